This design comes from an exercise in tuning for small area, a short achievable clock period and few clock cycles on the open sky130 flow, not from production work. At most, simulation tests tie the RTL to the original design; equivalence was not proved. Runs are listed by start time; runs that overlapped did not see each other's results, and the first one shown may already differ from the original design. Not every run is shown, and edits may drop behaviour that the tests do not exercise. For runs 1 to 5, 8 to 10, 14, 16, 18 to 21, 24, 27, 33, 34 and 37 to 39, only the layout was checked, not whether the RTL still works.

<file path="flow/run.sh">
#!/bin/bash
# synth_recipe.tcl (not shown) runs the flow's synth.tcl, then flattens the netlist and writes it again
# the make line also repeats each setting of config.mk as NAME=value (left out here)
make -C /OpenROAD-flow-scripts/flow DESIGN_CONFIG=/design/flow/config.mk WORK_HOME=/design/flow/orfs CLKGATE_MAP_FILE= SYNTH_SCRIPT=/design/flow/synth_recipe.tcl finish
</file>
<file path="flow/config.mk">
export PLATFORM = sky130hd
export DESIGN_NAME = geofence
export DESIGN_NICKNAME = geofence
export VERILOG_FILES = /design/flow/design.v
export SDC_FILE = /design/flow/constraint.sdc
export NUM_CORES = 4
export LEC_CHECK = 0
export CAP_MARGIN = 20
export CORE_MARGIN = 2
export CORE_UTILIZATION = 40
export SLEW_MARGIN = 20
</file>
<file path="flow/constraint.sdc">
create_clock -name core_clock -period 10.0 [get_ports {clk}]
set_input_delay 2.0000 -clock core_clock [delete_from_list [all_inputs] [get_ports {clk}]]
set_output_delay 2.0000 -clock core_clock [all_outputs]
set_load 0.01 [all_outputs]
</file>
<file path="flow/design.v">
module geofence ( clk,reset,X,Y,valid,is_inside);
input clk;
input reset;
input [9:0] X;
input [9:0] Y;
output reg valid;
output reg is_inside;
reg [2:0] cnt, base, now;
reg [9:0] x [5:0];
reg [9:0] y [5:0];
reg [9:0] xx,yy;
reg [3:0] state;
reg signed [20:0] cross_p;
reg signed [10:0] mul1, mul2, sub1, sub2;
wire signed [20:0] multiply; 
assign multiply = mul1 * mul2;
wire signed [10:0] substract; 
assign substract = sub1 - sub2;
always @(posedge clk or posedge reset) begin
    if(reset) begin
        valid <= 0;
        is_inside <= 0;
        cnt <= 0;
        state <= 0;
		mul1 <= 0;
		mul2 <= 0;
    end
    else begin
        case(state)
            4'd0: begin
				cnt <= 0;
                valid <= 0;
                xx <= X;
                yy <= Y;
                state <= 1;
            end
            4'd1: begin                
                x[cnt] <= X;
                y[cnt] <= Y;                
                if(cnt == 3'd5) begin
                    state <= 2;
                    base <= 5;
                    now <= 0;
                    cnt <= 0;
                end
                else begin
                    cnt <= cnt + 1;
                end
            end
            4'd2: begin
                sub1 <= x[now];
                sub2 <= x[0];
                state <= 3;
            end
            4'd3: begin
                sub1 <= y[now+1];
                sub2 <= y[0];
                mul1 <= substract;
                state <= 4;
            end
            4'd4: begin
                sub1 <= x[now+1];
                sub2 <= x[0];
                mul2 <= substract;
                state <= 5;
            end
            4'd5: begin
                cross_p <= multiply;
                sub1 <= y[now];
                sub2 <= y[0];
                mul1 <= substract;
                state <= 6;
            end
            4'd6: begin
                mul2 <= substract;
                state <= 7;
            end
            4'd7: begin
                if(cross_p > multiply) begin  
                    x[now+1] <= x[now];
                    y[now+1] <= y[now];
                    x[now] <= x[now+1];                             
                    y[now] <= y[now+1];                    
                end                  
                if(now + 1 == base) begin                                                
                    if(base == 1) begin
                        state <= 8;
                        is_inside <= 1;
                    end
                    else begin
                        base <= base - 1;
                        now <= 0;
                        state <= 4'd2;
                    end
                end
                else begin
                    now <= now + 1;
                    state <= 4'd2;
                end
            end
            4'd8: begin
                sub1 <= x[cnt];
                sub2 <= xx;
                state <= 9;
            end
            4'd9: begin
                if(cnt == 5)
                    sub1 <= y[0];
                else
                    sub1 <= y[cnt+1];
                sub2 <= y[cnt];
                mul1 <= substract;
                state <= 10;
            end
            4'd10: begin
                if(cnt == 5)
                    sub1 <= x[0];
                else
                    sub1 <= x[cnt+1];
                sub2 <= x[cnt];
                mul2 <= substract;
                state <= 11;
            end
            4'd11: begin
                cross_p <= multiply;
                sub1 <= y[cnt];
                sub2 <= yy;
                mul1 <= substract;
                state <= 12;
            end
            4'd12: begin
                mul2 <= substract;
                state <= 13;
            end
            4'd13: begin
                if(cross_p > multiply) begin
                    is_inside <= 0;
                    state <= 14;
                end
                else begin
                    if(cnt == 5) begin
                        state <= 14;
                    end
                    else begin
                        state <= 4'd8;
                        cnt <= cnt + 1;
                    end
                end                
            end
            4'd14: begin
                valid <= 1;
                state <= 15;
            end
			4'd15: begin
				valid <= 0;
				state <= 4'd0;
			end
        endcase
    end
end
endmodule
</file>
==> results of run 1 <==
-- metrics by stage --
stage          utilization, %  instances  hold slack (ps)  cell area (sq um)
2_1_floorplan               -       2038              515              18800
3_3_place_gp             42.1       2558              484              19600
3_5_place_dp             42.1       2558              484              19600
4_1_cts                  44.3       2610              500              20600
5_1_grt                  44.3       2610              538              20600
6_report                 44.3       2611              494              20600
-- worst min-delay path by stage --
stage | start | endpoint | slack, ps | cells past startpoint
after floorplan | cnt[0] | cnt[0] | 510 | 1
after global placement | is_inside | is_inside | 480 | 1
after detailed placement | is_inside | is_inside | 480 | 1
after CTS | is_inside | is_inside | 500 | 1
after global routing | is_inside | is_inside | 540 | 1
final | is_inside | is_inside | 490 | 1
-- layout by cell type, fill, tap and decap left out, types with 13 or more instances in the layout --
master             n
buf_4             46
dfrtp_1           31
o21ai_0          203
fa_1             114
nor2_1            97
o22ai_1           13
and2_1            63
a21oi_1          147
a222oi_1          84
clkdlybuf4s50_1   23
ha_1              87
a22oi_1           51
mux2_2            13
a221oi_1          35
inv_1            182
mux2i_1           31
a21o_1            24
nand2_1          216
xnor2_1           25
o21ai_1           19
nand2b_1          19
o211ai_1          29
clkbuf_16         28
nor2b_1           21
nor3_1            20
edfxtp_1         187
a211oi_1          20
-- registers in the layout, indices dropped and copies added, names as in the netlist, 4 cells and up --
register,cells
y,60
x,60
state,4
yy,10
mul2,11
sub2,10
cross_p,21
xx,10
sub1,10
mul1,11
-- per-layer routing --
layer | GRT usage, % | vias up | wire length [um]
li1 | - | 7338 | -
met1 | 36.0 | 7973 | 25900
met2 | 38.8 | 1167 | 27100
met3 | 6.38 | 181 | 7840
met4 | 9.98 | 0 | 2280
met5 | 0 | - | 0
-- cell families (layout without fill, tap and decap cells) --
kind of cell    count (synthesis)  after routing  share of synthesized area, %
compound gates                702            702                          24.6
xor+xnor                       35             35                          1.63
fa+ha+maj                     204            204                          18.1
buf+inv                       338            303                          6.95
flops                         218            218                          34.0
mux                            44             44                          2.43
other cells                     0              1                             0
simple gates                  497            497                          12.2
-- critical path: cells and delay by family, from the launching register on --
family	cells	cell delay, ps
AOI/OAI and AO/OA	6	1090
xor gates and xnor gates	1	180
adders and majority gates	7	3340
buffers and inverters	4	700
DFF	1	530
and+or+nand+nor	7	1660
-- cell type report --
type | count | area (sq um) | share of cell area, %
diodes | 1 | 2.50 | 0.0122
clock buffers | 36 | 751 | 3.65
clock inverters | 16 | 268 | 1.30
inverters | 182 | 683 | 3.32
multi-input cells | 1482 | 11100 | 54.2
flip-flops and latches | 218 | 6390 | 31.1
well taps | 607 | 759 | 3.69
repair buffers | 69 | 576 | 2.80
==> flow_metrics.env, run 1 <==
export IMPL_ys_seq_elements=218
export IMPL_grt_total_usage_pct=25.9
export IMPL_maxSlewHeadroom_pct=19.8
export IMPL_reg2reg_from="mul2[3]"
export IMPL_hold_violations=0
export IMPL_clk_pin_slew_ps=60
export IMPL_area_growth_pct=9.57
export IMPL_grt_max_degree=63
export IMPL_fin_skew_ps=63.5
export IMPL_yosysTopAreaCellShare_pct=29.9
export IMPL_syn_area_per_cell_sq_um=9.21
export IMPL_vias=16659
export IMPL_tritoncts="yes"
export IMPL_ys_seq_area_share_pct=34.0
export IMPL_portBuffers=23
export IMPL_crit_path_max_fanout=13
export IMPL_maxCapViolations=0
export IMPL_ff2ff_path_depth=25
export IMPL_first_iter_violations=3063
export IMPL_htreeDepth=1
export IMPL_crit_path_max_incr_delay_ps=740
export IMPL_worstSetupEndpointType="flop"
export IMPL_fin_tns_setup_ps=0
export IMPL_synthMostInstantiatedCell="nand2_1"
export IMPL_nets=2207
export IMPL_root_buffer="clkbuf_16"
export IMPL_cts_setup_buffers=0
export IMPL_yosys_warnings=3
export IMPL_layout_drive_gt1_share_pct=6.39
export IMPL_gp_congestion=0.949
export IMPL_numCtsBuffers=28
export IMPL_reg2reg_slack_ps=2160
export IMPL_viasPerCell=6.38
export IMPL_crit_path_start="mul2[3]"
export IMPL_synthArstFlopShare_pct=14.2
export IMPL_avgRoutedWirePerCell_um=24.2
export IMPL_antenna_left=0
export IMPL_critPathLaunchType="flop"
export IMPL_coreArea_sq_um=46500
export IMPL_clock_fmax_mhz=128
export IMPL_min_period_over_period_pct=78.4
export IMPL_worstMarginPinSlew_ps=1200
export IMPL_crit_slowest_cell="fa_1"
export IMPL_grt_pass1_wl_um=96900
export IMPL_cpMostUsedCell="fa_1"
export IMPL_critPathKind="reg -> reg"
export IMPL_clock_latency_ps=610
export IMPL_dp_slack_ps=2160
export IMPL_die_area_sq_um=48700
export IMPL_endpoint="x[2][4]"
export IMPL_drt_wl_total_um=63100
export IMPL_first_pass_iters=13
export IMPL_antenna_found_initial=0
export IMPL_synth_ff_type="edfxtp_1"
export IMPL_worst_slack_ps=2160
export IMPL_io_pin_count=24
export IMPL_initial_utilization_pct=40.4
export IMPL_report_final_slew_viol_count=0
export IMPL_synth_area_leaders="edfxtp_1 30%, fa_1 12%, ha_1 6.0%, o21ai_0 5.4%, a222oi_1 4.5%"
export IMPL_synth_commonest_cells="216 x nand2_1, 204 x o21ai_0, 187 x edfxtp_1, 182 x inv_1, 150 x a21oi_1"
export IMPL_hold_class="reg -> reg"
export IMPL_rows=79
export IMPL_setup_violations=0
export IMPL_synth_cells=2038
export IMPL_synth_edff_count=187
export IMPL_synth_top_area_cell="edfxtp_1"
export IMPL_die_h_um=221
export IMPL_r2r_end="x[2][4]"
export IMPL_cts_resized=0
export IMPL_worst_endpoint_required_ps=10240
export IMPL_yosysUniqueCellTypes=59
export IMPL_cts_buffer_depth=3
export IMPL_drc=0
export IMPL_arrival_ps=8080
export IMPL_synthesis_area_sq_um=18800
export IMPL_grt_pass1_vias=16369
export IMPL_fin_crit_ps=7840
export IMPL_status="complete, no violations"
export IMPL_hpwlAfterDp_um=41100
export IMPL_postCtsHoldBufs=0
export IMPL_rsz0062_at_grt="no"
export IMPL_die_w_um=221
export IMPL_syn_num_nets=2264
export IMPL_overflow=0
export IMPL_fillers=4418
export IMPL_cts_sinks=218
Power of run 1 is not shown: default switching activity piles up to over one toggle a cycle in this logic, so the estimate is an artifact.
==> run 2: changes to the inputs <==
==> flow/design.v (replaced) <==
module geofence (clk, reset, X, Y, valid, is_inside);
input clk;
input reset;
input [9:0] X;
input [9:0] Y;
output reg valid;
output reg is_inside;
reg [3:0] ph;
reg [9:0] rx, ry;                  
reg signed [10:0] vx, vy;          
reg vz;                            
reg signed [10:0] ax, ay, bx, by;  
reg ins;                           
wire signed [21:0] pa1 = ax * vy;
wire signed [21:0] pa2 = ay * vx;
wire signed [21:0] pb1 = bx * vy;
wire signed [21:0] pb2 = by * vx;
wire a_neg  = pa1 < pa2;
wire a_zero = pa1 == pa2;
wire b_pos  = pb1 > pb2;
wire b_zero = pb1 == pb2;
wire opp_a = (ax[10] ^ vx[10]) | (ay[10] ^ vy[10]);
wire opp_b = (bx[10] ^ vx[10]) | (by[10] ^ vy[10]);
wire hit = vz | (a_zero & opp_a) | (b_zero & opp_b) | (a_neg & b_pos);
wire new_a = a_neg & ~b_pos;
wire new_b = ~a_neg & b_pos;
wire first = (ph == 4'd2);
wire ins_nx = first ? vz : (ins | hit);
always @(posedge clk or posedge reset) begin
    if (reset) begin
        ph <= 4'd0;
        valid <= 1'b0;
    end else begin
        valid <= (ph == 4'd7);
        ph <= (ph == 4'd8) ? 4'd0 : ph + 4'd1;
    end
end
always @(posedge clk) begin
    if (ph == 4'd0) begin
        rx <= X;
        ry <= Y;
    end
    vx <= $signed({1'b0, X}) - $signed({1'b0, rx});
    vy <= $signed({1'b0, Y}) - $signed({1'b0, ry});
    vz <= (X == rx) & (Y == ry);
    if (first | new_a) begin
        ax <= vx;
        ay <= vy;
    end
    if (first | new_b) begin
        bx <= vx;
        by <= vy;
    end
    ins <= ins_nx;
    if (ph == 4'd7)
        is_inside <= ins_nx;
end
endmodule
==> run 2 against run 1 <==
- highest routed layer unchanged
- largest cell class unchanged
- still clean on timing, DRC and antenna
- sequential share of layout area fell by 21 points
- worst hold slack improved by 1.1 ps
- register-to-register slack got worse by 1200 ps
==> flow_metrics.env, run 2 <==
export IMPL_status="complete, no violations"
export IMPL_drt_wl_total_um=53300
export IMPL_hold_class="reg -> reg"
export IMPL_ys_seq_area_share_pct=10.7
export IMPL_antenna_left=0
export IMPL_die_w_um=248
export IMPL_portBuffers=23
export IMPL_maxCapViolations=0
export IMPL_rsz0062_at_grt="no"
export IMPL_clock_fmax_mhz=110
export IMPL_clk_pin_slew_ps=70
export IMPL_grt_pass1_wl_um=90300
export IMPL_yosysUniqueCellTypes=67
export IMPL_syn_area_per_cell_sq_um=9.24
export IMPL_timing_hold_worst_path_depth=1
export IMPL_yosysTopAreaCellShare_pct=39.5
export IMPL_setup_violations=0
export IMPL_cts_resized=0
export IMPL_synthArstFlopShare_pct=5.32
export IMPL_reg2reg_slack_ps=930
export IMPL_synth_area_leaders="fa_1 40%, ha_1 13%, inv_1 10%, edfxtp_1 8.2%, and2_1 5.6%"
export IMPL_hold_violations=0
export IMPL_report_final_slew_viol_count=0
export IMPL_worst_endpoint_required_ps=9960
export IMPL_io_pin_count=24
export IMPL_fin_skew_ps=11.4
export IMPL_worstMarginPinSlew_ps=1130
export IMPL_die_area_sq_um=61500
export IMPL_first_pass_iters=5
export IMPL_layout_commonest_cell="inv_1"
export IMPL_gp_congestion=0.876
export IMPL_tritoncts="yes"
export IMPL_synth_edff_count=65
export IMPL_reg2reg_from="vx[10]"
export IMPL_cts_setup_buffers=0
export IMPL_cts_buffer_depth=2
export IMPL_grt_total_usage_pct=18.5
export IMPL_final_cells=3315
export IMPL_initial_utilization_pct=40.4
export IMPL_hpwlAfterDp_um=44700
export IMPL_worstSetupEndpointType="flop"
export IMPL_root_buffer="clkbuf_16"
export IMPL_mostFrequentLayoutCells="657 x inv_1, 470 x fa_1, 272 x nand2_1, 255 x ha_1, 214 x and2_1"
export IMPL_avgRoutedWirePerCell_um=16.1
export IMPL_arrival_ps=9030
export IMPL_overflow=0
export IMPL_fin_tns_setup_ps=0
export IMPL_htreeDepth=3
export IMPL_synthesis_area_sq_um=23800
export IMPL_maxSlewHeadroom_pct=24.7
export IMPL_coreArea_sq_um=58900
export IMPL_nets=3284
export IMPL_area_growth_pct=5.65
export IMPL_viasPerCell=4.86
export IMPL_cts_sinks=94
export IMPL_min_to="ph[0]"
export IMPL_die_h_um=248
export IMPL_clock_latency_ps=350
export IMPL_yosys_warnings=1
export IMPL_critPathKind="reg -> reg"
export IMPL_synth_cells=2576
export IMPL_fin_crit_ps=9070
export IMPL_critPathLaunchType="flop"
export IMPL_antenna_found_initial=0
export IMPL_crit_path_max_fanout=22
export IMPL_layout_drive_gt1_share_pct=2.12
export IMPL_r2r_end="ax[5]"
export IMPL_grt_max_degree=25
export IMPL_antennaDiodeCount=0
export IMPL_postCtsHoldBufs=0
export IMPL_syn_num_nets=3323
export IMPL_first_iter_violations=764
export IMPL_fillers=5701
export IMPL_ff2ff_path_depth=23
export IMPL_synth_ff_type="edfxtp_1"
export IMPL_synth_commonest_cells="657 x inv_1, 470 x fa_1, 272 x nand2_1, 255 x ha_1, 214 x and2_1"
export IMPL_dp_cells=3299
export IMPL_hold_start="ph[0]"
export IMPL_numCtsBuffers=9
export IMPL_rows=89
export IMPL_synthMostInstantiatedCell="inv_1"
export IMPL_grt_pass1_vias=17764
export IMPL_ys_seq_elements=94
export IMPL_drc=0
export IMPL_synth_top_area_cell="fa_1"
export IMPL_vias=16097
export IMPL_min_period_over_period_pct=90.7
==> run 2: cell count changes after synthesis, sizes merged, moves of 122 or more <==
cell and change:
edfxtp -122, fa +356, inv +475, and2 +151, ha +165, o21ai -175
==> run 2: cells by family after synthesis <==
kind of cell / Yosys count / synth area share (%)
mux: 4 / 0.189
buf+inv: 751 / 11.8
fa+ha+maj: 725 / 52.9
flops: 94 / 10.7
compound gates: 233 / 6.66
xor+xnor: 106 / 3.90
simple gates: 663 / 13.7
==> run 2: area by class of cell <==
| class | count | area, sq um | area share, % |
|---|---|---|---|
| multi-input combinational | 1731 | 18400 | 73.3 |
| sequential | 94 | 2560 | 10.2 |
| inverter | 659 | 2470 | 9.84 |
| tap | 773 | 967 | 3.85 |
| timing repair buffer | 42 | 373 | 1.48 |
| clock buffer | 9 | 225 | 0.896 |
| clock inverter | 7 | 120 | 0.478 |
==> run 2: through the flow <==
step | hold slack [ps] | cell area [sq um] | setup slack [ps] | utilization (%)
after detailed placement | 482 | 24800 | 903 | 42.1
final | 495 | 25100 | 932 | 42.7
after global routing | 543 | 25100 | 392 | 42.7
after global placement | 468 | 24800 | 1260 | 42.1
after CTS | 493 | 25100 | 883 | 42.7
after floorplan | 420 | 23800 | 1550 | -
==> run 2: layer usage <==
layer	GRT usage [%]	wire, um
met2	33.5	26600
met4	4.23	1240
met3	1.08	1460
met1	24.3	24000
met5	0	0
==> run 2: worst max-delay path by stage <==
stage          endpoint   start  slack [ps]  cells after the start
2_1_floorplan     ax[0]  vx[10]        1550                     25
3_5_place_dp      ax[9]  vx[10]         900                     23
3_3_place_gp      ax[5]  vx[10]        1260                     23
6_report          ax[5]  vx[10]         930                     23
5_1_grt           ax[5]  vx[10]         390                     23
4_1_cts           ax[9]  vx[10]         880                     23
==> run 2: worst max-delay path, cell delays in order, from the launching register on <==
cell and delay (ps):
dfxtp_1 860, clkinv_1 740, nor2_1 310, fa_1 460, fa_1 520, fa_1 430
fa_1 500, inv_1 50, fa_1 470, inv_1 40, ha_1 340, a21o_1 210
a21oi_1 220, nor2b_1 210, a31oi_1 140, a311o_1 400, a21oi_1 190, xnor2_1 140
ha_1 370, nand4_1 150, nor4_1 510, a31oi_1 180, o21a_1 330, o21ai_2 870
Power of run 2 is left out for the same reason.
==> run 3: changes to the inputs <==
==> flow/design.v (replaced) <==
module geofence (clk, reset, X, Y, valid, is_inside);
input clk;
input reset;
input [9:0] X;
input [9:0] Y;
output reg valid;
output reg is_inside;
reg [3:0] ph;
reg [9:0] rx, ry;                  
reg vxs, vys;                      
reg [9:0] vxm, vym;                
reg vz;                            
reg axs, ays, bxs, bys;            
reg [9:0] axm, aym, bxm, bym;
reg ins;                           
wire [10:0] dx = {1'b0, X} - {1'b0, rx};
wire [10:0] dy = {1'b0, Y} - {1'b0, ry};
wire [9:0] dxm = dx[10] ? rx - X : dx[9:0];
wire [9:0] dym = dy[10] ? ry - Y : dy[9:0];
wire da_neg, da_zero, db_neg, db_zero;
geofence_xsign ua (.p(axm), .q(vym), .r(aym), .t(vxm), .neg(da_neg), .zero(da_zero));
geofence_xsign ub (.p(bxm), .q(vym), .r(bym), .t(vxm), .neg(db_neg), .zero(db_zero));
wire vxz = ~|vxm;
wire vyz = ~|vym;
wire a1 = axs ^ vys, a2 = ays ^ vxs;
wire b1 = bxs ^ vys, b2 = bys ^ vxs;
wire az = (~|axm | vyz) & (~|aym | vxz);
wire bz = (~|bxm | vyz) & (~|bym | vxz);
wire a_zero = (a1 == a2) ? da_zero : az;
wire b_zero = (b1 == b2) ? db_zero : bz;
wire a_neg = (a1 == a2) ? ~da_zero & (da_neg ^ a1) : ~az & a1;
wire b_pos = (b1 == b2) ? ~db_zero & ~(db_neg ^ b1) : ~bz & ~b1;
wire opp_a = (axs ^ vxs) | (ays ^ vys);
wire opp_b = (bxs ^ vxs) | (bys ^ vys);
wire hit = vz | (a_zero & opp_a) | (b_zero & opp_b) | (a_neg & b_pos);
wire new_a = a_neg & ~b_pos;
wire new_b = ~a_neg & b_pos;
wire first = (ph == 4'd2);
wire ins_nx = first ? vz : (ins | hit);
always @(posedge clk or posedge reset) begin
    if (reset) begin
        ph <= 4'd0;
        valid <= 1'b0;
    end else begin
        valid <= (ph == 4'd7);
        ph <= (ph == 4'd8) ? 4'd0 : ph + 4'd1;
    end
end
always @(posedge clk) begin
    if (ph == 4'd0) begin
        rx <= X;
        ry <= Y;
    end
    vxs <= dx[10];
    vys <= dy[10];
    vxm <= dxm;
    vym <= dym;
    vz <= (X == rx) & (Y == ry);
    if (first | new_a) begin
        axs <= vxs; ays <= vys; axm <= vxm; aym <= vym;
    end
    if (first | new_b) begin
        bxs <= vxs; bys <= vys; bxm <= vxm; bym <= vym;
    end
    ins <= ins_nx;
    if (ph == 4'd7)
        is_inside <= ins_nx;
end
endmodule
module geofence_xsign (p, q, r, t, neg, zero);
input [9:0] p, q, r, t;
output neg, zero;
wire n1 = (p[0] & q[0]);
wire n2 = ~(r[0] & t[0]);
wire n3 = (p[0] & q[1]);
wire n4 = ~(r[0] & t[1]);
wire n5 = (p[1] & q[0]);
wire n6 = ~(r[1] & t[0]);
wire n7 = (p[0] & q[2]);
wire n8 = ~(r[0] & t[2]);
wire n9 = (p[1] & q[1]);
wire n10 = ~(r[1] & t[1]);
wire n11 = (p[2] & q[0]);
wire n12 = ~(r[2] & t[0]);
wire n13 = (p[0] & q[3]);
wire n14 = ~(r[0] & t[3]);
wire n15 = (p[1] & q[2]);
wire n16 = ~(r[1] & t[2]);
wire n17 = (p[2] & q[1]);
wire n18 = ~(r[2] & t[1]);
wire n19 = (p[3] & q[0]);
wire n20 = ~(r[3] & t[0]);
wire n21 = (p[0] & q[4]);
wire n22 = ~(r[0] & t[4]);
wire n23 = (p[1] & q[3]);
wire n24 = ~(r[1] & t[3]);
wire n25 = (p[2] & q[2]);
wire n26 = ~(r[2] & t[2]);
wire n27 = (p[3] & q[1]);
wire n28 = ~(r[3] & t[1]);
wire n29 = (p[4] & q[0]);
wire n30 = ~(r[4] & t[0]);
wire n31 = (p[0] & q[5]);
wire n32 = ~(r[0] & t[5]);
wire n33 = (p[1] & q[4]);
wire n34 = ~(r[1] & t[4]);
wire n35 = (p[2] & q[3]);
wire n36 = ~(r[2] & t[3]);
wire n37 = (p[3] & q[2]);
wire n38 = ~(r[3] & t[2]);
wire n39 = (p[4] & q[1]);
wire n40 = ~(r[4] & t[1]);
wire n41 = (p[5] & q[0]);
wire n42 = ~(r[5] & t[0]);
wire n43 = (p[0] & q[6]);
wire n44 = ~(r[0] & t[6]);
wire n45 = (p[1] & q[5]);
wire n46 = ~(r[1] & t[5]);
wire n47 = (p[2] & q[4]);
wire n48 = ~(r[2] & t[4]);
wire n49 = (p[3] & q[3]);
wire n50 = ~(r[3] & t[3]);
wire n51 = (p[4] & q[2]);
wire n52 = ~(r[4] & t[2]);
wire n53 = (p[5] & q[1]);
wire n54 = ~(r[5] & t[1]);
wire n55 = (p[6] & q[0]);
wire n56 = ~(r[6] & t[0]);
wire n57 = (p[0] & q[7]);
wire n58 = ~(r[0] & t[7]);
wire n59 = (p[1] & q[6]);
wire n60 = ~(r[1] & t[6]);
wire n61 = (p[2] & q[5]);
wire n62 = ~(r[2] & t[5]);
wire n63 = (p[3] & q[4]);
wire n64 = ~(r[3] & t[4]);
wire n65 = (p[4] & q[3]);
wire n66 = ~(r[4] & t[3]);
wire n67 = (p[5] & q[2]);
wire n68 = ~(r[5] & t[2]);
wire n69 = (p[6] & q[1]);
wire n70 = ~(r[6] & t[1]);
wire n71 = (p[7] & q[0]);
wire n72 = ~(r[7] & t[0]);
wire n73 = (p[0] & q[8]);
wire n74 = ~(r[0] & t[8]);
wire n75 = (p[1] & q[7]);
wire n76 = ~(r[1] & t[7]);
wire n77 = (p[2] & q[6]);
wire n78 = ~(r[2] & t[6]);
wire n79 = (p[3] & q[5]);
wire n80 = ~(r[3] & t[5]);
wire n81 = (p[4] & q[4]);
wire n82 = ~(r[4] & t[4]);
wire n83 = (p[5] & q[3]);
wire n84 = ~(r[5] & t[3]);
wire n85 = (p[6] & q[2]);
wire n86 = ~(r[6] & t[2]);
wire n87 = (p[7] & q[1]);
wire n88 = ~(r[7] & t[1]);
wire n89 = (p[8] & q[0]);
wire n90 = ~(r[8] & t[0]);
wire n91 = (p[0] & q[9]);
wire n92 = ~(r[0] & t[9]);
wire n93 = (p[1] & q[8]);
wire n94 = ~(r[1] & t[8]);
wire n95 = (p[2] & q[7]);
wire n96 = ~(r[2] & t[7]);
wire n97 = (p[3] & q[6]);
wire n98 = ~(r[3] & t[6]);
wire n99 = (p[4] & q[5]);
wire n100 = ~(r[4] & t[5]);
wire n101 = (p[5] & q[4]);
wire n102 = ~(r[5] & t[4]);
wire n103 = (p[6] & q[3]);
wire n104 = ~(r[6] & t[3]);
wire n105 = (p[7] & q[2]);
wire n106 = ~(r[7] & t[2]);
wire n107 = (p[8] & q[1]);
wire n108 = ~(r[8] & t[1]);
wire n109 = (p[9] & q[0]);
wire n110 = ~(r[9] & t[0]);
wire n111 = (p[1] & q[9]);
wire n112 = ~(r[1] & t[9]);
wire n113 = (p[2] & q[8]);
wire n114 = ~(r[2] & t[8]);
wire n115 = (p[3] & q[7]);
wire n116 = ~(r[3] & t[7]);
wire n117 = (p[4] & q[6]);
wire n118 = ~(r[4] & t[6]);
wire n119 = (p[5] & q[5]);
wire n120 = ~(r[5] & t[5]);
wire n121 = (p[6] & q[4]);
wire n122 = ~(r[6] & t[4]);
wire n123 = (p[7] & q[3]);
wire n124 = ~(r[7] & t[3]);
wire n125 = (p[8] & q[2]);
wire n126 = ~(r[8] & t[2]);
wire n127 = (p[9] & q[1]);
wire n128 = ~(r[9] & t[1]);
wire n129 = (p[2] & q[9]);
wire n130 = ~(r[2] & t[9]);
wire n131 = (p[3] & q[8]);
wire n132 = ~(r[3] & t[8]);
wire n133 = (p[4] & q[7]);
wire n134 = ~(r[4] & t[7]);
wire n135 = (p[5] & q[6]);
wire n136 = ~(r[5] & t[6]);
wire n137 = (p[6] & q[5]);
wire n138 = ~(r[6] & t[5]);
wire n139 = (p[7] & q[4]);
wire n140 = ~(r[7] & t[4]);
wire n141 = (p[8] & q[3]);
wire n142 = ~(r[8] & t[3]);
wire n143 = (p[9] & q[2]);
wire n144 = ~(r[9] & t[2]);
wire n145 = (p[3] & q[9]);
wire n146 = ~(r[3] & t[9]);
wire n147 = (p[4] & q[8]);
wire n148 = ~(r[4] & t[8]);
wire n149 = (p[5] & q[7]);
wire n150 = ~(r[5] & t[7]);
wire n151 = (p[6] & q[6]);
wire n152 = ~(r[6] & t[6]);
wire n153 = (p[7] & q[5]);
wire n154 = ~(r[7] & t[5]);
wire n155 = (p[8] & q[4]);
wire n156 = ~(r[8] & t[4]);
wire n157 = (p[9] & q[3]);
wire n158 = ~(r[9] & t[3]);
wire n159 = (p[4] & q[9]);
wire n160 = ~(r[4] & t[9]);
wire n161 = (p[5] & q[8]);
wire n162 = ~(r[5] & t[8]);
wire n163 = (p[6] & q[7]);
wire n164 = ~(r[6] & t[7]);
wire n165 = (p[7] & q[6]);
wire n166 = ~(r[7] & t[6]);
wire n167 = (p[8] & q[5]);
wire n168 = ~(r[8] & t[5]);
wire n169 = (p[9] & q[4]);
wire n170 = ~(r[9] & t[4]);
wire n171 = (p[5] & q[9]);
wire n172 = ~(r[5] & t[9]);
wire n173 = (p[6] & q[8]);
wire n174 = ~(r[6] & t[8]);
wire n175 = (p[7] & q[7]);
wire n176 = ~(r[7] & t[7]);
wire n177 = (p[8] & q[6]);
wire n178 = ~(r[8] & t[6]);
wire n179 = (p[9] & q[5]);
wire n180 = ~(r[9] & t[5]);
wire n181 = (p[6] & q[9]);
wire n182 = ~(r[6] & t[9]);
wire n183 = (p[7] & q[8]);
wire n184 = ~(r[7] & t[8]);
wire n185 = (p[8] & q[7]);
wire n186 = ~(r[8] & t[7]);
wire n187 = (p[9] & q[6]);
wire n188 = ~(r[9] & t[6]);
wire n189 = (p[7] & q[9]);
wire n190 = ~(r[7] & t[9]);
wire n191 = (p[8] & q[8]);
wire n192 = ~(r[8] & t[8]);
wire n193 = (p[9] & q[7]);
wire n194 = ~(r[9] & t[7]);
wire n195 = (p[8] & q[9]);
wire n196 = ~(r[8] & t[9]);
wire n197 = (p[9] & q[8]);
wire n198 = ~(r[9] & t[8]);
wire n199 = (p[9] & q[9]);
wire n200 = ~(r[9] & t[9]);
wire n201 = n91 ^ n92 ^ n93;
wire n202 = (n91 & n92) | (n91 & n93) | (n92 & n93);
wire n203 = n111 ^ n112;
wire n204 = n111 & n112;
wire n205 = n43 ^ n44 ^ n45;
wire n206 = (n43 & n44) | (n43 & n45) | (n44 & n45);
wire n207 = n57 ^ n58 ^ n59;
wire n208 = (n57 & n58) | (n57 & n59) | (n58 & n59);
wire n209 = n60 ^ n61 ^ n62;
wire n210 = (n60 & n61) | (n60 & n62) | (n61 & n62);
wire n211 = n63 ^ n64;
wire n212 = n63 & n64;
wire n213 = n73 ^ n74 ^ n75;
wire n214 = (n73 & n74) | (n73 & n75) | (n74 & n75);
wire n215 = n76 ^ n77 ^ n78;
wire n216 = (n76 & n77) | (n76 & n78) | (n77 & n78);
wire n217 = n79 ^ n80 ^ n81;
wire n218 = (n79 & n80) | (n79 & n81) | (n80 & n81);
wire n219 = n82 ^ n83 ^ n84;
wire n220 = (n82 & n83) | (n82 & n84) | (n83 & n84);
wire n221 = n85 ^ n86;
wire n222 = n85 & n86;
wire n223 = n94 ^ n95 ^ n96;
wire n224 = (n94 & n95) | (n94 & n96) | (n95 & n96);
wire n225 = n97 ^ n98 ^ n99;
wire n226 = (n97 & n98) | (n97 & n99) | (n98 & n99);
wire n227 = n100 ^ n101 ^ n102;
wire n228 = (n100 & n101) | (n100 & n102) | (n101 & n102);
wire n229 = n103 ^ n104 ^ n105;
wire n230 = (n103 & n104) | (n103 & n105) | (n104 & n105);
wire n231 = n106 ^ n107 ^ n108;
wire n232 = (n106 & n107) | (n106 & n108) | (n107 & n108);
wire n233 = n109 ^ n110;
wire n234 = n109 & n110;
wire n235 = n113 ^ n114 ^ n115;
wire n236 = (n113 & n114) | (n113 & n115) | (n114 & n115);
wire n237 = n116 ^ n117 ^ n118;
wire n238 = (n116 & n117) | (n116 & n118) | (n117 & n118);
wire n239 = n119 ^ n120 ^ n121;
wire n240 = (n119 & n120) | (n119 & n121) | (n120 & n121);
wire n241 = n122 ^ n123 ^ n124;
wire n242 = (n122 & n123) | (n122 & n124) | (n123 & n124);
wire n243 = n125 ^ n126 ^ n127;
wire n244 = (n125 & n126) | (n125 & n127) | (n126 & n127);
wire n245 = n128 ^ 1'b1 ^ n202;
wire n246 = (n128 & 1'b1) | (n128 & n202) | (1'b1 & n202);
wire n247 = n129 ^ n130 ^ n131;
wire n248 = (n129 & n130) | (n129 & n131) | (n130 & n131);
wire n249 = n132 ^ n133 ^ n134;
wire n250 = (n132 & n133) | (n132 & n134) | (n133 & n134);
wire n251 = n135 ^ n136 ^ n137;
wire n252 = (n135 & n136) | (n135 & n137) | (n136 & n137);
wire n253 = n138 ^ n139 ^ n140;
wire n254 = (n138 & n139) | (n138 & n140) | (n139 & n140);
wire n255 = n141 ^ n142 ^ n143;
wire n256 = (n141 & n142) | (n141 & n143) | (n142 & n143);
wire n257 = n145 ^ n146 ^ n147;
wire n258 = (n145 & n146) | (n145 & n147) | (n146 & n147);
wire n259 = n148 ^ n149 ^ n150;
wire n260 = (n148 & n149) | (n148 & n150) | (n149 & n150);
wire n261 = n151 ^ n152 ^ n153;
wire n262 = (n151 & n152) | (n151 & n153) | (n152 & n153);
wire n263 = n159 ^ n160 ^ n161;
wire n264 = (n159 & n160) | (n159 & n161) | (n160 & n161);
wire n265 = n21 ^ n22 ^ n23;
wire n266 = (n21 & n22) | (n21 & n23) | (n22 & n23);
wire n267 = n31 ^ n32 ^ n33;
wire n268 = (n31 & n32) | (n31 & n33) | (n32 & n33);
wire n269 = n34 ^ n35 ^ n36;
wire n270 = (n34 & n35) | (n34 & n36) | (n35 & n36);
wire n271 = n37 ^ n38;
wire n272 = n37 & n38;
wire n273 = n46 ^ n47 ^ n48;
wire n274 = (n46 & n47) | (n46 & n48) | (n47 & n48);
wire n275 = n49 ^ n50 ^ n51;
wire n276 = (n49 & n50) | (n49 & n51) | (n50 & n51);
wire n277 = n52 ^ n53 ^ n54;
wire n278 = (n52 & n53) | (n52 & n54) | (n53 & n54);
wire n279 = n55 ^ n56;
wire n280 = n55 & n56;
wire n281 = n65 ^ n66 ^ n67;
wire n282 = (n65 & n66) | (n65 & n67) | (n66 & n67);
wire n283 = n68 ^ n69 ^ n70;
wire n284 = (n68 & n69) | (n68 & n70) | (n69 & n70);
wire n285 = n71 ^ n72 ^ 1'b1;
wire n286 = (n71 & n72) | (n71 & 1'b1) | (n72 & 1'b1);
wire n287 = n206 ^ n207 ^ n209;
wire n288 = (n206 & n207) | (n206 & n209) | (n207 & n209);
wire n289 = n87 ^ n88 ^ n89;
wire n290 = (n87 & n88) | (n87 & n89) | (n88 & n89);
wire n291 = n90 ^ 1'b1 ^ n208;
wire n292 = (n90 & 1'b1) | (n90 & n208) | (1'b1 & n208);
wire n293 = n210 ^ n212 ^ n213;
wire n294 = (n210 & n212) | (n210 & n213) | (n212 & n213);
wire n295 = n215 ^ n217 ^ n219;
wire n296 = (n215 & n217) | (n215 & n219) | (n217 & n219);
wire n297 = 1'b1 ^ n201 ^ n214;
wire n298 = (1'b1 & n201) | (1'b1 & n214) | (n201 & n214);
wire n299 = n216 ^ n218 ^ n220;
wire n300 = (n216 & n218) | (n216 & n220) | (n218 & n220);
wire n301 = n222 ^ n223 ^ n225;
wire n302 = (n222 & n223) | (n222 & n225) | (n223 & n225);
wire n303 = n227 ^ n229 ^ n231;
wire n304 = (n227 & n229) | (n227 & n231) | (n229 & n231);
wire n305 = n203 ^ n224 ^ n226;
wire n306 = (n203 & n224) | (n203 & n226) | (n224 & n226);
wire n307 = n228 ^ n230 ^ n232;
wire n308 = (n228 & n230) | (n228 & n232) | (n230 & n232);
wire n309 = n234 ^ n235 ^ n237;
wire n310 = (n234 & n235) | (n234 & n237) | (n235 & n237);
wire n311 = n239 ^ n241 ^ n243;
wire n312 = (n239 & n241) | (n239 & n243) | (n241 & n243);
wire n313 = n144 ^ n204 ^ n236;
wire n314 = (n144 & n204) | (n144 & n236) | (n204 & n236);
wire n315 = n238 ^ n240 ^ n242;
wire n316 = (n238 & n240) | (n238 & n242) | (n240 & n242);
wire n317 = n244 ^ n246 ^ n247;
wire n318 = (n244 & n246) | (n244 & n247) | (n246 & n247);
wire n319 = n249 ^ n251 ^ n253;
wire n320 = (n249 & n251) | (n249 & n253) | (n251 & n253);
wire n321 = n154 ^ n155 ^ n156;
wire n322 = (n154 & n155) | (n154 & n156) | (n155 & n156);
wire n323 = n157 ^ n158 ^ n248;
wire n324 = (n157 & n158) | (n157 & n248) | (n158 & n248);
wire n325 = n250 ^ n252 ^ n254;
wire n326 = (n250 & n252) | (n250 & n254) | (n252 & n254);
wire n327 = n256 ^ n257 ^ n259;
wire n328 = (n256 & n257) | (n256 & n259) | (n257 & n259);
wire n329 = n162 ^ n163 ^ n164;
wire n330 = (n162 & n163) | (n162 & n164) | (n163 & n164);
wire n331 = n165 ^ n166 ^ n167;
wire n332 = (n165 & n166) | (n165 & n167) | (n166 & n167);
wire n333 = n168 ^ n169 ^ n170;
wire n334 = (n168 & n169) | (n168 & n170) | (n169 & n170);
wire n335 = n258 ^ n260 ^ n262;
wire n336 = (n258 & n260) | (n258 & n262) | (n260 & n262);
wire n337 = n171 ^ n172 ^ n173;
wire n338 = (n171 & n172) | (n171 & n173) | (n172 & n173);
wire n339 = n174 ^ n175 ^ n176;
wire n340 = (n174 & n175) | (n174 & n176) | (n175 & n176);
wire n341 = n177 ^ n178 ^ n179;
wire n342 = (n177 & n178) | (n177 & n179) | (n178 & n179);
wire n343 = n181 ^ n182 ^ n183;
wire n344 = (n181 & n182) | (n181 & n183) | (n182 & n183);
wire n345 = n7 ^ n8;
wire n346 = n7 & n8;
wire n347 = n13 ^ n14 ^ n15;
wire n348 = (n13 & n14) | (n13 & n15) | (n14 & n15);
wire n349 = n16 ^ n17 ^ n18;
wire n350 = (n16 & n17) | (n16 & n18) | (n17 & n18);
wire n351 = n24 ^ n25 ^ n26;
wire n352 = (n24 & n25) | (n24 & n26) | (n25 & n26);
wire n353 = n27 ^ n28 ^ n29;
wire n354 = (n27 & n28) | (n27 & n29) | (n28 & n29);
wire n355 = n30 ^ 1'b1;
wire n356 = n30 & 1'b1;
wire n357 = n39 ^ n40 ^ n41;
wire n358 = (n39 & n40) | (n39 & n41) | (n40 & n41);
wire n359 = n42 ^ 1'b1 ^ n266;
wire n360 = (n42 & 1'b1) | (n42 & n266) | (1'b1 & n266);
wire n361 = n267 ^ n269 ^ n271;
wire n362 = (n267 & n269) | (n267 & n271) | (n269 & n271);
wire n363 = 1'b1 ^ n205 ^ n268;
wire n364 = (1'b1 & n205) | (1'b1 & n268) | (n205 & n268);
wire n365 = n270 ^ n272 ^ n273;
wire n366 = (n270 & n272) | (n270 & n273) | (n272 & n273);
wire n367 = n275 ^ n277 ^ n279;
wire n368 = (n275 & n277) | (n275 & n279) | (n277 & n279);
wire n369 = n211 ^ n274 ^ n276;
wire n370 = (n211 & n274) | (n211 & n276) | (n274 & n276);
wire n371 = n278 ^ n280 ^ n281;
wire n372 = (n278 & n280) | (n278 & n281) | (n280 & n281);
wire n373 = n283 ^ n285 ^ n287;
wire n374 = (n283 & n285) | (n283 & n287) | (n285 & n287);
wire n375 = n221 ^ n282 ^ n284;
wire n376 = (n221 & n282) | (n221 & n284) | (n282 & n284);
wire n377 = n286 ^ n288 ^ n289;
wire n378 = (n286 & n288) | (n286 & n289) | (n288 & n289);
wire n379 = n291 ^ n293 ^ n295;
wire n380 = (n291 & n293) | (n291 & n295) | (n293 & n295);
wire n381 = n233 ^ n290 ^ n292;
wire n382 = (n233 & n290) | (n233 & n292) | (n290 & n292);
wire n383 = n294 ^ n296 ^ n297;
wire n384 = (n294 & n296) | (n294 & n297) | (n296 & n297);
wire n385 = n299 ^ n301 ^ n303;
wire n386 = (n299 & n301) | (n299 & n303) | (n301 & n303);
wire n387 = n245 ^ n298 ^ n300;
wire n388 = (n245 & n298) | (n245 & n300) | (n298 & n300);
wire n389 = n302 ^ n304 ^ n305;
wire n390 = (n302 & n304) | (n302 & n305) | (n304 & n305);
wire n391 = n307 ^ n309 ^ n311;
wire n392 = (n307 & n309) | (n307 & n311) | (n309 & n311);
wire n393 = n255 ^ n306 ^ n308;
wire n394 = (n255 & n306) | (n255 & n308) | (n306 & n308);
wire n395 = n310 ^ n312 ^ n313;
wire n396 = (n310 & n312) | (n310 & n313) | (n312 & n313);
wire n397 = n315 ^ n317 ^ n319;
wire n398 = (n315 & n317) | (n315 & n319) | (n317 & n319);
wire n399 = n261 ^ n314 ^ n316;
wire n400 = (n261 & n314) | (n261 & n316) | (n314 & n316);
wire n401 = n318 ^ n320 ^ n321;
wire n402 = (n318 & n320) | (n318 & n321) | (n320 & n321);
wire n403 = n323 ^ n325 ^ n327;
wire n404 = (n323 & n325) | (n323 & n327) | (n325 & n327);
wire n405 = n263 ^ n322 ^ n324;
wire n406 = (n263 & n322) | (n263 & n324) | (n322 & n324);
wire n407 = n326 ^ n328 ^ n329;
wire n408 = (n326 & n328) | (n326 & n329) | (n328 & n329);
wire n409 = n331 ^ n333 ^ n335;
wire n410 = (n331 & n333) | (n331 & n335) | (n333 & n335);
wire n411 = n180 ^ n264 ^ n330;
wire n412 = (n180 & n264) | (n180 & n330) | (n264 & n330);
wire n413 = n332 ^ n334 ^ n336;
wire n414 = (n332 & n334) | (n332 & n336) | (n334 & n336);
wire n415 = n337 ^ n339 ^ n341;
wire n416 = (n337 & n339) | (n337 & n341) | (n339 & n341);
wire n417 = n184 ^ n185 ^ n186;
wire n418 = (n184 & n185) | (n184 & n186) | (n185 & n186);
wire n419 = n187 ^ n188 ^ n338;
wire n420 = (n187 & n188) | (n187 & n338) | (n188 & n338);
wire n421 = n340 ^ n342 ^ n343;
wire n422 = (n340 & n342) | (n340 & n343) | (n342 & n343);
wire n423 = n189 ^ n190 ^ n191;
wire n424 = (n189 & n190) | (n189 & n191) | (n190 & n191);
wire n425 = n192 ^ n193 ^ n194;
wire n426 = (n192 & n193) | (n192 & n194) | (n193 & n194);
wire n427 = n3 ^ n4;
wire n428 = n3 & n4;
wire n429 = n9 ^ n10 ^ n11;
wire n430 = (n9 & n10) | (n9 & n11) | (n10 & n11);
wire n431 = n12 ^ 1'b1;
wire n432 = n12 & 1'b1;
wire n433 = n19 ^ n20 ^ 1'b1;
wire n434 = (n19 & n20) | (n19 & 1'b1) | (n20 & 1'b1);
wire n435 = n346 ^ n347 ^ n349;
wire n436 = (n346 & n347) | (n346 & n349) | (n347 & n349);
wire n437 = n265 ^ n348 ^ n350;
wire n438 = (n265 & n348) | (n265 & n350) | (n348 & n350);
wire n439 = n351 ^ n353 ^ n355;
wire n440 = (n351 & n353) | (n351 & n355) | (n353 & n355);
wire n441 = n352 ^ n354 ^ n356;
wire n442 = (n352 & n354) | (n352 & n356) | (n354 & n356);
wire n443 = n357 ^ n359 ^ n361;
wire n444 = (n357 & n359) | (n357 & n361) | (n359 & n361);
wire n445 = n358 ^ n360 ^ n362;
wire n446 = (n358 & n360) | (n358 & n362) | (n360 & n362);
wire n447 = n363 ^ n365 ^ n367;
wire n448 = (n363 & n365) | (n363 & n367) | (n365 & n367);
wire n449 = n364 ^ n366 ^ n368;
wire n450 = (n364 & n366) | (n364 & n368) | (n366 & n368);
wire n451 = n369 ^ n371 ^ n373;
wire n452 = (n369 & n371) | (n369 & n373) | (n371 & n373);
wire n453 = n370 ^ n372 ^ n374;
wire n454 = (n370 & n372) | (n370 & n374) | (n372 & n374);
wire n455 = n375 ^ n377 ^ n379;
wire n456 = (n375 & n377) | (n375 & n379) | (n377 & n379);
wire n457 = n376 ^ n378 ^ n380;
wire n458 = (n376 & n378) | (n376 & n380) | (n378 & n380);
wire n459 = n381 ^ n383 ^ n385;
wire n460 = (n381 & n383) | (n381 & n385) | (n383 & n385);
wire n461 = n382 ^ n384 ^ n386;
wire n462 = (n382 & n384) | (n382 & n386) | (n384 & n386);
wire n463 = n387 ^ n389 ^ n391;
wire n464 = (n387 & n389) | (n387 & n391) | (n389 & n391);
wire n465 = n388 ^ n390 ^ n392;
wire n466 = (n388 & n390) | (n388 & n392) | (n390 & n392);
wire n467 = n393 ^ n395 ^ n397;
wire n468 = (n393 & n395) | (n393 & n397) | (n395 & n397);
wire n469 = n394 ^ n396 ^ n398;
wire n470 = (n394 & n396) | (n394 & n398) | (n396 & n398);
wire n471 = n399 ^ n401 ^ n403;
wire n472 = (n399 & n401) | (n399 & n403) | (n401 & n403);
wire n473 = n400 ^ n402 ^ n404;
wire n474 = (n400 & n402) | (n400 & n404) | (n402 & n404);
wire n475 = n405 ^ n407 ^ n409;
wire n476 = (n405 & n407) | (n405 & n409) | (n407 & n409);
wire n477 = n406 ^ n408 ^ n410;
wire n478 = (n406 & n408) | (n406 & n410) | (n408 & n410);
wire n479 = n411 ^ n413 ^ n415;
wire n480 = (n411 & n413) | (n411 & n415) | (n413 & n415);
wire n481 = n412 ^ n414 ^ n416;
wire n482 = (n412 & n414) | (n412 & n416) | (n414 & n416);
wire n483 = n417 ^ n419 ^ n421;
wire n484 = (n417 & n419) | (n417 & n421) | (n419 & n421);
wire n485 = n344 ^ n418 ^ n420;
wire n486 = (n344 & n418) | (n344 & n420) | (n418 & n420);
wire n487 = n422 ^ n423 ^ n425;
wire n488 = (n422 & n423) | (n422 & n425) | (n423 & n425);
wire n489 = n195 ^ n196 ^ n197;
wire n490 = (n195 & n196) | (n195 & n197) | (n196 & n197);
wire n491 = n198 ^ n424 ^ n426;
wire n492 = (n198 & n424) | (n198 & n426) | (n424 & n426);
wire n493 = n5 ^ n6;
wire n494 = n5 & n6;
wire n495 = n345 ^ n428 ^ n429;
wire n496 = (n345 & n428) | (n345 & n429) | (n428 & n429);
wire n497 = n430 ^ n432 ^ n433;
wire n498 = (n430 & n432) | (n430 & n433) | (n432 & n433);
wire n499 = n434 ^ n436 ^ n437;
wire n500 = (n434 & n436) | (n434 & n437) | (n436 & n437);
wire n501 = n438 ^ n440 ^ n441;
wire n502 = (n438 & n440) | (n438 & n441) | (n440 & n441);
wire n503 = n442 ^ n444 ^ n445;
wire n504 = (n442 & n444) | (n442 & n445) | (n444 & n445);
wire n505 = n446 ^ n448 ^ n449;
wire n506 = (n446 & n448) | (n446 & n449) | (n448 & n449);
wire n507 = n450 ^ n452 ^ n453;
wire n508 = (n450 & n452) | (n450 & n453) | (n452 & n453);
wire n509 = n454 ^ n456 ^ n457;
wire n510 = (n454 & n456) | (n454 & n457) | (n456 & n457);
wire n511 = n458 ^ n460 ^ n461;
wire n512 = (n458 & n460) | (n458 & n461) | (n460 & n461);
wire n513 = n462 ^ n464 ^ n465;
wire n514 = (n462 & n464) | (n462 & n465) | (n464 & n465);
wire n515 = n466 ^ n468 ^ n469;
wire n516 = (n466 & n468) | (n466 & n469) | (n468 & n469);
wire n517 = n470 ^ n472 ^ n473;
wire n518 = (n470 & n472) | (n470 & n473) | (n472 & n473);
wire n519 = n474 ^ n476 ^ n477;
wire n520 = (n474 & n476) | (n474 & n477) | (n476 & n477);
wire n521 = n478 ^ n480 ^ n481;
wire n522 = (n478 & n480) | (n478 & n481) | (n480 & n481);
wire n523 = n482 ^ n484 ^ n485;
wire n524 = (n482 & n484) | (n482 & n485) | (n484 & n485);
wire n525 = n486 ^ n488 ^ n489;
wire n526 = (n486 & n488) | (n486 & n489) | (n488 & n489);
wire n527 = n199 ^ n200 ^ n490;
wire n528 = (n199 & n200) | (n199 & n490) | (n200 & n490);
wire n529 = n1 ^ n2;
wire n530 = n1 & n2;
wire n531 = 1'b1 ^ n427 ^ n493;
wire n532 = (1'b1 & n427) | (1'b1 & n493) | (n427 & n493);
wire n533 = n431 ^ n494 ^ n495;
wire n534 = (n431 & n494) | (n431 & n495) | (n494 & n495);
wire n535 = n435 ^ n496 ^ n497;
wire n536 = (n435 & n496) | (n435 & n497) | (n496 & n497);
wire n537 = n439 ^ n498 ^ n499;
wire n538 = (n439 & n498) | (n439 & n499) | (n498 & n499);
wire n539 = n443 ^ n500 ^ n501;
wire n540 = (n443 & n500) | (n443 & n501) | (n500 & n501);
wire n541 = n447 ^ n502 ^ n503;
wire n542 = (n447 & n502) | (n447 & n503) | (n502 & n503);
wire n543 = n451 ^ n504 ^ n505;
wire n544 = (n451 & n504) | (n451 & n505) | (n504 & n505);
wire n545 = n455 ^ n506 ^ n507;
wire n546 = (n455 & n506) | (n455 & n507) | (n506 & n507);
wire n547 = n459 ^ n508 ^ n509;
wire n548 = (n459 & n508) | (n459 & n509) | (n508 & n509);
wire n549 = n463 ^ n510 ^ n511;
wire n550 = (n463 & n510) | (n463 & n511) | (n510 & n511);
wire n551 = n467 ^ n512 ^ n513;
wire n552 = (n467 & n512) | (n467 & n513) | (n512 & n513);
wire n553 = n471 ^ n514 ^ n515;
wire n554 = (n471 & n514) | (n471 & n515) | (n514 & n515);
wire n555 = n475 ^ n516 ^ n517;
wire n556 = (n475 & n516) | (n475 & n517) | (n516 & n517);
wire n557 = n479 ^ n518 ^ n519;
wire n558 = (n479 & n518) | (n479 & n519) | (n518 & n519);
wire n559 = n483 ^ n520 ^ n521;
wire n560 = (n483 & n520) | (n483 & n521) | (n520 & n521);
wire n561 = n487 ^ n522 ^ n523;
wire n562 = (n487 & n522) | (n487 & n523) | (n522 & n523);
wire n563 = n491 ^ n524 ^ n525;
wire n564 = (n491 & n524) | (n491 & n525) | (n524 & n525);
wire n565 = n492 ^ n526 ^ n527;
wire n566 = (n492 & n526) | (n492 & n527) | (n526 & n527);
wire [20:0] ra = {1'b1, n528, n564, n562, n560, n558, n556, n554, n552, n550, n548, n546, n544, n542, n540, n538, n536, n534, n532, n530, 1'b1};
wire [20:0] rb = {1'b0, n566, n565, n563, n561, n559, n557, n555, n553, n551, n549, n547, n545, n543, n541, n539, n537, n535, n533, n531, n529};
wire [20:0] sum = ra + rb;
assign neg = sum[20];
wire [20:0] zx = (ra ^ rb) ^ {(ra[19:0] | rb[19:0]), 1'b0};
assign zero = ~|zx;
endmodule
==> run 3 against run 2 <==
- still clean on timing, DRC and antenna
- register-to-register slack improved by 2000 ps
- global-route usage is 1.6 points higher
- fmax is 28% higher
- design area down 28%
- flip-flop and latch count stayed put
- critical endpoint is now bym[7]
==> flow_metrics.env, run 3 <==
export IMPL_status="complete, no violations"
export IMPL_ys_seq_area_share_pct=15.0
export IMPL_synth_mux_area_share_pct=1.00
export IMPL_crit_path_max_fanout=23
export IMPL_hold_class="reg -> reg"
export IMPL_fin_crit_ps=7080
export IMPL_synth_commonest_cells="411 x inv_1, 330 x fa_1, 235 x nand2_1, 188 x and2_1, 153 x ha_1"
export IMPL_coreArea_sq_um=41900
export IMPL_final_cells=2302
export IMPL_yosysUniqueCellTypes=55
export IMPL_die_w_um=210
export IMPL_synth_edff_count=65
export IMPL_grt_pass1_vias=13222
export IMPL_synth_area_leaders="fa_1 39%, edfxtp_1 11%, ha_1 11%, inv_1 9.1%, and2_1 6.9%"
export IMPL_portBuffers=23
export IMPL_fin_util_pct=42.9
export IMPL_maxCapViolations=0
export IMPL_root_buffer="clkbuf_16"
export IMPL_synth_xor_area_share_pct=3.29
export IMPL_synthMostInstantiatedCell="inv_1"
export IMPL_maxSlewHeadroom_pct=28.3
export IMPL_critPathLaunchType="flop"
export IMPL_synth_top_family_by_area="adder cells"
export IMPL_numCtsBuffers=9
export IMPL_overflow=0
export IMPL_die_area_sq_um=44200
export IMPL_initial_utilization_pct=40.6
export IMPL_synth_compound_area_share_pct=3.82
export IMPL_synthArstFlopShare_pct=5.32
export IMPL_antenna_found_initial=0
export IMPL_synthSimpleGateAreaFrac_pct=15.7
export IMPL_yosysTopAreaCellShare_pct=38.8
export IMPL_hpwlAfterDp_um=31700
export IMPL_clock_latency_ps=350
export IMPL_critPathKind="reg -> reg"
export IMPL_dp_slack_ps=2930
export IMPL_first_iter_violations=797
export IMPL_nets=2263
export IMPL_worst_endpoint_required_ps=9960
export IMPL_grt_pass1_wl_um=69100
export IMPL_min_period_over_period_pct=70.8
export IMPL_syn_num_nets=2301
export IMPL_grt_max_degree=24
export IMPL_cts_resized=0
export IMPL_worstSetupEndpointType="flop"
export IMPL_synth_ff_type="edfxtp_1"
export IMPL_rsz0062_at_grt="no"
export IMPL_first_pass_iters=5
export IMPL_layout_commonest_cell="inv_1"
export IMPL_cts_setup_buffers=0
export IMPL_cts_buffer_depth=2
export IMPL_io_pin_count=24
export IMPL_fin_tns_setup_ps=0
export IMPL_yosys_warnings=1
export IMPL_synthAdderAreaFrac_pct=50.1
export IMPL_drc=0
export IMPL_hold_violations=0
export IMPL_gp_congestion=0.850
export IMPL_layout_drive_gt1_share_pct=1.93
export IMPL_antennaDiodeCount=0
export IMPL_drt_wl_total_um=41700
export IMPL_report_final_slew_viol_count=0
export IMPL_ys_seq_elements=94
export IMPL_arrival_ps=7040
export IMPL_rows=75
export IMPL_viasPerCell=5.11
export IMPL_mostFrequentLayoutCells="411 x inv_1, 330 x fa_1, 235 x nand2_1, 188 x and2_1, 153 x ha_1"
export IMPL_grt_total_usage_pct=20.2
export IMPL_worstMarginPinSlew_ps=1070
export IMPL_htreeDepth=3
export IMPL_vias=11768
export IMPL_clock_fmax_mhz=141
export IMPL_avgRoutedWirePerCell_um=18.1
export IMPL_antenna_left=0
export IMPL_synth_cells=1796
export IMPL_synth_top_area_cell="fa_1"
export IMPL_fillers=4028
export IMPL_setup_violations=0
export IMPL_worst_slack_ps=2920
export IMPL_syn_area_per_cell_sq_um=9.48
export IMPL_synthesis_area_sq_um=17000
export IMPL_tritoncts="yes"
export IMPL_die_h_um=210
export IMPL_area_growth_pct=5.78
export IMPL_cts_sinks=94
export IMPL_clk_pin_slew_ps=70
export IMPL_dp_cells=2286
export IMPL_fin_skew_ps=11.2
export IMPL_postCtsHoldBufs=0
==> run 3: changes by cell type after synthesis, sizes merged, moves of 13 or more <==
cell / before / now
inv: 657 / 412
fa: 470 / 330
ha: 255 / 153
xnor2: 72 / 17
nor2: 75 / 34
a21oi: 66 / 29
nand2: 272 / 235
a21o: 36 / 6
and2: 214 / 188
o21ai: 49 / 25
nand2b: 22 / 4
mux2i: 3 / 17
xor2: 34 / 47
==> run 3: layout make-up <==
type | count | area (sq um) | share of cell area, %
multi-input combinational | 1204 | 12600 | 70.0
sequential | 94 | 2560 | 14.2
inverter | 412 | 1550 | 8.59
tap | 539 | 674 | 3.75
timing repair buffer | 37 | 335 | 1.86
clock buffer | 13 | 272 | 1.51
clock inverter | 3 | 25.0 | 0.139
==> run 3: worst paths after layout <==
check	from	end	cells after the start	slack, ps
max in group asynchronous	reset	ph[1]	2	7970
min	ph[0]	ph[0]	1	490
max	vym[4]	bym[7]	16	2920
max reg2reg	vym[4]	bym[7]	16	2920
min in group asynchronous	reset	valid	2	1860
min reg2reg	ph[0]	ph[0]	1	490
==> run 3: cell families after synthesis <==
kind of cell / Yosys count
AOI/OAI and AO/OA: 100
adders and majority gates: 483
and+or+nand+nor: 540
DFF: 94
muxes: 17
xor gates and xnor gates: 64
buffers and inverters: 498
==> run 3: layer usage <==
metal  vias up  wire (um)  GRT usage, %
li1       5267          -             -
met1      6050      17100          25.9
met2       387      20800          34.7
met3        64       2870          3.81
met4         0        935          5.70
met5         -          0             0
==> run 3: per-stage QoR <==
step | hold WS (ps) | instance area, sq um
final | 495 | 18000
after global routing | 499 | 18000
after CTS | 492 | 18000
after detailed placement | 480 | 17700
after global placement | 470 | 17700
after floorplan | 424 | 17000
==> run 3: worst max-delay path: stages, from the launching register on <==
cell and delay, ps:
dfxtp_1 1020, nand2_1 190, fa_1 610, fa_1 450, fa_1 480, fa_1 520, fa_1 540, inv_1 50
fa_1 490, ha_1 330, xor2_1 190, nand2_1 70, nor4_1 330, nand2_1 190, nand4b_1 140, o311a_1 270
a22o_1 790
Power of run 3 is left out for the same reason.
==> run 4: changes to the inputs <==
==> flow/design.v (replaced) <==
module geofence (clk, reset, X, Y, valid, is_inside);
input clk;
input reset;
input [9:0] X;
input [9:0] Y;
output reg valid;
output reg is_inside;
reg [3:0] ph;
reg [9:0] rx, ry;                  
reg vxs, vys;                      
reg [9:0] vxm, vym;                
reg vz;                            
reg axs, ays, bxs, bys;            
reg [9:0] axm, aym, bxm, bym;
reg ins;                           
wire [10:0] dx = {1'b0, X} - {1'b0, rx};
wire [10:0] dy = {1'b0, Y} - {1'b0, ry};
wire [9:0] dxm = dx[10] ? rx - X : dx[9:0];
wire [9:0] dym = dy[10] ? ry - Y : dy[9:0];
wire da_neg, da_zero, db_neg, db_zero;
geofence_xsign ua (.p(axm), .q(vym), .r(aym), .t(vxm), .neg(da_neg), .zero(da_zero));
geofence_xsign ub (.p(bxm), .q(vym), .r(bym), .t(vxm), .neg(db_neg), .zero(db_zero));
wire vxz = ~|vxm;
wire vyz = ~|vym;
wire a1 = axs ^ vys, a2 = ays ^ vxs;
wire b1 = bxs ^ vys, b2 = bys ^ vxs;
wire az = (~|axm | vyz) & (~|aym | vxz);
wire bz = (~|bxm | vyz) & (~|bym | vxz);
wire a_zero = (a1 == a2) ? da_zero : az;
wire b_zero = (b1 == b2) ? db_zero : bz;
wire a_neg = (a1 == a2) ? ~da_zero & (da_neg ^ a1) : ~az & a1;
wire b_pos = (b1 == b2) ? ~db_zero & ~(db_neg ^ b1) : ~bz & ~b1;
wire opp_a = (axs ^ vxs) | (ays ^ vys);
wire opp_b = (bxs ^ vxs) | (bys ^ vys);
wire hit = vz | (a_zero & opp_a) | (b_zero & opp_b) | (a_neg & b_pos);
wire new_a = a_neg & ~b_pos;
wire new_b = ~a_neg & b_pos;
wire first = (ph == 4'd2);
wire ins_nx = first ? vz : (ins | hit);
always @(posedge clk or posedge reset) begin
    if (reset) begin
        ph <= 4'd0;
        valid <= 1'b0;
    end else begin
        valid <= (ph == 4'd7);
        ph <= (ph == 4'd8) ? 4'd0 : ph + 4'd1;
    end
end
always @(posedge clk) begin
    if (ph == 4'd0) begin
        rx <= X;
        ry <= Y;
    end
    vxs <= dx[10];
    vys <= dy[10];
    vxm <= dxm;
    vym <= dym;
    vz <= (X == rx) & (Y == ry);
    if (first | new_a) begin
        axs <= vxs; ays <= vys; axm <= vxm; aym <= vym;
    end
    if (first | new_b) begin
        bxs <= vxs; bys <= vys; bxm <= vxm; bym <= vym;
    end
    ins <= ins_nx;
    if (ph == 4'd7)
        is_inside <= ins_nx;
end
endmodule
module geofence_xsign (p, q, r, t, neg, zero);
input [9:0] p, q, r, t;
output neg, zero;
wire n1 = (p[0] & q[0]);
wire n2 = ~(r[0] & t[0]);
wire n3 = (p[0] & q[1]);
wire n4 = ~(r[0] & t[1]);
wire n5 = (p[1] & q[0]);
wire n6 = ~(r[1] & t[0]);
wire n7 = (p[0] & q[2]);
wire n8 = ~(r[0] & t[2]);
wire n9 = (p[1] & q[1]);
wire n10 = ~(r[1] & t[1]);
wire n11 = (p[2] & q[0]);
wire n12 = ~(r[2] & t[0]);
wire n13 = (p[0] & q[3]);
wire n14 = ~(r[0] & t[3]);
wire n15 = (p[1] & q[2]);
wire n16 = ~(r[1] & t[2]);
wire n17 = (p[2] & q[1]);
wire n18 = ~(r[2] & t[1]);
wire n19 = (p[3] & q[0]);
wire n20 = ~(r[3] & t[0]);
wire n21 = (p[0] & q[4]);
wire n22 = ~(r[0] & t[4]);
wire n23 = (p[1] & q[3]);
wire n24 = ~(r[1] & t[3]);
wire n25 = (p[2] & q[2]);
wire n26 = ~(r[2] & t[2]);
wire n27 = (p[3] & q[1]);
wire n28 = ~(r[3] & t[1]);
wire n29 = (p[4] & q[0]);
wire n30 = ~(r[4] & t[0]);
wire n31 = (p[0] & q[5]);
wire n32 = ~(r[0] & t[5]);
wire n33 = (p[1] & q[4]);
wire n34 = ~(r[1] & t[4]);
wire n35 = (p[2] & q[3]);
wire n36 = ~(r[2] & t[3]);
wire n37 = (p[3] & q[2]);
wire n38 = ~(r[3] & t[2]);
wire n39 = (p[4] & q[1]);
wire n40 = ~(r[4] & t[1]);
wire n41 = (p[5] & q[0]);
wire n42 = ~(r[5] & t[0]);
wire n43 = (p[0] & q[6]);
wire n44 = ~(r[0] & t[6]);
wire n45 = (p[1] & q[5]);
wire n46 = ~(r[1] & t[5]);
wire n47 = (p[2] & q[4]);
wire n48 = ~(r[2] & t[4]);
wire n49 = (p[3] & q[3]);
wire n50 = ~(r[3] & t[3]);
wire n51 = (p[4] & q[2]);
wire n52 = ~(r[4] & t[2]);
wire n53 = (p[5] & q[1]);
wire n54 = ~(r[5] & t[1]);
wire n55 = (p[6] & q[0]);
wire n56 = ~(r[6] & t[0]);
wire n57 = (p[0] & q[7]);
wire n58 = ~(r[0] & t[7]);
wire n59 = (p[1] & q[6]);
wire n60 = ~(r[1] & t[6]);
wire n61 = (p[2] & q[5]);
wire n62 = ~(r[2] & t[5]);
wire n63 = (p[3] & q[4]);
wire n64 = ~(r[3] & t[4]);
wire n65 = (p[4] & q[3]);
wire n66 = ~(r[4] & t[3]);
wire n67 = (p[5] & q[2]);
wire n68 = ~(r[5] & t[2]);
wire n69 = (p[6] & q[1]);
wire n70 = ~(r[6] & t[1]);
wire n71 = (p[7] & q[0]);
wire n72 = ~(r[7] & t[0]);
wire n73 = (p[0] & q[8]);
wire n74 = ~(r[0] & t[8]);
wire n75 = (p[1] & q[7]);
wire n76 = ~(r[1] & t[7]);
wire n77 = (p[2] & q[6]);
wire n78 = ~(r[2] & t[6]);
wire n79 = (p[3] & q[5]);
wire n80 = ~(r[3] & t[5]);
wire n81 = (p[4] & q[4]);
wire n82 = ~(r[4] & t[4]);
wire n83 = (p[5] & q[3]);
wire n84 = ~(r[5] & t[3]);
wire n85 = (p[6] & q[2]);
wire n86 = ~(r[6] & t[2]);
wire n87 = (p[7] & q[1]);
wire n88 = ~(r[7] & t[1]);
wire n89 = (p[8] & q[0]);
wire n90 = ~(r[8] & t[0]);
wire n91 = (p[0] & q[9]);
wire n92 = ~(r[0] & t[9]);
wire n93 = (p[1] & q[8]);
wire n94 = ~(r[1] & t[8]);
wire n95 = (p[2] & q[7]);
wire n96 = ~(r[2] & t[7]);
wire n97 = (p[3] & q[6]);
wire n98 = ~(r[3] & t[6]);
wire n99 = (p[4] & q[5]);
wire n100 = ~(r[4] & t[5]);
wire n101 = (p[5] & q[4]);
wire n102 = ~(r[5] & t[4]);
wire n103 = (p[6] & q[3]);
wire n104 = ~(r[6] & t[3]);
wire n105 = (p[7] & q[2]);
wire n106 = ~(r[7] & t[2]);
wire n107 = (p[8] & q[1]);
wire n108 = ~(r[8] & t[1]);
wire n109 = (p[9] & q[0]);
wire n110 = ~(r[9] & t[0]);
wire n111 = (p[1] & q[9]);
wire n112 = ~(r[1] & t[9]);
wire n113 = (p[2] & q[8]);
wire n114 = ~(r[2] & t[8]);
wire n115 = (p[3] & q[7]);
wire n116 = ~(r[3] & t[7]);
wire n117 = (p[4] & q[6]);
wire n118 = ~(r[4] & t[6]);
wire n119 = (p[5] & q[5]);
wire n120 = ~(r[5] & t[5]);
wire n121 = (p[6] & q[4]);
wire n122 = ~(r[6] & t[4]);
wire n123 = (p[7] & q[3]);
wire n124 = ~(r[7] & t[3]);
wire n125 = (p[8] & q[2]);
wire n126 = ~(r[8] & t[2]);
wire n127 = (p[9] & q[1]);
wire n128 = ~(r[9] & t[1]);
wire n129 = (p[2] & q[9]);
wire n130 = ~(r[2] & t[9]);
wire n131 = (p[3] & q[8]);
wire n132 = ~(r[3] & t[8]);
wire n133 = (p[4] & q[7]);
wire n134 = ~(r[4] & t[7]);
wire n135 = (p[5] & q[6]);
wire n136 = ~(r[5] & t[6]);
wire n137 = (p[6] & q[5]);
wire n138 = ~(r[6] & t[5]);
wire n139 = (p[7] & q[4]);
wire n140 = ~(r[7] & t[4]);
wire n141 = (p[8] & q[3]);
wire n142 = ~(r[8] & t[3]);
wire n143 = (p[9] & q[2]);
wire n144 = ~(r[9] & t[2]);
wire n145 = (p[3] & q[9]);
wire n146 = ~(r[3] & t[9]);
wire n147 = (p[4] & q[8]);
wire n148 = ~(r[4] & t[8]);
wire n149 = (p[5] & q[7]);
wire n150 = ~(r[5] & t[7]);
wire n151 = (p[6] & q[6]);
wire n152 = ~(r[6] & t[6]);
wire n153 = (p[7] & q[5]);
wire n154 = ~(r[7] & t[5]);
wire n155 = (p[8] & q[4]);
wire n156 = ~(r[8] & t[4]);
wire n157 = (p[9] & q[3]);
wire n158 = ~(r[9] & t[3]);
wire n159 = (p[4] & q[9]);
wire n160 = ~(r[4] & t[9]);
wire n161 = (p[5] & q[8]);
wire n162 = ~(r[5] & t[8]);
wire n163 = (p[6] & q[7]);
wire n164 = ~(r[6] & t[7]);
wire n165 = (p[7] & q[6]);
wire n166 = ~(r[7] & t[6]);
wire n167 = (p[8] & q[5]);
wire n168 = ~(r[8] & t[5]);
wire n169 = (p[9] & q[4]);
wire n170 = ~(r[9] & t[4]);
wire n171 = (p[5] & q[9]);
wire n172 = ~(r[5] & t[9]);
wire n173 = (p[6] & q[8]);
wire n174 = ~(r[6] & t[8]);
wire n175 = (p[7] & q[7]);
wire n176 = ~(r[7] & t[7]);
wire n177 = (p[8] & q[6]);
wire n178 = ~(r[8] & t[6]);
wire n179 = (p[9] & q[5]);
wire n180 = ~(r[9] & t[5]);
wire n181 = (p[6] & q[9]);
wire n182 = ~(r[6] & t[9]);
wire n183 = (p[7] & q[8]);
wire n184 = ~(r[7] & t[8]);
wire n185 = (p[8] & q[7]);
wire n186 = ~(r[8] & t[7]);
wire n187 = (p[9] & q[6]);
wire n188 = ~(r[9] & t[6]);
wire n189 = (p[7] & q[9]);
wire n190 = ~(r[7] & t[9]);
wire n191 = (p[8] & q[8]);
wire n192 = ~(r[8] & t[8]);
wire n193 = (p[9] & q[7]);
wire n194 = ~(r[9] & t[7]);
wire n195 = (p[8] & q[9]);
wire n196 = ~(r[8] & t[9]);
wire n197 = (p[9] & q[8]);
wire n198 = ~(r[9] & t[8]);
wire n199 = (p[9] & q[9]);
wire n200 = ~(r[9] & t[9]);
wire n201, n202;
geofence_fa fn201 (.a(n91), .b(n92), .c(n93), .s(n201), .co(n202));
wire n203 = n111 ^ n112;
wire n204 = n111 & n112;
wire n205, n206;
geofence_fa fn205 (.a(n43), .b(n44), .c(n45), .s(n205), .co(n206));
wire n207, n208;
geofence_fa fn207 (.a(n57), .b(n58), .c(n59), .s(n207), .co(n208));
wire n209, n210;
geofence_fa fn209 (.a(n60), .b(n61), .c(n62), .s(n209), .co(n210));
wire n211 = n63 ^ n64;
wire n212 = n63 & n64;
wire n213, n214;
geofence_fa fn213 (.a(n73), .b(n74), .c(n75), .s(n213), .co(n214));
wire n215, n216;
geofence_fa fn215 (.a(n76), .b(n77), .c(n78), .s(n215), .co(n216));
wire n217, n218;
geofence_fa fn217 (.a(n79), .b(n80), .c(n81), .s(n217), .co(n218));
wire n219, n220;
geofence_fa fn219 (.a(n82), .b(n83), .c(n84), .s(n219), .co(n220));
wire n221 = n85 ^ n86;
wire n222 = n85 & n86;
wire n223, n224;
geofence_fa fn223 (.a(n94), .b(n95), .c(n96), .s(n223), .co(n224));
wire n225, n226;
geofence_fa fn225 (.a(n97), .b(n98), .c(n99), .s(n225), .co(n226));
wire n227, n228;
geofence_fa fn227 (.a(n100), .b(n101), .c(n102), .s(n227), .co(n228));
wire n229, n230;
geofence_fa fn229 (.a(n103), .b(n104), .c(n105), .s(n229), .co(n230));
wire n231, n232;
geofence_fa fn231 (.a(n106), .b(n107), .c(n108), .s(n231), .co(n232));
wire n233 = n109 ^ n110;
wire n234 = n109 & n110;
wire n235, n236;
geofence_fa fn235 (.a(n113), .b(n114), .c(n115), .s(n235), .co(n236));
wire n237, n238;
geofence_fa fn237 (.a(n116), .b(n117), .c(n118), .s(n237), .co(n238));
wire n239, n240;
geofence_fa fn239 (.a(n119), .b(n120), .c(n121), .s(n239), .co(n240));
wire n241, n242;
geofence_fa fn241 (.a(n122), .b(n123), .c(n124), .s(n241), .co(n242));
wire n243, n244;
geofence_fa fn243 (.a(n125), .b(n126), .c(n127), .s(n243), .co(n244));
wire n245 = ~(n128 ^ n202);
wire n246 = n128 | n202;
wire n247, n248;
geofence_fa fn247 (.a(n129), .b(n130), .c(n131), .s(n247), .co(n248));
wire n249, n250;
geofence_fa fn249 (.a(n132), .b(n133), .c(n134), .s(n249), .co(n250));
wire n251, n252;
geofence_fa fn251 (.a(n135), .b(n136), .c(n137), .s(n251), .co(n252));
wire n253, n254;
geofence_fa fn253 (.a(n138), .b(n139), .c(n140), .s(n253), .co(n254));
wire n255, n256;
geofence_fa fn255 (.a(n141), .b(n142), .c(n143), .s(n255), .co(n256));
wire n257, n258;
geofence_fa fn257 (.a(n145), .b(n146), .c(n147), .s(n257), .co(n258));
wire n259, n260;
geofence_fa fn259 (.a(n148), .b(n149), .c(n150), .s(n259), .co(n260));
wire n261, n262;
geofence_fa fn261 (.a(n151), .b(n152), .c(n153), .s(n261), .co(n262));
wire n263, n264;
geofence_fa fn263 (.a(n159), .b(n160), .c(n161), .s(n263), .co(n264));
wire n265, n266;
geofence_fa fn265 (.a(n21), .b(n22), .c(n23), .s(n265), .co(n266));
wire n267, n268;
geofence_fa fn267 (.a(n31), .b(n32), .c(n33), .s(n267), .co(n268));
wire n269, n270;
geofence_fa fn269 (.a(n34), .b(n35), .c(n36), .s(n269), .co(n270));
wire n271 = n37 ^ n38;
wire n272 = n37 & n38;
wire n273, n274;
geofence_fa fn273 (.a(n46), .b(n47), .c(n48), .s(n273), .co(n274));
wire n275, n276;
geofence_fa fn275 (.a(n49), .b(n50), .c(n51), .s(n275), .co(n276));
wire n277, n278;
geofence_fa fn277 (.a(n52), .b(n53), .c(n54), .s(n277), .co(n278));
wire n279 = n55 ^ n56;
wire n280 = n55 & n56;
wire n281, n282;
geofence_fa fn281 (.a(n65), .b(n66), .c(n67), .s(n281), .co(n282));
wire n283, n284;
geofence_fa fn283 (.a(n68), .b(n69), .c(n70), .s(n283), .co(n284));
wire n285 = ~(n71 ^ n72);
wire n286 = n71 | n72;
wire n287, n288;
geofence_fa fn287 (.a(n206), .b(n207), .c(n209), .s(n287), .co(n288));
wire n289, n290;
geofence_fa fn289 (.a(n87), .b(n88), .c(n89), .s(n289), .co(n290));
wire n291 = ~(n90 ^ n208);
wire n292 = n90 | n208;
wire n293, n294;
geofence_fa fn293 (.a(n210), .b(n212), .c(n213), .s(n293), .co(n294));
wire n295, n296;
geofence_fa fn295 (.a(n215), .b(n217), .c(n219), .s(n295), .co(n296));
wire n297 = ~(n201 ^ n214);
wire n298 = n201 | n214;
wire n299, n300;
geofence_fa fn299 (.a(n216), .b(n218), .c(n220), .s(n299), .co(n300));
wire n301, n302;
geofence_fa fn301 (.a(n222), .b(n223), .c(n225), .s(n301), .co(n302));
wire n303, n304;
geofence_fa fn303 (.a(n227), .b(n229), .c(n231), .s(n303), .co(n304));
wire n305, n306;
geofence_fa fn305 (.a(n203), .b(n224), .c(n226), .s(n305), .co(n306));
wire n307, n308;
geofence_fa fn307 (.a(n228), .b(n230), .c(n232), .s(n307), .co(n308));
wire n309, n310;
geofence_fa fn309 (.a(n234), .b(n235), .c(n237), .s(n309), .co(n310));
wire n311, n312;
geofence_fa fn311 (.a(n239), .b(n241), .c(n243), .s(n311), .co(n312));
wire n313, n314;
geofence_fa fn313 (.a(n144), .b(n204), .c(n236), .s(n313), .co(n314));
wire n315, n316;
geofence_fa fn315 (.a(n238), .b(n240), .c(n242), .s(n315), .co(n316));
wire n317, n318;
geofence_fa fn317 (.a(n244), .b(n246), .c(n247), .s(n317), .co(n318));
wire n319, n320;
geofence_fa fn319 (.a(n249), .b(n251), .c(n253), .s(n319), .co(n320));
wire n321, n322;
geofence_fa fn321 (.a(n154), .b(n155), .c(n156), .s(n321), .co(n322));
wire n323, n324;
geofence_fa fn323 (.a(n157), .b(n158), .c(n248), .s(n323), .co(n324));
wire n325, n326;
geofence_fa fn325 (.a(n250), .b(n252), .c(n254), .s(n325), .co(n326));
wire n327, n328;
geofence_fa fn327 (.a(n256), .b(n257), .c(n259), .s(n327), .co(n328));
wire n329, n330;
geofence_fa fn329 (.a(n162), .b(n163), .c(n164), .s(n329), .co(n330));
wire n331, n332;
geofence_fa fn331 (.a(n165), .b(n166), .c(n167), .s(n331), .co(n332));
wire n333, n334;
geofence_fa fn333 (.a(n168), .b(n169), .c(n170), .s(n333), .co(n334));
wire n335, n336;
geofence_fa fn335 (.a(n258), .b(n260), .c(n262), .s(n335), .co(n336));
wire n337, n338;
geofence_fa fn337 (.a(n171), .b(n172), .c(n173), .s(n337), .co(n338));
wire n339, n340;
geofence_fa fn339 (.a(n174), .b(n175), .c(n176), .s(n339), .co(n340));
wire n341, n342;
geofence_fa fn341 (.a(n177), .b(n178), .c(n179), .s(n341), .co(n342));
wire n343, n344;
geofence_fa fn343 (.a(n181), .b(n182), .c(n183), .s(n343), .co(n344));
wire n345 = n7 ^ n8;
wire n346 = n7 & n8;
wire n347, n348;
geofence_fa fn347 (.a(n13), .b(n14), .c(n15), .s(n347), .co(n348));
wire n349, n350;
geofence_fa fn349 (.a(n16), .b(n17), .c(n18), .s(n349), .co(n350));
wire n351, n352;
geofence_fa fn351 (.a(n24), .b(n25), .c(n26), .s(n351), .co(n352));
wire n353, n354;
geofence_fa fn353 (.a(n27), .b(n28), .c(n29), .s(n353), .co(n354));
wire n355 = ~n30;
wire n356 = n30;
wire n357, n358;
geofence_fa fn357 (.a(n39), .b(n40), .c(n41), .s(n357), .co(n358));
wire n359 = ~(n42 ^ n266);
wire n360 = n42 | n266;
wire n361, n362;
geofence_fa fn361 (.a(n267), .b(n269), .c(n271), .s(n361), .co(n362));
wire n363 = ~(n205 ^ n268);
wire n364 = n205 | n268;
wire n365, n366;
geofence_fa fn365 (.a(n270), .b(n272), .c(n273), .s(n365), .co(n366));
wire n367, n368;
geofence_fa fn367 (.a(n275), .b(n277), .c(n279), .s(n367), .co(n368));
wire n369, n370;
geofence_fa fn369 (.a(n211), .b(n274), .c(n276), .s(n369), .co(n370));
wire n371, n372;
geofence_fa fn371 (.a(n278), .b(n280), .c(n281), .s(n371), .co(n372));
wire n373, n374;
geofence_fa fn373 (.a(n283), .b(n285), .c(n287), .s(n373), .co(n374));
wire n375, n376;
geofence_fa fn375 (.a(n221), .b(n282), .c(n284), .s(n375), .co(n376));
wire n377, n378;
geofence_fa fn377 (.a(n286), .b(n288), .c(n289), .s(n377), .co(n378));
wire n379, n380;
geofence_fa fn379 (.a(n291), .b(n293), .c(n295), .s(n379), .co(n380));
wire n381, n382;
geofence_fa fn381 (.a(n233), .b(n290), .c(n292), .s(n381), .co(n382));
wire n383, n384;
geofence_fa fn383 (.a(n294), .b(n296), .c(n297), .s(n383), .co(n384));
wire n385, n386;
geofence_fa fn385 (.a(n299), .b(n301), .c(n303), .s(n385), .co(n386));
wire n387, n388;
geofence_fa fn387 (.a(n245), .b(n298), .c(n300), .s(n387), .co(n388));
wire n389, n390;
geofence_fa fn389 (.a(n302), .b(n304), .c(n305), .s(n389), .co(n390));
wire n391, n392;
geofence_fa fn391 (.a(n307), .b(n309), .c(n311), .s(n391), .co(n392));
wire n393, n394;
geofence_fa fn393 (.a(n255), .b(n306), .c(n308), .s(n393), .co(n394));
wire n395, n396;
geofence_fa fn395 (.a(n310), .b(n312), .c(n313), .s(n395), .co(n396));
wire n397, n398;
geofence_fa fn397 (.a(n315), .b(n317), .c(n319), .s(n397), .co(n398));
wire n399, n400;
geofence_fa fn399 (.a(n261), .b(n314), .c(n316), .s(n399), .co(n400));
wire n401, n402;
geofence_fa fn401 (.a(n318), .b(n320), .c(n321), .s(n401), .co(n402));
wire n403, n404;
geofence_fa fn403 (.a(n323), .b(n325), .c(n327), .s(n403), .co(n404));
wire n405, n406;
geofence_fa fn405 (.a(n263), .b(n322), .c(n324), .s(n405), .co(n406));
wire n407, n408;
geofence_fa fn407 (.a(n326), .b(n328), .c(n329), .s(n407), .co(n408));
wire n409, n410;
geofence_fa fn409 (.a(n331), .b(n333), .c(n335), .s(n409), .co(n410));
wire n411, n412;
geofence_fa fn411 (.a(n180), .b(n264), .c(n330), .s(n411), .co(n412));
wire n413, n414;
geofence_fa fn413 (.a(n332), .b(n334), .c(n336), .s(n413), .co(n414));
wire n415, n416;
geofence_fa fn415 (.a(n337), .b(n339), .c(n341), .s(n415), .co(n416));
wire n417, n418;
geofence_fa fn417 (.a(n184), .b(n185), .c(n186), .s(n417), .co(n418));
wire n419, n420;
geofence_fa fn419 (.a(n187), .b(n188), .c(n338), .s(n419), .co(n420));
wire n421, n422;
geofence_fa fn421 (.a(n340), .b(n342), .c(n343), .s(n421), .co(n422));
wire n423, n424;
geofence_fa fn423 (.a(n189), .b(n190), .c(n191), .s(n423), .co(n424));
wire n425, n426;
geofence_fa fn425 (.a(n192), .b(n193), .c(n194), .s(n425), .co(n426));
wire n427 = n3 ^ n4;
wire n428 = n3 & n4;
wire n429, n430;
geofence_fa fn429 (.a(n9), .b(n10), .c(n11), .s(n429), .co(n430));
wire n431 = ~n12;
wire n432 = n12;
wire n433 = ~(n19 ^ n20);
wire n434 = n19 | n20;
wire n435, n436;
geofence_fa fn435 (.a(n346), .b(n347), .c(n349), .s(n435), .co(n436));
wire n437, n438;
geofence_fa fn437 (.a(n265), .b(n348), .c(n350), .s(n437), .co(n438));
wire n439, n440;
geofence_fa fn439 (.a(n351), .b(n353), .c(n355), .s(n439), .co(n440));
wire n441, n442;
geofence_fa fn441 (.a(n352), .b(n354), .c(n356), .s(n441), .co(n442));
wire n443, n444;
geofence_fa fn443 (.a(n357), .b(n359), .c(n361), .s(n443), .co(n444));
wire n445, n446;
geofence_fa fn445 (.a(n358), .b(n360), .c(n362), .s(n445), .co(n446));
wire n447, n448;
geofence_fa fn447 (.a(n363), .b(n365), .c(n367), .s(n447), .co(n448));
wire n449, n450;
geofence_fa fn449 (.a(n364), .b(n366), .c(n368), .s(n449), .co(n450));
wire n451, n452;
geofence_fa fn451 (.a(n369), .b(n371), .c(n373), .s(n451), .co(n452));
wire n453, n454;
geofence_fa fn453 (.a(n370), .b(n372), .c(n374), .s(n453), .co(n454));
wire n455, n456;
geofence_fa fn455 (.a(n375), .b(n377), .c(n379), .s(n455), .co(n456));
wire n457, n458;
geofence_fa fn457 (.a(n376), .b(n378), .c(n380), .s(n457), .co(n458));
wire n459, n460;
geofence_fa fn459 (.a(n381), .b(n383), .c(n385), .s(n459), .co(n460));
wire n461, n462;
geofence_fa fn461 (.a(n382), .b(n384), .c(n386), .s(n461), .co(n462));
wire n463, n464;
geofence_fa fn463 (.a(n387), .b(n389), .c(n391), .s(n463), .co(n464));
wire n465, n466;
geofence_fa fn465 (.a(n388), .b(n390), .c(n392), .s(n465), .co(n466));
wire n467, n468;
geofence_fa fn467 (.a(n393), .b(n395), .c(n397), .s(n467), .co(n468));
wire n469, n470;
geofence_fa fn469 (.a(n394), .b(n396), .c(n398), .s(n469), .co(n470));
wire n471, n472;
geofence_fa fn471 (.a(n399), .b(n401), .c(n403), .s(n471), .co(n472));
wire n473, n474;
geofence_fa fn473 (.a(n400), .b(n402), .c(n404), .s(n473), .co(n474));
wire n475, n476;
geofence_fa fn475 (.a(n405), .b(n407), .c(n409), .s(n475), .co(n476));
wire n477, n478;
geofence_fa fn477 (.a(n406), .b(n408), .c(n410), .s(n477), .co(n478));
wire n479, n480;
geofence_fa fn479 (.a(n411), .b(n413), .c(n415), .s(n479), .co(n480));
wire n481, n482;
geofence_fa fn481 (.a(n412), .b(n414), .c(n416), .s(n481), .co(n482));
wire n483, n484;
geofence_fa fn483 (.a(n417), .b(n419), .c(n421), .s(n483), .co(n484));
wire n485, n486;
geofence_fa fn485 (.a(n344), .b(n418), .c(n420), .s(n485), .co(n486));
wire n487, n488;
geofence_fa fn487 (.a(n422), .b(n423), .c(n425), .s(n487), .co(n488));
wire n489, n490;
geofence_fa fn489 (.a(n195), .b(n196), .c(n197), .s(n489), .co(n490));
wire n491, n492;
geofence_fa fn491 (.a(n198), .b(n424), .c(n426), .s(n491), .co(n492));
wire n493 = n5 ^ n6;
wire n494 = n5 & n6;
wire n495, n496;
geofence_fa fn495 (.a(n345), .b(n428), .c(n429), .s(n495), .co(n496));
wire n497, n498;
geofence_fa fn497 (.a(n430), .b(n432), .c(n433), .s(n497), .co(n498));
wire n499, n500;
geofence_fa fn499 (.a(n434), .b(n436), .c(n437), .s(n499), .co(n500));
wire n501, n502;
geofence_fa fn501 (.a(n438), .b(n440), .c(n441), .s(n501), .co(n502));
wire n503, n504;
geofence_fa fn503 (.a(n442), .b(n444), .c(n445), .s(n503), .co(n504));
wire n505, n506;
geofence_fa fn505 (.a(n446), .b(n448), .c(n449), .s(n505), .co(n506));
wire n507, n508;
geofence_fa fn507 (.a(n450), .b(n452), .c(n453), .s(n507), .co(n508));
wire n509, n510;
geofence_fa fn509 (.a(n454), .b(n456), .c(n457), .s(n509), .co(n510));
wire n511, n512;
geofence_fa fn511 (.a(n458), .b(n460), .c(n461), .s(n511), .co(n512));
wire n513, n514;
geofence_fa fn513 (.a(n462), .b(n464), .c(n465), .s(n513), .co(n514));
wire n515, n516;
geofence_fa fn515 (.a(n466), .b(n468), .c(n469), .s(n515), .co(n516));
wire n517, n518;
geofence_fa fn517 (.a(n470), .b(n472), .c(n473), .s(n517), .co(n518));
wire n519, n520;
geofence_fa fn519 (.a(n474), .b(n476), .c(n477), .s(n519), .co(n520));
wire n521, n522;
geofence_fa fn521 (.a(n478), .b(n480), .c(n481), .s(n521), .co(n522));
wire n523, n524;
geofence_fa fn523 (.a(n482), .b(n484), .c(n485), .s(n523), .co(n524));
wire n525, n526;
geofence_fa fn525 (.a(n486), .b(n488), .c(n489), .s(n525), .co(n526));
wire n527, n528;
geofence_fa fn527 (.a(n199), .b(n200), .c(n490), .s(n527), .co(n528));
wire n529 = n1 ^ n2;
wire n530 = n1 & n2;
wire n531 = ~(n427 ^ n493);
wire n532 = n427 | n493;
wire n533, n534;
geofence_fa fn533 (.a(n431), .b(n494), .c(n495), .s(n533), .co(n534));
wire n535, n536;
geofence_fa fn535 (.a(n435), .b(n496), .c(n497), .s(n535), .co(n536));
wire n537, n538;
geofence_fa fn537 (.a(n439), .b(n498), .c(n499), .s(n537), .co(n538));
wire n539, n540;
geofence_fa fn539 (.a(n443), .b(n500), .c(n501), .s(n539), .co(n540));
wire n541, n542;
geofence_fa fn541 (.a(n447), .b(n502), .c(n503), .s(n541), .co(n542));
wire n543, n544;
geofence_fa fn543 (.a(n451), .b(n504), .c(n505), .s(n543), .co(n544));
wire n545, n546;
geofence_fa fn545 (.a(n455), .b(n506), .c(n507), .s(n545), .co(n546));
wire n547, n548;
geofence_fa fn547 (.a(n459), .b(n508), .c(n509), .s(n547), .co(n548));
wire n549, n550;
geofence_fa fn549 (.a(n463), .b(n510), .c(n511), .s(n549), .co(n550));
wire n551, n552;
geofence_fa fn551 (.a(n467), .b(n512), .c(n513), .s(n551), .co(n552));
wire n553, n554;
geofence_fa fn553 (.a(n471), .b(n514), .c(n515), .s(n553), .co(n554));
wire n555, n556;
geofence_fa fn555 (.a(n475), .b(n516), .c(n517), .s(n555), .co(n556));
wire n557, n558;
geofence_fa fn557 (.a(n479), .b(n518), .c(n519), .s(n557), .co(n558));
wire n559, n560;
geofence_fa fn559 (.a(n483), .b(n520), .c(n521), .s(n559), .co(n560));
wire n561, n562;
geofence_fa fn561 (.a(n487), .b(n522), .c(n523), .s(n561), .co(n562));
wire n563, n564;
geofence_fa fn563 (.a(n491), .b(n524), .c(n525), .s(n563), .co(n564));
wire n565, n566;
geofence_fa fn565 (.a(n492), .b(n526), .c(n527), .s(n565), .co(n566));
wire [20:0] ra = {1'b1, n528, n564, n562, n560, n558, n556, n554, n552, n550, n548, n546, n544, n542, n540, n538, n536, n534, n532, n530, 1'b1};
wire [20:0] rb = {1'b0, n566, n565, n563, n561, n559, n557, n555, n553, n551, n549, n547, n545, n543, n541, n539, n537, n535, n533, n531, n529};
wire [20:0] sum = ra + rb;
assign neg = sum[20];
wire [20:0] zx = (ra ^ rb) ^ {(ra[19:0] | rb[19:0]), 1'b0};
assign zero = ~|zx;
endmodule
module geofence_fa (a, b, c, s, co);
input a, b, c;
output s, co;
assign s = a ^ b ^ c;
assign co = (a & b) | (a & c) | (b & c);
endmodule
--- a/flow/config.mk
+++ b/flow/config.mk
@@ -10,2 +10,5 @@
 export CORE_UTILIZATION = 40
+export SETUP_SLACK_MARGIN = 4
 export SLEW_MARGIN = 20
+export SYNTH_HIERARCHICAL = 1
+export SYNTH_MINIMUM_KEEP_SIZE = 0
==> run 4 against run 3 <==
- count of clock-buffer cells in the layout shrank 4
- via count shrank 0.95%
- synthesized cell count shrank 15%
- highest routed layer unchanged
- critical path depth grew 3
- design area grew 6.5%
- first-iteration DRC count shrank 3.3%
- largest cell class unchanged
- cell count shrank 4.7%
- worst hold slack is essentially flat
- clock skew grew 1.5 ps
- non-clock buffer count grew 135
- die area shrank 5.3%
- utilization grew 5.3 points
- still clean on timing, DRC and antenna
==> flow_metrics.env, run 4 <==
export IMPL_die_w_um=205
export IMPL_io_pin_count=24
export IMPL_syn_num_nets=2033
export IMPL_endpoint="bxs"
export IMPL_first_iter_violations=771
export IMPL_synthMostInstantiatedCell="fa_1"
export IMPL_rsz0062_at_grt="yes"
export IMPL_reg2reg_from="bym[4]"
export IMPL_hold_start="ph[0]"
export IMPL_report_final_slew_viol_count=0
export IMPL_hold_class="reg -> reg"
export IMPL_clk_pin_slew_ps=70
export IMPL_postCtsHoldBufs=0
export IMPL_yosysTopAreaCellShare_pct=41.0
export IMPL_coreArea_sq_um=39700
export IMPL_clock_fmax_mhz=163
export IMPL_synthesis_area_sq_um=16100
export IMPL_fin_tns_setup_ps=0
export IMPL_cts_sinks=94
export IMPL_maxSlewHeadroom_pct=27.2
export IMPL_layout_drive_gt1_share_pct=20.8
export IMPL_synth_area_leaders="fa_1 41%, edfxtp_1 12%, ha_1 12%, and2_1 8.0%, nand2_1 5.3%"
export IMPL_cts_buffer_depth=2
export IMPL_crit_path_max_fanout=11
export IMPL_fin_crit_ps=6130
export IMPL_antenna_left=0
export IMPL_maxCapViolations=0
export IMPL_layout_commonest_cell="fa_1"
export IMPL_ys_seq_area_share_pct=15.9
export IMPL_die_h_um=205
export IMPL_synthArstFlopShare_pct=5.32
export IMPL_first_pass_iters=5
export IMPL_worstSetupEndpointType="flop"
export IMPL_synth_cells=1528
export IMPL_yosysUniqueCellTypes=54
export IMPL_setup_violations=0
export IMPL_crit_path_max_incr_delay_ps=590
export IMPL_initial_utilization_pct=40.5
export IMPL_worstMarginPinSlew_ps=1090
export IMPL_fin_skew_ps=12.6
export IMPL_synth_ff_type="edfxtp_1"
export IMPL_vias=11656
export IMPL_grt_max_degree=24
export IMPL_mostFrequentLayoutCells="255 x fa_1, 223 x nand2_1, 174 x and2_1, 173 x inv_1, 138 x ha_1"
export IMPL_antenna_found_initial=0
export IMPL_die_area_sq_um=41900
export IMPL_drt_wl_total_um=45900
export IMPL_gp_congestion=0.853
export IMPL_r2r_end="bxs"
export IMPL_critPathKind="reg -> reg"
export IMPL_synth_top_area_cell="fa_1"
export IMPL_cpMostUsedCell="fa_2"
export IMPL_tritoncts="yes"
export IMPL_hold_violations=0
export IMPL_arrival_ps=6200
export IMPL_critPathLaunchType="flop"
export IMPL_viasPerCell=5.32
export IMPL_ys_seq_elements=94
export IMPL_crit_slowest_cell="fa_2"
export IMPL_ff2ff_path_depth=19
export IMPL_htreeDepth=3
export IMPL_crit_path_start="bym[4]"
export IMPL_numCtsBuffers=9
export IMPL_worst_endpoint_required_ps=10070
export IMPL_synth_commonest_cells="330 x fa_1, 226 x nand2_1, 206 x and2_1, 180 x inv_1, 153 x ha_1"
export IMPL_path_cells="buf_4 -> nand2_1 -> fa_2 -> fa_2 -> fa_2 -> fa_1 -> fa_2 -> fa_1 -> inv_1 -> ha_4 -> nand3_1 -> nand2_1 -> a221o_1 -> a211oi_4 -> nor3b_2 -> a21oi_1 -> or2_4 -> o31ai_4 -> buf_12"
export IMPL_nets=2167
export IMPL_hpwlAfterDp_um=30100
export IMPL_min_period_over_period_pct=61.3
export IMPL_synth_edff_count=65
export IMPL_clock_latency_ps=350
export IMPL_syn_area_per_cell_sq_um=10.5
export IMPL_grt_pass1_vias=13066
export IMPL_grt_total_usage_pct=22.6
export IMPL_area_growth_pct=19.1
export IMPL_yosys_warnings=7
export IMPL_status="complete, no violations"
export IMPL_avgRoutedWirePerCell_um=20.9
export IMPL_root_buffer="clkbuf_16"
export IMPL_portBuffers=23
export IMPL_reg2reg_slack_ps=3870
export IMPL_overflow=0
export IMPL_rows=73
export IMPL_drc=0
export IMPL_grt_pass1_wl_um=71800
[run 4: cell count changes after synthesis, moves of 6 or more]
cell      change
xnor2_1      +27
clkbuf_1     -41
a21oi_1      +11
and2_1       +18
inv_1       -231
a21o_1        +6
nand4_1       -8
mux2i_1       -7
nand2_1       -9
nor2_1       -10
xor2_1       -28
o21ai_1       -7
[run 4: worst max-delay path: cells and delay by family, from the launching register on]
kind / cells / cell delay (ps)
AND/OR/NAND/NOR: 5 / 680
AO/OA/AOI/OAI: 4 / 1040
adder cells (fa/ha/maj): 7 / 3100
buffers and inverters: 3 / 430
flip-flops: 1 / 570
[run 4: metal layers]
layer	share of wire (%)	track usage, %	vias to the layer above
met1	40	28.8	5940
met4	3.3	7.63	0
met3	7.0	3.44	118
met5	0	0	-
met2	50	39.1	508
li1	-	-	5090
[run 4: modules after synthesis, one instance, submodules excluded]
module          flip-flops and latches  cell area (sq um)  copies in the design
geofence                            94               4810                     1
geofence_fa                          0               20.0                   326
geofence_xsign                       0               2380                     2
[run 4: kinds of logic (layout without fill, tap and decap cells)]
family	count (synthesis)	in the layout	synth area share (%)
buffers and inverters	231	368	5.58
and+or+nand+nor	525	526	16.5
DFF	94	94	15.9
xor gates and xnor gates	63	63	3.43
adders and majority gates	483	483	52.9
muxes	12	12	0.761
AOI/OAI and AO/OA	120	121	4.95
other	0	1	0
[run 4: per-stage QoR]
step | hold WS [ps] | cell area [sq um] | instances | setup slack, ps | util [%]
after floorplan | 420 | 16300 | 1528 | 4000 | -
after global placement | 471 | 17000 | 2036 | 3120 | 42.8
after detailed placement | 486 | 17000 | 2036 | 3040 | 42.8
after CTS | 496 | 18900 | 2179 | 3930 | 47.6
after global routing | 522 | 19200 | 2192 | 3720 | 48.3
final | 495 | 19200 | 2193 | 3870 | 48.3
[run 4: worst min path at each step]
stage / slack, ps / end / depth (start not counted)
3_5_place_dp: 490 / ph[0] / 1
4_1_cts: 500 / ph[0] / 1
6_report: 500 / ph[0] / 1
3_3_place_gp: 470 / ph[0] / 1
2_1_floorplan: 420 / ays / 0
5_1_grt: 520 / ph[0] / 1
[run 4: final cells by class]
class / instances / area (sq um)
Antenna cell: 1 / 2.50
Clock buffer: 9 / 225
Clock inverter: 7 / 77.6
Fill cell: 3586 / 20600
Inverter: 180 / 676
Multi-Input combinational cell: 1205 / 13300
Sequential cell: 94 / 2600
Tap cell: 525 / 657
Timing Repair Buffer: 172 / 1600
[run 4: repair_timing]
| action | CTS | global route |
|---|---|---|
| hold endpoints to repair | 0 | 0 |
| setup buffers | 123 | 11 |
| cloned | 4 | 2 |
| pin swaps | 51 | 45 |
| gates resized for setup | 143 | 38 |
| endpoints found under the setup margin | 46 | 46 |
Power of run 4 is left out for the same reason.
==> run 5: changes to the inputs <==
==> flow/design.v: back to that of run 3 <==
--- a/flow/config.mk
+++ b/flow/config.mk
@@ -12,3 +12 @@
 export SLEW_MARGIN = 20
-export SYNTH_HIERARCHICAL = 1
-export SYNTH_MINIMUM_KEEP_SIZE = 0
==> run 5 against run 4 <==
- register-to-register slack better by 270 ps
- first-iteration DRC count is 3.8% higher
- clock skew is 2.9 ps lower
- worst hold slack worse by 5.7 ps
- global-route usage is 1.8 points lower
- non-clock buffer count is 17 lower
- flip-flop and latch count stayed put
- critical path type unchanged
==> flow_metrics.env, run 5 <==
export IMPL_ys_seq_elements=94
export IMPL_fin_tns_setup_ps=0
export IMPL_numCtsBuffers=9
export IMPL_syn_area_per_cell_sq_um=9.48
export IMPL_cts_sinks=94
export IMPL_min_period_over_period_pct=58.5
export IMPL_drc=0
export IMPL_crit_path_max_fanout=23
export IMPL_portBuffers=23
export IMPL_vias=12354
export IMPL_layout_commonest_cell="inv_1"
export IMPL_synth_area_leaders="fa_1 39%, edfxtp_1 11%, ha_1 11%, inv_1 9.1%, and2_1 6.9%"
export IMPL_die_w_um=210
export IMPL_critPathKind="reg -> reg"
export IMPL_synthMostInstantiatedCell="inv_1"
export IMPL_clock_latency_ps=340
export IMPL_synth_top_area_cell="fa_1"
export IMPL_worstSetupEndpointType="flop"
export IMPL_maxCapViolations=0
export IMPL_area_growth_pct=14.5
export IMPL_antenna_found_initial=0
export IMPL_synth_cells=1796
export IMPL_overflow=0
export IMPL_critPathLaunchType="flop"
export IMPL_setup_violations=0
export IMPL_tritoncts="yes"
export IMPL_yosys_warnings=1
export IMPL_hold_class="reg -> reg"
export IMPL_fin_crit_ps=5850
export IMPL_synthesis_area_sq_um=17000
export IMPL_cts_buffer_depth=2
export IMPL_die_h_um=210
export IMPL_fin_skew_ps=9.75
export IMPL_mostFrequentLayoutCells="406 x inv_1, 314 x fa_1, 234 x nand2_1, 184 x and2_1, 142 x ha_1"
export IMPL_antenna_left=0
export IMPL_yosysTopAreaCellShare_pct=38.8
export IMPL_maxSlewHeadroom_pct=39.5
export IMPL_yosysUniqueCellTypes=55
export IMPL_postCtsHoldBufs=0
export IMPL_drt_wl_total_um=45000
export IMPL_synthArstFlopShare_pct=5.32
export IMPL_hold_violations=0
export IMPL_root_buffer="clkbuf_16"
export IMPL_clock_fmax_mhz=171
export IMPL_grt_total_usage_pct=20.8
export IMPL_grt_max_degree=24
export IMPL_io_pin_count=24
export IMPL_htreeDepth=3
export IMPL_layout_drive_gt1_share_pct=11.5
export IMPL_syn_num_nets=2301
export IMPL_routed_wl_met3_um=3400
export IMPL_viasPerCell=5.10
export IMPL_grt_pass1_vias=13509
export IMPL_nets=2385
export IMPL_clk_pin_slew_ps=60
export IMPL_topRoutingLayerUsed="met4"
export IMPL_avgRoutedWirePerCell_um=18.6
export IMPL_wirelength_met1_um=18200
export IMPL_coreArea_sq_um=41900
export IMPL_antennaDiodeCount=0
export IMPL_worstMarginPinSlew_ps=905
export IMPL_first_iter_violations=800
export IMPL_grt_pass1_wl_um=71200
export IMPL_gp_congestion=0.857
export IMPL_worst_endpoint_required_ps=10050
export IMPL_synth_commonest_cells="411 x inv_1, 330 x fa_1, 235 x nand2_1, 188 x and2_1, 153 x ha_1"
export IMPL_report_final_slew_viol_count=0
export IMPL_synth_edff_count=65
export IMPL_arrival_ps=5900
export IMPL_ys_seq_area_share_pct=15.0
export IMPL_rsz0062_at_grt="yes"
export IMPL_status="complete, no violations"
export IMPL_met2_length_um=21800
export IMPL_synth_ff_type="edfxtp_1"
export IMPL_hpwlAfterDp_um=31600
export IMPL_rows=75
export IMPL_initial_utilization_pct=40.6
export IMPL_first_pass_iters=5
export IMPL_die_area_sq_um=44200
export IMPL_fillers=3877
run 5: cell types whose count changed in the layout (fill, tap and decap cells not counted), moves of 8 or more:
| cell | delta |
|---|---|
| inv_1 | +233 |
| fa_1 | +59 |
| fa_2 | -59 |
| and2_4 | -28 |
| xnor2_1 | -25 |
| xor2_1 | +24 |
| buf_4 | -11 |
| nand2_1 | +11 |
| and2_1 | +10 |
| nor2_1 | +10 |
| a21oi_1 | -9 |
| nand4_1 | +8 |
run 5: final timing paths:
path	start	to	slack (ps)	cells after the start
max in group asynchronous	reset	ph[1]	7980	2
setup reg to reg	vym[2]	bxm[9]	4150	20
min in group asynchronous	reset	valid	1850	2
hold reg to reg	ph[0]	ph[0]	490	1
setup / recovery	vym[2]	bxm[9]	4150	20
hold / removal	ph[0]	ph[0]	490	1
run 5: cell type report:
type	instances	area, sq um	share of cell area [%]
timing repair buffer	155	1430	7.32
clock inverter	7	75.1	0.385
multi-input combinational	1208	13000	66.5
clock buffer	9	225	1.16
inverter	412	1550	7.94
sequential	94	2580	13.2
tap	539	674	3.46
run 5: worst max-delay path, cell delays in order, from the launching register on:
cell and delay (ps):
dfxtp_1 320, buf_6 260, nand2_1 140, fa_1 580, fa_1 460, fa_1 550
inv_1 50, fa_1 430, inv_2 70, fa_1 400, inv_1 70, fa_1 460
ha_4 310, nand4_1 150, nor3_2 190, a2bb2oi_2 90, o211ai_1 180, buf_4 150
nand4b_1 120, o311a_4 330, a22o_4 220
run 5: routing by layer:
layer  vias up  global-route usage [%]
met5         -                       0
met3       117                    3.43
li1       5521                       -
met1      6213                    27.1
met4         0                    8.02
met2       503                    34.8
run 5: what timing repair did:
action / in CTS / in global routing
pin swaps: 9 / 40
cloned: 4 / 2
setup buffers: 65 / 49
endpoints found under the setup margin: 46 / 46
resized for setup: 38 / 69
run 5: metrics by stage:
stage / std cells / hold slack (ps) / instance area (sq um) / util, % / worst slack [ps]
final: 2424 / 489 / 19500 / 46.4 / 4150
after global routing: 2424 / 519 / 19500 / 46.4 / 3940
after CTS: 2373 / 489 / 18700 / 44.7 / 4000
after detailed placement: 2288 / 479 / 17700 / 42.2 / 2850
after global placement: 2288 / 466 / 17700 / 42.2 / 2890
after floorplan: 1796 / 424 / 17000 / - / 4010
run 5: kinds of logic after synthesis:
kind of cell               share of synthesized area, %
and+or+nand+nor                                    15.7
buffers and inverters                              11.1
adders and majority gates                          50.1
AOI/OAI and AO/OA                                  3.82
DFF                                                15.0
xor gates and xnor gates                           3.29
muxes                                              1.00
Power of run 5 is left out for the same reason.
==> run 6: changes to the inputs <==
==> flow/design.v (replaced) <==
module geofence (clk, reset, X, Y, valid, is_inside);
input clk;
input reset;
input [9:0] X;
input [9:0] Y;
output reg valid;
output reg is_inside;
reg [3:0] ph;
reg [9:0] rx, ry;                  
reg vxs, vys;                      
reg [9:0] vxm, vym;                
reg vz;                            
reg axs, ays, bxs, bys;            
reg [9:0] axm, aym, bxm, bym;
reg deg;                           
reg ins;                           
wire [10:0] dx = {1'b0, X} - {1'b0, rx};
wire [10:0] dy = {1'b0, Y} - {1'b0, ry};
wire [9:0] dxm = (dx[9:0] ^ {10{dx[10]}}) + {9'd0, dx[10]};
wire [9:0] dym = (dy[9:0] ^ {10{dy[10]}}) + {9'd0, dy[10]};
wire vxz = ~|vxm;
wire vyz = ~|vym;
wire a1 = axs ^ vys, a2 = ays ^ vxs;
wire b1 = bxs ^ vys, b2 = bys ^ vxs;
wire az = (~|axm | vyz) & (~|aym | vxz);
wire bz = (~|bxm | vyz) & (~|bym | vxz);
wire ta, tb;
geofence_xsign ua (.p(axm), .q(vym), .r(aym), .t(vxm), .c(~a1), .neg(ta));
geofence_xsign ub (.p(bxm), .q(vym), .r(bym), .t(vxm), .c(b1), .neg(tb));
wire a_le = (a1 == a2) ? ta ^ a1 : a1 | az;     
wire b_ge = (b1 == b2) ? ~(tb ^ b1) : ~b1 | bz;  
wire opp = (axs ^ vxs) | (ays ^ vys);
wire hit = vz | (a_le & b_ge & (~deg | opp));
wire new_a = a_le & ~b_ge;
wire new_b = ~a_le & b_ge;
wire first = (ph == 4'd2);
wire ins_nx = first ? vz : (ins | hit);
always @(posedge clk or posedge reset) begin
    if (reset) begin
        ph <= 4'd0;
        valid <= 1'b0;
    end else begin
        valid <= (ph == 4'd7);
        ph <= (ph == 4'd8) ? 4'd0 : ph + 4'd1;
    end
end
always @(posedge clk) begin
    if (ph == 4'd0) begin
        rx <= X;
        ry <= Y;
    end
    vxs <= dx[10];
    vys <= dy[10];
    vxm <= dxm;
    vym <= dym;
    vz <= (X == rx) & (Y == ry);
    if (first | new_a) begin
        axs <= vxs; ays <= vys; axm <= vxm; aym <= vym;
    end
    if (first | new_b) begin
        bxs <= vxs; bys <= vys; bxm <= vxm; bym <= vym;
    end
    deg <= first | (deg & ~new_a & ~new_b);
    ins <= ins_nx;
    if (ph == 4'd7)
        is_inside <= ins_nx;
end
endmodule
module geofence_xsign (p, q, r, t, c, neg);
input [9:0] p, q, r, t;
input c;
output neg;
wire n1 = (p[0] & q[0]);
wire n2 = ~(r[0] & t[0]);
wire n3 = ~c;
wire n4 = (p[0] & q[1]);
wire n5 = ~(r[0] & t[1]);
wire n6 = (p[1] & q[0]);
wire n7 = ~(r[1] & t[0]);
wire n8 = (p[0] & q[2]);
wire n9 = ~(r[0] & t[2]);
wire n10 = (p[1] & q[1]);
wire n11 = ~(r[1] & t[1]);
wire n12 = (p[2] & q[0]);
wire n13 = ~(r[2] & t[0]);
wire n14 = (p[0] & q[3]);
wire n15 = ~(r[0] & t[3]);
wire n16 = (p[1] & q[2]);
wire n17 = ~(r[1] & t[2]);
wire n18 = (p[2] & q[1]);
wire n19 = ~(r[2] & t[1]);
wire n20 = (p[3] & q[0]);
wire n21 = ~(r[3] & t[0]);
wire n22 = (p[0] & q[4]);
wire n23 = ~(r[0] & t[4]);
wire n24 = (p[1] & q[3]);
wire n25 = ~(r[1] & t[3]);
wire n26 = (p[2] & q[2]);
wire n27 = ~(r[2] & t[2]);
wire n28 = (p[3] & q[1]);
wire n29 = ~(r[3] & t[1]);
wire n30 = (p[4] & q[0]);
wire n31 = ~(r[4] & t[0]);
wire n32 = (p[0] & q[5]);
wire n33 = ~(r[0] & t[5]);
wire n34 = (p[1] & q[4]);
wire n35 = ~(r[1] & t[4]);
wire n36 = (p[2] & q[3]);
wire n37 = ~(r[2] & t[3]);
wire n38 = (p[3] & q[2]);
wire n39 = ~(r[3] & t[2]);
wire n40 = (p[4] & q[1]);
wire n41 = ~(r[4] & t[1]);
wire n42 = (p[5] & q[0]);
wire n43 = ~(r[5] & t[0]);
wire n44 = (p[0] & q[6]);
wire n45 = ~(r[0] & t[6]);
wire n46 = (p[1] & q[5]);
wire n47 = ~(r[1] & t[5]);
wire n48 = (p[2] & q[4]);
wire n49 = ~(r[2] & t[4]);
wire n50 = (p[3] & q[3]);
wire n51 = ~(r[3] & t[3]);
wire n52 = (p[4] & q[2]);
wire n53 = ~(r[4] & t[2]);
wire n54 = (p[5] & q[1]);
wire n55 = ~(r[5] & t[1]);
wire n56 = (p[6] & q[0]);
wire n57 = ~(r[6] & t[0]);
wire n58 = (p[0] & q[7]);
wire n59 = ~(r[0] & t[7]);
wire n60 = (p[1] & q[6]);
wire n61 = ~(r[1] & t[6]);
wire n62 = (p[2] & q[5]);
wire n63 = ~(r[2] & t[5]);
wire n64 = (p[3] & q[4]);
wire n65 = ~(r[3] & t[4]);
wire n66 = (p[4] & q[3]);
wire n67 = ~(r[4] & t[3]);
wire n68 = (p[5] & q[2]);
wire n69 = ~(r[5] & t[2]);
wire n70 = (p[6] & q[1]);
wire n71 = ~(r[6] & t[1]);
wire n72 = (p[7] & q[0]);
wire n73 = ~(r[7] & t[0]);
wire n74 = (p[0] & q[8]);
wire n75 = ~(r[0] & t[8]);
wire n76 = (p[1] & q[7]);
wire n77 = ~(r[1] & t[7]);
wire n78 = (p[2] & q[6]);
wire n79 = ~(r[2] & t[6]);
wire n80 = (p[3] & q[5]);
wire n81 = ~(r[3] & t[5]);
wire n82 = (p[4] & q[4]);
wire n83 = ~(r[4] & t[4]);
wire n84 = (p[5] & q[3]);
wire n85 = ~(r[5] & t[3]);
wire n86 = (p[6] & q[2]);
wire n87 = ~(r[6] & t[2]);
wire n88 = (p[7] & q[1]);
wire n89 = ~(r[7] & t[1]);
wire n90 = (p[8] & q[0]);
wire n91 = ~(r[8] & t[0]);
wire n92 = (p[0] & q[9]);
wire n93 = ~(r[0] & t[9]);
wire n94 = (p[1] & q[8]);
wire n95 = ~(r[1] & t[8]);
wire n96 = (p[2] & q[7]);
wire n97 = ~(r[2] & t[7]);
wire n98 = (p[3] & q[6]);
wire n99 = ~(r[3] & t[6]);
wire n100 = (p[4] & q[5]);
wire n101 = ~(r[4] & t[5]);
wire n102 = (p[5] & q[4]);
wire n103 = ~(r[5] & t[4]);
wire n104 = (p[6] & q[3]);
wire n105 = ~(r[6] & t[3]);
wire n106 = (p[7] & q[2]);
wire n107 = ~(r[7] & t[2]);
wire n108 = (p[8] & q[1]);
wire n109 = ~(r[8] & t[1]);
wire n110 = (p[9] & q[0]);
wire n111 = ~(r[9] & t[0]);
wire n112 = (p[1] & q[9]);
wire n113 = ~(r[1] & t[9]);
wire n114 = (p[2] & q[8]);
wire n115 = ~(r[2] & t[8]);
wire n116 = (p[3] & q[7]);
wire n117 = ~(r[3] & t[7]);
wire n118 = (p[4] & q[6]);
wire n119 = ~(r[4] & t[6]);
wire n120 = (p[5] & q[5]);
wire n121 = ~(r[5] & t[5]);
wire n122 = (p[6] & q[4]);
wire n123 = ~(r[6] & t[4]);
wire n124 = (p[7] & q[3]);
wire n125 = ~(r[7] & t[3]);
wire n126 = (p[8] & q[2]);
wire n127 = ~(r[8] & t[2]);
wire n128 = (p[9] & q[1]);
wire n129 = ~(r[9] & t[1]);
wire n130 = (p[2] & q[9]);
wire n131 = ~(r[2] & t[9]);
wire n132 = (p[3] & q[8]);
wire n133 = ~(r[3] & t[8]);
wire n134 = (p[4] & q[7]);
wire n135 = ~(r[4] & t[7]);
wire n136 = (p[5] & q[6]);
wire n137 = ~(r[5] & t[6]);
wire n138 = (p[6] & q[5]);
wire n139 = ~(r[6] & t[5]);
wire n140 = (p[7] & q[4]);
wire n141 = ~(r[7] & t[4]);
wire n142 = (p[8] & q[3]);
wire n143 = ~(r[8] & t[3]);
wire n144 = (p[9] & q[2]);
wire n145 = ~(r[9] & t[2]);
wire n146 = (p[3] & q[9]);
wire n147 = ~(r[3] & t[9]);
wire n148 = (p[4] & q[8]);
wire n149 = ~(r[4] & t[8]);
wire n150 = (p[5] & q[7]);
wire n151 = ~(r[5] & t[7]);
wire n152 = (p[6] & q[6]);
wire n153 = ~(r[6] & t[6]);
wire n154 = (p[7] & q[5]);
wire n155 = ~(r[7] & t[5]);
wire n156 = (p[8] & q[4]);
wire n157 = ~(r[8] & t[4]);
wire n158 = (p[9] & q[3]);
wire n159 = ~(r[9] & t[3]);
wire n160 = (p[4] & q[9]);
wire n161 = ~(r[4] & t[9]);
wire n162 = (p[5] & q[8]);
wire n163 = ~(r[5] & t[8]);
wire n164 = (p[6] & q[7]);
wire n165 = ~(r[6] & t[7]);
wire n166 = (p[7] & q[6]);
wire n167 = ~(r[7] & t[6]);
wire n168 = (p[8] & q[5]);
wire n169 = ~(r[8] & t[5]);
wire n170 = (p[9] & q[4]);
wire n171 = ~(r[9] & t[4]);
wire n172 = (p[5] & q[9]);
wire n173 = ~(r[5] & t[9]);
wire n174 = (p[6] & q[8]);
wire n175 = ~(r[6] & t[8]);
wire n176 = (p[7] & q[7]);
wire n177 = ~(r[7] & t[7]);
wire n178 = (p[8] & q[6]);
wire n179 = ~(r[8] & t[6]);
wire n180 = (p[9] & q[5]);
wire n181 = ~(r[9] & t[5]);
wire n182 = (p[6] & q[9]);
wire n183 = ~(r[6] & t[9]);
wire n184 = (p[7] & q[8]);
wire n185 = ~(r[7] & t[8]);
wire n186 = (p[8] & q[7]);
wire n187 = ~(r[8] & t[7]);
wire n188 = (p[9] & q[6]);
wire n189 = ~(r[9] & t[6]);
wire n190 = (p[7] & q[9]);
wire n191 = ~(r[7] & t[9]);
wire n192 = (p[8] & q[8]);
wire n193 = ~(r[8] & t[8]);
wire n194 = (p[9] & q[7]);
wire n195 = ~(r[9] & t[7]);
wire n196 = (p[8] & q[9]);
wire n197 = ~(r[8] & t[9]);
wire n198 = (p[9] & q[8]);
wire n199 = ~(r[9] & t[8]);
wire n200 = (p[9] & q[9]);
wire n201 = ~(r[9] & t[9]);
wire n202, n203;
geofence_fa fn202 (.a(n92), .b(n93), .c(n94), .s(n202), .co(n203));
wire n204 = n112 ^ n113;
wire n205 = n112 & n113;
wire n206, n207;
geofence_fa fn206 (.a(n44), .b(n45), .c(n46), .s(n206), .co(n207));
wire n208, n209;
geofence_fa fn208 (.a(n58), .b(n59), .c(n60), .s(n208), .co(n209));
wire n210, n211;
geofence_fa fn210 (.a(n61), .b(n62), .c(n63), .s(n210), .co(n211));
wire n212 = n64 ^ n65;
wire n213 = n64 & n65;
wire n214, n215;
geofence_fa fn214 (.a(n74), .b(n75), .c(n76), .s(n214), .co(n215));
wire n216, n217;
geofence_fa fn216 (.a(n77), .b(n78), .c(n79), .s(n216), .co(n217));
wire n218, n219;
geofence_fa fn218 (.a(n80), .b(n81), .c(n82), .s(n218), .co(n219));
wire n220, n221;
geofence_fa fn220 (.a(n83), .b(n84), .c(n85), .s(n220), .co(n221));
wire n222 = n86 ^ n87;
wire n223 = n86 & n87;
wire n224, n225;
geofence_fa fn224 (.a(n95), .b(n96), .c(n97), .s(n224), .co(n225));
wire n226, n227;
geofence_fa fn226 (.a(n98), .b(n99), .c(n100), .s(n226), .co(n227));
wire n228, n229;
geofence_fa fn228 (.a(n101), .b(n102), .c(n103), .s(n228), .co(n229));
wire n230, n231;
geofence_fa fn230 (.a(n104), .b(n105), .c(n106), .s(n230), .co(n231));
wire n232, n233;
geofence_fa fn232 (.a(n107), .b(n108), .c(n109), .s(n232), .co(n233));
wire n234 = n110 ^ n111;
wire n235 = n110 & n111;
wire n236, n237;
geofence_fa fn236 (.a(n114), .b(n115), .c(n116), .s(n236), .co(n237));
wire n238, n239;
geofence_fa fn238 (.a(n117), .b(n118), .c(n119), .s(n238), .co(n239));
wire n240, n241;
geofence_fa fn240 (.a(n120), .b(n121), .c(n122), .s(n240), .co(n241));
wire n242, n243;
geofence_fa fn242 (.a(n123), .b(n124), .c(n125), .s(n242), .co(n243));
wire n244, n245;
geofence_fa fn244 (.a(n126), .b(n127), .c(n128), .s(n244), .co(n245));
wire n246 = ~(n129 ^ n203);
wire n247 = n129 | n203;
wire n248, n249;
geofence_fa fn248 (.a(n130), .b(n131), .c(n132), .s(n248), .co(n249));
wire n250, n251;
geofence_fa fn250 (.a(n133), .b(n134), .c(n135), .s(n250), .co(n251));
wire n252, n253;
geofence_fa fn252 (.a(n136), .b(n137), .c(n138), .s(n252), .co(n253));
wire n254, n255;
geofence_fa fn254 (.a(n139), .b(n140), .c(n141), .s(n254), .co(n255));
wire n256, n257;
geofence_fa fn256 (.a(n142), .b(n143), .c(n144), .s(n256), .co(n257));
wire n258, n259;
geofence_fa fn258 (.a(n146), .b(n147), .c(n148), .s(n258), .co(n259));
wire n260, n261;
geofence_fa fn260 (.a(n149), .b(n150), .c(n151), .s(n260), .co(n261));
wire n262, n263;
geofence_fa fn262 (.a(n152), .b(n153), .c(n154), .s(n262), .co(n263));
wire n264, n265;
geofence_fa fn264 (.a(n160), .b(n161), .c(n162), .s(n264), .co(n265));
wire n266, n267;
geofence_fa fn266 (.a(n22), .b(n23), .c(n24), .s(n266), .co(n267));
wire n268, n269;
geofence_fa fn268 (.a(n32), .b(n33), .c(n34), .s(n268), .co(n269));
wire n270, n271;
geofence_fa fn270 (.a(n35), .b(n36), .c(n37), .s(n270), .co(n271));
wire n272 = n38 ^ n39;
wire n273 = n38 & n39;
wire n274, n275;
geofence_fa fn274 (.a(n47), .b(n48), .c(n49), .s(n274), .co(n275));
wire n276, n277;
geofence_fa fn276 (.a(n50), .b(n51), .c(n52), .s(n276), .co(n277));
wire n278, n279;
geofence_fa fn278 (.a(n53), .b(n54), .c(n55), .s(n278), .co(n279));
wire n280 = n56 ^ n57;
wire n281 = n56 & n57;
wire n282, n283;
geofence_fa fn282 (.a(n66), .b(n67), .c(n68), .s(n282), .co(n283));
wire n284, n285;
geofence_fa fn284 (.a(n69), .b(n70), .c(n71), .s(n284), .co(n285));
wire n286 = ~(n72 ^ n73);
wire n287 = n72 | n73;
wire n288, n289;
geofence_fa fn288 (.a(n207), .b(n208), .c(n210), .s(n288), .co(n289));
wire n290, n291;
geofence_fa fn290 (.a(n88), .b(n89), .c(n90), .s(n290), .co(n291));
wire n292 = ~(n91 ^ n209);
wire n293 = n91 | n209;
wire n294, n295;
geofence_fa fn294 (.a(n211), .b(n213), .c(n214), .s(n294), .co(n295));
wire n296, n297;
geofence_fa fn296 (.a(n216), .b(n218), .c(n220), .s(n296), .co(n297));
wire n298 = ~(n202 ^ n215);
wire n299 = n202 | n215;
wire n300, n301;
geofence_fa fn300 (.a(n217), .b(n219), .c(n221), .s(n300), .co(n301));
wire n302, n303;
geofence_fa fn302 (.a(n223), .b(n224), .c(n226), .s(n302), .co(n303));
wire n304, n305;
geofence_fa fn304 (.a(n228), .b(n230), .c(n232), .s(n304), .co(n305));
wire n306, n307;
geofence_fa fn306 (.a(n204), .b(n225), .c(n227), .s(n306), .co(n307));
wire n308, n309;
geofence_fa fn308 (.a(n229), .b(n231), .c(n233), .s(n308), .co(n309));
wire n310, n311;
geofence_fa fn310 (.a(n235), .b(n236), .c(n238), .s(n310), .co(n311));
wire n312, n313;
geofence_fa fn312 (.a(n240), .b(n242), .c(n244), .s(n312), .co(n313));
wire n314, n315;
geofence_fa fn314 (.a(n145), .b(n205), .c(n237), .s(n314), .co(n315));
wire n316, n317;
geofence_fa fn316 (.a(n239), .b(n241), .c(n243), .s(n316), .co(n317));
wire n318, n319;
geofence_fa fn318 (.a(n245), .b(n247), .c(n248), .s(n318), .co(n319));
wire n320, n321;
geofence_fa fn320 (.a(n250), .b(n252), .c(n254), .s(n320), .co(n321));
wire n322, n323;
geofence_fa fn322 (.a(n155), .b(n156), .c(n157), .s(n322), .co(n323));
wire n324, n325;
geofence_fa fn324 (.a(n158), .b(n159), .c(n249), .s(n324), .co(n325));
wire n326, n327;
geofence_fa fn326 (.a(n251), .b(n253), .c(n255), .s(n326), .co(n327));
wire n328, n329;
geofence_fa fn328 (.a(n257), .b(n258), .c(n260), .s(n328), .co(n329));
wire n330, n331;
geofence_fa fn330 (.a(n163), .b(n164), .c(n165), .s(n330), .co(n331));
wire n332, n333;
geofence_fa fn332 (.a(n166), .b(n167), .c(n168), .s(n332), .co(n333));
wire n334, n335;
geofence_fa fn334 (.a(n169), .b(n170), .c(n171), .s(n334), .co(n335));
wire n336, n337;
geofence_fa fn336 (.a(n259), .b(n261), .c(n263), .s(n336), .co(n337));
wire n338, n339;
geofence_fa fn338 (.a(n172), .b(n173), .c(n174), .s(n338), .co(n339));
wire n340, n341;
geofence_fa fn340 (.a(n175), .b(n176), .c(n177), .s(n340), .co(n341));
wire n342, n343;
geofence_fa fn342 (.a(n178), .b(n179), .c(n180), .s(n342), .co(n343));
wire n344, n345;
geofence_fa fn344 (.a(n182), .b(n183), .c(n184), .s(n344), .co(n345));
wire n346 = n8 ^ n9;
wire n347 = n8 & n9;
wire n348, n349;
geofence_fa fn348 (.a(n14), .b(n15), .c(n16), .s(n348), .co(n349));
wire n350, n351;
geofence_fa fn350 (.a(n17), .b(n18), .c(n19), .s(n350), .co(n351));
wire n352, n353;
geofence_fa fn352 (.a(n25), .b(n26), .c(n27), .s(n352), .co(n353));
wire n354, n355;
geofence_fa fn354 (.a(n28), .b(n29), .c(n30), .s(n354), .co(n355));
wire n356 = ~n31;
wire n357 = n31;
wire n358, n359;
geofence_fa fn358 (.a(n40), .b(n41), .c(n42), .s(n358), .co(n359));
wire n360 = ~(n43 ^ n267);
wire n361 = n43 | n267;
wire n362, n363;
geofence_fa fn362 (.a(n268), .b(n270), .c(n272), .s(n362), .co(n363));
wire n364 = ~(n206 ^ n269);
wire n365 = n206 | n269;
wire n366, n367;
geofence_fa fn366 (.a(n271), .b(n273), .c(n274), .s(n366), .co(n367));
wire n368, n369;
geofence_fa fn368 (.a(n276), .b(n278), .c(n280), .s(n368), .co(n369));
wire n370, n371;
geofence_fa fn370 (.a(n212), .b(n275), .c(n277), .s(n370), .co(n371));
wire n372, n373;
geofence_fa fn372 (.a(n279), .b(n281), .c(n282), .s(n372), .co(n373));
wire n374, n375;
geofence_fa fn374 (.a(n284), .b(n286), .c(n288), .s(n374), .co(n375));
wire n376, n377;
geofence_fa fn376 (.a(n222), .b(n283), .c(n285), .s(n376), .co(n377));
wire n378, n379;
geofence_fa fn378 (.a(n287), .b(n289), .c(n290), .s(n378), .co(n379));
wire n380, n381;
geofence_fa fn380 (.a(n292), .b(n294), .c(n296), .s(n380), .co(n381));
wire n382, n383;
geofence_fa fn382 (.a(n234), .b(n291), .c(n293), .s(n382), .co(n383));
wire n384, n385;
geofence_fa fn384 (.a(n295), .b(n297), .c(n298), .s(n384), .co(n385));
wire n386, n387;
geofence_fa fn386 (.a(n300), .b(n302), .c(n304), .s(n386), .co(n387));
wire n388, n389;
geofence_fa fn388 (.a(n246), .b(n299), .c(n301), .s(n388), .co(n389));
wire n390, n391;
geofence_fa fn390 (.a(n303), .b(n305), .c(n306), .s(n390), .co(n391));
wire n392, n393;
geofence_fa fn392 (.a(n308), .b(n310), .c(n312), .s(n392), .co(n393));
wire n394, n395;
geofence_fa fn394 (.a(n256), .b(n307), .c(n309), .s(n394), .co(n395));
wire n396, n397;
geofence_fa fn396 (.a(n311), .b(n313), .c(n314), .s(n396), .co(n397));
wire n398, n399;
geofence_fa fn398 (.a(n316), .b(n318), .c(n320), .s(n398), .co(n399));
wire n400, n401;
geofence_fa fn400 (.a(n262), .b(n315), .c(n317), .s(n400), .co(n401));
wire n402, n403;
geofence_fa fn402 (.a(n319), .b(n321), .c(n322), .s(n402), .co(n403));
wire n404, n405;
geofence_fa fn404 (.a(n324), .b(n326), .c(n328), .s(n404), .co(n405));
wire n406, n407;
geofence_fa fn406 (.a(n264), .b(n323), .c(n325), .s(n406), .co(n407));
wire n408, n409;
geofence_fa fn408 (.a(n327), .b(n329), .c(n330), .s(n408), .co(n409));
wire n410, n411;
geofence_fa fn410 (.a(n332), .b(n334), .c(n336), .s(n410), .co(n411));
wire n412, n413;
geofence_fa fn412 (.a(n181), .b(n265), .c(n331), .s(n412), .co(n413));
wire n414, n415;
geofence_fa fn414 (.a(n333), .b(n335), .c(n337), .s(n414), .co(n415));
wire n416, n417;
geofence_fa fn416 (.a(n338), .b(n340), .c(n342), .s(n416), .co(n417));
wire n418, n419;
geofence_fa fn418 (.a(n185), .b(n186), .c(n187), .s(n418), .co(n419));
wire n420, n421;
geofence_fa fn420 (.a(n188), .b(n189), .c(n339), .s(n420), .co(n421));
wire n422, n423;
geofence_fa fn422 (.a(n341), .b(n343), .c(n344), .s(n422), .co(n423));
wire n424, n425;
geofence_fa fn424 (.a(n190), .b(n191), .c(n192), .s(n424), .co(n425));
wire n426, n427;
geofence_fa fn426 (.a(n193), .b(n194), .c(n195), .s(n426), .co(n427));
wire n428 = n4 ^ n5;
wire n429 = n4 & n5;
wire n430, n431;
geofence_fa fn430 (.a(n10), .b(n11), .c(n12), .s(n430), .co(n431));
wire n432 = ~n13;
wire n433 = n13;
wire n434 = ~(n20 ^ n21);
wire n435 = n20 | n21;
wire n436, n437;
geofence_fa fn436 (.a(n347), .b(n348), .c(n350), .s(n436), .co(n437));
wire n438, n439;
geofence_fa fn438 (.a(n266), .b(n349), .c(n351), .s(n438), .co(n439));
wire n440, n441;
geofence_fa fn440 (.a(n352), .b(n354), .c(n356), .s(n440), .co(n441));
wire n442, n443;
geofence_fa fn442 (.a(n353), .b(n355), .c(n357), .s(n442), .co(n443));
wire n444, n445;
geofence_fa fn444 (.a(n358), .b(n360), .c(n362), .s(n444), .co(n445));
wire n446, n447;
geofence_fa fn446 (.a(n359), .b(n361), .c(n363), .s(n446), .co(n447));
wire n448, n449;
geofence_fa fn448 (.a(n364), .b(n366), .c(n368), .s(n448), .co(n449));
wire n450, n451;
geofence_fa fn450 (.a(n365), .b(n367), .c(n369), .s(n450), .co(n451));
wire n452, n453;
geofence_fa fn452 (.a(n370), .b(n372), .c(n374), .s(n452), .co(n453));
wire n454, n455;
geofence_fa fn454 (.a(n371), .b(n373), .c(n375), .s(n454), .co(n455));
wire n456, n457;
geofence_fa fn456 (.a(n376), .b(n378), .c(n380), .s(n456), .co(n457));
wire n458, n459;
geofence_fa fn458 (.a(n377), .b(n379), .c(n381), .s(n458), .co(n459));
wire n460, n461;
geofence_fa fn460 (.a(n382), .b(n384), .c(n386), .s(n460), .co(n461));
wire n462, n463;
geofence_fa fn462 (.a(n383), .b(n385), .c(n387), .s(n462), .co(n463));
wire n464, n465;
geofence_fa fn464 (.a(n388), .b(n390), .c(n392), .s(n464), .co(n465));
wire n466, n467;
geofence_fa fn466 (.a(n389), .b(n391), .c(n393), .s(n466), .co(n467));
wire n468, n469;
geofence_fa fn468 (.a(n394), .b(n396), .c(n398), .s(n468), .co(n469));
wire n470, n471;
geofence_fa fn470 (.a(n395), .b(n397), .c(n399), .s(n470), .co(n471));
wire n472, n473;
geofence_fa fn472 (.a(n400), .b(n402), .c(n404), .s(n472), .co(n473));
wire n474, n475;
geofence_fa fn474 (.a(n401), .b(n403), .c(n405), .s(n474), .co(n475));
wire n476, n477;
geofence_fa fn476 (.a(n406), .b(n408), .c(n410), .s(n476), .co(n477));
wire n478, n479;
geofence_fa fn478 (.a(n407), .b(n409), .c(n411), .s(n478), .co(n479));
wire n480, n481;
geofence_fa fn480 (.a(n412), .b(n414), .c(n416), .s(n480), .co(n481));
wire n482, n483;
geofence_fa fn482 (.a(n413), .b(n415), .c(n417), .s(n482), .co(n483));
wire n484, n485;
geofence_fa fn484 (.a(n418), .b(n420), .c(n422), .s(n484), .co(n485));
wire n486, n487;
geofence_fa fn486 (.a(n345), .b(n419), .c(n421), .s(n486), .co(n487));
wire n488, n489;
geofence_fa fn488 (.a(n423), .b(n424), .c(n426), .s(n488), .co(n489));
wire n490, n491;
geofence_fa fn490 (.a(n196), .b(n197), .c(n198), .s(n490), .co(n491));
wire n492, n493;
geofence_fa fn492 (.a(n199), .b(n425), .c(n427), .s(n492), .co(n493));
wire n494 = n6 ^ n7;
wire n495 = n6 & n7;
wire n496, n497;
geofence_fa fn496 (.a(n346), .b(n429), .c(n430), .s(n496), .co(n497));
wire n498, n499;
geofence_fa fn498 (.a(n431), .b(n433), .c(n434), .s(n498), .co(n499));
wire n500, n501;
geofence_fa fn500 (.a(n435), .b(n437), .c(n438), .s(n500), .co(n501));
wire n502, n503;
geofence_fa fn502 (.a(n439), .b(n441), .c(n442), .s(n502), .co(n503));
wire n504, n505;
geofence_fa fn504 (.a(n443), .b(n445), .c(n446), .s(n504), .co(n505));
wire n506, n507;
geofence_fa fn506 (.a(n447), .b(n449), .c(n450), .s(n506), .co(n507));
wire n508, n509;
geofence_fa fn508 (.a(n451), .b(n453), .c(n454), .s(n508), .co(n509));
wire n510, n511;
geofence_fa fn510 (.a(n455), .b(n457), .c(n458), .s(n510), .co(n511));
wire n512, n513;
geofence_fa fn512 (.a(n459), .b(n461), .c(n462), .s(n512), .co(n513));
wire n514, n515;
geofence_fa fn514 (.a(n463), .b(n465), .c(n466), .s(n514), .co(n515));
wire n516, n517;
geofence_fa fn516 (.a(n467), .b(n469), .c(n470), .s(n516), .co(n517));
wire n518, n519;
geofence_fa fn518 (.a(n471), .b(n473), .c(n474), .s(n518), .co(n519));
wire n520, n521;
geofence_fa fn520 (.a(n475), .b(n477), .c(n478), .s(n520), .co(n521));
wire n522, n523;
geofence_fa fn522 (.a(n479), .b(n481), .c(n482), .s(n522), .co(n523));
wire n524, n525;
geofence_fa fn524 (.a(n483), .b(n485), .c(n486), .s(n524), .co(n525));
wire n526, n527;
geofence_fa fn526 (.a(n487), .b(n489), .c(n490), .s(n526), .co(n527));
wire n528, n529;
geofence_fa fn528 (.a(n200), .b(n201), .c(n491), .s(n528), .co(n529));
wire n530 = n1 ^ n2;
wire n531 = n1 & n2;
wire n532 = ~(n428 ^ n494);
wire n533 = n428 | n494;
wire n534, n535;
geofence_fa fn534 (.a(n432), .b(n495), .c(n496), .s(n534), .co(n535));
wire n536, n537;
geofence_fa fn536 (.a(n436), .b(n497), .c(n498), .s(n536), .co(n537));
wire n538, n539;
geofence_fa fn538 (.a(n440), .b(n499), .c(n500), .s(n538), .co(n539));
wire n540, n541;
geofence_fa fn540 (.a(n444), .b(n501), .c(n502), .s(n540), .co(n541));
wire n542, n543;
geofence_fa fn542 (.a(n448), .b(n503), .c(n504), .s(n542), .co(n543));
wire n544, n545;
geofence_fa fn544 (.a(n452), .b(n505), .c(n506), .s(n544), .co(n545));
wire n546, n547;
geofence_fa fn546 (.a(n456), .b(n507), .c(n508), .s(n546), .co(n547));
wire n548, n549;
geofence_fa fn548 (.a(n460), .b(n509), .c(n510), .s(n548), .co(n549));
wire n550, n551;
geofence_fa fn550 (.a(n464), .b(n511), .c(n512), .s(n550), .co(n551));
wire n552, n553;
geofence_fa fn552 (.a(n468), .b(n513), .c(n514), .s(n552), .co(n553));
wire n554, n555;
geofence_fa fn554 (.a(n472), .b(n515), .c(n516), .s(n554), .co(n555));
wire n556, n557;
geofence_fa fn556 (.a(n476), .b(n517), .c(n518), .s(n556), .co(n557));
wire n558, n559;
geofence_fa fn558 (.a(n480), .b(n519), .c(n520), .s(n558), .co(n559));
wire n560, n561;
geofence_fa fn560 (.a(n484), .b(n521), .c(n522), .s(n560), .co(n561));
wire n562, n563;
geofence_fa fn562 (.a(n488), .b(n523), .c(n524), .s(n562), .co(n563));
wire n564, n565;
geofence_fa fn564 (.a(n492), .b(n525), .c(n526), .s(n564), .co(n565));
wire n566, n567;
geofence_fa fn566 (.a(n493), .b(n527), .c(n528), .s(n566), .co(n567));
wire [20:0] ra = {1'b1, n529, n565, n563, n561, n559, n557, n555, n553, n551, n549, n547, n545, n543, n541, n539, n537, n535, n533, n531, n3};
wire [20:0] rb = {1'b0, n567, n566, n564, n562, n560, n558, n556, n554, n552, n550, n548, n546, n544, n542, n540, n538, n536, n534, n532, n530};
wire [20:0] sum = ra + rb;
assign neg = sum[20];
endmodule
module geofence_fa (a, b, c, s, co);
input a, b, c;
output s, co;
assign s = a ^ b ^ c;
assign co = (a & b) | (a & c) | (b & c);
endmodule
--- a/flow/config.mk
+++ b/flow/config.mk
@@ -12 +12,3 @@
 export SLEW_MARGIN = 20
+export SYNTH_HIERARCHICAL = 1
+export SYNTH_MINIMUM_KEEP_SIZE = 0
==> run 6 against run 5 <==
- clock skew is 0.66 ps lower
- register-to-register slack lost 140 ps
- die area is 14% lower
- routed wire length is 14% lower
- largest cell class unchanged
- highest routed layer unchanged
==> flow_metrics.env, run 6 <==
export IMPL_hpwlAfterDp_um=27500
export IMPL_gp_congestion=0.852
export IMPL_setup_violations=0
export IMPL_rsz0062_at_grt="yes"
export IMPL_nets=1893
export IMPL_synth_area_leaders="fa_1 45%, edfxtp_1 13%, and2_1 8.8%, ha_1 8.5%, nand2_1 5.8%"
export IMPL_synthesis_area_sq_um=14600
export IMPL_synthArstFlopShare_pct=5.26
export IMPL_status="complete, no violations"
export IMPL_antenna_left=0
export IMPL_first_iter_violations=839
export IMPL_initial_utilization_pct=40.3
export IMPL_hold_class="reg -> reg"
export IMPL_crit_slowest_cell="edfxtp_1"
export IMPL_synth_ff_type="edfxtp_1"
export IMPL_avgRoutedWirePerCell_um=20.2
export IMPL_timing_hold_worst_path_depth=2
export IMPL_ff2ff_path_depth=19
export IMPL_die_h_um=195
export IMPL_cts_sinks=95
export IMPL_first_pass_iters=5
export IMPL_coreArea_sq_um=36300
export IMPL_antenna_found_initial=0
export IMPL_synth_cells=1324
export IMPL_layout_commonest_cell="fa_1"
export IMPL_grt_max_degree=24
export IMPL_mostFrequentLayoutCells="295 x fa_1, 221 x nand2_1, 192 x and2_1, 94 x ha_1, 94 x buf_4"
export IMPL_htreeDepth=3
export IMPL_reg2reg_from="bxm[6]"
export IMPL_overflow=0
export IMPL_ys_seq_elements=95
export IMPL_vias=10344
export IMPL_worst_endpoint_required_ps=10060
export IMPL_endpoint="bxm[4]"
export IMPL_critPathLaunchType="flop"
export IMPL_yosysUniqueCellTypes=57
export IMPL_area_growth_pct=17.5
export IMPL_fin_crit_ps=5990
export IMPL_io_pin_count=24
export IMPL_layout_drive_gt1_share_pct=17.3
export IMPL_report_final_slew_viol_count=0
export IMPL_clk_pin_slew_ps=60
export IMPL_synth_commonest_cells="328 x fa_1, 226 x nand2_1, 207 x and2_1, 99 x ha_1, 87 x inv_1"
export IMPL_viasPerCell=5.40
export IMPL_die_w_um=195
export IMPL_critPathKind="reg -> reg"
export IMPL_grt_pass1_vias=11658
export IMPL_cpMostUsedCell="fa_1"
export IMPL_crit_path_max_incr_delay_ps=560
export IMPL_clock_fmax_mhz=167
export IMPL_r2r_end="bxm[4]"
export IMPL_synthMostInstantiatedCell="fa_1"
export IMPL_worstSetupEndpointType="flop"
export IMPL_rows=70
export IMPL_worstMarginPinSlew_ps=788
export IMPL_ys_seq_area_share_pct=17.6
export IMPL_die_area_sq_um=38100
export IMPL_arrival_ps=6050
export IMPL_path_cells="and2_1 -> fa_1 -> fa_1 -> fa_1 -> fa_1 -> fa_1 -> fa_1 -> ha_1 -> nand4_1 -> nor2_1 -> a221o_2 -> a211oi_4 -> nand2_1 -> o21ai_2 -> a31oi_4 -> buf_6 -> buf_6 -> o21ai_4 -> clkbuf_16"
export IMPL_fin_tns_setup_ps=0
export IMPL_fin_skew_ps=9.09
export IMPL_tritoncts="yes"
export IMPL_grt_total_usage_pct=21.3
export IMPL_drc=0
export IMPL_synth_edff_count=65
export IMPL_postCtsHoldBufs=0
export IMPL_yosys_warnings=7
export IMPL_drt_wl_total_um=38800
export IMPL_yosysTopAreaCellShare_pct=44.9
export IMPL_syn_area_per_cell_sq_um=11.1
export IMPL_synth_top_area_cell="fa_1"
export IMPL_fillers=3281
export IMPL_maxSlewHeadroom_pct=47.3
export IMPL_grt_pass1_wl_um=62800
export IMPL_crit_path_start="bxm[6]"
export IMPL_clock_latency_ps=350
export IMPL_syn_num_nets=1773
export IMPL_antennaDiodeCount=0
export IMPL_hold_violations=0
export IMPL_reg2reg_slack_ps=4010
export IMPL_crit_path_max_fanout=7
export IMPL_root_buffer="clkbuf_16"
export IMPL_maxCapViolations=0
export IMPL_numCtsBuffers=9
export IMPL_cts_buffer_depth=2
export IMPL_portBuffers=23
export IMPL_min_period_over_period_pct=59.9
==> run 6: cell families after synthesis <==
kind of cell             after synthesis  synth area share, %
AND/OR/NAND/NOR                      527                 18.2
adder cells (fa/ha/maj)              427                 53.3
buffers and inverters                133                 3.51
AO/OA/AOI/OAI                         96                 4.48
flip-flops                            95                 17.6
XOR/XNOR                              45                 2.85
multiplexers                           1               0.0684
==> run 6: worst min path at each step <==
stage,startpoint,to,slack [ps]
after CTS,deg,deg,490
after floorplan,vz,ins,400
final,deg,deg,500
after global routing,ph[0],ph[0],520
after global placement,deg,deg,450
after detailed placement,deg,deg,480
==> run 6: routing by layer <==
| layer | vias to the layer above | share of wire [%] | wire, um | GRT usage, % |
|---|---|---|---|---|
| li1 | 4493 | - | - | - |
| met3 | 91 | 7.1 | 2770 | 4.04 |
| met4 | 0 | 2.7 | 1040 | 6.39 |
| met2 | 420 | 49 | 19100 | 36.1 |
| met1 | 5340 | 41 | 15900 | 27.7 |
| met5 | - | 0 | 0 | 0 |
==> run 6: what timing repair did <==
action                                  CTS  global route
gates cloned                              2             2
buffers inserted                         84            21
endpoints found under the setup margin   47            47
endpoints found under the hold margin     0             0
gates resized for setup                  46           108
pin swaps                                 6            21
==> run 6: critical path: cells and delay by family (launching register included) <==
kind	cells	cell delay (ps)
simple gates	4	540
buf+inv	3	440
flops	1	560
fa+ha+maj	7	3150
compound gates	5	1020
==> run 6: final cells by class <==
cell class / count / area [sq um] / share of cell area (%)
Timing Repair Buffer: 150 / 1410 / 8.20
Clock buffer: 13 / 240 / 1.40
Tap cell: 468 / 586 / 3.40
Inverter: 90 / 340 / 1.98
Multi-Input combinational cell: 1098 / 12000 / 69.6
Sequential cell: 95 / 2610 / 15.2
Clock inverter: 3 / 43.8 / 0.255
==> run 6: stage by stage <==
step	setup WS [ps]	util, %	area, sq um	hold slack [ps]	cells
floorplan	3970	-	14600	397	1324
global placement	2730	42.5	15400	454	1792
detailed placement	2770	42.5	15400	479	1792
CTS	4000	45.6	16600	487	1894
global route	3890	47.3	17200	516	1917
finish	4010	47.3	17200	495	1917
==> run 6: per-module statistics from Yosys (local to each module, per instance) <==
module / cell area (sq um) / flops+latches
geofence_fa: 20.0 / 0
geofence: 4470 / 95
geofence_xsign: 1820 / 0
Testbench counts for the RTL of run 6, summed over its fixed seeds: cycles 21,600.
Power of run 6 is left out for the same reason.
==> run 7: changes to the inputs <==
--- a/flow/config.mk
+++ b/flow/config.mk
@@ -10,3 +10,3 @@
 export CORE_UTILIZATION = 40
-export SETUP_SLACK_MARGIN = 4
+export SETUP_SLACK_MARGIN = 5
 export SLEW_MARGIN = 20
==> run 7 against run 6 <==
- first-iteration DRC count decreased by 36%
- register-to-register slack improved by 98 ps
- design area increased by 0.73%
- synthesized cell count unchanged
- routed wire length increased by 1.5%
- clock skew decreased by 2.8 ps
- die area unchanged
- sequential share of layout area decreased by 0.12 points
- still clean on timing, DRC and antenna
- flip-flop and latch count unchanged
==> flow_metrics.env, run 7 <==
export IMPL_status="complete, no violations"
export IMPL_yosys_warnings=7
export IMPL_synth_ff_type="edfxtp_1"
export IMPL_critPathLaunchType="flop"
export IMPL_path_delay_family="adder cells"
export IMPL_synthesis_area_sq_um=14600
export IMPL_area_growth_pct=18.4
export IMPL_layout_commonest_cell="fa_1"
export IMPL_crit_slowest_cell="fa_2"
export IMPL_clock_fmax_mhz=170
export IMPL_fin_skew_ps=6.32
export IMPL_synthMostInstantiatedCell="fa_1"
export IMPL_antennaDiodeCount=0
export IMPL_worstSetupEndpointType="flop"
export IMPL_path_buf_inv=2
export IMPL_io_pin_count=24
export IMPL_ys_seq_area_share_pct=17.6
export IMPL_rsz0062_at_grt="yes"
export IMPL_postLayoutCellArea_sq_um=17300
export IMPL_synth_top_area_cell="fa_1"
export IMPL_die_h_um=195
export IMPL_antenna_found_initial=1
export IMPL_rows=70
export IMPL_dp_cells=1786
export IMPL_use_met3_pct=2.88
export IMPL_yosysTopAreaCellShare_pct=44.9
export IMPL_root_buffer="clkbuf_16"
export IMPL_busiest_layer="met2"
export IMPL_fillers=3228
export IMPL_ys_seq_elements=95
export IMPL_tritoncts="yes"
export IMPL_mostFrequentLayoutCells="280 x fa_1, 220 x nand2_1, 180 x and2_1, 104 x buf_4, 93 x ha_1"
export IMPL_final_cells=1922
export IMPL_avgRoutedWirePerCell_um=20.5
export IMPL_place_area_sq_um=15500
export IMPL_layout_drive_gt1_share_pct=20.1
export IMPL_maxCapViolations=0
export IMPL_vias=10304
export IMPL_die_w_um=195
export IMPL_fin_util_pct=47.7
export IMPL_met1_usage_pct=28.3
export IMPL_report_final_slew_viol_count=0
export IMPL_htreeDepth=3
export IMPL_coreArea_sq_um=36300
export IMPL_die_area_sq_um=38100
export IMPL_yosysUniqueCellTypes=57
export IMPL_fin_tns_setup_ps=0
export IMPL_hold_class="reg -> reg"
export IMPL_setup_violations=0
export IMPL_clock_latency_ps=340
export IMPL_gp_congestion=0.817
export IMPL_crit_path_max_fanout=6
export IMPL_clk_pin_slew_ps=70
export IMPL_path_cells="and2_4 -> fa_2 -> inv_2 -> ha_4 -> inv_2 -> fa_2 -> fa_2 -> fa_2 -> fa_1 -> fa_1 -> ha_1 -> nand4_1 -> nor2_1 -> a221o_2 -> a211oi_4 -> o21ai_2 -> a31oi_4 -> a31oi_1 -> a21o_1 -> a21o_1"
export IMPL_critPathKind="reg -> reg"
export IMPL_initial_utilization_pct=40.3
export IMPL_portBuffers=23
export IMPL_cts_buffer_depth=2
export IMPL_hpwlAfterDp_um=26800
export IMPL_synth_cells=1324
export IMPL_grt_pass1_wl_um=63700
export IMPL_antenna_left=0
export IMPL_syn_num_nets=1773
export IMPL_viasPerCell=5.36
export IMPL_hold_violations=0
export IMPL_first_iter_violations=539
export IMPL_synth_commonest_cells="328 x fa_1, 226 x nand2_1, 207 x and2_1, 99 x ha_1, 87 x inv_1"
export IMPL_grt_max_degree=24
export IMPL_grt_total_usage_pct=21.8
export IMPL_arrival_ps=5980
export IMPL_synthArstFlopShare_pct=5.26
export IMPL_fin_crit_ps=5890
export IMPL_nets=1898
export IMPL_synth_area_leaders="fa_1 45%, edfxtp_1 13%, and2_1 8.8%, ha_1 8.5%, nand2_1 5.8%"
export IMPL_met2_usage_pct=37.1
export IMPL_syn_area_per_cell_sq_um=11.1
export IMPL_grt_pass1_vias=11698
export IMPL_overflow=0
export IMPL_postCtsHoldBufs=0
export IMPL_drt_wl_total_um=39300
export IMPL_first_pass_iters=5
export IMPL_worstMarginPinSlew_ps=840
export IMPL_crit_path_max_incr_delay_ps=550
export IMPL_synth_edff_count=65
export IMPL_drc=0
export IMPL_maxSlewHeadroom_pct=43.9
export IMPL_min_period_over_period_pct=58.9
export IMPL_cpMostUsedCell="fa_2"
export IMPL_worst_endpoint_required_ps=10080
export IMPL_cts_sinks=95
export IMPL_numCtsBuffers=9
==> run 7: cell counts after synthesis <==
No cell type changed its count.
==> run 7: modules after synthesis (local to each module, per instance) <==
module	flops+latches	cells	cell area, sq um
geofence_fa	0	1	20.0
geofence	95	370	4470
geofence_xsign	0	314	1820
==> run 7: final timing paths <==
path | end | slack [ps] | from | cells after the start
hold / removal | ins | 470 | vz | 1
min in group asynchronous | valid | 1870 | reset | 2
setup / recovery | is_inside | 4110 | bxm[0] | 20
setup reg to reg | is_inside | 4110 | bxm[0] | 20
max in group asynchronous | ph[2] | 7950 | reset | 2
hold reg to reg | ins | 470 | vz | 1
==> run 7: per-layer routing <==
layer  up-vias  routed length (um)
met5         -                   0
met4         0                1440
met3       105                2580
met2       379               19400
met1      5309               15900
li1       4511                   -
==> run 7: worst register-to-register path: stages (launching register included) <==
cell and delay, ps:
edfxtp_1 510, and2_4 200, fa_2 380, inv_2 80, ha_4 130, inv_2 40, fa_2 550, fa_2 460
fa_2 380, fa_1 510, fa_1 410, ha_1 290, nand4_1 150, nor2_1 60, a221o_2 390, a211oi_4 270
o21ai_2 110, a31oi_4 270, a31oi_1 80, a21o_1 190, a21o_1 210
==> run 7: kinds of logic (layout without fill, tap and decap cells) <==
kind of cell | Yosys count | count (layout) | share of synthesized area [%]
compound gates | 96 | 97 | 4.48
flops | 95 | 95 | 17.6
mux | 1 | 1 | 0.0684
fa+ha+maj | 427 | 427 | 53.3
buf+inv | 133 | 259 | 3.51
xor+xnor | 45 | 45 | 2.85
simple gates | 527 | 530 | 18.2
==> run 7: cell type report <==
cell class | instances | area (sq um) | area share (%)
Tap cell | 468 | 586 | 3.38
Multi-Input combinational cell | 1100 | 12100 | 69.7
Inverter | 90 | 343 | 1.98
Timing Repair Buffer | 153 | 1460 | 8.40
Clock inverter | 4 | 23.8 | 0.137
Clock buffer | 12 | 236 | 1.37
Sequential cell | 95 | 2610 | 15.0
==> run 7: through the flow <==
stage | worst slack [ps] | hold WS [ps]
after floorplan | 4490 | 397
after global placement | 3560 | 434
after detailed placement | 3390 | 456
after CTS | 4110 | 480
after global routing | 3960 | 503
final | 4110 | 469
==> run 7: what timing repair did <==
item | 4_1_cts | 5_1_grt
buffers inserted | 101 | 13
gates resized for setup | 105 | 40
cloned | 5 | 1
pin swaps | 42 | 26
endpoints found under the setup margin | 49 | 51
Power of run 7 is left out for the same reason.
==> run 8: changes to the inputs <==
--- a/flow/design.v
+++ b/flow/design.v
@@ -641,4 +641,81 @@
 wire [20:0] rb = {1'b0, n567, n566, n564, n562, n560, n558, n556, n554, n552, n550, n548, n546, n544, n542, n540, n538, n536, n534, n532, n530};
-wire [20:0] sum = ra + rb;
-assign neg = sum[20];
+wire n568 = ra[0] & rb[0];
+wire n569 = ra[0] | rb[0];
+wire n570 = ra[1] & rb[1];
+wire n571 = ra[1] | rb[1];
+wire n572 = ra[2] & rb[2];
+wire n573 = ra[2] | rb[2];
+wire n574 = ra[3] & rb[3];
+wire n575 = ra[3] | rb[3];
+wire n576 = ra[4] & rb[4];
+wire n577 = ra[4] | rb[4];
+wire n578 = ra[5] & rb[5];
+wire n579 = ra[5] | rb[5];
+wire n580 = ra[6] & rb[6];
+wire n581 = ra[6] | rb[6];
+wire n582 = ra[7] & rb[7];
+wire n583 = ra[7] | rb[7];
+wire n584 = ra[8] & rb[8];
+wire n585 = ra[8] | rb[8];
+wire n586 = ra[9] & rb[9];
+wire n587 = ra[9] | rb[9];
+wire n588 = ra[10] & rb[10];
+wire n589 = ra[10] | rb[10];
+wire n590 = ra[11] & rb[11];
+wire n591 = ra[11] | rb[11];
+wire n592 = ra[12] & rb[12];
+wire n593 = ra[12] | rb[12];
+wire n594 = ra[13] & rb[13];
+wire n595 = ra[13] | rb[13];
+wire n596 = ra[14] & rb[14];
+wire n597 = ra[14] | rb[14];
+wire n598 = ra[15] & rb[15];
+wire n599 = ra[15] | rb[15];
+wire n600 = ra[16] & rb[16];
+wire n601 = ra[16] | rb[16];
+wire n602 = ra[17] & rb[17];
+wire n603 = ra[17] | rb[17];
+wire n604 = ra[18] & rb[18];
+wire n605 = ra[18] | rb[18];
+wire n606 = ra[19] & rb[19];
+wire n607 = ra[19] | rb[19];
+wire n608 = n570 | (n571 & n568);
+wire n609 = n571 & n569;
+wire n610 = n574 | (n575 & n572);
+wire n611 = n575 & n573;
+wire n612 = n578 | (n579 & n576);
+wire n613 = n579 & n577;
+wire n614 = n582 | (n583 & n580);
+wire n615 = n583 & n581;
+wire n616 = n586 | (n587 & n584);
+wire n617 = n587 & n585;
+wire n618 = n590 | (n591 & n588);
+wire n619 = n591 & n589;
+wire n620 = n594 | (n595 & n592);
+wire n621 = n595 & n593;
+wire n622 = n598 | (n599 & n596);
+wire n623 = n599 & n597;
+wire n624 = n602 | (n603 & n600);
+wire n625 = n603 & n601;
+wire n626 = n606 | (n607 & n604);
+wire n627 = n607 & n605;
+wire n628 = n610 | (n611 & n608);
+wire n629 = n611 & n609;
+wire n630 = n614 | (n615 & n612);
+wire n631 = n615 & n613;
+wire n632 = n618 | (n619 & n616);
+wire n633 = n619 & n617;
+wire n634 = n622 | (n623 & n620);
+wire n635 = n623 & n621;
+wire n636 = n626 | (n627 & n624);
+wire n637 = n627 & n625;
+wire n638 = n630 | (n631 & n628);
+wire n639 = n631 & n629;
+wire n640 = n634 | (n635 & n632);
+wire n641 = n635 & n633;
+wire n642 = n640 | (n641 & n638);
+wire n643 = n641 & n639;
+wire n644 = n636 | (n637 & n642);
+wire n645 = n637 & n643;
+assign neg = ra[20] ^ rb[20] ^ n644;
 endmodule
==> run 8 against run 7 <==
- utilization barely moved
- worst hold slack got worse by 1.9 ps
- non-clock buffer count rose by 1
- clock skew increased by 2.5 ps
- synthesized area shrank 1.8%
- critical path type unchanged
- largest cell class unchanged
==> flow_metrics.env, run 8 <==
export IMPL_synth_edff_count=65
export IMPL_synth_cells=1316
export IMPL_coreArea_sq_um=35500
export IMPL_nets=1852
export IMPL_r2r_end="bym[3]"
export IMPL_synthMostInstantiatedCell="fa_1"
export IMPL_maxCapViolations=0
export IMPL_syn_area_per_cell_sq_um=10.9
export IMPL_io_pin_count=24
export IMPL_die_area_sq_um=37500
export IMPL_die_h_um=194
export IMPL_worstSetupEndpointType="flop"
export IMPL_fin_skew_ps=8.85
export IMPL_maxSlewHeadroom_pct=42.5
export IMPL_initial_utilization_pct=40.5
export IMPL_min_period_over_period_pct=58.0
export IMPL_synth_ff_type="edfxtp_1"
export IMPL_grt_pass1_wl_um=65500
export IMPL_syn_num_nets=1727
export IMPL_hpwlAfterDp_um=27000
export IMPL_drc=0
export IMPL_crit_path_start="axm[1]"
export IMPL_layout_commonest_cell="fa_1"
export IMPL_portBuffers=23
export IMPL_ys_seq_elements=95
export IMPL_antennaDiodeCount=0
export IMPL_worst_endpoint_required_ps=10060
export IMPL_layout_drive_gt1_share_pct=18.1
export IMPL_gp_congestion=0.827
export IMPL_worstMarginPinSlew_ps=851
export IMPL_setup_violations=0
export IMPL_antenna_left=0
export IMPL_multi_input_area_sq_um=11700
export IMPL_area_growth_pct=17.6
export IMPL_crit_path_max_fanout=6
export IMPL_crit_slowest_cell="fa_1"
export IMPL_synth_commonest_cells="328 x fa_1, 222 x nand2_1, 207 x and2_1, 87 x inv_1, 65 x edfxtp_1"
export IMPL_grt_pass1_vias=11822
export IMPL_root_buffer="clkbuf_16"
export IMPL_critPathLaunchType="flop"
export IMPL_viasPerCell=5.47
export IMPL_synth_top_area_cell="fa_1"
export IMPL_avgRoutedWirePerCell_um=21.2
export IMPL_vias=10440
export IMPL_drt_wl_total_um=40500
export IMPL_synthesis_area_sq_um=14400
export IMPL_ff2ff_path_depth=20
export IMPL_clock_latency_ps=340
export IMPL_hold_class="reg -> reg"
export IMPL_rows=69
export IMPL_path_cells="buf_4 -> buf_4 -> and2_1 -> fa_1 -> fa_1 -> fa_1 -> fa_1 -> fa_1 -> fa_2 -> o21ai_0 -> o31ai_1 -> o2bb2ai_2 -> a31oi_2 -> buf_4 -> nand2b_4 -> a21oi_2 -> a31oi_4 -> buf_12 -> o21ai_4 -> buf_6"
export IMPL_rsz0062_at_grt="yes"
export IMPL_cpMostUsedCell="fa_1"
export IMPL_first_pass_iters=4
export IMPL_hold_violations=0
export IMPL_grt_total_usage_pct=22.5
export IMPL_fin_tns_setup_ps=0
export IMPL_report_final_slew_viol_count=0
export IMPL_overflow=0
export IMPL_yosysUniqueCellTypes=63
export IMPL_die_w_um=194
export IMPL_seq_area_sq_um=2610
export IMPL_met1_usage_pct=30.8
export IMPL_critPathKind="reg -> reg"
export IMPL_first_iter_violations=769
export IMPL_fin_crit_ps=5800
export IMPL_reg2reg_slack_ps=4200
export IMPL_clk_pin_slew_ps=70
export IMPL_crit_path_max_incr_delay_ps=600
export IMPL_arrival_ps=5860
export IMPL_numCtsBuffers=9
export IMPL_use_met3_pct=3.12
export IMPL_synth_area_leaders="fa_1 46%, edfxtp_1 14%, and2_1 9.0%, nand2_1 5.8%, ha_1 5.3%"
export IMPL_yosysTopAreaCellShare_pct=45.7
export IMPL_fillers=3189
export IMPL_reg2reg_from="axm[1]"
export IMPL_htreeDepth=3
export IMPL_grt_max_degree=24
export IMPL_synthArstFlopShare_pct=5.26
export IMPL_endpoint="bym[3]"
export IMPL_cts_sinks=95
export IMPL_busiest_layer="met2"
export IMPL_status="complete, no violations"
export IMPL_ys_seq_area_share_pct=17.9
export IMPL_yosys_warnings=7
export IMPL_tritoncts="yes"
export IMPL_antenna_found_initial=2
export IMPL_met2_usage_pct=37.5
export IMPL_mostFrequentLayoutCells="294 x fa_1, 219 x nand2_1, 189 x and2_1, 104 x buf_4, 85 x inv_1"
export IMPL_cts_buffer_depth=2
export IMPL_clock_fmax_mhz=172
## run 8: per-module statistics from Yosys (local to each module, per instance)
module,times used,cells inside,flops+latches
geofence_xsign,2,310,0
geofence,1,370,95
geofence_fa,326,1,0
## run 8: cell type report
class | count | share of cell area (%)
Multi-Input combinational cell | 1093 | 69.1
Sequential cell | 95 | 15.4
Timing Repair Buffer | 154 | 8.30
Tap cell | 461 | 3.41
Inverter | 88 | 1.97
Clock buffer | 10 | 1.41
Clock inverter | 6 | 0.392
## run 8: worst min-delay path by stage
stage / endpoint / slack, ps / depth (start not counted) / start
finish: ins / 470 / 1 / vz
global route: ins / 500 / 1 / vz
CTS: deg / 470 / 2 / deg
detailed placement: ins / 460 / 1 / vz
global placement: ins / 460 / 1 / vz
floorplan: ins / 400 / 1 / vz
## run 8: kinds of logic (layout without fill, tap and decap cells)
group | Yosys count | in the layout | share of synthesized area, %
adder cells (fa/ha/maj) | 391 | 391 | 51.2
buffers and inverters | 131 | 258 | 3.50
XOR/XNOR | 45 | 45 | 2.90
AND/OR/NAND/NOR | 533 | 535 | 18.5
multiplexers | 1 | 1 | 0.0696
flip-flops | 95 | 95 | 17.9
AO/OA/AOI/OAI | 120 | 121 | 5.99
## run 8: repair_timing
item                       in CTS  in global routing
cloned                          4                  0
resized for setup              73                 32
hold buffers                    0                  0
setup endpoints to repair      48                 51
setup buffers                 100                 16
pin swaps                      37                 30
## run 8: per-layer routing
layer,up-vias,share of wire (%)
li1,4492,-
met1,5374,41
met2,487,48
met3,85,8.4
met4,2,2.7
met5,-,0.032
## run 8: worst max-delay path: cells and delay by family, from the launching register on
kind            cells  cell delay (ps)
compound gates      7             1130
fa+ha+maj           6             2850
flops               1              440
simple gates        2              290
buf+inv             5              780
## run 8: metrics by stage
stage / std cells / setup slack (ps) / hold slack, ps / utilization [%] / area [sq um]
after global placement: 1771 / 3550 / 455 / 43.0 / 15200
after detailed placement: 1771 / 3490 / 456 / 43.0 / 15200
after global routing: 1907 / 4020 / 502 / 47.6 / 16900
after CTS: 1891 / 4230 / 474 / 47.0 / 16700
final: 1907 / 4200 / 467 / 47.6 / 16900
after floorplan: 1316 / 4740 / 397 / - / 14600
Power of run 8 is left out for the same reason.
==> run 9: changes to the inputs <==
==> flow/design.v (replaced) <==
module geofence (clk, reset, X, Y, valid, is_inside);
input clk;
input reset;
input [9:0] X;
input [9:0] Y;
output reg valid;
output reg is_inside;
reg [3:0] ph;
reg [9:0] rx, ry;                  
reg vxs, vys;                      
reg [9:0] vxm, vym;                
reg vz;                            
reg axs, ays, bxs, bys;            
reg [9:0] axm, aym, bxm, bym;
reg deg;                           
reg ins;                           
wire [10:0] dx = {1'b0, X} - {1'b0, rx};
wire [10:0] dy = {1'b0, Y} - {1'b0, ry};
wire [9:0] dxm = (dx[9:0] ^ {10{dx[10]}}) + {9'd0, dx[10]};
wire [9:0] dym = (dy[9:0] ^ {10{dy[10]}}) + {9'd0, dy[10]};
wire vxz = ~|vxm;
wire vyz = ~|vym;
wire a1 = axs ^ vys, a2 = ays ^ vxs;
wire b1 = bxs ^ vys, b2 = bys ^ vxs;
wire az = (~|axm | vyz) & (~|aym | vxz);
wire bz = (~|bxm | vyz) & (~|bym | vxz);
wire ta, tb;
wire [4:0] xone, xtwo, xneg, yone, ytwo, yneg;
geofence_booth ex (.x(vxm), .one(xone), .two(xtwo), .neg(xneg));
geofence_booth ey (.x(vym), .one(yone), .two(ytwo), .neg(yneg));
geofence_xsign ua (.p(axm), .r(aym), .qone(yone), .qtwo(ytwo), .qneg(yneg), .q9(vym[9]),
    .tone(xone), .ttwo(xtwo), .tneg(xneg), .t9(vxm[9]), .c(~a1), .neg(ta));
geofence_xsign ub (.p(bxm), .r(bym), .qone(yone), .qtwo(ytwo), .qneg(yneg), .q9(vym[9]),
    .tone(xone), .ttwo(xtwo), .tneg(xneg), .t9(vxm[9]), .c(b1), .neg(tb));
wire a_le = (a1 == a2) ? ta ^ a1 : a1 | az;     
wire b_ge = (b1 == b2) ? ~(tb ^ b1) : ~b1 | bz;  
wire opp = (axs ^ vxs) | (ays ^ vys);
wire hit = vz | (a_le & b_ge & (~deg | opp));
wire new_a = a_le & ~b_ge;
wire new_b = ~a_le & b_ge;
wire first = (ph == 4'd2);
wire ins_nx = first ? vz : (ins | hit);
always @(posedge clk or posedge reset) begin
    if (reset) begin
        ph <= 4'd0;
        valid <= 1'b0;
    end else begin
        valid <= (ph == 4'd7);
        ph <= (ph == 4'd8) ? 4'd0 : ph + 4'd1;
    end
end
always @(posedge clk) begin
    if (ph == 4'd0) begin
        rx <= X;
        ry <= Y;
    end
    vxs <= dx[10];
    vys <= dy[10];
    vxm <= dxm;
    vym <= dym;
    vz <= (X == rx) & (Y == ry);
    if (first | new_a) begin
        axs <= vxs; ays <= vys; axm <= vxm; aym <= vym;
    end
    if (first | new_b) begin
        bxs <= vxs; bys <= vys; bxm <= vxm; bym <= vym;
    end
    deg <= first | (deg & ~new_a & ~new_b);
    ins <= ins_nx;
    if (ph == 4'd7)
        is_inside <= ins_nx;
end
endmodule
module geofence_xsign (p, r, qone, qtwo, qneg, q9, tone, ttwo, tneg, t9, c, neg);
input [9:0] p, r;
input [4:0] qone, qtwo, qneg, tone, ttwo, tneg;
input q9, t9, c;
output neg;
wire n1 = qneg[0];
wire n2 = qneg[1];
wire n3 = qneg[2];
wire n4 = qneg[3];
wire n5 = qneg[4];
wire n6 = ~tneg[0];
wire n7 = ~tneg[1];
wire n8 = ~tneg[2];
wire n9 = ~tneg[3];
wire n10 = ~tneg[4];
wire n11 = (((qone[0] & p[0])) ^ n1);
wire n12 = n1;
wire n13 = (((tone[0] & r[0])) ^ n6);
wire n14 = n6;
wire n15 = ~c;
wire n16 = (((qone[0] & p[1]) | (qtwo[0] & p[0])) ^ n1);
wire n17 = (((tone[0] & r[1]) | (ttwo[0] & r[0])) ^ n6);
wire n18 = (((qone[0] & p[2]) | (qtwo[0] & p[1])) ^ n1);
wire n19 = (((qone[1] & p[0])) ^ n2);
wire n20 = n2;
wire n21 = (((tone[0] & r[2]) | (ttwo[0] & r[1])) ^ n6);
wire n22 = (((tone[1] & r[0])) ^ n7);
wire n23 = n7;
wire n24 = (((qone[0] & p[3]) | (qtwo[0] & p[2])) ^ n1);
wire n25 = (((qone[1] & p[1]) | (qtwo[1] & p[0])) ^ n2);
wire n26 = (((tone[0] & r[3]) | (ttwo[0] & r[2])) ^ n6);
wire n27 = (((tone[1] & r[1]) | (ttwo[1] & r[0])) ^ n7);
wire n28 = (((qone[0] & p[4]) | (qtwo[0] & p[3])) ^ n1);
wire n29 = (((qone[1] & p[2]) | (qtwo[1] & p[1])) ^ n2);
wire n30 = (((qone[2] & p[0])) ^ n3);
wire n31 = n3;
wire n32 = (((tone[0] & r[4]) | (ttwo[0] & r[3])) ^ n6);
wire n33 = (((tone[1] & r[2]) | (ttwo[1] & r[1])) ^ n7);
wire n34 = (((tone[2] & r[0])) ^ n8);
wire n35 = n8;
wire n36 = (((qone[0] & p[5]) | (qtwo[0] & p[4])) ^ n1);
wire n37 = (((qone[1] & p[3]) | (qtwo[1] & p[2])) ^ n2);
wire n38 = (((qone[2] & p[1]) | (qtwo[2] & p[0])) ^ n3);
wire n39 = (((tone[0] & r[5]) | (ttwo[0] & r[4])) ^ n6);
wire n40 = (((tone[1] & r[3]) | (ttwo[1] & r[2])) ^ n7);
wire n41 = (((tone[2] & r[1]) | (ttwo[2] & r[0])) ^ n8);
wire n42 = (((qone[0] & p[6]) | (qtwo[0] & p[5])) ^ n1);
wire n43 = (((qone[1] & p[4]) | (qtwo[1] & p[3])) ^ n2);
wire n44 = (((qone[2] & p[2]) | (qtwo[2] & p[1])) ^ n3);
wire n45 = (((qone[3] & p[0])) ^ n4);
wire n46 = n4;
wire n47 = (((tone[0] & r[6]) | (ttwo[0] & r[5])) ^ n6);
wire n48 = (((tone[1] & r[4]) | (ttwo[1] & r[3])) ^ n7);
wire n49 = (((tone[2] & r[2]) | (ttwo[2] & r[1])) ^ n8);
wire n50 = (((tone[3] & r[0])) ^ n9);
wire n51 = n9;
wire n52 = (((qone[0] & p[7]) | (qtwo[0] & p[6])) ^ n1);
wire n53 = (((qone[1] & p[5]) | (qtwo[1] & p[4])) ^ n2);
wire n54 = (((qone[2] & p[3]) | (qtwo[2] & p[2])) ^ n3);
wire n55 = (((qone[3] & p[1]) | (qtwo[3] & p[0])) ^ n4);
wire n56 = (((tone[0] & r[7]) | (ttwo[0] & r[6])) ^ n6);
wire n57 = (((tone[1] & r[5]) | (ttwo[1] & r[4])) ^ n7);
wire n58 = (((tone[2] & r[3]) | (ttwo[2] & r[2])) ^ n8);
wire n59 = (((tone[3] & r[1]) | (ttwo[3] & r[0])) ^ n9);
wire n60 = (((qone[0] & p[8]) | (qtwo[0] & p[7])) ^ n1);
wire n61 = (((qone[1] & p[6]) | (qtwo[1] & p[5])) ^ n2);
wire n62 = (((qone[2] & p[4]) | (qtwo[2] & p[3])) ^ n3);
wire n63 = (((qone[3] & p[2]) | (qtwo[3] & p[1])) ^ n4);
wire n64 = (((qone[4] & p[0])) ^ n5);
wire n65 = n5;
wire n66 = (((tone[0] & r[8]) | (ttwo[0] & r[7])) ^ n6);
wire n67 = (((tone[1] & r[6]) | (ttwo[1] & r[5])) ^ n7);
wire n68 = (((tone[2] & r[4]) | (ttwo[2] & r[3])) ^ n8);
wire n69 = (((tone[3] & r[2]) | (ttwo[3] & r[1])) ^ n9);
wire n70 = (((tone[4] & r[0])) ^ n10);
wire n71 = n10;
wire n72 = (((qone[0] & p[9]) | (qtwo[0] & p[8])) ^ n1);
wire n73 = (((qone[1] & p[7]) | (qtwo[1] & p[6])) ^ n2);
wire n74 = (((qone[2] & p[5]) | (qtwo[2] & p[4])) ^ n3);
wire n75 = (((qone[3] & p[3]) | (qtwo[3] & p[2])) ^ n4);
wire n76 = (((qone[4] & p[1]) | (qtwo[4] & p[0])) ^ n5);
wire n77 = (((tone[0] & r[9]) | (ttwo[0] & r[8])) ^ n6);
wire n78 = (((tone[1] & r[7]) | (ttwo[1] & r[6])) ^ n7);
wire n79 = (((tone[2] & r[5]) | (ttwo[2] & r[4])) ^ n8);
wire n80 = (((tone[3] & r[3]) | (ttwo[3] & r[2])) ^ n9);
wire n81 = (((tone[4] & r[1]) | (ttwo[4] & r[0])) ^ n10);
wire n82 = (((qtwo[0] & p[9])) ^ n1);
wire n83 = (((qone[1] & p[8]) | (qtwo[1] & p[7])) ^ n2);
wire n84 = (((qone[2] & p[6]) | (qtwo[2] & p[5])) ^ n3);
wire n85 = (((qone[3] & p[4]) | (qtwo[3] & p[3])) ^ n4);
wire n86 = (((qone[4] & p[2]) | (qtwo[4] & p[1])) ^ n5);
wire n87 = (p[0] & q9);
wire n88 = (((ttwo[0] & r[9])) ^ n6);
wire n89 = (((tone[1] & r[8]) | (ttwo[1] & r[7])) ^ n7);
wire n90 = (((tone[2] & r[6]) | (ttwo[2] & r[5])) ^ n8);
wire n91 = (((tone[3] & r[4]) | (ttwo[3] & r[3])) ^ n9);
wire n92 = (((tone[4] & r[2]) | (ttwo[4] & r[1])) ^ n10);
wire n93 = ~(r[0] & t9);
wire n94 = ~n1;
wire n95 = (((qone[1] & p[9]) | (qtwo[1] & p[8])) ^ n2);
wire n96 = (((qone[2] & p[7]) | (qtwo[2] & p[6])) ^ n3);
wire n97 = (((qone[3] & p[5]) | (qtwo[3] & p[4])) ^ n4);
wire n98 = (((qone[4] & p[3]) | (qtwo[4] & p[2])) ^ n5);
wire n99 = (p[1] & q9);
wire n100 = ~n6;
wire n101 = (((tone[1] & r[9]) | (ttwo[1] & r[8])) ^ n7);
wire n102 = (((tone[2] & r[7]) | (ttwo[2] & r[6])) ^ n8);
wire n103 = (((tone[3] & r[5]) | (ttwo[3] & r[4])) ^ n9);
wire n104 = (((tone[4] & r[3]) | (ttwo[4] & r[2])) ^ n10);
wire n105 = ~(r[1] & t9);
wire n106 = (((qtwo[1] & p[9])) ^ n2);
wire n107 = (((qone[2] & p[8]) | (qtwo[2] & p[7])) ^ n3);
wire n108 = (((qone[3] & p[6]) | (qtwo[3] & p[5])) ^ n4);
wire n109 = (((qone[4] & p[4]) | (qtwo[4] & p[3])) ^ n5);
wire n110 = (p[2] & q9);
wire n111 = (((ttwo[1] & r[9])) ^ n7);
wire n112 = (((tone[2] & r[8]) | (ttwo[2] & r[7])) ^ n8);
wire n113 = (((tone[3] & r[6]) | (ttwo[3] & r[5])) ^ n9);
wire n114 = (((tone[4] & r[4]) | (ttwo[4] & r[3])) ^ n10);
wire n115 = ~(r[2] & t9);
wire n116 = ~n2;
wire n117 = (((qone[2] & p[9]) | (qtwo[2] & p[8])) ^ n3);
wire n118 = (((qone[3] & p[7]) | (qtwo[3] & p[6])) ^ n4);
wire n119 = (((qone[4] & p[5]) | (qtwo[4] & p[4])) ^ n5);
wire n120 = (p[3] & q9);
wire n121 = ~n7;
wire n122 = (((tone[2] & r[9]) | (ttwo[2] & r[8])) ^ n8);
wire n123 = (((tone[3] & r[7]) | (ttwo[3] & r[6])) ^ n9);
wire n124 = (((tone[4] & r[5]) | (ttwo[4] & r[4])) ^ n10);
wire n125 = ~(r[3] & t9);
wire n126 = (((qtwo[2] & p[9])) ^ n3);
wire n127 = (((qone[3] & p[8]) | (qtwo[3] & p[7])) ^ n4);
wire n128 = (((qone[4] & p[6]) | (qtwo[4] & p[5])) ^ n5);
wire n129 = (p[4] & q9);
wire n130 = (((ttwo[2] & r[9])) ^ n8);
wire n131 = (((tone[3] & r[8]) | (ttwo[3] & r[7])) ^ n9);
wire n132 = (((tone[4] & r[6]) | (ttwo[4] & r[5])) ^ n10);
wire n133 = ~(r[4] & t9);
wire n134 = ~n3;
wire n135 = (((qone[3] & p[9]) | (qtwo[3] & p[8])) ^ n4);
wire n136 = (((qone[4] & p[7]) | (qtwo[4] & p[6])) ^ n5);
wire n137 = (p[5] & q9);
wire n138 = ~n8;
wire n139 = (((tone[3] & r[9]) | (ttwo[3] & r[8])) ^ n9);
wire n140 = (((tone[4] & r[7]) | (ttwo[4] & r[6])) ^ n10);
wire n141 = ~(r[5] & t9);
wire n142 = (((qtwo[3] & p[9])) ^ n4);
wire n143 = (((qone[4] & p[8]) | (qtwo[4] & p[7])) ^ n5);
wire n144 = (p[6] & q9);
wire n145 = (((ttwo[3] & r[9])) ^ n9);
wire n146 = (((tone[4] & r[8]) | (ttwo[4] & r[7])) ^ n10);
wire n147 = ~(r[6] & t9);
wire n148 = ~n4;
wire n149 = (((qone[4] & p[9]) | (qtwo[4] & p[8])) ^ n5);
wire n150 = (p[7] & q9);
wire n151 = ~n9;
wire n152 = (((tone[4] & r[9]) | (ttwo[4] & r[8])) ^ n10);
wire n153 = ~(r[7] & t9);
wire n154 = (((qtwo[4] & p[9])) ^ n5);
wire n155 = (p[8] & q9);
wire n156 = (((ttwo[4] & r[9])) ^ n10);
wire n157 = ~(r[8] & t9);
wire n158 = ~n5;
wire n159 = (p[9] & q9);
wire n160 = ~n10;
wire n161 = ~(r[9] & t9);
wire n162, n163;
geofence_fa fn162 (.a(n42), .b(n43), .c(n44), .s(n162), .co(n163));
wire n164 = n52 ^ n53;
wire n165 = n52 & n53;
wire n166, n167;
geofence_fa fn166 (.a(n60), .b(n61), .c(n62), .s(n166), .co(n167));
wire n168, n169;
geofence_fa fn168 (.a(n63), .b(n64), .c(n65), .s(n168), .co(n169));
wire n170 = n66 ^ n67;
wire n171 = n66 & n67;
wire n172, n173;
geofence_fa fn172 (.a(n72), .b(n73), .c(n74), .s(n172), .co(n173));
wire n174, n175;
geofence_fa fn174 (.a(n75), .b(n76), .c(n77), .s(n174), .co(n175));
wire n176 = n78 ^ n79;
wire n177 = n78 & n79;
wire n178, n179;
geofence_fa fn178 (.a(n82), .b(n83), .c(n84), .s(n178), .co(n179));
wire n180, n181;
geofence_fa fn180 (.a(n85), .b(n86), .c(n87), .s(n180), .co(n181));
wire n182, n183;
geofence_fa fn182 (.a(n88), .b(n89), .c(n90), .s(n182), .co(n183));
wire n184, n185;
geofence_fa fn184 (.a(n94), .b(n95), .c(n96), .s(n184), .co(n185));
wire n186, n187;
geofence_fa fn186 (.a(n97), .b(n98), .c(n99), .s(n186), .co(n187));
wire n188, n189;
geofence_fa fn188 (.a(n100), .b(n101), .c(n102), .s(n188), .co(n189));
wire n190, n191;
geofence_fa fn190 (.a(n106), .b(n107), .c(n108), .s(n190), .co(n191));
wire n192, n193;
geofence_fa fn192 (.a(n109), .b(n110), .c(n111), .s(n192), .co(n193));
wire n194 = n112 ^ n113;
wire n195 = n112 & n113;
wire n196, n197;
geofence_fa fn196 (.a(n116), .b(n117), .c(n118), .s(n196), .co(n197));
wire n198, n199;
geofence_fa fn198 (.a(n119), .b(n120), .c(n121), .s(n198), .co(n199));
wire n200 = n122 ^ n123;
wire n201 = n122 & n123;
wire n202, n203;
geofence_fa fn202 (.a(n126), .b(n127), .c(n128), .s(n202), .co(n203));
wire n204 = n134 ^ n135;
wire n205 = n134 & n135;
wire n206 = n18 ^ n19;
wire n207 = n18 & n19;
wire n208, n209;
geofence_fa fn208 (.a(n28), .b(n29), .c(n30), .s(n208), .co(n209));
wire n210 = n31 ^ n32;
wire n211 = n31 & n32;
wire n212, n213;
geofence_fa fn212 (.a(n36), .b(n37), .c(n38), .s(n212), .co(n213));
wire n214 = n39 ^ n40;
wire n215 = n39 & n40;
wire n216, n217;
geofence_fa fn216 (.a(n45), .b(n46), .c(n47), .s(n216), .co(n217));
wire n218, n219;
geofence_fa fn218 (.a(n48), .b(n49), .c(n50), .s(n218), .co(n219));
wire n220 = ~n51;
wire n221 = n51;
wire n222, n223;
geofence_fa fn222 (.a(n54), .b(n55), .c(n56), .s(n222), .co(n223));
wire n224, n225;
geofence_fa fn224 (.a(n57), .b(n58), .c(n59), .s(n224), .co(n225));
wire n226 = ~(n163 ^ n164);
wire n227 = n163 | n164;
wire n228, n229;
geofence_fa fn228 (.a(n68), .b(n69), .c(n70), .s(n228), .co(n229));
wire n230 = ~(n71 ^ n165);
wire n231 = n71 | n165;
wire n232, n233;
geofence_fa fn232 (.a(n166), .b(n168), .c(n170), .s(n232), .co(n233));
wire n234 = ~(n80 ^ n81);
wire n235 = n80 | n81;
wire n236, n237;
geofence_fa fn236 (.a(n167), .b(n169), .c(n171), .s(n236), .co(n237));
wire n238, n239;
geofence_fa fn238 (.a(n172), .b(n174), .c(n176), .s(n238), .co(n239));
wire n240, n241;
geofence_fa fn240 (.a(n91), .b(n92), .c(n93), .s(n240), .co(n241));
wire n242, n243;
geofence_fa fn242 (.a(n173), .b(n175), .c(n177), .s(n242), .co(n243));
wire n244, n245;
geofence_fa fn244 (.a(n178), .b(n180), .c(n182), .s(n244), .co(n245));
wire n246, n247;
geofence_fa fn246 (.a(n103), .b(n104), .c(n105), .s(n246), .co(n247));
wire n248, n249;
geofence_fa fn248 (.a(n179), .b(n181), .c(n183), .s(n248), .co(n249));
wire n250, n251;
geofence_fa fn250 (.a(n184), .b(n186), .c(n188), .s(n250), .co(n251));
wire n252 = ~(n114 ^ n115);
wire n253 = n114 | n115;
wire n254, n255;
geofence_fa fn254 (.a(n185), .b(n187), .c(n189), .s(n254), .co(n255));
wire n256, n257;
geofence_fa fn256 (.a(n190), .b(n192), .c(n194), .s(n256), .co(n257));
wire n258 = ~(n124 ^ n125);
wire n259 = n124 | n125;
wire n260, n261;
geofence_fa fn260 (.a(n191), .b(n193), .c(n195), .s(n260), .co(n261));
wire n262, n263;
geofence_fa fn262 (.a(n196), .b(n198), .c(n200), .s(n262), .co(n263));
wire n264, n265;
geofence_fa fn264 (.a(n129), .b(n130), .c(n131), .s(n264), .co(n265));
wire n266, n267;
geofence_fa fn266 (.a(n132), .b(n133), .c(n197), .s(n266), .co(n267));
wire n268, n269;
geofence_fa fn268 (.a(n199), .b(n201), .c(n202), .s(n268), .co(n269));
wire n270, n271;
geofence_fa fn270 (.a(n136), .b(n137), .c(n138), .s(n270), .co(n271));
wire n272, n273;
geofence_fa fn272 (.a(n139), .b(n140), .c(n141), .s(n272), .co(n273));
wire n274 = ~(n203 ^ n204);
wire n275 = n203 | n204;
wire n276, n277;
geofence_fa fn276 (.a(n142), .b(n143), .c(n144), .s(n276), .co(n277));
wire n278, n279;
geofence_fa fn278 (.a(n145), .b(n146), .c(n147), .s(n278), .co(n279));
wire n280, n281;
geofence_fa fn280 (.a(n148), .b(n149), .c(n150), .s(n280), .co(n281));
wire n282 = n151 ^ n152;
wire n283 = n151 & n152;
wire n284, n285;
geofence_fa fn284 (.a(n11), .b(n12), .c(n13), .s(n284), .co(n285));
wire n286, n287;
geofence_fa fn286 (.a(n20), .b(n21), .c(n22), .s(n286), .co(n287));
wire n288, n289;
geofence_fa fn288 (.a(n24), .b(n25), .c(n26), .s(n288), .co(n289));
wire n290 = ~n27;
wire n291 = n27;
wire n292, n293;
geofence_fa fn292 (.a(n33), .b(n34), .c(n35), .s(n292), .co(n293));
wire n294 = ~(n208 ^ n210);
wire n295 = n208 | n210;
wire n296 = ~(n41 ^ n209);
wire n297 = n41 | n209;
wire n298, n299;
geofence_fa fn298 (.a(n211), .b(n212), .c(n214), .s(n298), .co(n299));
wire n300, n301;
geofence_fa fn300 (.a(n162), .b(n213), .c(n215), .s(n300), .co(n301));
wire n302, n303;
geofence_fa fn302 (.a(n216), .b(n218), .c(n220), .s(n302), .co(n303));
wire n304, n305;
geofence_fa fn304 (.a(n217), .b(n219), .c(n221), .s(n304), .co(n305));
wire n306, n307;
geofence_fa fn306 (.a(n222), .b(n224), .c(n226), .s(n306), .co(n307));
wire n308, n309;
geofence_fa fn308 (.a(n223), .b(n225), .c(n227), .s(n308), .co(n309));
wire n310, n311;
geofence_fa fn310 (.a(n228), .b(n230), .c(n232), .s(n310), .co(n311));
wire n312, n313;
geofence_fa fn312 (.a(n229), .b(n231), .c(n233), .s(n312), .co(n313));
wire n314, n315;
geofence_fa fn314 (.a(n234), .b(n236), .c(n238), .s(n314), .co(n315));
wire n316, n317;
geofence_fa fn316 (.a(n235), .b(n237), .c(n239), .s(n316), .co(n317));
wire n318, n319;
geofence_fa fn318 (.a(n240), .b(n242), .c(n244), .s(n318), .co(n319));
wire n320, n321;
geofence_fa fn320 (.a(n241), .b(n243), .c(n245), .s(n320), .co(n321));
wire n322, n323;
geofence_fa fn322 (.a(n246), .b(n248), .c(n250), .s(n322), .co(n323));
wire n324, n325;
geofence_fa fn324 (.a(n247), .b(n249), .c(n251), .s(n324), .co(n325));
wire n326, n327;
geofence_fa fn326 (.a(n252), .b(n254), .c(n256), .s(n326), .co(n327));
wire n328, n329;
geofence_fa fn328 (.a(n253), .b(n255), .c(n257), .s(n328), .co(n329));
wire n330, n331;
geofence_fa fn330 (.a(n258), .b(n260), .c(n262), .s(n330), .co(n331));
wire n332, n333;
geofence_fa fn332 (.a(n259), .b(n261), .c(n263), .s(n332), .co(n333));
wire n334, n335;
geofence_fa fn334 (.a(n264), .b(n266), .c(n268), .s(n334), .co(n335));
wire n336, n337;
geofence_fa fn336 (.a(n265), .b(n267), .c(n269), .s(n336), .co(n337));
wire n338, n339;
geofence_fa fn338 (.a(n270), .b(n272), .c(n274), .s(n338), .co(n339));
wire n340, n341;
geofence_fa fn340 (.a(n205), .b(n271), .c(n273), .s(n340), .co(n341));
wire n342, n343;
geofence_fa fn342 (.a(n275), .b(n276), .c(n278), .s(n342), .co(n343));
wire n344 = ~(n153 ^ n277);
wire n345 = n153 | n277;
wire n346, n347;
geofence_fa fn346 (.a(n279), .b(n280), .c(n282), .s(n346), .co(n347));
wire n348, n349;
geofence_fa fn348 (.a(n154), .b(n155), .c(n156), .s(n348), .co(n349));
wire n350, n351;
geofence_fa fn350 (.a(n157), .b(n281), .c(n283), .s(n350), .co(n351));
wire n352, n353;
geofence_fa fn352 (.a(n158), .b(n159), .c(n160), .s(n352), .co(n353));
wire n354 = ~n161;
wire n355 = n161;
wire n356 = n14 ^ n15;
wire n357 = n14 & n15;
wire n358 = ~(n16 ^ n17);
wire n359 = n16 | n17;
wire n360 = ~(n23 ^ n206);
wire n361 = n23 | n206;
wire n362, n363;
geofence_fa fn362 (.a(n207), .b(n287), .c(n288), .s(n362), .co(n363));
wire n364, n365;
geofence_fa fn364 (.a(n289), .b(n291), .c(n292), .s(n364), .co(n365));
wire n366, n367;
geofence_fa fn366 (.a(n293), .b(n295), .c(n296), .s(n366), .co(n367));
wire n368, n369;
geofence_fa fn368 (.a(n297), .b(n299), .c(n300), .s(n368), .co(n369));
wire n370, n371;
geofence_fa fn370 (.a(n301), .b(n303), .c(n304), .s(n370), .co(n371));
wire n372, n373;
geofence_fa fn372 (.a(n305), .b(n307), .c(n308), .s(n372), .co(n373));
wire n374, n375;
geofence_fa fn374 (.a(n309), .b(n311), .c(n312), .s(n374), .co(n375));
wire n376, n377;
geofence_fa fn376 (.a(n313), .b(n315), .c(n316), .s(n376), .co(n377));
wire n378, n379;
geofence_fa fn378 (.a(n317), .b(n319), .c(n320), .s(n378), .co(n379));
wire n380, n381;
geofence_fa fn380 (.a(n321), .b(n323), .c(n324), .s(n380), .co(n381));
wire n382, n383;
geofence_fa fn382 (.a(n325), .b(n327), .c(n328), .s(n382), .co(n383));
wire n384, n385;
geofence_fa fn384 (.a(n329), .b(n331), .c(n332), .s(n384), .co(n385));
wire n386, n387;
geofence_fa fn386 (.a(n333), .b(n335), .c(n336), .s(n386), .co(n387));
wire n388, n389;
geofence_fa fn388 (.a(n337), .b(n339), .c(n340), .s(n388), .co(n389));
wire n390, n391;
geofence_fa fn390 (.a(n341), .b(n343), .c(n344), .s(n390), .co(n391));
wire n392, n393;
geofence_fa fn392 (.a(n345), .b(n347), .c(n348), .s(n392), .co(n393));
wire n394, n395;
geofence_fa fn394 (.a(n349), .b(n351), .c(n352), .s(n394), .co(n395));
wire n396 = ~n353;
wire n397 = n353;
wire n398 = ~n284;
wire n399 = n284;
wire n400, n401;
geofence_fa fn400 (.a(n285), .b(n357), .c(n358), .s(n400), .co(n401));
wire n402, n403;
geofence_fa fn402 (.a(n286), .b(n359), .c(n360), .s(n402), .co(n403));
wire n404, n405;
geofence_fa fn404 (.a(n290), .b(n361), .c(n362), .s(n404), .co(n405));
wire n406, n407;
geofence_fa fn406 (.a(n294), .b(n363), .c(n364), .s(n406), .co(n407));
wire n408, n409;
geofence_fa fn408 (.a(n298), .b(n365), .c(n366), .s(n408), .co(n409));
wire n410, n411;
geofence_fa fn410 (.a(n302), .b(n367), .c(n368), .s(n410), .co(n411));
wire n412, n413;
geofence_fa fn412 (.a(n306), .b(n369), .c(n370), .s(n412), .co(n413));
wire n414, n415;
geofence_fa fn414 (.a(n310), .b(n371), .c(n372), .s(n414), .co(n415));
wire n416, n417;
geofence_fa fn416 (.a(n314), .b(n373), .c(n374), .s(n416), .co(n417));
wire n418, n419;
geofence_fa fn418 (.a(n318), .b(n375), .c(n376), .s(n418), .co(n419));
wire n420, n421;
geofence_fa fn420 (.a(n322), .b(n377), .c(n378), .s(n420), .co(n421));
wire n422, n423;
geofence_fa fn422 (.a(n326), .b(n379), .c(n380), .s(n422), .co(n423));
wire n424, n425;
geofence_fa fn424 (.a(n330), .b(n381), .c(n382), .s(n424), .co(n425));
wire n426, n427;
geofence_fa fn426 (.a(n334), .b(n383), .c(n384), .s(n426), .co(n427));
wire n428, n429;
geofence_fa fn428 (.a(n338), .b(n385), .c(n386), .s(n428), .co(n429));
wire n430, n431;
geofence_fa fn430 (.a(n342), .b(n387), .c(n388), .s(n430), .co(n431));
wire n432, n433;
geofence_fa fn432 (.a(n346), .b(n389), .c(n390), .s(n432), .co(n433));
wire n434, n435;
geofence_fa fn434 (.a(n350), .b(n391), .c(n392), .s(n434), .co(n435));
wire n436, n437;
geofence_fa fn436 (.a(n354), .b(n393), .c(n394), .s(n436), .co(n437));
wire n438, n439;
geofence_fa fn438 (.a(n355), .b(n395), .c(n396), .s(n438), .co(n439));
wire n440 = n356 & n398;
wire n441 = n356 | n398;
wire n442 = n399 & n400;
wire n443 = n399 | n400;
wire n444 = n401 & n402;
wire n445 = n401 | n402;
wire n446 = n403 & n404;
wire n447 = n403 | n404;
wire n448 = n405 & n406;
wire n449 = n405 | n406;
wire n450 = n407 & n408;
wire n451 = n407 | n408;
wire n452 = n409 & n410;
wire n453 = n409 | n410;
wire n454 = n411 & n412;
wire n455 = n411 | n412;
wire n456 = n413 & n414;
wire n457 = n413 | n414;
wire n458 = n415 & n416;
wire n459 = n415 | n416;
wire n460 = n417 & n418;
wire n461 = n417 | n418;
wire n462 = n419 & n420;
wire n463 = n419 | n420;
wire n464 = n421 & n422;
wire n465 = n421 | n422;
wire n466 = n423 & n424;
wire n467 = n423 | n424;
wire n468 = n425 & n426;
wire n469 = n425 | n426;
wire n470 = n427 & n428;
wire n471 = n427 | n428;
wire n472 = n429 & n430;
wire n473 = n429 | n430;
wire n474 = n431 & n432;
wire n475 = n431 | n432;
wire n476 = n433 & n434;
wire n477 = n433 | n434;
wire n478 = n435 & n436;
wire n479 = n435 | n436;
wire n480 = n442 | (n443 & n440);
wire n481 = n443 & n441;
wire n482 = n446 | (n447 & n444);
wire n483 = n447 & n445;
wire n484 = n450 | (n451 & n448);
wire n485 = n451 & n449;
wire n486 = n454 | (n455 & n452);
wire n487 = n455 & n453;
wire n488 = n458 | (n459 & n456);
wire n489 = n459 & n457;
wire n490 = n462 | (n463 & n460);
wire n491 = n463 & n461;
wire n492 = n466 | (n467 & n464);
wire n493 = n467 & n465;
wire n494 = n470 | (n471 & n468);
wire n495 = n471 & n469;
wire n496 = n474 | (n475 & n472);
wire n497 = n475 & n473;
wire n498 = n478 | (n479 & n476);
wire n499 = n479 & n477;
wire n500 = n482 | (n483 & n480);
wire n501 = n483 & n481;
wire n502 = n486 | (n487 & n484);
wire n503 = n487 & n485;
wire n504 = n490 | (n491 & n488);
wire n505 = n491 & n489;
wire n506 = n494 | (n495 & n492);
wire n507 = n495 & n493;
wire n508 = n498 | (n499 & n496);
wire n509 = n499 & n497;
wire n510 = n502 | (n503 & n500);
wire n511 = n503 & n501;
wire n512 = n506 | (n507 & n504);
wire n513 = n507 & n505;
wire n514 = n512 | (n513 & n510);
wire n515 = n513 & n511;
wire n516 = n508 | (n509 & n514);
wire n517 = n509 & n515;
assign neg = n437 ^ n438 ^ n516;
endmodule
module geofence_fa (a, b, c, s, co);
input a, b, c;
output s, co;
assign s = a ^ b ^ c;
assign co = (a & b) | (a & c) | (b & c);
endmodule
module geofence_booth (x, one, two, neg);
input [9:0] x;
output [4:0] one, two, neg;
wire [10:0] xx = {x, 1'b0};
genvar k;
generate
    for (k = 0; k < 5; k = k + 1) begin : dig
        assign one[k] = xx[2*k+1] ^ xx[2*k];
        assign two[k] = (xx[2*k+2] & ~xx[2*k+1] & ~xx[2*k]) | (~xx[2*k+2] & xx[2*k+1] & xx[2*k]);
        assign neg[k] = xx[2*k+2];
    end
endgenerate
endmodule
==> run 9 against run 8 <==
- non-clock buffer count is 15 lower
- critical path depth increased by 1
- worst hold slack better by 24 ps
- synthesized area is 3.2% higher
- die area is 3.1% higher
- first-iteration DRC count is 24% higher
- sequential share of layout area decreased by 0.34 points
- utilization rose by 0.14 points
- routed wire length rose by 6.3%
- worst setup slack lost 33 ps
- count of clock-buffer cells in the layout increased by 5
- via count up 9.1%
==> flow_metrics.env, run 9 <==
export IMPL_status="complete, no violations"
export IMPL_synth_top_area_cell="fa_1"
export IMPL_cpMostUsedCell="fa_2"
export IMPL_synth_cells=1450
export IMPL_synth_area_leaders="fa_1 31%, edfxtp_1 13%, xnor2_1 12%, a22oi_1 9.7%, ha_1 5.8%"
export IMPL_drt_wl_total_um=43000
export IMPL_rows=70
export IMPL_postCtsHoldBufs=0
export IMPL_report_final_slew_viol_count=0
export IMPL_viasPerCell=5.82
export IMPL_crit_path_max_fanout=7
export IMPL_yosysTopAreaCellShare_pct=30.5
export IMPL_syn_num_nets=1767
export IMPL_path_cells="nand3b_1 -> buf_6 -> o21ai_4 -> a22oi_2 -> xnor2_2 -> fa_2 -> fa_2 -> fa_2 -> fa_1 -> fa_1 -> nor2_1 -> nor3_2 -> o211ai_1 -> o211ai_2 -> o211ai_2 -> nand2b_4 -> a21oi_4 -> a31oi_4 -> buf_12 -> a21o_1 -> a21o_1"
export IMPL_syn_area_per_cell_sq_um=10.2
export IMPL_maxSlewHeadroom_pct=47.9
export IMPL_layout_drive_gt1_share_pct=19.5
export IMPL_synth_commonest_cells="226 x fa_1, 208 x xnor2_1, 191 x a22oi_1, 119 x inv_1, 84 x nand2_1"
export IMPL_avgRoutedWirePerCell_um=22.0
export IMPL_crit_path_max_incr_delay_ps=570
export IMPL_ys_seq_elements=95
export IMPL_portBuffers=23
export IMPL_dp_cells=1847
export IMPL_maxCapViolations=0
export IMPL_antenna_found_initial=1
export IMPL_vias=11394
export IMPL_worstSetupEndpointType="flop"
export IMPL_root_buffer="clkbuf_16"
export IMPL_critPathKind="reg -> reg"
export IMPL_grt_total_usage_pct=22.6
export IMPL_min_period_over_period_pct=58.3
export IMPL_drc=0
export IMPL_antenna_left=0
export IMPL_first_iter_violations=951
export IMPL_synth_edff_count=65
export IMPL_overflow=0
export IMPL_arrival_ps=5920
export IMPL_hold_class="reg -> reg"
export IMPL_clk_pin_slew_ps=60
export IMPL_coreArea_sq_um=36500
export IMPL_numCtsBuffers=9
export IMPL_antennaDiodeCount=0
export IMPL_grt_pass1_vias=11843
export IMPL_rsz0062_at_grt="yes"
export IMPL_synthMostInstantiatedCell="fa_1"
export IMPL_dp_slack_ps=2930
export IMPL_ys_seq_area_share_pct=17.4
export IMPL_synthArstFlopShare_pct=5.26
export IMPL_fin_skew_ps=6.94
export IMPL_die_area_sq_um=38600
export IMPL_clock_fmax_mhz=171
export IMPL_worstMarginPinSlew_ps=772
export IMPL_mostFrequentLayoutCells="199 x xnor2_1, 190 x fa_1, 167 x a22oi_1, 118 x inv_1, 82 x nand2_1"
export IMPL_fin_crit_ps=5830
export IMPL_grt_pass1_wl_um=67200
export IMPL_fin_tns_setup_ps=0
export IMPL_cts_buffer_depth=2
export IMPL_die_h_um=197
export IMPL_synth_ff_type="edfxtp_1"
export IMPL_die_w_um=197
export IMPL_io_pin_count=24
export IMPL_cts_sinks=95
export IMPL_fin_util_pct=47.8
export IMPL_grt_max_degree=29
export IMPL_hold_violations=0
export IMPL_crit_slowest_cell="fa_2"
export IMPL_clock_latency_ps=340
export IMPL_nets=1803
export IMPL_layout_commonest_cell="xnor2_1"
export IMPL_htreeDepth=3
export IMPL_initial_utilization_pct=40.6
export IMPL_worst_slack_ps=4170
export IMPL_yosysUniqueCellTypes=62
export IMPL_hpwlAfterDp_um=27700
export IMPL_setup_violations=0
export IMPL_area_growth_pct=17.6
export IMPL_final_cells=1959
export IMPL_synthesis_area_sq_um=14800
export IMPL_gp_congestion=0.843
export IMPL_first_pass_iters=7
export IMPL_yosys_warnings=7
export IMPL_critPathLaunchType="flop"
export IMPL_tritoncts="yes"
export IMPL_worst_endpoint_required_ps=10080
==> run 9: cell count changes after synthesis, moves of 8 or more <==
cell / previous run / this run
buf_2: 0 / 20
inv_1: 87 / 119
xor2_1: 16 / 62
nand2_1: 222 / 84
xnor2_1: 26 / 208
fa_1: 328 / 226
and2_1: 207 / 27
a22oi_1: 7 / 191
clkbuf_1: 41 / 83
buf_4: 1 / 13
ha_1: 61 / 69
o22ai_1: 6 / 14
==> run 9: what timing repair did <==
action,CTS,global route
buffers inserted,82,3
resized for setup,130,21
cloned,11,0
pin swaps,68,12
endpoints found under the setup margin,48,52
==> run 9: cell families after synthesis <==
group | Yosys count | share of synthesized area (%)
XOR/XNOR | 275 | 16.5
adder cells (fa/ha/maj) | 295 | 36.3
AND/OR/NAND/NOR | 231 | 7.63
flip-flops | 95 | 17.4
multiplexers | 3 | 0.219
buffers and inverters | 237 | 6.55
AO/OA/AOI/OAI | 314 | 15.4
==> run 9: worst paths after layout <==
kind | start | end | slack (ps) | cells past startpoint
worst max register to register | vym[5] | is_inside | 4170 | 21
worst max-delay path | vym[5] | is_inside | 4170 | 21
max in group asynchronous | reset | ph[2] | 7950 | 2
worst min-delay path | vz | ins | 490 | 1
min in group asynchronous | reset | ph[3] | 1880 | 2
worst min register to register | vz | ins | 490 | 1
==> run 9: critical path, delay by kind of cell (launching register included) <==
family	cells	cell delay, ps
AND/OR/NAND/NOR	4	740
buffers and inverters	2	380
XOR/XNOR	1	190
adder cells (fa/ha/maj)	5	2390
flip-flops	1	400
AO/OA/AOI/OAI	9	1480
==> run 9: per-module statistics from Yosys (local to each module, per instance) <==
module | cells | copies in the design
geofence_fa | 1 | 224
geofence_booth | 23 | 2
geofence_xsign | 405 | 2
geofence | 370 | 1
==> run 9: cell type report <==
| cell class | instances | area, sq um |
|---|---|---|
| clock inverter | 1 | 7.51 |
| timing repair buffer | 139 | 1460 |
| fill | 3253 | 19100 |
| inverter | 120 | 454 |
| tap | 468 | 586 |
| sequential | 95 | 2630 |
| multi-input combinational | 1121 | 12000 |
| clock buffer | 15 | 300 |
==> run 9: per-stage QoR <==
stage	hold slack (ps)	area (sq um)
after detailed placement	470	15500
after floorplan	397	15100
after global placement	459	15500
final	490	17400
after global routing	516	17400
after CTS	487	17300
==> run 9: per-layer routing <==
layer / GRT usage, % / up-vias / routed length (um)
li1: - / 5011 / -
met1: 30.6 / 5764 / 17900
met2: 36.8 / 508 / 20300
met3: 3.27 / 109 / 3130
met4: 8.88 / 2 / 1620
met5: 0 / - / 11
Power of run 9 is left out for the same reason.
==> run 10: too many edits to list; what changed since run 9 <==
flow/design.v: 616 -> 1365 lines; modules unchanged: 1
  geofence: edited, 73 -> 1359 lines, shown in part
  removed: geofence_xsign, geofence_booth
==> module geofence, changes in run 10, first 17 of 1318 lines <==
@@ -11,3 +11,2 @@
 reg [9:0] vxm, vym;                
-reg vz;                            
 reg axs, ays, bxs, bys;            
@@ -22,2 +21,3 @@
 wire vyz = ~|vym;
+wire vz = vxz & vyz;               
 wire a1 = axs ^ vys, a2 = ays ^ vxs;
@@ -26,10 +26,1297 @@
 wire bz = (~|bxm | vyz) & (~|bym | vxz);
-wire ta, tb;
-wire [4:0] xone, xtwo, xneg, yone, ytwo, yneg;
-geofence_booth ex (.x(vxm), .one(xone), .two(xtwo), .neg(xneg));
-geofence_booth ey (.x(vym), .one(yone), .two(ytwo), .neg(yneg));
-geofence_xsign ua (.p(axm), .r(aym), .qone(yone), .qtwo(ytwo), .qneg(yneg), .q9(vym[9]),
-    .tone(xone), .ttwo(xtwo), .tneg(xneg), .t9(vxm[9]), .c(~a1), .neg(ta));
-geofence_xsign ub (.p(bxm), .r(bym), .qone(yone), .qtwo(ytwo), .qneg(yneg), .q9(vym[9]),
==> run 10 against run 9 <==
- still clean on timing, DRC and antenna
- sequential share of layout area barely moved
- critical path type unchanged
- utilization fell by 0.81 points
- flip-flop and latch count shrank 1
- largest cell class unchanged
==> flow_metrics.env, run 10 <==
export IMPL_synthesis_area_sq_um=14700
export IMPL_report_final_slew_viol_count=0
export IMPL_die_w_um=195
export IMPL_ys_seq_area_share_pct=17.4
export IMPL_tritoncts="yes"
export IMPL_postCtsHoldBufs=0
export IMPL_synth_cells=1403
export IMPL_yosysTopAreaCellShare_pct=44.8
export IMPL_gp_congestion=0.833
export IMPL_crit_path_max_fanout=11
export IMPL_die_area_sq_um=38200
export IMPL_arrival_ps=5700
export IMPL_worst_endpoint_required_ps=10060
export IMPL_crit_slowest_cell="fa_2"
export IMPL_drc=0
export IMPL_cts_sinks=94
export IMPL_htreeDepth=3
export IMPL_vias=10778
export IMPL_nets=1909
export IMPL_reg2reg_slack_ps=4360
export IMPL_fin_crit_ps=5640
export IMPL_mostFrequentLayoutCells="298 x fa_1, 223 x nand2_1, 200 x and2_1, 119 x buf_4, 106 x inv_1"
export IMPL_grt_total_usage_pct=22.1
export IMPL_hold_class="reg -> reg"
export IMPL_syn_num_nets=1814
export IMPL_critPathKind="reg -> reg"
export IMPL_fin_skew_ps=9.71
export IMPL_hold_violations=0
export IMPL_coreArea_sq_um=36300
export IMPL_grt_pass1_vias=11892
export IMPL_hold_slack_ps=474
export IMPL_root_buffer="clkbuf_16"
export IMPL_maxCapViolations=0
export IMPL_rows=70
export IMPL_syn_area_per_cell_sq_um=10.5
export IMPL_synth_commonest_cells="328 x fa_1, 227 x nand2_1, 205 x and2_1, 108 x inv_1, 83 x clkbuf_1"
export IMPL_cts_buffer_depth=2
export IMPL_synthArstFlopShare_pct=5.32
export IMPL_synth_edff_count=65
export IMPL_yosys_warnings=7
export IMPL_overflow=0
export IMPL_grt_pass1_wl_um=64600
export IMPL_grt_max_degree=24
export IMPL_synthMostInstantiatedCell="fa_1"
export IMPL_rsz0062_at_grt="yes"
export IMPL_drt_wl_total_um=39900
export IMPL_avgRoutedWirePerCell_um=20.2
export IMPL_synth_area_leaders="fa_1 45%, edfxtp_1 13%, and2_1 8.7%, nand2_1 5.8%, ha_1 5.2%"
export IMPL_synth_ff_type="edfxtp_1"
export IMPL_synth_top_area_cell="fa_1"
export IMPL_antennaDiodeCount=0
export IMPL_fin_tns_setup_ps=0
export IMPL_initial_utilization_pct=40.3
export IMPL_hpwlAfterDp_um=27700
export IMPL_portBuffers=23
export IMPL_io_pin_count=24
export IMPL_antenna_found_initial=1
export IMPL_worstSetupEndpointType="flop"
export IMPL_clk_pin_slew_ps=70
export IMPL_viasPerCell=5.47
export IMPL_cpMostUsedCell="fa_2"
export IMPL_min_period_over_period_pct=56.4
export IMPL_yosysUniqueCellTypes=63
export IMPL_numCtsBuffers=9
export IMPL_worstMarginPinSlew_ps=778
export IMPL_setup_violations=0
export IMPL_maxSlewHeadroom_pct=48.0
export IMPL_status="complete, no violations"
export IMPL_critPathLaunchType="flop"
export IMPL_path_cells="and2_4 -> fa_2 -> fa_2 -> fa_2 -> inv_2 -> ha_4 -> inv_2 -> fa_2 -> fa_1 -> fa_1 -> a31oi_1 -> nor3_1 -> o21ai_1 -> o2111ai_2 -> nand3_2 -> mux2i_1 -> nor3b_2 -> buf_4 -> buf_6 -> o21ai_4 -> buf_12"
export IMPL_first_iter_violations=738
export IMPL_antenna_left=0
export IMPL_first_pass_iters=5
export IMPL_layout_drive_gt1_share_pct=16.5
export IMPL_ys_seq_elements=94
export IMPL_area_growth_pct=16.4
export IMPL_layout_commonest_cell="fa_1"
export IMPL_die_h_um=195
export IMPL_clock_latency_ps=350
export IMPL_clock_fmax_mhz=177
export IMPL_crit_path_max_incr_delay_ps=540
## run 10: changes by cell type in the layout (fill, tap and decap cells not counted), sizes merged, moves of 6 or more
| cell | before | now |
|---|---|---|
| o211ai | 8 | 2 |
| fa | 226 | 328 |
| a22oi | 191 | 4 |
| nand2b | 12 | 5 |
| o22ai | 14 | 8 |
| xnor2 | 210 | 25 |
| xor2 | 65 | 13 |
| ha | 69 | 61 |
| inv | 119 | 110 |
| nand2 | 85 | 229 |
| buf | 115 | 142 |
| and2 | 27 | 205 |
## run 10: final cells by class
type | instances | area, sq um
clock inverter | 6 | 66.3
fill | 3264 | 19300
sequential | 94 | 2570
tap | 468 | 586
clock buffer | 10 | 250
multi-input combinational | 1118 | 11700
inverter | 108 | 405
timing repair buffer | 167 | 1500
## run 10: metrics by stage
step / worst slack, ps / area, sq um / std cells / util [%]
final: 4360 / 17100 / 1971 / 46.9
after global routing: 4190 / 17100 / 1971 / 46.9
after CTS: 4430 / 16800 / 1945 / 46.1
after detailed placement: 3700 / 15400 / 1829 / 42.3
after global placement: 3820 / 15400 / 1829 / 42.3
after floorplan: 4590 / 14700 / 1403 / -
## run 10: final timing paths
check / start / end / depth (start not counted)
worst max register to register: bxm[0] / bym[7] / 21
worst min register to register: deg / deg / 1
max in group asynchronous: reset / ph[2] / 2
min in group asynchronous: reset / ph[0] / 2
worst max-delay path: bxm[0] / bym[7] / 21
worst min-delay path: deg / deg / 1
## run 10: critical path: cells and delay by family (launching register included)
kind / cells / cell delay, ps
adders and majority gates: 7 / 2990
AOI/OAI and AO/OA: 4 / 610
and+or+nand+nor: 4 / 490
DFF: 1 / 500
buffers and inverters: 5 / 510
muxes: 1 / 220
## run 10: modules after synthesis (local to each module, per instance)
module / flip-flops and latches / cells inside / area (sq um)
geofence_fa: 0 / 1 / 20.0
geofence: 94 / 1077 / 8140
## run 10: logic make-up (layout without fill, tap and decap cells)
family | after synthesis | in the layout | share of synthesized area, %
simple gates | 555 | 557 | 19.0
fa+ha+maj | 392 | 392 | 50.2
buf+inv | 194 | 291 | 4.98
compound gates | 126 | 127 | 5.76
flops | 94 | 94 | 17.4
xor+xnor | 38 | 38 | 2.32
mux | 4 | 4 | 0.273
## run 10: per-layer routing
metal,track usage (%),part of all wire (%),vias to the layer above
met1,28.7,40,5534
met4,7.69,3.3,2
met5,0,0.033,-
met2,36.8,48,483
met3,4.75,8.2,103
li1,-,-,4656
## run 10: what timing repair did
| item | 4_1_cts | 5_1_grt |
|---|---|---|
| endpoints found under the setup margin | 52 | 56 |
| pin swaps | 38 | 26 |
| resized for setup | 60 | 29 |
| setup buffers | 96 | 25 |
| gates cloned | 4 | 1 |
Power of run 10 is left out for the same reason.
==> run 11: too many edits to list; what changed since run 10 <==
flow/design.v: 1365 -> 1457 lines; modules unchanged: 1
  geofence: edited, 1359 -> 1451 lines, not shown
==> run 11 against run 10 <==
- critical path type unchanged
- cell count is 0.30% higher
- largest cell class unchanged
- synthesized cell count increased by 2.4%
- still clean on timing, DRC and antenna
- design area decreased by 1.8%
==> flow_metrics.env, run 11 <==
export IMPL_viasPerCell=5.40
export IMPL_grt_max_degree=24
export IMPL_synth_edff_count=65
export IMPL_clk_pin_slew_ps=70
export IMPL_crit_path_max_incr_delay_ps=600
export IMPL_synth_area_leaders="fa_1 45%, edfxtp_1 14%, nand2_1 10%, ha_1 6.0%, inv_1 4.1%"
export IMPL_area_growth_pct=15.9
export IMPL_yosysTopAreaCellShare_pct=44.9
export IMPL_syn_num_nets=1851
export IMPL_layout_commonest_cell="nand2_1"
export IMPL_avgRoutedWirePerCell_um=19.0
export IMPL_cpMostUsedCell="fa_1"
export IMPL_ys_seq_area_share_pct=17.7
export IMPL_crit_path_max_fanout=11
export IMPL_worst_endpoint_required_ps=10070
export IMPL_vias=10668
export IMPL_yosysUniqueCellTypes=71
export IMPL_clock_latency_ps=350
export IMPL_status="complete, no violations"
export IMPL_path_delay_family="adder cells"
export IMPL_synth_ff_type="edfxtp_1"
export IMPL_fin_tns_setup_ps=0
export IMPL_initial_utilization_pct=40.6
export IMPL_syn_area_per_cell_sq_um=10.1
export IMPL_critPathLaunchType="flop"
export IMPL_portBuffers=23
export IMPL_ys_seq_elements=94
export IMPL_fin_util_pct=47.1
export IMPL_clock_fmax_mhz=176
export IMPL_die_w_um=194
export IMPL_antennaDiodeCount=0
export IMPL_htreeDepth=3
export IMPL_postLayoutCellArea_sq_um=16700
export IMPL_rsz0062_at_grt="yes"
export IMPL_coreArea_sq_um=35600
export IMPL_antenna_left=0
export IMPL_antenna_found_initial=0
export IMPL_place_area_sq_um=15200
export IMPL_crit_slowest_cell="fa_1"
export IMPL_path_buf_inv=2
export IMPL_maxSlewHeadroom_pct=35.9
export IMPL_io_pin_count=24
export IMPL_synthArstFlopShare_pct=5.32
export IMPL_first_iter_violations=687
export IMPL_hold_class="reg -> reg"
export IMPL_hpwlAfterDp_um=26000
export IMPL_grt_pass1_wl_um=61300
export IMPL_critPathKind="reg -> reg"
export IMPL_report_final_slew_viol_count=0
export IMPL_min_period_over_period_pct=56.7
export IMPL_maxCapViolations=0
export IMPL_layout_drive_gt1_share_pct=15.2
export IMPL_synthesis_area_sq_um=14500
export IMPL_nets=1926
export IMPL_fillers=3325
export IMPL_die_h_um=194
export IMPL_worstMarginPinSlew_ps=961
export IMPL_drt_wl_total_um=37600
export IMPL_gp_congestion=0.852
export IMPL_path_cells="buf_6 -> nand2_1 -> fa_1 -> fa_1 -> inv_2 -> fa_1 -> fa_1 -> fa_1 -> fa_1 -> o22ai_4 -> nor4_4 -> o2111ai_2 -> nor4_2 -> o211ai_1 -> nand3_4 -> nand2b_4 -> nand2_8"
export IMPL_hold_violations=0
export IMPL_numCtsBuffers=9
export IMPL_overflow=0
export IMPL_die_area_sq_um=37700
export IMPL_setup_violations=0
export IMPL_mostFrequentLayoutCells="393 x nand2_1, 305 x fa_1, 151 x inv_1, 99 x buf_4, 65 x edfxtp_1"
export IMPL_synth_top_area_cell="fa_1"
export IMPL_root_buffer="clkbuf_16"
export IMPL_synth_commonest_cells="399 x nand2_1, 324 x fa_1, 157 x inv_1, 81 x clkbuf_1, 69 x ha_1"
export IMPL_yosys_warnings=7
export IMPL_first_pass_iters=5
export IMPL_postCtsHoldBufs=0
export IMPL_grt_total_usage_pct=20.6
export IMPL_arrival_ps=5750
export IMPL_fin_crit_ps=5670
export IMPL_cts_sinks=94
export IMPL_worstSetupEndpointType="flop"
export IMPL_tritoncts="yes"
export IMPL_synth_cells=1436
export IMPL_fin_skew_ps=14.5
export IMPL_grt_pass1_vias=11825
export IMPL_drc=0
export IMPL_hold_slack_ps=488
export IMPL_cts_buffer_depth=2
export IMPL_synthMostInstantiatedCell="nand2_1"
export IMPL_rows=69
run 11: changes by cell type in the layout (fill, tap and decap cells not counted), moves of 5 or more:
cell,change
o21ai_1,-5
o21a_1,+5
fa_1,+7
nand2_1,+170
fa_2,-11
and2_1,-173
inv_1,+45
nor2_1,-8
buf_4,-20
nand3_1,-5
a22oi_1,+7
a21oi_1,-8
and2_4,-5
run 11: stage by stage:
stage | worst slack (ps) | cells
5_1_grt | 4130 | 1977
3_5_place_dp | 3950 | 1854
2_1_floorplan | 4680 | 1436
4_1_cts | 4370 | 1956
6_report | 4330 | 1977
3_3_place_gp | 4050 | 1854
run 11: kinds of logic after synthesis:
| kind of cell | Yosys count | share of synthesized area [%] |
|---|---|---|
| buf+inv | 241 | 6.28 |
| flops | 94 | 17.7 |
| simple gates | 535 | 15.8 |
| compound gates | 128 | 6.44 |
| mux | 4 | 0.372 |
| xor+xnor | 40 | 2.53 |
| fa+ha+maj | 394 | 50.9 |
run 11: metal layers:
metal,part of all wire (%),wire length (um),track usage [%],vias to the layer above
li1,-,-,-,4689
met1,40,14900,27.1,5489
met2,51,19000,35.2,432
met3,7.4,2790,4.09,58
met4,2.4,912,5.13,0
met5,0,0,0,-
run 11: final cells by class:
type	instances	area (sq um)	share of cell area [%]
Clock buffer	9	225	1.34
Clock inverter	7	55.1	0.329
Inverter	158	593	3.54
Multi-Input combinational cell	1103	11400	68.0
Sequential cell	94	2580	15.4
Tap cell	461	577	3.44
Timing Repair Buffer	145	1340	7.97
run 11: repair_timing:
action                     CTS  global route
setup endpoints to repair   53            51
pin swaps                   23            25
buffers inserted            85            18
gates cloned                 1             3
gates resized for setup     46            48
run 11: path summary, 6_finish.rpt:
kind                       startpoint  endpoint  slack (ps)  cells past startpoint
min                             ph[0]     ph[0]         490                      1
max                            vym[8]    bym[2]        4330                     17
min in group asynchronous       reset     ph[3]        1870                      2
max in group asynchronous       reset     valid        7940                      2
max reg2reg                    vym[8]    bym[2]        4330                     17
min reg2reg                     ph[0]     ph[0]         490                      1
run 11: Yosys stat by module (local to each module, per instance):
module | copies in the design | cells inside | flip-flops and latches | area (sq um)
geofence | 1 | 1114 | 94 | 8000
geofence_fa | 322 | 1 | 0 | 20.0
Testbench counts for the RTL of run 11, summed over its fixed seeds: cycles 21,600.
Power of run 11 is left out for the same reason.
==> run 12: changes to the inputs <==
--- a/flow/config.mk
+++ b/flow/config.mk
@@ -9,3 +9,4 @@
 export CORE_MARGIN = 2
-export CORE_UTILIZATION = 40
+export CORE_UTILIZATION = 60
+export PLACE_DENSITY = 0.8
 export SETUP_SLACK_MARGIN = 5
==> run 12 against run 11 <==
- highest routed layer unchanged
- non-clock buffer count rose by 10
- cell count decreased by 6.5%
- synthesized area unchanged
- utilization up 24 points
- still clean on timing, DRC and antenna
- sequential share of layout area grew 0.18 points
==> flow_metrics.env, run 12 <==
export IMPL_status="complete, no violations"
export IMPL_synth_commonest_cells="399 x nand2_1, 324 x fa_1, 157 x inv_1, 81 x clkbuf_1, 69 x ha_1"
export IMPL_synthMostInstantiatedCell="nand2_1"
export IMPL_hold_class="reg -> reg"
export IMPL_worst_endpoint_required_ps=10070
export IMPL_overflow=0
export IMPL_area_growth_pct=15.1
export IMPL_place_area_sq_um=15000
export IMPL_synth_cells=1436
export IMPL_grt_total_usage_pct=31.4
export IMPL_clock_latency_ps=360
export IMPL_synth_area_leaders="fa_1 45%, edfxtp_1 14%, nand2_1 10%, ha_1 6.0%, inv_1 4.1%"
export IMPL_die_h_um=159
export IMPL_root_buffer="clkbuf_16"
export IMPL_synth_top_area_cell="fa_1"
export IMPL_ys_seq_elements=94
export IMPL_worst_slack_ps=4050
export IMPL_avgRoutedWirePerCell_um=22.1
export IMPL_syn_area_per_cell_sq_um=10.1
export IMPL_fin_crit_ps=5950
export IMPL_cts_sinks=94
export IMPL_rows=56
export IMPL_mostFrequentLayoutCells="393 x nand2_1, 300 x fa_1, 150 x inv_1, 112 x buf_4, 65 x edfxtp_1"
export IMPL_yosysUniqueCellTypes=71
export IMPL_synth_edff_count=65
export IMPL_portBuffers=23
export IMPL_numCtsBuffers=9
export IMPL_worstSetupEndpointType="flop"
export IMPL_io_pin_count=24
export IMPL_layout_drive_gt1_share_pct=16.4
export IMPL_yosysTopAreaCellShare_pct=44.9
export IMPL_postLayoutCellArea_sq_um=16600
export IMPL_antenna_left=0
export IMPL_hold_violations=0
export IMPL_first_iter_violations=1498
export IMPL_fin_tns_setup_ps=0
export IMPL_fillers=1594
export IMPL_hpwlAfterDp_um=24700
export IMPL_die_w_um=159
export IMPL_critPathKind="reg -> reg"
export IMPL_synthesis_area_sq_um=14500
export IMPL_first_pass_iters=8
export IMPL_drc=0
export IMPL_critPathLaunchType="flop"
export IMPL_vias=11616
export IMPL_synthArstFlopShare_pct=5.32
export IMPL_initial_utilization_pct=61.4
export IMPL_grt_pass1_vias=12397
export IMPL_path_cells="nand2_2 -> fa_1 -> fa_1 -> inv_2 -> fa_1 -> inv_2 -> fa_2 -> inv_2 -> fa_1 -> fa_2 -> o22ai_4 -> nor4_4 -> buf_4 -> buf_4 -> nand4_1 -> o2111ai_2 -> o211ai_1 -> nand3_2 -> nand2b_4 -> nand2_4"
export IMPL_htreeDepth=3
export IMPL_worstMarginPinSlew_ps=966
export IMPL_grt_max_degree=24
export IMPL_gp_congestion=0.903
export IMPL_maxSlewHeadroom_pct=35.4
export IMPL_maxCapViolations=0
export IMPL_ys_seq_area_share_pct=17.7
export IMPL_path_delay_family="adder cells"
export IMPL_cpMostUsedCell="fa_1"
export IMPL_cts_buffer_depth=2
export IMPL_setup_violations=0
export IMPL_crit_path_max_incr_delay_ps=650
export IMPL_dp_slack_ps=3870
export IMPL_nets=1938
export IMPL_syn_num_nets=1851
export IMPL_grt_pass1_wl_um=62700
export IMPL_hold_slack_ps=486
export IMPL_clock_fmax_mhz=168
export IMPL_tritoncts="yes"
export IMPL_report_final_slew_viol_count=0
export IMPL_yosys_warnings=7
export IMPL_fin_skew_ps=17.2
export IMPL_crit_slowest_cell="fa_2"
export IMPL_min_period_over_period_pct=59.5
export IMPL_die_area_sq_um=25300
export IMPL_antenna_found_initial=1
export IMPL_rsz0062_at_grt="yes"
export IMPL_viasPerCell=6.29
export IMPL_crit_path_max_fanout=5
export IMPL_synth_ff_type="edfxtp_1"
export IMPL_path_buf_inv=5
export IMPL_arrival_ps=6020
export IMPL_coreArea_sq_um=23500
export IMPL_clk_pin_slew_ps=80
export IMPL_drt_wl_total_um=40800
export IMPL_layout_commonest_cell="nand2_1"
[run 12: worst paths after layout]
path,cells after the start,from,to,slack [ps]
max,20,axm[5],bym[5],4050
min,1,ph[0],ph[0],490
max reg2reg,20,axm[5],bym[5],4050
min reg2reg,1,ph[0],ph[0],490
max in group asynchronous,2,reset,ph[1],7980
min in group asynchronous,2,reset,valid,1850
[run 12: layout make-up]
type	instances	area (sq um)	share of cell area, %
antenna	1	2.50	0.0150
multi-input combinational	1105	11400	68.5
sequential	94	2590	15.6
clock buffer	9	225	1.35
timing repair buffer	155	1370	8.24
clock inverter	7	63.8	0.384
tap	319	399	2.40
inverter	158	593	3.57
[run 12: kinds of logic after synthesis]
family / synth area share (%)
adder cells (fa/ha/maj): 50.9
AND/OR/NAND/NOR: 15.8
flip-flops: 17.7
multiplexers: 0.372
buffers and inverters: 6.28
XOR/XNOR: 2.53
AO/OA/AOI/OAI: 6.44
[run 12: metal layers]
layer	global-route usage, %	up-vias	wire [um]
met1	39.7	5673	13500
met5	0	-	0
met3	6.46	305	4680
met2	52.0	911	19400
met4	15.5	0	3190
li1	-	4727	-
[run 12: repair_timing]
item                       4_1_cts  5_1_grt
hold buffers                     0        0
buffers inserted                85       34
gates cloned                     2        3
gates resized for setup         55       56
pin swaps                       32       36
setup endpoints to repair       53       49
[run 12: per-module statistics from Yosys, one instance, submodules excluded]
module,copies in the design,cells,flops+latches,cell area [sq um]
geofence_fa,322,1,0,20.0
geofence,1,1114,94,8000
[run 12: stage by stage]
| step | std cells | utilization, % |
|---|---|---|
| 3_5_place_dp | 1707 | 63.6 |
| 4_1_cts | 1810 | 68.4 |
| 3_3_place_gp | 1707 | 63.6 |
| 6_report | 1848 | 70.6 |
| 5_1_grt | 1848 | 70.6 |
| 2_1_floorplan | 1436 | - |
Power of run 12 is left out for the same reason.
==> run 13: changes to the inputs <==
--- a/flow/config.mk
+++ b/flow/config.mk
@@ -9,5 +9,4 @@
 export CORE_MARGIN = 2
-export CORE_UTILIZATION = 60
-export PLACE_DENSITY = 0.8
-export SETUP_SLACK_MARGIN = 5
+export CORE_UTILIZATION = 40
+export SETUP_SLACK_MARGIN = 3
 export SLEW_MARGIN = 20
==> run 13 against run 12 <==
- critical path type unchanged
- synthesized area did not move
- still clean
- die area rose by 49%
- highest routed layer is now met5
- clock skew fell by 8.8 ps
- synthesized cell count stayed put
==> flow_metrics.env, run 13 <==
export IMPL_path_delay_family="adder cells"
export IMPL_io_pin_count=24
export IMPL_fin_util_pct=43.3
export IMPL_path_cells="buf_4 -> nand2_1 -> fa_1 -> fa_1 -> fa_1 -> inv_1 -> fa_1 -> fa_1 -> fa_1 -> fa_1 -> o22ai_1 -> nor4_2 -> o2111ai_1 -> nor4_1 -> o211ai_1 -> nand3_1 -> nand2b_1 -> nand2_2"
export IMPL_ys_seq_area_share_pct=17.7
export IMPL_cpMostUsedCell="fa_1"
export IMPL_coreArea_sq_um=35600
export IMPL_synth_top_area_cell="fa_1"
export IMPL_grt_pass1_vias=11338
export IMPL_arrival_ps=6570
export IMPL_yosys_warnings=7
export IMPL_hold_violations=0
export IMPL_grt_pass1_wl_um=59900
export IMPL_initial_utilization_pct=40.6
export IMPL_nets=1822
export IMPL_antenna_left=0
export IMPL_dp_cells=1857
export IMPL_min_period_over_period_pct=65.8
export IMPL_die_w_um=194
export IMPL_drc=0
export IMPL_postCtsHoldBufs=0
export IMPL_layout_drive_gt1_share_pct=4.25
export IMPL_maxSlewHeadroom_pct=30.1
export IMPL_worstSetupEndpointType="flop"
export IMPL_layout_commonest_cell="nand2_1"
export IMPL_rsz0062_at_grt="no"
export IMPL_rows=69
export IMPL_status="complete, no violations"
export IMPL_yosysUniqueCellTypes=71
export IMPL_numCtsBuffers=9
export IMPL_tritoncts="yes"
export IMPL_synthMostInstantiatedCell="nand2_1"
export IMPL_grt_max_degree=24
export IMPL_syn_num_nets=1851
export IMPL_synthesis_area_sq_um=14500
export IMPL_worstMarginPinSlew_ps=1050
export IMPL_drt_wl_total_um=35600
export IMPL_die_h_um=194
export IMPL_synthArstFlopShare_pct=5.32
export IMPL_ys_seq_elements=94
export IMPL_cts_setup_buffers=0
export IMPL_portBuffers=23
export IMPL_mostFrequentLayoutCells="397 x nand2_1, 324 x fa_1, 157 x inv_1, 69 x ha_1, 65 x edfxtp_1"
export IMPL_gp_congestion=0.861
export IMPL_antenna_found_initial=1
export IMPL_report_final_slew_viol_count=0
export IMPL_fillers=3457
export IMPL_avgRoutedWirePerCell_um=19.0
export IMPL_synth_ff_type="edfxtp_1"
export IMPL_htreeDepth=3
export IMPL_maxCapViolations=0
export IMPL_synth_commonest_cells="399 x nand2_1, 324 x fa_1, 157 x inv_1, 81 x clkbuf_1, 69 x ha_1"
export IMPL_root_buffer="clkbuf_16"
export IMPL_crit_slowest_cell="fa_1"
export IMPL_synth_edff_count=65
export IMPL_synth_cells=1436
export IMPL_synth_area_leaders="fa_1 45%, edfxtp_1 14%, nand2_1 10%, ha_1 6.0%, inv_1 4.1%"
export IMPL_fin_tns_setup_ps=0
export IMPL_fin_skew_ps=8.40
export IMPL_clock_fmax_mhz=152
export IMPL_vias=10188
export IMPL_yosysTopAreaCellShare_pct=44.9
export IMPL_path_buf_inv=2
export IMPL_fin_crit_ps=6580
export IMPL_crit_path_max_fanout=22
export IMPL_hpwlAfterDp_um=26400
export IMPL_clk_pin_slew_ps=70
export IMPL_hold_class="reg -> reg"
export IMPL_first_iter_violations=665
export IMPL_viasPerCell=5.43
export IMPL_worst_endpoint_required_ps=9980
export IMPL_first_pass_iters=6
export IMPL_clock_latency_ps=350
export IMPL_die_area_sq_um=37700
export IMPL_syn_area_per_cell_sq_um=10.1
export IMPL_setup_violations=0
export IMPL_final_cells=1875
export IMPL_critPathKind="reg -> reg"
export IMPL_critPathLaunchType="flop"
export IMPL_grt_total_usage_pct=20.1
export IMPL_crit_path_max_incr_delay_ps=560
export IMPL_area_growth_pct=6.61
export IMPL_overflow=0
export IMPL_cts_buffer_depth=2
export IMPL_cts_sinks=94
-- run 13: Yosys stat by module (local to each module, per instance) --
module       area [sq um]  cells inside  copies in the design  flops+latches
geofence_fa          20.0             1                   322              0
geofence             8000          1114                     1             94
-- run 13: stage by stage --
stage               hold WS (ps)  instance area (sq um)  setup WS [ps]
floorplan                    449                  14500           3990
global placement             474                  15100           3290
detailed placement           478                  15100           3030
CTS                          488                  15400           3010
global route                 525                  15400           3080
finish                       484                  15400           3420
-- run 13: what timing repair did --
| item | 4_1_cts | 5_1_grt |
|---|---|---|
| endpoints found under the setup margin | 0 | 44 |
| gates resized for setup | 0 | 5 |
| endpoints found under the hold margin | 0 | 0 |
-- run 13: layout make-up --
type	count	area (sq um)	share of cell area (%)
antenna	2	5.00	0.0325
timing repair buffer	43	380	2.47
multi-input combinational	1101	11000	71.4
sequential	94	2560	16.6
tap	461	577	3.74
clock buffer	9	225	1.46
clock inverter	7	61.3	0.398
inverter	158	593	3.85
-- run 13: logic make-up after synthesis --
kind of cell / after synthesis / share of synthesized area, %
xor+xnor: 40 / 2.53
fa+ha+maj: 394 / 50.9
buf+inv: 241 / 6.28
mux: 4 / 0.372
simple gates: 535 / 15.8
flops: 94 / 17.7
compound gates: 128 / 6.44
-- run 13: final timing paths --
path	startpoint	end	slack [ps]	depth (start not counted)
max in group asynchronous	reset	ph[1]	7990	2
min in group asynchronous	reset	valid	1840	2
worst max-delay path	vym[8]	bym[6]	3420	18
worst max register to register	vym[8]	bym[6]	3420	18
worst min-delay path	ph[0]	ph[0]	480	1
worst min register to register	ph[0]	ph[0]	480	1
-- run 13: routing by layer --
| metal | track usage [%] | part of all wire (%) | up-vias |
|---|---|---|---|
| met1 | 27.0 | 42 | 5246 |
| met5 | 0 | 0.028 | - |
| met2 | 33.7 | 48 | 389 |
| met4 | 5.81 | 2.7 | 2 |
| met3 | 3.27 | 7.4 | 78 |
| li1 | - | - | 4473 |
-- run 13: worst reg2reg max path, delay by kind of cell, from the launching register on --
kind	cells	cell delay [ps]
adder cells (fa/ha/maj)	7	3250
AND/OR/NAND/NOR	6	1660
flip-flops	1	500
AO/OA/AOI/OAI	3	490
buffers and inverters	2	300
Power of run 13 is left out for the same reason.
## Run 14: large edit since run 13, in outline
flow/design.v: 1457 -> 1183 lines; modules unchanged: 1
  geofence: edited, 1451 -> 1172 lines, shown in part
  geofence_sel3: new, 5 lines
==> module geofence as of run 14, first 13 of 1172 lines <==
module geofence (clk, reset, X, Y, valid, is_inside);
input clk;
input reset;
input [9:0] X;
input [9:0] Y;
output reg valid;
output reg is_inside;
reg [3:0] ph;
reg [9:0] rx, ry;                  
reg vxs, vys;                      
reg [9:0] vxm, vym;                
reg [11:0] v3xm, v3ym;             
reg axs, ays, bxs, bys;            
==> module geofence_sel3 as of run 14 <==
module geofence_sel3 (s1, a, s2, b, s3, c, y);
input s1, a, s2, b, s3, c;
output y;
assign y = ~((s1 & a) | (s2 & b) | (s3 & c));
endmodule
--- a/flow/config.mk
+++ b/flow/config.mk
@@ -9,4 +9,4 @@
 export CORE_MARGIN = 2
-export CORE_UTILIZATION = 40
-export SETUP_SLACK_MARGIN = 3
+export CORE_UTILIZATION = 60
+export SETUP_SLACK_MARGIN = 5
 export SLEW_MARGIN = 20
==> run 14 against run 13 <==
- first-iteration DRC count increased to 4.0 times the previous value
- synthesized area decreased by 9.3%
- utilization increased by 31 points
- critical path type unchanged
- global-route usage increased by 16 points
- sequential share of layout area increased by 2.2 points
- flip-flop and latch count increased by 22
- die area decreased by 39%
- clock skew increased by 0.57 ps
- via count increased by 16%
- count of clock-buffer cells in the layout increased by 13
- still clean on timing, DRC and antenna
- non-clock buffer count increased by 72
- register-to-register slack improved by 750 ps
==> flow_metrics.env, run 14 <==
export IMPL_status="complete, no violations"
export IMPL_setup_violations=0
export IMPL_critPathLaunchType="flop"
export IMPL_grt_pass1_vias=11736
export IMPL_place_area_sq_um=14100
export IMPL_die_w_um=152
export IMPL_first_pass_iters=14
export IMPL_clock_fmax_mhz=171
export IMPL_hold_class="reg -> reg"
export IMPL_fin_skew_ps=8.97
export IMPL_maxSlewHeadroom_pct=29.5
export IMPL_avgRoutedWirePerCell_um=25.7
export IMPL_min_period_over_period_pct=58.3
export IMPL_path_cells="a222oi_1 -> fa_1 -> inv_1 -> fa_1 -> fa_1 -> fa_1 -> fa_1 -> a22oi_1 -> o21ai_1 -> o211a_1 -> o21a_1 -> o211a_1 -> nor3b_2 -> o211a_4 -> a21boi_2 -> or2_4"
export IMPL_antenna_left=0
export IMPL_hpwlAfterDp_um=27700
export IMPL_yosysTopAreaCellShare_pct=25.4
export IMPL_root_buffer="clkbuf_16"
export IMPL_fin_tns_setup_ps=0
export IMPL_ys_seq_elements=116
export IMPL_dp_slack_ps=3130
export IMPL_worstSetupEndpointType="flop"
export IMPL_gp_congestion=0.951
export IMPL_grt_pass1_wl_um=63000
export IMPL_mostFrequentLayoutCells="181 x a222oi_1, 156 x fa_1, 137 x inv_1, 79 x buf_4"
export IMPL_clock_latency_ps=420
export IMPL_drc=0
export IMPL_synth_cells=1226
export IMPL_critPathKind="reg -> reg"
export IMPL_synth_ff_type="edfxtp_1"
export IMPL_htreeDepth=4
export IMPL_coreArea_sq_um=21600
export IMPL_yosysUniqueCellTypes=65
export IMPL_area_growth_pct=21.8
export IMPL_synthMostInstantiatedCell="a222oi_1"
export IMPL_worst_slack_ps=4170
export IMPL_fillers=1484
export IMPL_overflow=0
export IMPL_synthArstFlopShare_pct=4.31
export IMPL_postLayoutCellArea_sq_um=16000
export IMPL_crit_slowest_cell="dfxtp_1"
export IMPL_endpoint="bym[3]"
export IMPL_antennaDiodeCount=0
export IMPL_layout_commonest_cell="a222oi_1"
export IMPL_cpMostUsedCell="fa_1"
export IMPL_ys_seq_area_share_pct=22.9
export IMPL_cts_buffer_depth=2
export IMPL_hold_slack_ps=466
export IMPL_yosys_warnings=7
export IMPL_top_regs="v3xm x12, v3ym x12"
export IMPL_reg2reg_from="v3ym[8]"
export IMPL_grt_max_degree=24
export IMPL_arrival_ps=5950
export IMPL_maxCapViolations=0
export IMPL_layout_drive_gt1_share_pct=21.7
export IMPL_path_buf_inv=1
export IMPL_synth_commonest_cells="181 x a222oi_1, 166 x fa_1, 151 x inv_1, 85 x ha_1, 69 x nand2_1"
export IMPL_worstMarginPinSlew_ps=1060
export IMPL_antenna_found_initial=0
export IMPL_io_pin_count=24
export IMPL_crit_path_max_incr_delay_ps=740
export IMPL_report_final_slew_viol_count=0
export IMPL_synthesis_area_sq_um=13100
export IMPL_nets=1625
export IMPL_portBuffers=23
export IMPL_cts_sinks=116
export IMPL_rsz0062_at_grt="yes"
export IMPL_crit_path_start="v3ym[8]"
export IMPL_reg2reg_slack_ps=4170
export IMPL_first_iter_violations=2664
export IMPL_synth_top_area_cell="fa_1"
export IMPL_cp_depth=16
export IMPL_numCtsBuffers=17
export IMPL_die_area_sq_um=23000
export IMPL_crit_path_max_fanout=11
export IMPL_fin_crit_ps=5830
export IMPL_syn_num_nets=1499
export IMPL_viasPerCell=7.19
export IMPL_synth_area_leaders="fa_1 25%, edfxtp_1 15%, a222oi_1 14%, ha_1 8.1%, dfxtp_1 7.0%"
export IMPL_rows=54
export IMPL_path_delay_family="adder cells"
export IMPL_postCtsHoldBufs=0
export IMPL_ff2ff_path_depth=16
export IMPL_drt_wl_total_um=42300
export IMPL_tritoncts="yes"
export IMPL_clk_pin_slew_ps=60
export IMPL_die_h_um=152
export IMPL_grt_total_usage_pct=36.1
export IMPL_synth_edff_count=65
export IMPL_r2r_end="bym[3]"
export IMPL_hold_violations=0
export IMPL_syn_area_per_cell_sq_um=10.7
export IMPL_worst_endpoint_required_ps=10110
export IMPL_initial_utilization_pct=60.6
export IMPL_vias=11832
## run 14: how the worst min path moves through the flow
stage	startpoint	endpoint	cells after the start
3_5_place_dp	deg	deg	2
4_1_cts	deg	deg	2
6_report	deg	deg	2
3_3_place_gp	deg	deg	2
2_1_floorplan	deg	deg	2
5_1_grt	deg	deg	2
## run 14: tightest hold or removal path, cell delays in order (launching register included)
cell and delay, ps:
dfxtp_1 310, inv_1 40, o31ai_1 70
## run 14: timing repair
item,CTS,global route
gates resized for setup,124,46
cloned,2,0
setup endpoints to repair,72,61
pin swaps,60,41
endpoints found under the hold margin,0,0
buffers inserted,56,19
## run 14: per-module statistics from Yosys (local to each module, per instance)
module         flip-flops and latches  area (sq um)
geofence_fa                         0          20.0
geofence_sel3                       0          10.0
geofence                          116          8060
## run 14: area by class of cell
cell class	count	area, sq um	share of cell area (%)
timing repair buffer	115	978	6.13
inverter	151	599	3.75
clock inverter	10	76.3	0.478
sequential	116	3010	18.8
clock buffer	22	539	3.38
tap	280	350	2.19
multi-input combinational	951	10400	65.2
## run 14: stage by stage
stage          std cells  utilization, %
2_1_floorplan       1226               -
3_5_place_dp        1536            65.1
4_1_cts             1626            72.1
3_3_place_gp        1536            65.1
6_report            1645            73.8
5_1_grt             1645            73.8
## run 14: layer usage
metal	track usage (%)	part of all wire [%]	vias to the layer above	routed length (um)
met5	0	0	-	0
met4	18.0	5.9	0	2480
met3	11.8	13	184	5370
met2	56.1	45	909	19200
met1	45.5	36	5687	15300
li1	-	-	5052	-
## run 14: logic make-up after synthesis
kind of cell,count (synthesis),share of synthesized area (%)
adder cells (fa/ha/maj),254,33.7
buffers and inverters,161,4.61
multiplexers,24,2.01
XOR/XNOR,63,4.21
AO/OA/AOI/OAI,344,22.1
flip-flops,116,22.9
AND/OR/NAND/NOR,264,10.5
Power of run 14 is left out for the same reason.
==> run 15: changes to the inputs <==
==> flow/design.v: back to that of run 11 <==
--- a/flow/config.mk
+++ b/flow/config.mk
@@ -9,3 +9,3 @@
 export CORE_MARGIN = 2
-export CORE_UTILIZATION = 60
+export CORE_UTILIZATION = 75
 export SETUP_SLACK_MARGIN = 5
==> run 15 against run 14 <==
- synthesized area is 10% higher
- worst setup slack better by 150 ps
- still clean on timing, DRC and antenna
- worst hold slack better by 23 ps
- flip-flop and latch count is 22 lower
- synthesized cell count is 17% higher
- fmax is 2.7% higher
- largest cell class unchanged
- via count is 3.7% lower
- register-to-register slack better by 150 ps
- count of clock-buffer cells in the layout is 12 lower
==> flow_metrics.env, run 15 <==
export IMPL_syn_num_nets=1851
export IMPL_min_period_over_period_pct=56.8
export IMPL_nets=1919
export IMPL_worstSetupEndpointType="flop"
export IMPL_yosysTopAreaCellShare_pct=44.9
export IMPL_initial_utilization_pct=76.7
export IMPL_ff2ff_path_depth=18
export IMPL_overflow=0
export IMPL_yosysUniqueCellTypes=71
export IMPL_grt_total_usage_pct=40.8
export IMPL_synth_area_leaders="fa_1 45%, edfxtp_1 14%, nand2_1 10%, ha_1 6.0%, inv_1 4.1%"
export IMPL_report_final_slew_viol_count=0
export IMPL_crit_path_max_fanout=11
export IMPL_clock_fmax_mhz=176
export IMPL_grt_pass1_vias=12430
export IMPL_postCtsHoldBufs=0
export IMPL_cpMostUsedCell="fa_1"
export IMPL_reg2reg_from="aym[8]"
export IMPL_status="complete, no violations"
export IMPL_htreeDepth=3
export IMPL_rsz0062_at_grt="yes"
export IMPL_gp_congestion=0.937
export IMPL_hold_class="reg -> reg"
export IMPL_hold_violations=0
export IMPL_layout_drive_gt1_share_pct=15.0
export IMPL_fin_tns_setup_ps=0
export IMPL_maxCapViolations=0
export IMPL_path_cells="nand2_1 -> fa_1 -> fa_1 -> fa_2 -> inv_2 -> fa_2 -> inv_2 -> fa_1 -> fa_1 -> o22ai_2 -> buf_4 -> o31ai_1 -> a21oi_2 -> o21a_1 -> o2111ai_2 -> nand3_2 -> nand2b_4 -> nand2_8"
export IMPL_first_iter_violations=1158
export IMPL_cts_buffer_depth=2
export IMPL_grt_max_degree=24
export IMPL_io_pin_count=24
export IMPL_ys_seq_elements=94
export IMPL_hold_slack_ps=488
export IMPL_critPathKind="reg -> reg"
export IMPL_crit_path_start="aym[8]"
export IMPL_avgRoutedWirePerCell_um=22.3
export IMPL_fillers=931
export IMPL_synth_cells=1436
export IMPL_die_w_um=143
export IMPL_antennaDiodeCount=0
export IMPL_cts_sinks=94
export IMPL_synth_ff_type="edfxtp_1"
export IMPL_antenna_found_initial=0
export IMPL_mostFrequentLayoutCells="391 x nand2_1, 307 x fa_1, 152 x inv_1, 107 x buf_4, 65 x edfxtp_1"
export IMPL_synthesis_area_sq_um=14500
export IMPL_synthMostInstantiatedCell="nand2_1"
export IMPL_layout_commonest_cell="nand2_1"
export IMPL_hold_start="ph[0]"
export IMPL_crit_slowest_cell="edfxtp_1"
export IMPL_yosys_warnings=7
export IMPL_setup_violations=0
export IMPL_crit_path_max_incr_delay_ps=650
export IMPL_vias=11400
export IMPL_critPathLaunchType="flop"
export IMPL_die_h_um=143
export IMPL_fin_skew_ps=9.32
export IMPL_syn_area_per_cell_sq_um=10.1
export IMPL_grt_pass1_wl_um=62800
export IMPL_portBuffers=23
export IMPL_coreArea_sq_um=18800
export IMPL_synth_edff_count=65
export IMPL_synth_commonest_cells="399 x nand2_1, 324 x fa_1, 157 x inv_1, 81 x clkbuf_1, 69 x ha_1"
export IMPL_ys_seq_area_share_pct=17.7
export IMPL_worst_endpoint_required_ps=10050
export IMPL_tritoncts="yes"
export IMPL_first_pass_iters=6
export IMPL_maxSlewHeadroom_pct=34.8
export IMPL_worstMarginPinSlew_ps=977
export IMPL_viasPerCell=6.44
export IMPL_drt_wl_total_um=39400
export IMPL_numCtsBuffers=9
export IMPL_clock_latency_ps=350
export IMPL_synth_top_area_cell="fa_1"
export IMPL_clk_pin_slew_ps=70
export IMPL_die_area_sq_um=20400
export IMPL_synthArstFlopShare_pct=5.32
export IMPL_root_buffer="clkbuf_16"
export IMPL_hpwlAfterDp_um=25000
export IMPL_arrival_ps=5720
export IMPL_fin_crit_ps=5680
export IMPL_drc=0
export IMPL_rows=50
export IMPL_area_growth_pct=12.8
export IMPL_timing_hold_worst_path_depth=1
export IMPL_antenna_left=0
-- run 15: cell types whose count changed in the layout (fill, tap and decap cells not counted), moves of 15 or more --
| cell | before | now |
|---|---|---|
| fa_1 | 156 | 307 |
| a21o_1 | 19 | 4 |
| mux2_2 | 17 | 0 |
| dfxtp_1 | 42 | 12 |
| a222oi_1 | 181 | 0 |
| ha_4 | 22 | 3 |
| nor2b_1 | 38 | 2 |
| inv_1 | 137 | 152 |
| nand2_1 | 65 | 391 |
| buf_4 | 79 | 107 |
-- run 15: worst max-delay path, delay by kind of cell, from the launching register on --
kind            cells  cell delay (ps)
buf+inv             3              250
simple gates        4              740
flops               1              650
compound gates      5              850
fa+ha+maj           6             2880
-- run 15: cell families after synthesis --
kind of cell             after synthesis  share of synthesized area, %
flip-flops                            94                          17.7
multiplexers                           4                         0.372
buffers and inverters                241                          6.28
XOR/XNOR                              40                          2.53
AO/OA/AOI/OAI                        128                          6.44
adder cells (fa/ha/maj)              394                          50.9
AND/OR/NAND/NOR                      535                          15.8
-- run 15: final cells by class --
| cell class | count | area, sq um | area share [%] |
|---|---|---|---|
| clock buffers | 10 | 229 | 1.40 |
| inverters | 158 | 593 | 3.64 |
| flip-flops and latches | 94 | 2600 | 15.9 |
| well taps | 260 | 325 | 2.00 |
| clock inverters | 6 | 37.5 | 0.230 |
| multi-input cells | 1102 | 11400 | 69.7 |
| repair buffers | 139 | 1150 | 7.08 |
-- run 15: final timing paths --
kind,endpoint,slack [ps]
worst max-delay path,bym[4],4320
worst min-delay path,ph[0],490
worst max register to register,bym[4],4320
worst min register to register,ph[0],490
max in group asynchronous,ph[1],7990
min in group asynchronous,ph[2],1850
-- run 15: timing repair --
action | 4_1_cts | 5_1_grt
resized for setup | 66 | 25
pin swaps | 38 | 20
setup buffers | 91 | 17
setup endpoints to repair | 54 | 52
cloned | 1 | 0
-- run 15: modules after synthesis (local to each module, per instance) --
module | copies in the design | flip-flops and latches | cells
geofence | 1 | 94 | 1114
geofence_fa | 322 | 0 | 1
-- run 15: metrics by stage --
| step | area (sq um) | setup slack (ps) | utilization (%) | cells |
|---|---|---|---|---|
| 5_1_grt | 16300 | 4130 | 86.6 | 1769 |
| 6_report | 16300 | 4320 | 86.6 | 1769 |
| 3_3_place_gp | 14900 | 3970 | 78.9 | 1644 |
| 4_1_cts | 16000 | 4420 | 85.2 | 1752 |
| 3_5_place_dp | 14900 | 3730 | 78.9 | 1644 |
| 2_1_floorplan | 14700 | 4680 | - | 1436 |
-- run 15: layer usage --
metal	track usage, %	share of wire [%]	vias to the layer above
li1	-	-	4675
met1	50.7	34	5711
met2	66.6	48	784
met3	9.49	11	230
met4	23.2	6.8	0
met5	0	0	-
Testbench counts for the RTL of run 15, summed over its fixed seeds: cycles 21,600.
Power of run 15 is left out for the same reason.
--- run 16: outline of the changes from run 15 ---
flow/design.v: 1457 -> 1180 lines; modules unchanged: 1
  geofence: edited, 1451 -> 1162 lines, shown in part
  geofence_dec: new, 7 lines, not shown
  geofence_sel3: new, 5 lines
==> module geofence as of run 16, first 14 of 1162 lines <==
module geofence (clk, reset, X, Y, valid, is_inside);
input clk;
input reset;
input [9:0] X;
input [9:0] Y;
output reg valid;
output reg is_inside;
reg [3:0] ph;
reg [9:0] rx, ry;                  
reg vxs, vys;                      
reg [9:0] vxm, vym;                
reg [11:0] v3xm, v3ym;             
reg axs, ays, bxs, bys;            
reg [9:0] axm, aym, bxm, bym;
==> module geofence_sel3 as of run 16 <==
module geofence_sel3 (s1, a, s2, b, s3, c, y);
input s1, a, s2, b, s3, c;
output y;
assign y = ~((s1 & a) | (s2 & b) | (s3 & c));
endmodule
--- a/flow/config.mk
+++ b/flow/config.mk
@@ -9,3 +9,3 @@
 export CORE_MARGIN = 2
-export CORE_UTILIZATION = 75
+export CORE_UTILIZATION = 60
 export SETUP_SLACK_MARGIN = 5
==> run 16 against run 15 <==
- clock skew is 0.96 ps higher
- critical path depth grew 1
- first-iteration DRC count grew to 2.6 times the previous value
- worst setup slack lost 450 ps
- non-clock buffer count up 9
- worst hold slack worse by 1.7 ps
- synthesized cell count fell by 17%
- synthesized area is 7.9% lower
- largest cell class unchanged
==> flow_metrics.env, run 16 <==
export IMPL_maxCapViolations=0
export IMPL_arrival_ps=6310
export IMPL_antenna_found_initial=0
export IMPL_hpwlAfterDp_um=28700
export IMPL_reg2reg_from="v3ym[7]"
export IMPL_hold_start="ph[0]"
export IMPL_critPathLaunchType="flop"
export IMPL_rsz0062_at_grt="yes"
export IMPL_numCtsBuffers=17
export IMPL_die_w_um=153
export IMPL_drc=0
export IMPL_synthArstFlopShare_pct=4.31
export IMPL_ff2ff_path_depth=19
export IMPL_vias=12407
export IMPL_synth_edff_count=65
export IMPL_worstSetupEndpointType="flop"
export IMPL_fin_skew_ps=10.3
export IMPL_place_area_sq_um=14200
export IMPL_postCtsHoldBufs=0
export IMPL_grt_pass1_vias=12942
export IMPL_first_iter_violations=3041
export IMPL_portBuffers=23
export IMPL_die_h_um=153
export IMPL_clock_latency_ps=420
export IMPL_root_buffer="clkbuf_16"
export IMPL_worst_endpoint_required_ps=10180
export IMPL_first_pass_iters=19
export IMPL_cts_sinks=116
export IMPL_grt_total_usage_pct=38.2
export IMPL_initial_utilization_pct=61.0
export IMPL_ys_seq_elements=116
export IMPL_area_growth_pct=23.2
export IMPL_synth_ff_type="edfxtp_1"
export IMPL_overflow=0
export IMPL_yosysTopAreaCellShare_pct=27.4
export IMPL_yosysUniqueCellTypes=68
export IMPL_cpMostUsedCell="fa_1"
export IMPL_postLayoutCellArea_sq_um=16400
export IMPL_grt_pass1_wl_um=69500
export IMPL_hold_class="reg -> reg"
export IMPL_viasPerCell=7.47
export IMPL_synthMostInstantiatedCell="fa_1"
export IMPL_avgRoutedWirePerCell_um=27.4
export IMPL_fin_tns_setup_ps=0
export IMPL_crit_slowest_cell="a222oi_1"
export IMPL_critPathKind="reg -> reg"
export IMPL_cts_buffer_depth=2
export IMPL_worstMarginPinSlew_ps=1140
export IMPL_crit_path_max_fanout=10
export IMPL_syn_num_nets=1494
export IMPL_antennaDiodeCount=0
export IMPL_htreeDepth=4
export IMPL_synth_area_leaders="fa_1 27%, edfxtp_1 15%, a222oi_1 14%, ha_1 8.6%, dfxtp_1 6.9%"
export IMPL_io_pin_count=24
export IMPL_path_delay_family="adder cells"
export IMPL_min_to="ph[0]"
export IMPL_synth_commonest_cells="182 x fa_1, 181 x a222oi_1, 129 x inv_1, 91 x ha_1, 65 x edfxtp_1"
export IMPL_maxSlewHeadroom_pct=23.7
export IMPL_die_area_sq_um=23400
export IMPL_min_period_over_period_pct=61.3
export IMPL_synth_cells=1199
export IMPL_report_final_slew_viol_count=0
export IMPL_antenna_left=0
export IMPL_mostFrequentLayoutCells="181 x a222oi_1, 169 x fa_1, 110 x inv_1, 107 x buf_4, 78 x ha_1"
export IMPL_path_buf_inv=3
export IMPL_coreArea_sq_um=21800
export IMPL_hold_violations=0
export IMPL_tritoncts="yes"
export IMPL_synth_top_area_cell="fa_1"
export IMPL_nets=1662
export IMPL_top_regs="v3xm x12, v3ym x12"
export IMPL_rows=54
export IMPL_clock_fmax_mhz=163
export IMPL_layout_commonest_cell="a222oi_1"
export IMPL_status="complete, no violations"
export IMPL_fin_crit_ps=6130
export IMPL_syn_area_per_cell_sq_um=11.1
export IMPL_timing_hold_worst_path_depth=1
export IMPL_path_cells="inv_1 -> a222oi_1 -> fa_1 -> fa_2 -> fa_1 -> fa_1 -> fa_1 -> a31oi_1 -> nor2_1 -> maj3_2 -> o21ai_4 -> o2111ai_4 -> maj3_2 -> a21oi_4 -> mux2i_4 -> buf_6 -> and2_4 -> o21ai_4 -> buf_12"
export IMPL_synthesis_area_sq_um=13300
export IMPL_clk_pin_slew_ps=60
export IMPL_setup_violations=0
export IMPL_layout_drive_gt1_share_pct=26.1
export IMPL_crit_path_max_incr_delay_ps=570
export IMPL_yosys_warnings=7
export IMPL_grt_max_degree=24
export IMPL_drt_wl_total_um=45500
export IMPL_reg2reg_slack_ps=3870
export IMPL_r2r_end="axs"
export IMPL_gp_congestion=0.951
export IMPL_ys_seq_area_share_pct=22.5
==> run 16: cell types whose count changed after synthesis, moves of 17 or more <==
cell      change
a21oi_1      +20
a222oi_1    +181
and2_1       -22
and2_2       +20
and2b_2      +20
clkbuf_1     -74
dfxtp_1      +22
fa_1        -142
ha_1         +22
inv_1        -28
nand2_1     -364
nor2_1       +22
nor2b_1      +25
o21ai_0      +17
==> run 16: worst max-delay path by stage <==
stage | startpoint | endpoint | slack (ps) | depth (start not counted)
3_5_place_dp | Y[0] | v3ym[9] | 2880 | 27
5_1_grt | bxm[3] | is_inside | 3710 | 20
3_3_place_gp | Y[0] | v3ym[9] | 3040 | 27
2_1_floorplan | Y[0] | v3ym[9] | 4070 | 27
6_report | v3ym[7] | axs | 3870 | 19
4_1_cts | vym[6] | axs | 4070 | 20
==> run 16: per-module statistics from Yosys (local to each module, per instance) <==
| module | cell area (sq um) | flops+latches | cells | times used |
|---|---|---|---|---|
| geofence | 7490 | 116 | 781 | 1 |
| geofence_sel3 | 10.0 | 0 | 1 | 180 |
| geofence_dec | 22.5 | 0 | 3 | 20 |
| geofence_fa | 20.0 | 0 | 1 | 178 |
==> run 16: cell families after synthesis <==
family,share of synthesized area [%]
adders and majority gates,36.3
xor gates and xnor gates,4.05
muxes,0.376
AOI/OAI and AO/OA,23.0
DFF,22.5
buffers and inverters,3.97
and+or+nand+nor,9.75
==> run 16: metal layers <==
| metal | vias up | routed length (um) | track usage, % |
|---|---|---|---|
| li1 | 5093 | - | - |
| met1 | 5920 | 15600 | 47.7 |
| met2 | 1078 | 20000 | 59.1 |
| met3 | 316 | 6400 | 12.6 |
| met4 | 0 | 3510 | 20.9 |
| met5 | - | 0 | 0 |
==> run 16: cell type report <==
cell class	count	area [sq um]
Multi-Input combinational cell	945	10600
Sequential cell	116	3020
Timing Repair inverter	8	47.5
Timing Repair Buffer	148	1270
Inverter	131	551
Clock inverter	12	123
Fill cell	1478	5420
Tap cell	280	350
Clock buffer	20	479
==> run 16: per-stage QoR <==
| step | instances | utilization (%) | hold slack, ps | worst slack [ps] |
|---|---|---|---|---|
| 2_1_floorplan | 1199 | - | 426 | 4070 |
| 4_1_cts | 1642 | 73.2 | 492 | 4070 |
| 3_3_place_gp | 1506 | 64.9 | 478 | 3040 |
| 6_report | 1660 | 75.2 | 487 | 3870 |
| 3_5_place_dp | 1506 | 64.9 | 482 | 2880 |
| 5_1_grt | 1660 | 75.2 | 515 | 3710 |
==> run 16: what timing repair did <==
item / 4_1_cts / 5_1_grt
resized for setup: 128 / 55
setup endpoints to repair: 76 / 65
gates cloned: 10 / 0
pin swaps: 101 / 63
setup buffers: 94 / 18
Power of run 16 is left out for the same reason.
==> run 17: changes to the inputs <==
==> flow/design.v: back to that of run 11 <==
==> run 17 against run 16 <==
- clock skew decreased by 2.1 ps
- via count fell by 13%
- synthesized cell count rose by 20%
- sequential share of layout area shrank 2.8 points
==> flow_metrics.env, run 17 <==
export IMPL_synth_commonest_cells="399 x nand2_1, 324 x fa_1, 157 x inv_1, 81 x clkbuf_1, 69 x ha_1"
export IMPL_first_pass_iters=7
export IMPL_hpwlAfterDp_um=25400
export IMPL_die_area_sq_um=25300
export IMPL_postLayoutCellArea_sq_um=16500
export IMPL_report_final_slew_viol_count=0
export IMPL_setup_violations=0
export IMPL_rows=56
export IMPL_worst_endpoint_required_ps=10050
export IMPL_yosys_warnings=7
export IMPL_syn_num_nets=1851
export IMPL_critPathLaunchType="flop"
export IMPL_dp_cells=1709
export IMPL_avgRoutedWirePerCell_um=20.8
export IMPL_reg2reg_slack_ps=4380
export IMPL_critPathKind="reg -> reg"
export IMPL_first_iter_violations=906
export IMPL_tritoncts="yes"
export IMPL_synth_cells=1436
export IMPL_synthArstFlopShare_pct=5.32
export IMPL_synth_area_leaders="fa_1 45%, edfxtp_1 14%, nand2_1 10%, ha_1 6.0%, inv_1 4.1%"
export IMPL_clk_pin_slew_ps=70
export IMPL_fin_crit_ps=5620
export IMPL_drt_wl_total_um=38000
export IMPL_die_w_um=159
export IMPL_viasPerCell=5.90
export IMPL_gp_congestion=0.884
export IMPL_fin_skew_ps=8.17
export IMPL_layout_drive_gt1_share_pct=14.5
export IMPL_antennaDiodeCount=0
export IMPL_grt_pass1_wl_um=62500
export IMPL_io_pin_count=24
export IMPL_numCtsBuffers=9
export IMPL_portBuffers=23
export IMPL_cts_sinks=94
export IMPL_vias=10770
export IMPL_hold_class="reg -> reg"
export IMPL_initial_utilization_pct=61.4
export IMPL_grt_total_usage_pct=31.8
export IMPL_drc=0
export IMPL_die_h_um=159
export IMPL_synth_top_area_cell="fa_1"
export IMPL_synthesis_area_sq_um=14500
export IMPL_worstSetupEndpointType="flop"
export IMPL_root_buffer="clkbuf_16"
export IMPL_place_area_sq_um=15000
export IMPL_path_cells="buf_8 -> nand2_1 -> fa_1 -> fa_1 -> fa_1 -> fa_1 -> fa_1 -> fa_1 -> o22ai_2 -> nor3_1 -> and3_1 -> o41ai_2 -> o21ai_2 -> mux2i_4 -> nand2b_4 -> nand2_8"
export IMPL_maxCapViolations=0
export IMPL_final_cells=1826
export IMPL_mostFrequentLayoutCells="391 x nand2_1, 306 x fa_1, 151 x inv_1, 87 x buf_4, 65 x edfxtp_1"
export IMPL_multi_input_area_sq_um=11400
export IMPL_synth_ff_type="edfxtp_1"
export IMPL_antenna_found_initial=0
export IMPL_crit_path_max_incr_delay_ps=580
export IMPL_crit_slowest_cell="fa_1"
export IMPL_fillers=1806
export IMPL_cpMostUsedCell="fa_1"
export IMPL_clock_latency_ps=340
export IMPL_cts_buffer_depth=2
export IMPL_coreArea_sq_um=23500
export IMPL_fin_tns_setup_ps=0
export IMPL_htreeDepth=3
export IMPL_crit_path_max_fanout=23
export IMPL_maxSlewHeadroom_pct=34.4
export IMPL_yosysTopAreaCellShare_pct=44.9
export IMPL_syn_area_per_cell_sq_um=10.1
export IMPL_hold_violations=0
export IMPL_min_period_over_period_pct=56.2
export IMPL_antenna_left=0
export IMPL_worstMarginPinSlew_ps=983
export IMPL_clock_fmax_mhz=178
export IMPL_status="complete, no violations"
export IMPL_grt_max_degree=24
export IMPL_grt_pass1_vias=11856
export IMPL_area_growth_pct=14.3
export IMPL_yosysUniqueCellTypes=71
export IMPL_layout_commonest_cell="nand2_1"
export IMPL_synth_edff_count=65
export IMPL_ys_seq_elements=94
export IMPL_seq_area_sq_um=2580
export IMPL_overflow=0
export IMPL_ys_seq_area_share_pct=17.7
export IMPL_hold_slack_ps=492
export IMPL_rsz0062_at_grt="yes"
export IMPL_nets=1917
export IMPL_arrival_ps=5670
export IMPL_synthMostInstantiatedCell="nand2_1"
-- run 17: cell types whose count changed after synthesis, moves of 25 or more --
| cell | delta |
|---|---|
| nand2_1 | +364 |
| nor2b_1 | -25 |
| fa_1 | +142 |
| inv_1 | +28 |
| clkbuf_1 | +74 |
| a222oi_1 | -181 |
-- run 17: layout make-up --
cell class	instances	share of cell area (%)
multi-input combinational	1105	68.8
clock buffer	13	1.77
sequential	94	15.6
tap	319	2.42
timing repair buffer	134	7.51
clock inverter	3	0.280
inverter	158	3.59
-- run 17: path summary, 6_finish.rpt --
path                       cells past startpoint   start      to
setup / recovery                              16  vxm[6]  aym[9]
hold / removal                                 1   ph[0]   ph[0]
setup reg to reg                              16  vxm[6]  aym[9]
hold reg to reg                                1   ph[0]   ph[0]
max in group asynchronous                      2   reset   ph[1]
min in group asynchronous                      2   reset   valid
-- run 17: repair_timing --
item | CTS | global route
setup endpoints to repair | 52 | 50
buffers inserted | 96 | 1
pin swaps | 31 | 10
gates cloned | 3 | 1
hold buffers | 0 | 0
resized for setup | 69 | 20
-- run 17: routing by layer --
metal | wire length, um | track usage (%) | vias up
met5 | 0 | 0 | -
met4 | 1320 | 11.6 | 0
met3 | 3180 | 5.29 | 99
met2 | 18700 | 53.1 | 496
met1 | 14800 | 42.6 | 5510
li1 | - | - | 4665
-- run 17: per-module statistics from Yosys (local to each module, per instance) --
module       flops+latches  area [sq um]  cells inside  times used
geofence                94          8000          1114           1
geofence_fa              0          20.0             1         322
-- run 17: cell families after synthesis --
family	synth area share, %
AOI/OAI and AO/OA	6.44
xor gates and xnor gates	2.53
adders and majority gates	50.9
buffers and inverters	6.28
DFF	17.7
muxes	0.372
and+or+nand+nor	15.8
-- run 17: critical path, delay by kind of cell (launching register included) --
kind	cells	cell delay, ps
mux	1	330
simple gates	5	1080
flops	1	350
compound gates	3	310
buf+inv	1	230
fa+ha+maj	6	3020
-- run 17: metrics by stage --
stage          util, %  worst slack (ps)
2_1_floorplan        -              4680
3_3_place_gp      63.6              3900
3_5_place_dp      63.6              3740
4_1_cts           69.6              4430
5_1_grt           70.1              4220
6_report          70.1              4380
Testbench counts for the RTL of run 17, summed over its fixed seeds: cycles 21,600.
Power of run 17 is left out for the same reason.
==> run 18: changes to the inputs <==
==> flow/design.v: back to that of run 16 <==
--- a/flow/config.mk
+++ b/flow/config.mk
@@ -9,3 +9,3 @@
 export CORE_MARGIN = 2
-export CORE_UTILIZATION = 60
+export CORE_UTILIZATION = 40
 export SETUP_SLACK_MARGIN = 5
==> run 18 against run 17 <==
- worst hold slack got worse by 4.0 ps
- die area increased by 37%
- first-iteration DRC count increased to 2.8 times the previous value
- fmax decreased by 6.5%
- register-to-register slack got worse by 390 ps
- synthesized cell count decreased by 17%
- flip-flop and latch count increased by 22
- critical endpoint unchanged
- largest cell class unchanged
==> flow_metrics.env, run 18 <==
export IMPL_numCtsBuffers=17
export IMPL_report_final_slew_viol_count=0
export IMPL_tritoncts="yes"
export IMPL_grt_pass1_vias=12412
export IMPL_top_regs="v3xm x12, v3ym x12"
export IMPL_maxSlewHeadroom_pct=39.6
export IMPL_ys_seq_elements=116
export IMPL_clock_fmax_mhz=167
export IMPL_arrival_ps=6190
export IMPL_synth_commonest_cells="182 x fa_1, 181 x a222oi_1, 129 x inv_1, 91 x ha_1, 65 x edfxtp_1"
export IMPL_io_pin_count=24
export IMPL_status="complete, no violations"
export IMPL_fin_tns_setup_ps=0
export IMPL_nets=1665
export IMPL_cpMostUsedCell="fa_1"
export IMPL_rsz0062_at_grt="yes"
export IMPL_cts_sinks=116
export IMPL_crit_path_max_incr_delay_ps=540
export IMPL_antenna_found_initial=0
export IMPL_setup_violations=0
export IMPL_yosysTopAreaCellShare_pct=27.4
export IMPL_synth_top_area_cell="fa_1"
export IMPL_drc=0
export IMPL_min_period_over_period_pct=60.1
export IMPL_die_h_um=186
export IMPL_maxCapViolations=0
export IMPL_worstMarginPinSlew_ps=904
export IMPL_cts_buffer_depth=2
export IMPL_grt_total_usage_pct=24.6
export IMPL_syn_num_nets=1494
export IMPL_synthesis_area_sq_um=13300
export IMPL_mostFrequentLayoutCells="181 x a222oi_1, 167 x fa_1, 111 x inv_1, 107 x buf_4, 79 x ha_1"
export IMPL_layout_drive_gt1_share_pct=26.2
export IMPL_worstSetupEndpointType="flop"
export IMPL_hold_class="reg -> reg"
export IMPL_path_delay_family="adder cells"
export IMPL_portBuffers=23
export IMPL_synth_edff_count=65
export IMPL_hold_violations=0
export IMPL_root_buffer="clkbuf_16"
export IMPL_crit_path_max_fanout=11
export IMPL_htreeDepth=4
export IMPL_first_iter_violations=2507
export IMPL_grt_max_degree=24
export IMPL_fin_crit_ps=6010
export IMPL_clock_latency_ps=420
export IMPL_overflow=0
export IMPL_coreArea_sq_um=32600
export IMPL_critPathKind="reg -> reg"
export IMPL_synthMostInstantiatedCell="fa_1"
export IMPL_viasPerCell=6.55
export IMPL_hpwlAfterDp_um=29100
export IMPL_synth_area_leaders="fa_1 27%, edfxtp_1 15%, a222oi_1 14%, ha_1 8.6%, dfxtp_1 6.9%"
export IMPL_die_area_sq_um=34700
export IMPL_initial_utilization_pct=40.8
export IMPL_antenna_left=0
export IMPL_crit_slowest_cell="fa_1"
export IMPL_yosys_warnings=7
export IMPL_critPathLaunchType="flop"
export IMPL_first_pass_iters=14
export IMPL_synth_cells=1199
export IMPL_path_cells="inv_1 -> a222oi_1 -> fa_1 -> fa_2 -> fa_2 -> fa_1 -> fa_1 -> a31oi_1 -> nor2_1 -> maj3_2 -> o21ai_2 -> o2111ai_2 -> maj3_2 -> a21oi_4 -> mux2i_4 -> and2_4 -> o21ai_4 -> buf_12"
export IMPL_fin_skew_ps=10.8
export IMPL_gp_congestion=0.909
export IMPL_worst_endpoint_required_ps=10180
export IMPL_vias=11954
export IMPL_clk_pin_slew_ps=60
export IMPL_ys_seq_area_share_pct=22.5
export IMPL_grt_pass1_wl_um=67200
export IMPL_die_w_um=186
export IMPL_fin_util_pct=50.9
export IMPL_rows=66
export IMPL_avgRoutedWirePerCell_um=23.9
export IMPL_synthArstFlopShare_pct=4.31
export IMPL_syn_area_per_cell_sq_um=11.1
export IMPL_layout_commonest_cell="a222oi_1"
export IMPL_yosysUniqueCellTypes=68
export IMPL_antennaDiodeCount=0
export IMPL_drt_wl_total_um=43600
export IMPL_area_growth_pct=24.8
export IMPL_path_buf_inv=2
export IMPL_synth_ff_type="edfxtp_1"
## run 18: what timing repair did
| item | CTS | global route |
|---|---|---|
| setup endpoints to repair | 76 | 68 |
| pin swaps | 90 | 55 |
| cloned | 9 | 0 |
| hold endpoints to repair | 0 | 0 |
| hold buffers | 0 | 0 |
| resized for setup | 132 | 48 |
| setup buffers | 80 | 30 |
## run 18: worst register-to-register path: cells and delay by family, from the launching register on
kind / cells / cell delay, ps
muxes: 1 / 330
buffers and inverters: 2 / 450
AOI/OAI and AO/OA: 6 / 1380
and+or+nand+nor: 2 / 330
DFF: 1 / 300
adders and majority gates: 7 / 3010
## run 18: metrics by stage
stage          cell area, sq um  worst slack, ps  instances  hold slack, ps
5_1_grt                   16600             3830       1825             498
6_report                  16600             3990       1825             488
3_5_place_dp              14400             2900       1674             439
2_1_floorplan             13500             4070       1199             426
3_3_place_gp              14400             3060       1674             436
4_1_cts                   16100             4070       1795             495
## run 18: Yosys stat by module, one instance, submodules excluded
module         area (sq um)  cells inside  flops+latches  times used
geofence               7490           781            116           1
geofence_sel3          10.0             1              0         180
geofence_dec           22.5             3              0          20
geofence_fa            20.0             1              0         178
## run 18: final timing paths
check / start / to / slack [ps] / cells after the start
hold reg to reg: vym[6] / aym[6] / 490 / 0
hold / removal: vym[6] / aym[6] / 490 / 0
setup reg to reg: v3ym[7] / aym[9] / 3990 / 18
max in group asynchronous: reset / ph[2] / 8060 / 2
min in group asynchronous: reset / ph[1] / 1770 / 2
setup / recovery: v3ym[7] / aym[9] / 3990 / 18
## run 18: logic make-up after synthesis
family                   share of synthesized area [%]
AO/OA/AOI/OAI                                     23.0
XOR/XNOR                                          4.05
adder cells (fa/ha/maj)                           36.3
buffers and inverters                             3.97
flip-flops                                        22.5
multiplexers                                     0.376
AND/OR/NAND/NOR                                   9.75
## run 18: per-layer routing
metal	global-route usage, %	up-vias	wire length, um
met5	0.824	-	0
met4	12.3	0	2140
met3	7.33	165	5180
met2	38.3	856	19500
met1	31.2	5844	16900
li1	-	5089	-
## run 18: layout make-up
class / count / area (sq um)
inverters: 131 / 541
clock buffers: 17 / 425
multi-input cells: 945 / 10500
well taps: 442 / 553
flip-flops and latches: 116 / 3020
repair buffers: 152 / 1320
clock inverters: 15 / 173
fillers: 2855 / 16000
repair inverters: 7 / 42.5
Power of run 18 is left out for the same reason.
## Run 19: large edit since run 18, in outline
flow/design.v: 1180 -> 1228 lines; modules unchanged: 3
  geofence: edited, 1162 -> 1195 lines, shown in part
  geofence_aoi: new, 5 lines
  geofence_oai: new, 5 lines, not shown
  geofence_mux: new, 5 lines
==> module geofence, changes in run 19, first 11 of 1977 lines <==
@@ -10,4 +10,4 @@
 reg vxs, vys;                      
-reg [9:0] vxm, vym;                
-reg [11:0] v3xm, v3ym;             
+reg [9:0] vxm, nvym;               
+reg [11:0] v3xm, nv3ym;            
 reg axs, ays, bxs, bys;            
@@ -23,3 +23,3 @@
 wire vxz = ~|vxm;
-wire vyz = ~|vym;
+wire vyz = &nvym;
==> module geofence_aoi as of run 19 <==
module geofence_aoi (gh, ph, gl, y);
input gh, ph, gl;
output y;
assign y = ~(gh | (ph & gl));
endmodule
==> module geofence_mux as of run 19 <==
module geofence_mux (s, a, b, y);
input s, a, b;
output y;
assign y = s ? b : a;
endmodule
--- a/flow/config.mk
+++ b/flow/config.mk
@@ -14 +14,2 @@
 export SYNTH_MINIMUM_KEEP_SIZE = 0
+export TNS_END_PERCENT = 0
==> run 19 against run 18 <==
- design area down 0.90%
- via count grew 1.8%
- highest routed layer unchanged
- synthesized cell count grew 9.0%
- critical endpoint is now v3xm[10]
- critical path type is now in -> reg
- cell count up 1.8%
- fmax rose by 7.5%
- register-to-register slack better by 490 ps
- routed wire length is 4.1% higher
- utilization decreased by 3.2 points
- critical path depth increased by 4
==> flow_metrics.env, run 19 <==
export IMPL_synth_area_leaders="fa_1 26%, edfxtp_1 14%, a222oi_1 13%, ha_1 7.7%, dfxtp_1 6.6%"
export IMPL_io_pin_count=24
export IMPL_synthesis_area_sq_um=14000
export IMPL_hold_class="reg -> reg"
export IMPL_cts_buffer_depth=2
export IMPL_overflow=0
export IMPL_die_w_um=191
export IMPL_hold_slack_ps=460
export IMPL_fin_crit_ps=5590
export IMPL_htreeDepth=4
export IMPL_dp_cells=1783
export IMPL_grt_max_degree=24
export IMPL_root_buffer="clkbuf_16"
export IMPL_grt_total_usage_pct=25.3
export IMPL_met1_usage_pct=32.1
export IMPL_hold_violations=0
export IMPL_drt_wl_total_um=45400
export IMPL_clock_fmax_mhz=179
export IMPL_ys_seq_area_share_pct=21.5
export IMPL_yosysTopAreaCellShare_pct=26.1
export IMPL_maxCapViolations=0
export IMPL_worstMarginPinSlew_ps=1030
export IMPL_gp_congestion=0.888
export IMPL_rows=68
export IMPL_hpwlAfterDp_um=31500
export IMPL_worstSetupEndpointType="flop"
export IMPL_first_pass_iters=12
export IMPL_postLayoutCellArea_sq_um=16500
export IMPL_ys_seq_elements=116
export IMPL_yosysUniqueCellTypes=81
export IMPL_fillers=3183
export IMPL_tritoncts="yes"
export IMPL_fin_tns_setup_ps=0
export IMPL_critPathKind="in -> reg"
export IMPL_reg2reg_from="axm[5]"
export IMPL_worst_endpoint_required_ps=10310
export IMPL_r2r_end="bxm[7]"
export IMPL_antenna_left=0
export IMPL_status="complete, no violations"
export IMPL_syn_num_nets=1597
export IMPL_busiest_layer="met2"
export IMPL_top_regs="nv3ym x12, v3xm x12"
export IMPL_mostFrequentLayoutCells="180 x fa_1, 180 x a222oi_1, 108 x inv_1, 89 x nor2_1, 68 x nand2_1"
export IMPL_report_final_slew_viol_count=0
export IMPL_vias=12164
export IMPL_fin_skew_ps=10.3
export IMPL_timing_hold_worst_path_depth=2
export IMPL_initial_utilization_pct=40.5
export IMPL_antenna_found_initial=0
export IMPL_syn_area_per_cell_sq_um=10.7
export IMPL_synthArstFlopShare_pct=4.31
export IMPL_use_met3_pct=6.37
export IMPL_clock_latency_ps=430
export IMPL_min_to="deg"
export IMPL_ff2ff_path_depth=16
export IMPL_synthMostInstantiatedCell="fa_1"
export IMPL_yosys_warnings=7
export IMPL_postCtsHoldBufs=0
export IMPL_drc=0
export IMPL_clk_pin_slew_ps=50
export IMPL_antennaDiodeCount=0
export IMPL_arrival_ps=5900
export IMPL_avgRoutedWirePerCell_um=24.4
export IMPL_grt_pass1_vias=12743
export IMPL_rsz0062_at_grt="yes"
export IMPL_synth_cells=1307
export IMPL_crit_path_max_fanout=8
export IMPL_crit_path_start="X[0]"
export IMPL_min_period_over_period_pct=55.9
export IMPL_synth_top_area_cell="fa_1"
export IMPL_critPathLaunchType="primary input"
export IMPL_viasPerCell=6.55
export IMPL_place_area_sq_um=14900
export IMPL_synth_commonest_cells="182 x fa_1, 180 x a222oi_1, 113 x inv_1, 96 x nor2_1, 86 x ha_1"
export IMPL_numCtsBuffers=17
export IMPL_die_area_sq_um=36400
export IMPL_reg2reg_slack_ps=4480
export IMPL_area_growth_pct=17.8
export IMPL_met2_usage_pct=39.8
export IMPL_layout_drive_gt1_share_pct=18.6
export IMPL_synth_edff_count=65
export IMPL_cts_sinks=116
export IMPL_nets=1680
export IMPL_maxSlewHeadroom_pct=31.3
export IMPL_synth_ff_type="edfxtp_1"
export IMPL_first_iter_violations=2273
export IMPL_die_h_um=191
export IMPL_grt_pass1_wl_um=71200
export IMPL_portBuffers=23
export IMPL_coreArea_sq_um=34500
export IMPL_final_cells=1858
export IMPL_hold_start="deg"
export IMPL_setup_violations=0
-- run 19: kinds of logic (layout without fill, tap and decap cells) --
group           Yosys count  count (layout)  synth area share [%]
xor+xnor                 71              71                  4.61
flops                   116             116                  21.5
simple gates            329             333                  12.4
mux                       9               9                 0.753
buf+inv                 131             223                  3.70
fa+ha+maj               268             268                  33.8
compound gates          383             383                  23.3
-- run 19: layout make-up --
type	count	area (sq um)	area share, %
clock buffer	25	551	3.35
clock inverter	7	63.8	0.388
inverter	116	453	2.75
multi-input combinational	1064	11200	67.9
sequential	116	3010	18.3
tap	455	569	3.46
timing repair buffer	75	633	3.85
-- run 19: timing repair --
item | in CTS | in global routing
setup buffers | 32 | 7
cloned | 0 | 4
endpoints found under the setup margin | 72 | 64
gates resized for setup | 95 | 62
pin swaps | 40 | 33
-- run 19: worst max path at each step --
stage                          end  slack [ps]  cells past startpoint
after detailed placement  v3xm[10]        2760                     23
after global routing      v3xm[10]        4220                     22
final                     v3xm[10]        4410                     22
after global placement    v3xm[10]        2850                     23
after floorplan           v3xm[10]        3930                     23
after CTS                 v3xm[10]        4360                     22
-- run 19: per-module statistics from Yosys, one instance, submodules excluded --
module / flops+latches / area, sq um / copies in the design
geofence: 116 / 7880 / 1
geofence_aoi: 0 / 8.76 / 12
geofence_dec: 0 / 22.5 / 20
geofence_fa: 0 / 20.0 / 178
geofence_mux: 0 / 15.0 / 2
geofence_oai: 0 / 5.00 / 26
geofence_sel3: 0 / 10.0 / 180
-- run 19: stage by stage --
| step | setup slack, ps | util, % |
|---|---|---|
| after CTS | 4360 | 46.7 |
| after detailed placement | 2760 | 43.1 |
| after floorplan | 3930 | - |
| after global routing | 4220 | 47.7 |
| after global placement | 2850 | 43.1 |
| final | 4410 | 47.7 |
-- run 19: per-layer routing --
layer | vias to the layer above | wire length, um
met1 | 5882 | 17300
met4 | 0 | 2420
met2 | 810 | 20600
li1 | 5294 | -
met3 | 178 | 5090
met5 | - | 0
-- run 19: critical path, stage by stage --
cell and delay, ps:
buf_8 80, inv_8 30, ha_4 150, fa_2 380, nor2b_4 140, o211ai_2 90, a311o_1 340, a21oi_4 240
inv_6 60, xnor2_4 150, ha_4 190, and2_4 170, nor2_4 40, xnor2_2 220, ha_1 270, a21o_1 180
a21oi_2 160, a311oi_2 70, o311a_1 370, a221oi_4 280, mux2i_1 220, nor3_1 70
Power of run 19 is left out for the same reason.
==> run 20: too many edits to list; what changed since run 19 <==
flow/design.v: 1228 -> 1509 lines; modules unchanged: 4
  geofence: edited, 1195 -> 1488 lines, shown in part
  removed: geofence_dec, geofence_sel3
==> module geofence as of run 20, first 19 of 1488 lines <==
module geofence (clk, reset, X, Y, valid, is_inside);
input clk;
input reset;
input [9:0] X;
input [9:0] Y;
output reg valid;
output reg is_inside;
reg [3:0] ph;
reg [9:0] rx, ry;                  
reg vxs, vys;                      
reg [9:0] vxm, vym;                
reg axs, ays, bxs, bys;            
reg [9:0] axm, aym, bxm, bym;
reg deg;                           
reg ins;                           
wire [10:0] dx = {1'b0, X} - {1'b0, rx};
wire [10:0] dy = {1'b0, Y} - {1'b0, ry};
wire [9:0] dxm = (dx[9:0] ^ {10{dx[10]}}) + {9'd0, dx[10]};
wire [9:0] dym = (dy[9:0] ^ {10{dy[10]}}) + {9'd0, dy[10]};
--- a/flow/config.mk
+++ b/flow/config.mk
@@ -9,3 +9,3 @@
 export CORE_MARGIN = 2
-export CORE_UTILIZATION = 40
+export CORE_UTILIZATION = 60
 export SETUP_SLACK_MARGIN = 5
==> run 20 against run 19 <==
- flip-flop and latch count is 22 lower
- still clean
- worst hold slack better by 19 ps
- synthesized cell count is 13% higher
- largest cell class unchanged
==> flow_metrics.env, run 20 <==
export IMPL_status="complete, no violations"
export IMPL_rsz0062_at_grt="yes"
export IMPL_antennaDiodeCount=0
export IMPL_nets=1967
export IMPL_routed_wl_met3_um=3190
export IMPL_syn_area_per_cell_sq_um=9.81
export IMPL_grt_pass1_vias=11578
export IMPL_arrival_ps=5670
export IMPL_layout_drive_gt1_share_pct=13.7
export IMPL_hold_violations=0
export IMPL_synth_ff_type="edfxtp_1"
export IMPL_hpwlAfterDp_um=24900
export IMPL_grt_max_degree=24
export IMPL_cts_sinks=94
export IMPL_rows=56
export IMPL_portBuffers=23
export IMPL_fin_skew_ps=12.1
export IMPL_drc=0
export IMPL_overflow=0
export IMPL_yosys_warnings=7
export IMPL_wirelength_met1_um=14200
export IMPL_io_pin_count=24
export IMPL_critPathLaunchType="flop"
export IMPL_seq_area_sq_um=2600
export IMPL_reg2reg_from="axm[5]"
export IMPL_mostFrequentLayoutCells="428 x nand2_1, 312 x fa_1, 159 x inv_1, 106 x buf_4, 69 x ha_1"
export IMPL_first_iter_violations=815
export IMPL_min_period_over_period_pct=56.3
export IMPL_clock_latency_ps=360
export IMPL_ff2ff_path_depth=18
export IMPL_grt_pass1_wl_um=59800
export IMPL_multi_input_area_sq_um=11300
export IMPL_avgRoutedWirePerCell_um=19.5
export IMPL_fin_crit_ps=5630
export IMPL_antenna_found_initial=0
export IMPL_setup_violations=0
export IMPL_hold_class="reg -> reg"
export IMPL_htreeDepth=3
export IMPL_synth_edff_count=65
export IMPL_clock_fmax_mhz=178
export IMPL_die_area_sq_um=25400
export IMPL_yosysUniqueCellTypes=55
export IMPL_area_growth_pct=12.8
export IMPL_coreArea_sq_um=23600
export IMPL_synth_area_leaders="fa_1 45%, edfxtp_1 13%, nand2_1 11%, ha_1 6.0%, inv_1 4.1%"
export IMPL_gp_congestion=0.864
export IMPL_crit_path_start="axm[5]"
export IMPL_root_buffer="clkbuf_16"
export IMPL_postCtsHoldBufs=0
export IMPL_met2_length_um=18200
export IMPL_topRoutingLayerUsed="met4"
export IMPL_synthArstFlopShare_pct=5.32
export IMPL_r2r_end="bxm[9]"
export IMPL_fillers=1842
export IMPL_die_h_um=159
export IMPL_crit_path_max_fanout=11
export IMPL_maxSlewHeadroom_pct=15.8
export IMPL_ys_seq_elements=94
export IMPL_ys_seq_area_share_pct=17.6
export IMPL_syn_num_nets=1894
export IMPL_cts_buffer_depth=2
export IMPL_clk_pin_slew_ps=80
export IMPL_synth_top_area_cell="fa_1"
export IMPL_endpoint="bxm[9]"
export IMPL_grt_total_usage_pct=30.4
export IMPL_worstSetupEndpointType="flop"
export IMPL_worst_endpoint_required_ps=10040
export IMPL_viasPerCell=5.73
export IMPL_worstMarginPinSlew_ps=1260
export IMPL_drt_wl_total_um=36600
export IMPL_synthesis_area_sq_um=14500
export IMPL_synth_cells=1479
export IMPL_numCtsBuffers=9
export IMPL_maxCapViolations=0
export IMPL_layout_commonest_cell="nand2_1"
export IMPL_yosysTopAreaCellShare_pct=44.7
export IMPL_vias=10756
export IMPL_tritoncts="yes"
export IMPL_synth_commonest_cells="435 x nand2_1, 324 x fa_1, 159 x inv_1, 82 x clkbuf_1, 69 x ha_1"
export IMPL_fin_tns_setup_ps=0
export IMPL_synthMostInstantiatedCell="nand2_1"
export IMPL_initial_utilization_pct=61.4
export IMPL_critPathKind="reg -> reg"
export IMPL_die_w_um=159
export IMPL_antenna_left=0
export IMPL_first_pass_iters=6
export IMPL_reg2reg_slack_ps=4370
export IMPL_report_final_slew_viol_count=0
[run 20: final cells by class]
type / instances / area share [%]
Multi-Input combinational cell: 1146 / 69.0
Clock buffer: 10 / 1.46
Tap cell: 319 / 2.44
Sequential cell: 94 / 15.9
Clock inverter: 6 / 0.466
Inverter: 159 / 3.65
Timing Repair Buffer: 142 / 7.15
[run 20: per-module statistics from Yosys, one instance, submodules excluded]
module / flops+latches / cell area, sq um
geofence_mux: 0 / 15.0
geofence_aoi: 0 / 8.76
geofence: 94 / 7790
geofence_oai: 0 / 5.00
geofence_fa: 0 / 20.0
[run 20: how the worst min path moves through the flow]
stage,startpoint,endpoint,slack (ps),cells past startpoint
global route,deg,deg,500,2
floorplan,deg,deg,430,2
CTS,deg,deg,480,2
detailed placement,deg,deg,460,2
global placement,deg,deg,460,2
finish,deg,deg,480,2
[run 20: logic make-up (layout without fill, tap and decap cells)]
kind of cell / Yosys count / count (layout) / synth area share, %
AND/OR/NAND/NOR: 586 / 590 / 17.1
XOR/XNOR: 37 / 37 / 2.23
adder cells (fa/ha/maj): 393 / 393 / 50.7
AO/OA/AOI/OAI: 122 / 122 / 5.74
buffers and inverters: 243 / 317 / 6.31
flip-flops: 94 / 94 / 17.6
multiplexers: 4 / 4 / 0.354
[run 20: layer usage]
layer	vias up	global-route usage, %
met4	0	9.88
met1	5420	40.8
met5	-	0
met2	492	50.6
li1	4774	-
met3	70	5.63
[run 20: critical path: stages, from the launching register on]
cell      delay (ps)
edfxtp_1         640
buf_4            220
nand2_1           70
fa_1             400
fa_1             500
fa_1             440
fa_1             440
inv_1             80
fa_1             430
fa_1             510
nor2_1            50
nor2_1           150
o221ai_1         160
nor2_1           220
nand2_1          110
o21ai_2          180
mux2_4           340
nand2b_4         210
nand2_8          140
[run 20: through the flow]
stage | setup WS (ps) | hold slack [ps] | area (sq um) | util, % | instances
after floorplan | 4720 | 434 | 14700 | - | 1479
after detailed placement | 3820 | 465 | 15000 | 63.4 | 1746
after global routing | 4200 | 502 | 16400 | 69.3 | 1876
after CTS | 4430 | 480 | 16100 | 68.0 | 1850
final | 4370 | 479 | 16400 | 69.3 | 1876
after global placement | 3910 | 463 | 15000 | 63.4 | 1746
[run 20: repair_timing]
item / 4_1_cts / 5_1_grt
hold endpoints to repair: 0 / 0
gates cloned: 2 / 2
resized for setup: 30 / 25
buffers inserted: 86 / 24
pin swaps: 5 / 13
setup endpoints to repair: 51 / 55
Power of run 20 is left out for the same reason.
==> run 21: changes to the inputs <==
--- a/flow/design.v
+++ b/flow/design.v
@@ -1452,2 +1452,5 @@
 geofence_mux mb (.s(ub_g), .a(b_ge0), .b(b_ge1), .y(b_ge));  
+wire [21:0] v_q = {vxs, vys, vxm, vym};
+wire [21:0] a_q = {axs, ays, axm, aym};
+wire [21:0] b_q = {bxs, bys, bxm, bym};
 wire opp = (axs ^ vxs) | (ays ^ vys);
@@ -1457,2 +1460,12 @@
 wire first = (ph == 4'd2);
+wire ld_a = first | new_a;
+wire ld_b = first | new_b;
+wire [21:0] a_nx, b_nx;
+genvar gi;
+generate
+    for (gi = 0; gi < 22; gi = gi + 1) begin : ldm
+        geofence_mux mxa (.s(ld_a), .a(a_q[gi]), .b(v_q[gi]), .y(a_nx[gi]));
+        geofence_mux mxb (.s(ld_b), .a(b_q[gi]), .b(v_q[gi]), .y(b_nx[gi]));
+    end
+endgenerate
 wire ins_nx = first ? vz : (ins | hit);
@@ -1476,8 +1489,4 @@
     vym <= dym;
-    if (first | new_a) begin
-        axs <= vxs; ays <= vys; axm <= vxm; aym <= vym;
-    end
-    if (first | new_b) begin
-        bxs <= vxs; bys <= vys; bxm <= vxm; bym <= vym;
-    end
+    {axs, ays, axm, aym} <= a_nx;
+    {bxs, bys, bxm, bym} <= b_nx;
     deg <= first | (deg & ~new_a & ~new_b);
==> run 21 against run 20 <==
- still clean on timing, DRC and antenna
- fmax shrank 1.2%
- global-route usage grew 0.53 points
- routed wire length grew 5.0%
- flip-flop and latch count is the same
==> flow_metrics.env, run 21 <==
export IMPL_status="complete, no violations"
export IMPL_min_period_over_period_pct=57.0
export IMPL_clock_fmax_mhz=175
export IMPL_synth_ff_type="dfxtp_1"
export IMPL_cpMostUsedCell="fa_1"
export IMPL_report_final_slew_viol_count=0
export IMPL_cp_depth=19
export IMPL_root_buffer="clkbuf_16"
export IMPL_crit_slowest_cell="fa_1"
export IMPL_synth_cells=1523
export IMPL_avgRoutedWirePerCell_um=20.7
export IMPL_arrival_ps=5950
export IMPL_synthMostInstantiatedCell="nand2_1"
export IMPL_first_iter_violations=902
export IMPL_fin_tns_setup_ps=0
export IMPL_viasPerCell=5.88
export IMPL_numCtsBuffers=9
export IMPL_synth_top_area_cell="fa_1"
export IMPL_critPathLaunchType="flop"
export IMPL_maxCapViolations=0
export IMPL_vias=10929
export IMPL_grt_total_usage_pct=31.0
export IMPL_die_h_um=161
export IMPL_gp_congestion=0.866
export IMPL_hpwlAfterDp_um=25600
export IMPL_crit_path_max_fanout=6
export IMPL_area_growth_pct=12.0
export IMPL_path_delay_family="adder cells"
export IMPL_synth_edff_count=21
export IMPL_layout_drive_gt1_share_pct=15.6
export IMPL_path_cells="buf_12 -> and2_1 -> ha_1 -> fa_1 -> fa_1 -> fa_1 -> fa_1 -> fa_1 -> fa_1 -> o22ai_2 -> inv_1 -> a21oi_2 -> o21ai_1 -> a21oi_2 -> o21ai_2 -> mux2_4 -> nand2b_4 -> nand2_8 -> mux2_4"
export IMPL_antenna_found_initial=1
export IMPL_mostFrequentLayoutCells="430 x nand2_1, 313 x fa_1, 153 x inv_1, 69 x ha_1, 46 x mux2_4"
export IMPL_worstSetupEndpointType="flop"
export IMPL_fin_skew_ps=14.7
export IMPL_reg2reg_slack_ps=4300
export IMPL_synth_commonest_cells="435 x nand2_1, 324 x fa_1, 159 x inv_1, 82 x clkbuf_1, 69 x ha_1"
export IMPL_yosysUniqueCellTypes=55
export IMPL_syn_area_per_cell_sq_um=9.67
export IMPL_ys_seq_elements=94
export IMPL_tritoncts="yes"
export IMPL_initial_utilization_pct=60.9
export IMPL_portBuffers=23
export IMPL_hold_start="deg"
export IMPL_fin_crit_ps=5700
export IMPL_crit_path_start="vym[9]"
export IMPL_nets=1945
export IMPL_synthesis_area_sq_um=14700
export IMPL_ys_seq_area_share_pct=14.4
export IMPL_syn_num_nets=1938
export IMPL_coreArea_sq_um=24200
export IMPL_grt_pass1_vias=11492
export IMPL_overflow=0
export IMPL_grt_pass1_wl_um=61400
export IMPL_htreeDepth=3
export IMPL_cts_buffer_depth=2
export IMPL_hold_violations=0
export IMPL_critPathKind="reg -> reg"
export IMPL_timing_hold_worst_path_depth=2
export IMPL_synth_area_leaders="fa_1 44%, nand2_1 11%, dfxtp_1 9.2%, ha_1 5.9%, mux2_4 4.7%"
export IMPL_yosys_warnings=7
export IMPL_cts_sinks=94
export IMPL_rows=57
export IMPL_synthArstFlopShare_pct=5.32
export IMPL_ff2ff_path_depth=19
export IMPL_worstMarginPinSlew_ps=895
export IMPL_clock_latency_ps=370
export IMPL_reg2reg_from="vym[9]"
export IMPL_drc=0
export IMPL_hold_class="reg -> reg"
export IMPL_io_pin_count=24
export IMPL_grt_max_degree=24
export IMPL_die_w_um=161
export IMPL_first_pass_iters=5
export IMPL_setup_violations=0
export IMPL_die_area_sq_um=25800
export IMPL_yosysTopAreaCellShare_pct=44.1
export IMPL_drt_wl_total_um=38500
export IMPL_rsz0062_at_grt="yes"
export IMPL_antenna_left=0
export IMPL_maxSlewHeadroom_pct=40.1
export IMPL_clk_pin_slew_ps=80
export IMPL_crit_path_max_incr_delay_ps=550
export IMPL_path_buf_inv=2
export IMPL_worst_endpoint_required_ps=10250
export IMPL_layout_commonest_cell="nand2_1"
## run 21: timing repair
action | 4_1_cts | 5_1_grt
cloned | 7 | 4
endpoints found under the hold margin | 0 | 0
pin swaps | 6 | 11
gates resized for setup | 95 | 45
endpoints found under the setup margin | 51 | 55
buffers inserted | 17 | 15
hold buffers | 0 | 0
## run 21: per-layer routing
metal | track usage, % | vias to the layer above | wire length, um | share of wire, %
li1 | - | 4787 | - | -
met1 | 42.0 | 5604 | 15400 | 40
met2 | 50.3 | 463 | 18700 | 49
met3 | 6.38 | 75 | 3230 | 8.4
met4 | 10.4 | 0 | 1190 | 3.1
met5 | 0 | - | 0 | 0
## run 21: area by class of cell
cell class | instances | area [sq um]
antenna | 1 | 2.50
clock buffer | 9 | 225
clock inverter | 7 | 62.6
fill | 1873 | 7690
inverter | 159 | 597
multi-input combinational | 1192 | 12000
sequential | 94 | 2250
tap | 324 | 405
timing repair buffer | 74 | 936
## run 21: through the flow
stage / std cells / worst slack (ps) / cell area, sq um / util (%) / hold WS, ps
2_1_floorplan: 1523 / 4550 / 14900 / - / 434
3_3_place_gp: 1800 / 3590 / 15200 / 63.1 / 473
3_5_place_dp: 1800 / 3530 / 15200 / 63.1 / 449
4_1_cts: 1840 / 4340 / 16000 / 66.3 / 463
5_1_grt: 1859 / 4060 / 16500 / 68.2 / 521
6_report: 1860 / 4300 / 16500 / 68.2 / 464
## run 21: final timing paths
path / end
worst max register to register: aym[1]
worst min-delay path: deg
worst min register to register: deg
min in group asynchronous: ph[0]
max in group asynchronous: ph[1]
worst max-delay path: aym[1]
## run 21: modules after synthesis (local to each module, per instance)
| module | flops+latches | cell area (sq um) | cells | copies in the design |
|---|---|---|---|---|
| geofence | 94 | 7350 | 1117 | 1 |
| geofence_aoi | 0 | 8.76 | 1 | 12 |
| geofence_fa | 0 | 20.0 | 1 | 322 |
| geofence_mux | 0 | 15.0 | 1 | 46 |
| geofence_oai | 0 | 5.00 | 1 | 26 |
## run 21: cell families (layout without fill, tap and decap cells)
kind of cell               Yosys count  count (layout)  share of synthesized area (%)
AOI/OAI and AO/OA                  122             122                           5.65
xor gates and xnor gates            37              37                           2.20
adders and majority gates          393             393                           49.9
buffers and inverters              243             249                           6.21
DFF                                 94              94                           14.4
muxes                               48              48                           4.84
other                                0               1                              0
and+or+nand+nor                    586             592                           16.8
## run 21: tightest hold or removal path: cells and delay by family (launching register included)
| kind | cells | cell delay (ps) |
|---|---|---|
| and+or+nand+nor | 2 | 110 |
| DFF | 1 | 310 |
Power of run 21 is left out for the same reason.
==> run 22: changes to the inputs <==
==> flow/design.v: back to that of run 11 <==
--- a/flow/config.mk
+++ b/flow/config.mk
@@ -7,3 +7,3 @@
 export LEC_CHECK = 0
-export CAP_MARGIN = 20
+export CAP_MARGIN = 0
 export CORE_MARGIN = 2
@@ -11,3 +11,3 @@
 export SETUP_SLACK_MARGIN = 5
-export SLEW_MARGIN = 20
+export SLEW_MARGIN = 0
 export SYNTH_HIERARCHICAL = 1
==> run 22 against run 21 <==
- still clean on timing, DRC and antenna
- highest routed layer unchanged
- utilization shrank 0.19 points
- count of clock-buffer cells in the layout increased by 2
- synthesized area fell by 1.9%
- critical path depth did not move
- design area down 2.9%
- synthesized cell count shrank 5.7%
- routed wire length shrank 5.6%
- clock skew is 8.1 ps lower
- global-route usage fell by 0.68 points
==> flow_metrics.env, run 22 <==
export IMPL_status="complete, no violations"
export IMPL_yosysTopAreaCellShare_pct=44.9
export IMPL_antenna_left=0
export IMPL_synth_commonest_cells="399 x nand2_1, 324 x fa_1, 157 x inv_1, 81 x clkbuf_1, 69 x ha_1"
export IMPL_crit_path_max_fanout=22
export IMPL_fin_tns_setup_ps=0
export IMPL_synth_top_area_cell="fa_1"
export IMPL_r2r_end="bxm[4]"
export IMPL_busiest_layer="met2"
export IMPL_rsz0062_at_grt="yes"
export IMPL_nets=1897
export IMPL_antennaDiodeCount=0
export IMPL_drt_wl_total_um=36300
export IMPL_gp_congestion=0.901
export IMPL_htreeDepth=3
export IMPL_reg2reg_slack_ps=4350
export IMPL_coreArea_sq_um=23500
export IMPL_setup_violations=0
export IMPL_layout_commonest_cell="nand2_1"
export IMPL_worst_endpoint_required_ps=10050
export IMPL_hpwlAfterDp_um=25500
export IMPL_die_area_sq_um=25300
export IMPL_vias=10551
export IMPL_die_w_um=159
export IMPL_worstMarginPinSlew_ps=966
export IMPL_met2_usage_pct=51.0
export IMPL_fin_skew_ps=6.61
export IMPL_synth_ff_type="edfxtp_1"
export IMPL_clock_fmax_mhz=177
export IMPL_clk_pin_slew_ps=60
export IMPL_synth_cells=1436
export IMPL_rows=56
export IMPL_synth_area_leaders="fa_1 45%, edfxtp_1 14%, nand2_1 10%, ha_1 6.0%, inv_1 4.1%"
export IMPL_root_buffer="clkbuf_16"
export IMPL_met1_usage_pct=40.0
export IMPL_path_delay_family="adder cells"
export IMPL_hold_class="reg -> reg"
export IMPL_path_buf_inv=3
export IMPL_crit_slowest_cell="fa_1"
export IMPL_maxCapViolations=0
export IMPL_synth_edff_count=65
export IMPL_syn_area_per_cell_sq_um=10.1
export IMPL_fin_crit_ps=5650
export IMPL_numCtsBuffers=9
export IMPL_path_cells="nand2_4 -> fa_2 -> fa_2 -> fa_1 -> inv_2 -> fa_2 -> inv_2 -> fa_2 -> inv_2 -> fa_1 -> fa_1 -> o22ai_2 -> nor4_4 -> o2111ai_1 -> nor4_2 -> o211ai_1 -> nand3_2 -> nand2b_4 -> nand2_8"
export IMPL_fillers=1882
export IMPL_cts_buffer_depth=2
export IMPL_critPathKind="reg -> reg"
export IMPL_reg2reg_from="vym[7]"
export IMPL_initial_utilization_pct=61.4
export IMPL_grt_pass1_vias=11529
export IMPL_min_to="ph[0]"
export IMPL_use_met3_pct=5.29
export IMPL_mostFrequentLayoutCells="396 x nand2_1, 313 x fa_1, 154 x inv_1, 82 x buf_4, 69 x ha_1"
export IMPL_report_final_slew_viol_count=0
export IMPL_overflow=0
export IMPL_first_iter_violations=824
export IMPL_arrival_ps=5700
export IMPL_cts_sinks=94
export IMPL_clock_latency_ps=340
export IMPL_crit_path_max_incr_delay_ps=570
export IMPL_synthArstFlopShare_pct=5.32
export IMPL_ys_seq_elements=94
export IMPL_area_growth_pct=10.8
export IMPL_maxSlewHeadroom_pct=35.5
export IMPL_grt_pass1_wl_um=59300
export IMPL_avgRoutedWirePerCell_um=20.1
export IMPL_viasPerCell=5.84
export IMPL_min_period_over_period_pct=56.5
export IMPL_yosys_warnings=7
export IMPL_worstSetupEndpointType="flop"
export IMPL_antenna_found_initial=0
export IMPL_ys_seq_area_share_pct=17.7
export IMPL_tritoncts="yes"
export IMPL_io_pin_count=24
export IMPL_grt_max_degree=24
export IMPL_portBuffers=23
export IMPL_hold_violations=0
export IMPL_syn_num_nets=1851
export IMPL_ff2ff_path_depth=19
export IMPL_critPathLaunchType="flop"
export IMPL_timing_hold_worst_path_depth=1
export IMPL_first_pass_iters=6
export IMPL_cpMostUsedCell="fa_2"
export IMPL_synthMostInstantiatedCell="nand2_1"
export IMPL_die_h_um=159
export IMPL_synthesis_area_sq_um=14500
export IMPL_hold_start="ph[0]"
export IMPL_drc=0
export IMPL_multi_input_area_sq_um=11100
export IMPL_yosysUniqueCellTypes=71
export IMPL_grt_total_usage_pct=30.3
export IMPL_layout_drive_gt1_share_pct=10.8
export IMPL_fin_util_pct=68.0
export IMPL_seq_area_sq_um=2580
## run 22: area by class of cell
type / instances / area share, %
timing repair buffer: 117 / 6.18
clock inverter: 5 / 0.461
inverter: 158 / 3.70
tap: 319 / 2.49
multi-input combinational: 1102 / 69.6
sequential: 94 / 16.1
clock buffer: 11 / 1.45
## run 22: per-module statistics from Yosys, one instance, submodules excluded
module / copies in the design / area, sq um / cells inside / flip-flops and latches
geofence_fa: 322 / 20.0 / 1 / 0
geofence: 1 / 8000 / 1114 / 94
## run 22: repair_timing
item                       4_1_cts  5_1_grt
setup endpoints to repair       53       54
gates cloned                     0        1
hold buffers                     0        0
pin swaps                        0        0
setup buffers                   67       14
resized for setup               22       10
## run 22: metrics by stage
stage / hold slack [ps] / cell area [sq um] / worst slack (ps) / instances
CTS: 493 / 15900 / 4390 / 1791
detailed placement: 482 / 15000 / 3690 / 1708
global route: 516 / 16000 / 4160 / 1806
global placement: 487 / 15000 / 3890 / 1708
floorplan: 446 / 14600 / 4680 / 1436
finish: 489 / 16000 / 4350 / 1806
## run 22: cells by family after synthesis
kind of cell / share of synthesized area (%)
compound gates: 6.44
xor+xnor: 2.53
fa+ha+maj: 50.9
buf+inv: 6.28
flops: 17.7
mux: 0.372
simple gates: 15.8
## run 22: worst max path at each step
stage / start / to / slack [ps] / cells after the start
final: vym[7] / bxm[4] / 4350 / 19
after global routing: vym[7] / bym[9] / 4160 / 17
after CTS: vym[9] / aym[6] / 4390 / 19
after detailed placement: vym[5] / bym[9] / 3690 / 18
after global placement: X[0] / vxm[8] / 3890 / 17
after floorplan: vym[7] / bxm[0] / 4680 / 20
## run 22: metal layers
metal | routed length, um | vias up
li1 | - | 4629
met1 | 14200 | 5354
met2 | 17700 | 469
met3 | 3070 | 99
met4 | 1370 | 0
met5 | 0 | -
Testbench counts for the RTL of run 22, summed over its fixed seeds: cycles 21,600.
Power of run 22 is left out for the same reason.
==> run 23: changes to the inputs <==
--- a/flow/config.mk
+++ b/flow/config.mk
@@ -7,7 +7,7 @@
 export LEC_CHECK = 0
-export CAP_MARGIN = 0
+export CAP_MARGIN = 20
 export CORE_MARGIN = 2
-export CORE_UTILIZATION = 60
+export CORE_UTILIZATION = 50
 export SETUP_SLACK_MARGIN = 5
-export SLEW_MARGIN = 0
+export SLEW_MARGIN = 20
 export SYNTH_HIERARCHICAL = 1
==> run 23 against run 22 <==
- highest routed layer unchanged
- routed wire length is 3.3% higher
- critical path depth stayed put
- utilization is 12 points lower
- design area is 0.14% higher
- cell count is 3.4% higher
- flip-flop and latch count stayed put
- largest cell class unchanged
==> flow_metrics.env, run 23 <==
export IMPL_nets=1894
export IMPL_syn_num_nets=1851
export IMPL_maxSlewHeadroom_pct=34.6
export IMPL_fin_tns_setup_ps=0
export IMPL_die_area_sq_um=30300
export IMPL_synth_ff_type="edfxtp_1"
export IMPL_overflow=0
export IMPL_grt_total_usage_pct=26.6
export IMPL_layout_drive_gt1_share_pct=10.4
export IMPL_first_iter_violations=702
export IMPL_dp_slack_ps=3640
export IMPL_antenna_left=0
export IMPL_yosysTopAreaCellShare_pct=44.9
export IMPL_clk_pin_slew_ps=70
export IMPL_area_growth_pct=11.0
export IMPL_maxCapViolations=0
export IMPL_die_w_um=174
export IMPL_numCtsBuffers=9
export IMPL_avgRoutedWirePerCell_um=20.1
export IMPL_viasPerCell=5.62
export IMPL_mostFrequentLayoutCells="396 x nand2_1, 314 x fa_1, 154 x inv_1, 78 x buf_4, 69 x ha_1"
export IMPL_report_final_slew_viol_count=0
export IMPL_antennaDiodeCount=0
export IMPL_coreArea_sq_um=28500
export IMPL_ys_seq_elements=94
export IMPL_layout_commonest_cell="nand2_1"
export IMPL_synth_commonest_cells="399 x nand2_1, 324 x fa_1, 157 x inv_1, 81 x clkbuf_1, 69 x ha_1"
export IMPL_rsz0062_at_grt="yes"
export IMPL_synthArstFlopShare_pct=5.32
export IMPL_gp_congestion=0.868
export IMPL_dp_cells=1777
export IMPL_drc=0
export IMPL_first_pass_iters=6
export IMPL_yosys_warnings=7
export IMPL_grt_max_degree=24
export IMPL_critPathKind="reg -> reg"
export IMPL_fin_crit_ps=5650
export IMPL_portBuffers=23
export IMPL_syn_area_per_cell_sq_um=10.1
export IMPL_htreeDepth=3
export IMPL_synthMostInstantiatedCell="nand2_1"
export IMPL_hpwlAfterDp_um=26000
export IMPL_initial_utilization_pct=50.6
export IMPL_postCtsHoldBufs=0
export IMPL_min_period_over_period_pct=56.5
export IMPL_cts_buffer_depth=2
export IMPL_final_cells=1868
export IMPL_synth_cells=1436
export IMPL_rows=62
export IMPL_hold_class="reg -> reg"
export IMPL_ys_seq_area_share_pct=17.7
export IMPL_clock_fmax_mhz=177
export IMPL_grt_pass1_wl_um=61600
export IMPL_worst_slack_ps=4350
export IMPL_vias=10505
export IMPL_hold_violations=0
export IMPL_worstMarginPinSlew_ps=979
export IMPL_cts_sinks=94
export IMPL_crit_path_max_fanout=23
export IMPL_critPathLaunchType="flop"
export IMPL_hold_slack_ps=490
export IMPL_tritoncts="yes"
export IMPL_clock_latency_ps=340
export IMPL_root_buffer="clkbuf_16"
export IMPL_die_h_um=174
export IMPL_drt_wl_total_um=37500
export IMPL_io_pin_count=24
export IMPL_arrival_ps=5710
export IMPL_synthesis_area_sq_um=14500
export IMPL_antenna_found_initial=0
export IMPL_fin_skew_ps=7.32
export IMPL_synth_top_area_cell="fa_1"
export IMPL_synth_edff_count=65
export IMPL_worst_endpoint_required_ps=10060
export IMPL_worstSetupEndpointType="flop"
export IMPL_grt_pass1_vias=11486
export IMPL_status="complete, no violations"
export IMPL_reg2reg_slack_ps=4350
export IMPL_synth_area_leaders="fa_1 45%, edfxtp_1 14%, nand2_1 10%, ha_1 6.0%, inv_1 4.1%"
export IMPL_yosysUniqueCellTypes=71
export IMPL_setup_violations=0
[run 23: through the flow]
| step | util, % | instance area (sq um) |
|---|---|---|
| final | 56.2 | 16000 |
| after global routing | 56.2 | 16000 |
| after CTS | 56.0 | 16000 |
| after detailed placement | 52.8 | 15100 |
| after global placement | 52.8 | 15100 |
| after floorplan | - | 14600 |
[run 23: cell type report]
class | count | area, sq um
fill | 2557 | 12500
inverter | 158 | 593
clock inverter | 7 | 63.8
tap | 384 | 480
clock buffer | 9 | 225
multi-input combinational | 1101 | 11100
timing repair buffer | 115 | 986
sequential | 94 | 2570
[run 23: critical path, cell delays in order, from the launching register on]
cell and delay (ps):
dfxtp_1 340, buf_8 220, nand2_1 110, fa_1 460, fa_1 510, inv_1 60
fa_1 530, inv_1 50, fa_1 350, inv_1 80, fa_1 430, fa_1 540
o22ai_1 160, nor4_4 380, o2111ai_1 180, nor4_2 260, o211ai_1 170, nand3_2 200
nand2b_4 180, nand2_8 130
[run 23: per-module statistics from Yosys (local to each module, per instance)]
module	cells	cell area [sq um]	flip-flops and latches	copies in the design
geofence	1114	8000	94	1
geofence_fa	1	20.0	0	322
[run 23: kinds of logic after synthesis]
kind of cell	synth area share, %
buffers and inverters	6.28
flip-flops	17.7
XOR/XNOR	2.53
AO/OA/AOI/OAI	6.44
multiplexers	0.372
AND/OR/NAND/NOR	15.8
adder cells (fa/ha/maj)	50.9
[run 23: final timing paths]
check / start / to / depth (start not counted)
min in group asynchronous: reset / ph[1] / 2
hold reg to reg: ph[0] / ph[0] / 1
hold / removal: ph[0] / ph[0] / 1
setup reg to reg: vym[6] / bxm[7] / 19
setup / recovery: vym[6] / bxm[7] / 19
max in group asynchronous: reset / ph[2] / 2
[run 23: metal layers]
| layer | GRT usage (%) | routed length, um | vias to the layer above |
|---|---|---|---|
| met5 | 0 | 0 | - |
| met2 | 45.1 | 18600 | 420 |
| li1 | - | - | 4624 |
| met4 | 7.77 | 1090 | 0 |
| met1 | 35.0 | 14600 | 5390 |
| met3 | 4.90 | 3200 | 71 |
[run 23: timing repair]
item | 4_1_cts | 5_1_grt
resized for setup | 21 | 2
pin swaps | 0 | 1
buffers inserted | 69 | 6
endpoints found under the setup margin | 51 | 54
Power of run 23 is left out for the same reason.
==> run 24: changes to the inputs <==
--- a/flow/design.v
+++ b/flow/design.v
@@ -11,4 +11,10 @@
 reg [9:0] vxm, vym;                
-reg axs, ays, bxs, bys;            
-reg [9:0] axm, aym, bxm, bym;
+reg [21:0] ao, bo, vp;
+reg sa, sb;
+wire [21:0] ae = sa ? vp : ao;
+wire [21:0] be = sb ? vp : bo;
+wire axs = ae[21], ays = ae[20];
+wire [9:0] axm = ae[19:10], aym = ae[9:0];
+wire bxs = be[21], bys = be[20];
+wire [9:0] bxm = be[19:10], bym = be[9:0];
 reg deg;                           
@@ -1439,8 +1445,7 @@
     vym <= dym;
-    if (first | new_a) begin
-        axs <= vxs; ays <= vys; axm <= vxm; aym <= vym;
-    end
-    if (first | new_b) begin
-        bxs <= vxs; bys <= vys; bxm <= vxm; bym <= vym;
-    end
+    ao <= ae;
+    bo <= be;
+    vp <= {vxs, vys, vxm, vym};
+    sa <= first | new_a;
+    sb <= first | new_b;
     deg <= first | (deg & ~new_a & ~new_b);
--- a/flow/config.mk
+++ b/flow/config.mk
@@ -9,3 +9,3 @@
 export CORE_MARGIN = 2
-export CORE_UTILIZATION = 50
+export CORE_UTILIZATION = 60
 export SETUP_SLACK_MARGIN = 5
==> run 24 against run 23 <==
- design area grew 2.9%
- via count grew 1.3%
- non-clock buffer count shrank 62
- synthesized area grew 4.2%
- critical path type unchanged
- global-route usage grew 4.5 points
==> flow_metrics.env, run 24 <==
export IMPL_io_pin_count=24
export IMPL_synthArstFlopShare_pct=4.24
export IMPL_area_growth_pct=9.54
export IMPL_crit_slowest_cell="fa_1"
export IMPL_mostFrequentLayoutCells="393 x nand2_1, 303 x fa_1, 162 x inv_1, 83 x dfxtp_1, 68 x ha_1"
export IMPL_worstMarginPinSlew_ps=1000
export IMPL_crit_path_max_fanout=13
export IMPL_layout_commonest_cell="nand2_1"
export IMPL_grt_pass1_wl_um=62200
export IMPL_die_h_um=162
export IMPL_synth_commonest_cells="396 x nand2_1, 324 x fa_1, 165 x inv_1, 92 x dfxtp_1, 81 x clkbuf_1"
export IMPL_first_pass_iters=5
export IMPL_yosys_warnings=7
export IMPL_numCtsBuffers=17
export IMPL_worst_slack_ps=4210
export IMPL_fin_crit_ps=5790
export IMPL_setup_violations=0
export IMPL_antennaDiodeCount=0
export IMPL_worstSetupEndpointType="flop"
export IMPL_yosysUniqueCellTypes=76
export IMPL_hold_class="reg -> reg"
export IMPL_cpMostUsedCell="fa_1"
export IMPL_hpwlAfterDp_um=27900
export IMPL_syn_area_per_cell_sq_um=9.97
export IMPL_synthesis_area_sq_um=15100
export IMPL_synth_ff_type="dfxtp_1"
export IMPL_postCtsHoldBufs=0
export IMPL_fin_util_pct=67.4
export IMPL_dp_slack_ps=3840
export IMPL_maxCapViolations=0
export IMPL_viasPerCell=5.81
export IMPL_clk_pin_slew_ps=60
export IMPL_rsz0062_at_grt="yes"
export IMPL_synth_edff_count=21
export IMPL_ys_seq_area_share_pct=17.2
export IMPL_drc=0
export IMPL_die_w_um=162
export IMPL_yosysTopAreaCellShare_pct=43.1
export IMPL_root_buffer="clkbuf_16"
export IMPL_grt_total_usage_pct=31.0
export IMPL_clock_fmax_mhz=173
export IMPL_rows=57
export IMPL_die_area_sq_um=26400
export IMPL_cts_sinks=118
export IMPL_drt_wl_total_um=37000
export IMPL_maxSlewHeadroom_pct=33.3
export IMPL_ys_seq_elements=118
export IMPL_cts_buffer_depth=2
export IMPL_vias=10638
export IMPL_critPathKind="reg -> reg"
export IMPL_synth_area_leaders="fa_1 43%, dfxtp_1 12%, nand2_1 9.9%, ha_1 5.7%, edfxtp_1 4.2%"
export IMPL_critPathLaunchType="flop"
export IMPL_fin_tns_setup_ps=0
export IMPL_path_cells="buf_12 -> mux2_2 -> nand2_1 -> fa_1 -> fa_1 -> inv_1 -> fa_1 -> inv_1 -> fa_1 -> inv_1 -> fa_1 -> fa_1 -> a31oi_1 -> a2bb2oi_1 -> o2bb2ai_1 -> maj3_2 -> o21ai_2 -> a211o_1 -> nand2_2 -> o31ai_4"
export IMPL_first_iter_violations=760
export IMPL_gp_congestion=0.868
export IMPL_report_final_slew_viol_count=0
export IMPL_coreArea_sq_um=24500
export IMPL_hold_violations=0
export IMPL_nets=1910
export IMPL_arrival_ps=6030
export IMPL_crit_path_max_incr_delay_ps=540
export IMPL_antenna_left=0
export IMPL_layout_drive_gt1_share_pct=10.9
export IMPL_portBuffers=23
export IMPL_synth_top_area_cell="fa_1"
export IMPL_htreeDepth=4
export IMPL_worst_endpoint_required_ps=10250
export IMPL_fin_skew_ps=11.5
export IMPL_status="complete, no violations"
export IMPL_top_regs="ao x22, bo x22, vp x22"
export IMPL_grt_max_degree=23
export IMPL_synth_cells=1511
export IMPL_initial_utilization_pct=61.6
export IMPL_tritoncts="yes"
export IMPL_overflow=0
export IMPL_syn_num_nets=1926
export IMPL_reg2reg_slack_ps=4210
export IMPL_synthMostInstantiatedCell="nand2_1"
export IMPL_min_period_over_period_pct=57.9
export IMPL_avgRoutedWirePerCell_um=20.2
export IMPL_grt_pass1_vias=11814
export IMPL_antenna_found_initial=0
export IMPL_clock_latency_ps=420
run 24: cell types whose count changed after synthesis, moves of 5 or more:
cell	delta
nor4_1	+5
edfxtp_1	-44
or4_1	-6
mux2_2	+36
nor2_1	-5
dfxtp_1	+68
inv_1	+8
a211oi_1	-5
a22oi_1	-7
run 24: area by class of cell:
cell class	count	area (sq um)
well taps	324	405
fillers	1971	7960
clock buffers	19	443
repair buffers	53	509
multi-input cells	1140	11700
clock inverters	13	226
inverters	165	619
flip-flops and latches	118	2610
run 24: per-layer routing:
metal | GRT usage [%] | routed length (um) | vias to the layer above
met4 | 7.84 | 810 | 0
met1 | 42.0 | 14800 | 5400
met5 | 0 | 0 | -
met3 | 6.47 | 3230 | 54
li1 | - | - | 4727
met2 | 51.7 | 18200 | 457
run 24: cell families (layout without fill, tap and decap cells):
logic type	count (synthesis)	count (layout)	synth area share [%]
simple gates	535	535	15.3
fa+ha+maj	395	395	48.9
buf+inv	253	250	6.56
compound gates	122	122	5.91
flops	118	118	17.2
mux	46	46	3.52
xor+xnor	42	42	2.54
run 24: modules after synthesis (local to each module, per instance):
module	cells inside	cell area, sq um	times used
geofence	1189	8620	1
geofence_fa	1	20.0	322
run 24: path summary, 6_finish.rpt:
path	startpoint	to	cells after the start
min in group asynchronous	reset	valid	2
max in group asynchronous	reset	ph[1]	2
worst min register to register	vxs	vp[21]	0
worst min-delay path	vxs	vp[21]	0
worst max register to register	sa	is_inside	20
worst max-delay path	sa	is_inside	20
run 24: what timing repair did:
action	CTS	global route
endpoints found under the hold margin	0	0
gates resized for setup	32	5
buffers inserted	7	7
pin swaps	3	2
gates cloned	1	0
setup endpoints to repair	9	10
run 24: per-stage QoR:
stage / hold slack, ps / area (sq um) / std cells
finish: 449 / 16500 / 1832
global route: 462 / 16500 / 1832
CTS: 447 / 16400 / 1825
detailed placement: 439 / 15500 / 1785
global placement: 430 / 15500 / 1785
floorplan: 361 / 15300 / 1511
run 24: worst max-delay path, delay by kind of cell, from the launching register on:
kind,cells,cell delay (ps)
mux,1,470
compound gates,6,1100
simple gates,2,220
flops,1,390
buf+inv,4,360
fa+ha+maj,7,3050
Power of run 24 is left out for the same reason.
==> run 25: changes to the inputs <==
--- a/flow/design.v
+++ b/flow/design.v
@@ -11,10 +11,4 @@
 reg [9:0] vxm, vym;                
-reg [21:0] ao, bo, vp;
-reg sa, sb;
-wire [21:0] ae = sa ? vp : ao;
-wire [21:0] be = sb ? vp : bo;
-wire axs = ae[21], ays = ae[20];
-wire [9:0] axm = ae[19:10], aym = ae[9:0];
-wire bxs = be[21], bys = be[20];
-wire [9:0] bxm = be[19:10], bym = be[9:0];
+reg axs, ays, bxs, bys;            
+reg [9:0] axm, aym, bxm, bym;
 reg deg;                           
@@ -1445,7 +1439,8 @@
     vym <= dym;
-    ao <= ae;
-    bo <= be;
-    vp <= {vxs, vys, vxm, vym};
-    sa <= first | new_a;
-    sb <= first | new_b;
+    if (first | new_a) begin
+        axs <= vxs; ays <= vys; axm <= vxm; aym <= vym;
+    end
+    if (first | new_b) begin
+        bxs <= vxs; bys <= vys; bxm <= vxm; bym <= vym;
+    end
     deg <= first | (deg & ~new_a & ~new_b);
--- a/flow/config.mk
+++ b/flow/config.mk
@@ -8,2 +8,3 @@
 export CAP_MARGIN = 20
+export CORE_ASPECT_RATIO = 0.5
 export CORE_MARGIN = 2
==> run 25 against run 24 <==
- still clean on timing, DRC and antenna
- critical path depth is 4 lower
- cell count is 2.0% lower
- non-clock buffer count is 59 higher
- worst setup slack better by 100 ps
- routed wire length is 2.9% lower
- worst hold slack better by 34 ps
- sequential share of layout area is 0.43 points higher
==> flow_metrics.env, run 25 <==
export IMPL_status="complete, no violations"
export IMPL_worst_endpoint_required_ps=10030
export IMPL_nets=1891
export IMPL_first_iter_violations=885
export IMPL_gp_congestion=0.892
export IMPL_setup_violations=0
export IMPL_synth_cells=1436
export IMPL_syn_area_per_cell_sq_um=10.1
export IMPL_critPathKind="reg -> reg"
export IMPL_htreeDepth=3
export IMPL_grt_pass1_vias=11276
export IMPL_path_buf_inv=1
export IMPL_portBuffers=23
export IMPL_tritoncts="yes"
export IMPL_die_area_sq_um=25400
export IMPL_area_growth_pct=10.4
export IMPL_clock_fmax_mhz=176
export IMPL_postCtsHoldBufs=0
export IMPL_drc=0
export IMPL_clock_latency_ps=340
export IMPL_antenna_found_initial=0
export IMPL_antenna_left=0
export IMPL_critPathLaunchType="flop"
export IMPL_die_w_um=223
export IMPL_worst_slack_ps=4320
export IMPL_path_cells="nand2_1 -> fa_1 -> fa_1 -> inv_1 -> fa_1 -> fa_1 -> fa_1 -> fa_1 -> o22ai_1 -> nor4_4 -> a31oi_1 -> o21a_1 -> o2111ai_1 -> nand3_2 -> nand2b_4 -> nand2_8"
export IMPL_report_final_slew_viol_count=0
export IMPL_synth_commonest_cells="399 x nand2_1, 324 x fa_1, 157 x inv_1, 81 x clkbuf_1, 69 x ha_1"
export IMPL_antennaDiodeCount=0
export IMPL_synthArstFlopShare_pct=5.32
export IMPL_viasPerCell=5.87
export IMPL_die_h_um=114
export IMPL_rows=40
export IMPL_clk_pin_slew_ps=60
export IMPL_layout_drive_gt1_share_pct=10.8
export IMPL_grt_max_degree=24
export IMPL_overflow=0
export IMPL_cpMostUsedCell="fa_1"
export IMPL_synth_ff_type="edfxtp_1"
export IMPL_ys_seq_area_share_pct=17.7
export IMPL_initial_utilization_pct=60.7
export IMPL_hold_class="reg -> reg"
export IMPL_multi_input_area_sq_um=11100
export IMPL_hold_violations=0
export IMPL_fillers=1851
export IMPL_maxCapViolations=0
export IMPL_avgRoutedWirePerCell_um=20.0
export IMPL_synth_area_leaders="fa_1 45%, edfxtp_1 14%, nand2_1 10%, ha_1 6.0%, inv_1 4.1%"
export IMPL_hold_start="ph[0]"
export IMPL_mostFrequentLayoutCells="396 x nand2_1, 314 x fa_1, 154 x inv_1, 79 x buf_4, 69 x ha_1"
export IMPL_syn_num_nets=1851
export IMPL_yosysTopAreaCellShare_pct=44.9
export IMPL_dp_slack_ps=3530
export IMPL_synth_top_area_cell="fa_1"
export IMPL_crit_path_start="vym[4]"
export IMPL_first_pass_iters=5
export IMPL_hpwlAfterDp_um=26800
export IMPL_crit_path_max_fanout=23
export IMPL_synthesis_area_sq_um=14500
export IMPL_reg2reg_from="vym[4]"
export IMPL_crit_path_max_incr_delay_ps=580
export IMPL_path_delay_family="adder cells"
export IMPL_numCtsBuffers=9
export IMPL_seq_area_sq_um=2590
export IMPL_layout_commonest_cell="nand2_1"
export IMPL_worstMarginPinSlew_ps=812
export IMPL_io_pin_count=24
export IMPL_drt_wl_total_um=36000
export IMPL_worstSetupEndpointType="flop"
export IMPL_vias=10537
export IMPL_fin_crit_ps=5680
export IMPL_coreArea_sq_um=23800
export IMPL_hold_slack_ps=484
export IMPL_crit_slowest_cell="fa_1"
export IMPL_grt_pass1_wl_um=59400
export IMPL_arrival_ps=5710
export IMPL_min_period_over_period_pct=56.8
export IMPL_grt_total_usage_pct=30.6
export IMPL_synth_edff_count=65
export IMPL_root_buffer="clkbuf_16"
export IMPL_yosysUniqueCellTypes=71
export IMPL_ys_seq_elements=94
export IMPL_rsz0062_at_grt="yes"
export IMPL_fin_skew_ps=7.17
export IMPL_synthMostInstantiatedCell="nand2_1"
export IMPL_cts_sinks=94
export IMPL_yosys_warnings=7
export IMPL_reg2reg_slack_ps=4320
export IMPL_cts_buffer_depth=2
export IMPL_fin_tns_setup_ps=0
export IMPL_maxSlewHeadroom_pct=45.4
[run 25: cell types whose count changed after synthesis, sizes merged, moves of 5 or more]
cell	delta
a22oi	+6
inv	-8
mux2	-39
a211oi	+6
buf	-5
edfxtp	+44
or4	+6
dfxtp	-68
nand3	-5
nor4	-7
nor2	+5
[run 25: worst register-to-register path, stage by stage, from the launching register on]
cell and delay [ps]:
dfxtp_4 570, nand2_1 130, fa_1 410, fa_1 510, inv_1 50, fa_1 430
fa_1 450, fa_1 530, fa_1 580, o22ai_1 170, nor4_4 380, a31oi_1 160
o21a_1 150, o2111ai_1 210, nand3_2 220, nand2b_4 240, nand2_8 170
[run 25: kinds of logic (layout without fill, tap and decap cells)]
group	after synthesis	count (layout)	share of synthesized area (%)
buffers and inverters	241	286	6.28
XOR/XNOR	40	40	2.53
adder cells (fa/ha/maj)	394	394	50.9
AO/OA/AOI/OAI	128	128	6.44
AND/OR/NAND/NOR	535	535	15.8
flip-flops	94	94	17.7
multiplexers	4	4	0.372
[run 25: layout make-up]
type,count,share of cell area (%)
multi-input combinational,1101,69.7
sequential,94,16.3
clock buffer,9,1.41
clock inverter,7,0.471
timing repair buffer,112,5.95
tap,315,2.47
inverter,158,3.72
[run 25: routing by layer]
metal | routed length, um | share of wire, % | global-route usage [%] | vias up
li1 | - | - | - | 4616
met1 | 15400 | 43 | 45.7 | 5300
met2 | 15800 | 44 | 46.0 | 554
met3 | 4200 | 12 | 7.57 | 67
met4 | 654 | 1.8 | 6.84 | 0
met5 | 0 | 0 | 0 | -
[run 25: worst paths after layout]
check / to / cells after the start
worst min register to register: ph[0] / 1
max in group asynchronous: ph[0] / 2
worst max-delay path: bxm[4] / 16
worst max register to register: bxm[4] / 16
worst min-delay path: ph[0] / 1
min in group asynchronous: valid / 2
[run 25: what timing repair did]
| item | in CTS | in global routing |
|---|---|---|
| cloned | 0 | 0 |
| buffers inserted | 78 | 0 |
| endpoints found under the setup margin | 53 | 54 |
| pin swaps | 2 | 1 |
| resized for setup | 35 | 0 |
[run 25: Yosys stat by module (local to each module, per instance)]
module | times used | cell area, sq um | cells
geofence_fa | 322 | 20.0 | 1
geofence | 1 | 8000 | 1114
[run 25: per-stage QoR]
step	cell area, sq um	cells	utilization (%)
after global placement	14900	1701	62.7
after CTS	15900	1795	66.9
after global routing	16000	1796	67.0
final	16000	1796	67.0
after detailed placement	14900	1701	62.7
after floorplan	14600	1436	-
Testbench counts for the RTL of run 25, summed over its fixed seeds: cycles 21,600.
Power of run 25 is left out for the same reason.
==> run 26: changes to the inputs <==
--- a/flow/config.mk
+++ b/flow/config.mk
@@ -8,5 +8,5 @@
 export CAP_MARGIN = 20
-export CORE_ASPECT_RATIO = 0.5
 export CORE_MARGIN = 2
 export CORE_UTILIZATION = 60
+export GPL_ROUTABILITY_DRIVEN = 0
 export SETUP_SLACK_MARGIN = 5
==> run 26 against run 25 <==
- sequential share of layout area decreased by 0.13 points
- flip-flop and latch count unchanged
- critical path type unchanged
- synthesized cell count unchanged
- global-route usage is 0.36 points lower
- critical endpoint unchanged
- count of clock-buffer cells in the layout is 2 higher
- cell count rose by 0.56%
- first-iteration DRC count down 6.9%
- register-to-register slack better by 40 ps
==> flow_metrics.env, run 26 <==
export IMPL_clock_latency_ps=340
export IMPL_initial_utilization_pct=61.4
export IMPL_synthSimpleGateAreaFrac_pct=15.8
export IMPL_synth_mux_area_share_pct=0.372
export IMPL_coreArea_sq_um=23500
export IMPL_rows=56
export IMPL_hold_violations=0
export IMPL_setup_violations=0
export IMPL_synth_ff_type="edfxtp_1"
export IMPL_r2r_end="bxm[4]"
export IMPL_maxSlewHeadroom_pct=35.5
export IMPL_hpwlAfterDp_um=25500
export IMPL_rsz0062_at_grt="yes"
export IMPL_layout_commonest_cell="nand2_1"
export IMPL_viasPerCell=5.84
export IMPL_layout_drive_gt1_share_pct=10.8
export IMPL_ys_seq_elements=94
export IMPL_root_buffer="clkbuf_16"
export IMPL_syn_area_per_cell_sq_um=10.1
export IMPL_grt_max_degree=24
export IMPL_cts_buffer_depth=2
export IMPL_avgRoutedWirePerCell_um=20.1
export IMPL_synth_top_family_by_area="adder cells"
export IMPL_io_pin_count=24
export IMPL_antennaDiodeCount=0
export IMPL_synth_xor_area_share_pct=2.53
export IMPL_synthesis_area_sq_um=14500
export IMPL_synthAdderAreaFrac_pct=50.9
export IMPL_yosysUniqueCellTypes=71
export IMPL_drc=0
export IMPL_crit_path_start="vym[7]"
export IMPL_tritoncts="yes"
export IMPL_critPathLaunchType="flop"
export IMPL_reg2reg_from="vym[7]"
export IMPL_first_pass_iters=6
export IMPL_endpoint="bxm[4]"
export IMPL_grt_pass1_vias=11529
export IMPL_synth_commonest_cells="399 x nand2_1, 324 x fa_1, 157 x inv_1, 81 x clkbuf_1, 69 x ha_1"
export IMPL_yosysTopAreaCellShare_pct=44.9
export IMPL_ys_seq_area_share_pct=17.7
export IMPL_status="complete, no violations"
export IMPL_synth_compound_area_share_pct=6.44
export IMPL_antenna_left=0
export IMPL_die_h_um=159
export IMPL_hold_class="reg -> reg"
export IMPL_synth_top_area_cell="fa_1"
export IMPL_arrival_ps=5700
export IMPL_fin_crit_ps=5650
export IMPL_synth_area_leaders="fa_1 45%, edfxtp_1 14%, nand2_1 10%, ha_1 6.0%, inv_1 4.1%"
export IMPL_report_final_slew_viol_count=0
export IMPL_min_period_over_period_pct=56.5
export IMPL_first_iter_violations=824
export IMPL_portBuffers=23
export IMPL_synthArstFlopShare_pct=5.32
export IMPL_reg2reg_slack_ps=4350
export IMPL_area_growth_pct=10.8
export IMPL_critPathKind="reg -> reg"
export IMPL_fin_tns_setup_ps=0
export IMPL_worst_endpoint_required_ps=10050
export IMPL_clk_pin_slew_ps=60
export IMPL_cts_sinks=94
export IMPL_maxCapViolations=0
export IMPL_syn_num_nets=1851
export IMPL_numCtsBuffers=9
export IMPL_htreeDepth=3
export IMPL_synthMostInstantiatedCell="nand2_1"
export IMPL_clock_fmax_mhz=177
export IMPL_die_area_sq_um=25300
export IMPL_grt_total_usage_pct=30.3
export IMPL_crit_path_max_fanout=22
export IMPL_die_w_um=159
export IMPL_synth_cells=1436
export IMPL_nets=1897
export IMPL_fin_skew_ps=6.61
export IMPL_ff2ff_path_depth=19
export IMPL_multi_input_area_sq_um=11100
export IMPL_vias=10551
export IMPL_grt_pass1_wl_um=59300
export IMPL_worstMarginPinSlew_ps=966
export IMPL_overflow=0
export IMPL_seq_area_sq_um=2580
export IMPL_drt_wl_total_um=36300
export IMPL_yosys_warnings=7
export IMPL_mostFrequentLayoutCells="396 x nand2_1, 313 x fa_1, 154 x inv_1, 82 x buf_4, 69 x ha_1"
export IMPL_worstSetupEndpointType="flop"
export IMPL_fillers=1882
export IMPL_postCtsHoldBufs=0
export IMPL_synth_edff_count=65
export IMPL_antenna_found_initial=0
run 26: changes by cell type in the layout (fill, tap and decap cells not counted), sizes merged:
cell,delta
clkinv,-1
clkbuf,+2
bufinv,+1
nand2,+1
buf,+5
clkinvlp,-2
run 26: worst max-delay path, cell delays in order (launching register included):
cell       delay [ps]
dfxtp_4           490
nand2_4            80
fa_2              410
fa_2              370
fa_1              500
inv_2              50
fa_2              530
inv_2              40
fa_2              340
inv_2              60
fa_1              420
fa_1              570
o22ai_2           110
nor4_4            200
o2111ai_1         180
nor4_2            300
o211ai_1          170
nand3_2           190
nand2b_4          190
nand2_8           130
run 26: through the flow:
step                hold WS (ps)  instance area (sq um)  instances  worst slack (ps)  util, %
floorplan                    446                  14600       1436              4680        -
global placement             487                  15000       1708              3890     63.6
detailed placement           482                  15000       1708              3690     63.6
CTS                          493                  15900       1791              4390     67.3
global route                 516                  16000       1806              4160     68.0
finish                       489                  16000       1806              4350     68.0
run 26: worst min path at each step:
| stage | from | endpoint | slack, ps | cells after the start |
|---|---|---|---|---|
| after detailed placement | ph[0] | ph[0] | 480 | 1 |
| final | ph[0] | ph[0] | 490 | 1 |
| after global routing | ph[0] | ph[0] | 520 | 1 |
| after global placement | ph[0] | ph[0] | 490 | 1 |
| after CTS | ph[0] | ph[0] | 490 | 1 |
| after floorplan | vym[7] | aym[7] | 450 | 0 |
run 26: cell type report:
| cell class | count | share of cell area (%) |
|---|---|---|
| Clock buffer | 11 | 1.45 |
| Multi-Input combinational cell | 1102 | 69.6 |
| Sequential cell | 94 | 16.1 |
| Inverter | 158 | 3.70 |
| Tap cell | 319 | 2.49 |
| Clock inverter | 5 | 0.461 |
| Timing Repair Buffer | 117 | 6.18 |
run 26: layer usage:
metal | up-vias | track usage (%) | wire (um) | part of all wire (%)
met2 | 469 | 51.0 | 17700 | 49
met1 | 5354 | 40.0 | 14200 | 39
li1 | 4629 | - | - | -
met3 | 99 | 5.29 | 3070 | 8.5
met5 | - | 0 | 0 | 0
met4 | 0 | 10.9 | 1370 | 3.8
run 26: kinds of logic (layout without fill, tap and decap cells):
family / after synthesis / count (layout)
DFF: 94 / 94
muxes: 4 / 4
adders and majority gates: 394 / 394
xor gates and xnor gates: 40 / 40
buffers and inverters: 241 / 291
and+or+nand+nor: 535 / 536
AOI/OAI and AO/OA: 128 / 128
run 26: modules after synthesis, one instance, submodules excluded:
module,copies in the design,flops+latches
geofence,1,94
geofence_fa,322,0
run 26: repair_timing:
action                     CTS  global route
pin swaps                    0             0
setup endpoints to repair   53            54
buffers inserted            67            14
resized for setup           22            10
gates cloned                 0             1
Power of run 26 is left out for the same reason.
==> run 27: changes to the inputs <==
--- a/flow/design.v
+++ b/flow/design.v
@@ -6,3 +6,3 @@
 output reg valid;
-output reg is_inside;
+output is_inside;
 reg [3:0] ph;
@@ -15,2 +15,3 @@
 reg ins;                           
+assign is_inside = ins;            
 wire [10:0] dx = {1'b0, X} - {1'b0, rx};
@@ -1447,4 +1448,2 @@
     ins <= ins_nx;
-    if (ph == 4'd7)
-        is_inside <= ins_nx;
 end
--- a/flow/config.mk
+++ b/flow/config.mk
@@ -10,3 +10,2 @@
 export CORE_UTILIZATION = 60
-export GPL_ROUTABILITY_DRIVEN = 0
 export SETUP_SLACK_MARGIN = 5
==> run 27 against run 26 <==
- first-iteration DRC count is 0.73% higher
- non-clock buffer count is 9 higher
- routed wire length is 2.4% lower
- synthesized cell count is 0.70% higher
- die area is 0.19% lower
- synthesized area is 0.19% lower
- clock skew is 4.0 ps higher
- count of clock-buffer cells in the layout stayed put
- register-to-register slack worse by 330 ps
- cell count is 1.4% higher
- fmax is 5.6% lower
- critical endpoint is now aym[5]
==> flow_metrics.env, run 27 <==
export IMPL_synthesis_area_sq_um=14400
export IMPL_gp_congestion=0.831
export IMPL_synth_edff_count=64
export IMPL_yosysUniqueCellTypes=66
export IMPL_ys_seq_elements=93
export IMPL_coreArea_sq_um=23500
export IMPL_layout_drive_gt1_share_pct=12.2
export IMPL_area_growth_pct=12.0
export IMPL_die_w_um=159
export IMPL_synth_ff_type="edfxtp_1"
export IMPL_setup_violations=0
export IMPL_clock_latency_ps=340
export IMPL_yosys_warnings=7
export IMPL_reg2reg_from="vxm[6]"
export IMPL_ff2ff_path_depth=16
export IMPL_tritoncts="yes"
export IMPL_grt_pass1_wl_um=58200
export IMPL_rows=56
export IMPL_cp_depth=16
export IMPL_antenna_left=0
export IMPL_synthArstFlopShare_pct=5.38
export IMPL_synthMostInstantiatedCell="nand2_1"
export IMPL_clock_fmax_mhz=167
export IMPL_synth_area_leaders="fa_1 45%, edfxtp_1 13%, nand2_1 10%, ha_1 6.0%, inv_1 4.1%"
export IMPL_synth_cells=1446
export IMPL_maxSlewHeadroom_pct=23.1
export IMPL_hpwlAfterDp_um=25100
export IMPL_fin_skew_ps=10.6
export IMPL_numCtsBuffers=9
export IMPL_path_delay_family="adder cells"
export IMPL_grt_max_degree=24
export IMPL_synth_top_area_cell="fa_1"
export IMPL_portBuffers=23
export IMPL_vias=10557
export IMPL_worstMarginPinSlew_ps=1150
export IMPL_first_iter_violations=830
export IMPL_crit_path_start="vxm[6]"
export IMPL_maxCapViolations=0
export IMPL_cts_sinks=93
export IMPL_grt_total_usage_pct=29.6
export IMPL_antenna_found_initial=0
export IMPL_layout_commonest_cell="nand2_1"
export IMPL_crit_slowest_cell="dfxtp_4"
export IMPL_postCtsHoldBufs=0
export IMPL_first_pass_iters=5
export IMPL_crit_path_max_incr_delay_ps=570
export IMPL_viasPerCell=5.77
export IMPL_syn_num_nets=1861
export IMPL_path_buf_inv=1
export IMPL_cpMostUsedCell="fa_1"
export IMPL_die_h_um=159
export IMPL_fin_crit_ps=5980
export IMPL_fin_tns_setup_ps=0
export IMPL_worst_endpoint_required_ps=10050
export IMPL_status="complete, no violations"
export IMPL_cts_buffer_depth=2
export IMPL_die_area_sq_um=25300
export IMPL_critPathLaunchType="flop"
export IMPL_worst_slack_ps=4020
export IMPL_io_pin_count=24
export IMPL_nets=1922
export IMPL_grt_pass1_vias=11415
export IMPL_root_buffer="clkbuf_16"
export IMPL_yosysTopAreaCellShare_pct=45.0
export IMPL_ys_seq_area_share_pct=17.5
export IMPL_worstSetupEndpointType="flop"
export IMPL_crit_path_max_fanout=23
export IMPL_endpoint="aym[5]"
export IMPL_dp_slack_ps=3460
export IMPL_rsz0062_at_grt="yes"
export IMPL_htreeDepth=3
export IMPL_overflow=0
export IMPL_path_cells="nand2_1 -> fa_1 -> fa_1 -> fa_1 -> fa_1 -> fa_1 -> fa_1 -> o22ai_1 -> nor3_2 -> nand2_1 -> or4_1 -> a32o_2 -> mux2i_4 -> a211oi_4 -> buf_6 -> a21o_4"
export IMPL_synth_commonest_cells="397 x nand2_1, 324 x fa_1, 159 x inv_1, 80 x clkbuf_1, 69 x ha_1"
export IMPL_clk_pin_slew_ps=70
export IMPL_avgRoutedWirePerCell_um=19.4
export IMPL_fin_util_pct=68.6
export IMPL_reg2reg_slack_ps=4020
export IMPL_report_final_slew_viol_count=0
export IMPL_hold_class="reg -> reg"
export IMPL_drt_wl_total_um=35500
export IMPL_antennaDiodeCount=0
export IMPL_drc=0
export IMPL_initial_utilization_pct=61.3
export IMPL_r2r_end="aym[5]"
export IMPL_hold_violations=0
export IMPL_arrival_ps=6020
export IMPL_mostFrequentLayoutCells="394 x nand2_1, 310 x fa_1, 158 x inv_1, 87 x buf_4, 69 x ha_1"
export IMPL_syn_area_per_cell_sq_um=9.97
export IMPL_critPathKind="reg -> reg"
export IMPL_min_period_over_period_pct=59.8
-- run 27: changes by cell type in the layout (fill, tap and decap cells not counted), sizes merged, moves of 6 or more --
cell | before | now
nor2b | 2 | 9
a21o | 4 | 15
buf | 94 | 103
nor2 | 37 | 48
xnor2 | 28 | 22
o21ai | 19 | 26
-- run 27: cells by family after synthesis --
logic type	count (synthesis)	share of synthesized area, %
compound gates	134	6.61
mux	4	0.278
xor+xnor	35	2.13
flops	93	17.5
simple gates	541	15.9
buf+inv	242	6.32
fa+ha+maj	397	51.2
-- run 27: per-stage QoR --
stage	hold WS, ps	std cells	instance area, sq um
finish	492	1831	16200
global route	515	1831	16200
CTS	491	1826	16100
detailed placement	483	1716	14900
global placement	475	1716	14900
floorplan	442	1446	14600
-- run 27: worst register-to-register path: cells and delay by family (launching register included) --
kind,cells,cell delay (ps)
buffers and inverters,1,150
muxes,1,210
DFF,1,570
adders and majority gates,6,2950
and+or+nand+nor,4,950
AOI/OAI and AO/OA,4,820
-- run 27: per-layer routing --
metal / vias up / global-route usage [%] / share of wire [%]
met1: 5347 / 39.0 / 39
met5: - / 0 / 0
li1: 4686 / - / -
met3: 76 / 4.71 / 7.4
met4: 0 / 10.6 / 3.3
met2: 448 / 50.2 / 50
-- run 27: worst min path at each step --
| stage | endpoint | depth (start not counted) | start | slack, ps |
|---|---|---|---|---|
| after floorplan | aym[8] | 0 | vym[8] | 440 |
| after global placement | deg | 2 | deg | 470 |
| after detailed placement | ph[0] | 1 | ph[0] | 480 |
| after CTS | ph[0] | 1 | ph[0] | 490 |
| after global routing | ph[0] | 1 | ph[0] | 510 |
| final | ph[0] | 1 | ph[0] | 490 |
-- run 27: cell type report --
| type | instances | area, sq um |
|---|---|---|
| Clock buffer | 11 | 253 |
| Tap cell | 319 | 399 |
| Inverter | 160 | 601 |
| Sequential cell | 93 | 2570 |
| Clock inverter | 5 | 32.5 |
| Fill cell | 1853 | 7390 |
| Timing Repair Buffer | 126 | 1110 |
| Multi-Input combinational cell | 1117 | 11200 |
-- run 27: Yosys stat by module, one instance, submodules excluded --
module / area, sq um / copies in the design
geofence: 7980 / 1
geofence_fa: 20.0 / 322
-- run 27: repair_timing --
| action | 4_1_cts | 5_1_grt |
|---|---|---|
| cloned | 6 | 0 |
| setup buffers | 88 | 5 |
| pin swaps | 17 | 0 |
| resized for setup | 54 | 1 |
| endpoints found under the setup margin | 54 | 55 |
Power of run 27 is left out for the same reason.
==> run 28: changes to the inputs <==
--- a/flow/design.v
+++ b/flow/design.v
@@ -6,3 +6,3 @@
 output reg valid;
-output is_inside;
+output reg is_inside;
 reg [3:0] ph;
@@ -15,3 +15,2 @@
 reg ins;                           
-assign is_inside = ins;            
 wire [10:0] dx = {1'b0, X} - {1'b0, rx};
@@ -1448,2 +1447,4 @@
     ins <= ins_nx;
+    if (ph == 4'd7)
+        is_inside <= ins_nx;
 end
--- a/flow/config.mk
+++ b/flow/config.mk
@@ -10,2 +10,3 @@
 export CORE_UTILIZATION = 60
+export PLACE_DENSITY = 0.5
 export SETUP_SLACK_MARGIN = 5
==> run 28 against run 27 <==
- critical path type unchanged
- highest routed layer unchanged
- synthesized cell count down 0.69%
- sequential share of layout area up 0.25 points
- cell count down 1.4%
==> flow_metrics.env, run 28 <==
export IMPL_clock_fmax_mhz=177
export IMPL_rsz0062_at_grt="yes"
export IMPL_worst_slack_ps=4350
export IMPL_root_buffer="clkbuf_16"
export IMPL_cts_buffer_depth=2
export IMPL_timing_hold_worst_path_depth=1
export IMPL_fillers=1882
export IMPL_layout_drive_gt1_share_pct=10.8
export IMPL_tritoncts="yes"
export IMPL_yosys_warnings=7
export IMPL_grt_pass1_wl_um=59300
export IMPL_htreeDepth=3
export IMPL_grt_pass1_vias=11529
export IMPL_path_delay_family="adder cells"
export IMPL_setup_violations=0
export IMPL_min_period_over_period_pct=56.5
export IMPL_arrival_ps=5700
export IMPL_die_area_sq_um=25300
export IMPL_reg2reg_from="vym[7]"
export IMPL_antenna_left=0
export IMPL_hold_class="reg -> reg"
export IMPL_synthArstFlopShare_pct=5.32
export IMPL_avgRoutedWirePerCell_um=20.1
export IMPL_critPathKind="reg -> reg"
export IMPL_worstMarginPinSlew_ps=966
export IMPL_synth_top_area_cell="fa_1"
export IMPL_drc=0
export IMPL_dp_slack_ps=3690
export IMPL_mostFrequentLayoutCells="396 x nand2_1, 313 x fa_1, 154 x inv_1, 82 x buf_4, 69 x ha_1"
export IMPL_initial_utilization_pct=61.4
export IMPL_r2r_end="bxm[4]"
export IMPL_portBuffers=23
export IMPL_gp_congestion=0.901
export IMPL_fin_tns_setup_ps=0
export IMPL_ys_seq_elements=94
export IMPL_clock_latency_ps=340
export IMPL_synth_area_leaders="fa_1 45%, edfxtp_1 14%, nand2_1 10%, ha_1 6.0%, inv_1 4.1%"
export IMPL_maxSlewHeadroom_pct=35.5
export IMPL_path_cells="nand2_4 -> fa_2 -> fa_2 -> fa_1 -> inv_2 -> fa_2 -> inv_2 -> fa_2 -> inv_2 -> fa_1 -> fa_1 -> o22ai_2 -> nor4_4 -> o2111ai_1 -> nor4_2 -> o211ai_1 -> nand3_2 -> nand2b_4 -> nand2_8"
export IMPL_die_w_um=159
export IMPL_overflow=0
export IMPL_syn_num_nets=1851
export IMPL_io_pin_count=24
export IMPL_synth_cells=1436
export IMPL_yosysTopAreaCellShare_pct=44.9
export IMPL_clk_pin_slew_ps=60
export IMPL_first_pass_iters=6
export IMPL_drt_wl_total_um=36300
export IMPL_worst_endpoint_required_ps=10050
export IMPL_report_final_slew_viol_count=0
export IMPL_reg2reg_slack_ps=4350
export IMPL_cts_sinks=94
export IMPL_area_growth_pct=10.8
export IMPL_synthMostInstantiatedCell="nand2_1"
export IMPL_fin_crit_ps=5650
export IMPL_crit_slowest_cell="fa_1"
export IMPL_crit_path_start="vym[7]"
export IMPL_crit_path_max_incr_delay_ps=570
export IMPL_layout_commonest_cell="nand2_1"
export IMPL_nets=1897
export IMPL_numCtsBuffers=9
export IMPL_hpwlAfterDp_um=25500
export IMPL_first_iter_violations=824
export IMPL_antenna_found_initial=0
export IMPL_maxCapViolations=0
export IMPL_synthesis_area_sq_um=14500
export IMPL_rows=56
export IMPL_cpMostUsedCell="fa_2"
export IMPL_grt_total_usage_pct=30.3
export IMPL_hold_start="ph[0]"
export IMPL_synth_commonest_cells="399 x nand2_1, 324 x fa_1, 157 x inv_1, 81 x clkbuf_1, 69 x ha_1"
export IMPL_yosysUniqueCellTypes=71
export IMPL_coreArea_sq_um=23500
export IMPL_postCtsHoldBufs=0
export IMPL_ys_seq_area_share_pct=17.7
export IMPL_path_buf_inv=3
export IMPL_vias=10551
export IMPL_viasPerCell=5.84
export IMPL_dp_cells=1708
export IMPL_fin_skew_ps=6.61
export IMPL_min_to="ph[0]"
export IMPL_crit_path_max_fanout=22
export IMPL_worstSetupEndpointType="flop"
export IMPL_antennaDiodeCount=0
export IMPL_synth_ff_type="edfxtp_1"
export IMPL_hold_violations=0
export IMPL_critPathLaunchType="flop"
export IMPL_syn_area_per_cell_sq_um=10.1
export IMPL_final_cells=1806
export IMPL_die_h_um=159
export IMPL_status="complete, no violations"
export IMPL_grt_max_degree=24
export IMPL_synth_edff_count=65
export IMPL_ff2ff_path_depth=19
==> run 28: cell types whose count changed in the layout (fill, tap and decap cells not counted), sizes merged, moves of 6 or more <==
cell | previous run | this run
nor2 | 48 | 37
o21ai | 26 | 19
a21o | 15 | 4
xnor2 | 22 | 28
nor2b | 9 | 2
buf | 103 | 94
==> run 28: worst register-to-register path: stages (launching register included) <==
cell and delay [ps]:
dfxtp_4 490, nand2_4 80, fa_2 410, fa_2 370
fa_1 500, inv_2 50, fa_2 530, inv_2 40
fa_2 340, inv_2 60, fa_1 420, fa_1 570
o22ai_2 110, nor4_4 210, o2111ai_1 180, nor4_2 300
o211ai_1 180, nand3_2 190, nand2b_4 190, nand2_8 130
==> run 28: cell type report <==
class	instances	area, sq um	share of cell area, %
clock buffers	11	233	1.45
well taps	319	399	2.49
clock inverters	5	73.8	0.461
inverters	158	593	3.70
flip-flops and latches	94	2580	16.1
multi-input cells	1102	11100	69.6
repair buffers	117	990	6.18
==> run 28: repair_timing <==
| item | in CTS | in global routing |
|---|---|---|
| gates resized for setup | 22 | 10 |
| setup endpoints to repair | 53 | 54 |
| cloned | 0 | 1 |
| setup buffers | 67 | 14 |
==> run 28: through the flow <==
step | hold WS [ps] | area (sq um) | utilization (%)
final | 489 | 16000 | 68.0
after CTS | 493 | 15900 | 67.3
after detailed placement | 482 | 15000 | 63.6
after global routing | 516 | 16000 | 68.0
after global placement | 487 | 15000 | 63.6
after floorplan | 446 | 14600 | -
==> run 28: how the worst max path moves through the flow <==
stage	to	slack [ps]	depth (start not counted)
global route	bym[9]	4160	17
CTS	aym[6]	4390	19
global placement	vxm[8]	3890	17
floorplan	bxm[0]	4680	20
finish	bxm[4]	4350	19
detailed placement	bym[9]	3690	18
==> run 28: per-module statistics from Yosys (local to each module, per instance) <==
| module | cells inside | flops+latches |
|---|---|---|
| geofence_fa | 1 | 0 |
| geofence | 1114 | 94 |
==> run 28: routing by layer <==
layer	GRT usage (%)	vias to the layer above	wire length, um
li1	-	4629	-
met1	40.0	5354	14200
met2	51.0	469	17700
met3	5.29	99	3070
met4	10.9	0	1370
met5	0	-	0
==> run 28: kinds of logic after synthesis <==
logic type               after synthesis  synth area share, %
buffers and inverters                241                 6.28
AND/OR/NAND/NOR                      535                 15.8
adder cells (fa/ha/maj)              394                 50.9
XOR/XNOR                              40                 2.53
flip-flops                            94                 17.7
AO/OA/AOI/OAI                        128                 6.44
multiplexers                           4                0.372
Testbench counts for the RTL of run 28, summed over its fixed seeds: cycles 21,600.
Power of run 28 is left out for the same reason.
==> run 29: changes to the inputs <==
--- a/flow/config.mk
+++ b/flow/config.mk
@@ -10,3 +10,3 @@
 export CORE_UTILIZATION = 60
-export PLACE_DENSITY = 0.5
+export PLACE_DENSITY_LB_ADDON = 0.2
 export SETUP_SLACK_MARGIN = 5
==> run 29 against run 28 <==
- synthesized area is the same
- largest cell class unchanged
- count of clock-buffer cells in the layout shrank 2
- fmax shrank 2.6%
- synthesized cell count is the same
- flip-flop and latch count is the same
- design area shrank 1.1%
- clock skew grew 2.2 ps
- critical path depth shrank 2
- cell count shrank 1.3%
- worst hold slack lost 8.7 ps
- worst setup slack lost 150 ps
- non-clock buffer count shrank 23
- still clean on timing, DRC and antenna
==> flow_metrics.env, run 29 <==
export IMPL_status="complete, no violations"
export IMPL_ys_seq_elements=94
export IMPL_layout_commonest_cell="nand2_1"
export IMPL_cts_sinks=94
export IMPL_area_growth_pct=9.58
export IMPL_fin_skew_ps=8.78
export IMPL_die_w_um=159
export IMPL_report_final_slew_viol_count=0
export IMPL_antenna_found_initial=0
export IMPL_synth_area_leaders="fa_1 45%, edfxtp_1 14%, nand2_1 10%, ha_1 6.0%, inv_1 4.1%"
export IMPL_synthArstFlopShare_pct=5.32
export IMPL_vias=10642
export IMPL_rsz0062_at_grt="yes"
export IMPL_antennaDiodeCount=0
export IMPL_place_area_sq_um=14900
export IMPL_initial_utilization_pct=61.4
export IMPL_fillers=1826
export IMPL_synth_commonest_cells="399 x nand2_1, 324 x fa_1, 157 x inv_1, 81 x clkbuf_1, 69 x ha_1"
export IMPL_ff2ff_path_depth=17
export IMPL_arrival_ps=5870
export IMPL_syn_area_per_cell_sq_um=10.1
export IMPL_critPathKind="reg -> reg"
export IMPL_setup_violations=0
export IMPL_mostFrequentLayoutCells="396 x nand2_1, 314 x fa_1, 154 x inv_1, 69 x ha_1, 65 x edfxtp_1"
export IMPL_yosysTopAreaCellShare_pct=44.9
export IMPL_htreeDepth=3
export IMPL_grt_pass1_wl_um=58800
export IMPL_fin_crit_ps=5800
export IMPL_synthMostInstantiatedCell="nand2_1"
export IMPL_maxSlewHeadroom_pct=37.8
export IMPL_root_buffer="clkbuf_16"
export IMPL_nets=1874
export IMPL_rows=56
export IMPL_numCtsBuffers=9
export IMPL_drt_wl_total_um=35600
export IMPL_worst_endpoint_required_ps=10070
export IMPL_hold_class="reg -> reg"
export IMPL_worstMarginPinSlew_ps=932
export IMPL_critPathLaunchType="flop"
export IMPL_viasPerCell=5.97
export IMPL_synth_top_area_cell="fa_1"
export IMPL_first_pass_iters=5
export IMPL_clock_latency_ps=350
export IMPL_tritoncts="yes"
export IMPL_min_period_over_period_pct=58.0
export IMPL_postCtsHoldBufs=0
export IMPL_dp_slack_ps=3720
export IMPL_timing_hold_worst_path_depth=1
export IMPL_first_iter_violations=949
export IMPL_synth_cells=1436
export IMPL_grt_max_degree=24
export IMPL_hold_slack_ps=480
export IMPL_antenna_left=0
export IMPL_gp_congestion=0.877
export IMPL_grt_total_usage_pct=29.7
export IMPL_worst_slack_ps=4200
export IMPL_synth_ff_type="edfxtp_1"
export IMPL_synth_edff_count=65
export IMPL_yosys_warnings=7
export IMPL_ys_seq_area_share_pct=17.7
export IMPL_crit_path_max_fanout=11
export IMPL_synthesis_area_sq_um=14500
export IMPL_die_area_sq_um=25300
export IMPL_layout_drive_gt1_share_pct=9.84
export IMPL_drc=0
export IMPL_clock_fmax_mhz=172
export IMPL_overflow=0
export IMPL_postLayoutCellArea_sq_um=15800
export IMPL_coreArea_sq_um=23500
export IMPL_yosysUniqueCellTypes=71
export IMPL_die_h_um=159
export IMPL_hold_violations=0
export IMPL_portBuffers=23
export IMPL_worstSetupEndpointType="flop"
export IMPL_multi_input_area_sq_um=11100
export IMPL_fin_tns_setup_ps=0
export IMPL_maxCapViolations=0
export IMPL_seq_area_sq_um=2600
export IMPL_cts_buffer_depth=2
export IMPL_syn_num_nets=1851
export IMPL_io_pin_count=24
export IMPL_grt_pass1_vias=11718
export IMPL_avgRoutedWirePerCell_um=19.9
export IMPL_hpwlAfterDp_um=25100
export IMPL_clk_pin_slew_ps=70
==> run 29: cell counts after synthesis <==
Identical to the previous run, type by type.
==> run 29: cells by family (layout without fill, tap and decap cells) <==
logic type,count (synthesis),count (layout),synth area share (%)
flip-flops,94,94,17.7
buffers and inverters,241,268,6.28
XOR/XNOR,40,40,2.53
adder cells (fa/ha/maj),394,394,50.9
AND/OR/NAND/NOR,535,536,15.8
AO/OA/AOI/OAI,128,128,6.44
multiplexers,4,4,0.372
==> run 29: area by class of cell <==
cell class                 instances  share of cell area, %
clock inverter                     7                  0.506
tap                              319                   2.52
multi-input combinational       1102                   70.3
timing repair buffer              94                   5.09
inverter                         158                   3.75
sequential                        94                   16.4
clock buffer                       9                   1.42
==> run 29: metrics by stage <==
stage,utilization [%],std cells
after floorplan,-,1436
after global placement,63.5,1705
after detailed placement,63.5,1705
after CTS,67.1,1781
after global routing,67.3,1783
final,67.3,1783
==> run 29: worst paths after layout <==
check | slack [ps] | startpoint | to
max in group asynchronous | 7980 | reset | ph[1]
worst max-delay path | 4200 | aym[5] | bym[9]
worst max register to register | 4200 | aym[5] | bym[9]
worst min-delay path | 480 | ph[0] | ph[0]
worst min register to register | 480 | ph[0] | ph[0]
min in group asynchronous | 1850 | reset | ph[0]
==> run 29: timing repair <==
item / in CTS / in global routing
setup endpoints to repair: 53 / 55
pin swaps: 0 / 2
endpoints found under the hold margin: 0 / 0
gates cloned: 0 / 1
resized for setup: 29 / 3
setup buffers: 60 / 1
==> run 29: Yosys stat by module (local to each module, per instance) <==
module       flops+latches  area, sq um  cells  copies in the design
geofence                94         8000   1114                     1
geofence_fa              0         20.0      1                   322
==> run 29: worst max-delay path, cell delays in order (launching register included) <==
cell and delay [ps]:
edfxtp_1 690, nand2_1 170, fa_1 590, fa_1 440, fa_2 550, inv_2 40
fa_2 340, inv_2 60, fa_1 420, fa_1 590, o22ai_2 130, nor4_4 370
o2111ai_1 180, nor4_2 280, o211ai_1 150, nand3_2 180, nand2b_4 230, nand2_8 110
==> run 29: per-layer routing <==
layer	global-route usage, %	wire [um]	up-vias
met5	0	0	-
met4	12.9	1730	0
met3	6.41	3390	140
met2	49.7	17500	558
met1	37.5	13000	5359
li1	-	-	4585
Power of run 29 is left out for the same reason.
==> run 30: changes to the inputs <==
--- a/flow/config.mk
+++ b/flow/config.mk
@@ -10,3 +10,2 @@
 export CORE_UTILIZATION = 60
-export PLACE_DENSITY_LB_ADDON = 0.2
 export SETUP_SLACK_MARGIN = 5
==> run 30 against run 29 <==
- utilization increased by 0.75 points
- routed wire length increased by 2.2%
- via count decreased by 0.86%
- fmax increased by 2.7%
- non-clock buffer count increased by 23
- clock skew decreased by 2.2 ps
- synthesized cell count unchanged
- die area unchanged
- critical path depth increased by 2
- still clean
- register-to-register slack improved by 150 ps
==> flow_metrics.env, run 30 <==
export IMPL_status="complete, no violations"
export IMPL_clock_latency_ps=340
export IMPL_htreeDepth=3
export IMPL_synth_mux_area_share_pct=0.372
export IMPL_min_period_over_period_pct=56.5
export IMPL_syn_num_nets=1851
export IMPL_fin_skew_ps=6.61
export IMPL_root_buffer="clkbuf_16"
export IMPL_yosys_warnings=7
export IMPL_rsz0062_at_grt="yes"
export IMPL_worstMarginPinSlew_ps=966
export IMPL_clock_fmax_mhz=177
export IMPL_portBuffers=23
export IMPL_critPathLaunchType="flop"
export IMPL_syn_area_per_cell_sq_um=10.1
export IMPL_drc=0
export IMPL_crit_path_start="vym[7]"
export IMPL_crit_path_max_fanout=22
export IMPL_synthSimpleGateAreaFrac_pct=15.8
export IMPL_layout_drive_gt1_share_pct=10.8
export IMPL_crit_path_max_incr_delay_ps=570
export IMPL_reg2reg_from="vym[7]"
export IMPL_synth_area_leaders="fa_1 45%, edfxtp_1 14%, nand2_1 10%, ha_1 6.0%, inv_1 4.1%"
export IMPL_worst_endpoint_required_ps=10050
export IMPL_hpwlAfterDp_um=25500
export IMPL_setup_violations=0
export IMPL_ff2ff_path_depth=19
export IMPL_synth_commonest_cells="399 x nand2_1, 324 x fa_1, 157 x inv_1, 81 x clkbuf_1, 69 x ha_1"
export IMPL_synth_edff_count=65
export IMPL_viasPerCell=5.84
export IMPL_reg2reg_slack_ps=4350
export IMPL_grt_pass1_vias=11529
export IMPL_cts_buffer_depth=2
export IMPL_grt_pass1_wl_um=59300
export IMPL_numCtsBuffers=9
export IMPL_crit_slowest_cell="fa_1"
export IMPL_antenna_left=0
export IMPL_synth_top_family_by_area="adder cells"
export IMPL_cp_depth=19
export IMPL_path_cells="nand2_4 -> fa_2 -> fa_2 -> fa_1 -> inv_2 -> fa_2 -> inv_2 -> fa_2 -> inv_2 -> fa_1 -> fa_1 -> o22ai_2 -> nor4_4 -> o2111ai_1 -> nor4_2 -> o211ai_1 -> nand3_2 -> nand2b_4 -> nand2_8"
export IMPL_path_delay_family="adder cells"
export IMPL_die_area_sq_um=25300
export IMPL_grt_max_degree=24
export IMPL_synthAdderAreaFrac_pct=50.9
export IMPL_hold_class="reg -> reg"
export IMPL_layout_commonest_cell="nand2_1"
export IMPL_maxCapViolations=0
export IMPL_arrival_ps=5700
export IMPL_seq_area_sq_um=2580
export IMPL_io_pin_count=24
export IMPL_report_final_slew_viol_count=0
export IMPL_multi_input_area_sq_um=11100
export IMPL_area_growth_pct=10.8
export IMPL_ys_seq_area_share_pct=17.7
export IMPL_first_iter_violations=824
export IMPL_synth_top_area_cell="fa_1"
export IMPL_synth_ff_type="edfxtp_1"
export IMPL_worstSetupEndpointType="flop"
export IMPL_clk_pin_slew_ps=60
export IMPL_synthesis_area_sq_um=14500
export IMPL_antennaDiodeCount=0
export IMPL_initial_utilization_pct=61.4
export IMPL_drt_wl_total_um=36300
export IMPL_synthArstFlopShare_pct=5.32
export IMPL_hold_violations=0
export IMPL_path_buf_inv=3
export IMPL_cts_sinks=94
export IMPL_yosysUniqueCellTypes=71
export IMPL_die_w_um=159
export IMPL_tritoncts="yes"
export IMPL_fin_tns_setup_ps=0
export IMPL_endpoint="bxm[4]"
export IMPL_critPathKind="reg -> reg"
export IMPL_synth_xor_area_share_pct=2.53
export IMPL_rows=56
export IMPL_dp_slack_ps=3690
export IMPL_synth_cells=1436
export IMPL_final_cells=1806
export IMPL_cpMostUsedCell="fa_2"
export IMPL_vias=10551
export IMPL_worst_slack_ps=4350
export IMPL_grt_total_usage_pct=30.3
export IMPL_nets=1897
export IMPL_hold_slack_ps=489
export IMPL_yosysTopAreaCellShare_pct=44.9
export IMPL_coreArea_sq_um=23500
export IMPL_synthMostInstantiatedCell="nand2_1"
export IMPL_mostFrequentLayoutCells="396 x nand2_1, 313 x fa_1, 154 x inv_1, 82 x buf_4, 69 x ha_1"
export IMPL_die_h_um=159
export IMPL_fillers=1882
export IMPL_r2r_end="bxm[4]"
export IMPL_overflow=0
export IMPL_avgRoutedWirePerCell_um=20.1
export IMPL_maxSlewHeadroom_pct=35.5
export IMPL_fin_crit_ps=5650
export IMPL_dp_cells=1708
export IMPL_gp_congestion=0.901
export IMPL_first_pass_iters=6
export IMPL_ys_seq_elements=94
export IMPL_synth_compound_area_share_pct=6.44
export IMPL_antenna_found_initial=0
==> run 30: per-stage QoR <==
step	utilization (%)	area, sq um
global route	68.0	16000
CTS	67.3	15900
finish	68.0	16000
detailed placement	63.6	15000
global placement	63.6	15000
floorplan	-	14600
==> run 30: Yosys stat by module, one instance, submodules excluded <==
module       area [sq um]  flip-flops and latches  times used
geofence_fa          20.0                       0         322
geofence             8000                      94           1
==> run 30: what timing repair did <==
item | 4_1_cts | 5_1_grt
hold buffers | 0 | 0
gates cloned | 0 | 1
setup endpoints to repair | 53 | 54
buffers inserted | 67 | 14
gates resized for setup | 22 | 10
==> run 30: cell families after synthesis <==
kind of cell	Yosys count
adders and majority gates	394
AOI/OAI and AO/OA	128
xor gates and xnor gates	40
buffers and inverters	241
and+or+nand+nor	535
DFF	94
muxes	4
==> run 30: worst min-delay path by stage <==
| stage | cells after the start | startpoint | slack [ps] | endpoint |
|---|---|---|---|---|
| final | 1 | ph[0] | 490 | ph[0] |
| after global routing | 1 | ph[0] | 520 | ph[0] |
| after CTS | 1 | ph[0] | 490 | ph[0] |
| after detailed placement | 1 | ph[0] | 480 | ph[0] |
| after global placement | 1 | ph[0] | 490 | ph[0] |
| after floorplan | 0 | vym[7] | 450 | aym[7] |
==> run 30: worst register-to-register path, cell delays in order (launching register included) <==
cell	delay, ps
dfxtp_4	490
nand2_4	80
fa_2	410
fa_2	370
fa_1	500
inv_2	50
fa_2	530
inv_2	40
fa_2	340
inv_2	60
fa_1	420
fa_1	570
o22ai_2	110
nor4_4	210
o2111ai_1	180
nor4_2	300
o211ai_1	180
nand3_2	190
nand2b_4	190
nand2_8	130
==> run 30: final cells by class <==
type                    instances  share of cell area [%]
clock buffers                  11                    1.45
flip-flops and latches         94                    16.1
repair buffers                117                    6.18
inverters                     158                    3.70
well taps                     319                    2.49
multi-input cells            1102                    69.6
clock inverters                 5                   0.461
==> run 30: metal layers <==
metal / global-route usage, % / wire length, um / up-vias
met4: 10.9 / 1370 / 0
met5: 0 / 0 / -
met3: 5.29 / 3070 / 99
li1: - / - / 4629
met1: 40.0 / 14200 / 5354
met2: 51.0 / 17700 / 469
Power of run 30 is left out for the same reason.
--- run 31: outline of the changes from run 30 ---
flow/design.v: 1457 -> 1230 lines; modules unchanged: 1
  geofence: edited, 1451 -> 1197 lines, shown in part
  geofence_aoi: new, 5 lines, not shown
  geofence_oai: new, 5 lines, not shown
  geofence_mux: new, 5 lines
  geofence_dec: new, 7 lines, not shown
  geofence_sel3: new, 5 lines, not shown
==> module geofence, changes in run 31, first 7 of 2460 lines <==
@@ -10,3 +10,4 @@
 reg vxs, vys;                      
-reg [9:0] vxm, vym;                
+reg [9:0] vxm, nvym;               
+reg [11:0] v3xm, nv3ym;            
 reg axs, ays, bxs, bys;            
@@ -17,6 +18,10 @@
==> module geofence_mux as of run 31 <==
module geofence_mux (s, a, b, y);
input s, a, b;
output y;
assign y = s ? b : a;
endmodule
--- a/flow/config.mk
+++ b/flow/config.mk
@@ -8,4 +8,5 @@
 export CAP_MARGIN = 20
+export CELL_PAD_IN_SITES_DETAIL_PLACEMENT = 1
 export CORE_MARGIN = 2
-export CORE_UTILIZATION = 60
+export CORE_UTILIZATION = 40
 export SETUP_SLACK_MARGIN = 5
==> run 31 against run 30 <==
- still clean
- worst setup slack gained 47 ps
- clock skew increased by 12 ps
- synthesized cell count fell by 10%
- via count is 20% higher
- design area up 1.5%
- routed wire length rose by 38%
- register-to-register slack improved by 50 ps
- synthesized area decreased by 4.2%
- flip-flop and latch count is 22 higher
- critical path type unchanged
- largest cell class unchanged
- highest routed layer is now met5
==> flow_metrics.env, run 31 <==
export IMPL_gp_congestion=0.936
export IMPL_root_buffer="clkbuf_16"
export IMPL_synthArstFlopShare_pct=4.31
export IMPL_grt_max_degree=24
export IMPL_initial_utilization_pct=40.4
export IMPL_antenna_found_initial=3
export IMPL_antenna_left=0
export IMPL_grt_total_usage_pct=27.8
export IMPL_synth_commonest_cells="182 x fa_1, 180 x a222oi_1, 108 x inv_1, 96 x ha_1, 92 x nor2_1"
export IMPL_ys_seq_elements=116
export IMPL_overflow=0
export IMPL_htreeDepth=4
export IMPL_area_growth_pct=17.4
export IMPL_drc=0
export IMPL_worstMarginPinSlew_ps=1140
export IMPL_worst_endpoint_required_ps=10110
export IMPL_postLayoutCellArea_sq_um=16200
export IMPL_grt_pass1_vias=13396
export IMPL_tritoncts="yes"
export IMPL_antennaDiodeCount=0
export IMPL_postCtsHoldBufs=0
export IMPL_place_area_sq_um=14900
export IMPL_min_period_over_period_pct=56.0
export IMPL_coreArea_sq_um=34300
export IMPL_clk_pin_slew_ps=70
export IMPL_synthMostInstantiatedCell="fa_1"
export IMPL_cts_sinks=116
export IMPL_synth_cells=1293
export IMPL_viasPerCell=6.83
export IMPL_synth_top_area_cell="fa_1"
export IMPL_synth_area_leaders="fa_1 26%, edfxtp_1 14%, a222oi_1 13%, ha_1 8.7%, dfxtp_1 6.7%"
export IMPL_worst_slack_ps=4400
export IMPL_syn_num_nets=1593
export IMPL_maxSlewHeadroom_pct=24.0
export IMPL_io_pin_count=24
export IMPL_crit_path_max_fanout=10
export IMPL_top_regs="nv3ym x12, v3xm x12"
export IMPL_avgRoutedWirePerCell_um=27.1
export IMPL_worstSetupEndpointType="flop"
export IMPL_path_buf_inv=3
export IMPL_die_area_sq_um=36100
export IMPL_layout_drive_gt1_share_pct=17.9
export IMPL_fillers=3642
export IMPL_die_h_um=190
export IMPL_rsz0062_at_grt="yes"
export IMPL_clock_latency_ps=430
export IMPL_crit_path_max_incr_delay_ps=560
export IMPL_fin_tns_setup_ps=0
export IMPL_vias=12661
export IMPL_hold_class="reg -> reg"
export IMPL_synth_edff_count=65
export IMPL_hold_violations=0
export IMPL_grt_pass1_wl_um=76500
export IMPL_yosysTopAreaCellShare_pct=26.3
export IMPL_clock_fmax_mhz=179
export IMPL_nets=1687
export IMPL_critPathKind="reg -> reg"
export IMPL_first_iter_violations=2840
export IMPL_hpwlAfterDp_um=34600
export IMPL_die_w_um=190
export IMPL_setup_violations=0
export IMPL_yosys_warnings=7
export IMPL_first_pass_iters=23
export IMPL_rows=68
export IMPL_arrival_ps=5700
export IMPL_layout_commonest_cell="a222oi_1"
export IMPL_drt_wl_total_um=50200
export IMPL_portBuffers=23
export IMPL_dp_slack_ps=3710
export IMPL_mostFrequentLayoutCells="180 x a222oi_1, 170 x fa_1, 105 x inv_1, 91 x ha_1, 84 x nor2_1"
export IMPL_syn_area_per_cell_sq_um=10.7
export IMPL_fin_skew_ps=18.6
export IMPL_report_final_slew_viol_count=0
export IMPL_status="complete, no violations"
export IMPL_cts_buffer_depth=2
export IMPL_crit_slowest_cell="a222oi_1"
export IMPL_critPathLaunchType="flop"
export IMPL_fin_crit_ps=5600
export IMPL_synthesis_area_sq_um=13800
export IMPL_numCtsBuffers=17
export IMPL_synth_ff_type="edfxtp_1"
export IMPL_maxCapViolations=0
export IMPL_path_delay_family="adder cells"
export IMPL_ys_seq_area_share_pct=21.7
export IMPL_yosysUniqueCellTypes=67
export IMPL_path_cells="nor2b_4 -> buf_4 -> a222oi_1 -> fa_2 -> inv_1 -> ha_1 -> inv_1 -> fa_2 -> fa_1 -> fa_1 -> nor2_1 -> o21ai_1 -> a21oi_4 -> o21ai_2 -> a21oi_2 -> o21ai_4 -> mux2_4 -> nand2b_4 -> nand2_8"
-- run 31: cell families after synthesis --
| logic type | after synthesis | share of synthesized area (%) |
|---|---|---|
| xor+xnor | 82 | 5.34 |
| simple gates | 312 | 11.5 |
| fa+ha+maj | 278 | 35.0 |
| buf+inv | 124 | 3.44 |
| mux | 9 | 0.760 |
| flops | 116 | 21.7 |
| compound gates | 372 | 22.3 |
-- run 31: per-layer routing --
layer | routed length [um] | vias up | GRT usage, % | part of all wire (%)
met2 | 23000 | 924 | 44.1 | 46
met3 | 5980 | 236 | 7.80 | 12
met5 | 26 | - | 0 | 0.052
met4 | 2980 | 4 | 14.9 | 5.9
li1 | - | 5249 | - | -
met1 | 18200 | 6248 | 34.4 | 36
-- run 31: metrics by stage --
step / hold slack [ps] / util, % / instances
finish: 481 / 47.4 / 1855
global route: 516 / 47.4 / 1855
CTS: 485 / 46.8 / 1835
detailed placement: 477 / 43.4 / 1768
global placement: 468 / 43.4 / 1768
floorplan: 434 / - / 1293
-- run 31: modules after synthesis, one instance, submodules excluded --
module | flops+latches | cells inside | copies in the design | cell area [sq um]
geofence | 116 | 835 | 1 | 7760
geofence_dec | 0 | 3 | 20 | 22.5
geofence_fa | 0 | 1 | 178 | 20.0
geofence_mux | 0 | 1 | 2 | 15.0
geofence_sel3 | 0 | 1 | 180 | 10.0
geofence_aoi | 0 | 1 | 12 | 8.76
geofence_oai | 0 | 1 | 26 | 5.00
-- run 31: cell type report --
| type | count | area (sq um) | share of cell area [%] |
|---|---|---|---|
| well taps | 455 | 569 | 3.50 |
| repair buffers | 83 | 678 | 4.17 |
| clock inverters | 10 | 93.8 | 0.578 |
| flip-flops and latches | 116 | 3010 | 18.5 |
| multi-input cells | 1059 | 11000 | 67.6 |
| clock buffers | 22 | 475 | 2.93 |
| inverters | 110 | 437 | 2.69 |
-- run 31: worst register-to-register path, cell delays in order (launching register included) --
cell	delay, ps
edfxtp_1	460
nor2b_4	210
buf_4	160
a222oi_1	560
fa_2	560
inv_1	70
ha_1	190
inv_1	60
fa_2	520
fa_1	420
fa_1	500
nor2_1	130
o21ai_1	100
a21oi_4	170
o21ai_2	80
a21oi_2	180
o21ai_4	100
mux2_4	320
nand2b_4	280
nand2_8	210
-- run 31: final timing paths --
check	from	to	slack (ps)	cells after the start
worst max-delay path	axm[0]	bym[1]	4400	19
worst min-delay path	deg	deg	480	2
worst max register to register	axm[0]	bym[1]	4400	19
worst min register to register	deg	deg	480	2
max in group asynchronous	reset	ph[1]	8060	2
min in group asynchronous	reset	ph[2]	1760	2
-- run 31: what timing repair did --
action	in CTS	in global routing
pin swaps	39	24
setup buffers	29	20
gates cloned	6	0
gates resized for setup	82	17
endpoints found under the setup margin	65	62
Testbench counts for the RTL of run 31, summed over its fixed seeds: cycles 21,600.
Power of run 31 is left out for the same reason.
==> run 32: changes to the inputs <==
--- a/flow/config.mk
+++ b/flow/config.mk
@@ -8,3 +8,2 @@
 export CAP_MARGIN = 20
-export CELL_PAD_IN_SITES_DETAIL_PLACEMENT = 1
 export CORE_MARGIN = 2
==> run 32 against run 31 <==
- die area is the same
- worst hold slack lost 21 ps
- critical endpoint is now axm[2]
- largest cell class unchanged
- worst setup slack gained 86 ps
- still clean
- flip-flop and latch count is the same
==> flow_metrics.env, run 32 <==
export IMPL_fillers=3171
export IMPL_layout_commonest_cell="a222oi_1"
export IMPL_hpwlAfterDp_um=31800
export IMPL_synthSimpleGateAreaFrac_pct=11.5
export IMPL_reg2reg_slack_ps=4490
export IMPL_fin_crit_ps=5510
export IMPL_crit_slowest_cell="dfxtp_1"
export IMPL_grt_total_usage_pct=24.7
export IMPL_portBuffers=23
export IMPL_clock_fmax_mhz=181
export IMPL_initial_utilization_pct=40.4
export IMPL_report_final_slew_viol_count=0
export IMPL_grt_pass1_vias=12158
export IMPL_worstMarginPinSlew_ps=1090
export IMPL_syn_area_per_cell_sq_um=10.7
export IMPL_rows=68
export IMPL_synthArstFlopShare_pct=4.31
export IMPL_r2r_end="axm[2]"
export IMPL_fin_skew_ps=25.4
export IMPL_crit_path_max_fanout=13
export IMPL_top_regs="nv3ym x12, v3xm x12"
export IMPL_dp_slack_ps=3800
export IMPL_antenna_found_initial=2
export IMPL_synth_commonest_cells="182 x fa_1, 180 x a222oi_1, 108 x inv_1, 96 x ha_1, 92 x nor2_1"
export IMPL_fin_util_pct=46.6
export IMPL_worstSetupEndpointType="flop"
export IMPL_vias=12087
export IMPL_root_buffer="clkbuf_16"
export IMPL_critPathLaunchType="flop"
export IMPL_maxCapViolations=0
export IMPL_synthesis_area_sq_um=13800
export IMPL_first_iter_violations=2710
export IMPL_synth_area_leaders="fa_1 26%, edfxtp_1 14%, a222oi_1 13%, ha_1 8.7%, dfxtp_1 6.7%"
export IMPL_mostFrequentLayoutCells="180 x a222oi_1, 171 x fa_1, 106 x inv_1, 91 x ha_1, 86 x nor2_1"
export IMPL_layout_drive_gt1_share_pct=15.1
export IMPL_worst_slack_ps=4490
export IMPL_ff2ff_path_depth=17
export IMPL_die_area_sq_um=36100
export IMPL_yosysTopAreaCellShare_pct=26.3
export IMPL_clock_latency_ps=430
export IMPL_critPathKind="reg -> reg"
export IMPL_die_h_um=190
export IMPL_ys_seq_area_share_pct=21.7
export IMPL_dp_cells=1768
export IMPL_clk_pin_slew_ps=70
export IMPL_viasPerCell=6.62
export IMPL_maxSlewHeadroom_pct=27.0
export IMPL_synth_edff_count=65
export IMPL_synthAdderAreaFrac_pct=35.0
export IMPL_synthMostInstantiatedCell="fa_1"
export IMPL_worst_endpoint_required_ps=10130
export IMPL_cts_buffer_depth=2
export IMPL_drc=0
export IMPL_synth_ff_type="edfxtp_1"
export IMPL_synth_compound_area_share_pct=22.3
export IMPL_grt_max_degree=24
export IMPL_drt_wl_total_um=44500
export IMPL_synth_top_family_by_area="adder cells"
export IMPL_overflow=0
export IMPL_antenna_left=0
export IMPL_synth_xor_area_share_pct=5.34
export IMPL_coreArea_sq_um=34300
export IMPL_final_cells=1827
export IMPL_io_pin_count=24
export IMPL_rsz0062_at_grt="yes"
export IMPL_endpoint="axm[2]"
export IMPL_arrival_ps=5640
export IMPL_status="complete, no violations"
export IMPL_first_pass_iters=14
export IMPL_htreeDepth=4
export IMPL_fin_tns_setup_ps=0
export IMPL_nets=1658
export IMPL_tritoncts="yes"
export IMPL_die_w_um=190
export IMPL_gp_congestion=0.936
export IMPL_min_period_over_period_pct=55.1
export IMPL_setup_violations=0
export IMPL_path_cells="inv_1 -> nor2_1 -> nor2_1 -> ha_1 -> fa_1 -> fa_2 -> fa_1 -> fa_1 -> nor2_1 -> nor2_2 -> o221ai_2 -> nor2_2 -> nand2_2 -> o21ai_4 -> mux2_4 -> nand2b_4 -> nand2_4"
export IMPL_avgRoutedWirePerCell_um=24.4
export IMPL_hold_class="reg -> reg"
export IMPL_numCtsBuffers=17
export IMPL_synth_cells=1293
export IMPL_crit_path_start="nv3ym[0]"
export IMPL_postCtsHoldBufs=0
export IMPL_area_growth_pct=15.4
export IMPL_synth_top_area_cell="fa_1"
export IMPL_reg2reg_from="nv3ym[0]"
export IMPL_cts_sinks=116
export IMPL_grt_pass1_wl_um=68400
export IMPL_syn_num_nets=1593
export IMPL_yosysUniqueCellTypes=67
export IMPL_hold_violations=0
export IMPL_ys_seq_elements=116
export IMPL_crit_path_max_incr_delay_ps=680
export IMPL_yosys_warnings=7
export IMPL_synth_mux_area_share_pct=0.760
==> run 32: per-stage QoR <==
stage	hold WS, ps	instance area, sq um
floorplan	434	14100
global placement	468	14900
detailed placement	450	14900
CTS	460	15900
global route	472	16000
finish	460	16000
==> run 32: worst min-delay path by stage <==
| stage | start | end | depth (start not counted) |
|---|---|---|---|
| global placement | deg | deg | 2 |
| CTS | deg | deg | 2 |
| global route | deg | deg | 2 |
| floorplan | deg | deg | 2 |
| detailed placement | deg | deg | 2 |
| finish | deg | deg | 2 |
==> run 32: per-layer routing <==
layer	global-route usage, %	up-vias	share of wire (%)
met5	0	-	0
li1	-	5199	-
met2	37.3	898	44
met3	7.40	163	13
met1	32.1	5827	38
met4	12.9	0	5.5
==> run 32: cells by family (layout without fill, tap and decap cells) <==
family                     count (synthesis)  in the layout
muxes                                      9              9
DFF                                      116            116
other                                      0              1
AOI/OAI and AO/OA                        372            372
and+or+nand+nor                          312            318
buffers and inverters                    124            196
adders and majority gates                278            278
xor gates and xnor gates                  82             82
==> run 32: repair_timing <==
action                                  in CTS  in global routing
pin swaps                                   41                  6
endpoints found under the setup margin      63                 60
resized for setup                           80                  4
cloned                                       6                  0
buffers inserted                            19                  1
==> run 32: per-module statistics from Yosys (local to each module, per instance) <==
module,cell area [sq um],cells inside
geofence_aoi,8.76,1
geofence_oai,5.00,1
geofence,7760,835
geofence_sel3,10.0,1
geofence_dec,22.5,3
geofence_fa,20.0,1
geofence_mux,15.0,1
==> run 32: layout make-up <==
class / count / area, sq um / share of cell area (%)
sequential: 116 / 3010 / 18.9
multi-input combinational: 1059 / 10900 / 68.4
clock inverter: 12 / 105 / 0.658
timing repair buffer: 54 / 465 / 2.92
inverter: 110 / 433 / 2.71
clock buffer: 20 / 458 / 2.87
antenna: 1 / 2.50 / 0.0157
tap: 455 / 569 / 3.57
==> run 32: critical path: cells and delay by family (launching register included) <==
kind	cells	cell delay, ps
compound gates	2	390
fa+ha+maj	5	2120
buf+inv	1	490
flops	1	680
mux	1	360
simple gates	8	1170
Power of run 32 is left out for the same reason.
--- run 33: outline of the changes from run 32 ---
flow/design.v: 1230 -> 1310 lines; modules unchanged: 5
  geofence: edited, 1197 -> 1257 lines, not shown
  geofence_ao10: new, 5 lines
  geofence_ao12: new, 5 lines
  geofence_ao20: new, 5 lines, not shown
  geofence_ao21: new, 5 lines, not shown
  geofence_ao30: new, 5 lines, not shown
  removed: geofence_sel3
==> module geofence_ao10 as of run 33 <==
module geofence_ao10 (s0, d0, y);
input s0, d0;
output y;
assign y = ~((s0 & d0));
endmodule
==> module geofence_ao12 as of run 33 <==
module geofence_ao12 (s0, d0, e0, e1, y);
input s0, d0, e0, e1;
output y;
assign y = ~((s0 & d0) | e0 | e1);
endmodule
==> run 33 against run 32 <==
- first-iteration DRC count shrank 11%
- cell count grew 3.5%
- flip-flop and latch count stayed put
- critical path depth shrank 2
- synthesized area up 3.4%
- via count is 2.7% higher
- worst hold slack better by 14 ps
- register-to-register slack gained 130 ps
- critical endpoint is now aym[2]
- highest routed layer unchanged
==> flow_metrics.env, run 33 <==
export IMPL_synthesis_area_sq_um=14300
export IMPL_grt_total_usage_pct=25.4
export IMPL_portBuffers=23
export IMPL_min_period_over_period_pct=53.8
export IMPL_synthAdderAreaFrac_pct=33.9
export IMPL_synthSimpleGateAreaFrac_pct=11.6
export IMPL_final_cells=1891
export IMPL_synthArstFlopShare_pct=4.31
export IMPL_report_final_slew_viol_count=0
export IMPL_tritoncts="yes"
export IMPL_status="complete, no violations"
export IMPL_critPathLaunchType="flop"
export IMPL_first_pass_iters=13
export IMPL_place_area_sq_um=15300
export IMPL_worstMarginPinSlew_ps=880
export IMPL_first_iter_violations=2414
export IMPL_fin_crit_ps=5380
export IMPL_drc=0
export IMPL_clk_pin_slew_ps=60
export IMPL_critPathKind="reg -> reg"
export IMPL_synth_top_family_by_area="adder cells"
export IMPL_io_pin_count=24
export IMPL_layout_drive_gt1_share_pct=23.5
export IMPL_gp_congestion=0.897
export IMPL_die_area_sq_um=37300
export IMPL_ys_seq_area_share_pct=20.9
export IMPL_setup_violations=0
export IMPL_rsz0062_at_grt="yes"
export IMPL_synth_xor_area_share_pct=5.21
export IMPL_area_growth_pct=17.5
export IMPL_syn_num_nets=1596
export IMPL_cts_sinks=116
export IMPL_coreArea_sq_um=35400
export IMPL_timing_hold_worst_path_depth=2
export IMPL_cpMostUsedCell="fa_2"
export IMPL_rows=69
export IMPL_min_to="deg"
export IMPL_postLayoutCellArea_sq_um=16800
export IMPL_synth_top_area_cell="fa_1"
export IMPL_htreeDepth=4
export IMPL_avgRoutedWirePerCell_um=24.4
export IMPL_hold_class="reg -> reg"
export IMPL_maxCapViolations=0
export IMPL_reg2reg_from="nv3ym[5]"
export IMPL_top_regs="nv3ym x12, v3xm x12"
export IMPL_grt_max_degree=34
export IMPL_synth_edff_count=65
export IMPL_ff2ff_path_depth=15
export IMPL_die_w_um=193
export IMPL_hold_start="deg"
export IMPL_yosysTopAreaCellShare_pct=25.5
export IMPL_yosysUniqueCellTypes=79
export IMPL_grt_pass1_wl_um=71500
export IMPL_ys_seq_elements=116
export IMPL_antenna_left=0
export IMPL_overflow=0
export IMPL_initial_utilization_pct=40.4
export IMPL_crit_path_max_incr_delay_ps=680
export IMPL_crit_slowest_cell="a222oi_1"
export IMPL_hpwlAfterDp_um=32100
export IMPL_clock_latency_ps=430
export IMPL_arrival_ps=5490
export IMPL_synth_cells=1295
export IMPL_synth_compound_area_share_pct=24.3
export IMPL_fin_skew_ps=9.57
export IMPL_maxSlewHeadroom_pct=41.3
export IMPL_synth_mux_area_share_pct=0.647
export IMPL_synthMostInstantiatedCell="fa_1"
export IMPL_cts_buffer_depth=2
export IMPL_clock_fmax_mhz=186
export IMPL_syn_area_per_cell_sq_um=11.1
export IMPL_worst_endpoint_required_ps=10110
export IMPL_reg2reg_slack_ps=4620
export IMPL_drt_wl_total_um=46100
export IMPL_numCtsBuffers=17
export IMPL_layout_commonest_cell="a222oi_1"
export IMPL_worstSetupEndpointType="flop"
export IMPL_yosys_warnings=7
export IMPL_synth_area_leaders="fa_1 25%, edfxtp_1 14%, a222oi_1 13%, ha_1 8.5%, dfxtp_1 6.4%"
export IMPL_synth_commonest_cells="182 x fa_1, 180 x a222oi_1, 112 x inv_1, 97 x ha_1, 77 x nor2_1"
export IMPL_vias=12409
export IMPL_viasPerCell=6.56
export IMPL_antennaDiodeCount=0
export IMPL_die_h_um=193
export IMPL_mostFrequentLayoutCells="180 x a222oi_1, 167 x fa_1, 109 x inv_1, 93 x ha_1, 83 x buf_4"
export IMPL_grt_pass1_vias=12545
export IMPL_nets=1718
export IMPL_antenna_found_initial=0
export IMPL_hold_violations=0
export IMPL_root_buffer="clkbuf_16"
export IMPL_crit_path_max_fanout=10
export IMPL_path_cells="a222oi_1 -> fa_1 -> fa_2 -> fa_2 -> fa_2 -> fa_1 -> nor2_1 -> nor2_2 -> o221ai_2 -> nor2_1 -> nand2_1 -> o21ai_2 -> mux2_4 -> nand2b_4 -> nand2_2"
export IMPL_r2r_end="aym[2]"
export IMPL_fin_tns_setup_ps=0
export IMPL_hold_slack_ps=474
export IMPL_synth_ff_type="edfxtp_1"
export IMPL_dp_cells=1789
run 33: kinds of logic after synthesis:
kind of cell,Yosys count
AO/OA/AOI/OAI,382
flip-flops,116
multiplexers,7
adder cells (fa/ha/maj),279
AND/OR/NAND/NOR,308
XOR/XNOR,80
buffers and inverters,123
run 33: critical path, delay by kind of cell, from the launching register on:
family / cells / cell delay [ps]
AOI/OAI and AO/OA: 3 / 1000
DFF: 1 / 540
and+or+nand+nor: 6 / 780
muxes: 1 / 360
adders and majority gates: 5 / 2400
run 33: worst max path at each step:
stage | startpoint | endpoint | slack [ps]
global route | bxm[2] | is_inside | 4470
global placement | X[0] | v3xm[10] | 3710
detailed placement | X[0] | v3xm[10] | 3650
CTS | bxm[2] | is_inside | 4590
floorplan | X[0] | v3xm[9] | 4680
finish | nv3ym[5] | aym[2] | 4620
run 33: cell type report:
class / instances / area [sq um]
sequential: 116 / 3000
clock buffer: 18 / 429
inverter: 113 / 442
clock inverter: 14 / 210
tap: 461 / 577
timing repair buffer: 107 / 866
fill: 3284 / 18600
multi-input combinational: 1062 / 11300
run 33: metrics by stage:
step | utilization, % | setup WS [ps]
final | 47.5 | 4620
after global routing | 47.5 | 4470
after floorplan | - | 4680
after detailed placement | 43.2 | 3650
after global placement | 43.2 | 3710
after CTS | 46.8 | 4590
run 33: Yosys stat by module, one instance, submodules excluded, a selection:
| module | cells inside | cell area, sq um |
|---|---|---|
| geofence | 777 | 7520 |
| geofence_fa | 1 | 20.0 |
| geofence_ao21 | 1 | 15.0 |
| geofence_ao20 | 1 | 12.5 |
| geofence_ao12 | 1 | 12.5 |
| geofence_aoi | 1 | 8.76 |
run 33: routing by layer:
metal / GRT usage [%] / up-vias / part of all wire, %
met2: 41.0 / 840 / 46
li1: - / 5352 / -
met1: 32.3 / 6015 / 37
met5: 0 / - / 0
met3: 5.54 / 202 / 12
met4: 12.0 / 0 / 5.3
run 33: repair_timing:
| item | in CTS | in global routing |
|---|---|---|
| hold buffers | 0 | 0 |
| pin swaps | 30 | 41 |
| setup endpoints to repair | 66 | 61 |
| gates cloned | 6 | 0 |
| setup buffers | 46 | 18 |
| gates resized for setup | 74 | 30 |
Power of run 33 is left out for the same reason.
==> run 34: changes to the inputs <==
--- a/flow/design.v
+++ b/flow/design.v
@@ -56,4 +56,3 @@
 geofence_ao21 gua_14 (.s0(ua_2), .d0(nvym[9]), .s1(ua_3), .d1(nv3ym[10]), .e0(ua_1), .y(ua_14));
-wire ua_15;
-geofence_ao12 gua_15 (.s0(ua_3), .d0(nv3ym[11]), .e0(ua_1), .e1(ua_2), .y(ua_15));
+wire ua_15 = ~((ua_3 & nv3ym[11]) | ua_1 | ua_2);
 wire ua_16 = ~(axm[0] | axm[1]);
@@ -83,4 +82,3 @@
 geofence_ao21 gua_30 (.s0(ua_18), .d0(nvym[9]), .s1(ua_19), .d1(nv3ym[10]), .e0(ua_17), .y(ua_30));
-wire ua_31;
-geofence_ao12 gua_31 (.s0(ua_19), .d0(nv3ym[11]), .e0(ua_17), .e1(ua_18), .y(ua_31));
+wire ua_31 = ~((ua_19 & nv3ym[11]) | ua_17 | ua_18);
 wire ua_32 = ~(axm[2] | axm[3]);
@@ -110,4 +108,3 @@
 geofence_ao21 gua_46 (.s0(ua_34), .d0(nvym[9]), .s1(ua_35), .d1(nv3ym[10]), .e0(ua_33), .y(ua_46));
-wire ua_47;
-geofence_ao12 gua_47 (.s0(ua_35), .d0(nv3ym[11]), .e0(ua_33), .e1(ua_34), .y(ua_47));
+wire ua_47 = ~((ua_35 & nv3ym[11]) | ua_33 | ua_34);
 wire ua_48 = ~(axm[4] | axm[5]);
@@ -137,4 +134,3 @@
 geofence_ao21 gua_62 (.s0(ua_50), .d0(nvym[9]), .s1(ua_51), .d1(nv3ym[10]), .e0(ua_49), .y(ua_62));
-wire ua_63;
-geofence_ao12 gua_63 (.s0(ua_51), .d0(nv3ym[11]), .e0(ua_49), .e1(ua_50), .y(ua_63));
+wire ua_63 = ~((ua_51 & nv3ym[11]) | ua_49 | ua_50);
 wire ua_64 = ~(axm[6] | axm[7]);
@@ -164,4 +160,3 @@
 geofence_ao21 gua_78 (.s0(ua_66), .d0(nvym[9]), .s1(ua_67), .d1(nv3ym[10]), .e0(ua_65), .y(ua_78));
-wire ua_79;
-geofence_ao12 gua_79 (.s0(ua_67), .d0(nv3ym[11]), .e0(ua_65), .e1(ua_66), .y(ua_79));
+wire ua_79 = ~((ua_67 & nv3ym[11]) | ua_65 | ua_66);
 wire ua_80 = ~(axm[8] | axm[9]);
@@ -169,4 +164,3 @@
 geofence_dec dua_81 (.a0(aym[0]), .a1(aym[1]), .s1(ua_81), .s2(ua_82), .s3(ua_83));
-wire ua_84;
-geofence_ao20 gua_84 (.s0(ua_81), .d0(vxm[0]), .s1(ua_83), .d1(v3xm[0]), .y(ua_84));
+wire ua_84 = ~((ua_81 & vxm[0]) | (ua_83 & v3xm[0]));
 wire ua_85;
@@ -189,10 +183,7 @@
 geofence_ao30 gua_93 (.s0(ua_81), .d0(vxm[9]), .s1(ua_82), .d1(vxm[8]), .s2(ua_83), .d2(v3xm[9]), .y(ua_93));
-wire ua_94;
-geofence_ao20 gua_94 (.s0(ua_82), .d0(vxm[9]), .s1(ua_83), .d1(v3xm[10]), .y(ua_94));
-wire ua_95;
-geofence_ao10 gua_95 (.s0(ua_83), .d0(v3xm[11]), .y(ua_95));
+wire ua_94 = ~((ua_82 & vxm[9]) | (ua_83 & v3xm[10]));
+wire ua_95 = ~((ua_83 & v3xm[11]));
 wire ua_96, ua_97, ua_98;
 geofence_dec dua_96 (.a0(aym[2]), .a1(aym[3]), .s1(ua_96), .s2(ua_97), .s3(ua_98));
-wire ua_99;
-geofence_ao20 gua_99 (.s0(ua_96), .d0(vxm[0]), .s1(ua_98), .d1(v3xm[0]), .y(ua_99));
+wire ua_99 = ~((ua_96 & vxm[0]) | (ua_98 & v3xm[0]));
 wire ua_100;
@@ -215,10 +206,7 @@
 geofence_ao30 gua_108 (.s0(ua_96), .d0(vxm[9]), .s1(ua_97), .d1(vxm[8]), .s2(ua_98), .d2(v3xm[9]), .y(ua_108));
-wire ua_109;
-geofence_ao20 gua_109 (.s0(ua_97), .d0(vxm[9]), .s1(ua_98), .d1(v3xm[10]), .y(ua_109));
-wire ua_110;
-geofence_ao10 gua_110 (.s0(ua_98), .d0(v3xm[11]), .y(ua_110));
+wire ua_109 = ~((ua_97 & vxm[9]) | (ua_98 & v3xm[10]));
+wire ua_110 = ~((ua_98 & v3xm[11]));
 wire ua_111, ua_112, ua_113;
 geofence_dec dua_111 (.a0(aym[4]), .a1(aym[5]), .s1(ua_111), .s2(ua_112), .s3(ua_113));
-wire ua_114;
-geofence_ao20 gua_114 (.s0(ua_111), .d0(vxm[0]), .s1(ua_113), .d1(v3xm[0]), .y(ua_114));
+wire ua_114 = ~((ua_111 & vxm[0]) | (ua_113 & v3xm[0]));
 wire ua_115;
@@ -241,10 +229,7 @@
 geofence_ao30 gua_123 (.s0(ua_111), .d0(vxm[9]), .s1(ua_112), .d1(vxm[8]), .s2(ua_113), .d2(v3xm[9]), .y(ua_123));
-wire ua_124;
-geofence_ao20 gua_124 (.s0(ua_112), .d0(vxm[9]), .s1(ua_113), .d1(v3xm[10]), .y(ua_124));
-wire ua_125;
-geofence_ao10 gua_125 (.s0(ua_113), .d0(v3xm[11]), .y(ua_125));
+wire ua_124 = ~((ua_112 & vxm[9]) | (ua_113 & v3xm[10]));
+wire ua_125 = ~((ua_113 & v3xm[11]));
 wire ua_126, ua_127, ua_128;
 geofence_dec dua_126 (.a0(aym[6]), .a1(aym[7]), .s1(ua_126), .s2(ua_127), .s3(ua_128));
-wire ua_129;
-geofence_ao20 gua_129 (.s0(ua_126), .d0(vxm[0]), .s1(ua_128), .d1(v3xm[0]), .y(ua_129));
+wire ua_129 = ~((ua_126 & vxm[0]) | (ua_128 & v3xm[0]));
 wire ua_130;
@@ -267,10 +252,7 @@
 geofence_ao30 gua_138 (.s0(ua_126), .d0(vxm[9]), .s1(ua_127), .d1(vxm[8]), .s2(ua_128), .d2(v3xm[9]), .y(ua_138));
-wire ua_139;
-geofence_ao20 gua_139 (.s0(ua_127), .d0(vxm[9]), .s1(ua_128), .d1(v3xm[10]), .y(ua_139));
-wire ua_140;
-geofence_ao10 gua_140 (.s0(ua_128), .d0(v3xm[11]), .y(ua_140));
+wire ua_139 = ~((ua_127 & vxm[9]) | (ua_128 & v3xm[10]));
+wire ua_140 = ~((ua_128 & v3xm[11]));
 wire ua_141, ua_142, ua_143;
 geofence_dec dua_141 (.a0(aym[8]), .a1(aym[9]), .s1(ua_141), .s2(ua_142), .s3(ua_143));
-wire ua_144;
-geofence_ao20 gua_144 (.s0(ua_141), .d0(vxm[0]), .s1(ua_143), .d1(v3xm[0]), .y(ua_144));
+wire ua_144 = ~((ua_141 & vxm[0]) | (ua_143 & v3xm[0]));
 wire ua_145;
@@ -293,6 +275,4 @@
 geofence_ao30 gua_153 (.s0(ua_141), .d0(vxm[9]), .s1(ua_142), .d1(vxm[8]), .s2(ua_143), .d2(v3xm[9]), .y(ua_153));
-wire ua_154;
-geofence_ao20 gua_154 (.s0(ua_142), .d0(vxm[9]), .s1(ua_143), .d1(v3xm[10]), .y(ua_154));
-wire ua_155;
-geofence_ao10 gua_155 (.s0(ua_143), .d0(v3xm[11]), .y(ua_155));
+wire ua_154 = ~((ua_142 & vxm[9]) | (ua_143 & v3xm[10]));
+wire ua_155 = ~((ua_143 & v3xm[11]));
 wire ua_156 = ca;
@@ -646,4 +626,3 @@
 geofence_ao21 gub_14 (.s0(ub_2), .d0(nvym[9]), .s1(ub_3), .d1(nv3ym[10]), .e0(ub_1), .y(ub_14));
-wire ub_15;
-geofence_ao12 gub_15 (.s0(ub_3), .d0(nv3ym[11]), .e0(ub_1), .e1(ub_2), .y(ub_15));
+wire ub_15 = ~((ub_3 & nv3ym[11]) | ub_1 | ub_2);
 wire ub_16 = ~(bxm[0] | bxm[1]);
@@ -673,4 +652,3 @@
 geofence_ao21 gub_30 (.s0(ub_18), .d0(nvym[9]), .s1(ub_19), .d1(nv3ym[10]), .e0(ub_17), .y(ub_30));
-wire ub_31;
-geofence_ao12 gub_31 (.s0(ub_19), .d0(nv3ym[11]), .e0(ub_17), .e1(ub_18), .y(ub_31));
+wire ub_31 = ~((ub_19 & nv3ym[11]) | ub_17 | ub_18);
 wire ub_32 = ~(bxm[2] | bxm[3]);
@@ -700,4 +678,3 @@
 geofence_ao21 gub_46 (.s0(ub_34), .d0(nvym[9]), .s1(ub_35), .d1(nv3ym[10]), .e0(ub_33), .y(ub_46));
-wire ub_47;
-geofence_ao12 gub_47 (.s0(ub_35), .d0(nv3ym[11]), .e0(ub_33), .e1(ub_34), .y(ub_47));
+wire ub_47 = ~((ub_35 & nv3ym[11]) | ub_33 | ub_34);
 wire ub_48 = ~(bxm[4] | bxm[5]);
@@ -727,4 +704,3 @@
 geofence_ao21 gub_62 (.s0(ub_50), .d0(nvym[9]), .s1(ub_51), .d1(nv3ym[10]), .e0(ub_49), .y(ub_62));
-wire ub_63;
-geofence_ao12 gub_63 (.s0(ub_51), .d0(nv3ym[11]), .e0(ub_49), .e1(ub_50), .y(ub_63));
+wire ub_63 = ~((ub_51 & nv3ym[11]) | ub_49 | ub_50);
 wire ub_64 = ~(bxm[6] | bxm[7]);
@@ -754,4 +730,3 @@
 geofence_ao21 gub_78 (.s0(ub_66), .d0(nvym[9]), .s1(ub_67), .d1(nv3ym[10]), .e0(ub_65), .y(ub_78));
-wire ub_79;
-geofence_ao12 gub_79 (.s0(ub_67), .d0(nv3ym[11]), .e0(ub_65), .e1(ub_66), .y(ub_79));
+wire ub_79 = ~((ub_67 & nv3ym[11]) | ub_65 | ub_66);
 wire ub_80 = ~(bxm[8] | bxm[9]);
@@ -759,4 +734,3 @@
 geofence_dec dub_81 (.a0(bym[0]), .a1(bym[1]), .s1(ub_81), .s2(ub_82), .s3(ub_83));
-wire ub_84;
-geofence_ao20 gub_84 (.s0(ub_81), .d0(vxm[0]), .s1(ub_83), .d1(v3xm[0]), .y(ub_84));
+wire ub_84 = ~((ub_81 & vxm[0]) | (ub_83 & v3xm[0]));
 wire ub_85;
@@ -779,10 +753,7 @@
 geofence_ao30 gub_93 (.s0(ub_81), .d0(vxm[9]), .s1(ub_82), .d1(vxm[8]), .s2(ub_83), .d2(v3xm[9]), .y(ub_93));
-wire ub_94;
-geofence_ao20 gub_94 (.s0(ub_82), .d0(vxm[9]), .s1(ub_83), .d1(v3xm[10]), .y(ub_94));
-wire ub_95;
-geofence_ao10 gub_95 (.s0(ub_83), .d0(v3xm[11]), .y(ub_95));
+wire ub_94 = ~((ub_82 & vxm[9]) | (ub_83 & v3xm[10]));
+wire ub_95 = ~((ub_83 & v3xm[11]));
 wire ub_96, ub_97, ub_98;
 geofence_dec dub_96 (.a0(bym[2]), .a1(bym[3]), .s1(ub_96), .s2(ub_97), .s3(ub_98));
-wire ub_99;
-geofence_ao20 gub_99 (.s0(ub_96), .d0(vxm[0]), .s1(ub_98), .d1(v3xm[0]), .y(ub_99));
+wire ub_99 = ~((ub_96 & vxm[0]) | (ub_98 & v3xm[0]));
 wire ub_100;
@@ -805,10 +776,7 @@
 geofence_ao30 gub_108 (.s0(ub_96), .d0(vxm[9]), .s1(ub_97), .d1(vxm[8]), .s2(ub_98), .d2(v3xm[9]), .y(ub_108));
-wire ub_109;
-geofence_ao20 gub_109 (.s0(ub_97), .d0(vxm[9]), .s1(ub_98), .d1(v3xm[10]), .y(ub_109));
-wire ub_110;
-geofence_ao10 gub_110 (.s0(ub_98), .d0(v3xm[11]), .y(ub_110));
+wire ub_109 = ~((ub_97 & vxm[9]) | (ub_98 & v3xm[10]));
+wire ub_110 = ~((ub_98 & v3xm[11]));
 wire ub_111, ub_112, ub_113;
 geofence_dec dub_111 (.a0(bym[4]), .a1(bym[5]), .s1(ub_111), .s2(ub_112), .s3(ub_113));
-wire ub_114;
-geofence_ao20 gub_114 (.s0(ub_111), .d0(vxm[0]), .s1(ub_113), .d1(v3xm[0]), .y(ub_114));
+wire ub_114 = ~((ub_111 & vxm[0]) | (ub_113 & v3xm[0]));
 wire ub_115;
@@ -831,10 +799,7 @@
 geofence_ao30 gub_123 (.s0(ub_111), .d0(vxm[9]), .s1(ub_112), .d1(vxm[8]), .s2(ub_113), .d2(v3xm[9]), .y(ub_123));
-wire ub_124;
-geofence_ao20 gub_124 (.s0(ub_112), .d0(vxm[9]), .s1(ub_113), .d1(v3xm[10]), .y(ub_124));
-wire ub_125;
-geofence_ao10 gub_125 (.s0(ub_113), .d0(v3xm[11]), .y(ub_125));
+wire ub_124 = ~((ub_112 & vxm[9]) | (ub_113 & v3xm[10]));
+wire ub_125 = ~((ub_113 & v3xm[11]));
 wire ub_126, ub_127, ub_128;
 geofence_dec dub_126 (.a0(bym[6]), .a1(bym[7]), .s1(ub_126), .s2(ub_127), .s3(ub_128));
-wire ub_129;
-geofence_ao20 gub_129 (.s0(ub_126), .d0(vxm[0]), .s1(ub_128), .d1(v3xm[0]), .y(ub_129));
+wire ub_129 = ~((ub_126 & vxm[0]) | (ub_128 & v3xm[0]));
 wire ub_130;
@@ -857,10 +822,7 @@
 geofence_ao30 gub_138 (.s0(ub_126), .d0(vxm[9]), .s1(ub_127), .d1(vxm[8]), .s2(ub_128), .d2(v3xm[9]), .y(ub_138));
-wire ub_139;
-geofence_ao20 gub_139 (.s0(ub_127), .d0(vxm[9]), .s1(ub_128), .d1(v3xm[10]), .y(ub_139));
-wire ub_140;
-geofence_ao10 gub_140 (.s0(ub_128), .d0(v3xm[11]), .y(ub_140));
+wire ub_139 = ~((ub_127 & vxm[9]) | (ub_128 & v3xm[10]));
+wire ub_140 = ~((ub_128 & v3xm[11]));
 wire ub_141, ub_142, ub_143;
 geofence_dec dub_141 (.a0(bym[8]), .a1(bym[9]), .s1(ub_141), .s2(ub_142), .s3(ub_143));
-wire ub_144;
-geofence_ao20 gub_144 (.s0(ub_141), .d0(vxm[0]), .s1(ub_143), .d1(v3xm[0]), .y(ub_144));
+wire ub_144 = ~((ub_141 & vxm[0]) | (ub_143 & v3xm[0]));
 wire ub_145;
@@ -883,6 +845,4 @@
 geofence_ao30 gub_153 (.s0(ub_141), .d0(vxm[9]), .s1(ub_142), .d1(vxm[8]), .s2(ub_143), .d2(v3xm[9]), .y(ub_153));
-wire ub_154;
-geofence_ao20 gub_154 (.s0(ub_142), .d0(vxm[9]), .s1(ub_143), .d1(v3xm[10]), .y(ub_154));
-wire ub_155;
-geofence_ao10 gub_155 (.s0(ub_143), .d0(v3xm[11]), .y(ub_155));
+wire ub_154 = ~((ub_142 & vxm[9]) | (ub_143 & v3xm[10]));
+wire ub_155 = ~((ub_143 & v3xm[11]));
 wire ub_156 = b1;
@@ -1285,17 +1245,2 @@
 endmodule
-module geofence_ao10 (s0, d0, y);
-input s0, d0;
-output y;
-assign y = ~((s0 & d0));
-endmodule
-module geofence_ao12 (s0, d0, e0, e1, y);
-input s0, d0, e0, e1;
-output y;
-assign y = ~((s0 & d0) | e0 | e1);
-endmodule
-module geofence_ao20 (s0, d0, s1, d1, y);
-input s0, d0, s1, d1;
-output y;
-assign y = ~((s0 & d0) | (s1 & d1));
-endmodule
 module geofence_ao21 (s0, d0, s1, d1, e0, y);
==> run 34 against run 33 <==
- clock skew shrank 1.7 ps
- largest cell class unchanged
- highest routed layer unchanged
- register-to-register slack about the same
- routed wire length is essentially flat
- non-clock buffer count shrank 20
- count of clock-buffer cells in the layout is 1 higher
- critical path type unchanged
- flip-flop and latch count unchanged
- critical endpoint is now bys
==> flow_metrics.env, run 34 <==
export IMPL_layout_commonest_cell="a222oi_1"
export IMPL_clk_pin_slew_ps=60
export IMPL_numCtsBuffers=17
export IMPL_fin_skew_ps=7.90
export IMPL_cts_buffer_depth=2
export IMPL_rsz0062_at_grt="yes"
export IMPL_vias=12206
export IMPL_hpwlAfterDp_um=32000
export IMPL_reg2reg_from="axm[4]"
export IMPL_syn_num_nets=1596
export IMPL_first_pass_iters=19
export IMPL_worstMarginPinSlew_ps=1130
export IMPL_synth_edff_count=65
export IMPL_viasPerCell=6.55
export IMPL_worstSetupEndpointType="flop"
export IMPL_synth_cells=1295
export IMPL_grt_total_usage_pct=25.7
export IMPL_layout_drive_gt1_share_pct=20.7
export IMPL_mostFrequentLayoutCells="180 x a222oi_1, 170 x fa_1, 102 x inv_1, 87 x ha_1, 77 x nand2_1"
export IMPL_r2r_end="bys"
export IMPL_yosysTopAreaCellShare_pct=25.8
export IMPL_die_area_sq_um=36800
export IMPL_hold_violations=0
export IMPL_clock_fmax_mhz=186
export IMPL_drc=0
export IMPL_status="complete, no violations"
export IMPL_antenna_found_initial=0
export IMPL_critPathKind="reg -> reg"
export IMPL_cts_sinks=116
export IMPL_fin_crit_ps=5380
export IMPL_report_final_slew_viol_count=0
export IMPL_ys_seq_area_share_pct=21.2
export IMPL_seq_area_sq_um=3010
export IMPL_fin_tns_setup_ps=0
export IMPL_die_h_um=192
export IMPL_synth_top_area_cell="fa_1"
export IMPL_hold_start="deg"
export IMPL_clock_latency_ps=430
export IMPL_reg2reg_slack_ps=4620
export IMPL_maxSlewHeadroom_pct=24.3
export IMPL_syn_area_per_cell_sq_um=10.9
export IMPL_worst_endpoint_required_ps=10120
export IMPL_top_regs="nv3ym x12, v3xm x12"
export IMPL_setup_violations=0
export IMPL_overflow=0
export IMPL_crit_path_max_fanout=6
export IMPL_multi_input_area_sq_um=11200
export IMPL_area_growth_pct=17.4
export IMPL_ys_seq_elements=116
export IMPL_hold_class="reg -> reg"
export IMPL_io_pin_count=24
export IMPL_htreeDepth=4
export IMPL_drt_wl_total_um=46100
export IMPL_nets=1697
export IMPL_rows=68
export IMPL_postCtsHoldBufs=0
export IMPL_initial_utilization_pct=40.8
export IMPL_synth_ff_type="edfxtp_1"
export IMPL_portBuffers=23
export IMPL_die_w_um=192
export IMPL_min_period_over_period_pct=53.8
export IMPL_fillers=3151
export IMPL_critPathLaunchType="flop"
export IMPL_root_buffer="clkbuf_16"
export IMPL_gp_congestion=0.909
export IMPL_ff2ff_path_depth=16
export IMPL_min_to="deg"
export IMPL_arrival_ps=5500
export IMPL_maxCapViolations=0
export IMPL_grt_max_degree=32
export IMPL_synthesis_area_sq_um=14100
export IMPL_timing_hold_worst_path_depth=2
export IMPL_tritoncts="yes"
export IMPL_yosys_warnings=7
export IMPL_antenna_left=0
export IMPL_synth_commonest_cells="182 x fa_1, 180 x a222oi_1, 108 x inv_1, 97 x ha_1, 80 x nand2_1"
export IMPL_grt_pass1_wl_um=72200
export IMPL_synth_area_leaders="fa_1 26%, edfxtp_1 14%, a222oi_1 13%, ha_1 8.6%, dfxtp_1 6.5%"
export IMPL_yosysUniqueCellTypes=75
export IMPL_first_iter_violations=2438
export IMPL_grt_pass1_vias=12792
export IMPL_avgRoutedWirePerCell_um=24.7
export IMPL_synthMostInstantiatedCell="fa_1"
export IMPL_antennaDiodeCount=0
export IMPL_synthArstFlopShare_pct=4.31
export IMPL_coreArea_sq_um=34600
==> run 34: per-module statistics from Yosys, one instance, submodules excluded <==
| module | flops+latches | cell area [sq um] | cells inside | times used |
|---|---|---|---|---|
| geofence_ao21 | 0 | 15.0 | 1 | 20 |
| geofence | 116 | 7730 | 817 | 1 |
| geofence_ao30 | 0 | 10.0 | 1 | 180 |
| geofence_dec | 0 | 22.5 | 3 | 20 |
| geofence_mux | 0 | 15.0 | 1 | 2 |
| geofence_aoi | 0 | 8.76 | 1 | 12 |
| geofence_oai | 0 | 5.00 | 1 | 26 |
| geofence_fa | 0 | 20.0 | 1 | 178 |
==> run 34: stage by stage <==
step / std cells / setup slack [ps] / cell area (sq um) / utilization [%] / hold slack [ps]
after floorplan: 1295 / 4430 / 14200 / - / 434
final: 1864 / 4620 / 16600 / 47.9 / 459
after detailed placement: 1779 / 2970 / 15100 / 43.5 / 458
after global routing: 1864 / 4430 / 16600 / 47.9 / 498
after CTS: 1851 / 4600 / 16400 / 47.3 / 467
after global placement: 1778 / 3080 / 15100 / 43.5 / 465
==> run 34: how the worst max path moves through the flow <==
stage	start	slack (ps)	to
floorplan	X[0]	4430	v3xm[9]
global placement	X[0]	3080	v3xm[10]
detailed placement	X[0]	2970	v3xm[10]
CTS	bxm[2]	4600	axm[8]
global route	bxm[0]	4430	axm[2]
finish	axm[4]	4620	bys
==> run 34: critical path, stage by stage, from the launching register on <==
cell	delay [ps]
edfxtp_1	440
nor2b_4	180
buf_4	150
a222oi_1	400
fa_1	520
fa_1	410
fa_1	410
fa_1	450
fa_1	580
o22ai_2	140
nor4_4	350
buf_4	170
a21oi_2	50
o21ai_2	100
mux2_4	350
nand2b_4	230
nand2_4	140
==> run 34: layout make-up <==
type / instances / share of cell area, %
multi-input cells: 1065 / 67.8
flip-flops and latches: 116 / 18.1
repair buffers: 87 / 4.31
inverters: 109 / 2.57
well taps: 455 / 3.43
clock inverters: 13 / 1.09
clock buffers: 19 / 2.61
==> run 34: logic make-up (layout without fill, tap and decap cells) <==
| group | Yosys count | after routing | synth area share (%) |
|---|---|---|---|
| AND/OR/NAND/NOR | 306 | 312 | 11.6 |
| buffers and inverters | 121 | 228 | 3.39 |
| adder cells (fa/ha/maj) | 279 | 279 | 34.4 |
| multiplexers | 9 | 9 | 0.718 |
| XOR/XNOR | 81 | 81 | 5.19 |
| flip-flops | 116 | 116 | 21.2 |
| AO/OA/AOI/OAI | 383 | 384 | 23.5 |
==> run 34: per-layer routing <==
metal,GRT usage (%),wire [um],vias up
met5,0,0,-
met4,12.7,2360,0
met1,31.8,17300,5920
li1,-,-,5293
met2,42.2,21500,803
met3,5.96,4910,190
==> run 34: timing repair <==
item / in CTS / in global routing
cloned: 7 / 0
gates resized for setup: 109 / 25
pin swaps: 54 / 33
setup endpoints to repair: 74 / 60
setup buffers: 33 / 13
hold endpoints to repair: 0 / 0
Power of run 34 is left out for the same reason.
==> run 35: changes to the inputs <==
==> flow/design.v: back to that of run 31 <==
--- a/flow/config.mk
+++ b/flow/config.mk
@@ -9,3 +9,3 @@
 export CORE_MARGIN = 2
-export CORE_UTILIZATION = 40
+export CORE_UTILIZATION = 55
 export SETUP_SLACK_MARGIN = 5
==> run 35 against run 34 <==
- routed wire length is 7.2% lower
- critical path depth down 1
- die area decreased by 28%
- synthesized cell count is 0.15% lower
- non-clock buffer count decreased by 26
- worst setup slack better by 44 ps
- worst hold slack better by 31 ps
- first-iteration DRC count increased by 18%
- fmax up 0.82%
- largest cell class unchanged
==> flow_metrics.env, run 35 <==
export IMPL_synthArstFlopShare_pct=4.31
export IMPL_grt_total_usage_pct=33.4
export IMPL_overflow=0
export IMPL_seq_area_sq_um=3010
export IMPL_maxCapViolations=0
export IMPL_die_area_sq_um=26400
export IMPL_status="complete, no violations"
export IMPL_crit_path_max_incr_delay_ps=710
export IMPL_hold_violations=0
export IMPL_fin_crit_ps=5340
export IMPL_drc=0
export IMPL_place_area_sq_um=14800
export IMPL_maxSlewHeadroom_pct=27.4
export IMPL_worstSetupEndpointType="flop"
export IMPL_yosysUniqueCellTypes=67
export IMPL_rows=58
export IMPL_rsz0062_at_grt="yes"
export IMPL_setup_violations=0
export IMPL_first_iter_violations=2871
export IMPL_drt_wl_total_um=42700
export IMPL_crit_path_max_fanout=10
export IMPL_grt_max_degree=24
export IMPL_top_regs="nv3ym x12, v3xm x12"
export IMPL_numCtsBuffers=17
export IMPL_first_pass_iters=15
export IMPL_die_h_um=163
export IMPL_synth_cells=1293
export IMPL_cpMostUsedCell="fa_1"
export IMPL_worst_endpoint_required_ps=10100
export IMPL_syn_area_per_cell_sq_um=10.7
export IMPL_antennaDiodeCount=0
export IMPL_initial_utilization_pct=55.4
export IMPL_portBuffers=23
export IMPL_synth_top_area_cell="fa_1"
export IMPL_cts_sinks=116
export IMPL_min_period_over_period_pct=53.4
export IMPL_busiest_layer="met2"
export IMPL_mostFrequentLayoutCells="180 x a222oi_1, 169 x fa_1, 106 x inv_1, 90 x ha_1, 86 x nor2_1"
export IMPL_area_growth_pct=14.9
export IMPL_fillers=2103
export IMPL_syn_num_nets=1593
export IMPL_fin_skew_ps=10.5
export IMPL_avgRoutedWirePerCell_um=25.0
export IMPL_synth_edff_count=65
export IMPL_synthMostInstantiatedCell="fa_1"
export IMPL_fin_tns_setup_ps=0
export IMPL_gp_congestion=0.904
export IMPL_viasPerCell=6.98
export IMPL_coreArea_sq_um=25000
export IMPL_multi_input_area_sq_um=10900
export IMPL_critPathKind="reg -> reg"
export IMPL_nets=1665
export IMPL_layout_drive_gt1_share_pct=16.1
export IMPL_tritoncts="yes"
export IMPL_htreeDepth=4
export IMPL_clock_latency_ps=410
export IMPL_yosysTopAreaCellShare_pct=26.3
export IMPL_cts_buffer_depth=2
export IMPL_antenna_found_initial=0
export IMPL_grt_pass1_wl_um=67200
export IMPL_layout_commonest_cell="a222oi_1"
export IMPL_path_cells="nor2b_1 -> a222oi_1 -> fa_1 -> fa_1 -> fa_1 -> fa_1 -> nor2_1 -> nor2_2 -> o221ai_2 -> nor2_2 -> nand2_1 -> o21ai_2 -> mux2_4 -> nand2b_4 -> nand2_4"
export IMPL_synthesis_area_sq_um=13800
export IMPL_met1_usage_pct=44.1
export IMPL_synth_area_leaders="fa_1 26%, edfxtp_1 14%, a222oi_1 13%, ha_1 8.7%, dfxtp_1 6.7%"
export IMPL_antenna_left=0
export IMPL_clk_pin_slew_ps=60
export IMPL_grt_pass1_vias=12005
export IMPL_io_pin_count=24
export IMPL_synth_commonest_cells="182 x fa_1, 180 x a222oi_1, 108 x inv_1, 96 x ha_1, 92 x nor2_1"
export IMPL_ys_seq_elements=116
export IMPL_postLayoutCellArea_sq_um=15900
export IMPL_root_buffer="clkbuf_16"
export IMPL_crit_slowest_cell="nor2b_1"
export IMPL_report_final_slew_viol_count=0
export IMPL_synth_ff_type="edfxtp_1"
export IMPL_clock_fmax_mhz=187
export IMPL_hold_class="reg -> reg"
export IMPL_ys_seq_area_share_pct=21.7
export IMPL_arrival_ps=5440
export IMPL_yosys_warnings=7
export IMPL_use_met3_pct=7.54
export IMPL_critPathLaunchType="flop"
export IMPL_worstMarginPinSlew_ps=1090
export IMPL_met2_usage_pct=52.2
export IMPL_die_w_um=163
export IMPL_vias=11927
export IMPL_hpwlAfterDp_um=30400
## run 35: cell types whose count changed in the layout (fill, tap and decap cells not counted), moves of 5 or more
cell	previous run	this run
a221oi_1	2	8
nor2_1	62	86
clkinv_4	0	5
nor2b_1	19	14
or3_1	7	2
clkinvlp_4	5	0
a21o_1	8	18
buf_4	60	36
a221oi_2	20	4
## run 35: critical path: cells and delay by family, from the launching register on
| kind | cells | cell delay [ps] |
|---|---|---|
| fa+ha+maj | 4 | 2020 |
| simple gates | 7 | 1560 |
| compound gates | 3 | 660 |
| flops | 1 | 430 |
| mux | 1 | 360 |
## run 35: path summary, 6_finish.rpt
kind	start	to	slack, ps	cells past startpoint
max in group asynchronous	reset	valid	8040	2
setup / recovery	aym[7]	bxm[2]	4660	15
setup reg to reg	aym[7]	bxm[2]	4660	15
hold / removal	deg	deg	490	2
hold reg to reg	deg	deg	490	2
min in group asynchronous	reset	ph[0]	1790	2
## run 35: Yosys stat by module (local to each module, per instance)
module,flops+latches,cell area [sq um],cells inside,times used
geofence,116,7760,835,1
geofence_aoi,0,8.76,1,12
geofence_dec,0,22.5,3,20
geofence_fa,0,20.0,1,178
geofence_mux,0,15.0,1,2
geofence_oai,0,5.00,1,26
geofence_sel3,0,10.0,1,180
## run 35: what timing repair did
action | CTS | global route
endpoints found under the setup margin | 64 | 60
cloned | 6 | 0
pin swaps | 48 | 5
resized for setup | 89 | 4
buffers inserted | 25 | 0
hold buffers | 0 | 0
## run 35: routing by layer
layer | vias to the layer above | wire (um)
met2 | 893 | 19100
met4 | 0 | 2360
met3 | 165 | 5470
met1 | 5661 | 15800
met5 | - | 0
li1 | 5208 | -
## run 35: cell families after synthesis
| group | share of synthesized area (%) |
|---|---|
| XOR/XNOR | 5.34 |
| multiplexers | 0.760 |
| AND/OR/NAND/NOR | 11.5 |
| buffers and inverters | 3.44 |
| AO/OA/AOI/OAI | 22.3 |
| adder cells (fa/ha/maj) | 35.0 |
| flip-flops | 21.7 |
## run 35: stage by stage
step / worst slack [ps] / hold slack [ps] / utilization, % / instances
floorplan: 4870 / 434 / - / 1293
global placement: 3850 / 462 / 59.1 / 1645
detailed placement: 3850 / 453 / 59.1 / 1645
CTS: 4700 / 468 / 63.6 / 1708
global route: 4420 / 505 / 63.7 / 1708
finish: 4660 / 490 / 63.7 / 1708
## run 35: cell type report
class	count	share of cell area [%]
Inverter	110	2.72
Sequential cell	116	18.9
Multi-Input combinational cell	1059	68.8
Clock buffer	21	3.16
Timing Repair Buffer	61	3.30
Clock inverter	11	0.543
Tap cell	330	2.60
Testbench counts for the RTL of run 35, summed over its fixed seeds: cycles 21,600.
Power of run 35 is left out for the same reason.
==> run 36: changes to the inputs <==
--- a/flow/config.mk
+++ b/flow/config.mk
@@ -9,3 +9,3 @@
 export CORE_MARGIN = 2
-export CORE_UTILIZATION = 55
+export CORE_UTILIZATION = 62
 export SETUP_SLACK_MARGIN = 5
==> run 36 against run 35 <==
- still clean
- cell count is 1.7% lower
- die area is 11% lower
- sequential share of layout area shrank 0.066 points
- first-iteration DRC count is 3.4% higher
- count of clock-buffer cells in the layout is 2 lower
- via count increased by 3.2%
- design area rose by 0.43%
- global-route usage increased by 3.6 points
- worst setup slack got worse by 83 ps
- flip-flop and latch count did not move
- fmax is 1.5% lower
- critical endpoint is now bym[7]
- highest routed layer unchanged
==> flow_metrics.env, run 36 <==
export IMPL_status="complete, no violations"
export IMPL_die_area_sq_um=23500
export IMPL_setup_violations=0
export IMPL_first_iter_violations=2969
export IMPL_path_cells="and2b_4 -> buf_4 -> a221oi_2 -> fa_1 -> fa_1 -> fa_1 -> fa_1 -> fa_1 -> nor2_1 -> nor2_2 -> o221ai_2 -> nor2_2 -> nand2_1 -> o21ai_4 -> mux2_4 -> nand2b_4 -> nand2_4"
export IMPL_maxCapViolations=0
export IMPL_postCtsHoldBufs=0
export IMPL_top_regs="nv3ym x12, v3xm x12"
export IMPL_first_pass_iters=19
export IMPL_worst_endpoint_required_ps=10110
export IMPL_fillers=1651
export IMPL_synth_top_family_by_area="adder cells"
export IMPL_maxSlewHeadroom_pct=24.4
export IMPL_tritoncts="yes"
export IMPL_htreeDepth=4
export IMPL_nets=1686
export IMPL_vias=12309
export IMPL_cts_buffer_depth=2
export IMPL_report_final_slew_viol_count=0
export IMPL_grt_total_usage_pct=37.0
export IMPL_viasPerCell=7.33
export IMPL_drc=0
export IMPL_synth_commonest_cells="182 x fa_1, 180 x a222oi_1, 108 x inv_1, 96 x ha_1, 92 x nor2_1"
export IMPL_grt_max_degree=24
export IMPL_fin_tns_setup_ps=0
export IMPL_grt_pass1_vias=12871
export IMPL_grt_pass1_wl_um=68300
export IMPL_synthAdderAreaFrac_pct=35.0
export IMPL_crit_path_max_fanout=6
export IMPL_yosysUniqueCellTypes=67
export IMPL_r2r_end="bym[7]"
export IMPL_area_growth_pct=15.4
export IMPL_clock_latency_ps=420
export IMPL_synth_cells=1293
export IMPL_reg2reg_from="axm[1]"
export IMPL_layout_drive_gt1_share_pct=17.2
export IMPL_dp_cells=1591
export IMPL_root_buffer="clkbuf_16"
export IMPL_synth_area_leaders="fa_1 26%, edfxtp_1 14%, a222oi_1 13%, ha_1 8.7%, dfxtp_1 6.7%"
export IMPL_final_cells=1679
export IMPL_multi_input_area_sq_um=10900
export IMPL_coreArea_sq_um=21900
export IMPL_fin_util_pct=73.0
export IMPL_synth_xor_area_share_pct=5.34
export IMPL_antenna_found_initial=1
export IMPL_min_to="ph[0]"
export IMPL_gp_congestion=0.920
export IMPL_hold_class="reg -> reg"
export IMPL_min_period_over_period_pct=54.2
export IMPL_ys_seq_elements=116
export IMPL_timing_hold_worst_path_depth=1
export IMPL_portBuffers=23
export IMPL_arrival_ps=5530
export IMPL_worstSetupEndpointType="flop"
export IMPL_syn_area_per_cell_sq_um=10.7
export IMPL_avgRoutedWirePerCell_um=25.7
export IMPL_synth_compound_area_share_pct=22.3
export IMPL_io_pin_count=24
export IMPL_reg2reg_slack_ps=4580
export IMPL_mostFrequentLayoutCells="180 x a222oi_1, 173 x fa_1, 106 x inv_1, 90 x ha_1, 84 x nor2_1"
export IMPL_hold_violations=0
export IMPL_fin_skew_ps=11.9
export IMPL_hold_start="ph[0]"
export IMPL_ff2ff_path_depth=17
export IMPL_rsz0062_at_grt="yes"
export IMPL_overflow=0
export IMPL_syn_num_nets=1593
export IMPL_die_h_um=153
export IMPL_die_w_um=153
export IMPL_worstMarginPinSlew_ps=1130
export IMPL_synthesis_area_sq_um=13800
export IMPL_cpMostUsedCell="fa_1"
export IMPL_clock_fmax_mhz=184
export IMPL_numCtsBuffers=17
export IMPL_rows=54
export IMPL_synth_top_area_cell="fa_1"
export IMPL_ys_seq_area_share_pct=21.7
export IMPL_critPathLaunchType="flop"
export IMPL_layout_commonest_cell="a222oi_1"
export IMPL_path_buf_inv=1
export IMPL_synthArstFlopShare_pct=4.31
export IMPL_yosys_warnings=7
export IMPL_critPathKind="reg -> reg"
export IMPL_path_delay_family="adder cells"
export IMPL_synthMostInstantiatedCell="fa_1"
export IMPL_crit_slowest_cell="fa_1"
export IMPL_initial_utilization_pct=63.2
export IMPL_hpwlAfterDp_um=29800
export IMPL_synth_edff_count=65
export IMPL_fin_crit_ps=5420
export IMPL_yosysTopAreaCellShare_pct=26.3
export IMPL_antenna_left=0
export IMPL_hold_slack_ps=492
export IMPL_crit_path_max_incr_delay_ps=510
export IMPL_synth_ff_type="edfxtp_1"
export IMPL_seq_area_sq_um=3010
export IMPL_synth_mux_area_share_pct=0.760
export IMPL_clk_pin_slew_ps=60
export IMPL_synthSimpleGateAreaFrac_pct=11.5
export IMPL_drt_wl_total_um=43200
export IMPL_cts_sinks=116
==> run 36: cell counts after synthesis <==
No cell type changed its count.
==> run 36: cell families (layout without fill, tap and decap cells) <==
kind of cell / after synthesis / count (layout)
simple gates: 312 / 319
xor+xnor: 82 / 82
flops: 116 / 116
compound gates: 372 / 372
fa+ha+maj: 278 / 278
buf+inv: 124 / 222
mux: 9 / 9
other cells: 0 / 1
==> run 36: metrics by stage <==
stage / area (sq um) / setup slack, ps
4_1_cts: 15700 / 4660
6_report: 16000 / 4580
3_3_place_gp: 14700 / 3860
5_1_grt: 16000 / 4390
2_1_floorplan: 14100 / 4870
3_5_place_dp: 14700 / 3840
==> run 36: worst max path at each step <==
stage                     startpoint        end  cells past startpoint
final                         axm[1]     bym[7]                     17
after global routing          axm[1]     bym[7]                     16
after CTS                     bxm[3]     aym[6]                     16
after detailed placement        X[0]    v3xm[9]                     18
after global placement          Y[0]  nv3ym[10]                     18
after floorplan                 X[0]    v3xm[9]                     16
==> run 36: final cells by class <==
type,instances,share of cell area (%)
multi-input cells,1060,68.5
flip-flops and latches,116,18.8
repair buffers,81,4.21
clock buffers,19,2.98
inverters,110,2.71
well taps,280,2.19
clock inverters,12,0.564
diodes,1,0.0157
==> run 36: layer usage <==
layer,vias up,part of all wire (%),track usage (%)
met3,253,14,9.47
met1,5769,35,47.8
met4,0,6.9,18.3
li1,5256,-,-
met5,-,0,0
met2,1031,44,58.4
==> run 36: timing repair <==
action,in CTS,in global routing
gates cloned,6,1
endpoints found under the setup margin,64,61
resized for setup,77,14
pin swaps,42,26
buffers inserted,28,21
==> run 36: per-module statistics from Yosys, one instance, submodules excluded, excerpt <==
module	cells	times used	cell area, sq um	flip-flops and latches
geofence	835	1	7760	116
geofence_dec	3	20	22.5	0
geofence_fa	1	178	20.0	0
geofence_sel3	1	180	10.0	0
geofence_aoi	1	12	8.76	0
geofence_oai	1	26	5.00	0
Power of run 36 is left out for the same reason.
==> run 37: changes to the inputs <==
==> flow/design.v: back to that of run 34 <==
--- a/flow/config.mk
+++ b/flow/config.mk
@@ -9,3 +9,3 @@
 export CORE_MARGIN = 2
-export CORE_UTILIZATION = 62
+export CORE_UTILIZATION = 55
 export SETUP_SLACK_MARGIN = 5
==> run 37 against run 36 <==
- highest routed layer is now met5
- still clean on timing, DRC and antenna
- sequential share of layout area down 0.67 points
- count of clock-buffer cells in the layout is the same
- cell count increased by 4.2%
- routed wire length increased by 8.7%
- largest cell class unchanged
==> flow_metrics.env, run 37 <==
export IMPL_numCtsBuffers=17
export IMPL_crit_path_max_incr_delay_ps=520
export IMPL_grt_max_degree=32
export IMPL_antenna_found_initial=0
export IMPL_mostFrequentLayoutCells="180 x a222oi_1, 161 x fa_1, 103 x inv_1, 88 x ha_1, 77 x nand2_1"
export IMPL_place_area_sq_um=14900
export IMPL_antenna_left=0
export IMPL_synth_ff_type="edfxtp_1"
export IMPL_antennaDiodeCount=0
export IMPL_syn_area_per_cell_sq_um=10.9
export IMPL_coreArea_sq_um=25200
export IMPL_multi_input_area_sq_um=11300
export IMPL_grt_total_usage_pct=34.9
export IMPL_hpwlAfterDp_um=31700
export IMPL_min_period_over_period_pct=54.3
export IMPL_rows=58
export IMPL_hold_start="deg"
export IMPL_drt_wl_total_um=46900
export IMPL_cpMostUsedCell="fa_1"
export IMPL_top_regs="nv3ym x12, v3xm x12"
export IMPL_die_w_um=164
export IMPL_reg2reg_from="axm[4]"
export IMPL_layout_drive_gt1_share_pct=22.8
export IMPL_cts_buffer_depth=2
export IMPL_arrival_ps=5590
export IMPL_ys_seq_elements=116
export IMPL_status="complete, no violations"
export IMPL_grt_pass1_vias=12725
export IMPL_dp_cells=1652
export IMPL_yosysUniqueCellTypes=75
export IMPL_path_cells="nor2b_4 -> buf_6 -> a222oi_1 -> fa_1 -> fa_2 -> fa_1 -> fa_1 -> fa_1 -> nor2_2 -> nor2_2 -> buf_4 -> a21oi_2 -> o21ai_2 -> a21oi_2 -> o21ai_2 -> mux2_4 -> nand2_2 -> a31oi_1 -> o21ai_1 -> o21ai_2"
export IMPL_worstMarginPinSlew_ps=864
export IMPL_first_iter_violations=2601
export IMPL_setup_violations=0
export IMPL_first_pass_iters=17
export IMPL_root_buffer="clkbuf_16"
export IMPL_clock_fmax_mhz=184
export IMPL_overflow=0
export IMPL_area_growth_pct=17.3
export IMPL_fin_skew_ps=15.1
export IMPL_fin_tns_setup_ps=0
export IMPL_critPathKind="reg -> reg"
export IMPL_rsz0062_at_grt="yes"
export IMPL_synth_cells=1295
export IMPL_fillers=1986
export IMPL_drc=0
export IMPL_yosysTopAreaCellShare_pct=25.8
export IMPL_worst_slack_ps=4570
export IMPL_grt_pass1_wl_um=70600
export IMPL_die_area_sq_um=27000
export IMPL_tritoncts="yes"
export IMPL_cts_sinks=116
export IMPL_layout_commonest_cell="a222oi_1"
export IMPL_maxCapViolations=0
export IMPL_die_h_um=164
export IMPL_synth_area_leaders="fa_1 26%, edfxtp_1 14%, a222oi_1 13%, ha_1 8.6%, dfxtp_1 6.5%"
export IMPL_hold_class="reg -> reg"
export IMPL_clk_pin_slew_ps=70
export IMPL_crit_path_start="axm[4]"
export IMPL_postCtsHoldBufs=0
export IMPL_seq_area_sq_um=3010
export IMPL_avgRoutedWirePerCell_um=26.8
export IMPL_portBuffers=23
export IMPL_synthArstFlopShare_pct=4.31
export IMPL_worstSetupEndpointType="flop"
export IMPL_syn_num_nets=1596
export IMPL_worst_endpoint_required_ps=10160
export IMPL_hold_violations=0
export IMPL_io_pin_count=24
export IMPL_ys_seq_area_share_pct=21.2
export IMPL_postLayoutCellArea_sq_um=16600
export IMPL_maxSlewHeadroom_pct=42.3
export IMPL_initial_utilization_pct=56.1
export IMPL_vias=12630
export IMPL_nets=1707
export IMPL_htreeDepth=4
export IMPL_report_final_slew_viol_count=0
export IMPL_fin_crit_ps=5430
export IMPL_synthMostInstantiatedCell="fa_1"
export IMPL_yosys_warnings=7
export IMPL_dp_slack_ps=3010
export IMPL_gp_congestion=0.947
export IMPL_synth_top_area_cell="fa_1"
export IMPL_synth_commonest_cells="182 x fa_1, 180 x a222oi_1, 108 x inv_1, 97 x ha_1, 80 x nand2_1"
export IMPL_viasPerCell=7.22
export IMPL_crit_slowest_cell="fa_1"
export IMPL_clock_latency_ps=430
export IMPL_synthesis_area_sq_um=14100
export IMPL_critPathLaunchType="flop"
export IMPL_synth_edff_count=65
export IMPL_crit_path_max_fanout=7
export IMPL_final_cells=1749
[run 37: cell types whose count changed after synthesis, sizes merged, moves of 4 or more]
cell / change
or2: +4
nand2b: +4
o21ai: +4
or3: +5
a21oi: +5
nor2b: +5
nor2: -22
and3: -4
a21o: -9
a221oi: +10
[run 37: worst paths after layout]
check,endpoint,cells past startpoint,slack (ps)
min in group asynchronous,ph[2],2,1760
worst min register to register,deg,2,470
worst max register to register,is_inside,20,4570
worst max-delay path,is_inside,20,4570
max in group asynchronous,valid,2,8060
worst min-delay path,deg,2,470
[run 37: logic make-up after synthesis]
group	count (synthesis)	synth area share, %
AND/OR/NAND/NOR	306	11.6
XOR/XNOR	81	5.19
multiplexers	9	0.718
AO/OA/AOI/OAI	383	23.5
adder cells (fa/ha/maj)	279	34.4
flip-flops	116	21.2
buffers and inverters	121	3.39
[run 37: final cells by class]
class | count | share of cell area [%]
inverters | 109 | 2.58
clock inverters | 13 | 0.650
repair buffers | 100 | 4.96
multi-input cells | 1062 | 68.4
clock buffers | 19 | 2.74
flip-flops and latches | 116 | 18.2
well taps | 330 | 2.49
[run 37: per-stage QoR]
stage	hold WS, ps	utilization (%)
2_1_floorplan	434	-
4_1_cts	472	63.7
3_3_place_gp	468	59.1
3_5_place_dp	463	59.1
6_report	471	65.8
5_1_grt	503	65.8
[run 37: timing repair]
action	4_1_cts	5_1_grt
buffers inserted	25	36
setup endpoints to repair	74	63
pin swaps	48	75
cloned	4	0
gates resized for setup	103	65
[run 37: worst max-delay path: cells and delay by family (launching register included)]
family                   cells  cell delay (ps)
AND/OR/NAND/NOR              4              470
adder cells (fa/ha/maj)      5             2320
buffers and inverters        2              260
multiplexers                 1              340
flip-flops                   1              440
AO/OA/AOI/OAI                8             1340
[run 37: modules after synthesis (local to each module, per instance)]
module / cell area (sq um) / flops+latches / times used
geofence: 7730 / 116 / 1
geofence_aoi: 8.76 / 0 / 12
geofence_fa: 20.0 / 0 / 178
geofence_ao30: 10.0 / 0 / 180
geofence_mux: 15.0 / 0 / 2
geofence_ao21: 15.0 / 0 / 20
geofence_oai: 5.00 / 0 / 26
geofence_dec: 22.5 / 0 / 20
[run 37: per-layer routing]
layer,wire length (um),global-route usage (%)
met1,16900,43.8
met2,21000,53.5
met3,6500,12.3
met4,2530,16.7
met5,35,2.27
Power of run 37 is left out for the same reason.
==> run 38: too many edits to list; what changed since run 37 <==
flow/design.v: 1255 -> 1229 lines; modules unchanged: 5
  geofence: edited, 1217 -> 1196 lines, shown in part
  geofence_sel3: new, 5 lines
  removed: geofence_ao21, geofence_ao30
==> module geofence, changes in run 38, first 15 of 684 lines <==
@@ -6,3 +6,3 @@
 output reg valid;
-output reg is_inside;
+output is_inside;
 reg [3:0] ph;
@@ -16,2 +16,3 @@
 reg ins;                           
+assign is_inside = ins;            
 wire [10:0] dx = {1'b0, X} - {1'b0, rx};
@@ -34,25 +35,23 @@
 geofence_dec dua_1 (.a0(axm[0]), .a1(axm[1]), .s1(ua_1), .s2(ua_2), .s3(ua_3));
-wire ua_4;
-geofence_ao21 gua_4 (.s0(ua_1), .d0(nvym[0]), .s1(ua_3), .d1(nv3ym[0]), .e0(ua_2), .y(ua_4));
+wire ua_4 = ~((ua_1 & nvym[0]) | ua_2 | (ua_3 & nv3ym[0]));
 wire ua_5;
==> module geofence_sel3 as of run 38 <==
module geofence_sel3 (s1, a, s2, b, s3, c, y);
input s1, a, s2, b, s3, c;
output y;
assign y = ~((s1 & a) | (s2 & b) | (s3 & c));
endmodule
==> run 38 against run 37 <==
- still clean on timing, DRC and antenna
- critical path depth is 6 lower
- die area is 1.9% lower
- global-route usage is 0.52 points higher
- worst hold slack worse by 5.7 ps
- routed wire length is 2.5% lower
- critical path type unchanged
- critical endpoint is now bym[4]
==> flow_metrics.env, run 38 <==
export IMPL_min_period_over_period_pct=54.2
export IMPL_avgRoutedWirePerCell_um=26.5
export IMPL_tritoncts="yes"
export IMPL_timing_hold_worst_path_depth=2
export IMPL_first_iter_violations=2926
export IMPL_hold_start="deg"
export IMPL_cts_sinks=115
export IMPL_hpwlAfterDp_um=31600
export IMPL_rows=58
export IMPL_ys_seq_elements=115
export IMPL_clock_fmax_mhz=185
export IMPL_layout_commonest_cell="a222oi_1"
export IMPL_grt_pass1_wl_um=70500
export IMPL_critPathLaunchType="flop"
export IMPL_mostFrequentLayoutCells="180 x a222oi_1, 178 x fa_1, 110 x inv_1, 92 x nor2_1, 90 x ha_1"
export IMPL_worst_endpoint_required_ps=10100
export IMPL_die_h_um=163
export IMPL_hold_class="reg -> reg"
export IMPL_clk_pin_slew_ps=60
export IMPL_endpoint="bym[4]"
export IMPL_status="complete, no violations"
export IMPL_viasPerCell=7.09
export IMPL_yosysUniqueCellTypes=66
export IMPL_antenna_found_initial=0
export IMPL_coreArea_sq_um=25000
export IMPL_yosysTopAreaCellShare_pct=26.3
export IMPL_cpMostUsedCell="fa_1"
export IMPL_crit_path_start="aym[9]"
export IMPL_synthesis_area_sq_um=13800
export IMPL_area_growth_pct=14.4
export IMPL_vias=12238
export IMPL_fin_skew_ps=11.7
export IMPL_gp_congestion=0.920
export IMPL_cts_buffer_depth=2
export IMPL_arrival_ps=5510
export IMPL_ys_seq_area_share_pct=21.4
export IMPL_path_cells="nor2b_1 -> a222oi_1 -> fa_1 -> fa_1 -> fa_1 -> fa_1 -> o221ai_1 -> nor4_2 -> buf_4 -> nand2_1 -> o21ai_1 -> mux2_4 -> nand2b_4 -> nand2_8"
export IMPL_syn_num_nets=1603
export IMPL_drc=0
export IMPL_synthArstFlopShare_pct=4.35
export IMPL_critPathKind="reg -> reg"
export IMPL_overflow=0
export IMPL_first_pass_iters=17
export IMPL_grt_pass1_vias=12304
export IMPL_synth_area_leaders="fa_1 26%, edfxtp_1 14%, a222oi_1 13%, ha_1 8.7%, dfxtp_1 6.7%"
export IMPL_syn_area_per_cell_sq_um=10.6
export IMPL_synth_cells=1303
export IMPL_numCtsBuffers=17
export IMPL_hold_violations=0
export IMPL_clock_latency_ps=420
export IMPL_fin_crit_ps=5420
export IMPL_drt_wl_total_um=45800
export IMPL_worstMarginPinSlew_ps=992
export IMPL_die_w_um=163
export IMPL_root_buffer="clkbuf_16"
export IMPL_worstSetupEndpointType="flop"
export IMPL_synth_commonest_cells="182 x fa_1, 180 x a222oi_1, 110 x inv_1, 98 x nor2_1, 96 x ha_1"
export IMPL_ff2ff_path_depth=14
export IMPL_r2r_end="bym[4]"
export IMPL_report_final_slew_viol_count=0
export IMPL_maxSlewHeadroom_pct=33.7
export IMPL_initial_utilization_pct=55.5
export IMPL_synthMostInstantiatedCell="fa_1"
export IMPL_antenna_left=0
export IMPL_fin_tns_setup_ps=0
export IMPL_synth_ff_type="edfxtp_1"
export IMPL_grt_total_usage_pct=35.4
export IMPL_rsz0062_at_grt="yes"
export IMPL_crit_path_max_fanout=11
export IMPL_synth_top_area_cell="fa_1"
export IMPL_die_area_sq_um=26500
export IMPL_top_regs="nv3ym x12, v3xm x12"
export IMPL_reg2reg_from="aym[9]"
export IMPL_reg2reg_slack_ps=4580
export IMPL_crit_slowest_cell="nor2b_1"
export IMPL_setup_violations=0
export IMPL_layout_drive_gt1_share_pct=16.2
export IMPL_crit_path_max_incr_delay_ps=710
export IMPL_maxCapViolations=0
export IMPL_grt_max_degree=24
export IMPL_portBuffers=23
export IMPL_nets=1684
export IMPL_antennaDiodeCount=0
export IMPL_htreeDepth=4
export IMPL_synth_edff_count=64
export IMPL_yosys_warnings=7
export IMPL_io_pin_count=24
-- run 38: through the flow --
step	hold WS [ps]	util [%]	worst slack, ps	cell area, sq um	std cells
finish	465	63.5	4580	15800	1727
global route	494	63.5	4420	15800	1727
CTS	465	63.2	4670	15800	1722
detailed placement	458	58.6	3860	14600	1658
global placement	465	58.6	3960	14600	1658
floorplan	434	-	4790	13900	1303
-- run 38: per-module statistics from Yosys, one instance, submodules excluded --
module,flip-flops and latches,cell area (sq um),times used
geofence_aoi,0,8.76,12
geofence_sel3,0,10.0,180
geofence_fa,0,20.0,178
geofence_oai,0,5.00,26
geofence_mux,0,15.0,2
geofence,115,7760,1
geofence_dec,0,22.5,20
-- run 38: how the worst min path moves through the flow --
| stage | slack (ps) | end |
|---|---|---|
| global placement | 460 | deg |
| floorplan | 430 | deg |
| finish | 470 | deg |
| global route | 490 | ph[0] |
| CTS | 470 | deg |
| detailed placement | 460 | deg |
-- run 38: cells by family (layout without fill, tap and decap cells) --
kind of cell	count (synthesis)	count (layout)	share of synthesized area [%]
xor+xnor	82	82	5.30
buf+inv	126	214	3.46
flops	115	115	21.4
compound gates	368	370	22.1
mux	8	8	0.669
fa+ha+maj	278	278	35.0
simple gates	326	330	12.0
-- run 38: metal layers --
layer / up-vias / wire (um) / track usage (%)
met5: - / 0 / 0
met1: 5859 / 17400 / 46.8
met2: 914 / 19900 / 52.8
met3: 217 / 5990 / 11.4
li1: 5248 / - / -
met4: 0 / 2460 / 17.3
-- run 38: cell type report --
cell class	instances	area [sq um]
Clock buffer	19	464
Clock inverter	13	111
Fill cell	2082	9120
Inverter	113	424
Multi-Input combinational cell	1068	10900
Sequential cell	115	2980
Tap cell	330	413
Timing Repair Buffer	69	574
-- run 38: critical path: cells and delay by family, from the launching register on --
family | cells | cell delay [ps]
AOI/OAI and AO/OA | 3 | 710
adders and majority gates | 4 | 1920
buffers and inverters | 1 | 200
DFF | 1 | 430
muxes | 1 | 350
and+or+nand+nor | 5 | 1490
-- run 38: timing repair --
item	4_1_cts	5_1_grt
endpoints found under the setup margin	60	61
hold buffers	0	0
cloned	6	0
pin swaps	46	8
gates resized for setup	80	9
setup buffers	26	5
Power of run 38 is left out for the same reason.
--- run 39: outline of the changes from run 38 ---
flow/design.v: 1229 -> 1269 lines; modules unchanged: 6
  geofence: edited, 1196 -> 1236 lines, not shown
==> run 39 against run 38 <==
- critical endpoint is now nv3ym[9]
- die area is 4.0% higher
- still clean
- synthesized cell count is 5.6% higher
- cell count is 4.1% higher
- critical path depth is 3 higher
- global-route usage is 4.4 points lower
- fmax is 1.8% lower
- first-iteration DRC count is 5.8% lower
- critical path type is now in -> reg
- via count is 0.86% higher
==> flow_metrics.env, run 39 <==
export IMPL_rsz0062_at_grt="yes"
export IMPL_overflow=0
export IMPL_fin_tns_setup_ps=0
export IMPL_crit_slowest_cell="clkdlybuf4s50_1"
export IMPL_die_area_sq_um=27500
export IMPL_top_regs="nv3ym x12, v3xm x12"
export IMPL_drc=0
export IMPL_drt_wl_total_um=42900
export IMPL_tritoncts="yes"
export IMPL_synth_area_leaders="fa_1 25%, edfxtp_1 13%, a222oi_1 13%, ha_1 8.3%, dfxtp_1 6.4%"
export IMPL_yosysTopAreaCellShare_pct=25.3
export IMPL_synth_top_area_cell="fa_1"
export IMPL_grt_pass1_wl_um=66900
export IMPL_numCtsBuffers=17
export IMPL_synthMostInstantiatedCell="fa_1"
export IMPL_worstSetupEndpointType="flop"
export IMPL_met2_length_um=19500
export IMPL_layout_commonest_cell="a222oi_1"
export IMPL_status="complete, no violations"
export IMPL_yosysUniqueCellTypes=66
export IMPL_critPathKind="in -> reg"
export IMPL_topRoutingLayerUsed="met4"
export IMPL_io_pin_count=24
export IMPL_cts_buffer_depth=2
export IMPL_rows=59
export IMPL_antenna_left=0
export IMPL_antenna_found_initial=0
export IMPL_root_buffer="clkbuf_16"
export IMPL_timing_hold_worst_path_depth=2
export IMPL_path_buf_inv=2
export IMPL_synth_cells=1376
export IMPL_coreArea_sq_um=25900
export IMPL_path_cells="clkdlybuf4s50_1 -> ha_2 -> a211oi_2 -> o21bai_1 -> o311a_4 -> o41ai_4 -> buf_6 -> xor2_4 -> xnor2_1 -> ha_1 -> fa_2 -> a21o_1 -> a21oi_2 -> o21bai_1 -> a21oi_2 -> o21ai_1 -> xnor2_1"
export IMPL_hpwlAfterDp_um=31000
export IMPL_ys_seq_elements=115
export IMPL_clock_latency_ps=430
export IMPL_nets=1750
export IMPL_viasPerCell=6.86
export IMPL_fillers=2183
export IMPL_critPathLaunchType="primary input"
export IMPL_die_h_um=166
export IMPL_crit_path_max_incr_delay_ps=480
export IMPL_initial_utilization_pct=55.6
export IMPL_syn_area_per_cell_sq_um=10.5
export IMPL_antennaDiodeCount=0
export IMPL_hold_violations=0
export IMPL_hold_class="reg -> reg"
export IMPL_path_delay_family="compound AO/OA/AOI/OAI gates"
export IMPL_ys_seq_area_share_pct=20.6
export IMPL_crit_path_start="Y[2]"
export IMPL_wirelength_met1_um=16600
export IMPL_arrival_ps=5820
export IMPL_htreeDepth=4
export IMPL_multi_input_area_sq_um=11500
export IMPL_vias=12343
export IMPL_grt_max_degree=24
export IMPL_grt_total_usage_pct=31.0
export IMPL_clk_pin_slew_ps=50
export IMPL_synth_edff_count=64
export IMPL_area_growth_pct=13.8
export IMPL_report_final_slew_viol_count=0
export IMPL_portBuffers=23
export IMPL_reg2reg_from="axm[5]"
export IMPL_seq_area_sq_um=2970
export IMPL_worst_endpoint_required_ps=10300
export IMPL_ff2ff_path_depth=17
export IMPL_die_w_um=166
export IMPL_min_period_over_period_pct=55.1
export IMPL_fin_skew_ps=14.7
export IMPL_gp_congestion=0.882
export IMPL_first_pass_iters=17
export IMPL_grt_pass1_vias=12244
export IMPL_synth_commonest_cells="182 x fa_1, 180 x a222oi_1, 109 x inv_1, 96 x ha_1, 96 x nor2_1"
export IMPL_layout_drive_gt1_share_pct=17.2
export IMPL_routed_wl_met3_um=5030
export IMPL_worstMarginPinSlew_ps=1370
export IMPL_synth_ff_type="edfxtp_1"
export IMPL_maxSlewHeadroom_pct=8.58
export IMPL_cp_depth=17
export IMPL_syn_num_nets=1676
export IMPL_first_iter_violations=2757
export IMPL_yosys_warnings=7
export IMPL_cts_sinks=115
export IMPL_fin_crit_ps=5510
export IMPL_setup_violations=0
export IMPL_clock_fmax_mhz=181
export IMPL_synthArstFlopShare_pct=4.35
export IMPL_maxCapViolations=0
export IMPL_hold_start="deg"
export IMPL_mostFrequentLayoutCells="180 x a222oi_1, 174 x fa_1, 106 x inv_1, 93 x ha_1, 90 x nor2_1"
export IMPL_synthesis_area_sq_um=14400
export IMPL_crit_path_max_fanout=6
export IMPL_avgRoutedWirePerCell_um=23.8
## run 39: cell types whose count changed after synthesis, sizes merged, moves of 4 or more
cell / before / now
nand2: 80 / 86
inv: 113 / 109
a21o: 5 / 9
and2: 21 / 45
a21oi: 52 / 46
nor2b: 32 / 54
xnor2: 60 / 53
and2b: 20 / 40
xor2: 21 / 25
## run 39: Yosys stat by module (local to each module, per instance)
| module | flip-flops and latches | cells | area, sq um | times used |
|---|---|---|---|---|
| geofence_fa | 0 | 1 | 20.0 | 178 |
| geofence_dec | 0 | 3 | 22.5 | 40 |
| geofence_mux | 0 | 1 | 15.0 | 2 |
| geofence_oai | 0 | 1 | 5.00 | 26 |
| geofence_sel3 | 0 | 1 | 10.0 | 180 |
| geofence_aoi | 0 | 1 | 8.76 | 12 |
| geofence | 115 | 858 | 7880 | 1 |
## run 39: cell families (layout without fill, tap and decap cells)
logic type / Yosys count / in the layout / synth area share (%)
AO/OA/AOI/OAI: 375 / 375 / 21.8
XOR/XNOR: 79 / 79 / 5.00
adder cells (fa/ha/maj): 278 / 278 / 33.6
buffers and inverters: 124 / 205 / 3.32
flip-flops: 115 / 115 / 20.6
multiplexers: 9 / 9 / 0.695
AND/OR/NAND/NOR: 396 / 402 / 14.9
## run 39: repair_timing
item	CTS	global route
gates cloned	7	0
hold buffers	0	0
pin swaps	22	32
setup endpoints to repair	71	61
setup buffers	14	9
gates resized for setup	59	36
## run 39: final timing paths
path / end / slack [ps]
worst max-delay path: nv3ym[9] / 4490
worst min-delay path: deg / 470
worst max register to register: bym[5] / 4530
worst min register to register: deg / 470
max in group asynchronous: valid / 8070
min in group asynchronous: ph[0] / 1770
## run 39: area by class of cell
type | count | area share [%]
multi-input combinational | 1143 | 69.9
inverter | 109 | 2.59
timing repair buffer | 64 | 3.30
clock buffer | 24 | 3.07
tap | 335 | 2.56
clock inverter | 8 | 0.435
sequential | 115 | 18.1
## run 39: tightest hold or removal path, stage by stage (launching register included)
cell and delay [ps]:
dfxtp_1 310, nand3_1 60, nand2_1 50
## run 39: per-stage QoR
step	cells	hold WS (ps)	setup slack [ps]	area, sq um	utilization, %
floorplan	1376	434	4430	14500	-
global placement	1736	469	3480	15200	58.6
detailed placement	1736	464	3390	15200	58.6
CTS	1789	475	4530	16200	62.4
global route	1798	499	4300	16400	63.3
finish	1798	473	4490	16400	63.3
## run 39: per-layer routing
layer | vias up | track usage [%]
li1 | 5471 | -
met2 | 827 | 49.2
met4 | 0 | 11.6
met5 | - | 0
met1 | 5909 | 42.0
met3 | 136 | 6.94
Power of run 39 is left out for the same reason.
==> run 40: changes to the inputs <==
==> flow/design.v: back to that of run 31 <==
--- a/flow/config.mk
+++ b/flow/config.mk
@@ -9,3 +9,3 @@
 export CORE_MARGIN = 2
-export CORE_UTILIZATION = 55
+export CORE_UTILIZATION = 50
 export SETUP_SLACK_MARGIN = 5
==> run 40 against run 39 <==
- count of clock-buffer cells in the layout decreased by 3
- flip-flop and latch count rose by 1
- cell count is 3.7% lower
- worst setup slack gained 96 ps
- synthesized area down 4.0%
- non-clock buffer count increased by 9
- design area down 2.2%
- routed wire length up 2.8%
- critical path depth decreased by 2
- worst hold slack better by 2.3 ps
- sequential share of layout area grew 0.64 points
- fmax grew 1.8%
- critical path type is now reg -> reg
==> flow_metrics.env, run 40 <==
export IMPL_status="complete, no violations"
export IMPL_ff2ff_path_depth=15
export IMPL_vias=12036
export IMPL_worstSetupEndpointType="flop"
export IMPL_synth_area_leaders="fa_1 26%, edfxtp_1 14%, a222oi_1 13%, ha_1 8.7%, dfxtp_1 6.7%"
export IMPL_antenna_left=0
export IMPL_hpwlAfterDp_um=30800
export IMPL_timing_hold_worst_path_depth=2
export IMPL_first_pass_iters=14
export IMPL_top_regs="nv3ym x12, v3xm x12"
export IMPL_fin_crit_ps=5420
export IMPL_root_buffer="clkbuf_16"
export IMPL_grt_max_degree=24
export IMPL_nets=1677
export IMPL_rows=60
export IMPL_hold_class="reg -> reg"
export IMPL_clock_fmax_mhz=185
export IMPL_grt_total_usage_pct=31.2
export IMPL_maxSlewHeadroom_pct=15.8
export IMPL_antenna_found_initial=0
export IMPL_min_to="deg"
export IMPL_grt_pass1_vias=12319
export IMPL_setup_violations=0
export IMPL_syn_area_per_cell_sq_um=10.7
export IMPL_die_area_sq_um=29000
export IMPL_hold_violations=0
export IMPL_first_iter_violations=2640
export IMPL_report_final_slew_viol_count=0
export IMPL_min_period_over_period_pct=54.2
export IMPL_critPathKind="reg -> reg"
export IMPL_multi_input_area_sq_um=11000
export IMPL_drc=0
export IMPL_rsz0062_at_grt="yes"
export IMPL_synth_commonest_cells="182 x fa_1, 180 x a222oi_1, 108 x inv_1, 96 x ha_1, 92 x nor2_1"
export IMPL_die_h_um=170
export IMPL_ys_seq_area_share_pct=21.7
export IMPL_seq_area_sq_um=3010
export IMPL_layout_drive_gt1_share_pct=17.6
export IMPL_yosys_warnings=7
export IMPL_tritoncts="yes"
export IMPL_coreArea_sq_um=27000
export IMPL_crit_path_max_fanout=10
export IMPL_cts_sinks=116
export IMPL_hold_start="deg"
export IMPL_drt_wl_total_um=44100
export IMPL_numCtsBuffers=17
export IMPL_gp_congestion=0.902
export IMPL_fin_util_pct=59.3
export IMPL_initial_utilization_pct=51.2
export IMPL_syn_num_nets=1593
export IMPL_synth_top_area_cell="fa_1"
export IMPL_synthArstFlopShare_pct=4.31
export IMPL_reg2reg_slack_ps=4580
export IMPL_portBuffers=23
export IMPL_clk_pin_slew_ps=60
export IMPL_maxCapViolations=0
export IMPL_area_growth_pct=15.9
export IMPL_die_w_um=170
export IMPL_yosysUniqueCellTypes=67
export IMPL_synth_edff_count=65
export IMPL_clock_latency_ps=420
export IMPL_mostFrequentLayoutCells="180 x a222oi_1, 164 x fa_1, 106 x inv_1, 90 x ha_1, 86 x nor2_1"
export IMPL_viasPerCell=6.95
export IMPL_fillers=2304
export IMPL_arrival_ps=5510
export IMPL_io_pin_count=24
export IMPL_layout_commonest_cell="a222oi_1"
export IMPL_postCtsHoldBufs=0
export IMPL_synth_cells=1293
export IMPL_synthMostInstantiatedCell="fa_1"
export IMPL_r2r_end="axm[7]"
export IMPL_synthesis_area_sq_um=13800
export IMPL_ys_seq_elements=116
export IMPL_htreeDepth=4
export IMPL_cts_buffer_depth=2
export IMPL_yosysTopAreaCellShare_pct=26.3
export IMPL_fin_tns_setup_ps=0
export IMPL_synth_ff_type="edfxtp_1"
export IMPL_worst_endpoint_required_ps=10090
export IMPL_reg2reg_from="nv3ym[6]"
export IMPL_antennaDiodeCount=0
export IMPL_fin_skew_ps=16.6
export IMPL_critPathLaunchType="flop"
export IMPL_avgRoutedWirePerCell_um=25.5
export IMPL_worstMarginPinSlew_ps=1260
export IMPL_overflow=0
export IMPL_grt_pass1_wl_um=68800
==> run 40: per-module statistics from Yosys, one instance, submodules excluded <==
| module | flops+latches | area [sq um] |
|---|---|---|
| geofence_fa | 0 | 20.0 |
| geofence_sel3 | 0 | 10.0 |
| geofence_mux | 0 | 15.0 |
| geofence | 116 | 7760 |
| geofence_dec | 0 | 22.5 |
| geofence_oai | 0 | 5.00 |
| geofence_aoi | 0 | 8.76 |
==> run 40: cells by family after synthesis <==
kind of cell	after synthesis	share of synthesized area (%)
AO/OA/AOI/OAI	372	22.3
AND/OR/NAND/NOR	312	11.5
adder cells (fa/ha/maj)	278	35.0
buffers and inverters	124	3.44
flip-flops	116	21.7
XOR/XNOR	82	5.34
multiplexers	9	0.760
==> run 40: worst max path at each step <==
stage                     startpoint       to  slack, ps  cells past startpoint
final                       nv3ym[6]   axm[7]       4580                     15
after CTS                     bxm[2]   axm[7]       4700                     16
after global placement          X[0]  v3xm[9]       3880                     18
after floorplan                 X[0]  v3xm[9]       4870                     16
after global routing          axm[1]   bym[9]       4390                     16
after detailed placement        X[0]  v3xm[9]       3840                     18
==> run 40: repair_timing <==
item / 4_1_cts / 5_1_grt
pin swaps: 39 / 11
setup endpoints to repair: 65 / 60
cloned: 6 / 0
buffers inserted: 32 / 5
gates resized for setup: 93 / 10
==> run 40: worst max-delay path: stages (launching register included) <==
cell and delay [ps]:
dfxtp_1 780, a222oi_1 240, fa_1 660, fa_2 470, fa_2 360, fa_1 470, fa_1 520, nor2_1 70
nor2_2 130, o221ai_2 130, nor2_2 190, nand2_2 100, o21ai_4 210, mux2_4 350, nand2b_4 230, nand2_4 160
==> run 40: routing by layer <==
layer  global-route usage, %  vias up  routed length (um)
li1                        -     5254                   -
met1                    40.0     5708               16700
met2                    48.5      895               19600
met3                    8.95      179                5520
met4                    15.5        0                2260
met5                       0        -                   0
==> run 40: cell type report <==
class | instances | share of cell area, %
clock buffers | 21 | 3.07
clock inverters | 11 | 0.531
inverters | 110 | 2.70
multi-input cells | 1059 | 68.4
flip-flops and latches | 116 | 18.7
well taps | 341 | 2.66
repair buffers | 73 | 3.91
==> run 40: metrics by stage <==
| step | setup WS, ps | std cells | cell area [sq um] | hold WS, ps |
|---|---|---|---|---|
| finish | 4580 | 1731 | 16000 | 475 |
| global placement | 3880 | 1656 | 14800 | 458 |
| floorplan | 4870 | 1293 | 14100 | 434 |
| global route | 4390 | 1731 | 16000 | 513 |
| detailed placement | 3840 | 1656 | 14800 | 455 |
| CTS | 4700 | 1726 | 15900 | 473 |
Testbench counts for the RTL of run 40, summed over its fixed seeds: cycles 21,600.
Power of run 40 is left out for the same reason.
==> run 41: changes to the inputs <==
--- a/flow/config.mk
+++ b/flow/config.mk
@@ -9,3 +9,3 @@
 export CORE_MARGIN = 2
-export CORE_UTILIZATION = 50
+export CORE_UTILIZATION = 58
 export SETUP_SLACK_MARGIN = 5
==> run 41 against run 40 <==
- utilization up 8.3 points
- first-iteration DRC count increased by 1.6%
- count of clock-buffer cells in the layout fell by 2
- clock skew decreased by 2.1 ps
- routed wire length shrank 1.5%
- via count increased by 1.8%
- design area down 1.0%
- critical path depth is the same
- register-to-register slack got worse by 40 ps
- synthesized cell count unchanged
- critical endpoint is now bxm[9]
==> flow_metrics.env, run 41 <==
export IMPL_status="complete, no violations"
export IMPL_vias=12254
export IMPL_die_area_sq_um=25100
export IMPL_grt_total_usage_pct=34.8
export IMPL_drt_wl_total_um=43400
export IMPL_arrival_ps=5580
export IMPL_htreeDepth=4
export IMPL_antenna_found_initial=1
export IMPL_rows=56
export IMPL_fin_tns_setup_ps=0
export IMPL_avgRoutedWirePerCell_um=25.5
export IMPL_grt_pass1_vias=11899
export IMPL_first_iter_violations=2683
export IMPL_clock_fmax_mhz=183
export IMPL_synth_commonest_cells="182 x fa_1, 180 x a222oi_1, 108 x inv_1, 96 x ha_1, 92 x nor2_1"
export IMPL_io_pin_count=24
export IMPL_cp_depth=15
export IMPL_cpMostUsedCell="fa_1"
export IMPL_syn_area_per_cell_sq_um=10.7
export IMPL_ys_seq_area_share_pct=21.7
export IMPL_path_buf_inv=1
export IMPL_synth_top_area_cell="fa_1"
export IMPL_path_delay_family="adder cells"
export IMPL_antennaDiodeCount=0
export IMPL_hold_class="reg -> reg"
export IMPL_final_cells=1704
export IMPL_initial_utilization_pct=58.9
export IMPL_worst_slack_ps=4550
export IMPL_crit_path_max_incr_delay_ps=1100
export IMPL_yosysTopAreaCellShare_pct=26.3
export IMPL_grt_pass1_wl_um=65300
export IMPL_path_cells="a222oi_1 -> fa_1 -> fa_1 -> fa_1 -> fa_1 -> nor2_1 -> nor2_1 -> o221ai_1 -> nor2_2 -> nand2_2 -> o21ai_4 -> mux2_4 -> buf_4 -> nand2b_4 -> nand2_4"
export IMPL_layout_drive_gt1_share_pct=16.5
export IMPL_die_h_um=158
export IMPL_overflow=0
export IMPL_grt_max_degree=24
export IMPL_crit_slowest_cell="dfxtp_1"
export IMPL_mostFrequentLayoutCells="180 x a222oi_1, 166 x fa_1, 106 x inv_1, 91 x ha_1, 86 x nor2_1"
export IMPL_rsz0062_at_grt="yes"
export IMPL_tritoncts="yes"
export IMPL_yosys_warnings=7
export IMPL_synthMostInstantiatedCell="fa_1"
export IMPL_worstMarginPinSlew_ps=1180
export IMPL_fillers=1854
export IMPL_layout_commonest_cell="a222oi_1"
export IMPL_cts_buffer_depth=2
export IMPL_antenna_left=0
export IMPL_ff2ff_path_depth=15
export IMPL_coreArea_sq_um=23500
export IMPL_min_period_over_period_pct=54.5
export IMPL_timing_hold_worst_path_depth=2
export IMPL_setup_violations=0
export IMPL_synth_ff_type="edfxtp_1"
export IMPL_nets=1672
export IMPL_first_pass_iters=22
export IMPL_ys_seq_elements=116
export IMPL_clk_pin_slew_ps=60
export IMPL_cts_sinks=116
export IMPL_maxCapViolations=0
export IMPL_clock_latency_ps=420
export IMPL_gp_congestion=0.965
export IMPL_critPathKind="reg -> reg"
export IMPL_root_buffer="clkbuf_16"
export IMPL_maxSlewHeadroom_pct=21.1
export IMPL_fin_crit_ps=5450
export IMPL_fin_skew_ps=14.5
export IMPL_worst_endpoint_required_ps=10120
export IMPL_synth_edff_count=65
export IMPL_critPathLaunchType="flop"
export IMPL_synthesis_area_sq_um=13800
export IMPL_postCtsHoldBufs=0
export IMPL_synth_cells=1293
export IMPL_numCtsBuffers=17
export IMPL_hold_violations=0
export IMPL_hpwlAfterDp_um=30400
export IMPL_top_regs="nv3ym x12, v3xm x12"
export IMPL_area_growth_pct=14.7
export IMPL_viasPerCell=7.19
export IMPL_yosysUniqueCellTypes=67
export IMPL_crit_path_max_fanout=23
export IMPL_worstSetupEndpointType="flop"
export IMPL_drc=0
export IMPL_synthArstFlopShare_pct=4.31
export IMPL_dp_slack_ps=3780
export IMPL_die_w_um=158
export IMPL_synth_area_leaders="fa_1 26%, edfxtp_1 14%, a222oi_1 13%, ha_1 8.7%, dfxtp_1 6.7%"
export IMPL_report_final_slew_viol_count=0
export IMPL_syn_num_nets=1593
export IMPL_portBuffers=23
export IMPL_dp_cells=1635
run 41: cell count changes in the layout (fill, tap and decap cells not counted), sizes merged:
cell and delta:
dlygate4sd2 +1, clkbuf -1, inv +2, clkdlybuf4s15 -1, nand2 -1, buf -5
run 41: layout make-up:
cell class	instances	area (sq um)	share of cell area, %
Multi-Input combinational cell	1058	10900	68.8
Inverter	110	430	2.71
Timing Repair Buffer	69	576	3.63
Sequential cell	116	3000	18.9
Clock inverter	13	92.6	0.583
Clock buffer	19	454	2.86
Tap cell	319	399	2.51
run 41: worst register-to-register path, delay by kind of cell (launching register included):
family,cells,cell delay [ps]
buf+inv,1,150
fa+ha+maj,4,2010
simple gates,6,830
mux,1,340
flops,1,1100
compound gates,3,740
run 41: final timing paths:
check | startpoint | slack, ps | end
max | vxm[6] | 4550 | bxm[9]
min | deg | 470 | deg
max reg2reg | vxm[6] | 4550 | bxm[9]
min reg2reg | deg | 470 | deg
max in group asynchronous | reset | 8030 | ph[3]
min in group asynchronous | reset | 1780 | ph[0]
run 41: cell families (layout without fill, tap and decap cells):
kind of cell | Yosys count | count (layout) | share of synthesized area [%]
AO/OA/AOI/OAI | 372 | 372 | 22.3
XOR/XNOR | 82 | 82 | 5.34
buffers and inverters | 124 | 211 | 3.44
AND/OR/NAND/NOR | 312 | 317 | 11.5
adder cells (fa/ha/maj) | 278 | 278 | 35.0
multiplexers | 9 | 9 | 0.760
flip-flops | 116 | 116 | 21.7
run 41: through the flow:
step	cell area (sq um)	hold WS [ps]	util, %
2_1_floorplan	14100	434	-
3_3_place_gp	14700	460	62.8
3_5_place_dp	14700	451	62.8
4_1_cts	15600	466	66.6
5_1_grt	15900	505	67.6
6_report	15900	468	67.6
run 41: layer usage:
| layer | vias up | part of all wire [%] | routed length, um | track usage (%) |
|---|---|---|---|---|
| li1 | 5233 | - | - | - |
| met1 | 5847 | 37 | 15900 | 43.7 |
| met2 | 955 | 44 | 19200 | 53.9 |
| met3 | 217 | 13 | 5790 | 11.2 |
| met4 | 2 | 5.9 | 2570 | 18.6 |
| met5 | - | 0.021 | 9 | 0 |
run 41: repair_timing:
item | CTS | global route
pin swaps | 27 | 31
resized for setup | 58 | 28
cloned | 5 | 0
buffers inserted | 14 | 18
endpoints found under the hold margin | 0 | 0
setup endpoints to repair | 64 | 61
run 41: Yosys stat by module, one instance, submodules excluded:
module	cell area, sq um	cells
geofence	7760	835
geofence_aoi	8.76	1
geofence_dec	22.5	3
geofence_fa	20.0	1
geofence_mux	15.0	1
geofence_oai	5.00	1
geofence_sel3	10.0	1
Power of run 41 is left out for the same reason.

port drivers added, routing unchanged:
The flow's constraints put no driver on any port. The routed layouts listed below were extracted and timed again, unchanged, in two steps. Step 1 (the two cells are an assumption about what drives the block):
set clk [get_ports {clk}]
set_driving_cell -lib_cell sky130_fd_sc_hd__clkbuf_16 $clk
set_driving_cell -lib_cell sky130_fd_sc_hd__buf_2 [delete_from_list [all_inputs] $clk]
Step 2 moves the port delays by t, midway between the first and last clock arrival at a register: inputs arrive t later, outputs are due t later. That takes back most of the time a late clock gives input paths. Slacks: ideal / step 1 / step 2; pairs: ideal / step 1.
run	t, ns	slack for setup (ns)	worst register clock-pin slew, ns
run 1	0.631	2.160 / 2.160 / 2.160	0.07 / 0.07
run 2	0.387	0.932 / 0.932 / 0.932	0.07 / 0.07
run 3	0.384	2.921 / 2.921 / 2.921	0.07 / 0.07
run 4	0.387	3.873 / 3.873 / 3.873	0.07 / 0.07
run 5	0.376	4.146 / 4.146 / 4.146	0.07 / 0.07
run 6	0.384	4.009 / 4.009 / 4.009	0.06 / 0.06
run 7	0.376	4.107 / 4.107 / 4.107	0.07 / 0.07
run 8	0.369	4.198 / 4.198 / 4.198	0.07 / 0.07
run 9	0.376	4.165 / 4.165 / 4.165	0.07 / 0.07
run 10	0.390	4.365 / 4.365 / 4.365	0.07 / 0.07
run 11	0.378	4.327 / 4.327 / 4.327	0.07 / 0.07
run 12	0.387	4.054 / 4.054 / 4.054	0.08 / 0.08
run 13	0.387	3.419 / 3.419 / 3.419	0.07 / 0.07
run 14	0.466	4.169 / 4.169 / 4.052	0.06 / 0.06
run 15	0.383	4.323 / 4.323 / 4.323	0.07 / 0.07
run 16	0.456	3.875 / 3.875 / 3.672	0.06 / 0.06
run 17	0.378	4.383 / 4.383 / 4.383	0.07 / 0.07
run 18	0.458	3.994 / 3.994 / 3.848	0.06 / 0.06
run 19	0.472	4.413 / 4.407 / 3.935	0.06 / 0.06
run 20	0.405	4.369 / 4.369 / 4.315	0.08 / 0.08
run 21	0.411	4.301 / 4.301 / 4.224	0.08 / 0.08
run 22	0.382	4.354 / 4.354 / 4.190	0.06 / 0.06
run 23	0.378	4.352 / 4.352 / 4.319	0.07 / 0.07
run 24	0.461	4.211 / 4.211 / 4.018	0.06 / 0.06
run 25	0.374	4.316 / 4.316 / 4.156	0.07 / 0.07
run 26	0.382	4.354 / 4.354 / 4.190	0.06 / 0.06
run 27	0.381	4.022 / 4.022 / 4.022	0.07 / 0.07
run 28	0.382	4.354 / 4.354 / 4.190	0.06 / 0.06
run 29	0.387	4.202 / 4.202 / 4.155	0.07 / 0.07
run 30	0.382	4.354 / 4.354 / 4.190	0.06 / 0.06
run 31	0.472	4.401 / 4.401 / 4.123	0.07 / 0.07
run 32	0.460	4.487 / 4.487 / 4.161	0.07 / 0.07
run 33	0.469	4.620 / 4.620 / 4.243	0.06 / 0.06
run 34	0.469	4.617 / 4.617 / 4.196	0.06 / 0.06
run 35	0.453	4.661 / 4.661 / 4.288	0.06 / 0.06
run 36	0.459	4.578 / 4.578 / 4.245	0.06 / 0.06
run 37	0.474	4.569 / 4.569 / 4.219	0.07 / 0.07
run 38	0.466	4.585 / 4.585 / 4.254	0.06 / 0.06
run 39	0.470	4.486 / 4.510 / 4.041	0.06 / 0.06
run 40	0.458	4.582 / 4.582 / 4.270	0.06 / 0.06
run 41	0.461	4.546 / 4.546 / 4.225	0.06 / 0.06
After both steps setup and hold are still met in every run listed. The setup slack of run 19, which loses most, moves by -0.006 ns with the drivers and by -0.478 ns with both steps.
